What follows belongs to an exercise in optimizing a design on an open flow for small area, a short achievable clock period and few clock cycles per item; a production flow would make more cautious choices. Where RTL was checked, it was by simulation tests only, not by an equivalence proof against the original. Runs are listed by start time; runs that overlapped did not see each other's results, and the first one shown may already differ from the original design. The series may have gaps, and a smaller design here may also do less where the tests do not look. Function not checked in runs 2 to 23, 29 to 32, 34, 37 to 42, 45 to 47, 52 and 54 to 56: the RTL went through the layout flow alone. No activity file was given, so power comes from the tool's default toggle rates.

==> flow/run.sh <==
#!/bin/bash
# synth_recipe.tcl (not shown) runs the flow's synth.tcl, then flattens the netlist and writes it again
# the make line also repeats each setting of config.mk as NAME=value (left out here)
make -C /OpenROAD-flow-scripts/flow DESIGN_CONFIG=/design/flow/config.mk WORK_HOME=/design/flow/orfs CLKGATE_MAP_FILE= SYNTH_SCRIPT=/design/flow/synth_recipe.tcl finish
==> flow/config.mk <==
export PLATFORM = sky130hd
export DESIGN_NAME = modulo_sec
export DESIGN_NICKNAME = modulo_sec
export VERILOG_FILES = /design/flow/design.v
export SDC_FILE = /design/flow/constraint.sdc
export NUM_CORES = 4
export LEC_CHECK = 0
export CAP_MARGIN = 20
export CORE_MARGIN = 2
export CORE_UTILIZATION = 40
export SLEW_MARGIN = 20
==> flow/constraint.sdc <==
create_clock -name core_clock -period 4.0 [get_ports {clk}]
set_input_delay 0.8000 -clock core_clock [delete_from_list [all_inputs] [get_ports {clk}]]
set_output_delay 0.8000 -clock core_clock [all_outputs]
set_load 0.01 [all_outputs]
==> flow/design.v <==
module modulo_sec#(
  parameter SIZE = 16,
  parameter CALCULATION_OUT = 1'b0 )(
  input clk,
  input rst,
  input [(SIZE-1):0] divident,
  input [(SIZE-1):0] divisor,
  input start,
  output done,
  output [(SIZE-1):0] remainder);
  reg calculating;  
  wire negativeRes;
  reg [(SIZE-1):0] stepVal, divisor_reg;
  wire [(SIZE-1):0] stepRes;
  assign done = ~calculating;
  assign remainder = (done) ? stepVal : {SIZE{CALCULATION_OUT}};
  assign {negativeRes, stepRes} = {1'b0, stepVal} - {1'b0, divisor_reg};
  always@(posedge clk)
    begin
      if(start & done)
        begin
          stepVal <= divident;
        end
      else
        begin
          stepVal <= (~negativeRes & calculating) ? stepRes : stepVal;
        end
    end
  always@(posedge clk)
    begin
      divisor_reg <= (done) ? divisor : divisor_reg;
    end
  always@(posedge clk or posedge rst)
    begin
      if(rst)
        begin
          calculating <= 1'b0;
        end
      else
        begin
          case(calculating)
            1'b0:
              begin
                calculating <= start;
              end
            1'b1:
              begin
                calculating <= ~negativeRes;
              end
          endcase
        end
    end
endmodule
==> impl_results.md, run 1 <==
- Status: no timing/DRC/antenna violations
- DIE HEIGHT: ~80 µm
- Slowest CP cell: fa_1
- WP data arrival: 2560 ps
- Fin. max-slew vios: 0
- RD Place Congestion: slightly above 0.8
- Synthesized area per cell: 9.53 µm²
- Core Box Area: 5510 µm²
- Met3 routed WL: 232 µm
- Highest clock rate: 386 MHz
- Clk pin slew, worst setup/hold paths: 60 ps
- First-pass GRT wire length: 9280 µm
- Final Routed Wirelength: 5450 µm
- Yosys warning count: 1
- GRT Total Usage: 0.191
- NumNets Final: 345
- CTS tree: yes
- Post-CTS sizing: 0
- CP Buf/Inv Count: 2
- Cell area after synthesis: ~2300 µm²
- Setup Skew: 9.30 ps
- Post-CTS Hold Fix Bufs: 0
- Synth area leader: edfxtp_1
- Syn Nets: roughly 290
- Sequential cell area fraction in the yosys report: 0.431
- Top Layer Used: met4
- # placed instances: 358
- Diode count: 0
- Slew headroom: 0.492
- Root Driver: clkbuf_8
- DRC: 0
- Layout cells sized above 1: 0.0510
- 1st-pass router iterations: 4
- TritonCTS buffer count: 5
- CP endpoint kind: flip-flop
- Synth cell count leaders: edfxtp_1 (32), nor2_1 (25), inv_1 (22)
- Final setup TNS: 0 ps
- Area of the multi-input gates: ~1200 µm²
- DP HPWL: 3960 µm
- Critical Path, Cell by Cell: inv_1, ha_1, fa_1, nor2b_1, o31a_1, o31ai_1, a21oi_1, a2bb2oi_1, buf_4
- Vias in the first global route: 1982
- Crit start category: flip-flop
- Final Hold Viols: 0
- Post-CTS Setup Bufs: 0
- Finished Core Util: 0.537
- Max H-tree Level: 2
- Fillers: 529
- Sequential cell area: 986 µm²
- Critical Path Fanout Max: 17
- WP data required: 3970 ps
- Ranking of synthesized cells by area: edfxtp_1 (42%), ha_1 (8.8%), nor2b_1 (4.6%)
- Post-synth ARST share: 0.0303
- I/O pins: 52
- Max Buffers Root-to-Sink: 2
- Post-route minimum period: 2590 ps
- Total die area: about 6300 µm²
- CP delay by family, top: compound AO/OA/AOI/OAI gates
- RSZ-0062 raised after global routing: false
- Average routed wire per standard cell: 14.9 µm
- Cell variety after synth: 50
- Wl on met1: 2580 µm
- Max cap viols: 0
- Most frequent cell after synthesis: edfxtp_1
- # port buffers: slightly above 50
- Die X: 79.6 µm
- Antenna Nets Post-Route: 0
- Final setup violation count: 0
- Worst Tran Pin Value: between 700 and 800 ps
- # clock sinks: 33
- Hold crit path type: in -> async
- Number of flops mapped to enable cells by yosys: 32
- Pin count of the biggest net entering global routing: 23
- Most used DFF post-synth: edfxtp_1
- Vias per cell: 5.32
- Rows: 27
- Initial antenna violation count: 0
- Starting density of the core: 0.415
- WL met2: 2550 µm
- Post-synth top area share: 0.420
- Register bit count reported by yosys: 33
- Area growth, synth to finish: 29.3%
- Initial drt markers: about 120
- Post-Synthesis Cells: 240
- Grt ovf: 0
- Tcrit/Tclk final: 0.647
- Vias: 1948
- Fin cells: 366
- CP Class: reg -> reg
- Critical Path Max Stage Delay: 410 ps
- Clock Latency Late Sink: ~290 ps
## final timing paths
check                                         start                    end  slack (ps)  cells after the start
max                            stepVal[0]$_DFFE_PP_   stepVal[7]$_DFFE_PP_        1410                      9
min                                             rst  calculating$_DFF_PP0_         650                      2
max reg2reg                    stepVal[0]$_DFFE_PP_   stepVal[7]$_DFFE_PP_        1410                      9
min reg2reg                divisor_reg[0]$_DFFE_PN_   stepVal[0]$_DFFE_PP_         660                      2
max in group asynchronous                       rst  calculating$_DFF_PP0_        3260                      2
min in group core_clock    divisor_reg[0]$_DFFE_PN_   stepVal[0]$_DFFE_PP_         660                      2
## stage by stage
step	hold WS (ps)	setup slack (ps)	instance area, µm²
final	650	1410	2960
after global routing	646	1270	2960
after CTS	642	1390	2960
after detailed placement	659	1250	2880
after global placement	646	1280	2880
after floorplan	529	1110	2290
## area by class of cell
class                   instances  area share
repair buffers                 55       0.183
flip-flops and latches         33       0.333
well taps                      72      0.0305
multi-input cells             176       0.398
clock buffers                   8      0.0271
inverters                      22      0.0279
## placed cells by master, fill, tap and decap left out, types with 2 or more instances in the layout
master and count:
buf_4 4, a21oi_1 13, nand3_1 4, or3_1 2, edfxtp_1 32, o211a_1 2, clkbuf_1 3, a21o_1 4
nor2b_1 17, or4_1 2, clkbuf_8 5, nor4_1 2, o21ai_1 3, o22ai_1 4, o21ai_0 7, nor3_1 7
o311a_1 2, o211ai_1 2, and3_1 4, xor2_1 3, a211oi_1 7, nor2_1 25, inv_1 22, mux2i_1 2
clkdlybuf4s50_1 51, o31ai_1 3, a211o_1 2, ha_1 16, nand2_1 17, o21a_1 7
## per-layer routing
| metal | global-route usage | vias up |
|---|---|---|
| li1 | - | 987 |
| met1 | 0.259 | 907 |
| met2 | 0.303 | 45 |
| met3 | 0.0373 | 9 |
| met4 | 0.0655 | 0 |
| met5 | 0 | - |
## kinds of logic after synthesis
| family | Yosys count | synth area share |
|---|---|---|
| XOR/XNOR | 3 | 0.0115 |
| AO/OA/AOI/OAI | 69 | 0.216 |
| buffers and inverters | 31 | 0.0536 |
| AND/OR/NAND/NOR | 85 | 0.183 |
| adder cells (fa/ha/maj) | 17 | 0.0963 |
| flip-flops | 33 | 0.431 |
| multiplexers | 2 | 0.00875 |
Testbench counts, summed over its fixed seeds: cycles 864,721, items 1,280.
Power of run 1 is not shown: the default activity estimate is doubtful for this run.
==> run 2, diff against run 1 <==
==> flow/design.v (replaced) <==
module modulo_sec#(
  parameter SIZE = 16,
  parameter CALCULATION_OUT = 1'b0 )(
  input clk,
  input rst,
  input [(SIZE-1):0] divident,
  input [(SIZE-1):0] divisor,
  input start,
  output done,
  output [(SIZE-1):0] remainder);
  localparam CW = $clog2(SIZE);
  function [CW-1:0] lzc;
    input [SIZE-1:0] v;
    integer i;
    begin
      lzc = SIZE-1;
      for (i = 0; i < SIZE; i = i + 1)
        if (v[i]) lzc = SIZE-1-i;
    end
  endfunction
  reg busy;
  reg [SIZE-1:0] rem_reg, div_reg;
  reg [CW-1:0] cnt;
  assign done = ~busy;
  assign remainder = rem_reg;
  wire [CW-1:0] lz_a = lzc(divident);
  wire [CW-1:0] lz_b = lzc(divisor);
  wire [CW:0] shift = {1'b0, lz_b} - {1'b0, lz_a};
  wire [SIZE:0] diff = {1'b0, rem_reg} - {1'b0, div_reg};
  always @(posedge clk) begin
    if (busy) begin
      if (~diff[SIZE])
        rem_reg <= diff[SIZE-1:0];
      div_reg <= div_reg >> 1;
      cnt <= cnt - 1'b1;
    end else begin
      if (start)
        rem_reg <= divident;
      div_reg <= divisor << shift[CW-1:0];
      cnt <= shift[CW-1:0];
    end
  end
  always @(posedge clk or posedge rst) begin
    if (rst)
      busy <= 1'b0;
    else if (busy)
      busy <= |cnt;
    else
      busy <= start & ~shift[CW];
  end
endmodule
==> run 2 against run 1 <==
Critical path depth is 5 higher. Sequential share of layout area is 11 points lower. First-iteration DRC count is 8.1% higher. Area after synthesis is 42% higher. Register-to-register slack better by 40 ps. Global-route usage is 0.40 points higher. Worst hold slack worse by 170 ps. Highest routed layer unchanged. Worst setup slack worse by 1100 ps. Design area is 39% higher. Clock-buffer cell count is 2 lower.
==> impl_results.md, run 2 <==
- Status: no timing/DRC/antenna violations
- Synthesized area per cell: 8.66 µm² (-9.1%)
- NumNets Final: 497 (+44%)
- Slew headroom: 0.604 (+0.112)
- Vias per cell: 5.43 (+2.0%)
- Crit start category: primary input
- Highest clock rate: 268 MHz (-31%)
- Fin. max-slew vios: 0 (unchanged)
- Tcrit/Tclk final: 0.932 (+0.285)
- # port buffers: 51 (unchanged)
- Setup Skew: 8.45 ps (-0.850 ps)
- Post-Synthesis Cells: 375 (+56%)
- Max cap viols: 0 (unchanged)
- Fillers: 759 (+43%)
- Leak: 1.75 nW
- Vias: 2936 (+51%)
- Syn Nets: 434 (+49%)
- Grt met3 use: 0.0281 (-0.00924)
- DP HPWL: 6610 µm (+67%)
- Core Box Area: 7810 µm² (+42%)
- Root Driver: clkbuf_8
- Worst path most repeated cell: a21oi_1
- Antenna Nets Post-Route: 0 (unchanged)
- # placed instances: 533 (+49%)
- Post-CTS Hold Fix Bufs: 0 (unchanged)
- RSZ-0062 raised after global routing: false
- Final Hold Viols: 0 (unchanged)
- Yosys warning count: 1 (unchanged)
- Fin cells: 541 (+48%)
- Pin count of the biggest net entering global routing: 55 (+140%)
- Power density over cell area: 855 nW/µm²
- Slowest CP cell: clkdlybuf4s50_1
- Max VDD drop: 0.000269 V
- Most frequent cell after synthesis: inv_1
- Cell variety after synth: 60 (+20%)
- Post-route minimum period: 3730 ps (+1140 ps)
- Layout cells sized above 1: 0.125 (+0.0743)
- Max Buffers Root-to-Sink: 2 (unchanged)
- DIE HEIGHT: 94.1 µm (+18%)
- Vias in the first global route: 2821 (+42%)
- Final setup violation count: 0 (unchanged)
- Overall power: about 3.5 mW
- Cell area after synthesis: 3250 µm² (+42%)
- GRT Total Usage: 0.195 (+0.00399)
- Synth cell count leaders: inv_1 (37), nand2_1 (35), a21oi_1 (30)
- Diode count: 0 (unchanged)
- Initial antenna violation count: 0 (unchanged)
- Sequential cell area fraction in the yosys report: 0.279 (-0.152)
- Average routed wire per standard cell: 15.2 µm (+2.0%)
- DRC: 0 (unchanged)
- Rows: 32 (+19%)
- CP endpoint kind: flip-flop
- Hold crit path type: reg -> reg
- WP data arrival: 3890 ps (+1330 ps)
- Final Routed Wirelength: 8220 µm (+51%)
- WP data required: 4160 ps (+190 ps)
- Register bit count reported by yosys: 37 (+12%)
- TritonCTS buffer count: 5 (unchanged)
- Most common cell after layout, fill and taps aside: clkdlybuf4s50_1
- 1st-pass router iterations: 4 (unchanged)
- Number of flops mapped to enable cells by yosys: 16 (-50%)
- Critical Path, Cell by Cell: clkdlybuf4s50_1, inv_1, a21oi_1, o21bai_1, a21oi_1, o31ai_1, a221oi_1, ha_1, fa_1, buf_12, o21ai_1, nor2_1, a21oi_1, a211oi_2
- Initial drt markers: 133 (+8.1%)
- Grt ovf: 0 (unchanged)
- CP Class: in -> reg
- GRT busiest layer: met2
- Global Route met2 Usage: 0.336 (+0.0329)
- Ranking of synthesized cells by area: edfxtp_1 (15%), dfxtp_1 (12%), ha_1 (8.5%)
- Post-CTS sizing: 0 (unchanged)
- Post-synth top area share: 0.148 (-0.272)
- Critical Path Fanout Max: 20 (+3)
- Most frequent cells in the layout: clkdlybuf4s50_1 (51), inv_1 (37), nand2_1 (35), a21oi_1 (30), nor2_1 (26)
- Die X: 94.1 µm (+18%)
- Max H-tree Level: 2 (unchanged)
- Clock Latency Late Sink: 290 ps (about the same)
- Synth area leader: edfxtp_1
- Clk pin slew, worst setup/hold paths: 80 ps (+20 ps)
- RD Place Congestion: 0.957 (+17%)
- I/O pins: 52 (unchanged)
- Area growth, synth to finish: 26.6%
- Worst Tran Pin Value: 594 ps (-166 ps)
- # clock sinks: 37 (+12%)
- CTS tree: yes
- Critical Path Max Stage Delay: 480 ps (+70 ps)
- Most used DFF post-synth: dfxtp_1
- Total die area: 8850 µm² (+40%)
- First-pass GRT wire length: 13600 µm (+46%)
- Post-CTS Setup Bufs: 0 (unchanged)
- Starting density of the core: 0.416 (+0.000505)
- Met1 usage: 0.258 (-0.000735)
- Post-synth ARST share: 0.0270 (-0.00328)
## run 2: stage by stage
stage	hold slack, ps	instance area [µm²]	TNS [ps]	utilization	worst slack, ps
after global routing	495	4110	0	0.526	49.5
after CTS	479	4110	0	0.526	122
after floorplan	425	3250	0	-	724
after detailed placement	463	3980	-479	0.509	-200
final	476	4110	0	0.526	272
after global placement	446	3980	-473	0.509	-210
## run 2: critical path, delay by kind of cell
family / cells / cell delay (ps)
AOI/OAI and AO/OA: 8 / 1580
adders and majority gates: 2 / 720
buffers and inverters: 3 / 710
and+or+nand+nor: 1 / 80
## run 2: layout make-up
type | instances | area (µm²) | area share
clock inverter | 2 | 38.8 | 0.00944
multi-input combinational | 287 | 2120 | 0.517
timing repair buffer | 70 | 678 | 0.165
clock buffer | 6 | 93.8 | 0.0228
inverter | 37 | 139 | 0.0338
sequential | 37 | 907 | 0.221
tap | 102 | 128 | 0.0311
## run 2: power by group
group | internal (mW) | total, mW | leakage (nW) | switching [mW]
logic | 1.07 | 2.32 | 1.35 | 1.26
registers | 0.710 | 0.816 | 0.336 | 0.105
clock network | 0.226 | 0.375 | 0.0669 | 0.149
## run 2: cell families (layout without fill, tap and decap cells)
logic type,Yosys count,count (layout),share of synthesized area
multiplexers,39,39,0.146
XOR/XNOR,13,13,0.0443
adder cells (fa/ha/maj),24,24,0.0971
AO/OA/AOI/OAI,105,105,0.216
AND/OR/NAND/NOR,106,106,0.151
flip-flops,37,37,0.279
buffers and inverters,51,115,0.0667
## run 2: path summary, 6_finish.rpt
kind                                          end                  from  slack, ps  cells past startpoint
min in group asynchronous          busy$_DFF_PP0_                   rst        640                      2
min                                cnt[0]$_DFF_P_        cnt[0]$_DFF_P_        480                      1
min reg2reg                        cnt[0]$_DFF_P_        cnt[0]$_DFF_P_        480                      1
max in group asynchronous          busy$_DFF_PP0_                   rst       3260                      2
max                        div_reg[15]$_SDFF_PP0_           divident[2]        270                     14
max reg2reg                  rem_reg[8]$_DFFE_PP_  rem_reg[0]$_DFFE_PP_       1450                     10
## run 2: metal layers
metal / up-vias / wire (µm)
met5: - / 0
met4: 0 / 59
met3: 4 / 288
met2: 64 / 3950
met1: 1371 / 3930
li1: 1497 / -
==> run 3, diff against run 2 <==
--- a/flow/design.v
+++ b/flow/design.v
@@ -10,4 +10,5 @@
   output [(SIZE-1):0] remainder);
   localparam CW = $clog2(SIZE);
+  localparam STEPS = 2;
   function [CW-1:0] lzc;
     input [SIZE-1:0] v;
@@ -21,5 +22,5 @@
   reg busy;
   reg [SIZE-1:0] rem_reg, div_reg;
-  reg [CW-1:0] cnt;
+  reg [CW-1:0] cnt;   
   assign done = ~busy;
   assign remainder = rem_reg;
@@ -27,11 +28,19 @@
   wire [CW-1:0] lz_b = lzc(divisor);
   wire [CW:0] shift = {1'b0, lz_b} - {1'b0, lz_a};
-  wire [SIZE:0] diff = {1'b0, rem_reg} - {1'b0, div_reg};
+  reg [SIZE-1:0] r [0:STEPS];
+  reg [SIZE:0] diff;
+  integer j;
+  always @(*) begin
+    r[0] = rem_reg;
+    for (j = 0; j < STEPS; j = j + 1) begin
+      diff = {1'b0, r[j]} - {1'b0, div_reg >> j};
+      r[j+1] = (~diff[SIZE] && cnt >= j) ? diff[SIZE-1:0] : r[j];
+    end
+  end
   always @(posedge clk) begin
     if (busy) begin
-      if (~diff[SIZE])
-        rem_reg <= diff[SIZE-1:0];
-      div_reg <= div_reg >> 1;
-      cnt <= cnt - 1'b1;
+      rem_reg <= r[STEPS];
+      div_reg <= div_reg >> STEPS;
+      cnt <= cnt - STEPS;
     end else begin
       if (start)
@@ -45,5 +54,5 @@
       busy <= 1'b0;
     else if (busy)
-      busy <= |cnt;
+      busy <= (cnt >= STEPS);
     else
       busy <= start & ~shift[CW];
==> run 3 against run 2 <==
The layout now fails its checks (negative setup slack). Via count is 55% higher. Critical path depth increased by 9. Die area up 24%. Clock skew down 1.9 ps. Design area increased by 57%. Non-clock buffer count grew 166. Sequential share of layout area fell by 7.8 points. Cell count rose by 60%. First-iteration DRC count is 140% higher. Critical endpoint is now rem_reg[3]$_DFFE_PP_.
==> impl_results.md, run 3 <==
- Status: failed layout checks
- Layout Check Fails: negative setup slack
- CP startpoint: rem_reg[0]$_DFFE_PP_
- Fin cells: 865 (+60%)
- Cell variety after synth: 59 (-1.7%)
- Crit start category: flip-flop
- Setup Skew: 6.58 ps (-1.86 ps)
- Core Box Area: 9820 µm² (+26%)
- Clk pin slew, worst setup/hold paths: 80 ps (about the same)
- Vias per cell: 5.26 (-3.0%)
- Area of the multi-input gates: 3130 µm² (+47%)
- Max cap viols: 0 (unchanged)
- Ranking of synthesized cells by area: edfxtp_1 (13%), ha_1 (11%), dfxtp_1 (9.3%)
- Average routed wire per standard cell: 15.6 µm (+2.6%)
- Pin count of the biggest net entering global routing: 64 (+16%)
- Hold crit path type: reg -> reg
- First-pass GRT wire length: 20900 µm (+54%)
- Post-route minimum period: 4750 ps (+1020 ps)
- Final setup TNS: -10510 ps (-10510 ps)
- Area growth, synth to finish: 58.0%
- Initial drt markers: 316 (+140%)
- RD Place Congestion: 0.944 (-1.4%)
- Worst reg2reg path depth: 23 (+13)
- Layout cells sized above 1: 0.347 (+0.222)
- Grt ovf: 0 (unchanged)
- Synthesized area per cell: 8.06 µm² (-6.9%)
- WP data required: 4030 ps (-130 ps)
- Post-synth top area share: 0.125 (-0.0228)
- DIE HEIGHT: 105 µm (+12%)
- Antenna Nets Post-Route: 0 (unchanged)
- CP Class: reg -> reg
- Most frequent cell after synthesis: a21oi_1
- Critical Path Max Stage Delay: 400 ps (-80 ps)
- Register bit count reported by yosys: 37 (unchanged)
- Worst Tran Pin Value: 641 ps (+46.5 ps)
- CP endpoint kind: flip-flop
- Highest clock rate: 210 MHz (-22%)
- R2r setup slk: -750 ps (-2200 ps)
- Fin. max-slew vios: 0 (unchanged)
- NumNets Final: 805 (+62%)
- Max Buffers Root-to-Sink: 2 (unchanged)
- Total die area: 11000 µm² (+24%)
- DP HPWL: 10400 µm (+57%)
- Critical Path, Cell by Cell: inv_1, ha_2, fa_2, and2b_1, o31ai_2, a21oi_2, a21boi_2, o21ai_2, nand2_1, o21ai_2, ha_2, inv_2, fa_2, a21oi_2, o211ai_1, o311ai_2, a21oi_1, or2_1, a21o_1, o21ba_4, buf_12, mux2i_1, a21oi_1
- Final setup violation count: 16 (+16)
- TritonCTS buffer count: 5 (unchanged)
- Tcrit/Tclk final: 1.19 (+0.256)
- Final worst slack: -751 ps (-1020 ps)
- RR Startpoint: rem_reg[0]$_DFFE_PP_
- Most common cell after layout, fill and taps aside: buf_4
- Syn Nets: 580 (+34%)
- Starting density of the core: 0.415 (-0.000600)
- Final Routed Wirelength: 13500 µm (+64%)
- Clock Latency Late Sink: 310 ps (+20 ps)
- Post-Synthesis Cells: 506 (+35%)
- CTS tree: yes
- Diode count: 0 (unchanged)
- CP Capture Point: rem_reg[3]$_DFFE_PP_
- Slowest CP cell: fa_2
- Vias in the first global route: 4468 (+58%)
- RSZ-0062 raised after global routing: true
- Cell area after synthesis: 4080 µm² (+26%)
- I/O pins: 52 (unchanged)
- Root Driver: clkbuf_8
- Max H-tree Level: 2 (unchanged)
- 1st-pass router iterations: 4 (unchanged)
- R2R Path End: rem_reg[3]$_DFFE_PP_
- Initial antenna violation count: 0 (unchanged)
- Slew headroom: 0.573 (-0.0310)
- Most used DFF post-synth: dfxtp_1
- Critical Path Fanout Max: 5 (-75%)
- DRC: 0 (unchanged)
- WP data arrival: 4780 ps (+890 ps)
- Place WS: -804 ps (-604 ps)
- Rows: 36 (+13%)
- Die X: 105 µm (+12%)
- Sequential cell area: 917 µm² (+1.1%)
- # clock sinks: 37 (unchanged)
- Yosys warning count: 2 (+1)
- Vias: 4554 (+55%)
- Synth cell count leaders: a21oi_1 (63), nor2_1 (49), nand2_1 (40)
- # port buffers: 51 (unchanged)
- # placed instances: 826 (+55%)
- Synth area leader: edfxtp_1
- Final Hold Viols: 0 (unchanged)
- GRT Total Usage: 0.237 (+0.0424)
- Most frequent cells in the layout: buf_4 (177), a21oi_1 (51), clkdlybuf4s50_1 (50), nor2_1 (47), nand2_1 (40)
- Number of flops mapped to enable cells by yosys: 17 (+1)
- Fillers: 851 (+12%)
- Sequential cell area fraction in the yosys report: 0.225 (-0.0544)
- Post-synth ARST share: 0.0270 (unchanged)
run 3: layout make-up:
type | instances | area share
tap | 133 | 0.0258
timing repair buffer | 236 | 0.306
sequential | 37 | 0.142
clock buffer | 7 | 0.0167
inverter | 38 | 0.0221
clock inverter | 1 | 0.00117
multi-input combinational | 413 | 0.486
run 3: critical path: cells and delay by family, from the launching register on:
family                   cells  cell delay [ps]
buffers and inverters        3              240
flip-flops                   1              360
multiplexers                 1              190
AO/OA/AOI/OAI               12             1950
adder cells (fa/ha/maj)      4             1160
AND/OR/NAND/NOR              3              570
run 3: how the worst min path moves through the flow:
stage,endpoint,cells past startpoint,startpoint,slack (ps)
after floorplan,div_reg[0]$_DFF_P_,2,div_reg[2]$_DFF_P_,430
after global placement,cnt[1]$_DFF_P_,1,cnt[1]$_DFF_P_,470
after detailed placement,div_reg[13]$_DFF_P_,2,div_reg[15]$_SDFF_PP0_,480
after CTS,div_reg[13]$_DFF_P_,2,div_reg[15]$_SDFF_PP0_,500
after global routing,cnt[1]$_DFF_P_,1,cnt[1]$_DFF_P_,520
final,div_reg[13]$_DFF_P_,2,div_reg[15]$_SDFF_PP0_,490
run 3: cells by family (layout without fill, tap and decap cells):
family,count (synthesis),in the layout,share of synthesized area
and+or+nand+nor,145,145,0.164
DFF,37,37,0.225
buffers and inverters,56,282,0.0574
adders and majority gates,39,39,0.125
muxes,35,35,0.104
AOI/OAI and AO/OA,169,169,0.272
xor gates and xnor gates,25,25,0.0537
run 3: metrics by stage:
stage | instance area, µm² | hold WS, ps | utilization
global route | 6440 | 521 | 0.656
finish | 6440 | 493 | 0.656
global placement | 5870 | 471 | 0.598
CTS | 6210 | 504 | 0.632
floorplan | 4130 | 425 | -
detailed placement | 5870 | 484 | 0.598
run 3: repair_timing:
item / 4_1_cts / 5_1_grt
buffers inserted: 17 / 13
hold buffers: 0 / 0
pin swaps: 16 / 21
setup endpoints to repair: 24 / 28
resized for setup: 13 / 38
gates cloned: 2 / 0
run 3: layer usage:
metal | vias up | track usage | wire length (µm)
li1 | 2307 | - | -
met1 | 2106 | 0.279 | 5570
met2 | 114 | 0.437 | 6940
met3 | 27 | 0.0318 | 608
met4 | 0 | 0.0819 | 371
met5 | - | 0 | 0
Power of run 3 is not shown: default switching activity piles up to over one toggle a cycle in this logic, so the estimate is an artifact.
==> run 4, diff against run 3 <==
==> flow/design.v (replaced) <==
module modulo_sec#(
  parameter SIZE = 16,
  parameter CALCULATION_OUT = 1'b0 )(
  input clk,
  input rst,
  input [(SIZE-1):0] divident,
  input [(SIZE-1):0] divisor,
  input start,
  output done,
  output [(SIZE-1):0] remainder);
  localparam CW = $clog2(SIZE);
  function [CW-1:0] lzc;
    input [SIZE-1:0] v;
    integer i;
    begin
      lzc = SIZE-1;
      for (i = 0; i < SIZE; i = i + 1)
        if (v[i]) lzc = SIZE-1-i;
    end
  endfunction
  reg busy;
  reg [SIZE-1:0] rem_reg, div_reg;
  reg [CW-1:0] cnt;
  assign done = ~busy;
  assign remainder = rem_reg;
  wire [CW-1:0] lz_a = lzc(divident);
  wire [CW-1:0] lz_b = lzc(divisor);
  wire [CW:0] shift = {1'b0, lz_b} - {1'b0, lz_a};
  wire [SIZE-1:0] step_div = div_reg << cnt;
  wire [SIZE:0] diff = {1'b0, rem_reg} - {1'b0, step_div};
  always @(posedge clk) begin
    if (busy) begin
      if (~diff[SIZE])
        rem_reg <= diff[SIZE-1:0];
      cnt <= cnt - 1'b1;
    end else begin
      if (start)
        rem_reg <= divident;
      div_reg <= divisor;
      cnt <= shift[CW-1:0];
    end
  end
  always @(posedge clk or posedge rst) begin
    if (rst)
      busy <= 1'b0;
    else if (busy)
      busy <= |cnt;
    else
      busy <= start & ~shift[CW];
  end
endmodule
==> run 4 against run 3 <==
Now clean on timing, DRC and antenna. Worst setup slack better by 1200 ps. Area after synthesis is 23% lower. Die area is 22% lower. Wire length is 44% lower. Design area is 40% lower. Non-clock buffer count is 177 lower. Sequential share of layout area is 13 points higher. Worst hold slack better by 150 ps. Critical path depth is 12 lower. Core utilization is 16 points lower. Critical endpoint is now rem_reg[11]$_DFFE_PP_. Highest routed layer unchanged.
==> impl_results.md, run 4 <==
- Rows: 32 (-11%)
- 1st-pass router iterations: 4 (unchanged)
- Post-CTS Hold Fix Bufs: 0 (unchanged)
- Post-synth top area share: 0.305 (+0.180)
- Total die area: 8590 µm² (-22%)
- Most common cell after layout, fill and taps aside: clkdlybuf4s50_1
- Most frequent cells in the layout: clkdlybuf4s50_1 (51), nand2_1 (32), edfxtp_1 (32), o21ai_0 (29), a21oi_1 (23)
- Sequential cell area: 1070 µm² (+16%)
- Ranking of synthesized cells by area: edfxtp_1 (31%), ha_1 (8.8%), mux2_2 (5.4%)
- RD Place Congestion: 0.810 (-14%)
- Most used DFF post-synth: edfxtp_1
- Pin count of the biggest net entering global routing: 30 (-53%)
- Register bit count reported by yosys: 37 (unchanged)
- DIE HEIGHT: 92.7 µm (-12%)
- Fin. max-slew vios: 0 (unchanged)
- Vias: 2637 (-42%)
- RSZ-0062 raised after global routing: false
- Synthesized area per cell: 9.59 µm² (+19%)
- Final setup TNS: 0 ps (+10510 ps)
- Highest clock rate: 280 MHz (+33%)
- # clock sinks: 37 (unchanged)
- Setup Skew: 10.2 ps (+3.64 ps)
- Synth area leader: edfxtp_1
- Vias per cell: 5.46 (+3.7%)
- # port buffers: 51 (unchanged)
- WP data required: 4060 ps (+30 ps)
- Post-route minimum period: 3580 ps (-1170 ps)
- Clk pin slew, worst setup/hold paths: 90 ps (about the same)
- Final Hold Viols: 0 (unchanged)
- Syn Nets: 387 (-33%)
- Worst Tran Pin Value: 766 ps (+126 ps)
- I/O pins: 52 (unchanged)
- Area of the multi-input gates: 1930 µm² (-38%)
- Synth cell count leaders: edfxtp_1 (32), nand2_1 (32), o21ai_0 (29)
- Die X: 92.7 µm (-12%)
- Final Routed Wirelength: 7540 µm (-44%)
- Antenna Nets Post-Route: 0 (unchanged)
- Min Hold Slack: 642 ps (+149 ps)
- DRC: 0 (unchanged)
- Clock Latency Late Sink: 300 ps (about the same)
- Cell variety after synth: 56 (-5.1%)
- Post-synth ARST share: 0.0270 (unchanged)
- Diode count: 0 (unchanged)
- Layout cells sized above 1: 0.121 (-0.226)
- Initial antenna violation count: 0 (unchanged)
- WP data arrival: 3640 ps (-1140 ps)
- Hold crit path type: in -> async
- Fillers: 732 (-14%)
- Sequential cell area fraction in the yosys report: 0.339 (+0.114)
- Number of flops mapped to enable cells by yosys: 32 (+15)
- Grt ovf: 0 (unchanged)
- GRT Total Usage: 0.183 (-0.0542)
- TritonCTS buffer count: 5 (unchanged)
- Core Box Area: 7690 µm² (-22%)
- Area growth, synth to finish: 22.3%
- Post-CTS Setup Bufs: 0 (-17)
- Tcrit/Tclk final: 0.894 (-0.293)
- Final setup violation count: 0 (-16)
- Max H-tree Level: 2 (unchanged)
- Average routed wire per standard cell: 15.6 µm (+0.15%)
- Max cap viols: 0 (unchanged)
- CP endpoint kind: flip-flop
- Initial drt markers: 140 (-56%)
- NumNets Final: 439 (-45%)
- DP HPWL: 5860 µm (-44%)
- Slew headroom: 0.482 (-0.0905)
- CP Class: reg -> reg
- CTS tree: yes
- Starting density of the core: 0.409 (-0.00609)
- Max Buffers Root-to-Sink: 2 (unchanged)
- Status: no timing/DRC/antenna violations
- Root Driver: clkbuf_8
- Post-CTS sizing: 0 (-13)
- Post-Synthesis Cells: 328 (-35%)
- Yosys warning count: 1 (-1)
- Critical Path Fanout Max: 9 (+4)
- Vias in the first global route: 2559 (-43%)
- Crit start category: flip-flop
- First-pass GRT wire length: 12300 µm (-41%)
- Cell area after synthesis: 3150 µm² (-23%)
[run 4: critical path: stages, from the launching register on]
cell	delay, ps
dfxtp_1	590
clkinv_1	350
and3_1	270
mux2_2	260
o21ai_0	350
ha_1	380
a21o_1	220
nand2_1	70
o21ai_0	130
a311oi_2	360
nor4b_1	90
a211o_1	270
[run 4: kinds of logic (layout without fill, tap and decap cells)]
group | count (synthesis) | count (layout) | share of synthesized area
compound gates | 93 | 93 | 0.186
xor+xnor | 11 | 11 | 0.0306
fa+ha+maj | 24 | 24 | 0.100
buf+inv | 31 | 84 | 0.0485
flops | 37 | 37 | 0.339
mux | 37 | 37 | 0.149
simple gates | 95 | 95 | 0.146
[run 4: area by class of cell]
cell class              count  area share
clock buffers               5      0.0179
clock inverters             3     0.00586
inverters                  17      0.0166
multi-input cells         260       0.501
flip-flops and latches     37       0.277
well taps                 102      0.0332
repair buffers             59       0.148
[run 4: path summary, 6_finish.rpt]
check | from | end | slack, ps | cells past startpoint
setup / recovery | cnt[0]$_DFF_P_ | rem_reg[11]$_DFFE_PP_ | 420 | 11
hold / removal | rst | busy$_DFF_PP0_ | 640 | 2
setup reg to reg | cnt[0]$_DFF_P_ | rem_reg[11]$_DFFE_PP_ | 420 | 11
hold reg to reg | cnt[0]$_DFF_P_ | cnt[0]$_DFF_P_ | 650 | 1
max in group asynchronous | rst | busy$_DFF_PP0_ | 3270 | 2
min in group core_clock | cnt[0]$_DFF_P_ | cnt[0]$_DFF_P_ | 650 | 1
[run 4: per-layer routing]
| metal | vias to the layer above | GRT usage | share of wire |
|---|---|---|---|
| met4 | 0 | 0.0539 | 0.018 |
| met1 | 1213 | 0.237 | 0.45 |
| met5 | - | 0 | 0 |
| met3 | 11 | 0.0309 | 0.052 |
| met2 | 79 | 0.313 | 0.48 |
| li1 | 1334 | - | - |
[run 4: stage by stage]
stage | cells | utilization | setup slack (ps) | cell area, µm²
CTS | 483 | 0.500 | 406 | 3850
finish | 483 | 0.500 | 423 | 3850
global route | 483 | 0.500 | 122 | 3850
floorplan | 328 | - | 415 | 3150
detailed placement | 475 | 0.488 | 462 | 3750
global placement | 475 | 0.488 | 542 | 3750
Power of run 4 is not shown: the default activity estimate is doubtful for this run.
==> run 5, diff against run 4 <==
--- a/flow/design.v
+++ b/flow/design.v
@@ -19,5 +19,5 @@
     end
   endfunction
-  reg busy;
+  reg busy, align;
   reg [SIZE-1:0] rem_reg, div_reg;
   reg [CW-1:0] cnt;
@@ -27,16 +27,20 @@
   wire [CW-1:0] lz_b = lzc(divisor);
   wire [CW:0] shift = {1'b0, lz_b} - {1'b0, lz_a};
-  wire [SIZE-1:0] step_div = div_reg << cnt;
-  wire [SIZE:0] diff = {1'b0, rem_reg} - {1'b0, step_div};
+  wire [SIZE:0] diff = {1'b0, rem_reg} - {1'b0, div_reg};
   always @(posedge clk) begin
-    if (busy) begin
-      if (~diff[SIZE])
-        rem_reg <= diff[SIZE-1:0];
-      cnt <= cnt - 1'b1;
-    end else begin
+    if (~busy) begin
       if (start)
         rem_reg <= divident;
       div_reg <= divisor;
       cnt <= shift[CW-1:0];
+      align <= |shift[CW-1:0];
+    end else if (align) begin
+      div_reg <= div_reg << cnt;
+      align <= 1'b0;
+    end else begin
+      if (~diff[SIZE])
+        rem_reg <= diff[SIZE-1:0];
+      div_reg <= div_reg >> 1;
+      cnt <= cnt - 1'b1;
     end
   end
@@ -44,8 +48,8 @@
     if (rst)
       busy <= 1'b0;
-    else if (busy)
+    else if (~busy)
+      busy <= start & ~shift[CW];
+    else if (~align)
       busy <= |cnt;
-    else
-      busy <= start & ~shift[CW];
   end
 endmodule
==> run 5 against run 4 <==
Still clean on timing, DRC and antenna. Fmax up 17%. Area after synthesis grew 7.3%. Clock skew down 2.9 ps. Worst setup slack improved by 520 ps.
==> impl_results.md, run 5 <==
- Most frequent cells in the layout: clkdlybuf4s50_1 (51), nand2_1 (35), nor2_1 (33), inv_1 (32), a21oi_1 (30)
- Number of flops mapped to enable cells by yosys: 22 (-31%)
- Area after DPL: 3920 µm² (+4.5%)
- Vias: 3202 (+21%)
- Antenna Nets Post-Route: 0 (unchanged)
- Rows: 33 (+3.1%)
- Sequential cell area: 986 µm² (-7.5%)
- Post-synth top area share: 0.196 (-0.110)
- Die X: 95.9 µm (+3.4%)
- Grt ovf: 0 (unchanged)
- R2r setup slk: 1090 ps (+670 ps)
- Max H-tree Level: 2 (unchanged)
- DP HPWL: 7500 µm (+28%)
- Fillers: 812 (+11%)
- Post-Synthesis Cells: 398 (+21%)
- # port buffers: 51 (unchanged)
- Cell area after synthesis: 3370 µm² (+7.3%)
- CP endpoint kind: flip-flop
- Layout cells sized above 1: 0.0753 (-0.0454)
- Slew headroom: 0.442 (-0.0406)
- Final setup TNS: 0 ps (unchanged)
- RR Startpoint: rem_reg[0]$_DFFE_PP_
- Initial drt markers: 211 (+51%)
- WP data arrival: 3230 ps (-410 ps)
- Status: no timing/DRC/antenna violations
- RD Place Congestion: 0.923 (+14%)
- Tcrit/Tclk final: 0.765 (-0.129)
- Worst Tran Pin Value: 837 ps (+70.9 ps)
- Register bit count reported by yosys: 38 (+2.7%)
- Slowest CP cell: clkdlybuf4s50_1
- Starting density of the core: 0.411 (+0.00151)
- Min Hold Slack: 618 ps (-23.7 ps)
- Final Hold Viols: 0 (unchanged)
- Setup Skew: 7.37 ps (-2.85 ps)
- Synth area leader: edfxtp_1
- Most frequent cell after synthesis: nand2_1
- Most common cell after layout, fill and taps aside: clkdlybuf4s50_1
- Critical Path Max Stage Delay: 480 ps (-110 ps)
- Post-CTS Hold Fix Bufs: 0 (unchanged)
- Hold crit path type: in -> async
- I/O pins: 52 (unchanged)
- Sequential cell area fraction in the yosys report: 0.292 (-0.0467)
- Diode count: 0 (unchanged)
- CTS tree: yes
- Yosys warning count: 1 (unchanged)
- DRC: 0 (unchanged)
- Area growth, synth to finish: 18.7%
- Synth cell count leaders: nand2_1 (35), nor2_1 (33), inv_1 (32)
- Pin count of the biggest net entering global routing: 57 (+90%)
- Fin. max-slew vios: 0 (unchanged)
- 1st-pass router iterations: 5 (+1)
- NumNets Final: 496 (+13%)
- First-pass GRT wire length: 15600 µm (+26%)
- Crit start category: primary input
- Initial antenna violation count: 0 (unchanged)
- Cell variety after synth: 64 (+14%)
- Syn Nets: 457 (+18%)
- CP Class: in -> reg
- Clk pin slew, worst setup/hold paths: 90 ps (about the same)
- DIE HEIGHT: 95.9 µm (+3.4%)
- Vias per cell: 5.90 (+8.0%)
- Total die area: 9190 µm² (+7.0%)
- # placed instances: 535 (+13%)
- CP delay by family, top: compound AO/OA/AOI/OAI gates
- Highest clock rate: 327 MHz (+17%)
- Area of the multi-input gates: 2160 µm² (+12%)
- RSZ-0062 raised after global routing: false
- WP data required: 4170 ps (+110 ps)
- Critical Path Fanout Max: 2 (-7)
- Most used DFF post-synth: edfxtp_1
- CP startpoint: divident[2]
- Worst path most repeated cell: a21oi_1
- Final setup violation count: 0 (unchanged)
- Clock Latency Late Sink: 300 ps (about the same)
- Final instance area: 4010 µm² (+4.1%)
- Fin cells: 543 (+12%)
- Max cap viols: 0 (unchanged)
- Post-route minimum period: 3060 ps (-517 ps)
- Root Driver: clkbuf_8
- Critical Path, Cell by Cell: clkdlybuf4s50_1, inv_1, a21oi_1, o21bai_1, a21oi_1, o21ai_0, a221oi_1, ha_1, inv_1, fa_1, xor2_1, nor3b_1, a21oi_1
- Final Routed Wirelength: 9780 µm (+30%)
- Max Buffers Root-to-Sink: 2 (unchanged)
- Worst reg2reg path depth: 9 (-2)
- Post-synth ARST share: 0.0263 (-0.000711)
- Worst path depth: 13 (+2)
- Core Box Area: 8220 µm² (+6.9%)
- CP Buf/Inv Count: 3 (+2)
- R2R Path End: rem_reg[0]$_DFFE_PP_
- Vias in the first global route: 3073 (+20%)
- CP Capture Point: align$_SDFF_PP0_
- Post-CTS sizing: 0 (unchanged)
- Synthesized area per cell: 8.48 µm² (-12%)
- Ranking of synthesized cells by area: edfxtp_1 (20%), dfxtp_1 (8.9%), ha_1 (8.2%)
- GRT Total Usage: 0.224 (+0.0409)
- Average routed wire per standard cell: 18.0 µm (+15%)
- Post-CTS Setup Bufs: 0 (unchanged)
- TritonCTS buffer count: 5 (unchanged)
- # clock sinks: 38 (+2.7%)
## run 5: kinds of logic after synthesis
| group | share of synthesized area |
|---|---|
| adders and majority gates | 0.0934 |
| DFF | 0.292 |
| xor gates and xnor gates | 0.0311 |
| AOI/OAI and AO/OA | 0.240 |
| buffers and inverters | 0.0690 |
| muxes | 0.112 |
| and+or+nand+nor | 0.162 |
## run 5: per-layer routing
| metal | vias to the layer above | global-route usage | share of wire |
|---|---|---|---|
| met5 | - | 0 | 0 |
| met4 | 0 | 0.0643 | 0.016 |
| met3 | 14 | 0.0298 | 0.054 |
| met2 | 108 | 0.367 | 0.46 |
| met1 | 1538 | 0.308 | 0.47 |
| li1 | 1542 | - | - |
## run 5: final cells by class
cell class	instances	share of cell area
Multi-Input combinational cell	306	0.538
Sequential cell	38	0.246
Timing Repair Buffer	53	0.131
Tap cell	105	0.0328
Inverter	33	0.0309
Clock buffer	6	0.0181
Clock inverter	2	0.00250
## run 5: worst min-delay path by stage
stage | cells past startpoint | to | from
after CTS | 2 | busy$_DFF_PP0_ | rst
after floorplan | 1 | busy$_DFF_PP0_ | rst
after detailed placement | 2 | div_reg[2]$_DFF_P_ | div_reg[3]$_DFF_P_
after global placement | 2 | div_reg[2]$_DFF_P_ | div_reg[3]$_DFF_P_
final | 2 | busy$_DFF_PP0_ | rst
after global routing | 2 | busy$_DFF_PP0_ | rst
## run 5: per-stage QoR
step           worst slack (ps)  utilization
2_1_floorplan              1360            -
5_1_grt                     677        0.487
4_1_cts                     903        0.487
6_report                    940        0.487
3_3_place_gp                627        0.477
3_5_place_dp                580        0.477
Power of run 5 is not shown: the default activity estimate is doubtful for this run.
==> run 6, diff against run 5 <==
--- a/flow/design.v
+++ b/flow/design.v
@@ -19,5 +19,5 @@
     end
   endfunction
-  reg busy, align;
+  reg busy;
   reg [SIZE-1:0] rem_reg, div_reg;
   reg [CW-1:0] cnt;
@@ -27,20 +27,16 @@
   wire [CW-1:0] lz_b = lzc(divisor);
   wire [CW:0] shift = {1'b0, lz_b} - {1'b0, lz_a};
-  wire [SIZE:0] diff = {1'b0, rem_reg} - {1'b0, div_reg};
+  wire [SIZE-1:0] step_div = div_reg << cnt;
+  wire [SIZE:0] diff = {1'b0, rem_reg} - {1'b0, step_div};
   always @(posedge clk) begin
-    if (~busy) begin
+    if (busy) begin
+      if (~diff[SIZE])
+        rem_reg <= diff[SIZE-1:0];
+      cnt <= cnt - 1'b1;
+    end else begin
       if (start)
         rem_reg <= divident;
       div_reg <= divisor;
       cnt <= shift[CW-1:0];
-      align <= |shift[CW-1:0];
-    end else if (align) begin
-      div_reg <= div_reg << cnt;
-      align <= 1'b0;
-    end else begin
-      if (~diff[SIZE])
-        rem_reg <= diff[SIZE-1:0];
-      div_reg <= div_reg >> 1;
-      cnt <= cnt - 1'b1;
     end
   end
@@ -48,8 +44,8 @@
     if (rst)
       busy <= 1'b0;
-    else if (~busy)
+    else if (busy)
+      busy <= |cnt;
+    else
       busy <= start & ~shift[CW];
-    else if (~align)
-      busy <= |cnt;
   end
 endmodule
--- a/flow/config.mk
+++ b/flow/config.mk
@@ -9,3 +9,4 @@
 export CORE_MARGIN = 2
 export CORE_UTILIZATION = 40
+export SETUP_SLACK_MARGIN = 1.0
 export SLEW_MARGIN = 20
==> run 6 against run 5 <==
Still clean on timing, DRC and antenna. Clock-buffer cell count is the same. Sequential share of layout area is 1.2 points lower. Area after synthesis shrank 6.8%. Design area grew 15%. Global-route usage fell by 1.5 points. Clock skew down 5.0 ps. Synthesized cell count decreased by 18%. Cell count fell by 4.6%.
==> impl_results.md, run 6 <==
- Cell area after synthesis: 3150 µm² (-6.8%)
- # clock sinks: 37 (-2.6%)
- Layout cells sized above 1: 0.339 (+0.264)
- Core Box Area: 7690 µm² (-6.4%)
- Clock Latency Late Sink: 300 ps (about the same)
- Status: no timing/DRC/antenna violations
- TritonCTS buffer count: 5 (unchanged)
- Max cap viols: 0 (unchanged)
- Final setup violation count: 0 (unchanged)
- CP endpoint kind: flip-flop
- Yosys warning count: 1 (unchanged)
- Critical Path Max Stage Delay: 480 ps (about the same)
- Syn Nets: 387 (-15%)
- Setup Skew: 2.35 ps (-5.02 ps)
- DRC: 0 (unchanged)
- Most frequent cells in the layout: clkdlybuf4s50_1 (41), buf_4 (35), edfxtp_1 (32), nand2_1 (31), inv_1 (16)
- Final instance area: 4590 µm² (+15%)
- Total die area: 8590 µm² (-6.5%)
- First-pass GRT wire length: 13900 µm (-11%)
- Number of flops mapped to enable cells by yosys: 32 (+45%)
- Highest clock rate: 333 MHz (+1.9%)
- Post-Synthesis Cells: 328 (-18%)
- Cell variety after synth: 56 (-13%)
- Crit start category: flip-flop
- Die X: 92.7 µm (-3.3%)
- Fin. max-slew vios: 0 (unchanged)
- Post-route minimum period: 3000 ps (-58.1 ps)
- CP delay by family, top: compound AO/OA/AOI/OAI gates
- Critical Path, Cell by Cell: mux2_2, mux2i_1, o21ai_2, nand2b_1, ha_4, a21oi_2, o21ai_2, a31o_4, a211oi_4, nand2b_4, a31oi_4, buf_6, buf_16
- Average routed wire per standard cell: 16.7 µm (-7.0%)
- DIE HEIGHT: 92.7 µm (-3.3%)
- Max H-tree Level: 2 (unchanged)
- Diode count: 0 (unchanged)
- RSZ-0062 raised after global routing: true
- Slew headroom: 0.575 (+0.133)
- NumNets Final: 474 (-4.4%)
- Most common cell after layout, fill and taps aside: clkdlybuf4s50_1
- Starting density of the core: 0.409 (-0.00151)
- Sequential cell area fraction in the yosys report: 0.339 (+0.0467)
- Synth cell count leaders: edfxtp_1 (32), nand2_1 (32), o21ai_0 (29)
- Max Buffers Root-to-Sink: 2 (unchanged)
- Clk pin slew, worst setup/hold paths: 80 ps (about the same)
- WP data required: 4070 ps (-100 ps)
- WP data arrival: 3070 ps (-160 ps)
- Place WS: 415 ps (-165 ps)
- CTS tree: yes
- Area growth, synth to finish: 45.9%
- Register bit count reported by yosys: 37 (-2.6%)
- Worst path most repeated cell: o21ai_2
- Tcrit/Tclk final: 0.750 (-0.0145)
- Antenna Nets Post-Route: 0 (unchanged)
- RD Place Congestion: 0.901 (-2.3%)
- Slowest CP cell: edfxtp_1
- Synth area leader: edfxtp_1
- Final Routed Wirelength: 8680 µm (-11%)
- Most used DFF post-synth: edfxtp_1
- Final worst slack: 998 ps (+58.1 ps)
- GRT Total Usage: 0.209 (-0.0148)
- Critical Path Fanout Max: 7 (+5)
- Post-synth ARST share: 0.0270 (+0.000711)
- Final Hold Viols: 0 (unchanged)
- Area after DPL: 3800 µm² (-3.2%)
- Worst Tran Pin Value: 629 ps (-208 ps)
- Hold crit path type: in -> async
- I/O pins: 52 (unchanged)
- CP Buf/Inv Count: 2 (-1)
- Pin count of the biggest net entering global routing: 30 (-47%)
- Grt ovf: 0 (unchanged)
- # port buffers: 51 (unchanged)
- Vias: 2872 (-10%)
- Vias in the first global route: 2830 (-7.9%)
- Post-synth top area share: 0.305 (+0.110)
- Rows: 32 (-3.0%)
- Ranking of synthesized cells by area: edfxtp_1 (31%), ha_1 (8.8%), mux2_2 (5.4%)
- 1st-pass router iterations: 4 (-1)
- Synthesized area per cell: 9.59 µm² (+13%)
- Vias per cell: 5.54 (-6.0%)
- Initial antenna violation count: 0 (unchanged)
- DP HPWL: 6000 µm (-20%)
- Root Driver: clkbuf_8
- Initial drt markers: 163 (-23%)
- Final setup TNS: 0 ps (unchanged)
- CP Class: reg -> reg
==> run 6: changes by cell type after synthesis, sizes merged, moves of 10 or more <==
| cell | delta |
|---|---|
| inv | -17 |
| nor2 | -16 |
| dfxtp | -11 |
| a221oi | -10 |
| edfxtp | +10 |
==> run 6: final timing paths <==
check	from	endpoint	slack [ps]	cells past startpoint
min in group core_clock	cnt[0]$_DFF_P_	cnt[0]$_DFF_P_	640	2
hold / removal	rst	busy$_DFF_PP0_	620	2
setup / recovery	div_reg[7]$_DFFE_PN_	rem_reg[1]$_DFFE_PP_	1000	13
max in group asynchronous	rst	busy$_DFF_PP0_	3290	2
setup reg to reg	div_reg[7]$_DFFE_PN_	rem_reg[1]$_DFFE_PP_	1000	13
hold reg to reg	cnt[0]$_DFF_P_	cnt[0]$_DFF_P_	640	2
==> run 6: cell type report <==
type                    count  area [µm²]
well taps                 102         128
clock inverters             2        15.0
fillers                   687        3100
inverters                  17        65.1
multi-input cells         260        2320
clock buffers               6        72.6
flip-flops and latches     37        1070
repair buffers             94         915
==> run 6: metrics by stage <==
step                std cells  hold WS [ps]   util
floorplan                 328           529      -
global placement          475           736  0.494
detailed placement        475           726  0.494
CTS                       511           619  0.567
global route              518           630  0.597
finish                    518           622  0.597
==> run 6: what timing repair did <==
action                                  4_1_cts  5_1_grt
pin swaps                                    24       28
gates resized for setup                      65       43
hold buffers                                  0        0
gates cloned                                  1        0
buffers inserted                             27        7
endpoints found under the setup margin       27       26
==> run 6: cells by family after synthesis <==
group	Yosys count	share of synthesized area
buffers and inverters	31	0.0485
and+or+nand+nor	95	0.146
DFF	37	0.339
xor gates and xnor gates	11	0.0306
AOI/OAI and AO/OA	93	0.186
adders and majority gates	24	0.100
muxes	37	0.149
==> run 6: routing by layer <==
| layer | vias up | track usage | part of all wire |
|---|---|---|---|
| met5 | - | 0 | 0 |
| met1 | 1367 | 0.274 | 0.43 |
| met4 | 0 | 0.0662 | 0.020 |
| met3 | 14 | 0.0260 | 0.057 |
| met2 | 87 | 0.359 | 0.49 |
| li1 | 1404 | - | - |
Power of run 6 is not shown: the default activity estimate is doubtful for this run.
==> run 7, diff against run 6 <==
--- a/flow/design.v
+++ b/flow/design.v
@@ -19,5 +19,5 @@
     end
   endfunction
-  reg busy;
+  reg busy, align;
   reg [SIZE-1:0] rem_reg, div_reg;
   reg [CW-1:0] cnt;
@@ -27,16 +27,20 @@
   wire [CW-1:0] lz_b = lzc(divisor);
   wire [CW:0] shift = {1'b0, lz_b} - {1'b0, lz_a};
-  wire [SIZE-1:0] step_div = div_reg << cnt;
-  wire [SIZE:0] diff = {1'b0, rem_reg} - {1'b0, step_div};
+  wire [SIZE:0] diff = {1'b0, rem_reg} - {1'b0, div_reg};
   always @(posedge clk) begin
-    if (busy) begin
-      if (~diff[SIZE])
-        rem_reg <= diff[SIZE-1:0];
-      cnt <= cnt - 1'b1;
-    end else begin
+    if (~busy) begin
       if (start)
         rem_reg <= divident;
       div_reg <= divisor;
       cnt <= shift[CW-1:0];
+      align <= |shift[CW-1:0];
+    end else if (align) begin
+      div_reg <= div_reg << cnt;
+      align <= 1'b0;
+    end else begin
+      if (~diff[SIZE])
+        rem_reg <= diff[SIZE-1:0];
+      div_reg <= div_reg >> 1;
+      cnt <= cnt - 1'b1;
     end
   end
@@ -44,8 +48,8 @@
     if (rst)
       busy <= 1'b0;
-    else if (busy)
+    else if (~busy)
+      busy <= start & ~shift[CW];
+    else if (~align)
       busy <= |cnt;
-    else
-      busy <= start & ~shift[CW];
   end
 endmodule
--- a/flow/config.mk
+++ b/flow/config.mk
@@ -6,7 +6,7 @@
 export NUM_CORES = 4
 export LEC_CHECK = 0
+export ABC_CLOCK_PERIOD_IN_PS = 2000
 export CAP_MARGIN = 20
 export CORE_MARGIN = 2
 export CORE_UTILIZATION = 40
-export SETUP_SLACK_MARGIN = 1.0
 export SLEW_MARGIN = 20
==> run 7 against run 6 <==
Non-clock buffer count is 41 lower. Highest routed layer unchanged. Still clean. Wire length rose by 13%. Die area is 7.0% higher.
==> impl_results.md, run 7 <==
- Status: no timing/DRC/antenna violations
- DRC: 0 (unchanged)
- Synth cell count leaders: nand2_1 (35), nor2_1 (33), inv_1 (32)
- Crit start category: primary input
- DIE HEIGHT: 95.9 µm (+3.4%)
- Hold crit path type: in -> async
- Area growth, synth to finish: 18.7%
- Cell area after synthesis: 3370 µm² (+7.3%)
- Tcrit/Tclk final: 0.765 (+0.0145)
- Ranking of synthesized cells by area: edfxtp_1 (20%), dfxtp_1 (8.9%), ha_1 (8.2%)
- Vias in the first global route: 3073 (+8.6%)
- Place WS: 580 ps (+165 ps)
- Critical Path Fanout Max: 2 (-5)
- GRT Total Usage: 0.224 (+0.0148)
- Vias: 3202 (+11%)
- Synthesized area per cell: 8.48 µm² (-12%)
- DP HPWL: 7500 µm (+25%)
- CP endpoint kind: flip-flop
- Final setup violation count: 0 (unchanged)
- Post-synth top area share: 0.196 (-0.110)
- Register bit count reported by yosys: 38 (+2.7%)
- Clk pin slew, worst setup/hold paths: 90 ps (about the same)
- WP data arrival: 3230 ps (+160 ps)
- Final Routed Wirelength: 9780 µm (+13%)
- TritonCTS buffer count: 5 (unchanged)
- Post-synth ARST share: 0.0263 (-0.000711)
- R2r setup slk: 1090 ps (+90 ps)
- Cell variety after synth: 64 (+14%)
- Layout cells sized above 1: 0.0753 (-0.264)
- RD Place Congestion: 0.923 (+2.4%)
- # placed instances: 535 (+13%)
- Post-Synthesis Cells: 398 (+21%)
- Initial antenna violation count: 0 (unchanged)
- R2R Path End: rem_reg[0]$_DFFE_PP_
- Yosys warning count: 1 (unchanged)
- Fin cells: 543 (+4.8%)
- # clock sinks: 38 (+2.7%)
- WP data required: 4170 ps (+100 ps)
- Most frequent cells in the layout: clkdlybuf4s50_1 (51), nand2_1 (35), nor2_1 (33), inv_1 (32), a21oi_1 (30)
- Slew headroom: 0.442 (-0.133)
- Die X: 95.9 µm (+3.4%)
- Pin count of the biggest net entering global routing: 57 (+90%)
- Most frequent cell after synthesis: nand2_1
- CTS tree: yes
- Post-CTS sizing: 0 (-100%)
- Most used DFF post-synth: edfxtp_1
- Highest clock rate: 327 MHz (-1.9%)
- Post-CTS Hold Fix Bufs: 0 (unchanged)
- Final worst slack: 940 ps (-58.1 ps)
- # port buffers: 51 (unchanged)
- Most common cell after layout, fill and taps aside: clkdlybuf4s50_1
- Diode count: 0 (unchanged)
- Synth area leader: edfxtp_1
- Final Hold Viols: 0 (unchanged)
- Total die area: 9190 µm² (+7.0%)
- Initial drt markers: 211 (+29%)
- I/O pins: 52 (unchanged)
- Max cap viols: 0 (unchanged)
- Clock Latency Late Sink: 300 ps (about the same)
- Post-route minimum period: 3060 ps (+58.1 ps)
- Root Driver: clkbuf_8
- Antenna Nets Post-Route: 0 (unchanged)
- Max H-tree Level: 2 (unchanged)
- Syn Nets: 457 (+18%)
- Sequential cell area fraction in the yosys report: 0.292 (-0.0467)
- Grt ovf: 0 (unchanged)
- RR Startpoint: rem_reg[0]$_DFFE_PP_
- First-pass GRT wire length: 15600 µm (+12%)
- 1st-pass router iterations: 5 (+1)
- CP Class: in -> reg
- Number of flops mapped to enable cells by yosys: 22 (-31%)
- RSZ-0062 raised after global routing: false
- Setup Skew: 7.37 ps (+5.02 ps)
- Worst Tran Pin Value: 837 ps (+208 ps)
- Post-CTS Setup Bufs: 0 (-100%)
- Core Box Area: 8220 µm² (+6.9%)
- NumNets Final: 496 (+4.6%)
- Vias per cell: 5.90 (+6.4%)
- Average routed wire per standard cell: 18.0 µm (+7.5%)
- Starting density of the core: 0.411 (+0.00151)
- Worst reg2reg path depth: 9 (-4)
- Rows: 33 (+3.1%)
- Max Buffers Root-to-Sink: 2 (unchanged)
- Final setup TNS: 0 ps (unchanged)
- Fin. max-slew vios: 0 (unchanged)
[run 7: cell count changes after synthesis, sizes merged, moves of 7 or more]
cell,delta
a21oi,+7
a221oi,+10
dfxtp,+11
edfxtp,-10
inv,+17
nand2b,-7
nor2,+16
[run 7: cells by family (layout without fill, tap and decap cells)]
| group | after synthesis | after routing | synth area share |
|---|---|---|---|
| compound gates | 119 | 119 | 0.240 |
| simple gates | 117 | 117 | 0.162 |
| buf+inv | 54 | 94 | 0.0690 |
| flops | 38 | 38 | 0.292 |
| mux | 34 | 34 | 0.112 |
| fa+ha+maj | 24 | 24 | 0.0934 |
| xor+xnor | 12 | 12 | 0.0311 |
[run 7: cell type report]
class | count | area (µm²)
fillers | 812 | 4210
multi-input cells | 306 | 2160
flip-flops and latches | 38 | 986
repair buffers | 53 | 526
well taps | 105 | 131
inverters | 33 | 124
clock buffers | 6 | 72.6
clock inverters | 2 | 10.0
[run 7: critical path, stage by stage]
cell,delay [ps]
clkdlybuf4s50_1,480
inv_1,50
a21oi_1,160
o21bai_1,90
a21oi_1,170
o21ai_0,110
a221oi_1,260
ha_1,190
inv_1,60
fa_1,390
xor2_1,180
nor3b_1,210
a21oi_1,90
[run 7: metal layers]
| metal | vias up | share of wire | global-route usage |
|---|---|---|---|
| met5 | - | 0 | 0 |
| met3 | 14 | 0.054 | 0.0298 |
| met2 | 108 | 0.46 | 0.367 |
| met1 | 1538 | 0.47 | 0.308 |
| met4 | 0 | 0.016 | 0.0643 |
| li1 | 1542 | - | - |
[run 7: worst max path at each step]
stage	start	to	slack, ps
final	divident[2]	align$_SDFF_PP0_	940
after global routing	divident[3]	cnt[3]$_DFFE_PP_	680
after CTS	divident[2]	align$_SDFF_PP0_	900
after detailed placement	divident[2]	align$_SDFF_PP0_	580
after global placement	divident[2]	busy$_DFF_PP0_	630
after floorplan	divident[5]	cnt[3]$_DFFE_PP_	1360
[run 7: through the flow]
stage	utilization	hold slack, ps	cell area (µm²)
after global routing	0.487	617	4010
after floorplan	-	529	3370
after detailed placement	0.477	615	3920
after CTS	0.487	618	4010
after global placement	0.477	605	3920
final	0.487	618	4010
Power of run 7 is not shown: the default activity estimate is doubtful for this run.
==> run 8, diff against run 7 <==
--- a/flow/config.mk
+++ b/flow/config.mk
@@ -6,5 +6,5 @@
 export NUM_CORES = 4
 export LEC_CHECK = 0
-export ABC_CLOCK_PERIOD_IN_PS = 2000
+export ABC_CLOCK_PERIOD_IN_PS = 2800
 export CAP_MARGIN = 20
 export CORE_MARGIN = 2
==> run 8 against run 7 <==
Still clean. Critical path depth unchanged. Core utilization unchanged. Design area unchanged.
==> impl_results.md, run 8 <==
- Status: no timing/DRC/antenna violations
- Setup Skew: 7.37 ps (unchanged)
- Layout cells sized above 1: 0.0753 (unchanged)
- Root Driver: clkbuf_8
- Final Routed Wirelength: 9780 µm (unchanged)
- # port buffers: 51 (unchanged)
- Final setup TNS: 0 ps (unchanged)
- Most used DFF post-synth: edfxtp_1
- Critical Path Fanout Max: 2 (unchanged)
- WP data arrival: 3230 ps (about the same)
- RD Place Congestion: 0.923 (unchanged)
- Yosys warning count: 1 (unchanged)
- R2r setup slk: 1090 ps (about the same)
- Average routed wire per standard cell: 18.0 µm (unchanged)
- Clock Latency Late Sink: 300 ps (about the same)
- Worst Tran Pin Value: 837 ps (unchanged)
- Syn Nets: 457 (unchanged)
- I/O pins: 52 (unchanged)
- Post-CTS Hold Fix Bufs: 0 (unchanged)
- Core Box Area: 8220 µm² (unchanged)
- CP Class: in -> reg
- Most frequent cell after synthesis: nand2_1
- GRT Total Usage: 0.224 (unchanged)
- Main combinational cell family by area after synthesis: compound AO/OA/AOI/OAI gates
- Starting density of the core: 0.411 (unchanged)
- Max Buffers Root-to-Sink: 2 (unchanged)
- CTS tree: yes
- Vias: 3202 (unchanged)
- Synth area leader: edfxtp_1
- Critical Path Max Stage Delay: 480 ps (about the same)
- Most frequent cells in the layout: clkdlybuf4s50_1 (51), nand2_1 (35), nor2_1 (33), inv_1 (32), a21oi_1 (30)
- Clk pin slew, worst setup/hold paths: 90 ps (about the same)
- RR Startpoint: rem_reg[0]$_DFFE_PP_
- R2R Path End: rem_reg[0]$_DFFE_PP_
- Initial antenna violation count: 0 (unchanged)
- Antenna Nets Post-Route: 0 (unchanged)
- CP delay by family, top: compound AO/OA/AOI/OAI gates
- Die X: 95.9 µm (unchanged)
- Final instance area: 4010 µm² (unchanged)
- Synthesized area per cell: 8.48 µm² (unchanged)
- Post-Synth Simple-Gate Area: 0.162 (unchanged)
- Synth cell count leaders: nand2_1 (35), nor2_1 (33), inv_1 (32)
- Register bit count reported by yosys: 38 (unchanged)
- Crit start category: primary input
- Area after DPL: 3920 µm² (unchanged)
- Grt ovf: 0 (unchanged)
- Slew headroom: 0.442 (unchanged)
- Hold crit path type: in -> async
- Post-Synth Adder-Cell Area: 0.0934 (unchanged)
- Cell area after synthesis: 3370 µm² (unchanged)
- Post-CTS sizing: 0 (unchanged)
- Post-route minimum period: 3060 ps (unchanged)
- Ranking of synthesized cells by area: edfxtp_1 (20%), dfxtp_1 (8.9%), ha_1 (8.2%)
- Post-synth ARST share: 0.0263 (unchanged)
- Place WS: 580 ps (unchanged)
- Slowest CP cell: clkdlybuf4s50_1
- Sequential cell area fraction in the yosys report: 0.292 (unchanged)
- Most common cell after layout, fill and taps aside: clkdlybuf4s50_1
- Final setup violation count: 0 (unchanged)
- Critical Path, Cell by Cell: clkdlybuf4s50_1, inv_1, a21oi_1, o21bai_1, a21oi_1, o21ai_0, a221oi_1, ha_1, inv_1, fa_1, xor2_1, nor3b_1, a21oi_1
- Final Hold Viols: 0 (unchanged)
- Tcrit/Tclk final: 0.765 (unchanged)
- Compound-gate portion of the synthesized area: 0.240 (unchanged)
- Vias per cell: 5.90 (unchanged)
- Max H-tree Level: 2 (unchanged)
- DRC: 0 (unchanged)
- Post-Synthesis Cells: 398 (unchanged)
- Cell variety after synth: 64 (unchanged)
- Post-CTS Setup Bufs: 0 (unchanged)
- Worst reg2reg path depth: 9 (unchanged)
- Rows: 33 (unchanged)
- Worst path most repeated cell: a21oi_1
- WP data required: 4170 ps (about the same)
- Fin. max-slew vios: 0 (unchanged)
- Area growth, synth to finish: 18.7% (unchanged)
- Total die area: 9190 µm² (unchanged)
- Post-synth top area share: 0.196 (unchanged)
- Final worst slack: 940 ps (unchanged)
- First-pass GRT wire length: 15600 µm (unchanged)
- Fillers: 812 (unchanged)
- Pin count of the biggest net entering global routing: 57 (unchanged)
- Xor and xnor area share after synthesis: 0.0311 (unchanged)
- # clock sinks: 38 (unchanged)
- Highest clock rate: 327 MHz (unchanged)
- DP HPWL: 7500 µm (unchanged)
- Multiplexer share of the synthesized area: 0.112 (unchanged)
- CP endpoint kind: flip-flop
- CP Buf/Inv Count: 3 (unchanged)
- NumNets Final: 496 (unchanged)
- RSZ-0062 raised after global routing: false
- Number of flops mapped to enable cells by yosys: 22 (unchanged)
- Max cap viols: 0 (unchanged)
- Vias in the first global route: 3073 (unchanged)
- DIE HEIGHT: 95.9 µm (unchanged)
- TritonCTS buffer count: 5 (unchanged)
- Initial drt markers: 211 (unchanged)
- 1st-pass router iterations: 5 (unchanged)
- Diode count: 0 (unchanged)
run 8: cell counts after synthesis:
No cell type changed its count.
run 8: worst reg2reg max path: cells and delay by family (launching register included):
| family | cells | cell delay [ps] |
|---|---|---|
| flops | 1 | 350 |
| simple gates | 1 | 210 |
| buf+inv | 1 | 50 |
| compound gates | 5 | 1330 |
| fa+ha+maj | 2 | 600 |
run 8: per-stage QoR:
stage	util	hold slack [ps]	instances
6_report	0.487	618	543
5_1_grt	0.487	617	543
4_1_cts	0.487	618	543
3_5_place_dp	0.477	615	535
3_3_place_gp	0.477	605	535
2_1_floorplan	-	529	398
run 8: layout make-up:
type	count	area, µm²	area share
Clock buffer	6	72.6	0.0181
Clock inverter	2	10.0	0.00250
Inverter	33	124	0.0309
Multi-Input combinational cell	306	2160	0.538
Sequential cell	38	986	0.246
Tap cell	105	131	0.0328
Timing Repair Buffer	53	526	0.131
run 8: cell families (layout without fill, tap and decap cells):
| logic type | count (synthesis) | in the layout |
|---|---|---|
| AOI/OAI and AO/OA | 119 | 119 |
| and+or+nand+nor | 117 | 117 |
| buffers and inverters | 54 | 94 |
| DFF | 38 | 38 |
| muxes | 34 | 34 |
| adders and majority gates | 24 | 24 |
| xor gates and xnor gates | 12 | 12 |
run 8: metal layers:
layer | vias up | part of all wire | track usage
li1 | 1542 | - | -
met4 | 0 | 0.016 | 0.0643
met1 | 1538 | 0.47 | 0.308
met5 | - | 0 | 0
met2 | 108 | 0.46 | 0.367
met3 | 14 | 0.054 | 0.0298
run 8: worst max path at each step:
stage,cells past startpoint,slack (ps),end,startpoint
final,13,940,align$_SDFF_PP0_,divident[2]
after detailed placement,13,580,align$_SDFF_PP0_,divident[2]
after global routing,12,680,cnt[3]$_DFFE_PP_,divident[3]
after global placement,14,630,busy$_DFF_PP0_,divident[2]
after CTS,13,900,align$_SDFF_PP0_,divident[2]
after floorplan,10,1360,cnt[3]$_DFFE_PP_,divident[5]
Power of run 8 is not shown: the default activity estimate is doubtful for this run.
==> run 9, diff against run 8 <==
==> flow/flow/run.sh (new file) <==
#!/bin/bash
# The standard layout, with plain buf_1 cells (not delay cells) as the port buffers.
set -euo pipefail
bash standard.sh BUFFER_PORTS_ARGS="-buffer_cell sky130_fd_sc_hd__buf_1" finish > standard.log 2>&1
==> flow/standard.sh (new file) <==
#!/bin/bash
# synth_recipe.tcl (not shown) runs the flow's synth.tcl, then flattens the netlist and writes it again
# the make line also repeats each setting of config.mk as NAME=value (left out here)
make -C /OpenROAD-flow-scripts/flow DESIGN_CONFIG=/design/flow/config.mk WORK_HOME=/design/flow/orfs CLKGATE_MAP_FILE= SYNTH_SCRIPT=/design/flow/synth_recipe.tcl "${@:-finish}"
--- a/flow/config.mk
+++ b/flow/config.mk
@@ -6,5 +6,4 @@
 export NUM_CORES = 4
 export LEC_CHECK = 0
-export ABC_CLOCK_PERIOD_IN_PS = 2800
 export CAP_MARGIN = 20
 export CORE_MARGIN = 2
removed: flow/run.sh
==> run 9 against run 8 <==
Non-clock buffer count unchanged. Fmax increased by 4.9%. Sequential cell count unchanged. Wire length decreased by 2.6%. Synthesized cell count unchanged. Via count decreased by 1.6%. Worst setup slack improved by 140 ps. Design area decreased by 7.3%. Register-to-register slack about the same. Core utilization decreased by 3.5 points. Clock-buffer cell count decreased by 1. Die area unchanged.
==> impl_results.md, run 9 <==
- Status: no timing/DRC/antenna violations
- WP data arrival: 2860 ps (-370 ps)
- Most frequent cells in the layout: buf_1 (51), nand2_1 (35), nor2_1 (33), inv_1 (32), a21oi_1 (30)
- Root Driver: clkbuf_8
- Post-synth ARST share: 0.0263 (unchanged)
- I/O pins: 52 (unchanged)
- RSZ-0062 raised after global routing: false
- WP data required: 3940 ps (-230 ps)
- Rows: 33 (unchanged)
- CP delay by family, top: compound AO/OA/AOI/OAI gates
- Grt met3 use: 0.0384 (+0.00861)
- Grt ovf: 0 (unchanged)
- CP Class: reg -> reg
- Antenna Nets Post-Route: 0 (unchanged)
- Global Route met2 Usage: 0.338 (-0.0286)
- CP endpoint kind: flip-flop
- Ranking of synthesized cells by area: edfxtp_1 (20%), dfxtp_1 (8.9%), ha_1 (8.2%)
- Number of flops mapped to enable cells by yosys: 22 (unchanged)
- DP HPWL: 7420 µm (-0.98%)
- DIE HEIGHT: 95.9 µm (unchanged)
- Synth cell count leaders: nand2_1 (35), nor2_1 (33), inv_1 (32)
- NumNets Final: 496 (unchanged)
- Synthesized area per cell: 8.48 µm² (unchanged)
- Vias in the first global route: 2959 (-3.7%)
- Syn Nets: 457 (unchanged)
- Vias: 3150 (-1.6%)
- Register bit count reported by yosys: 38 (unchanged)
- TritonCTS buffer count: 5 (unchanged)
- Final Hold Viols: 0 (unchanged)
- Most frequent cell after synthesis: nand2_1
- CP Buf/Inv Count: 1 (-2)
- Final setup TNS: 0 ps (unchanged)
- Starting density of the core: 0.411 (unchanged)
- Max H-tree Level: 2 (unchanged)
- 1st-pass router iterations: 4 (-1)
- Critical Path, Cell by Cell: inv_1, ha_1, fa_1, nand2b_1, a21oi_2, o211ai_2, a21o_1, a21oi_1, o221a_2
- Pin count of the biggest net entering global routing: 51 (-11%)
- Post-CTS Setup Bufs: 0 (unchanged)
- Final setup violation count: 0 (unchanged)
- GRT Total Usage: 0.215 (-0.00848)
- Diode count: 0 (unchanged)
- GRT busiest layer: met2
- Initial drt markers: 157 (-26%)
- Clock Latency Late Sink: 310 ps (about the same)
- Total die area: 9190 µm² (unchanged)
- Core Box Area: 8220 µm² (unchanged)
- Cell variety after synth: 64 (unchanged)
- Slowest CP cell: o221a_2
- Setup Skew: 12.3 ps (+4.93 ps)
- # port buffers: 51 (unchanged)
- Post-route minimum period: 2920 ps (-144 ps)
- Critical Path Fanout Max: 16 (+14)
- Initial antenna violation count: 0 (unchanged)
- Max cap viols: 0 (unchanged)
- First-pass GRT wire length: 15000 µm (-3.9%)
- Fin. max-slew vios: 0 (unchanged)
- # clock sinks: 38 (unchanged)
- Vias per cell: 5.80 (-1.6%)
- Post-Synthesis Cells: 398 (unchanged)
- Critical Path Max Stage Delay: 540 ps (+60 ps)
- Cell area after synthesis: 3370 µm² (unchanged)
- Sequential cell area fraction in the yosys report: 0.292 (unchanged)
- Post-CTS Hold Fix Bufs: 0 (unchanged)
- Worst Tran Pin Value: 860 ps (+22.5 ps)
- Slew headroom: 0.427 (-0.0150)
- Synth area leader: edfxtp_1
- Die X: 95.9 µm (unchanged)
- Yosys warning count: 1 (unchanged)
- Most common cell after layout, fill and taps aside: buf_1
- Crit start category: flip-flop
- Layout cells sized above 1: 0.0799 (+0.00457)
- Clk pin slew, worst setup/hold paths: 80 ps (about the same)
- Most used DFF post-synth: edfxtp_1
- Area growth, synth to finish: 10.0%
- DRC: 0 (unchanged)
- CTS tree: yes
- Met1 usage: 0.298 (-0.00949)
- Hold crit path type: in -> async
- Highest clock rate: 343 MHz (+4.9%)
- Max Buffers Root-to-Sink: 2 (unchanged)
- RD Place Congestion: 0.958 (+3.9%)
- Final Routed Wirelength: 9530 µm (-2.6%)
- Post-CTS sizing: 0 (unchanged)
- Tcrit/Tclk final: 0.729 (-0.0359)
- Post-synth top area share: 0.196 (unchanged)
- Average routed wire per standard cell: 17.5 µm (-2.6%)
## run 9: cell counts after synthesis
Identical to the previous run, type by type.
## run 9: layout make-up
class | count | area (µm²)
tap | 105 | 131
sequential | 38 | 987
clock buffer | 5 | 68.8
timing repair buffer | 53 | 206
inverter | 33 | 124
multi-input combinational | 306 | 2160
clock inverter | 3 | 40.0
fill | 816 | 4500
## run 9: worst register-to-register path: stages, from the launching register on
cell and delay, ps:
edfxtp_1 350, inv_1 50, ha_1 220, fa_1 390, nand2b_1 210, a21oi_2 190, o211ai_2 140, a21o_1 260
a21oi_1 200, o221a_2 540
## run 9: worst paths after layout
path	from	endpoint	slack, ps	cells after the start
worst max-delay path	rem_reg[0]$_DFFE_PP_	rem_reg[14]$_DFFE_PP_	1080	9
worst min-delay path	rst	busy$_DFF_PP0_	290	2
worst max register to register	rem_reg[0]$_DFFE_PP_	rem_reg[14]$_DFFE_PP_	1080	9
worst min register to register	busy$_DFF_PP0_	div_reg[12]$_DFF_P_	590	1
max in group asynchronous	rst	busy$_DFF_PP0_	3610	2
min in group core_clock	busy$_DFF_PP0_	div_reg[12]$_DFF_P_	590	1
## run 9: cell families (layout without fill, tap and decap cells)
kind of cell    count (synthesis)  count (layout)  share of synthesized area
compound gates                119             119                      0.240
flops                          38              38                      0.292
mux                            34              34                      0.112
xor+xnor                       12              12                     0.0311
fa+ha+maj                      24              24                     0.0934
buf+inv                        54              94                     0.0690
simple gates                  117             117                      0.162
## run 9: routing by layer
metal,vias up,share of wire
li1,1541,-
met1,1475,0.47
met2,113,0.45
met3,21,0.058
met4,0,0.022
met5,-,0
## run 9: through the flow
| step | instance area (µm²) | hold slack, ps | worst slack (ps) | instances | utilization |
|---|---|---|---|---|---|
| 6_report | 3710 | 294 | 1080 | 543 | 0.452 |
| 5_1_grt | 3710 | 294 | 939 | 543 | 0.452 |
| 3_5_place_dp | 3600 | 594 | 941 | 535 | 0.439 |
| 4_1_cts | 3710 | 293 | 1080 | 543 | 0.452 |
| 2_1_floorplan | 3370 | 529 | 1360 | 398 | - |
| 3_3_place_gp | 3600 | 594 | 974 | 535 | 0.439 |
Power of run 9 is not shown: the default activity estimate is doubtful for this run.
==> run 10, diff against run 9 <==
--- a/flow/config.mk
+++ b/flow/config.mk
@@ -9,3 +9,4 @@
 export CORE_MARGIN = 2
 export CORE_UTILIZATION = 40
+export SETUP_SLACK_MARGIN = 0.5
 export SLEW_MARGIN = 20
==> run 10 against run 9 <==
Critical path depth unchanged. First-iteration DRC count unchanged. Cell count is the same. Clock-buffer cell count did not move. Critical path type unchanged. Area after synthesis did not move. Still clean.
==> impl_results.md, run 10 <==
- Status: no timing/DRC/antenna violations
- Initial antenna violation count: 0 (unchanged)
- Initial drt markers: 157 (unchanged)
- Setup Skew: 12.3 ps (unchanged)
- Post-CTS sizing: 0 (unchanged)
- Max H-tree Level: 2 (unchanged)
- Post-CTS Setup Bufs: 0 (unchanged)
- RR Startpoint: rem_reg[0]$_DFFE_PP_
- Core Box Area: 8220 µm² (unchanged)
- I/O pins: 52 (unchanged)
- Rows: 33 (unchanged)
- Sequential cell area fraction in the yosys report: 0.292 (unchanged)
- Post-synth ARST share: 0.0263 (unchanged)
- Most frequent cell after synthesis: nand2_1
- Final Hold Viols: 0 (unchanged)
- Die X: 95.9 µm (unchanged)
- TritonCTS buffer count: 5 (unchanged)
- Diode count: 0 (unchanged)
- CP endpoint kind: flip-flop
- # clock sinks: 38 (unchanged)
- Fin. max-slew vios: 0 (unchanged)
- Syn Nets: 457 (unchanged)
- Synth cell count leaders: nand2_1 (35), nor2_1 (33), inv_1 (32)
- Yosys warning count: 1 (unchanged)
- Root Driver: clkbuf_8
- Final setup TNS: 0 ps (unchanged)
- R2R Path End: rem_reg[14]$_DFFE_PP_
- GRT Total Usage: 0.215 (unchanged)
- Most common cell after layout, fill and taps aside: buf_1
- Number of flops mapped to enable cells by yosys: 22 (unchanged)
- Sequential cell area: 987 µm² (unchanged)
- Post-synth top area share: 0.196 (unchanged)
- Synth area leader: edfxtp_1
- CP Class: reg -> reg
- Fillers: 816 (unchanged)
- Post-route minimum period: 2920 ps (unchanged)
- Grt ovf: 0 (unchanged)
- Highest clock rate: 343 MHz (unchanged)
- Vias per cell: 5.80 (unchanged)
- CP startpoint: rem_reg[0]$_DFFE_PP_
- Synthesized area per cell: 8.48 µm² (unchanged)
- NumNets Final: 496 (unchanged)
- Worst Tran Pin Value: 860 ps (unchanged)
- Post-Synthesis Cells: 398 (unchanged)
- RD Place Congestion: 0.958 (unchanged)
- CTS tree: yes
- Hold crit path type: in -> async
- Worst reg2reg path depth: 9 (unchanged)
- DIE HEIGHT: 95.9 µm (unchanged)
- Area of the multi-input gates: 2160 µm² (unchanged)
- Tcrit/Tclk final: 0.729 (unchanged)
- WP data required: 3940 ps (about the same)
- Area growth, synth to finish: 10.0% (unchanged)
- DRC: 0 (unchanged)
- RSZ-0062 raised after global routing: false
- Antenna Nets Post-Route: 0 (unchanged)
- Layout cells sized above 1: 0.0799 (unchanged)
- Starting density of the core: 0.411 (unchanged)
- R2r setup slk: 1080 ps (about the same)
- Vias: 3150 (unchanged)
- Vias in the first global route: 2959 (unchanged)
- First-pass GRT wire length: 15000 µm (unchanged)
- Max cap viols: 0 (unchanged)
- WP data arrival: 2860 ps (about the same)
- Clk pin slew, worst setup/hold paths: 80 ps (about the same)
- Final setup violation count: 0 (unchanged)
- Post-CTS Hold Fix Bufs: 0 (unchanged)
- Final Routed Wirelength: 9530 µm (unchanged)
- Most used DFF post-synth: edfxtp_1
- Pin count of the biggest net entering global routing: 51 (unchanged)
- Register bit count reported by yosys: 38 (unchanged)
- Crit start category: flip-flop
- Clock Latency Late Sink: 310 ps (about the same)
- Average routed wire per standard cell: 17.5 µm (unchanged)
- Ranking of synthesized cells by area: edfxtp_1 (20%), dfxtp_1 (8.9%), ha_1 (8.2%)
- Critical Path Fanout Max: 16 (unchanged)
- Slew headroom: 0.427 (unchanged)
- Cell variety after synth: 64 (unchanged)
- # port buffers: 51 (unchanged)
- Total die area: 9190 µm² (unchanged)
- Most frequent cells in the layout: buf_1 (51), nand2_1 (35), nor2_1 (33), inv_1 (32), a21oi_1 (30)
- DP HPWL: 7420 µm (unchanged)
- Cell area after synthesis: 3370 µm² (unchanged)
- CP Capture Point: rem_reg[14]$_DFFE_PP_
- Max Buffers Root-to-Sink: 2 (unchanged)
- 1st-pass router iterations: 4 (unchanged)
run 10: cell counts after synthesis:
Identical to the previous run, type by type.
run 10: stage by stage:
stage	setup slack [ps]	hold slack [ps]	cells	utilization	area (µm²)
6_report	1080	294	543	0.452	3710
5_1_grt	939	294	543	0.452	3710
4_1_cts	1080	293	543	0.452	3710
3_5_place_dp	941	594	535	0.439	3600
3_3_place_gp	974	594	535	0.439	3600
2_1_floorplan	1360	529	398	-	3370
run 10: how the worst min path moves through the flow:
stage | slack, ps | start | endpoint | depth (start not counted)
after global placement | 590 | busy$_DFF_PP0_ | div_reg[12]$_DFF_P_ | 1
after floorplan | 530 | rst | busy$_DFF_PP0_ | 1
final | 290 | rst | busy$_DFF_PP0_ | 2
after global routing | 290 | rst | busy$_DFF_PP0_ | 2
after detailed placement | 590 | busy$_DFF_PP0_ | div_reg[12]$_DFF_P_ | 1
after CTS | 290 | rst | busy$_DFF_PP0_ | 2
run 10: critical path, stage by stage (launching register included):
cell and delay [ps]:
edfxtp_1 350, inv_1 50, ha_1 220, fa_1 390, nand2b_1 210, a21oi_2 190
o211ai_2 140, a21o_1 260, a21oi_1 200, o221a_2 540
run 10: layout make-up:
type,instances,share of cell area
Multi-Input combinational cell,306,0.581
Sequential cell,38,0.266
Timing Repair Buffer,53,0.0556
Tap cell,105,0.0354
Inverter,33,0.0334
Clock buffer,5,0.0185
Clock inverter,3,0.0108
run 10: layer usage:
| layer | global-route usage | share of wire | vias up |
|---|---|---|---|
| li1 | - | - | 1541 |
| met1 | 0.298 | 0.47 | 1475 |
| met2 | 0.338 | 0.45 | 113 |
| met3 | 0.0384 | 0.058 | 21 |
| met4 | 0.0714 | 0.022 | 0 |
| met5 | 0 | 0 | - |
run 10: kinds of logic after synthesis:
family	count (synthesis)	synth area share
AO/OA/AOI/OAI	119	0.240
AND/OR/NAND/NOR	117	0.162
buffers and inverters	54	0.0690
flip-flops	38	0.292
multiplexers	34	0.112
adder cells (fa/ha/maj)	24	0.0934
XOR/XNOR	12	0.0311
Power of run 10 is not shown: the default activity estimate is doubtful for this run.
==> run 11, diff against run 10 <==
--- a/flow/design.v
+++ b/flow/design.v
@@ -19,4 +19,39 @@
     end
   endfunction
+  function [SIZE:0] sub_bk;
+    input [SIZE-1:0] x, y;
+    reg [SIZE-1:0] g, p, gn, pn;
+    integer i, j, l;
+    begin
+      for (i = 0; i < SIZE; i = i + 1) begin
+        g[i] = ~x[i] & y[i];
+        p[i] = ~(x[i] ^ y[i]);
+      end
+      for (l = 0; (1 << l) < SIZE; l = l + 1) begin
+        gn = g; pn = p;
+        for (i = 0; i < SIZE; i = i + 1)
+          if (((i + 1) % (2 << l)) == 0) begin
+            j = i - (1 << l);
+            gn[i] = g[i] | (p[i] & g[j]);
+            pn[i] = p[i] & p[j];
+          end
+        g = gn; p = pn;
+      end
+      for (l = CW - 2; l >= 0; l = l - 1) begin
+        gn = g; pn = p;
+        for (i = 0; i < SIZE; i = i + 1)
+          if (((i + 1) % (2 << l)) == (1 << l) && i > (1 << l)) begin
+            j = i - (1 << l);
+            gn[i] = g[i] | (p[i] & g[j]);
+            pn[i] = p[i] & p[j];
+          end
+        g = gn; p = pn;
+      end
+      sub_bk[SIZE] = g[SIZE-1];
+      sub_bk[0] = x[0] ^ y[0];
+      for (i = 1; i < SIZE; i = i + 1)
+        sub_bk[i] = x[i] ^ y[i] ^ g[i-1];
+    end
+  endfunction
   reg busy, align;
   reg [SIZE-1:0] rem_reg, div_reg;
@@ -27,5 +62,5 @@
   wire [CW-1:0] lz_b = lzc(divisor);
   wire [CW:0] shift = {1'b0, lz_b} - {1'b0, lz_a};
-  wire [SIZE:0] diff = {1'b0, rem_reg} - {1'b0, div_reg};
+  wire [SIZE:0] diff = sub_bk(rem_reg, div_reg);
   always @(posedge clk) begin
     if (~busy) begin
--- a/flow/config.mk
+++ b/flow/config.mk
@@ -9,4 +9,3 @@
 export CORE_MARGIN = 2
 export CORE_UTILIZATION = 40
-export SETUP_SLACK_MARGIN = 0.5
 export SLEW_MARGIN = 20
==> run 11 against run 10 <==
Die area shrank 1.7%. Core utilization is 0.059 points higher. Design area fell by 0.88%. Worst setup slack better by 35 ps. Sequential cell count unchanged. Critical endpoint is now rem_reg[15]$_DFFE_PP_. Area after synthesis is 1.7% lower. Clock skew decreased by 3.2 ps. Synthesized cell count down 11%.
==> impl_results.md, run 11 <==
- Status: no timing/DRC/antenna violations
- DP HPWL: 6930 µm (-6.6%)
- Most common cell after layout, fill and taps aside: buf_1
- Post-synth top area share: 0.199 (+0.00347)
- Grt ovf: 0 (unchanged)
- Critical Path Max Stage Delay: 510 ps (-30 ps)
- # clock sinks: 38 (unchanged)
- Initial antenna violation count: 0 (unchanged)
- Syn Nets: 420 (-8.1%)
- Cell variety after synth: 60 (-6.3%)
- Post-CTS Setup Bufs: 0 (unchanged)
- CP Class: reg -> reg
- Vias per cell: 5.65 (-2.7%)
- Crit start category: flip-flop
- Initial drt markers: 205 (+31%)
- Synth area leader: edfxtp_1
- Synthesized area per cell: 9.34 µm² (+10%)
- Vias: 2863 (-9.1%)
- Max Buffers Root-to-Sink: 2 (unchanged)
- Worst path most repeated cell: a21oi_1
- Number of flops mapped to enable cells by yosys: 22 (unchanged)
- # placed instances: 498 (-6.9%)
- Post-Synthesis Cells: 355 (-11%)
- Core Box Area: 8130 µm² (-1.0%)
- Synth cell count leaders: nor2_1 (36), inv_1 (35), a21oi_1 (25)
- Highest clock rate: 347 MHz (+1.2%)
- Antenna Nets Post-Route: 0 (unchanged)
- CP delay by family, top: compound AO/OA/AOI/OAI gates
- Sequential cell area fraction in the yosys report: 0.297 (+0.00518)
- Clock Latency Late Sink: 300 ps (about the same)
- Average routed wire per standard cell: 17.7 µm (+0.65%)
- I/O pins: 52 (unchanged)
- Final Hold Viols: 0 (unchanged)
- GRT Total Usage: 0.208 (-0.00715)
- # port buffers: 51 (unchanged)
- Area growth, synth to finish: 11.0%
- Slew headroom: 0.362 (-0.0645)
- Fin. max-slew vios: 0 (unchanged)
- WP data required: 4050 ps (+110 ps)
- Yosys warning count: 1 (unchanged)
- Post-route minimum period: 2880 ps (-34.8 ps)
- TritonCTS buffer count: 5 (unchanged)
- Die X: 95.0 µm (-0.84%)
- Rows: 33 (unchanged)
- Layout cells sized above 1: 0.0896 (+0.00964)
- CP Buf/Inv Count: 0 (-1)
- Area after DPL: 3570 µm² (-0.83%)
- Root Driver: clkbuf_8
- Register bit count reported by yosys: 38 (unchanged)
- Starting density of the core: 0.408 (-0.00306)
- NumNets Final: 466 (-6.0%)
- Critical Path Fanout Max: 7 (-9)
- Clk pin slew, worst setup/hold paths: 80 ps (about the same)
- Min Hold Slack: 300 ps (+5.57 ps)
- Slowest CP cell: dfxtp_1
- Pin count of the biggest net entering global routing: 39 (-24%)
- Post-CTS sizing: 0 (unchanged)
- Max H-tree Level: 2 (unchanged)
- Hold crit path type: in -> async
- Diode count: 0 (unchanged)
- Fillers: 804 (-1.5%)
- RSZ-0062 raised after global routing: false
- Most frequent cells in the layout: buf_1 (51), nor2_1 (36), inv_1 (35), a21oi_1 (25), o21ai_0 (23)
- Final setup violation count: 0 (unchanged)
- CTS tree: yes
- Most frequent cell after synthesis: nor2_1
- Most used DFF post-synth: edfxtp_1
- Final instance area: 3680 µm² (-0.88%)
- Ranking of synthesized cells by area: edfxtp_1 (20%), dfxtp_1 (9.1%), ha_1 (7.9%)
- Tcrit/Tclk final: 0.720 (-0.00871)
- CP endpoint kind: flip-flop
- Final setup TNS: 0 ps (unchanged)
- Post-CTS Hold Fix Bufs: 0 (unchanged)
- 1st-pass router iterations: 5 (+1)
- First-pass GRT wire length: 14400 µm (-3.8%)
- DIE HEIGHT: 95.0 µm (-0.84%)
- Cell area after synthesis: 3320 µm² (-1.7%)
- Final Routed Wirelength: 8950 µm (-6.0%)
- Critical Path, Cell by Cell: ha_1, a21o_1, a21oi_1, nand3_1, a41oi_1, a21oi_1, fa_1, xnor2_1, mux2_2
- Post-synth ARST share: 0.0263 (unchanged)
- Setup Skew: 9.13 ps (-3.17 ps)
- WP data arrival: 2930 ps (+70 ps)
- DRC: 0 (unchanged)
- Total die area: 9030 µm² (-1.7%)
- Fin cells: 507 (-6.6%)
- Max cap viols: 0 (unchanged)
- RD Place Congestion: 0.873 (-8.9%)
- Worst Tran Pin Value: 956 ps (+95.9 ps)
- Vias in the first global route: 2844 (-3.9%)
==> run 11: changes by cell type after synthesis, sizes merged, moves of 6 or more <==
cell / before / now
nor3: 12 / 3
fa: 2 / 9
mux4: 2 / 9
clkbuf: 12 / 5
a21oi: 32 / 26
a221oi: 11 / 3
o211ai: 6 / 0
nand2: 35 / 22
==> run 11: stage by stage <==
step | util | setup slack (ps)
finish | 0.453 | 1120
global route | 0.453 | 875
CTS | 0.451 | 1100
detailed placement | 0.439 | 974
global placement | 0.439 | 1020
floorplan | - | 1160
==> run 11: area by class of cell <==
cell class                      count  area, µm²  share of cell area
Clock buffer                        7       86.3              0.0235
Timing Repair Buffer               54        221              0.0602
Multi-Input combinational cell    264       2110               0.573
Tap cell                          105        131              0.0357
Inverter                           38        143              0.0387
Sequential cell                    38        986               0.268
Clock inverter                      1       5.00             0.00136
==> run 11: path summary, 6_finish.rpt <==
check / start / to / slack [ps] / cells past startpoint
setup / recovery: div_reg[4]$_DFF_P_ / rem_reg[15]$_DFFE_PP_ / 1120 / 9
hold / removal: rst / busy$_DFF_PP0_ / 300 / 2
setup reg to reg: div_reg[4]$_DFF_P_ / rem_reg[15]$_DFFE_PP_ / 1120 / 9
hold reg to reg: div_reg[1]$_DFF_P_ / div_reg[0]$_DFF_P_ / 660 / 2
max in group asynchronous: rst / busy$_DFF_PP0_ / 3610 / 2
min in group core_clock: div_reg[1]$_DFF_P_ / div_reg[0]$_DFF_P_ / 660 / 2
==> run 11: logic make-up after synthesis <==
family | share of synthesized area
XOR/XNOR | 0.0291
flip-flops | 0.297
AND/OR/NAND/NOR | 0.126
AO/OA/AOI/OAI | 0.179
adder cells (fa/ha/maj) | 0.134
buffers and inverters | 0.0687
multiplexers | 0.166
==> run 11: layer usage <==
layer	track usage	share of wire
met1	0.276	0.43
met5	0	0
met4	0.0556	0.017
met3	0.0348	0.063
met2	0.353	0.49
Power of run 11 is not shown: the default activity estimate is doubtful for this run.
==> run 12, diff against run 11 <==
==> flow/design.v (replaced) <==
module modulo_sec#(
  parameter SIZE = 16,
  parameter CALCULATION_OUT = 1'b0 )(
  input clk,
  input rst,
  input [(SIZE-1):0] divident,
  input [(SIZE-1):0] divisor,
  input start,
  output done,
  output [(SIZE-1):0] remainder);
  localparam CW = $clog2(SIZE);
  function [CW-1:0] lzc;
    input [SIZE-1:0] v;
    integer i;
    begin
      lzc = SIZE-1;
      for (i = 0; i < SIZE; i = i + 1)
        if (v[i]) lzc = SIZE-1-i;
    end
  endfunction
  reg busy, align;
  reg [SIZE-1:0] rem_reg, div_reg;
  reg [CW-1:0] cnt;
  assign done = ~busy;
  assign remainder = rem_reg;
  wire [CW-1:0] lz_a = lzc(divident);
  wire [CW-1:0] lz_b = lzc(divisor);
  wire [CW:0] shift = {1'b0, lz_b} - {1'b0, lz_a};
  wire [SIZE:0] diff = {1'b0, rem_reg} - {1'b0, div_reg};
  always @(posedge clk) begin
    if (~busy) begin
      if (start)
        rem_reg <= divident;
      div_reg <= divisor;
      cnt <= shift[CW-1:0];
      align <= |shift[CW-1:0];
    end else if (align) begin
      div_reg <= div_reg << cnt;
      align <= 1'b0;
    end else begin
      if (~diff[SIZE])
        rem_reg <= diff[SIZE-1:0];
      div_reg <= div_reg >> 1;
      cnt <= cnt - 1'b1;
    end
  end
  always @(posedge clk or posedge rst) begin
    if (rst)
      busy <= 1'b0;
    else if (~busy)
      busy <= start & ~shift[CW];
    else if (~align)
      busy <= |cnt;
  end
endmodule
--- a/flow/config.mk
+++ b/flow/config.mk
@@ -9,3 +9,4 @@
 export CORE_MARGIN = 2
 export CORE_UTILIZATION = 40
+export SETUP_SLACK_MARGIN = 1.5
 export SLEW_MARGIN = 20
==> run 12 against run 11 <==
Still clean on timing, DRC and antenna. Via count up 12%. Wire length up 13%. Worst setup slack better by 290 ps. Die area up 1.7%. Cell count up 8.5%. Global-route usage up 1.7 points. Fmax up 11%. Non-clock buffer count up 5. Sequential cell count unchanged. Sequential share of layout area down 1.9 points. Clock-buffer cell count down 2. Critical path type is now in -> reg. Largest cell class unchanged.
==> impl_results.md, run 12 <==
- Synth area leader: edfxtp_1
- Hold crit path type: in -> async
- Crit start category: primary input
- Antenna Nets Post-Route: 0 (unchanged)
- Sequential cell area fraction in the yosys report: 0.292 (-0.00518)
- Most frequent cell after synthesis: nand2_1
- Most used DFF post-synth: edfxtp_1
- Syn Nets: 457 (+8.8%)
- Most frequent cells in the layout: buf_1 (46), nand2_1 (34), nor2_1 (31), inv_1 (29), a21oi_1 (23)
- Critical Path Fanout Max: 3 (-4)
- Cell variety after synth: 64 (+6.7%)
- Slew headroom: 0.488 (+0.126)
- Area growth, synth to finish: 17.6%
- WP data required: 4030 ps (-20 ps)
- Die X: 95.9 µm (+0.85%)
- Status: no timing/DRC/antenna violations
- Synth cell count leaders: nand2_1 (35), nor2_1 (33), inv_1 (32)
- Final Routed Wirelength: 10100 µm (+13%)
- DRC: 0 (unchanged)
- Vias in the first global route: 2987 (+5.0%)
- Initial drt markers: 196 (-4.4%)
- Area of the multi-input gates: 2320 µm² (+10%)
- Tcrit/Tclk final: 0.649 (-0.0716)
- 1st-pass router iterations: 4 (-1)
- DIE HEIGHT: 95.9 µm (+0.85%)
- Layout cells sized above 1: 0.175 (+0.0857)
- CP endpoint kind: flip-flop
- Average routed wire per standard cell: 18.4 µm (+4.4%)
- TritonCTS buffer count: 5 (unchanged)
- Grt ovf: 0 (unchanged)
- Diode count: 0 (unchanged)
- Core Box Area: 8220 µm² (+1.0%)
- # port buffers: 51 (unchanged)
- I/O pins: 52 (unchanged)
- Root Driver: clkbuf_8
- # placed instances: 535 (+7.4%)
- CP Class: in -> reg
- Synthesized area per cell: 8.48 µm² (-9.2%)
- Max H-tree Level: 2 (unchanged)
- Finished Core Util: 0.483 (+0.0303)
- RSZ-0062 raised after global routing: true
- Post-route minimum period: 2590 ps (-286 ps)
- Initial antenna violation count: 0 (unchanged)
- Final setup violation count: 0 (unchanged)
- Min Hold Slack: 306 ps (+6.01 ps)
- Final worst slack: 1410 ps (+286 ps)
- Max cap viols: 0 (unchanged)
- RD Place Congestion: 0.938 (+7.4%)
- Post-synth ARST share: 0.0263 (unchanged)
- Post-synth top area share: 0.196 (-0.00347)
- Place WS: 918 ps (-55.7 ps)
- Yosys warning count: 1 (unchanged)
- Final setup TNS: 0 ps (unchanged)
- NumNets Final: 503 (+7.9%)
- Worst Tran Pin Value: 768 ps (-188 ps)
- Ranking of synthesized cells by area: edfxtp_1 (20%), dfxtp_1 (8.9%), ha_1 (8.2%)
- Final Hold Viols: 0 (unchanged)
- WP data arrival: 2620 ps (-310 ps)
- Highest clock rate: 385 MHz (+11%)
- Pin count of the biggest net entering global routing: 32 (-18%)
- GRT Total Usage: 0.225 (+0.0166)
- Vias per cell: 5.85 (+3.7%)
- Post-Synthesis Cells: 398 (+12%)
- Fillers: 808 (+0.50%)
- Register bit count reported by yosys: 38 (unchanged)
- CTS tree: yes
- Cell area after synthesis: 3370 µm² (+1.8%)
- Starting density of the core: 0.411 (+0.00306)
- Number of flops mapped to enable cells by yosys: 22 (unchanged)
- Clock Latency Late Sink: 290 ps (about the same)
- Final instance area: 3970 µm² (+7.8%)
- Total die area: 9190 µm² (+1.7%)
- Fin. max-slew vios: 0 (unchanged)
- Area after DPL: 3620 µm² (+1.2%)
- Clk pin slew, worst setup/hold paths: 80 ps (about the same)
- Vias: 3220 (+12%)
- Max Buffers Root-to-Sink: 2 (unchanged)
- Post-CTS Hold Fix Bufs: 0 (unchanged)
- DP HPWL: 7430 µm (+7.2%)
- First-pass GRT wire length: 15700 µm (+9.0%)
- # clock sinks: 38 (unchanged)
- Rows: 33 (unchanged)
- Sequential cell area: 987 µm² (+0.13%)
- Fin cells: 550 (+8.5%)
- Most common cell after layout, fill and taps aside: buf_1
- Setup Skew: 8.32 ps (-0.802 ps)
==> run 12: changes by cell type in the layout (fill, tap and decap cells not counted), sizes merged, moves of 6 or more <==
cell / before / now
fa: 9 / 2
nand2: 22 / 35
mux4: 9 / 2
o211ai: 0 / 6
a21oi: 26 / 32
a221oi: 3 / 11
nor3: 3 / 12
==> run 12: final cells by class <==
| class | instances | share of cell area |
|---|---|---|
| Multi-Input combinational cell | 307 | 0.585 |
| Sequential cell | 38 | 0.249 |
| Timing Repair Buffer | 59 | 0.0732 |
| Tap cell | 105 | 0.0331 |
| Inverter | 33 | 0.0325 |
| Clock buffer | 5 | 0.0173 |
| Clock inverter | 3 | 0.0101 |
==> run 12: critical path: stages <==
cell      delay (ps)
buf_1            110
nor2_2           170
o21ai_2          100
a211oi_1         200
nor3_1            70
nor3_1           220
nor3_2            90
ha_1             280
a21o_1           160
a21oi_2          140
xor2_1           200
o21ai_1           70
==> run 12: metal layers <==
layer	global-route usage	part of all wire
met5	0	0
met4	0.0583	0.017
met3	0.0298	0.051
met2	0.362	0.46
met1	0.317	0.47
==> run 12: logic make-up after synthesis <==
| family | count (synthesis) | synth area share |
|---|---|---|
| AOI/OAI and AO/OA | 119 | 0.240 |
| xor gates and xnor gates | 12 | 0.0311 |
| adders and majority gates | 24 | 0.0934 |
| buffers and inverters | 54 | 0.0690 |
| DFF | 38 | 0.292 |
| muxes | 34 | 0.112 |
| and+or+nand+nor | 117 | 0.162 |
==> run 12: final timing paths <==
path / startpoint / slack, ps / depth (start not counted) / endpoint
max: divisor[5] / 1410 / 12 / cnt[3]$_DFFE_PP_
max in group asynchronous: rst / 3590 / 2 / busy$_DFF_PP0_
min in group core_clock: div_reg[3]$_DFF_P_ / 650 / 2 / div_reg[2]$_DFF_P_
min: rst / 310 / 2 / busy$_DFF_PP0_
max reg2reg: rem_reg[0]$_DFFE_PP_ / 1530 / 9 / rem_reg[15]$_DFFE_PP_
min reg2reg: div_reg[3]$_DFF_P_ / 650 / 2 / div_reg[2]$_DFF_P_
==> run 12: repair_timing <==
item                                    CTS  global route
endpoints found under the setup margin   21            24
cloned                                    1             0
gates resized for setup                  17            40
pin swaps                                14            30
setup buffers                             2             4
Power of run 12 is not shown: the default activity estimate is doubtful for this run.
==> run 13, diff against run 12 <==
--- a/flow/design.v
+++ b/flow/design.v
@@ -19,4 +19,39 @@
     end
   endfunction
+  function [SIZE:0] sub_bk;
+    input [SIZE-1:0] x, y;
+    reg [SIZE-1:0] g, p, gn, pn;
+    integer i, j, l;
+    begin
+      for (i = 0; i < SIZE; i = i + 1) begin
+        g[i] = ~x[i] & y[i];
+        p[i] = ~(x[i] ^ y[i]);
+      end
+      for (l = 0; (1 << l) < SIZE; l = l + 1) begin
+        gn = g; pn = p;
+        for (i = 0; i < SIZE; i = i + 1)
+          if (((i + 1) % (2 << l)) == 0) begin
+            j = i - (1 << l);
+            gn[i] = g[i] | (p[i] & g[j]);
+            pn[i] = p[i] & p[j];
+          end
+        g = gn; p = pn;
+      end
+      for (l = CW - 2; l >= 0; l = l - 1) begin
+        gn = g; pn = p;
+        for (i = 0; i < SIZE; i = i + 1)
+          if (((i + 1) % (2 << l)) == (1 << l) && i > (1 << l)) begin
+            j = i - (1 << l);
+            gn[i] = g[i] | (p[i] & g[j]);
+            pn[i] = p[i] & p[j];
+          end
+        g = gn; p = pn;
+      end
+      sub_bk[SIZE] = g[SIZE-1];
+      sub_bk[0] = x[0] ^ y[0];
+      for (i = 1; i < SIZE; i = i + 1)
+        sub_bk[i] = x[i] ^ y[i] ^ g[i-1];
+    end
+  endfunction
   reg busy, align;
   reg [SIZE-1:0] rem_reg, div_reg;
@@ -27,5 +62,5 @@
   wire [CW-1:0] lz_b = lzc(divisor);
   wire [CW:0] shift = {1'b0, lz_b} - {1'b0, lz_a};
-  wire [SIZE:0] diff = {1'b0, rem_reg} - {1'b0, div_reg};
+  wire [SIZE:0] diff = sub_bk(rem_reg, div_reg);
   always @(posedge clk) begin
     if (~busy) begin
--- a/flow/config.mk
+++ b/flow/config.mk
@@ -6,7 +6,7 @@
 export NUM_CORES = 4
 export LEC_CHECK = 0
+export ABC_AREA = 1
 export CAP_MARGIN = 20
 export CORE_MARGIN = 2
 export CORE_UTILIZATION = 40
-export SETUP_SLACK_MARGIN = 1.5
 export SLEW_MARGIN = 20
==> run 13 against run 12 <==
Clock skew shrank 2.2 ps. Area after synthesis shrank 3.2%. Non-clock buffer count shrank 6. Core utilization shrank 2.4 points. Wire length shrank 19%. Synthesized cell count grew 12%.
==> impl_results.md, run 13 <==
- Sequential cell area: 986 µm² (-0.13%)
- RSZ-0062 raised after global routing: false
- Most frequent cell after synthesis: nand2_1
- Pin count of the biggest net entering global routing: 34 (+6.3%)
- WP data arrival: 2710 ps (+90 ps)
- Hold crit path type: in -> async
- Register bit count reported by yosys: 38 (unchanged)
- Synthesized area per cell: 7.32 µm² (-14%)
- Status: no timing/DRC/antenna violations
- Layout cells sized above 1: 0.0613 (-0.114)
- Tcrit/Tclk final: 0.713 (+0.0639)
- Most common cell after layout, fill and taps aside: nand2_1
- First-pass GRT wire length: 14200 µm (-9.7%)
- TritonCTS buffer count: 5 (unchanged)
- Final Hold Viols: 0 (unchanged)
- Syn Nets: 511 (+12%)
- Max cap viols: 0 (unchanged)
- Vias per cell: 5.07 (-13%)
- Area of the multi-input gates: 1930 µm² (-17%)
- # clock sinks: 38 (unchanged)
- Synth area leader: edfxtp_1
- I/O pins: 52 (unchanged)
- Grt ovf: 0 (unchanged)
- Worst path most repeated cell: nand2_1
- Post-Synthesis Cells: 446 (+12%)
- Synth cell count leaders: nand2_1 (130), inv_1 (61), o21ai_0 (28)
- Core Box Area: 7810 µm² (-5.0%)
- Die X: 94.4 µm (-1.6%)
- R2r setup slk: 1150 ps (-380 ps)
- DP HPWL: 6560 µm (-12%)
- Max Buffers Root-to-Sink: 2 (unchanged)
- Post-synth top area share: 0.202 (+0.00653)
- NumNets Final: 553 (+9.9%)
- Final Routed Wirelength: 8190 µm (-19%)
- Diode count: 0 (unchanged)
- Fillers: 851 (+5.3%)
- Ranking of synthesized cells by area: edfxtp_1 (20%), nand2_1 (15%), dfxtp_1 (9.2%)
- RR Startpoint: rem_reg[0]$_DFFE_PP_
- CP endpoint kind: flip-flop
- Critical Path, Cell by Cell: inv_1, ha_1, inv_1, fa_1, inv_1, nand3_1, nand2_1, nand3_1, nand2_1, nand2_1, nand2_1, nand4_1, nand2_1, nand2_1, nand2_1, nand2_1
- Crit start category: flip-flop
- GRT Total Usage: 0.204 (-0.0207)
- Average routed wire per standard cell: 13.9 µm (-25%)
- CP Class: reg -> reg
- Cell area after synthesis: 3270 µm² (-3.2%)
- Initial antenna violation count: 0 (unchanged)
- Worst Tran Pin Value: 783 ps (+15.7 ps)
- Fin. max-slew vios: 0 (unchanged)
- Area growth, synth to finish: 9.62%
- Vias: 2999 (-6.9%)
- Root Driver: clkbuf_8
- 1st-pass router iterations: 4 (unchanged)
- Worst reg2reg path depth: 16 (+7)
- Sequential cell area fraction in the yosys report: 0.302 (+0.00974)
- Starting density of the core: 0.418 (+0.00758)
- Yosys warning count: 1 (unchanged)
- Slowest CP cell: nand2_1
- Vias in the first global route: 2942 (-1.5%)
- Highest clock rate: 351 MHz (-9.0%)
- Final setup violation count: 0 (unchanged)
- Post-synth ARST share: 0.0263 (unchanged)
- Total die area: 8900 µm² (-3.1%)
- Post-CTS Hold Fix Bufs: 0 (unchanged)
- Final setup TNS: 0 ps (unchanged)
- Initial drt markers: 188 (-4.1%)
- Post-CTS sizing: 0 (-17)
- CTS tree: yes
- RD Place Congestion: 0.919 (-2.0%)
- Clk pin slew, worst setup/hold paths: 80 ps (about the same)
- Rows: 32 (-3.0%)
- Slew headroom: 0.476 (-0.0124)
- Post-route minimum period: 2850 ps (+255 ps)
- Critical Path Fanout Max: 16 (+13)
- Most frequent cells in the layout: nand2_1 (130), inv_1 (61), buf_1 (51), o21ai_0 (28)
- DRC: 0 (unchanged)
- Post-CTS Setup Bufs: 0 (-2)
- DIE HEIGHT: 94.4 µm (-1.6%)
- Most used DFF post-synth: edfxtp_1
- WP data required: 3860 ps (-170 ps)
- # port buffers: 51 (unchanged)
- Cell variety after synth: 43 (-33%)
- R2R Path End: rem_reg[0]$_DFFE_PP_
- Critical Path Max Stage Delay: 450 ps (+170 ps)
- Max H-tree Level: 2 (unchanged)
- Clock Latency Late Sink: 290 ps (about the same)
- Setup Skew: 6.15 ps (-2.17 ps)
- Number of flops mapped to enable cells by yosys: 22 (unchanged)
- Antenna Nets Post-Route: 0 (unchanged)
==> run 13: cell types whose count changed after synthesis, moves of 13 or more <==
| cell | delta |
|---|---|
| inv_1 | +29 |
| mux2i_1 | -19 |
| nand2_1 | +95 |
| nand3_1 | +15 |
| nor2_1 | -13 |
==> run 13: cell type report <==
class	count	share of cell area
Clock buffer	5	0.0192
Clock inverter	3	0.00454
Inverter	65	0.0689
Multi-Input combinational cell	325	0.539
Sequential cell	38	0.275
Tap cell	102	0.0357
Timing Repair Buffer	53	0.0577
==> run 13: layer usage <==
metal | routed length, µm | global-route usage
met4 | 165 | 0.0580
met3 | 401 | 0.0271
met2 | 3860 | 0.340
met1 | 3770 | 0.278
met5 | 0 | 0
==> run 13: worst max-delay path: cells and delay by family (launching register included) <==
family,cells,cell delay (ps)
flip-flops,1,390
AND/OR/NAND/NOR,11,1350
buffers and inverters,3,200
adder cells (fa/ha/maj),2,480
==> run 13: worst max-delay path by stage <==
stage	startpoint	endpoint	slack, ps	cells past startpoint
after floorplan	divisor[1]	cnt[2]$_DFFE_PP_	1400	20
after global placement	divident[2]	cnt[2]$_DFFE_PP_	1050	21
after detailed placement	divident[2]	cnt[2]$_DFFE_PP_	930	21
after CTS	rem_reg[0]$_DFFE_PP_	rem_reg[0]$_DFFE_PP_	1090	16
after global routing	rem_reg[0]$_DFFE_PP_	rem_reg[0]$_DFFE_PP_	780	16
final	rem_reg[0]$_DFFE_PP_	rem_reg[0]$_DFFE_PP_	1150	16
==> run 13: cells by family (layout without fill, tap and decap cells) <==
logic type               after synthesis  after routing  share of synthesized area
buffers and inverters                 83            126                      0.108
AND/OR/NAND/NOR                      187            187                      0.238
XOR/XNOR                              11             11                     0.0295
flip-flops                            38             38                      0.302
AO/OA/AOI/OAI                         95             95                      0.182
adder cells (fa/ha/maj)               30             30                      0.136
multiplexers                           2              2                    0.00613
==> run 13: stage by stage <==
step | utilization | worst slack [ps] | area, µm² | std cells | hold slack, ps
2_1_floorplan | - | 1400 | 3270 | 446 | 529
3_3_place_gp | 0.448 | 1050 | 3490 | 583 | 584
3_5_place_dp | 0.448 | 934 | 3490 | 583 | 589
4_1_cts | 0.458 | 1090 | 3580 | 591 | 296
5_1_grt | 0.458 | 778 | 3580 | 591 | 298
6_report | 0.458 | 1150 | 3580 | 591 | 296
Power of run 13 is not shown: the default activity estimate is doubtful for this run.
==> run 14, diff against run 13 <==
--- a/flow/design.v
+++ b/flow/design.v
@@ -54,5 +54,5 @@
     end
   endfunction
-  reg busy, align;
+  reg busy;
   reg [SIZE-1:0] rem_reg, div_reg;
   reg [CW-1:0] cnt;
@@ -64,18 +64,14 @@
   wire [SIZE:0] diff = sub_bk(rem_reg, div_reg);
   always @(posedge clk) begin
-    if (~busy) begin
-      if (start)
-        rem_reg <= divident;
-      div_reg <= divisor;
-      cnt <= shift[CW-1:0];
-      align <= |shift[CW-1:0];
-    end else if (align) begin
-      div_reg <= div_reg << cnt;
-      align <= 1'b0;
-    end else begin
+    if (busy) begin
       if (~diff[SIZE])
         rem_reg <= diff[SIZE-1:0];
       div_reg <= div_reg >> 1;
       cnt <= cnt - 1'b1;
+    end else begin
+      if (start)
+        rem_reg <= divident;
+      div_reg <= divisor << shift[CW-1:0];
+      cnt <= shift[CW-1:0];
     end
   end
@@ -83,8 +79,8 @@
     if (rst)
       busy <= 1'b0;
-    else if (~busy)
+    else if (busy)
+      busy <= |cnt;
+    else
       busy <= start & ~shift[CW];
-    else if (~align)
-      busy <= |cnt;
   end
 endmodule
--- a/flow/config.mk
+++ b/flow/config.mk
@@ -6,5 +6,4 @@
 export NUM_CORES = 4
 export LEC_CHECK = 0
-export ABC_AREA = 1
 export CAP_MARGIN = 20
 export CORE_MARGIN = 2
==> run 14 against run 13 <==
Critical path type is now in -> reg. Wire length down 12%. Highest routed layer unchanged. Still clean. Global-route usage down 2.0 points. First-iteration DRC count fell by 57%.
==> impl_results.md, run 14 <==
- Diode count: 0 (unchanged)
- DP HPWL: 5880 µm (-10%)
- Core Box Area: 7290 µm² (-6.6%)
- Post-synth ARST share: 0.0270 (+0.000711)
- Post-synth top area share: 0.159 (-0.0434)
- Status: no timing/DRC/antenna violations
- Max VDD drop: 0.000228 V
- Critical Path Fanout Max: 7 (-9)
- Vias: 2539 (-15%)
- Power density over cell area: 800 nW/µm²
- GRT Total Usage: 0.184 (-0.0202)
- Most frequent cells in the layout: buf_1 (51), inv_1 (39), nand2_1 (26), nor2_1 (25), mux2i_1 (23)
- Final Routed Wirelength: 7200 µm (-12%)
- CP delay by family, top: compound AO/OA/AOI/OAI gates
- Clock Latency Late Sink: 280 ps (about the same)
- Worst Tran Pin Value: 607 ps (-177 ps)
- WP data arrival: 3600 ps (+890 ps)
- Critical Path, Cell by Cell: buf_1, inv_1, a21oi_1, o21bai_1, a21oi_1, o21ai_0, a221oi_1, buf_4, ha_1, fa_1, buf_4, o21ai_0, nor2_1, a21oi_1, a211oi_1
- CTS tree: yes
- CP Class: in -> reg
- Layout cells sized above 1: 0.110 (+0.0483)
- Root Driver: clkbuf_8
- Critical Path Max Stage Delay: 500 ps (+50 ps)
- Area growth, synth to finish: 14.7%
- WP data required: 4150 ps (+290 ps)
- Vias in the first global route: 2513 (-15%)
- Number of flops mapped to enable cells by yosys: 16 (-27%)
- Total die area: 8270 µm² (-7.1%)
- First-pass GRT wire length: 12300 µm (-13%)
- Yosys warning count: 1 (unchanged)
- Hold crit path type: in -> async
- TritonCTS buffer count: 5 (unchanged)
- Slew headroom: 0.593 (+0.117)
- Post-route minimum period: 3450 ps (+599 ps)
- Place WS: 265 ps (-669 ps)
- Pin count of the biggest net entering global routing: 31 (-8.8%)
- Cell variety after synth: 57 (+33%)
- Post-CTS sizing: 0 (unchanged)
- Initial antenna violation count: 0 (unchanged)
- Cell area after synthesis: 3020 µm² (-7.4%)
- Final worst slack: 550 ps (-599 ps)
- Die X: 90.9 µm (-3.6%)
- Setup Skew: 6.50 ps (+0.350 ps)
- Most used DFF post-synth: dfxtp_1
- Final setup TNS: 0 ps (unchanged)
- DRC: 0 (unchanged)
- Crit start category: primary input
- Synth cell count leaders: inv_1 (39), nand2_1 (26), nor2_1 (25)
- Highest clock rate: 290 MHz (-17%)
- Most common cell after layout, fill and taps aside: buf_1
- Final Hold Viols: 0 (unchanged)
- Starting density of the core: 0.415 (-0.00372)
- Clk pin slew, worst setup/hold paths: 70 ps (about the same)
- Antenna Nets Post-Route: 0 (unchanged)
- Average routed wire per standard cell: 14.7 µm (+5.8%)
- Grt ovf: 0 (unchanged)
- Post-Synthesis Cells: 330 (-26%)
- DIE HEIGHT: 90.9 µm (-3.6%)
- Fin. max-slew vios: 0 (unchanged)
- CP endpoint kind: flip-flop
- Ranking of synthesized cells by area: edfxtp_1 (16%), dfxtp_1 (13%), ha_1 (8.7%)
- Register bit count reported by yosys: 37 (-2.6%)
- RSZ-0062 raised after global routing: false
- Final setup violation count: 0 (unchanged)
- Initial drt markers: 81 (-57%)
- Worst path most repeated cell: a21oi_1
- Post-CTS Hold Fix Bufs: 0 (unchanged)
- Tcrit/Tclk final: 0.862 (+0.150)
- Max Buffers Root-to-Sink: 2 (unchanged)
- Sequential cell area fraction in the yosys report: 0.300 (-0.00225)
- Post-CTS Setup Bufs: 0 (unchanged)
- Fillers: 730 (-14%)
- # port buffers: 51 (unchanged)
- Leak: 1.52 nW
- Max cap viols: 0 (unchanged)
- # clock sinks: 37 (-2.6%)
- RD Place Congestion: 0.875 (-4.9%)
- CP Buf/Inv Count: 4 (+1)
- I/O pins: 52 (unchanged)
- Syn Nets: 395 (-23%)
- Most frequent cell after synthesis: inv_1
- Max H-tree Level: 2 (unchanged)
- Slowest CP cell: fa_1
- Rows: 31 (-3.1%)
- 1st-pass router iterations: 4 (unchanged)
- NumNets Final: 456 (-18%)
- Vias per cell: 5.17 (+1.9%)
- Synth area leader: edfxtp_1
- Synthesized area per cell: 9.16 µm² (+25%)
[run 14: cell types whose count changed after synthesis, moves of 11 or more]
cell	change
mux2_2	+13
mux2i_1	+21
inv_1	-22
nand3_1	-18
nand2_1	-104
o21ai_1	-11
[run 14: cells by family (layout without fill, tap and decap cells)]
group                      after synthesis  count (layout)  share of synthesized area
and+or+nand+nor                         81              81                      0.122
AOI/OAI and AO/OA                       79              79                      0.172
buffers and inverters                   51             113                     0.0728
muxes                                   39              39                      0.141
DFF                                     37              37                      0.300
adders and majority gates               30              30                      0.147
xor gates and xnor gates                13              13                     0.0464
[run 14: final timing paths]
check,start,to,cells after the start,slack [ps]
worst min-delay path,rst,busy$_DFF_PP0_,2,320
worst min register to register,cnt[0]$_DFF_P_,cnt[0]$_DFF_P_,1,480
max in group asynchronous,rst,busy$_DFF_PP0_,2,3590
worst max register to register,rem_reg[2]$_DFFE_PP_,rem_reg[11]$_DFFE_PP_,11,930
min in group core_clock,cnt[0]$_DFF_P_,cnt[0]$_DFF_P_,1,480
worst max-delay path,divident[2],div_reg[15]$_SDFF_PP0_,15,550
[run 14: cell type report]
class                   count  area [µm²]  share of cell area
multi-input cells         242        1900               0.547
repair buffers             66         304              0.0877
clock buffers               8        90.1              0.0260
inverters                  39         146              0.0422
well taps                  99         124              0.0357
flip-flops and latches     37         906               0.261
[run 14: per-layer routing]
layer / wire [µm] / vias to the layer above / track usage
met5: 0 / - / 0
met2: 3380 / 64 / 0.303
li1: - / 1304 / -
met3: 352 / 10 / 0.0290
met1: 3340 / 1161 / 0.250
met4: 126 / 0 / 0.0518
[run 14: through the flow]
stage / instance area (µm²) / instances / total power, mW / util / hold WS [ps]
floorplan: 3020 / 330 / 2.10 / - / 432
global placement: 3380 / 483 / 2.47 / 0.463 / 465
detailed placement: 3380 / 483 / 2.52 / 0.463 / 470
CTS: 3470 / 491 / 2.81 / 0.475 / 307
global route: 3470 / 491 / 3.06 / 0.475 / 306
finish: 3470 / 491 / 2.77 / 0.475 / 317
[run 14: report_power, final]
part / total (mW) / switching [mW] / internal [mW]
registers: 0.857 / 0.140 / 0.717
clock network: 0.271 / 0.130 / 0.141
logic: 1.65 / 0.871 / 0.774
total: 2.77 / 1.14 / 1.63
==> run 15, diff against run 14 <==
--- a/flow/design.v
+++ b/flow/design.v
@@ -54,5 +54,5 @@
     end
   endfunction
-  reg busy;
+  reg busy, align;
   reg [SIZE-1:0] rem_reg, div_reg;
   reg [CW-1:0] cnt;
@@ -64,14 +64,18 @@
   wire [SIZE:0] diff = sub_bk(rem_reg, div_reg);
   always @(posedge clk) begin
-    if (busy) begin
+    if (~busy) begin
+      if (start)
+        rem_reg <= divident;
+      div_reg <= divisor;
+      cnt <= shift[CW-1:0];
+      align <= |shift[CW-1:0];
+    end else if (align) begin
+      div_reg <= div_reg << cnt;
+      align <= 1'b0;
+    end else begin
       if (~diff[SIZE])
         rem_reg <= diff[SIZE-1:0];
       div_reg <= div_reg >> 1;
       cnt <= cnt - 1'b1;
-    end else begin
-      if (start)
-        rem_reg <= divident;
-      div_reg <= divisor << shift[CW-1:0];
-      cnt <= shift[CW-1:0];
     end
   end
@@ -79,8 +83,8 @@
     if (rst)
       busy <= 1'b0;
-    else if (busy)
+    else if (~busy)
+      busy <= start & ~shift[CW];
+    else if (~align)
       busy <= |cnt;
-    else
-      busy <= start & ~shift[CW];
   end
 endmodule
--- a/flow/config.mk
+++ b/flow/config.mk
@@ -6,6 +6,8 @@
 export NUM_CORES = 4
 export LEC_CHECK = 0
+export ABC_AREA = 1
 export CAP_MARGIN = 20
 export CORE_MARGIN = 2
 export CORE_UTILIZATION = 40
+export SETUP_SLACK_MARGIN = 1.5
 export SLEW_MARGIN = 20
==> run 15 against run 14 <==
Still clean on timing, DRC and antenna. Wire length is 25% higher. Clock-buffer cell count is 3 lower. Clock skew is 5.7 ps higher. Area after synthesis is 8.0% higher. Critical path depth is 6 higher. Non-clock buffer count is 3 lower. Sequential cell count is 1 higher. Worst setup slack better by 850 ps. Sequential share of layout area is 0.72 points lower. First-iteration DRC count grew to 2.6 times the previous value. Critical endpoint is now cnt[2]$_DFFE_PP_.
==> impl_results.md, run 15 <==
- Status: no timing/DRC/antenna violations
- Max Buffers Root-to-Sink: 2 (unchanged)
- Critical Path Fanout Max: 2 (-5)
- Slowest CP cell: fa_2
- Cell variety after synth: 43 (-25%)
- Syn Nets: 511 (+29%)
- CP Class: in -> reg
- Post-CTS sizing: 23 (+23)
- Most common cell after layout, fill and taps aside: nand2_1
- Most frequent cell after synthesis: nand2_1
- Antenna Nets Post-Route: 0 (unchanged)
- Worst reg2reg path depth: 17 (+6)
- Layout cells sized above 1: 0.170 (+0.0603)
- Number of flops mapped to enable cells by yosys: 22 (+6)
- GRT Total Usage: 0.206 (+0.0220)
- Highest clock rate: 385 MHz (+33%)
- Critical Path Max Stage Delay: 380 ps (-120 ps)
- Final Hold Viols: 0 (unchanged)
- Synthesized area per cell: 7.32 µm² (-20%)
- Vias in the first global route: 2918 (+16%)
- Total die area: 8900 µm² (+7.7%)
- Worst path depth: 21 (+6)
- DRC: 0 (unchanged)
- Max cap viols: 0 (unchanged)
- 1st-pass router iterations: 4 (unchanged)
- CP endpoint kind: flip-flop
- Register bit count reported by yosys: 38 (+2.7%)
- Root Driver: clkbuf_8
- Synth area leader: edfxtp_1
- Initial antenna violation count: 0 (unchanged)
- DIE HEIGHT: 94.4 µm (+3.8%)
- Tcrit/Tclk final: 0.649 (-0.213)
- Ranking of synthesized cells by area: edfxtp_1 (20%), nand2_1 (15%), dfxtp_1 (9.2%)
- CP Buf/Inv Count: 3 (-1)
- Clk pin slew, worst setup/hold paths: 70 ps (about the same)
- Worst Tran Pin Value: 919 ps (+312 ps)
- CTS tree: yes
- CP delay by family, top: simple AND/OR/NAND/NOR gates
- # port buffers: 51 (unchanged)
- Average routed wire per standard cell: 15.0 µm (+2.4%)
- Starting density of the core: 0.418 (+0.00372)
- Vias per cell: 5.27 (+2.0%)
- Final Routed Wirelength: 9030 µm (+25%)
- RSZ-0062 raised after global routing: true
- Clock Latency Late Sink: 300 ps (+20 ps)
- Slew headroom: 0.385 (-0.207)
- DP HPWL: 6830 µm (+16%)
- Vias: 3175 (+25%)
- Crit start category: primary input
- Fin. max-slew vios: 0 (unchanged)
- Post-Synthesis Cells: 446 (+35%)
- Post-CTS Setup Bufs: 6 (+6)
- I/O pins: 52 (unchanged)
- Initial drt markers: 211 (+160%)
- Rows: 32 (+3.2%)
- Worst path most repeated cell: nand2_1
- Die X: 94.4 µm (+3.8%)
- Area growth, synth to finish: 18.9%
- TritonCTS buffer count: 5 (unchanged)
- Max H-tree Level: 2 (unchanged)
- Critical Path, Cell by Cell: buf_8, inv_2, nand2_2, nand2_2, nand2_1, nand2_1, nand2_1, nand2_1, nand2_1, nand2_1, nand2_1, nand2_2, nand2_2, nand2_2, a21oi_2, ha_2, inv_2, fa_2, xor2_2, nand2_1, o21ai_1
- Final setup violation count: 0 (unchanged)
- Sequential cell area fraction in the yosys report: 0.302 (+0.00225)
- Grt ovf: 0 (unchanged)
- # clock sinks: 38 (+2.7%)
- Post-CTS Hold Fix Bufs: 0 (unchanged)
- Post-synth top area share: 0.202 (+0.0434)
- Core Box Area: 7810 µm² (+7.1%)
- Synth cell count leaders: nand2_1 (130), inv_1 (61), o21ai_0 (28)
- Most frequent cells in the layout: nand2_1 (115), inv_1 (56), buf_1 (47), edfxtp_1 (22), o21ai_1 (21)
- First-pass GRT wire length: 14300 µm (+16%)
- WP data arrival: 2630 ps (-970 ps)
- Yosys warning count: 1 (unchanged)
- Setup Skew: 12.2 ps (+5.74 ps)
- Cell area after synthesis: 3270 µm² (+8.0%)
- RD Place Congestion: 0.933 (+6.7%)
- Post-route minimum period: 2600 ps (-854 ps)
- WP data required: 4030 ps (-120 ps)
- Hold crit path type: in -> async
- NumNets Final: 564 (+24%)
- Diode count: 0 (unchanged)
- Pin count of the biggest net entering global routing: 40 (+29%)
- Post-synth ARST share: 0.0263 (-0.000711)
- Final setup TNS: 0 ps (unchanged)
- Most used DFF post-synth: edfxtp_1
-- run 15: cell count changes in the layout (fill, tap and decap cells not counted), sizes merged, moves of 15 or more --
cell and delta:
inv +26, mux2 -15, mux2i -21, nand2 +106, nand3 +21, o21ai +26
-- run 15: cell type report --
type	instances	area [µm²]
inverters	65	246
multi-input cells	326	2090
repair buffers	63	317
flip-flops and latches	38	986
well taps	102	128
clock buffers	5	68.8
clock inverters	3	45.0
fillers	807	3930
-- run 15: kinds of logic (layout without fill, tap and decap cells) --
| logic type | after synthesis | in the layout | share of synthesized area |
|---|---|---|---|
| adder cells (fa/ha/maj) | 30 | 30 | 0.136 |
| buffers and inverters | 83 | 136 | 0.108 |
| flip-flops | 38 | 38 | 0.302 |
| XOR/XNOR | 11 | 11 | 0.0295 |
| AO/OA/AOI/OAI | 95 | 95 | 0.182 |
| AND/OR/NAND/NOR | 187 | 188 | 0.238 |
| multiplexers | 2 | 2 | 0.00613 |
-- run 15: final timing paths --
check                                      from                    end  slack [ps]
hold reg to reg              div_reg[1]$_DFF_P_     div_reg[0]$_DFF_P_         620
setup / recovery                    divident[2]       cnt[2]$_DFFE_PP_        1400
hold / removal                              rst         busy$_DFF_PP0_         300
min in group core_clock      div_reg[1]$_DFF_P_     div_reg[0]$_DFF_P_         620
setup reg to reg           rem_reg[0]$_DFFE_PP_  rem_reg[14]$_DFFE_PP_        1410
max in group asynchronous                   rst         busy$_DFF_PP0_        3620
-- run 15: per-layer routing --
metal | vias to the layer above | wire length [µm] | track usage
li1 | 1592 | - | -
met1 | 1455 | 4280 | 0.287
met2 | 120 | 4120 | 0.347
met3 | 8 | 570 | 0.0263
met4 | 0 | 63 | 0.0362
met5 | - | 0 | 0
-- run 15: through the flow --
stage / worst slack [ps] / util / instances / instance area [µm²] / hold slack [ps]
6_report: 1400 / 0.497 / 602 / 3880 / 295
5_1_grt: 1240 / 0.497 / 602 / 3880 / 298
4_1_cts: 1410 / 0.478 / 596 / 3730 / 295
3_5_place_dp: 1000 / 0.448 / 582 / 3500 / 592
3_3_place_gp: 1090 / 0.448 / 582 / 3500 / 592
2_1_floorplan: 1480 / - / 446 / 3280 / 529
-- run 15: worst reg2reg max path: cells and delay by family, from the launching register on --
family          cells  cell delay [ps]
buf+inv             3              200
fa+ha+maj           3              940
compound gates      1              120
flops               1              400
simple gates       10              800
Power of run 15 is not shown: the default activity estimate is doubtful for this run.
==> run 16, diff against run 15 <==
--- a/flow/design.v
+++ b/flow/design.v
@@ -54,5 +54,5 @@
     end
   endfunction
-  reg busy, align;
+  reg busy;
   reg [SIZE-1:0] rem_reg, div_reg;
   reg [CW-1:0] cnt;
@@ -64,18 +64,14 @@
   wire [SIZE:0] diff = sub_bk(rem_reg, div_reg);
   always @(posedge clk) begin
-    if (~busy) begin
-      if (start)
-        rem_reg <= divident;
-      div_reg <= divisor;
-      cnt <= shift[CW-1:0];
-      align <= |shift[CW-1:0];
-    end else if (align) begin
-      div_reg <= div_reg << cnt;
-      align <= 1'b0;
-    end else begin
+    if (busy) begin
       if (~diff[SIZE])
         rem_reg <= diff[SIZE-1:0];
       div_reg <= div_reg >> 1;
       cnt <= cnt - 1'b1;
+    end else begin
+      if (start)
+        rem_reg <= divident;
+      div_reg <= divisor << shift[CW-1:0];
+      cnt <= shift[CW-1:0];
     end
   end
@@ -83,8 +79,8 @@
     if (rst)
       busy <= 1'b0;
-    else if (~busy)
+    else if (busy)
+      busy <= |cnt;
+    else
       busy <= start & ~shift[CW];
-    else if (~align)
-      busy <= |cnt;
   end
 endmodule
--- a/flow/config.mk
+++ b/flow/config.mk
@@ -10,4 +10,4 @@
 export CORE_MARGIN = 2
 export CORE_UTILIZATION = 40
-export SETUP_SLACK_MARGIN = 1.5
+export SETUP_SLACK_MARGIN = 1.0
 export SLEW_MARGIN = 20
==> run 16 against run 15 <==
Core utilization increased by 0.30 points. Via count down 13%. Clock skew decreased by 7.8 ps. Register-to-register slack worse by 120 ps. Die area fell by 10%. Clock-buffer cell count is 3 higher. Worst hold slack gained 7.1 ps. First-iteration DRC count decreased by 58%. Area after synthesis down 10%. Worst setup slack worse by 430 ps.
==> impl_results.md, run 16 <==
- Diode count: 0 (unchanged)
- Slew headroom: 0.699 (+0.314)
- Hold crit path type: in -> async
- DRC: 0 (unchanged)
- Critical Path, Cell by Cell: buf_6, inv_2, nand2_1, nand2_1, nand2_1, nand2_1, nand2_1, nand2_1, nand2_1, nand2_1, nand2_1, nand2_1, nand2_1, nand2_1, a21oi_4, ha_4, fa_2, clkinvlp_4, o21ai_1, o21ai_0, o22ai_1, nand2_1
- WP data arrival: 3220 ps (+590 ps)
- Worst reg2reg path depth: 17 (unchanged)
- Global Route met2 Usage: 0.301 (-0.0460)
- Post-CTS Hold Fix Bufs: 0 (unchanged)
- CP delay by family, top: adder cells
- Synthesized area per cell: 7.23 µm² (-1.2%)
- Worst Tran Pin Value: 447 ps (-471 ps)
- Fin cells: 563 (-6.5%)
- CP Capture Point: div_reg[10]$_DFF_P_
- Critical Path Max Stage Delay: 630 ps (+250 ps)
- Starting density of the core: 0.407 (-0.0109)
- Status: no timing/DRC/antenna violations
- Fin. max-slew vios: 0 (unchanged)
- DIE HEIGHT: 89.5 µm (-5.2%)
- Average routed wire per standard cell: 12.5 µm (-17%)
- Grt ovf: 0 (unchanged)
- Final instance area: 3590 µm² (-7.5%)
- CP startpoint: divident[2]
- Total die area: 8010 µm² (-10%)
- Tcrit/Tclk final: 0.758 (+0.109)
- CP Buf/Inv Count: 3 (unchanged)
- Initial antenna violation count: 0 (unchanged)
- Pin count of the biggest net entering global routing: 25 (-38%)
- WP data required: 4190 ps (+160 ps)
- R2r setup slk: 1290 ps (-120 ps)
- Cell area after synthesis: 2920 µm² (-10%)
- Vias: 2767 (-13%)
- # port buffers: 51 (unchanged)
- First-pass GRT wire length: 11400 µm (-20%)
- Worst path most repeated cell: nand2_1
- Die X: 89.5 µm (-5.2%)
- Met1 usage: 0.248 (-0.0389)
- Ranking of synthesized cells by area: edfxtp_1 (16%), nand2_1 (15%), dfxtp_1 (14%)
- Vias in the first global route: 2543 (-13%)
- RD Place Congestion: 0.840 (-9.9%)
- Area growth, synth to finish: 22.8%
- Final worst slack: 970 ps (-435 ps)
- Syn Nets: 469 (-8.2%)
- Most common cell after layout, fill and taps aside: nand2_1
- Min Hold Slack: 303 ps (+7.09 ps)
- 1st-pass router iterations: 4 (unchanged)
- GRT Total Usage: 0.183 (-0.0223)
- RR Startpoint: rem_reg[0]$_DFFE_PP_
- Synth cell count leaders: nand2_1 (114), inv_1 (59), o21ai_0 (57)
- Clock Latency Late Sink: 300 ps (about the same)
- Area after DPL: 3210 µm² (-8.2%)
- Post-route minimum period: 3030 ps (+435 ps)
- Most frequent cells in the layout: nand2_1 (107), inv_1 (52), buf_1 (46), o21ai_0 (38)
- Grt met3 use: 0.0314 (+0.00506)
- R2R Path End: rem_reg[14]$_DFFE_PP_
- Finished Core Util: 0.500 (+0.00297)
- Number of flops mapped to enable cells by yosys: 16 (-27%)
- Core Box Area: 7180 µm² (-8.1%)
- Most frequent cell after synthesis: nand2_1
- NumNets Final: 528 (-6.4%)
- Slowest CP cell: fa_2
- Max cap viols: 0 (unchanged)
- Max Buffers Root-to-Sink: 2 (unchanged)
- Place WS: 590 ps (-413 ps)
- CP endpoint kind: flip-flop
- Final setup TNS: 0 ps (unchanged)
- Initial drt markers: 89 (-58%)
- RSZ-0062 raised after global routing: true
- CP Class: in -> reg
- Highest clock rate: 330 MHz (-14%)
- Final Hold Viols: 0 (unchanged)
run 16: power by group:
| part | switching (mW) | total [mW] | internal (mW) | leakage [nW] |
|---|---|---|---|---|
| logic | 0.879 | 1.45 | 0.568 | 1.24 |
| registers | 0.120 | 0.813 | 0.692 | 0.340 |
| clock network | 0.143 | 0.321 | 0.178 | 0.0566 |
| total | 1.14 | 2.58 | 1.44 | 1.64 |
run 16: cell families after synthesis:
logic type | Yosys count | share of synthesized area
AND/OR/NAND/NOR | 154 | 0.212
flip-flops | 37 | 0.310
AO/OA/AOI/OAI | 94 | 0.182
buffers and inverters | 76 | 0.102
multiplexers | 2 | 0.00685
adder cells (fa/ha/maj) | 30 | 0.152
XOR/XNOR | 11 | 0.0355
run 16: what timing repair did:
action,4_1_cts,5_1_grt
pin swaps,5,15
gates resized for setup,21,52
gates cloned,1,1
buffers inserted,4,5
setup endpoints to repair,16,33
run 16: final cells by class:
| type | count | area, µm² |
|---|---|---|
| fill | 748 | 3590 |
| multi-input combinational | 291 | 1850 |
| sequential | 37 | 906 |
| timing repair buffer | 66 | 349 |
| inverter | 61 | 244 |
| tap | 99 | 124 |
| clock buffer | 8 | 111 |
| timing repair inverter | 1 | 7.51 |
run 16: worst min-delay path by stage:
| stage | from | end | slack, ps | depth (start not counted) |
|---|---|---|---|---|
| 2_1_floorplan | div_reg[9]$_DFF_P_ | div_reg[8]$_DFF_P_ | 430 | 2 |
| 3_3_place_gp | div_reg[9]$_DFF_P_ | div_reg[8]$_DFF_P_ | 470 | 2 |
| 3_5_place_dp | div_reg[9]$_DFF_P_ | div_reg[8]$_DFF_P_ | 460 | 2 |
| 4_1_cts | rst | busy$_DFF_PP0_ | 300 | 2 |
| 5_1_grt | rst | busy$_DFF_PP0_ | 300 | 2 |
| 6_report | rst | busy$_DFF_PP0_ | 300 | 2 |
run 16: layer usage:
layer / vias to the layer above / wire (µm)
li1: 1444 / -
met1: 1248 / 3310
met2: 66 / 3310
met3: 9 / 269
met4: 0 / 121
met5: - / 0
==> run 17, diff against run 16 <==
--- a/flow/design.v
+++ b/flow/design.v
@@ -10,11 +10,21 @@
   output [(SIZE-1):0] remainder);
   localparam CW = $clog2(SIZE);
-  function [CW-1:0] lzc;
-    input [SIZE-1:0] v;
-    integer i;
+  function [3:0] lzc;
+    input [15:0] v;
+    reg [3:0] z;
+    reg [1:0] lz0, lz1, lz2, lz3, hi;
     begin
-      lzc = SIZE-1;
-      for (i = 0; i < SIZE; i = i + 1)
-        if (v[i]) lzc = SIZE-1-i;
+      z[3] = ~|v[15:12]; z[2] = ~|v[11:8]; z[1] = ~|v[7:4]; z[0] = ~|v[3:0];
+      lz3 = {~v[15] & ~v[14], ~v[15] & (v[14] | ~v[13])};
+      lz2 = {~v[11] & ~v[10], ~v[11] & (v[10] | ~v[9])};
+      lz1 = {~v[7] & ~v[6], ~v[7] & (v[6] | ~v[5])};
+      lz0 = {~v[3] & ~v[2], ~v[3] & (v[2] | ~v[1])};
+      hi = {z[3] & z[2], z[3] & (~z[2] | z[1])};
+      case (hi)
+        2'd0: lzc = {hi, lz3};
+        2'd1: lzc = {hi, lz2};
+        2'd2: lzc = {hi, lz1};
+        default: lzc = {hi, lz0};
+      endcase
     end
   endfunction
--- a/flow/config.mk
+++ b/flow/config.mk
@@ -6,8 +6,6 @@
 export NUM_CORES = 4
 export LEC_CHECK = 0
-export ABC_AREA = 1
 export CAP_MARGIN = 20
 export CORE_MARGIN = 2
 export CORE_UTILIZATION = 40
-export SETUP_SLACK_MARGIN = 1.0
 export SLEW_MARGIN = 20
==> run 17 against run 16 <==
Clock-buffer cell count down 2. Core utilization down 1.2 points. Clock power decreased by 21%. Combinational power is 13% higher. Highest routed layer unchanged. Non-clock buffer count increased by 11. Critical path type unchanged. Global-route usage about the same. Worst hold slack improved by 12 ps. Die area increased by 4.1%.
==> impl_results.md, run 17 <==
- Ranking of synthesized cells by area: edfxtp_1 (16%), dfxtp_1 (13%), ha_1 (8.6%)
- Area growth, synth to finish: 17.3%
- Most frequent cells in the layout: buf_1 (51), nor2_1 (30), inv_1 (30), nand2_1 (25), buf_4 (25)
- Post-route minimum period: 3840 ps (+813 ps)
- Sequential cell area fraction in the yosys report: 0.297
- Overall power: ~2.8 mW
- Pin count of the biggest net entering global routing: 38 (+52%)
- Fin. max-slew vios: 0 (unchanged)
- WP data arrival: 4000 ps (+780 ps)
- DP HPWL: 6070 µm
- CP Buf/Inv Count: 2 (-1)
- CP delay by family, top: simple AND/OR/NAND/NOR gates
- CP Class: in -> reg
- Power density over cell area: ~770 nW/µm²
- Leak: 1.57 nW
- Initial drt markers: 126 (+42%)
- Post-Synth Simple-Gate Area: 0.142 (-0.0702)
- Clock Latency Late Sink: 280 ps (-20 ps)
- Yosys warning count: 1
- Grt ovf: 0 (unchanged)
- Vias per cell: 5.27
- Post-Synthesis Cells: 329
- Layout cells sized above 1: 0.141
- WP data required: 4160 ps (-30 ps)
- RSZ-0062 raised after global routing: false
- Multiplexer share of the synthesized area: 0.137 (+0.130)
- Cell area after synthesis: 3050 µm² (+4.2%)
- Final worst slack: 157 ps (-813 ps)
- DIE HEIGHT: 91.3 µm (+2.0%)
- Tcrit/Tclk final: 0.961 (+0.203)
- Max VDD drop: between 0.0002 and 0.00025 V
- Root Driver: clkbuf_8
- Most used DFF post-synth: dfxtp_1
- Post-CTS sizing: 0 (-100%)
- Vias: 2618 (-5.4%)
- Vias in the first global route: 2548 (+0.20%)
- Highest clock rate: 260 MHz (-21%)
- Min Hold Slack: 315 ps (+12.3 ps)
- Status: no timing/DRC/antenna violations
- GRT Total Usage: 0.183 (-0.000334)
- Synth area leader: edfxtp_1
- DRC: 0 (unchanged)
- NumNets Final: 462 (-13%)
- Core Box Area: 7330 µm² (+2.2%)
- Die X: 91.3 µm (+2.0%)
- CP endpoint kind: flip-flop
- Average routed wire per standard cell: 14.9 µm (+20%)
- Synth cell count leaders: inv_1 (30), nor2_1 (30), nand2_1 (25)
- Post-CTS Hold Fix Bufs: 0 (unchanged)
- Slowest CP cell: or4_4
- Register bit count reported by yosys: 37
- # clock sinks: 37
- Fillers: 741 (-0.94%)
- Starting density of the core: 0.416 (+0.00828)
- Hold crit path type: in -> async
- Diode count: 0 (unchanged)
- Total die area: 8330 µm² (+4.1%)
- CTS tree: yes
- Worst path most repeated cell: o22ai_1
- RD Place Congestion: 0.846 (+0.65%)
- Setup Skew: 6.01 ps
- Final setup violation count: 0
- I/O pins: 52
- Worst Tran Pin Value: 462 ps (+15.2 ps)
- Final Hold Viols: 0 (unchanged)
- Area after DPL: 3490 µm² (+8.8%)
- Final instance area: 3570 µm² (-0.38%)
- Post-synth top area share: 0.158
- Rows: 31
- Slew headroom: 0.689 (-0.0102)
- 1st-pass router iterations: 4 (unchanged)
- Compound-gate portion of the synthesized area: 0.178 (-0.00370)
- TritonCTS buffer count: 5
- Xor and xnor area share after synthesis: 0.0374 (+0.00184)
- Post-CTS Setup Bufs: 0 (-4)
- Max Buffers Root-to-Sink: 2 (unchanged)
- Place WS: -113 ps (-703 ps)
- Clk pin slew, worst setup/hold paths: ~70 ps
- Max H-tree Level: 2
- Most common cell after layout, fill and taps aside: buf_1
- Syn Nets: 394 (-16%)
- Initial antenna violation count: 0 (unchanged)
- Critical Path, Cell by Cell: buf_1, or4_4, nor2b_4, nand2b_1, o22ai_1, o22ai_1, ha_1, fa_1, buf_12, mux2_1, mux2i_1, nor2_1, a211oi_1, o31ai_1
- Max cap viols: 0 (unchanged)
- Antenna Nets Post-Route: 0
- # port buffers: 51 (unchanged)
- Critical Path Max Stage Delay: 570 ps (-60 ps)
- Post-Synth Adder-Cell Area: 0.145 (-0.00616)
- Post-synth ARST share: 0.0270
- Crit start category: primary input
- Number of flops mapped to enable cells by yosys: 16 (unchanged)
- Cell variety after synth: 55
- First-pass GRT wire length: 12300 µm (+7.6%)
- Main combinational cell family by area after synthesis: compound AO/OA/AOI/OAI gates
- Final Routed Wirelength: between 7000 and 8000 µm
- Synthesized area per cell: 9.26 µm² (+28%)
- Critical Path Fanout Max: 22
## run 17: final cells by class
type                    instances  area [µm²]  share of cell area
multi-input cells             246        1950               0.546
clock inverters                 2        10.0             0.00280
clock buffers                   6        72.6              0.0203
flip-flops and latches         37         906               0.253
inverters                      30         113              0.0315
repair buffers                 77         399               0.112
well taps                      99         124              0.0347
## run 17: power by group
part	switching [mW]	internal (mW)	total, mW	leakage, nW
clock network	0.131	0.121	0.252	0.0450
registers	0.142	0.720	0.862	0.340
logic	0.866	0.772	1.64	1.19
## run 17: worst register-to-register path, stage by stage (launching register included)
cell and delay (ps):
edfxtp_1 340, inv_1 50, ha_1 200, fa_1 400, a21o_1 170, nand2_1 100, o21ai_1 130, a41o_1 330
a31o_1 250, fa_1 370, xnor2_1 130, mux2_2 250
## run 17: per-layer routing
metal	vias to the layer above	global-route usage	share of wire	routed length, µm
met5	-	0	0	0
met4	0	0.0429	0.015	110
met3	10	0.0232	0.043	321
met2	77	0.312	0.47	3500
met1	1208	0.247	0.47	3480
li1	1323	-	-	-
## run 17: kinds of logic (layout without fill, tap and decap cells)
group,after synthesis,count (layout)
xor gates and xnor gates,13,13
adders and majority gates,30,30
and+or+nand+nor,88,88
DFF,37,37
AOI/OAI and AO/OA,80,80
buffers and inverters,46,115
muxes,35,35
## run 17: final timing paths
check,from,depth (start not counted),end,slack (ps)
min in group core_clock,div_reg[13]$_DFF_P_,2,div_reg[12]$_DFF_P_,480
worst max-delay path,divisor[13],14,div_reg[13]$_DFF_P_,160
worst min-delay path,rst,2,busy$_DFF_PP0_,310
max in group asynchronous,rst,2,busy$_DFF_PP0_,3590
worst max register to register,rem_reg[0]$_DFFE_PP_,11,rem_reg[15]$_DFFE_PP_,1020
worst min register to register,div_reg[13]$_DFF_P_,2,div_reg[12]$_DFF_P_,480
## run 17: through the flow
| step | setup TNS [ps] | utilization | std cells |
|---|---|---|---|
| 2_1_floorplan | 0 | - | 329 |
| 3_3_place_gp | -72.3 | 0.476 | 489 |
| 3_5_place_dp | -174 | 0.476 | 489 |
| 4_1_cts | 0 | 0.488 | 497 |
| 5_1_grt | 0 | 0.488 | 497 |
| 6_report | 0 | 0.488 | 497 |
==> run 18, diff against run 17 <==
--- a/flow/design.v
+++ b/flow/design.v
@@ -10,21 +10,11 @@
   output [(SIZE-1):0] remainder);
   localparam CW = $clog2(SIZE);
-  function [3:0] lzc;
-    input [15:0] v;
-    reg [3:0] z;
-    reg [1:0] lz0, lz1, lz2, lz3, hi;
+  function [CW-1:0] lzc;
+    input [SIZE-1:0] v;
+    integer i;
     begin
-      z[3] = ~|v[15:12]; z[2] = ~|v[11:8]; z[1] = ~|v[7:4]; z[0] = ~|v[3:0];
-      lz3 = {~v[15] & ~v[14], ~v[15] & (v[14] | ~v[13])};
-      lz2 = {~v[11] & ~v[10], ~v[11] & (v[10] | ~v[9])};
-      lz1 = {~v[7] & ~v[6], ~v[7] & (v[6] | ~v[5])};
-      lz0 = {~v[3] & ~v[2], ~v[3] & (v[2] | ~v[1])};
-      hi = {z[3] & z[2], z[3] & (~z[2] | z[1])};
-      case (hi)
-        2'd0: lzc = {hi, lz3};
-        2'd1: lzc = {hi, lz2};
-        2'd2: lzc = {hi, lz1};
-        default: lzc = {hi, lz0};
-      endcase
+      lzc = SIZE-1;
+      for (i = 0; i < SIZE; i = i + 1)
+        if (v[i]) lzc = SIZE-1-i;
     end
   endfunction
--- a/flow/config.mk
+++ b/flow/config.mk
@@ -6,6 +6,8 @@
 export NUM_CORES = 4
 export LEC_CHECK = 0
+export ABC_AREA = 1
 export CAP_MARGIN = 20
 export CORE_MARGIN = 2
 export CORE_UTILIZATION = 40
+export SETUP_SLACK_MARGIN = 1.5
 export SLEW_MARGIN = 20
==> run 18 against run 17 <==
Worst hold slack lost 3.5 ps. Still clean. First-iteration DRC count down 17%. Critical endpoint is now div_reg[8]$_DFF_P_. Critical path depth grew 9. Non-clock buffer count down 4. Sequential cell count did not move. Combinational power grew 4%. Core utilization up 5.1 points.
==> impl_results.md, run 18 <==
- GRT Total Usage: 0.185 (+0.00227)
- Max H-tree Level: 2 (unchanged)
- Total die area: 8010 µm² (-3.9%)
- 1st-pass router iterations: 4 (unchanged)
- Rows: 31 (unchanged)
- Critical Path Fanout Max: 7 (-68%)
- Fin. max-slew vios: 0 (unchanged)
- DRC: 0 (unchanged)
- Post-synth ARST share: 0.0270 (unchanged)
- Starting density of the core: 0.407 (-0.00828)
- Register bit count reported by yosys: 37 (unchanged)
- Root Driver: clkbuf_8
- Die X: 89.5 µm (-2.0%)
- TritonCTS buffer count: 5 (unchanged)
- Worst Tran Pin Value: 499 ps (+36.5 ps)
- Grt ovf: 0 (unchanged)
- Number of flops mapped to enable cells by yosys: 16 (unchanged)
- Leak: 1.73 nW (+9.7%)
- Max VDD drop: 0.000230 V (+6.5%)
- Vias per cell: 4.92 (-6.6%)
- Seq power: 817 µW (-5.2%)
- Final worst slack: 1070 ps (+912 ps)
- Min Hold Slack: 311 ps (-3.47 ps)
- Final instance area: 3870 µm² (+8.2%)
- I/O pins: 52 (unchanged)
- Clock Latency Late Sink: 290 ps (about the same)
- RD Place Congestion: 0.867 (+2.5%)
- Synth cell count leaders: nand2_1 (114), inv_1 (59), o21ai_0 (57)
- CTS tree: yes
- # clock sinks: 37 (unchanged)
- Diode count: 0 (unchanged)
- Ranking of synthesized cells by area: edfxtp_1 (16%), nand2_1 (15%), dfxtp_1 (14%)
- WP data required: 4240 ps (+80 ps)
- Max cap viols: 0 (unchanged)
- Final Hold Viols: 0 (unchanged)
- Initial drt markers: 104 (-17%)
- Vias in the first global route: 2598 (+2.0%)
- Internal Power: 1.61 mW (-0.21%)
- Reg power frac: 0.286 (-0.027)
- Comb pwr: 1.70 mW (+4%)
- Top Consumer: combinational logic
- Core Box Area: 7180 µm² (-2.1%)
- Most common cell after layout, fill and taps aside: nand2_1
- Most frequent cell after synthesis: nand2_1
- Yosys warning count: 1 (unchanged)
- Antenna Nets Post-Route: 0 (unchanged)
- Syn Nets: 469 (+19%)
- Clk pin slew, worst setup/hold paths: 80 ps (about the same)
- Sequential cell area fraction in the yosys report: 0.310 (+0.0126)
- Final setup violation count: 0 (unchanged)
- Clock network fraction of total power: 0.119 (+0.028)
- CP Class: in -> reg
- Most frequent cells in the layout: nand2_1 (99), inv_1 (49), buf_1 (43), o21ai_0 (27)
- Switching power: 1.25 mW (+9.4%)
- Slew headroom: 0.664 (-0.0250)
- Cell variety after synth: 35 (-36%)
- Setup Skew: 8.94 ps (+2.93 ps)
- Area after DPL: 3300 µm² (-5.6%)
- Logic pwr share: 0.594 (about the same)
- Post-synth top area share: 0.164 (+0.00668)
- Cell area after synthesis: 2920 µm² (-4.1%)
- Max Buffers Root-to-Sink: 2 (unchanged)
- Area growth, synth to finish: 32.3%
- Hold crit path type: in -> async
- Finished Core Util: 0.539 (+0.0513)
- Highest clock rate: 341 MHz (+31%)
- Synthesized area per cell: 7.23 µm² (-22%)
- Tcrit/Tclk final: 0.733 (-0.228)
- RSZ-0062 raised after global routing: true
- NumNets Final: 535 (+16%)
- DP HPWL: 5390 µm (-11%)
- Overall power: 2.85 mW (+3.8%)
- DIE HEIGHT: 89.5 µm (-2.0%)
- Clock Power: 341 µW (+35%)
- Power density over cell area: 738 nW/µm² (-4.1%)
- Post-Synthesis Cells: 404 (+23%)
- Pin count of the biggest net entering global routing: 28 (-26%)
- Final setup TNS: 0 ps (unchanged)
- Fin cells: 570 (+15%)
- First-pass GRT wire length: 11500 µm (-6.3%)
- Crit start category: primary input
- Initial antenna violation count: 0 (unchanged)
- Layout cells sized above 1: 0.234 (+0.0928)
- # port buffers: 51 (unchanged)
- Post-CTS Hold Fix Bufs: 0 (unchanged)
- CP endpoint kind: flip-flop
- # placed instances: 545 (+11%)
- Final Routed Wirelength: 7230 µm (-2.4%)
- Synth area leader: edfxtp_1
- Place WS: 585 ps (+699 ps)
- Average routed wire per standard cell: 12.7 µm (-15%)
- WP data arrival: 3170 ps (-830 ps)
- Status: no timing/DRC/antenna violations
- Vias: 2803 (+7.1%)
- Most used DFF post-synth: dfxtp_1
- Post-route minimum period: 2930 ps (-912 ps)
- Switching Share: 0.436 (+0.0224)
-- run 18: cell types whose count changed after synthesis, moves of 12 or more --
| cell | change |
|---|---|
| nand3_1 | +12 |
| mux2i_1 | -15 |
| nand2_1 | +89 |
| nor2_1 | -14 |
| inv_1 | +29 |
| o21ai_0 | +44 |
-- run 18: final timing paths --
kind                            slack (ps)                    end  cells after the start                 start
worst max-delay path                  1070     div_reg[8]$_DFF_P_                     23            divisor[1]
worst min-delay path                   310         busy$_DFF_PP0_                      2                   rst
worst max register to register        1500  rem_reg[15]$_DFFE_PP_                     18  rem_reg[0]$_DFFE_PP_
worst min register to register         480     div_reg[8]$_DFF_P_                      2    div_reg[9]$_DFF_P_
max in group asynchronous             3600         busy$_DFF_PP0_                      2                   rst
min in group core_clock                480     div_reg[8]$_DFF_P_                      2    div_reg[9]$_DFF_P_
-- run 18: cells by family after synthesis --
family | Yosys count | share of synthesized area
AOI/OAI and AO/OA | 94 | 0.182
DFF | 37 | 0.310
xor gates and xnor gates | 11 | 0.0355
buffers and inverters | 76 | 0.102
muxes | 2 | 0.00685
adders and majority gates | 30 | 0.152
and+or+nand+nor | 154 | 0.212
-- run 18: layout make-up --
class | instances | area [µm²]
clock inverters | 1 | 30.0
well taps | 99 | 124
flip-flops and latches | 37 | 906
fillers | 696 | 3310
repair buffers | 73 | 433
inverters | 61 | 246
multi-input cells | 291 | 2040
repair inverters | 1 | 3.75
clock buffers | 7 | 86.3
-- run 18: what timing repair did --
action | CTS | global route
cloned | 2 | 0
resized for setup | 53 | 52
setup buffers | 11 | 4
pin swaps | 16 | 26
setup endpoints to repair | 39 | 42
-- run 18: routing by layer --
metal	track usage	vias to the layer above	wire length, µm	part of all wire
met4	0.0611	0	120	0.017
li1	-	1455	-	-
met5	0	-	0	0
met3	0.0268	11	275	0.038
met1	0.244	1275	3350	0.46
met2	0.312	62	3490	0.48
-- run 18: worst max-delay path: stages --
cell	delay [ps]
buf_8	110
inv_12	40
o21ai_1	50
nand2_1	60
nand2_1	40
nand2_1	50
nand2_1	40
nand2_1	50
nand2_1	50
nand2_1	60
nand2_1	40
nand2_1	50
nand2_1	50
nand2_1	60
nand2_2	60
ha_4	170
fa_2	670
buf_6	180
mux2i_4	240
nand2_1	80
o21ai_2	60
o22ai_2	80
nand2_1	60
==> run 19, diff against run 18 <==
--- a/flow/design.v
+++ b/flow/design.v
@@ -10,11 +10,21 @@
   output [(SIZE-1):0] remainder);
   localparam CW = $clog2(SIZE);
-  function [CW-1:0] lzc;
-    input [SIZE-1:0] v;
-    integer i;
+  function [3:0] lzc;
+    input [15:0] v;
+    reg [3:0] z;
+    reg [1:0] lz0, lz1, lz2, lz3, hi;
     begin
-      lzc = SIZE-1;
-      for (i = 0; i < SIZE; i = i + 1)
-        if (v[i]) lzc = SIZE-1-i;
+      z[3] = ~|v[15:12]; z[2] = ~|v[11:8]; z[1] = ~|v[7:4]; z[0] = ~|v[3:0];
+      lz3 = {~v[15] & ~v[14], ~v[15] & (v[14] | ~v[13])};
+      lz2 = {~v[11] & ~v[10], ~v[11] & (v[10] | ~v[9])};
+      lz1 = {~v[7] & ~v[6], ~v[7] & (v[6] | ~v[5])};
+      lz0 = {~v[3] & ~v[2], ~v[3] & (v[2] | ~v[1])};
+      hi = {z[3] & z[2], z[3] & (~z[2] | z[1])};
+      case (hi)
+        2'd0: lzc = {hi, lz3};
+        2'd1: lzc = {hi, lz2};
+        2'd2: lzc = {hi, lz1};
+        default: lzc = {hi, lz0};
+      endcase
     end
   endfunction
==> run 19 against run 18 <==
Clock power up 1%. Worst hold slack worse by 7.4 ps. Clock skew about the same. Non-clock buffer count up 2. Design area up 4.3%. First-iteration DRC count up 41%. Via count up 12%. Largest cell class unchanged.
==> impl_results.md, run 19 <==
- Status: no timing/DRC/antenna violations
- Ranking of synthesized cells by area: nand2_1 (18%), edfxtp_1 (16%), dfxtp_1 (13%)
- Post-route minimum period: 2880 ps (-49.4 ps)
- CP Class: in -> reg
- Highest clock rate: 347 MHz (+1.7%)
- Grt met3 use: 0.0207 (-0.00603)
- # port buffers: 51 (unchanged)
- RSZ-0062 raised after global routing: true
- Fillers: 751 (+7.9%)
- WP data required: 4190 ps (-50 ps)
- Overall power: 2.88 mW (+1.0%)
- Yosys warning count: 1 (unchanged)
- Sequential cell area: 906 µm² (unchanged)
- Layout cells sized above 1: 0.229 (-0.00442)
- Post-CTS Hold Fix Bufs: 0 (unchanged)
- Average routed wire per standard cell: 13.8 µm (+8.9%)
- Critical Path, Cell by Cell: buf_6, or2_4, nor3_4, nand2_2, o21ai_1, inv_1, ha_4, fa_2, buf_6, nand3_2, nand3_2, nand3_2, nand2_1, nand2_1
- Area growth, synth to finish: 33.2%
- # placed instances: 582 (+6.8%)
- Worst path depth: 14 (-39%)
- Worst Tran Pin Value: 489 ps (-10.4 ps)
- Most common cell after layout, fill and taps aside: nand2_1
- Max Buffers Root-to-Sink: 2 (unchanged)
- Final instance area: 4030 µm² (+4.3%)
- Fin. max-slew vios: 0 (unchanged)
- Cell area after synthesis: 3030 µm² (+3.6%)
- Synth area leader: nand2_1
- Met1 usage: 0.261 (+0.0171)
- Area of the multi-input gates: 2260 µm² (+11%)
- WP data arrival: 3070 ps (-100 ps)
- Rows: 31 (unchanged)
- DP HPWL: 6170 µm (+14%)
- Finished Core Util: 0.553 (+0.0142)
- CP delay by family, top: simple AND/OR/NAND/NOR gates
- Starting density of the core: 0.415 (+0.00808)
- GRT Total Usage: 0.202 (+0.0170)
- Min Hold Slack: 304 ps (-7.37 ps)
- Hold crit path type: in -> async
- Crit start category: primary input
- Slowest CP cell: fa_2
- Setup Skew: 8.80 ps (-0.143 ps)
- Critical Path Max Stage Delay: 680 ps (about the same)
- Initial drt markers: 147 (+41%)
- Global Route met2 Usage: 0.360 (+0.0480)
- Fin cells: 614 (+7.7%)
- 1st-pass router iterations: 4 (unchanged)
- Cell variety after synth: 30 (-14%)
- Register bit count reported by yosys: 37 (unchanged)
- # clock sinks: 37 (unchanged)
- Final setup violation count: 0 (unchanged)
- Max cap viols: 0 (unchanged)
- Clk pin slew, worst setup/hold paths: 70 ps (about the same)
- Final worst slack: 1120 ps (+49.4 ps)
- First-pass GRT wire length: 13700 µm (+19%)
- Final Routed Wirelength: 8480 µm (+17%)
- Critical Path Fanout Max: 7 (unchanged)
- RR Startpoint: rem_reg[0]$_DFFE_PP_
- Max VDD drop: 0.000255 V (+11%)
- Number of flops mapped to enable cells by yosys: 16 (unchanged)
- Synth cell count leaders: nand2_1 (148), nand3_1 (68), inv_1 (48)
- CP Buf/Inv Count: 3 (unchanged)
- Tcrit/Tclk final: 0.720 (-0.0124)
- I/O pins: 52 (unchanged)
- CP endpoint kind: flip-flop
- Slew headroom: 0.671 (+0.00701)
- Max H-tree Level: 2 (unchanged)
- Clock Latency Late Sink: 300 ps (about the same)
- Area after DPL: 3380 µm² (+2.6%)
- Total die area: 8280 µm² (+3.5%)
- Core Box Area: 7290 µm² (+1.6%)
- Most frequent cells in the layout: nand2_1 (133), inv_1 (45), buf_1 (44), nand3_1 (35), nand3_2 (28)
## run 19: cell count changes in the layout (fill, tap and decap cells not counted), sizes merged, moves of 4 or more
cell,previous run,this run
a22o,6,0
o22ai,5,1
inv,61,48
nor2,18,24
nand2,114,148
o211ai,5,1
nand3,17,68
o21ai,58,33
## run 19: layout make-up
| cell class | count | share of cell area |
|---|---|---|
| multi-input combinational | 344 | 0.561 |
| clock inverter | 1 | 0.00744 |
| clock buffer | 7 | 0.0214 |
| inverter | 49 | 0.0487 |
| timing repair inverter | 2 | 0.00217 |
| tap | 99 | 0.0307 |
| timing repair buffer | 75 | 0.104 |
| sequential | 37 | 0.225 |
## run 19: logic make-up (layout without fill, tap and decap cells)
| family | count (synthesis) | after routing | synth area share |
|---|---|---|---|
| adders and majority gates | 30 | 30 | 0.146 |
| AOI/OAI and AO/OA | 56 | 56 | 0.0983 |
| xor gates and xnor gates | 11 | 11 | 0.0318 |
| buffers and inverters | 62 | 134 | 0.0843 |
| and+or+nand+nor | 246 | 247 | 0.340 |
| DFF | 37 | 37 | 0.299 |
## run 19: path summary, 6_finish.rpt
| path | slack (ps) | to |
|---|---|---|
| worst max register to register | 1630 | rem_reg[14]$_DFFE_PP_ |
| worst min-delay path | 300 | busy$_DFF_PP0_ |
| worst max-delay path | 1120 | div_reg[11]$_DFF_P_ |
| worst min register to register | 460 | div_reg[10]$_DFF_P_ |
| min in group core_clock | 460 | div_reg[10]$_DFF_P_ |
| max in group asynchronous | 3610 | busy$_DFF_PP0_ |
## run 19: worst register-to-register path: stages, from the launching register on
cell	delay [ps]
edfxtp_1	350
inv_1	50
ha_2	180
fa_2	400
nand2_1	70
nand2_1	60
nand3_1	80
nand2_2	90
nand2_2	100
nand2_2	60
nand2_1	60
nand2_1	60
fa_2	520
o21ai_1	50
## run 19: what timing repair did
action	4_1_cts	5_1_grt
pin swaps	22	21
endpoints found under the setup margin	39	26
gates cloned	3	0
buffers inserted	12	9
gates resized for setup	48	52
## run 19: layer usage
metal / up-vias / share of wire
li1: 1592 / -
met1: 1466 / 0.45
met2: 80 / 0.51
met3: 7 / 0.036
met4: 0 / 0.011
met5: - / 0
## run 19: power by group
group          internal (mW)  total (mW)  switching (mW)
combinational          0.664        1.71            1.05
sequential             0.701       0.825           0.124
clock                  0.203       0.345           0.142
==> run 20, diff against run 19 <==
--- a/flow/config.mk
+++ b/flow/config.mk
@@ -6,5 +6,4 @@
 export NUM_CORES = 4
 export LEC_CHECK = 0
-export ABC_AREA = 1
 export CAP_MARGIN = 20
 export CORE_MARGIN = 2
==> run 20 against run 19 <==
Critical path type unchanged. Still clean. Combinational power increased by 21%. Design area rose by 0.90%. Area after synthesis up 0.58%. Power up 15%. Largest cell class unchanged.
==> impl_results.md, run 20 <==
- Switching Share: 0.394 (-0.0614)
- DIE HEIGHT: 91.3 µm
- Synth cell count leaders: inv_1 (30), nor2_1 (30), nand2_1 (25)
- Slew headroom: 0.635 (-0.0362)
- CTS tree: yes
- Most common cell after layout, fill and taps aside: buf_1
- First-pass GRT wire length: 12900 µm (-5.7%)
- Critical Path Max Stage Delay: 700 ps (+20 ps)
- Reg power frac: 0.258 (-0.028)
- Most used DFF post-synth: dfxtp_1
- Post-route minimum period: 3690 ps (+804 ps)
- Worst Tran Pin Value: 545 ps (+56.7 ps)
- Setup Skew: 5.55 ps (-3.25 ps)
- Cell area after synthesis: 3050 µm² (+0.58%)
- WP data arrival: 3880 ps (+810 ps)
- Die X: 91.3 µm
- Final worst slack: 314 ps (-804 ps)
- Worst path most repeated cell: a22o_1
- Grt ovf: 0
- Status: no timing/DRC/antenna violations
- Initial drt markers: 136 (-7.5%)
- Crit start category: primary input
- Post-synth top area share: 0.158
- Final setup violation count: 0 (unchanged)
- Clk pin slew, worst setup/hold paths: 80 ps (about the same)
- Antenna Nets Post-Route: 0
- Synth area leader: edfxtp_1
- Diode count: 0
- Vias: 2760
- Pin count of the biggest net entering global routing: 45
- Power density over cell area: 815 nW/µm²
- Logic pwr share: 0.625 (+0.031)
- Max VDD drop: 0.000320 V (+26%)
- Initial antenna violation count: 0
- Internal Power: 2.01 mW (+28%)
- I/O pins: 52 (unchanged)
- Register bit count reported by yosys: 37 (unchanged)
- Cell variety after synth: 55 (+83%)
- Highest clock rate: 271 MHz (-22%)
- Min Hold Slack: 293 ps (-10.8 ps)
- # port buffers: 51 (unchanged)
- Syn Nets: 394
- Vias per cell: around 5.4
- Fin. max-slew vios: 0 (unchanged)
- NumNets Final: 480
- CP Buf/Inv Count: 3 (unchanged)
- CP endpoint kind: flip-flop
- Post-CTS Hold Fix Bufs: 0 (unchanged)
- Post-synth ARST share: 0.0270
- Sequential cell area fraction in the yosys report: 0.297
- RD Place Congestion: 0.825
- Final Routed Wirelength: 7960 µm (-6.1%)
- Final Hold Viols: 0
- Max Buffers Root-to-Sink: 2 (unchanged)
- Starting density of the core: 0.416 (about the same)
- Place WS: -39.7 ps
- Switching power: 1.31 mW (-0.49%)
- Root Driver: clkbuf_8
- Layout cells sized above 1: 0.288 (+0.0593)
- Rows: 31 (unchanged)
- GRT Total Usage: 0.193 (-0.00913)
- Critical Path Fanout Max: 7 (unchanged)
- Hold crit path type: in -> async
- Total die area: 8330 µm² (+0.56%)
- Ranking of synthesized cells by area: edfxtp_1 (16%), dfxtp_1 (13%), ha_1 (8.6%)
- Area growth, synth to finish: 33.6%
- Critical Path, Cell by Cell: buf_8, or4_4, nor2b_4, nand2b_1, o22ai_2, o22ai_1, ha_2, fa_2, buf_6, mux2i_2, mux2i_1, a22o_1, buf_4, a22o_1
- Slowest CP cell: fa_2
- RSZ-0062 raised after global routing: true
- CP delay by family, top: adder cells
- Vias in the first global route: 2693
- Core Box Area: 7330 µm² (+0.53%)
- Number of flops mapped to enable cells by yosys: 16 (unchanged)
- Max cap viols: 0 (unchanged)
- Yosys warning count: 1 (unchanged)
- TritonCTS buffer count: 5
- Most frequent cells in the layout: buf_1 (50), buf_4 (33), nor2_1 (29), inv_1 (28), nand2_1 (23)
- # clock sinks: 37 (unchanged)
- Clock Latency Late Sink: 290 ps (about the same)
- CP Class: in -> reg
- Average routed wire per standard cell: 15.5 µm (+12%)
- Tcrit/Tclk final: 0.921 (+0.201)
- Synthesized area per cell: 9.26 µm²
- Clock network fraction of total power: 0.117 (-0.003)
- DRC: 0
- Post-Synthesis Cells: about 330
- 1st-pass router iterations: 4 (unchanged)
- Overall power: 3.32 mW (+15%)
- Leak: approximately 1.7 nW
- WP data required: 4190 ps (about the same)
- DP HPWL: 5940 µm (-3.7%)
- Max H-tree Level: 2 (unchanged)
## run 20: layout make-up
class,instances,area [µm²]
fillers,672,3260
clock inverters,3,65.1
well taps,99,124
inverters,30,113
multi-input cells,246,2200
repair buffers,95,592
clock buffers,5,68.8
flip-flops and latches,37,906
## run 20: worst paths after layout
check | start | endpoint | slack (ps) | cells past startpoint
setup / recovery | divisor[15] | div_reg[5]$_DFF_P_ | 310 | 14
hold reg to reg | cnt[0]$_DFF_P_ | cnt[0]$_DFF_P_ | 480 | 1
min in group core_clock | cnt[0]$_DFF_P_ | cnt[0]$_DFF_P_ | 480 | 1
hold / removal | rst | busy$_DFF_PP0_ | 290 | 2
setup reg to reg | rem_reg[9]$_DFFE_PP_ | rem_reg[15]$_DFFE_PP_ | 1170 | 10
max in group asynchronous | rst | busy$_DFF_PP0_ | 3620 | 2
## run 20: power by group through the flow
stage / clock network, mW / registers (mW) / logic (mW)
after CTS: 0.397 / 0.856 / 1.96
after global routing: 0.414 / 0.882 / 2.31
after floorplan: 0 / 0.877 / 1.30
after detailed placement: 0 / 0.866 / 1.72
final: 0.390 / 0.855 / 2.07
after global placement: 0 / 0.860 / 1.68
## run 20: metal layers
layer  global-route usage  wire length, µm
met2                0.331             3860
met4               0.0518              112
met3               0.0241              356
met5                    0                0
met1                0.257             3630
## run 20: repair_timing
action / in CTS / in global routing
gates resized for setup: 27 / 26
cloned: 1 / 0
setup buffers: 13 / 9
endpoints found under the hold margin: 0 / 0
setup endpoints to repair: 44 / 45
pin swaps: 17 / 13
## run 20: through the flow
stage,instance area [µm²],util,TNS (ps),cells
after floorplan,3150,-,0,329
after global placement,3530,0.481,0,484
after detailed placement,3530,0.481,-125,484
after CTS,3890,0.531,0,506
after global routing,4070,0.555,0,515
final,4070,0.555,0,515
## run 20: cells by family (layout without fill, tap and decap cells)
family	after synthesis	count (layout)	synth area share
fa+ha+maj	30	30	0.145
buf+inv	46	133	0.0624
flops	37	37	0.297
compound gates	80	80	0.178
mux	35	35	0.137
simple gates	88	88	0.142
xor+xnor	13	13	0.0374
==> run 21, diff against run 20 <==
--- a/flow/design.v
+++ b/flow/design.v
@@ -64,5 +64,5 @@
     end
   endfunction
-  reg busy;
+  reg busy, align;
   reg [SIZE-1:0] rem_reg, div_reg;
   reg [CW-1:0] cnt;
@@ -74,14 +74,18 @@
   wire [SIZE:0] diff = sub_bk(rem_reg, div_reg);
   always @(posedge clk) begin
-    if (busy) begin
+    if (~busy) begin
+      if (start)
+        rem_reg <= divident;
+      div_reg <= divisor;
+      cnt <= shift[CW-1:0];
+      align <= |shift[CW-1:0];
+    end else if (align) begin
+      div_reg <= div_reg << cnt;
+      align <= 1'b0;
+    end else begin
       if (~diff[SIZE])
         rem_reg <= diff[SIZE-1:0];
       div_reg <= div_reg >> 1;
       cnt <= cnt - 1'b1;
-    end else begin
-      if (start)
-        rem_reg <= divident;
-      div_reg <= divisor << shift[CW-1:0];
-      cnt <= shift[CW-1:0];
     end
   end
@@ -89,8 +93,8 @@
     if (rst)
       busy <= 1'b0;
-    else if (busy)
+    else if (~busy)
+      busy <= start & ~shift[CW];
+    else if (~align)
       busy <= |cnt;
-    else
-      busy <= start & ~shift[CW];
   end
 endmodule
--- a/flow/config.mk
+++ b/flow/config.mk
@@ -6,4 +6,5 @@
 export NUM_CORES = 4
 export LEC_CHECK = 0
+export ABC_AREA = 1
 export CAP_MARGIN = 20
 export CORE_MARGIN = 2
==> run 21 against run 20 <==
Still clean. Sequential cell count is 1 higher. First-iteration DRC count increased by 38%. Global-route usage up 2.8 points. Critical path depth shrank 2. Sequential share of layout area rose by 3.3 points. Worst hold slack improved by 8.0 ps. Via count increased by 21%. Critical path type is now reg -> reg. Highest routed layer unchanged.
==> impl_results.md, run 21 <==
- # clock sinks: 38 (+2.7%)
- Final instance area: 3860 µm² (-5.1%)
- Synth cell count leaders: nand2_1 (125), nand3_1 (64), inv_1 (57)
- Number of flops mapped to enable cells by yosys: 22 (+6)
- WP data required: 4050 ps (-140 ps)
- DRC: 0 (unchanged)
- Post-synth ARST share: 0.0263 (-0.000711)
- Met1 usage: 0.302 (+0.0445)
- Ranking of synthesized cells by area: edfxtp_1 (19%), nand2_1 (14%), nand3_1 (9.4%)
- RR Startpoint: rem_reg[0]$_DFFE_PP_
- RSZ-0062 raised after global routing: true
- Final Routed Wirelength: 9580 µm (+20%)
- Critical Path Fanout Max: 3 (-4)
- DP HPWL: 7230 µm (+22%)
- Vias: 3348 (+21%)
- Most common cell after layout, fill and taps aside: nand2_1
- WP data arrival: 2520 ps (-1360 ps)
- Post-CTS Hold Fix Bufs: 0 (unchanged)
- Die X: 96.2 µm (+5.3%)
- Sequential cell area: 986 µm² (+8.8%)
- Area of the multi-input gates: 2150 µm² (-2.2%)
- Vias in the first global route: 3130 (+16%)
- Average routed wire per standard cell: 15.1 µm (-2.1%)
- Syn Nets: 544 (+38%)
- Initial antenna violation count: 0 (unchanged)
- Slew headroom: 0.498 (-0.136)
- # port buffers: 51 (unchanged)
- Max H-tree Level: 2 (unchanged)
- Total die area: 9250 µm² (+11%)
- Area growth, synth to finish: 13.7%
- TritonCTS buffer count: 5 (unchanged)
- I/O pins: 52 (unchanged)
- Vias per cell: 5.29 (-1.3%)
- CP startpoint: rem_reg[0]$_DFFE_PP_
- Yosys warning count: 1 (unchanged)
- Hold crit path type: in -> async
- Pin count of the biggest net entering global routing: 38 (-16%)
- Clk pin slew, worst setup/hold paths: 80 ps (about the same)
- Tcrit/Tclk final: 0.617 (-0.305)
- Synthesized area per cell: 7.09 µm² (-23%)
- Final setup TNS: 0 ps (unchanged)
- NumNets Final: 592 (+23%)
- GRT busiest layer: met2
- Clock Latency Late Sink: 300 ps (about the same)
- Layout cells sized above 1: 0.131 (-0.158)
- RD Place Congestion: 0.916 (+11%)
- Starting density of the core: 0.413 (-0.00217)
- Post-Synthesis Cells: 479 (+46%)
- Area after DPL: 3590 µm² (+2.0%)
- Most frequent cells in the layout: nand2_1 (117), nand3_1 (59), inv_1 (52), buf_1 (46), a21oi_1 (30)
- Post-route minimum period: 2470 ps (-1220 ps)
- Crit start category: flip-flop
- Rows: 33 (+6.5%)
- Most frequent cell after synthesis: nand2_1
- CTS tree: yes
- CP endpoint kind: flip-flop
- Status: no timing/DRC/antenna violations
- Max Buffers Root-to-Sink: 2 (unchanged)
- DIE HEIGHT: 96.2 µm (+5.3%)
- Initial drt markers: 188 (+38%)
- Root Driver: clkbuf_8
- CP Class: reg -> reg
- Final setup violation count: 0 (unchanged)
- Setup Skew: 9.36 ps (+3.81 ps)
- Final Hold Viols: 0 (unchanged)
- 1st-pass router iterations: 5 (+1)
- Most used DFF post-synth: edfxtp_1
- GRT Total Usage: 0.221 (+0.0279)
- Fillers: 847 (+26%)
- Cell area after synthesis: 3400 µm² (+11%)
- Grt met3 use: 0.0290 (+0.00491)
- Register bit count reported by yosys: 38 (+2.7%)
- Fin. max-slew vios: 0 (unchanged)
- Synth area leader: edfxtp_1
- Max cap viols: 0 (unchanged)
- Highest clock rate: 405 MHz (+49%)
- Antenna Nets Post-Route: 0 (unchanged)
- Post-synth top area share: 0.194 (+0.0368)
- Diode count: 0 (unchanged)
- Grt ovf: 0 (unchanged)
- Worst Tran Pin Value: 752 ps (+207 ps)
- Core Box Area: 8220 µm² (+12%)
- Cell variety after synth: 39 (-29%)
- Sequential cell area fraction in the yosys report: 0.290 (-0.00709)
- First-pass GRT wire length: 15500 µm (+20%)
- Global Route met2 Usage: 0.348 (+0.0169)
[run 21: cell count changes after synthesis, sizes merged, moves of 9 or more]
cell   before  now
nand3       5   66
a21oi      20   31
xnor2      10    1
nand2      25  130
mux2i      17    0
o21ai      17   38
inv        30   61
mux2       14    0
[run 21: cells by family after synthesis]
family / count (synthesis) / synth area share
AOI/OAI and AO/OA: 80 / 0.127
xor gates and xnor gates: 11 / 0.0284
adders and majority gates: 30 / 0.130
buffers and inverters: 79 / 0.112
DFF: 38 / 0.290
and+or+nand+nor: 241 / 0.312
[run 21: worst max-delay path: stages (launching register included)]
cell and delay (ps):
edfxtp_1 360, inv_1 60, ha_2 190, fa_2 410, nand3_2 80, nand2_2 80
nand2_2 100, nand3_4 90, buf_4 160, nand3_1 60, nand2_1 70, fa_2 520
o21ai_1 60
[run 21: area by class of cell]
cell class              instances  share of cell area
clock inverters                 2             0.00227
repair buffers                 59              0.0677
flip-flops and latches         38               0.255
well taps                     105              0.0340
multi-input cells             362               0.558
clock buffers                   6              0.0188
inverters                      61              0.0638
[run 21: stage by stage]
stage	setup slack [ps]	utilization	hold slack [ps]	instances
3_3_place_gp	1220	0.437	606	618
6_report	1530	0.470	301	633
4_1_cts	1490	0.457	294	631
2_1_floorplan	1520	-	525	479
5_1_grt	1410	0.470	320	633
3_5_place_dp	1110	0.437	609	618
[run 21: final timing paths]
check,cells past startpoint,slack [ps],to
max,12,1530,rem_reg[10]$_DFFE_PP_
min,2,300,busy$_DFF_PP0_
max reg2reg,12,1530,rem_reg[10]$_DFFE_PP_
min reg2reg,2,650,div_reg[2]$_DFF_P_
max in group asynchronous,2,3610,busy$_DFF_PP0_
min in group core_clock,2,650,div_reg[2]$_DFF_P_
[run 21: per-layer routing]
metal / up-vias / wire length (µm)
li1: 1695 / -
met5: - / 0
met2: 103 / 4430
met4: 0 / 352
met1: 1528 / 4400
met3: 22 / 400
[run 21: timing repair]
| item | 4_1_cts | 5_1_grt |
|---|---|---|
| buffers inserted | 5 | 2 |
| setup endpoints to repair | 25 | 11 |
| pin swaps | 6 | 21 |
| resized for setup | 14 | 36 |
Power of run 21 is not shown: the default activity estimate is doubtful for this run.
==> run 22, diff against run 21 <==
--- a/flow/config.mk
+++ b/flow/config.mk
@@ -10,4 +10,4 @@
 export CORE_MARGIN = 2
 export CORE_UTILIZATION = 40
-export SETUP_SLACK_MARGIN = 1.5
+export SETUP_SLACK_MARGIN = 1.8
 export SLEW_MARGIN = 20
==> run 22 against run 21 <==
Design area up 8.1%. Worst setup slack better by 44 ps. First-iteration DRC count rose by 24%. Global-route usage grew 1.2 points. Critical endpoint is now cnt[2]$_DFFE_PP_. Highest routed layer unchanged.
==> impl_results.md, run 22 <==
- Final Hold Viols: 0 (unchanged)
- Post-synth ARST share: 0.0263 (unchanged)
- Synthesized area per cell: 7.09 µm² (unchanged)
- Fin. max-slew vios: 0 (unchanged)
- GRT Total Usage: 0.233 (+0.0120)
- Critical Path Max Stage Delay: 380 ps (-140 ps)
- DIE HEIGHT: 96.2 µm (unchanged)
- Post-synth top area share: 0.194 (unchanged)
- Clk pin slew, worst setup/hold paths: 80 ps (about the same)
- Final setup violation count: 0 (unchanged)
- Register bit count reported by yosys: 38 (unchanged)
- Number of flops mapped to enable cells by yosys: 22 (unchanged)
- Post-route minimum period: 2420 ps (-44.1 ps)
- Worst reg2reg path depth: 13 (+1)
- R2R Path End: rem_reg[14]$_DFFE_PP_
- Total die area: 9250 µm² (unchanged)
- CTS tree: yes
- Average routed wire per standard cell: 15.7 µm (+3.6%)
- Root Driver: clkbuf_8
- Global Route met2 Usage: 0.361 (+0.0133)
- Hold crit path type: in -> async
- Area growth, synth to finish: 22.9%
- Critical Path Fanout Max: 3 (unchanged)
- Highest clock rate: 413 MHz (+1.8%)
- Final instance area: 4180 µm² (+8.1%)
- Vias in the first global route: 3305 (+5.6%)
- DP HPWL: 7270 µm (+0.59%)
- Syn Nets: 544 (unchanged)
- Initial drt markers: 234 (+24%)
- R2r setup slk: 1610 ps (+80 ps)
- # clock sinks: 38 (unchanged)
- Vias: 3485 (+4.1%)
- Max H-tree Level: 2 (unchanged)
- Yosys warning count: 1 (unchanged)
- # port buffers: 51 (unchanged)
- Vias per cell: 5.37 (+1.5%)
- Most used DFF post-synth: edfxtp_1
- Slew headroom: 0.507 (+0.00835)
- TritonCTS buffer count: 5 (unchanged)
- Slowest CP cell: fa_2
- Most frequent cells in the layout: nand2_1 (115), nand3_1 (58), inv_1 (49), buf_1 (38), a21oi_1 (30)
- Core Box Area: 8220 µm² (unchanged)
- Sequential cell area fraction in the yosys report: 0.290 (unchanged)
- Ranking of synthesized cells by area: edfxtp_1 (19%), nand2_1 (14%), nand3_1 (9.4%)
- Grt met3 use: 0.0446 (+0.0157)
- NumNets Final: 608 (+2.7%)
- WP data required: 4050 ps (about the same)
- First-pass GRT wire length: 16300 µm (+5.1%)
- Initial antenna violation count: 0 (unchanged)
- Most frequent cell after synthesis: nand2_1
- Max cap viols: 0 (unchanged)
- Cell variety after synth: 39 (unchanged)
- CP Class: in -> reg
- Layout cells sized above 1: 0.206 (+0.0752)
- GRT busiest layer: met2
- Max Buffers Root-to-Sink: 2 (unchanged)
- Final Routed Wirelength: 10200 µm (+6.2%)
- Pin count of the biggest net entering global routing: 37 (-2.6%)
- Crit start category: primary input
- 1st-pass router iterations: 5 (unchanged)
- CP delay by family, top: adder cells
- RSZ-0062 raised after global routing: true
- Status: no timing/DRC/antenna violations
- Critical Path, Cell by Cell: clkbuf_2, nor2_4, nand3_2, nand3b_1, inv_2, o21ai_1, o21ai_1, ha_2, inv_2, fa_2, xor2_2, nand2_1, o21ai_1
- Synth area leader: edfxtp_1
- Rows: 33 (unchanged)
- Most common cell after layout, fill and taps aside: nand2_1
- Clock Latency Late Sink: 320 ps (+20 ps)
- Met1 usage: 0.315 (+0.0132)
- Sequential cell area: 987 µm² (+0.13%)
- Final setup TNS: 0 ps (unchanged)
- I/O pins: 52 (unchanged)
- Fillers: 817 (-3.5%)
- DRC: 0 (unchanged)
- CP Buf/Inv Count: 3 (+1)
- Die X: 96.2 µm (unchanged)
- Post-CTS Hold Fix Bufs: 0 (unchanged)
- Grt ovf: 0 (unchanged)
- Starting density of the core: 0.413 (unchanged)
- CP endpoint kind: flip-flop
- Setup Skew: 10.2 ps (+0.795 ps)
- WP data arrival: 2480 ps (-40 ps)
- Post-Synthesis Cells: 479 (unchanged)
- RD Place Congestion: 0.867 (-5.3%)
- Worst Tran Pin Value: 740 ps (-12.5 ps)
- Area after DPL: 3670 µm² (+2.2%)
- Cell area after synthesis: 3400 µm² (unchanged)
- Antenna Nets Post-Route: 0 (unchanged)
- Synth cell count leaders: nand2_1 (125), nand3_1 (64), inv_1 (57)
- Tcrit/Tclk final: 0.606 (-0.0110)
- Area of the multi-input gates: 2250 µm² (+4.3%)
- Worst path most repeated cell: o21ai_1
- Diode count: 0 (unchanged)
- RR Startpoint: rem_reg[0]$_DFFE_PP_
-- run 22: cell counts after synthesis --
Identical to the previous run, type by type.
-- run 22: how the worst max path moves through the flow --
stage,start,endpoint,cells past startpoint
2_1_floorplan,divident[11],cnt[2]$_DFFE_PP_,13
3_3_place_gp,divisor[9],cnt[2]$_DFFE_PP_,14
3_5_place_dp,divident[14],align$_SDFF_PP0_,14
4_1_cts,rem_reg[0]$_DFFE_PP_,rem_reg[14]$_DFFE_PP_,13
5_1_grt,divisor[8],align$_SDFF_PP0_,14
6_report,divisor[6],cnt[2]$_DFFE_PP_,13
-- run 22: cells by family after synthesis --
group                    share of synthesized area
AO/OA/AOI/OAI                                0.127
XOR/XNOR                                    0.0284
adder cells (fa/ha/maj)                      0.130
buffers and inverters                        0.112
flip-flops                                   0.290
AND/OR/NAND/NOR                              0.312
-- run 22: per-layer routing --
layer,vias to the layer above,part of all wire
li1,1723,-
met3,25,0.073
met2,140,0.45
met5,-,0
met1,1597,0.45
met4,0,0.030
-- run 22: final cells by class --
type / instances / area share
multi-input cells: 363 / 0.538
flip-flops and latches: 38 / 0.236
repair buffers: 74 / 0.104
inverters: 61 / 0.0584
well taps: 105 / 0.0315
clock buffers: 5 / 0.0165
clock inverters: 3 / 0.0153
-- run 22: repair_timing --
action	CTS	global route
resized for setup	40	34
pin swaps	19	24
setup endpoints to repair	29	32
gates cloned	0	1
setup buffers	17	5
-- run 22: worst reg2reg max path, cell delays in order, from the launching register on --
cell,delay [ps]
edfxtp_1,350
inv_1,50
ha_2,180
fa_2,350
nand3_2,80
nand2_2,60
nand2_2,100
nand3_4,110
nand2_2,90
nand2_2,60
nand2_1,50
nand2_1,60
fa_2,540
o21ai_2,60
-- run 22: per-stage QoR --
step                       util  hold WS [ps]  std cells  setup WS [ps]
after floorplan               -           529        479           1570
after global placement    0.447           602        618           1270
after detailed placement  0.447           606        618           1220
after CTS                 0.492           270        643           1590
after global routing      0.508           275        649           1470
final                     0.508           275        649           1580
Power of run 22 is not shown: the default activity estimate is doubtful for this run.
==> run 23, diff against run 22 <==
--- a/flow/config.mk
+++ b/flow/config.mk
@@ -10,4 +10,3 @@
 export CORE_MARGIN = 2
 export CORE_UTILIZATION = 40
-export SETUP_SLACK_MARGIN = 1.8
 export SLEW_MARGIN = 20
==> run 23 against run 22 <==
Still clean on timing, DRC and antenna. Sequential cell count unchanged. Global-route usage shrank 1.3 points. Cell count is 3.5% lower. Via count fell by 6.2%. Clock-buffer cell count grew 2. Synthesized cell count did not move. Worst setup slack got worse by 310 ps. Register-to-register slack worse by 300 ps. Design area decreased by 12%. Critical path type unchanged. Largest cell class unchanged.
==> impl_results.md, run 23 <==
- Status: no timing/DRC/antenna violations
- Post-route minimum period: 2730 ps (+311 ps)
- CP startpoint: divisor[15]
- Pin count of the biggest net entering global routing: 35 (-5.4%)
- Synthesized area per cell: 7.09 µm² (unchanged)
- Total die area: 9250 µm² (unchanged)
- Initial antenna violation count: 0 (unchanged)
- CP Class: in -> reg
- Clk pin slew, worst setup/hold paths: 70 ps (about the same)
- Starting density of the core: 0.413 (unchanged)
- CTS tree: yes
- Cell variety after synth: 39 (unchanged)
- Slew headroom: 0.481 (-0.0254)
- Rows: 33 (unchanged)
- Final setup violation count: 0 (unchanged)
- Initial drt markers: 272 (+16%)
- Register bit count reported by yosys: 38 (unchanged)
- Critical Path Fanout Max: 4 (+1)
- Diode count: 0 (unchanged)
- Layout cells sized above 1: 0.0461 (-0.160)
- Root Driver: clkbuf_8
- Sequential cell area fraction in the yosys report: 0.290 (unchanged)
- Number of flops mapped to enable cells by yosys: 22 (unchanged)
- Synth area leader: edfxtp_1
- Top Layer Used: met4
- Post-Synthesis Cells: 479 (unchanged)
- Worst Tran Pin Value: 776 ps (+36.2 ps)
- Ranking of synthesized cells by area: edfxtp_1 (19%), nand2_1 (14%), nand3_1 (9.4%)
- TritonCTS buffer count: 5 (unchanged)
- Most frequent cell after synthesis: nand2_1
- Vias per cell: 5.22 (-2.7%)
- Final setup TNS: 0 ps (unchanged)
- Antenna Nets Post-Route: 0 (unchanged)
- Min Hold Slack: 298 ps (+22.5 ps)
- GRT Total Usage: 0.220 (-0.0134)
- # port buffers: 51 (unchanged)
- Grt ovf: 0 (unchanged)
- WP data required: 4040 ps (about the same)
- Max cap viols: 0 (unchanged)
- Met3 routed WL: 544 µm (-27%)
- WP data arrival: 2770 ps (+290 ps)
- Syn Nets: 544 (unchanged)
- Clock Latency Late Sink: 300 ps (-20 ps)
- Most common cell after layout, fill and taps aside: nand2_1
- Post-CTS Setup Bufs: 0 (-17)
- Post-CTS sizing: 0 (-100%)
- Final Hold Viols: 0 (unchanged)
- Post-synth ARST share: 0.0263 (unchanged)
- # placed instances: 618 (unchanged)
- Most used DFF post-synth: edfxtp_1
- RD Place Congestion: 0.860 (-0.78%)
- NumNets Final: 585 (-3.8%)
- RSZ-0062 raised after global routing: false
- CP endpoint kind: flip-flop
- Die X: 96.2 µm (unchanged)
- Wl on met1: 4330 µm (-5.2%)
- Vias in the first global route: 3154 (-4.6%)
- Max Buffers Root-to-Sink: 2 (unchanged)
- RR Startpoint: rem_reg[0]$_DFFE_PP_
- Fin cells: 626 (-3.5%)
- Average routed wire per standard cell: 15.0 µm (-4.6%)
- Highest clock rate: 366 MHz (-11%)
- Cell area after synthesis: 3400 µm² (unchanged)
- DRC: 0 (unchanged)
- Post-CTS Hold Fix Bufs: 0 (unchanged)
- Fin. max-slew vios: 0 (unchanged)
- Synth cell count leaders: nand2_1 (125), nand3_1 (64), inv_1 (57)
- Final Routed Wirelength: 9370 µm (-8.0%)
- Max H-tree Level: 2 (unchanged)
- First-pass GRT wire length: 15500 µm (-5.1%)
- I/O pins: 52 (unchanged)
- Post-synth top area share: 0.194 (unchanged)
- DIE HEIGHT: 96.2 µm (unchanged)
- Vias: 3270 (-6.2%)
- Hold crit path type: in -> async
- Yosys warning count: 1 (unchanged)
- 1st-pass router iterations: 5 (unchanged)
- Crit start category: primary input
- DP HPWL: 7250 µm (-0.25%)
- # clock sinks: 38 (unchanged)
- Setup Skew: 6.65 ps (-3.50 ps)
- Most frequent cells in the layout: nand2_1 (125), nand3_1 (64), inv_1 (57), buf_1 (51), nor2_1 (31)
- Area growth, synth to finish: 8.36%
- Tcrit/Tclk final: 0.683 (+0.0777)
- WL met2: 4330 µm (-4.9%)
- Core Box Area: 8220 µm² (unchanged)
run 23: path summary, 6_finish.rpt:
kind                            slack, ps  depth (start not counted)                    end
worst max register to register       1310                         14  rem_reg[15]$_DFFE_PP_
worst min register to register        620                          2     div_reg[2]$_DFF_P_
worst max-delay path                 1270                         14       cnt[2]$_DFFE_PP_
max in group asynchronous            3610                          2         busy$_DFF_PP0_
worst min-delay path                  300                          2         busy$_DFF_PP0_
min in group core_clock               620                          2     div_reg[2]$_DFF_P_
run 23: worst max-delay path, stage by stage:
cell and delay (ps):
buf_1 100, nor2_1 270, nand2_1 170, inv_1 130, nand3b_1 80, inv_1 80, o21ai_0 80, o21ai_0 100
ha_1 180, inv_1 50, fa_1 400, xor2_1 190, nand2_1 60, o21ai_0 80
run 23: cell type report:
class,instances,area (µm²)
sequential,38,986
clock buffer,7,86.3
fill,891,4540
multi-input combinational,362,2030
timing repair buffer,52,199
inverter,61,241
tap,105,131
clock inverter,1,5.00
run 23: kinds of logic after synthesis:
| family | Yosys count | synth area share |
|---|---|---|
| DFF | 38 | 0.290 |
| adders and majority gates | 30 | 0.130 |
| and+or+nand+nor | 241 | 0.312 |
| AOI/OAI and AO/OA | 80 | 0.127 |
| buffers and inverters | 79 | 0.112 |
| xor gates and xnor gates | 11 | 0.0284 |
run 23: stage by stage:
step	utilization	instance area, µm²	setup WS [ps]
2_1_floorplan	-	3400	1470
3_3_place_gp	0.437	3590	1090
3_5_place_dp	0.437	3590	1030
4_1_cts	0.448	3680	1290
5_1_grt	0.448	3680	1010
6_report	0.448	3680	1270
run 23: per-layer routing:
layer,global-route usage,vias up
met1,0.299,1476
met2,0.361,116
li1,-,1663
met4,0.0607,0
met3,0.0352,15
met5,0,-
Power of run 23 is not shown: the default activity estimate is doubtful for this run.
==> run 24, diff against run 23 <==
--- a/flow/design.v
+++ b/flow/design.v
@@ -9,5 +9,5 @@
   output done,
   output [(SIZE-1):0] remainder);
-  localparam CW = $clog2(SIZE);
+  localparam CW = 4;   
   function [3:0] lzc;
     input [15:0] v;
--- a/flow/config.mk
+++ b/flow/config.mk
@@ -10,3 +10,4 @@
 export CORE_MARGIN = 2
 export CORE_UTILIZATION = 40
+export SETUP_SLACK_MARGIN = 1.5
 export SLEW_MARGIN = 20
==> run 24 against run 23 <==
Critical path depth fell by 2. Worst setup slack better by 270 ps. Via count is 2.4% higher. Fmax is 11% higher. Global-route usage increased by 0.14 points. Worst hold slack improved by 3.6 ps. Die area did not move. Clock-buffer cell count fell by 1. Area after synthesis unchanged. First-iteration DRC count fell by 31%.
==> impl_results.md, run 24 <==
- Synthesized area per cell: 7.09 µm² (unchanged)
- Wl on met1: 4400 µm (+1.5%)
- Final setup violation count: 0 (unchanged)
- Most frequent cell after synthesis: nand2_1
- Pin count of the biggest net entering global routing: 38 (+8.6%)
- Final Routed Wirelength: 9580 µm (+2.3%)
- Vias in the first global route: 3130 (-0.76%)
- GRT Total Usage: 0.221 (+0.00141)
- Vias per cell: 5.29 (+1.3%)
- Hold crit path type: in -> async
- Synth area leader: edfxtp_1
- Critical Path Max Stage Delay: 520 ps (+120 ps)
- Synth cell count leaders: nand2_1 (125), nand3_1 (64), inv_1 (57)
- # port buffers: 51 (unchanged)
- CP Buf/Inv Count: 2 (-2)
- Critical Path Fanout Max: 3 (-1)
- Tcrit/Tclk final: 0.617 (-0.0667)
- Syn Nets: 544 (unchanged)
- Vias: 3348 (+2.4%)
- RD Place Congestion: 0.916 (+6.5%)
- Post-Synthesis Cells: 479 (unchanged)
- Most frequent cells in the layout: nand2_1 (117), nand3_1 (59), inv_1 (52), buf_1 (46), a21oi_1 (30)
- CP delay by family, top: adder cells
- Post-synth ARST share: 0.0263 (unchanged)
- Die X: 96.2 µm (unchanged)
- CP Class: reg -> reg
- Area growth, synth to finish: 13.7%
- Core Box Area: 8220 µm² (unchanged)
- WP data required: 4050 ps (about the same)
- NumNets Final: 592 (+1.2%)
- Layout cells sized above 1: 0.131 (+0.0846)
- TritonCTS buffer count: 5 (unchanged)
- Max Buffers Root-to-Sink: 2 (unchanged)
- RSZ-0062 raised after global routing: true
- Critical Path, Cell by Cell: inv_1, ha_2, fa_2, nand3_2, nand2_2, nand2_2, nand3_4, buf_4, nand3_1, nand2_1, fa_2, o21ai_1
- Initial antenna violation count: 0 (unchanged)
- DIE HEIGHT: 96.2 µm (unchanged)
- WP data arrival: 2520 ps (-250 ps)
- Top Layer Used: met4
- Post-route minimum period: 2470 ps (-267 ps)
- Met3 routed WL: 400 µm (-26%)
- Ranking of synthesized cells by area: edfxtp_1 (19%), nand2_1 (14%), nand3_1 (9.4%)
- Max H-tree Level: 2 (unchanged)
- Initial drt markers: 188 (-31%)
- Setup Skew: 9.36 ps (+2.70 ps)
- Root Driver: clkbuf_8
- Cell area after synthesis: 3400 µm² (unchanged)
- Post-CTS Hold Fix Bufs: 0 (unchanged)
- Total die area: 9250 µm² (unchanged)
- DRC: 0 (unchanged)
- # clock sinks: 38 (unchanged)
- DP HPWL: 7230 µm (-0.34%)
- Slew headroom: 0.498 (+0.0170)
- Cell variety after synth: 39 (unchanged)
- Most common cell after layout, fill and taps aside: nand2_1
- Starting density of the core: 0.413 (unchanged)
- Rows: 33 (unchanged)
- 1st-pass router iterations: 5 (unchanged)
- I/O pins: 52 (unchanged)
- CP endpoint kind: flip-flop
- CTS tree: yes
- Most used DFF post-synth: edfxtp_1
- First-pass GRT wire length: 15500 µm (+0.27%)
- Max cap viols: 0 (unchanged)
- Yosys warning count: 1 (unchanged)
- Antenna Nets Post-Route: 0 (unchanged)
- Average routed wire per standard cell: 15.1 µm (+1.2%)
- Highest clock rate: 405 MHz (+11%)
- Sequential cell area fraction in the yosys report: 0.290 (unchanged)
- Final Hold Viols: 0 (unchanged)
- Diode count: 0 (unchanged)
- Clock Latency Late Sink: 300 ps (about the same)
- WL met2: 4430 µm (+2.3%)
- Register bit count reported by yosys: 38 (unchanged)
- Status: no timing/DRC/antenna violations
- Fin. max-slew vios: 0 (unchanged)
- Clk pin slew, worst setup/hold paths: 80 ps (about the same)
- Grt ovf: 0 (unchanged)
- Final setup TNS: 0 ps (unchanged)
- Slowest CP cell: fa_2
- Crit start category: flip-flop
- Number of flops mapped to enable cells by yosys: 22 (unchanged)
- Post-synth top area share: 0.194 (unchanged)
- Worst Tran Pin Value: 752 ps (-23.7 ps)
## run 24: cell types whose count changed in the layout (fill, tap and decap cells not counted), moves of 5 or more
cell     before  now
buf_1        51   46
buf_4         1    7
inv_1        57   52
nand2_1     125  117
nand2_2       3   11
nand3_1      64   59
nor2_1       31   23
nor2_2        0    5
## run 24: final cells by class
cell class	instances	area, µm²
Fill cell	847	4360
Sequential cell	38	986
Inverter	61	246
Clock buffer	6	72.6
Tap cell	105	131
Clock inverter	2	8.76
Timing Repair Buffer	59	262
Multi-Input combinational cell	362	2150
## run 24: metrics by stage
stage               hold slack (ps)  cells  cell area, µm²  utilization  setup slack, ps
floorplan                       525    479            3400            -             1520
global placement                606    618            3590        0.437             1220
detailed placement              609    618            3590        0.437             1110
CTS                             294    631            3750        0.457             1490
global route                    320    633            3860        0.470             1410
finish                          301    633            3860        0.470             1530
## run 24: worst paths after layout
kind / depth (start not counted) / slack, ps / end / from
max: 12 / 1530 / rem_reg[10]$_DFFE_PP_ / rem_reg[0]$_DFFE_PP_
min: 2 / 300 / busy$_DFF_PP0_ / rst
max reg2reg: 12 / 1530 / rem_reg[10]$_DFFE_PP_ / rem_reg[0]$_DFFE_PP_
min reg2reg: 2 / 650 / div_reg[2]$_DFF_P_ / div_reg[3]$_DFF_P_
max in group asynchronous: 2 / 3610 / busy$_DFF_PP0_ / rst
min in group core_clock: 2 / 650 / div_reg[2]$_DFF_P_ / div_reg[3]$_DFF_P_
## run 24: cells by family (layout without fill, tap and decap cells)
family | Yosys count | in the layout | share of synthesized area
xor+xnor | 11 | 11 | 0.0284
compound gates | 80 | 80 | 0.127
flops | 38 | 38 | 0.290
simple gates | 241 | 241 | 0.312
fa+ha+maj | 30 | 30 | 0.130
buf+inv | 79 | 128 | 0.112
## run 24: routing by layer
layer,track usage,vias to the layer above
li1,-,1695
met1,0.302,1528
met3,0.0290,22
met4,0.0988,0
met2,0.348,103
met5,0,-
## run 24: worst register-to-register path, delay by kind of cell, from the launching register on
family | cells | cell delay, ps
simple gates | 6 | 480
buf+inv | 2 | 220
compound gates | 1 | 60
flops | 1 | 360
fa+ha+maj | 3 | 1120
## run 24: timing repair
item | in CTS | in global routing
resized for setup | 14 | 36
pin swaps | 6 | 21
setup buffers | 5 | 2
hold endpoints to repair | 0 | 0
setup endpoints to repair | 25 | 11
Testbench counts for the RTL of run 24, summed over its fixed seeds: cycles 6,344, items 1,280.
Power of run 24 is not shown: the default activity estimate is doubtful for this run.
==> run 25, diff against run 24 <==
--- a/flow/config.mk
+++ b/flow/config.mk
@@ -10,4 +10,4 @@
 export CORE_MARGIN = 2
 export CORE_UTILIZATION = 40
-export SETUP_SLACK_MARGIN = 1.5
+export SETUP_SLACK_MARGIN = 1.3
 export SLEW_MARGIN = 20
==> run 25 against run 24 <==
Sequential cell count unchanged. Design area decreased by 2.6%. Area after synthesis unchanged. Core utilization decreased by 1.2 points. Cell count decreased by 0.63%. Clock skew decreased by 3.1 ps. Global-route usage decreased by 0.14 points. First-iteration DRC count increased by 51%. Critical path type is now in -> reg.
==> impl_results.md, run 25 <==
- Final setup TNS: 0 ps (unchanged)
- Worst path depth: 14 (+2)
- Area growth, synth to finish: 10.7%
- # clock sinks: 38 (unchanged)
- Average routed wire per standard cell: 15.1 µm (about the same)
- # placed instances: 618 (unchanged)
- Critical Path Fanout Max: 3 (unchanged)
- Number of flops mapped to enable cells by yosys: 22 (unchanged)
- Vias per cell: 5.22 (-1.4%)
- Most common cell after layout, fill and taps aside: nand2_1
- Fin cells: 629 (-0.63%)
- R2R Path End: rem_reg[15]$_DFFE_PP_
- CP Buf/Inv Count: 4 (+2)
- DRC: 0 (unchanged)
- I/O pins: 52 (unchanged)
- Post-synth top area share: 0.194 (unchanged)
- Cell variety after synth: 39 (unchanged)
- Final setup violation count: 0 (unchanged)
- Finished Core Util: 0.458 (-0.0122)
- Post-route minimum period: 2530 ps (+58.6 ps)
- CP Class: in -> reg
- Most frequent cell after synthesis: nand2_1
- Hold crit path type: in -> async
- Worst reg2reg path depth: 14 (+2)
- Fin. max-slew vios: 0 (unchanged)
- # port buffers: 51 (unchanged)
- First-pass GRT wire length: 15500 µm (-0.26%)
- Slowest CP cell: fa_2
- Antenna Nets Post-Route: 0 (unchanged)
- Die X: 96.2 µm (unchanged)
- WP data arrival: 2570 ps (+50 ps)
- Final Hold Viols: 0 (unchanged)
- Slew headroom: 0.506 (+0.00768)
- Vias in the first global route: 3154 (+0.77%)
- CP Capture Point: cnt[1]$_DFFE_PP_
- DIE HEIGHT: 96.2 µm (unchanged)
- Min Hold Slack: 294 ps (-6.84 ps)
- CP startpoint: divident[11]
- Crit start category: primary input
- TritonCTS buffer count: 5 (unchanged)
- Cell area after synthesis: 3400 µm² (unchanged)
- Area of the multi-input gates: 2090 µm² (-3.0%)
- Worst Tran Pin Value: 741 ps (-11.5 ps)
- Clk pin slew, worst setup/hold paths: 80 ps (about the same)
- Max Buffers Root-to-Sink: 2 (unchanged)
- Most frequent cells in the layout: nand2_1 (121), nand3_1 (61), inv_1 (57), buf_1 (51), a21oi_1 (30)
- RSZ-0062 raised after global routing: false
- Total die area: 9250 µm² (unchanged)
- Highest clock rate: 396 MHz (-2.3%)
- Register bit count reported by yosys: 38 (unchanged)
- Layout cells sized above 1: 0.0821 (-0.0486)
- Rows: 33 (unchanged)
- Post-synth ARST share: 0.0263 (unchanged)
- GRT Total Usage: 0.220 (-0.00141)
- Critical Path Max Stage Delay: 450 ps (-70 ps)
- R2r setup slk: 1500 ps (-30 ps)
- CP delay by family, top: simple AND/OR/NAND/NOR gates
- NumNets Final: 588 (-0.68%)
- Core Box Area: 8220 µm² (unchanged)
- Synthesized area per cell: 7.09 µm² (unchanged)
- CP endpoint kind: flip-flop
- Root Driver: clkbuf_8
- Status: no timing/DRC/antenna violations
- RR Startpoint: rem_reg[0]$_DFFE_PP_
- Post-CTS Hold Fix Bufs: 0 (unchanged)
- Initial antenna violation count: 0 (unchanged)
- Sequential cell area fraction in the yosys report: 0.290 (unchanged)
- Most used DFF post-synth: edfxtp_1
- Syn Nets: 544 (unchanged)
- Initial drt markers: 284 (+51%)
- Synth cell count leaders: nand2_1 (125), nand3_1 (64), inv_1 (57)
- Pin count of the biggest net entering global routing: 35 (-7.9%)
- Vias: 3281 (-2.0%)
- Yosys warning count: 1 (unchanged)
- Fillers: 889 (+5.0%)
- 1st-pass router iterations: 5 (unchanged)
- Grt ovf: 0 (unchanged)
- Starting density of the core: 0.413 (unchanged)
- Tcrit/Tclk final: 0.631 (+0.0147)
- Critical Path, Cell by Cell: buf_1, nor2_2, nand3_2, nor2_2, nand2_1, inv_1, o21ai_0, nand2_1, inv_1, ha_1, inv_1, fa_2, nand2_1, o21ai_0
- Post-Synthesis Cells: 479 (unchanged)
- CTS tree: yes
- WP data required: 4040 ps (about the same)
- Synth area leader: edfxtp_1
- Final Routed Wirelength: 9520 µm (-0.64%)
- Clock Latency Late Sink: 300 ps (about the same)
- Max cap viols: 0 (unchanged)
- Setup Skew: 6.30 ps (-3.06 ps)
- Ranking of synthesized cells by area: edfxtp_1 (19%), nand2_1 (14%), nand3_1 (9.4%)
- Max H-tree Level: 2 (unchanged)
- Diode count: 0 (unchanged)
- DP HPWL: 7250 µm (+0.34%)
- Sequential cell area: 986 µm² (unchanged)
- RD Place Congestion: 0.860 (-6.1%)
## run 25: worst min-delay path by stage
stage	start	end	slack (ps)	cells after the start
CTS	rst	busy$_DFF_PP0_	290	2
detailed placement	rst	busy$_DFF_PP0_	610	2
global route	rst	busy$_DFF_PP0_	300	2
floorplan	align$_SDFF_PP0_	busy$_DFF_PP0_	520	2
global placement	div_reg[3]$_DFF_P_	div_reg[2]$_DFF_P_	600	2
finish	rst	busy$_DFF_PP0_	290	2
## run 25: logic make-up (layout without fill, tap and decap cells)
family	after synthesis	count (layout)	share of synthesized area
XOR/XNOR	11	11	0.0284
adder cells (fa/ha/maj)	30	30	0.130
flip-flops	38	38	0.290
AND/OR/NAND/NOR	241	241	0.312
buffers and inverters	79	124	0.112
AO/OA/AOI/OAI	80	80	0.127
## run 25: routing by layer
layer | up-vias | GRT usage | part of all wire
li1 | 1674 | - | -
met1 | 1489 | 0.299 | 0.46
met2 | 104 | 0.361 | 0.47
met3 | 14 | 0.0352 | 0.056
met4 | 0 | 0.0607 | 0.015
met5 | - | 0 | 0
## run 25: cell type report
class,instances,area share
repair buffers,55,0.0589
clock buffers,7,0.0230
clock inverters,1,0.00133
well taps,105,0.0349
multi-input cells,362,0.556
inverters,61,0.0642
flip-flops and latches,38,0.262
## run 25: repair_timing
item / in CTS / in global routing
buffers inserted: 0 / 3
pin swaps: 0 / 4
gates resized for setup: 1 / 16
endpoints found under the setup margin: 1 / 23
## run 25: through the flow
stage               setup WS (ps)  cell area [µm²]
finish                       1470             3760
global route                 1300             3760
CTS                          1330             3690
detailed placement           1030             3590
global placement             1090             3590
floorplan                    1470             3400
Power of run 25 is not shown: the default activity estimate is doubtful for this run.
==> run 26, diff against run 25 <==
--- a/flow/design.v
+++ b/flow/design.v
@@ -64,8 +64,8 @@
     end
   endfunction
-  reg busy, align;
+  reg idle, align;
   reg [SIZE-1:0] rem_reg, div_reg;
   reg [CW-1:0] cnt;
-  assign done = ~busy;
+  assign done = idle;
   assign remainder = rem_reg;
   wire [CW-1:0] lz_a = lzc(divident);
@@ -74,5 +74,5 @@
   wire [SIZE:0] diff = sub_bk(rem_reg, div_reg);
   always @(posedge clk) begin
-    if (~busy) begin
+    if (idle) begin
       if (start)
         rem_reg <= divident;
@@ -92,9 +92,9 @@
   always @(posedge clk or posedge rst) begin
     if (rst)
-      busy <= 1'b0;
-    else if (~busy)
-      busy <= start & ~shift[CW];
+      idle <= 1'b1;
+    else if (idle)
+      idle <= ~start | shift[CW];
     else if (~align)
-      busy <= |cnt;
+      idle <= ~|cnt;
   end
 endmodule
--- a/flow/config.mk
+++ b/flow/config.mk
@@ -10,4 +10,4 @@
 export CORE_MARGIN = 2
 export CORE_UTILIZATION = 40
-export SETUP_SLACK_MARGIN = 1.3
+export SETUP_SLACK_MARGIN = 1.65
 export SLEW_MARGIN = 20
==> run 26 against run 25 <==
Fmax grew 4.9%. Design area grew 9.8%. Die area shrank 1.3%. Area after synthesis shrank 1.3%. Clock-buffer cell count is the same. Cell count grew 0.32%. Non-clock buffer count grew 12. Highest routed layer unchanged. Clock skew grew 3.0 ps. Sequential share of layout area shrank 2.3 points. Worst hold slack gained 170 ps. Still clean. Core utilization grew 4.7 points. Register-to-register slack gained 130 ps.
==> impl_results.md, run 26 <==
- Status: no timing/DRC/antenna violations
- NumNets Final: 590 (+0.34%)
- CP delay by family, top: adder cells
- Core Box Area: 8180 µm² (-0.50%)
- Finished Core Util: 0.505 (+0.0475)
- Grt met3 use: 0.0324 (-0.00283)
- Final setup TNS: 0 ps (unchanged)
- WP data required: 4040 ps (about the same)
- CP endpoint kind: flip-flop
- CP startpoint: divisor[7]
- Max cap viols: 0 (unchanged)
- Synth area leader: edfxtp_1
- Register bit count reported by yosys: 38 (unchanged)
- Critical Path, Cell by Cell: buf_1, nor2_2, nand3_2, inv_1, nand2_2, nand4_1, o21ai_2, ha_2, inv_2, fa_2, nand2_1, o21ai_1
- CP Class: in -> reg
- Cell variety after synth: 39 (unchanged)
- Vias in the first global route: 3259 (+3.3%)
- Post-synth ARST share: 0.0263 (unchanged)
- Most frequent cell after synthesis: nand2_1
- Post-CTS Hold Fix Bufs: 0 (unchanged)
- Max Buffers Root-to-Sink: 2 (unchanged)
- Sequential cell area fraction in the yosys report: 0.295 (+0.00427)
- 1st-pass router iterations: 7 (+2)
- Met1 usage: 0.320 (+0.0215)
- DIE HEIGHT: 95.5 µm (-0.64%)
- Hold crit path type: in -> async
- Fin. max-slew vios: 0 (unchanged)
- Clk pin slew, worst setup/hold paths: 80 ps (about the same)
- Max H-tree Level: 2 (unchanged)
- Slowest CP cell: fa_2
- CP Buf/Inv Count: 3 (-1)
- Tcrit/Tclk final: 0.602 (-0.0293)
- Die X: 95.5 µm (-0.64%)
- Root Driver: clkbuf_8
- WL met2: 4720 µm (+5.4%)
- Syn Nets: 530 (-2.6%)
- Most used DFF post-synth: edfxtp_1
- Post-Synthesis Cells: 465 (-2.9%)
- Synth cell count leaders: nand2_1 (123), nand3_1 (56), inv_1 (54)
- Crit start category: primary input
- Final instance area: 4130 µm² (+9.8%)
- Starting density of the core: 0.410 (-0.00342)
- Final Routed Wirelength: 10200 µm (+6.7%)
- DRC: 0 (unchanged)
- RD Place Congestion: 0.957 (+11%)
- Ranking of synthesized cells by area: edfxtp_1 (20%), nand2_1 (14%), dfxtp_1 (9.0%)
- Layout cells sized above 1: 0.230 (+0.148)
- Number of flops mapped to enable cells by yosys: 22 (unchanged)
- Top Layer Used: met4
- Vias per cell: 5.33 (+2.2%)
- Yosys warning count: 1 (unchanged)
- I/O pins: 52 (unchanged)
- Synthesized area per cell: 7.21 µm² (+1.6%)
- GRT Total Usage: 0.233 (+0.0135)
- Most frequent cells in the layout: nand2_1 (109), nand3_1 (50), inv_1 (48), buf_1 (39), edfxtp_1 (22)
- RSZ-0062 raised after global routing: true
- GRT busiest layer: met2
- Average routed wire per standard cell: 16.1 µm (+6.4%)
- Cell area after synthesis: 3350 µm² (-1.3%)
- Initial drt markers: 320 (+13%)
- TritonCTS buffer count: 5 (unchanged)
- Final Hold Viols: 0 (unchanged)
- First-pass GRT wire length: 16300 µm (+5.6%)
- # clock sinks: 38 (unchanged)
- Initial antenna violation count: 0 (unchanged)
- Critical Path Fanout Max: 3 (unchanged)
- Min Hold Slack: 467 ps (+173 ps)
- Wl on met1: 4500 µm (+3.1%)
- Clock Latency Late Sink: 300 ps (about the same)
- Rows: 33 (unchanged)
- Area after DPL: 3640 µm² (+1.5%)
==> run 26: cell type report <==
cell class | count | area (µm²)
Tap cell | 105 | 131
Inverter | 60 | 233
Sequential cell | 38 | 988
Timing Repair Buffer | 67 | 398
Clock inverter | 1 | 5.00
Multi-Input combinational cell | 353 | 2290
Fill cell | 805 | 4050
Clock buffer | 7 | 86.3
==> run 26: cells by family (layout without fill, tap and decap cells) <==
kind of cell	Yosys count	count (layout)	share of synthesized area
simple gates	236	236	0.314
flops	38	38	0.295
buf+inv	74	135	0.102
compound gates	76	76	0.129
fa+ha+maj	30	30	0.132
xor+xnor	11	11	0.0287
==> run 26: power by group through the flow <==
stage / logic [mW] / clock network (mW) / registers [mW]
floorplan: 1.68 / 0 / 0.971
global placement: 2.04 / 0 / 1.08
detailed placement: 2.08 / 0 / 1.09
CTS: 2.16 / 0.295 / 1.08
global route: 2.60 / 0.309 / 1.12
finish: 2.26 / 0.293 / 1.08
==> run 26: worst paths after layout <==
| path | to | slack [ps] | depth (start not counted) |
|---|---|---|---|
| worst max register to register | rem_reg[11]$_DFFE_PP_ | 1630 | 10 |
| worst min register to register | div_reg[0]$_DFF_P_ | 580 | 2 |
| max in group asynchronous | idle$_DFF_PP1_ | 3510 | 2 |
| min in group core_clock | div_reg[0]$_DFF_P_ | 580 | 2 |
| worst max-delay path | cnt[1]$_DFFE_PP_ | 1590 | 12 |
| worst min-delay path | idle$_DFF_PP1_ | 470 | 2 |
==> run 26: what timing repair did <==
item,CTS,global route
setup buffers,9,6
gates resized for setup,32,67
setup endpoints to repair,27,14
pin swaps,21,24
cloned,0,0
==> run 26: worst reg2reg max path: cells and delay by family (launching register included) <==
family	cells	cell delay, ps
flops	1	380
simple gates	4	490
compound gates	2	160
fa+ha+maj	3	940
xor+xnor	1	150
==> run 26: stage by stage <==
| stage | cells | total power, mW | setup WS (ps) |
|---|---|---|---|
| after floorplan | 465 | 2.65 | 1570 |
| after global placement | 608 | 3.12 | 1260 |
| after detailed placement | 608 | 3.17 | 1220 |
| after CTS | 625 | 3.54 | 1630 |
| after global routing | 631 | 4.03 | 1480 |
| final | 631 | 3.63 | 1590 |
Testbench counts for the RTL of run 26, summed over its fixed seeds: cycles 6,344, items 1,280.
==> run 27, diff against run 26 <==
--- a/flow/config.mk
+++ b/flow/config.mk
@@ -9,5 +9,5 @@
 export CAP_MARGIN = 20
 export CORE_MARGIN = 2
-export CORE_UTILIZATION = 40
-export SETUP_SLACK_MARGIN = 1.65
+export CORE_UTILIZATION = 65
+export SETUP_SLACK_MARGIN = 1.5
 export SLEW_MARGIN = 20
==> run 27 against run 26 <==
Register-to-register slack got worse by 130 ps. Still clean. Core utilization grew 26 points. Via count is 2.1% higher. Critical endpoint is now rem_reg[10]$_DFFE_PP_.
==> impl_results.md, run 27 <==
- Max cap viols: 0 (unchanged)
- NumNets Final: 580 (-1.7%)
- Initial drt markers: 393 (+23%)
- Fin. max-slew vios: 0 (unchanged)
- Post-route minimum period: around 2500 ps
- Syn Nets: 530 (unchanged)
- Crit start category: flip-flop
- R2r setup slk: 1500 ps (-130 ps)
- Final setup TNS: 0 ps (unchanged)
- Number of flops mapped to enable cells by yosys: 22 (unchanged)
- Status: no timing/DRC/antenna violations
- I/O pins: 52 (unchanged)
- RR Startpoint: rem_reg[0]$_DFFE_PP_
- Most used DFF post-synth: edfxtp_1
- Cell area after synthesis: 3350 µm² (unchanged)
- Final Routed Wirelength: 9180 µm (-9.7%)
- Slew headroom: 0.470
- Die X: 75.8 µm (-21%)
- Setup Skew: 2.47 ps
- Cell variety after synth: 39 (unchanged)
- DRC: 0 (unchanged)
- Root Driver: clkbuf_8
- Pin count of the biggest net entering global routing: 60
- Layout cells sized above 1: 0.151 (-0.0789)
- CP endpoint kind: flip-flop
- Rows: 26 (-21%)
- Initial antenna violation count: 0 (unchanged)
- WP data required: 4040 ps (about the same)
- Highest clock rate: roughly 400 MHz
- Area growth, synth to finish: 14.7%
- Worst reg2reg path depth: 10 (unchanged)
- Final Hold Viols: 0 (unchanged)
- CP Class: reg -> reg
- Synth cell count leaders: nand2_1 (123), nand3_1 (56), inv_1 (54)
- Diode count: 0
- RSZ-0062 raised after global routing: true
- Most frequent cell after synthesis: nand2_1
- Clk pin slew, worst setup/hold paths: 80 ps (about the same)
- Ranking of synthesized cells by area: edfxtp_1 (20%), nand2_1 (14%), dfxtp_1 (9.0%)
- Synthesized area per cell: 7.21 µm² (unchanged)
- Tcrit/Tclk final: 0.625 (+0.0224)
- Vias: 3435
- WL met2: 4280 µm (-9.2%)
- R2R Path End: rem_reg[10]$_DFFE_PP_
- 1st-pass router iterations: 5 (-2)
- Wl on met1: 3920 µm (-13%)
- RD Place Congestion: 0.954 (-0.33%)
- Yosys warning count: 1 (unchanged)
- DP HPWL: 6630 µm
- Synth area leader: edfxtp_1
- Finished Core Util: 0.762 (+0.257)
- Sequential cell area fraction in the yosys report: 0.295 (unchanged)
- Max Buffers Root-to-Sink: 2 (unchanged)
- Clock Latency Late Sink: 290 ps (about the same)
- TritonCTS buffer count: 5 (unchanged)
- Register bit count reported by yosys: 38 (unchanged)
- Post-synth ARST share: 0.0263 (unchanged)
- Post-Synthesis Cells: 465 (unchanged)
- Vias per cell: 5.86 (+9.9%)
- CTS tree: yes
- Most frequent cells in the layout: nand2_1 (113), inv_1 (53), nand3_1 (51), buf_1 (49), nor2_1 (25)
- Post-synth top area share: 0.197
- GRT Total Usage: 0.318 (+0.0849)
- # clock sinks: 38 (unchanged)
- Met3 routed WL: 832 µm
- Core Box Area: 5040 µm² (-38%)
- WP data arrival: approximately 2500 ps
- # port buffers: a little over 50
- Antenna Nets Post-Route: 0
- DIE HEIGHT: 75.8 µm (-21%)
- Worst Tran Pin Value: 796 ps
- Max H-tree Level: 2 (unchanged)
- Top Layer Used: met4
- Most common cell after layout, fill and taps aside: nand2_1
- First-pass GRT wire length: 13600 µm (-17%)
- Grt ovf: 0
- Starting density of the core: 0.665 (+0.255)
- Hold crit path type: in -> async
- Post-CTS Hold Fix Bufs: 0 (unchanged)
- Final setup violation count: 0
- Critical Path Fanout Max: 3 (unchanged)
- Average routed wire per standard cell: 15.7 µm (-2.7%)
- Total die area: between 5000 and 6000 µm²
- Vias in the first global route: 2865 (-12%)
-- run 27: changes by cell type in the layout (fill, tap and decap cells not counted), moves of 5 or more --
cell,delta
buf_1,+10
buf_4,-7
buf_6,-11
inv_1,+5
inv_2,-5
o21ai_0,+9
o21ai_1,-8
-- run 27: layout make-up --
type / instances / area [µm²]
clock inverters: 3 / 40.0
well taps: 70 / 87.6
inverters: 60 / 233
clock buffers: 5 / 68.8
fillers: 410 / 1200
repair buffers: 57 / 239
multi-input cells: 353 / 2190
flip-flops and latches: 38 / 988
-- run 27: kinds of logic after synthesis --
| group | synth area share |
|---|---|
| simple gates | 0.314 |
| compound gates | 0.129 |
| buf+inv | 0.102 |
| fa+ha+maj | 0.132 |
| flops | 0.295 |
| xor+xnor | 0.0287 |
-- run 27: how the worst max path moves through the flow --
stage	startpoint	end	slack (ps)	cells past startpoint
after CTS	rem_reg[0]$_DFFE_PP_	rem_reg[11]$_DFFE_PP_	1500	11
final	rem_reg[0]$_DFFE_PP_	rem_reg[10]$_DFFE_PP_	1500	10
after detailed placement	divisor[8]	cnt[1]$_DFFE_PP_	1230	12
after global routing	rem_reg[0]$_DFFE_PP_	rem_reg[11]$_DFFE_PP_	1450	11
after floorplan	divident[11]	cnt[1]$_DFFE_PP_	1510	13
after global placement	divisor[8]	cnt[1]$_DFFE_PP_	1280	12
-- run 27: layer usage --
layer | track usage | vias up
li1 | - | 1639
met1 | 0.446 | 1596
met2 | 0.500 | 185
met3 | 0.0648 | 15
met4 | 0.0877 | 0
met5 | 0 | -
-- run 27: timing repair --
action	CTS	global route
gates resized for setup	6	42
buffers inserted	1	4
setup endpoints to repair	21	25
pin swaps	2	17
-- run 27: worst max-delay path, stage by stage, from the launching register on --
cell      delay [ps]
edfxtp_1         360
inv_1             60
ha_2             190
fa_2             410
nand3_2           80
nand2_2           80
nand3_4          100
a21oi_2           70
or2_4            260
fa_2             570
o21ai_2           60
-- run 27: per-stage QoR --
step,setup slack (ps),hold WS [ps],instance area [µm²],std cells
final,1500,466,3840,586
after global routing,1450,487,3840,586
after CTS,1500,470,3670,582
after detailed placement,1230,550,3540,573
after global placement,1280,552,3540,573
after floorplan,1510,496,3360,465
Power of run 27 is not shown: the default activity estimate is doubtful for this run.
==> run 28, diff against run 27 <==
--- a/flow/config.mk
+++ b/flow/config.mk
@@ -9,5 +9,7 @@
 export CAP_MARGIN = 20
 export CORE_MARGIN = 2
-export CORE_UTILIZATION = 65
+export CORE_UTILIZATION = 40
+export CTS_CLUSTER_DIAMETER = 200
+export CTS_CLUSTER_SIZE = 40
 export SETUP_SLACK_MARGIN = 1.5
 export SLEW_MARGIN = 20
==> run 28 against run 27 <==
Still clean on timing, DRC and antenna. Core utilization fell by 29 points. Clock-buffer cell count did not move. Wire length rose by 3.5%. Clock skew rose by 6.3 ps. Fmax rose by 3.6%. Design area rose by 0.39%. Via count fell by 3.7%. Largest cell class unchanged. Highest routed layer unchanged.
==> impl_results.md, run 28 <==
- # clock sinks: 38 (unchanged)
- DP HPWL: 7300 µm (+10%)
- Post-CTS Hold Fix Bufs: 0 (unchanged)
- Yosys warning count: 1 (unchanged)
- Setup Skew: 8.77 ps (+6.30 ps)
- TritonCTS buffer count: 5 (unchanged)
- I/O pins: 52 (unchanged)
- Synth area leader: edfxtp_1
- Post-synth top area share: 0.197 (unchanged)
- WP data arrival: 2440 ps (-100 ps)
- Critical Path, Cell by Cell: buf_1, nor2_2, nand3_2, nor2_4, nand2_1, o21ai_1, ha_1, inv_2, fa_2, xor2_1, nand2_1, o21ai_0
- Total die area: 9130 µm² (+59%)
- RSZ-0062 raised after global routing: true
- Number of flops mapped to enable cells by yosys: 22 (unchanged)
- Ranking of synthesized cells by area: edfxtp_1 (20%), nand2_1 (14%), dfxtp_1 (9.0%)
- Fillers: 850 (+110%)
- Final instance area: 3860 µm² (+0.39%)
- Vias in the first global route: 3021 (+5.4%)
- Area after DPL: 3580 µm² (+1.2%)
- DIE HEIGHT: 95.5 µm (+26%)
- Final setup violation count: 0 (unchanged)
- Worst Tran Pin Value: 833 ps (+37.8 ps)
- Max cap viols: 0 (unchanged)
- Critical Path Max Stage Delay: 350 ps (-220 ps)
- 1st-pass router iterations: 5 (unchanged)
- Final Hold Viols: 0 (unchanged)
- Initial drt markers: 258 (-34%)
- Slowest CP cell: fa_2
- Most used DFF post-synth: edfxtp_1
- Post-Synthesis Cells: 465 (unchanged)
- Vias: 3309 (-3.7%)
- Sequential cell area fraction in the yosys report: 0.295 (unchanged)
- DRC: 0 (unchanged)
- Syn Nets: 530 (unchanged)
- Final setup TNS: 0 ps (unchanged)
- Vias per cell: 5.33 (-9.1%)
- RR Startpoint: rem_reg[0]$_DFFE_PP_
- NumNets Final: 580 (unchanged)
- Cell variety after synth: 39 (unchanged)
- Rows: 33 (+27%)
- Most frequent cell after synthesis: nand2_1
- Status: no timing/DRC/antenna violations
- Die X: 95.5 µm (+26%)
- Final worst slack: 1590 ps (+86.2 ps)
- Final Routed Wirelength: 9500 µm (+3.5%)
- Initial antenna violation count: 0 (unchanged)
- First-pass GRT wire length: 15000 µm (+10%)
- Post-synth ARST share: 0.0263 (unchanged)
- Antenna Nets Post-Route: 0 (unchanged)
- GRT Total Usage: 0.215 (-0.103)
- Hold crit path type: in -> async
- Most common cell after layout, fill and taps aside: nand2_1
- Slew headroom: 0.444 (-0.0252)
- Tcrit/Tclk final: 0.603 (-0.0215)
- Post-route minimum period: 2410 ps (-86.2 ps)
- Average routed wire per standard cell: 15.3 µm (-2.3%)
- WP data required: 4030 ps (about the same)
- Pin count of the biggest net entering global routing: 60 (unchanged)
- Worst path most repeated cell: nand2_1
- Area growth, synth to finish: 15.1%
- CTS tree: yes
- Diode count: 0 (unchanged)
- Fin cells: 621 (+6.0%)
- Root Driver: clkbuf_8
- Layout cells sized above 1: 0.138 (-0.0136)
- CP startpoint: divisor[9]
- Max Buffers Root-to-Sink: 2 (unchanged)
- Register bit count reported by yosys: 38 (unchanged)
- Synth cell count leaders: nand2_1 (123), nand3_1 (56), inv_1 (54)
- Synthesized area per cell: 7.21 µm² (unchanged)
- Cell area after synthesis: 3350 µm² (unchanged)
- Sequential cell area: 990 µm² (+0.13%)
- Fin. max-slew vios: 0 (unchanged)
- Grt ovf: 0 (unchanged)
- Most frequent cells in the layout: nand2_1 (115), inv_1 (53), nand3_1 (52), buf_1 (50), nor2_1 (26)
- Clock Latency Late Sink: 300 ps (about the same)
- CP Class: in -> reg
- Critical Path Fanout Max: 3 (unchanged)
- CP endpoint kind: flip-flop
- Highest clock rate: 415 MHz (+3.6%)
- Crit start category: primary input
- Starting density of the core: 0.410 (-0.255)
- Core Box Area: 8180 µm² (+62%)
- # port buffers: 51 (unchanged)
- Area of the multi-input gates: 2130 µm² (-2.6%)
- Clk pin slew, worst setup/hold paths: 90 ps (about the same)
- Max H-tree Level: 2 (unchanged)
- Place WS: 1170 ps (-52.2 ps)
- # placed instances: 608 (+6.1%)
- RD Place Congestion: 0.905 (-5.2%)
run 28: cell type report:
cell class	count	area share
clock buffer	5	0.0178
clock inverter	3	0.0178
inverter	60	0.0603
multi-input combinational	353	0.552
sequential	38	0.256
tap	105	0.0340
timing repair buffer	57	0.0616
run 28: repair_timing:
action                     4_1_cts  5_1_grt
setup endpoints to repair       22       26
gates resized for setup         11       26
buffers inserted                 0        5
pin swaps                        3       11
run 28: per-stage QoR:
step,hold WS (ps),utilization
after global routing,470,0.472
final,463,0.472
after global placement,550,0.438
after detailed placement,556,0.438
after floorplan,496,-
after CTS,470,0.459
run 28: worst max-delay path: cells and delay by family:
family          cells  cell delay (ps)
simple gates        5              600
compound gates      2              210
fa+ha+maj           2              520
xor+xnor            1              160
buf+inv             2              150
run 28: path summary, 6_finish.rpt:
| check | to | slack [ps] | cells past startpoint |
|---|---|---|---|
| worst min-delay path | idle$_DFF_PP1_ | 460 | 2 |
| worst max register to register | rem_reg[14]$_DFFE_PP_ | 1630 | 13 |
| worst min register to register | div_reg[0]$_DFF_P_ | 560 | 2 |
| min in group core_clock | div_reg[0]$_DFF_P_ | 560 | 2 |
| worst max-delay path | cnt[2]$_DFFE_PP_ | 1590 | 12 |
| max in group asynchronous | idle$_DFF_PP1_ | 3520 | 2 |
run 28: cell families after synthesis:
logic type               Yosys count  synth area share
AND/OR/NAND/NOR                  236             0.314
AO/OA/AOI/OAI                     76             0.129
buffers and inverters             74             0.102
flip-flops                        38             0.295
adder cells (fa/ha/maj)           30             0.132
XOR/XNOR                          11            0.0287
run 28: per-layer routing:
metal	part of all wire	track usage	vias up
met3	0.072	0.0300	16
met4	0.011	0.0381	0
met5	0	0	-
met2	0.46	0.348	142
li1	-	-	1633
met1	0.46	0.307	1518
Power of run 28 is not shown: the default activity estimate is doubtful for this run.
==> run 29, diff against run 28 <==
--- a/flow/design.v
+++ b/flow/design.v
@@ -64,5 +64,5 @@
     end
   endfunction
-  reg idle, align;
+  reg idle;
   reg [SIZE-1:0] rem_reg, div_reg;
   reg [CW-1:0] cnt;
@@ -72,4 +72,9 @@
   wire [CW-1:0] lz_b = lzc(divisor);
   wire [CW:0] shift = {1'b0, lz_b} - {1'b0, lz_a};
+  wire [1:0] hi_d = lz_b[3:2] - lz_a[3:2];
+  wire [2:0] lo_d = {1'b0, lz_b[1:0]} + {1'b0, ~lz_a[1:0]};
+  wire [SIZE+2:0] by_nibbles = {3'b000, divisor} << {hi_d, 2'b00};
+  wire [SIZE+8:0] by_bits = {6'b000000, by_nibbles} << lo_d;
+  wire [SIZE-1:0] aligned = by_bits[SIZE+2:3];
   wire [SIZE:0] diff = sub_bk(rem_reg, div_reg);
   always @(posedge clk) begin
@@ -77,10 +82,6 @@
       if (start)
         rem_reg <= divident;
-      div_reg <= divisor;
+      div_reg <= aligned;
       cnt <= shift[CW-1:0];
-      align <= |shift[CW-1:0];
-    end else if (align) begin
-      div_reg <= div_reg << cnt;
-      align <= 1'b0;
     end else begin
       if (~diff[SIZE])
@@ -95,5 +96,5 @@
     else if (idle)
       idle <= ~start | shift[CW];
-    else if (~align)
+    else
       idle <= ~|cnt;
   end
--- a/flow/config.mk
+++ b/flow/config.mk
@@ -10,6 +10,3 @@
 export CORE_MARGIN = 2
 export CORE_UTILIZATION = 40
-export CTS_CLUSTER_DIAMETER = 200
-export CTS_CLUSTER_SIZE = 40
-export SETUP_SLACK_MARGIN = 1.5
 export SLEW_MARGIN = 20
==> run 29 against run 28 <==
Die area is 4.7% higher. Sequential cell count is 1 lower. Critical path type unchanged. Via count grew 4.8%. Clock skew rose by 0.97 ps. Global-route usage fell by 2.3 points. Cell count grew 6.9%. First-iteration DRC count is 33% lower. Synthesized cell count increased by 10%. Area after synthesis up 4.9%. Sequential share of layout area fell by 2.1 points. Register-to-register slack worse by 350 ps. Fmax decreased by 24%.
==> impl_results.md, run 29 <==
- Status: no timing/DRC/antenna violations
- Synthesized area per cell: 6.87 µm² (-4.7%)
- First-pass GRT wire length: 15200 µm (+1.5%)
- RR Startpoint: rem_reg[0]$_DFFE_PP_
- R2r setup slk: 1280 ps (-350 ps)
- 1st-pass router iterations: 5 (unchanged)
- Worst Hold Path Cells: 1
- Fin. max-slew vios: 0 (unchanged)
- Total die area: 9560 µm² (+4.7%)
- Hold Crit Endpoint: cnt[0]$_DFF_P_
- Sequential cell area fraction in the yosys report: 0.258 (-0.0365)
- Max H-tree Level: 2 (unchanged)
- WP data required: 4170 ps (+140 ps)
- DRC: 0 (unchanged)
- Average routed wire per standard cell: 13.2 µm (-14%)
- Grt ovf: 0 (unchanged)
- Most common cell after layout, fill and taps aside: nand2_1
- Post-CTS Hold Fix Bufs: 0 (unchanged)
- Post-Synth Adder-Cell Area: 0.135 (+0.00309)
- Layout cells sized above 1: 0.0701 (-0.0675)
- Critical Path, Cell by Cell: buf_1, nor2_1, nand3_1, nor2_1, nand2_1, nand4_1, nand2_1, ha_1, inv_1, o21ai_0, or2_1, nand3_1, nand3_1
- I/O pins: 52 (unchanged)
- Post-CTS sizing: 0 (-11)
- Post-Synth Simple-Gate Area: 0.341 (+0.0274)
- Vias: 3468 (+4.8%)
- Clock Latency Late Sink: 290 ps (about the same)
- Core Box Area: 8640 µm² (+5.6%)
- Final Hold Viols: 0 (unchanged)
- Most frequent cell after synthesis: nand2_1
- Xor and xnor area share after synthesis: 0.0249 (-0.00383)
- Initial drt markers: 174 (-33%)
- Main combinational cell family by area after synthesis: simple AND/OR/NAND/NOR gates
- CP Buf/Inv Count: 2 (unchanged)
- Cell variety after synth: 35 (-10%)
- Max Buffers Root-to-Sink: 2 (unchanged)
- Antenna Nets Post-Route: 0 (unchanged)
- Final instance area: 3850 µm² (-0.23%)
- Final setup violation count: 0 (unchanged)
- Pin count of the biggest net entering global routing: 31 (-48%)
- Crit start category: primary input
- Post-route minimum period: 3160 ps (+752 ps)
- CTS tree: yes
- Highest clock rate: 316 MHz (-24%)
- Worst reg2reg path depth: 16 (+3)
- Worst Tran Pin Value: 772 ps (-61.0 ps)
- Post-CTS Setup Bufs: 0 (unchanged)
- Slowest CP cell: inv_1
- Post-synth top area share: 0.144 (-0.0530)
- Worst path most repeated cell: nand3_1
- RSZ-0062 raised after global routing: false
- Clk pin slew, worst setup/hold paths: 80 ps (about the same)
- Vias per cell: 5.22 (-2.0%)
- Final worst slack: 836 ps (-752 ps)
- Synth area leader: nand2_1
- Root Driver: clkbuf_8
- Fillers: 938 (+10%)
- Rows: 34 (+3.0%)
- Most used DFF post-synth: dfxtp_1
- Slew headroom: 0.484 (+0.0394)
- R2R Path End: rem_reg[15]$_DFFE_PP_
- Diode count: 0 (unchanged)
- Area growth, synth to finish: 9.50%
- Die X: 97.8 µm (+2.3%)
- Place WS: 556 ps (-618 ps)
- Register bit count reported by yosys: 37 (-2.6%)
- # clock sinks: 37 (-2.6%)
- Final setup TNS: 0 ps (unchanged)
- Area after DPL: 3760 µm² (+4.9%)
- Post-synth ARST share: 0.0270 (+0.000711)
- Critical Path Fanout Max: 23 (+20)
- Cell area after synthesis: 3520 µm² (+4.9%)
-- run 29: cell types whose count changed after synthesis, moves of 8 or more --
cell	before	now
nand3_1	56	84
nor2_1	33	18
a22oi_1	8	0
nand2_1	123	135
o211ai_1	1	14
inv_1	54	65
-- run 29: through the flow --
stage	hold slack (ps)	std cells	util
floorplan	427	512	-
global placement	448	656	0.435
detailed placement	448	656	0.435
CTS	458	664	0.446
global route	474	664	0.446
finish	462	664	0.446
-- run 29: cell type report --
type	count	area (µm²)	share of cell area
Clock buffer	6	82.6	0.0214
Inverter	68	255	0.0663
Clock inverter	2	8.76	0.00227
Multi-Input combinational cell	384	2210	0.574
Timing Repair Buffer	59	251	0.0653
Tap cell	108	135	0.0351
Sequential cell	37	907	0.236
-- run 29: routing by layer --
| layer | up-vias | global-route usage | part of all wire |
|---|---|---|---|
| li1 | 1781 | - | - |
| met1 | 1587 | 0.260 | 0.49 |
| met3 | 14 | 0.0243 | 0.042 |
| met2 | 86 | 0.317 | 0.45 |
| met4 | 0 | 0.0662 | 0.021 |
| met5 | - | 0 | 0 |
-- run 29: worst max-delay path by stage --
stage                          end  slack, ps  cells after the start
2_1_floorplan  div_reg[10]$_DFF_P_        720                     12
3_3_place_gp    div_reg[5]$_DFF_P_        540                     13
3_5_place_dp    div_reg[5]$_DFF_P_        560                     13
4_1_cts         div_reg[5]$_DFF_P_        860                     13
5_1_grt         div_reg[5]$_DFF_P_        610                     13
6_report        div_reg[5]$_DFF_P_        840                     13
-- run 29: power groups by stage --
stage / combinational (mW) / sequential, mW / clock (mW)
final: 1.52 / 0.842 / 0.275
after detailed placement: 1.53 / 0.855 / 0
after global routing: 1.80 / 0.876 / 0.294
after CTS: 1.53 / 0.848 / 0.281
after global placement: 1.50 / 0.849 / 0
after floorplan: 1.16 / 0.846 / 0
-- run 29: cell families (layout without fill, tap and decap cells) --
logic type               count (synthesis)  after routing
AND/OR/NAND/NOR                        269            269
buffers and inverters                   91            135
adder cells (fa/ha/maj)                 32             32
XOR/XNOR                                10             10
AO/OA/AOI/OAI                           73             73
flip-flops                              37             37
==> run 30, diff against run 29 <==
--- a/flow/config.mk
+++ b/flow/config.mk
@@ -10,3 +10,4 @@
 export CORE_MARGIN = 2
 export CORE_UTILIZATION = 40
+export SETUP_SLACK_MARGIN = 1.5
 export SLEW_MARGIN = 20
==> run 30 against run 29 <==
Still clean. Core utilization increased by 11 points. Wire length increased by 20%. Sequential cell count unchanged. Critical path depth increased by 2. Fmax increased by 8.9%. Global-route usage increased by 2.5 points. Via count increased by 9.5%. Worst setup slack improved by 260 ps. Critical path type unchanged. Largest cell class unchanged.
==> impl_results.md, run 30 <==
- Vias: 3798 (+9.5%)
- Starting density of the core: 0.407
- Hold path startpoint: cnt[0]$_DFF_P_
- Syn Nets: 579
- Initial drt markers: 206 (+18%)
- Pin count of the biggest net entering global routing: 45 (+45%)
- Yosys warning count: 1
- DIE HEIGHT: ~98 µm
- Synth cell count leaders: nand2_1 (135), nand3_1 (84), inv_1 (65)
- Place WS: 372 ps (-184 ps)
- Post-CTS Hold Fix Bufs: 0 (unchanged)
- Critical Path, Cell by Cell: buf_1, inv_2, nand2_4, nor3_4, nor3_2, nand2_1, nand4_1, nand2_2, inv_2, ha_4, fa_2, buf_6, o211ai_1, o211ai_1, nand3_1
- Leak: 2.23 nW
- DRC: 0 (unchanged)
- Synth area leader: nand2_1
- Clock Latency Late Sink: 290 ps (about the same)
- Highest clock rate: 344 MHz (+8.9%)
- Worst reg2reg path depth: 16 (unchanged)
- Slew headroom: 0.551 (+0.0674)
- Fin. max-slew vios: 0 (unchanged)
- # placed instances: 654 (-0.30%)
- Fillers: 837 (-11%)
- Cell variety after synth: 35 (unchanged)
- Slowest CP cell: fa_2
- RSZ-0062 raised after global routing: true
- Max cap viols: 0
- GRT Total Usage: 0.217
- Layout cells sized above 1: 0.302 (+0.232)
- Crit start category: primary input
- Most frequent cells in the layout: nand2_1 (121), nand3_1 (68), inv_1 (48), buf_4 (41), buf_1 (37)
- Vias in the first global route: 3704
- CP startpoint: divisor[6]
- Critical Path Fanout Max: 5 (-78%)
- Root Driver: clkbuf_8
- Final setup TNS: 0 ps (unchanged)
- RD Place Congestion: 0.878
- Fin cells: 711 (+7.1%)
- I/O pins: 52 (unchanged)
- Overall power: 3.27 mW
- Post-Synthesis Cells: 512
- Status: no timing/DRC/antenna violations
- Power density over cell area: 680 nW/µm²
- Diode count: 0 (unchanged)
- Grt ovf: 0 (unchanged)
- TritonCTS buffer count: 5
- Average routed wire per standard cell: 14.8 µm (+12%)
- Rows: 34 (unchanged)
- Most common cell after layout, fill and taps aside: nand2_1
- Worst Hold Path Cells: 1 (unchanged)
- Setup Skew: 8.91 ps
- First-pass GRT wire length: 17100 µm (+12%)
- Max H-tree Level: 2 (unchanged)
- CP delay by family, top: adder cells
- Antenna Nets Post-Route: 0 (unchanged)
- Sequential cell area fraction in the yosys report: 0.258 (unchanged)
- Final Hold Viols: 0 (unchanged)
- Critical Path Max Stage Delay: 680 ps
- Core Box Area: 8640 µm² (unchanged)
- Clk pin slew, worst setup/hold paths: 70 ps (about the same)
- Worst path depth: 15 (+2)
- Hold crit path type: reg -> reg
- Vias per cell: 5.34 (+2.3%)
- Ranking of synthesized cells by area: nand2_1 (14%), edfxtp_1 (14%), nand3_1 (12%)
- Register bit count reported by yosys: 37 (unchanged)
- Max VDD drop: around 0.00028 V
- # port buffers: 51
- Most frequent cell after synthesis: nand2_1
- Most used DFF post-synth: dfxtp_1
- Cell area after synthesis: 3520 µm² (unchanged)
- Min Hold Slack: 462 ps (-0.628 ps)
- Final instance area: 4810 µm² (+25%)
- Number of flops mapped to enable cells by yosys: 16
- Synthesized area per cell: 6.87 µm² (unchanged)
- NumNets Final: 669
- Tcrit/Tclk final: 0.726
- Area of the multi-input gates: 2640 µm² (+20%)
- Area growth, synth to finish: 36.7%
- DP HPWL: around 7300 µm
- 1st-pass router iterations: 5 (unchanged)
- WP data arrival: 3070 ps
- WP data required: 4160 ps (about the same)
- Final worst slack: 1090 ps (+258 ps)
- CP Buf/Inv Count: 4 (+2)
- Finished Core Util: 0.557 (+0.111)
- Area after DPL: 3870 µm² (+3.1%)
- Post-synth top area share: 0.144 (unchanged)
- CTS tree: yes
- CP endpoint kind: flip-flop
- RR Startpoint: rem_reg[0]$_DFFE_PP_
- Max Buffers Root-to-Sink: 2 (unchanged)
- Die X: 97.8 µm (unchanged)
- Total die area: 9560 µm² (unchanged)
- Final Routed Wirelength: 10500 µm
- CP Class: in -> reg
- # clock sinks: 37 (unchanged)
- Sequential cell area: 907 µm² (unchanged)
- Post-synth ARST share: 0.0270 (unchanged)
- Post-route minimum period: 2910 ps (-258 ps)
- Final setup violation count: 0 (unchanged)
- Worst Tran Pin Value: 673 ps (-99.9 ps)
- Initial antenna violation count: 0
[run 30: cell counts after synthesis]
No cell type changed its count.
[run 30: area by class of cell]
cell class,count,share of cell area
multi-input cells,385,0.550
clock inverters,1,0.00104
flip-flops and latches,37,0.189
repair inverters,2,0.00364
inverters,68,0.0643
repair buffers,103,0.144
well taps,108,0.0281
clock buffers,7,0.0200
[run 30: worst reg2reg max path, cell delays in order (launching register included)]
cell and delay, ps:
edfxtp_1 360, inv_1 50, ha_2 170, fa_2 330
nand2_1 70, nand2_1 60, nand2_2 110, o21bai_4 80
nand2_2 80, nand2_4 60, nand2_2 70, nand3_2 90
nand2_1 80, nand2_1 60, fa_2 330, xor2_1 170
o21ai_1 80
[run 30: report_power, final]
group / switching, mW / total (mW) / internal, mW
combinational: 1.24 / 2.15 / 0.914
sequential: 0.133 / 0.829 / 0.695
clock: 0.137 / 0.293 / 0.156
[run 30: worst paths after layout]
| kind | end | slack (ps) |
|---|---|---|
| worst max-delay path | div_reg[3]$_DFF_P_ | 1090 |
| worst min-delay path | cnt[0]$_DFF_P_ | 460 |
| worst max register to register | rem_reg[15]$_DFFE_PP_ | 1500 |
| worst min register to register | cnt[0]$_DFF_P_ | 460 |
| max in group asynchronous | idle$_DFF_PP1_ | 3510 |
| min in group asynchronous | idle$_DFF_PP1_ | 470 |
[run 30: cell families (layout without fill, tap and decap cells)]
family | after synthesis | in the layout | synth area share
AND/OR/NAND/NOR | 269 | 270 | 0.341
buffers and inverters | 91 | 181 | 0.114
AO/OA/AOI/OAI | 73 | 73 | 0.127
flip-flops | 37 | 37 | 0.258
adder cells (fa/ha/maj) | 32 | 32 | 0.135
XOR/XNOR | 10 | 10 | 0.0249
[run 30: per-layer routing]
layer	part of all wire	up-vias	track usage
li1	-	1884	-
met1	0.43	1771	0.269
met2	0.49	125	0.381
met3	0.051	18	0.0308
met4	0.023	0	0.0833
met5	0	-	0
[run 30: repair_timing]
action / 4_1_cts / 5_1_grt
pin swaps: 32 / 40
resized for setup: 74 / 65
endpoints found under the setup margin: 42 / 45
cloned: 4 / 1
setup buffers: 31 / 13
==> run 31, diff against run 30 <==
--- a/flow/design.v
+++ b/flow/design.v
@@ -72,6 +72,18 @@
   wire [CW-1:0] lz_b = lzc(divisor);
   wire [CW:0] shift = {1'b0, lz_b} - {1'b0, lz_a};
-  wire [1:0] hi_d = lz_b[3:2] - lz_a[3:2];
-  wire [2:0] lo_d = {1'b0, lz_b[1:0]} + {1'b0, ~lz_a[1:0]};
+  reg [1:0] hi_d;
+  reg [2:0] lo_d;
+  integer x, y;
+  always @(*) begin
+    hi_d = 2'd0;
+    lo_d = 3'd0;
+    for (x = 0; x < 4; x = x + 1)
+      for (y = 0; y < 4; y = y + 1) begin
+        if (lz_b[3:2] == x && lz_a[3:2] == y)
+          hi_d = hi_d | ((x - y) & 3);
+        if (lz_b[1:0] == x && lz_a[1:0] == y)
+          lo_d = lo_d | (x - y + 3);
+      end
+  end
   wire [SIZE+2:0] by_nibbles = {3'b000, divisor} << {hi_d, 2'b00};
   wire [SIZE+8:0] by_bits = {6'b000000, by_nibbles} << lo_d;
==> run 31 against run 30 <==
Worst setup slack better by 260 ps. Combinational power is 3% lower. Worst hold slack got worse by 11 ps. Clock power shrank 5%. Critical path depth is 2 higher. Non-clock buffer count increased by 6. Sequential share of layout area is 3.2 points lower. Die area increased by 9.6%. Sequential power down 0.6%. Cell count up 11%. Clock-buffer cell count down 2. Register-to-register slack got worse by 50 ps.
==> impl_results.md, run 31 <==
- Status: no timing/DRC/antenna violations
- Vias: 4301 (+13%)
- Starting density of the core: 0.415 (+0.00749)
- Max Buffers Root-to-Sink: 2 (unchanged)
- Max cap viols: 0 (unchanged)
- Average routed wire per standard cell: 17.1 µm (+15%)
- Ranking of synthesized cells by area: nand3_1 (15%), edfxtp_1 (12%), nand2_1 (12%)
- Post-synth ARST share: 0.0270 (unchanged)
- Final setup violation count: 0 (unchanged)
- Register bit count reported by yosys: 37 (unchanged)
- Pin count of the biggest net entering global routing: 44 (-2.2%)
- WL met2: 6440 µm (+24%)
- # clock sinks: 37 (unchanged)
- Final setup TNS: 0 ps (unchanged)
- Setup Skew: 11.1 ps (+2.17 ps)
- Most frequent cells in the layout: nand2_1 (89), nand3_1 (60), inv_1 (49), nand3_2 (46), buf_4 (45)
- NumNets Final: 723 (+8.1%)
- Highest clock rate: 378 MHz (+9.8%)
- Post-route minimum period: 2650 ps (-260 ps)
- Leak: 2.66 nW (+19%)
- Clk pin slew, worst setup/hold paths: 90 ps (+20 ps)
- Final Hold Viols: 0 (unchanged)
- DIE HEIGHT: 102 µm (+4.7%)
- Die X: 102 µm (+4.7%)
- Hold crit path type: in -> async
- GRT busiest layer: met2
- Root Driver: clkbuf_8
- Vias per cell: 5.44 (+1.9%)
- # placed instances: 718 (+9.8%)
- Clock Latency Late Sink: 300 ps (about the same)
- Top Layer Used: met4
- TritonCTS buffer count: 5 (unchanged)
- Yosys warning count: 1 (unchanged)
- Post-Synthesis Cells: 557 (+8.8%)
- Grt ovf: 0 (unchanged)
- Fin. max-slew vios: 0 (unchanged)
- Crit start category: primary input
- Layout cells sized above 1: 0.443 (+0.141)
- Worst Tran Pin Value: 489 ps (-183 ps)
- Met1 usage: 0.309 (+0.0396)
- RD Place Congestion: 0.866 (-1.3%)
- Global Route met2 Usage: 0.367 (-0.0140)
- Critical Path Fanout Max: 4 (-1)
- Cell area after synthesis: 3870 µm² (+10%)
- Post-synth top area share: 0.148 (+0.00340)
- CP Class: in -> reg
- Number of flops mapped to enable cells by yosys: 16 (unchanged)
- Grt met3 use: 0.0178 (-0.0130)
- Area growth, synth to finish: 49.4%
- WP data arrival: 2890 ps (-180 ps)
- Syn Nets: 620 (+7.1%)
- Wl on met1: 5850 µm (+28%)
- Most frequent cell after synthesis: nand2_1
- Synth area leader: nand3_1
- Cell variety after synth: 43 (+23%)
- Synthesized area per cell: 6.94 µm² (+1.1%)
- Core Box Area: 9330 µm² (+8.0%)
- Diode count: 0 (unchanged)
- Power density over cell area: 551 nW/µm² (-19%)
- WP data required: 4240 ps (+80 ps)
- Antenna Nets Post-Route: 0 (unchanged)
- Rows: 35 (+2.9%)
- Slew headroom: 0.670 (+0.119)
- Fin cells: 790 (+11%)
- Max H-tree Level: 2 (unchanged)
- Most used DFF post-synth: dfxtp_1
- RSZ-0062 raised after global routing: true
- Total die area: 10500 µm² (+9.6%)
- Met3 routed WL: 717 µm (+35%)
- Initial antenna violation count: 0 (unchanged)
- Synth cell count leaders: nand2_1 (125), nand3_1 (114), inv_1 (55)
- First-pass GRT wire length: 18200 µm (+6.6%)
- GRT Total Usage: 0.221 (+0.00390)
- 1st-pass router iterations: 5 (unchanged)
- # port buffers: 51 (unchanged)
- Post-CTS Hold Fix Bufs: 0 (unchanged)
- CP endpoint kind: flip-flop
- DP HPWL: 8430 µm (+15%)
- DRC: 0 (unchanged)
- Tcrit/Tclk final: 0.661 (-0.0649)
- Vias in the first global route: 3764 (+1.6%)
- Sequential cell area fraction in the yosys report: 0.235 (-0.0235)
- Initial drt markers: 259 (+26%)
- Max VDD drop: 0.000241 V (-15%)
- CTS tree: yes
- Most common cell after layout, fill and taps aside: nand2_1
- Final Routed Wirelength: 13500 µm (+28%)
- I/O pins: 52 (unchanged)
run 31: layout make-up:
class                   instances  area, µm²
clock inverters                 3       17.5
multi-input cells             434       3480
clock buffers                   5       68.8
repair inverters                1       8.76
inverters                      72        315
repair buffers                109        818
flip-flops and latches         37        907
fillers                       783       3550
well taps                     129        161
run 31: logic make-up after synthesis:
group                      after synthesis  share of synthesized area
DFF                                     37                      0.235
xor gates and xnor gates                 7                     0.0159
buffers and inverters                   93                      0.106
and+or+nand+nor                        324                      0.434
adders and majority gates               28                      0.106
AOI/OAI and AO/OA                       68                      0.104
run 31: path summary, 6_finish.rpt:
kind | startpoint | end | slack [ps] | depth (start not counted)
max | divisor[9] | idle$_DFF_PP1_ | 1350 | 17
min | rst | idle$_DFF_PP1_ | 450 | 2
max reg2reg | rem_reg[5]$_DFFE_PP_ | rem_reg[10]$_DFFE_PP_ | 1450 | 12
min reg2reg | div_reg[13]$_DFF_P_ | div_reg[12]$_DFF_P_ | 480 | 2
max in group asynchronous | rst | idle$_DFF_PP1_ | 3530 | 2
min in group core_clock | div_reg[13]$_DFF_P_ | div_reg[12]$_DFF_P_ | 480 | 2
run 31: repair_timing:
item	CTS	global route
resized for setup	38	236
cloned	2	8
hold endpoints to repair	0	0
endpoints found under the setup margin	37	41
buffers inserted	12	42
pin swaps	14	83
run 31: critical path: stages:
cell,delay (ps)
buf_4,130
inv_4,70
nand2_4,50
nor2_4,210
nand2_8,100
nor2_4,200
nand2_2,80
nand4_1,180
nand2_4,100
nand2_4,110
inv_1,50
ha_1,210
nor2_2,140
nor2_1,70
o21ai_1,140
a21oi_1,110
nor2_1,110
run 31: power breakdown:
| group | switching (mW) | leakage, nW | internal [mW] |
|---|---|---|---|
| Sequential | 0.134 | 0.339 | 0.690 |
| Combinational | 1.21 | 2.27 | 0.870 |
| Clock | 0.158 | 0.0455 | 0.121 |
| Total | 1.50 | 2.66 | 1.68 |
run 31: stage by stage:
stage	utilization	worst slack, ps	area, µm²	hold WS (ps)	power [mW]
after floorplan	-	1520	3880	430	1.97
after global placement	0.442	780	4120	470	2.30
after detailed placement	0.442	725	4120	469	2.37
after CTS	0.483	1450	4500	457	2.91
after global routing	0.619	1240	5780	453	3.49
final	0.619	1350	5780	451	3.18
==> run 32, diff against run 31 <==
--- a/flow/config.mk
+++ b/flow/config.mk
@@ -10,4 +10,3 @@
 export CORE_MARGIN = 2
 export CORE_UTILIZATION = 40
-export SETUP_SLACK_MARGIN = 1.5
 export SLEW_MARGIN = 20
==> run 32 against run 31 <==
Combinational power down 29%. Area after synthesis unchanged. Wire length down 25%. Clock-buffer cell count unchanged. Global-route usage down 1.2 points. Power down 17%. Cell count down 8.1%. Register-to-register slack worse by 540 ps. First-iteration DRC count down 15%. Fmax down 14%. Core utilization down 17 points. Via count down 14%. Largest cell class unchanged.
==> impl_results.md, run 32 <==
- Status: no timing/DRC/antenna violations
- Post-CTS Setup Bufs: 0 (-12)
- Grt ovf: 0 (unchanged)
- Initial drt markers: 221 (-15%)
- TritonCTS buffer count: 5 (unchanged)
- Tcrit/Tclk final: 0.773 (+0.111)
- Diode count: 0 (unchanged)
- DRC: 0 (unchanged)
- Leak: 2.01 nW (-24%)
- Highest clock rate: 324 MHz (-14%)
- Max VDD drop: 0.000220 V (-8.5%)
- Core Box Area: 9330 µm² (unchanged)
- Sequential cell area fraction in the yosys report: 0.235 (unchanged)
- Slew headroom: 0.478 (-0.192)
- Cell variety after synth: 43 (unchanged)
- Worst Tran Pin Value: 780 ps (+290 ps)
- Most common cell after layout, fill and taps aside: nand2_1
- Antenna Nets Post-Route: 0 (unchanged)
- WP data arrival: 2970 ps (+80 ps)
- Setup Skew: 5.24 ps (-5.83 ps)
- Rows: 35 (unchanged)
- Synth cell count leaders: nand2_1 (125), nand3_1 (114), inv_1 (55)
- Synthesized area per cell: 6.94 µm² (unchanged)
- Synth area leader: nand3_1
- Post-synth ARST share: 0.0270 (unchanged)
- Syn Nets: 620 (unchanged)
- # clock sinks: 37 (unchanged)
- Post-synth top area share: 0.148 (unchanged)
- Fin cells: 726 (-8.1%)
- Vias per cell: 5.09 (-6.5%)
- Max H-tree Level: 2 (unchanged)
- CP endpoint kind: flip-flop
- Pin count of the biggest net entering global routing: 36 (-18%)
- Power density over cell area: 628 nW/µm² (+14%)
- RD Place Congestion: 0.876 (+1.1%)
- Most frequent cell after synthesis: nand2_1
- Max cap viols: 0 (unchanged)
- Final Routed Wirelength: 10200 µm (-25%)
- DIE HEIGHT: 102 µm (unchanged)
- Critical Path Fanout Max: 16 (+12)
- Vias: 3694 (-14%)
- Max Buffers Root-to-Sink: 2 (unchanged)
- Total die area: 10500 µm² (unchanged)
- Post-CTS Hold Fix Bufs: 0 (unchanged)
- Initial antenna violation count: 0 (unchanged)
- DP HPWL: 8450 µm (+0.20%)
- Final instance area: 4210 µm² (-27%)
- Cell area after synthesis: 3870 µm² (unchanged)
- CP Class: reg -> reg
- Average routed wire per standard cell: 14.0 µm (-18%)
- Post-Synthesis Cells: 557 (unchanged)
- Ranking of synthesized cells by area: nand3_1 (15%), edfxtp_1 (12%), nand2_1 (12%)
- Crit start category: flip-flop
- CTS tree: yes
- Final setup violation count: 0 (unchanged)
- Fin. max-slew vios: 0 (unchanged)
- Area growth, synth to finish: 8.96%
- Most used DFF post-synth: dfxtp_1
- 1st-pass router iterations: 5 (unchanged)
- Post-route minimum period: 3090 ps (+445 ps)
- Number of flops mapped to enable cells by yosys: 16 (unchanged)
- Place WS: 781 ps (+56.1 ps)
- First-pass GRT wire length: 17200 µm (-5.7%)
- Post-CTS sizing: 0 (-100%)
- Vias in the first global route: 3457 (-8.2%)
- Area after DPL: 4100 µm² (-0.36%)
- Most frequent cells in the layout: nand2_1 (125), nand3_1 (114), inv_1 (55), buf_1 (51), nor2_1 (33)
- Root Driver: clkbuf_8
- RSZ-0062 raised after global routing: false
- NumNets Final: 659 (-8.9%)
- Starting density of the core: 0.415 (unchanged)
- # placed instances: 718 (unchanged)
- Final setup TNS: 0 ps (unchanged)
- Register bit count reported by yosys: 37 (unchanged)
- Yosys warning count: 1 (unchanged)
- Hold crit path type: in -> async
- Die X: 102 µm (unchanged)
- I/O pins: 52 (unchanged)
- WP data required: 3880 ps (-360 ps)
- Final worst slack: 909 ps (-445 ps)
- GRT Total Usage: 0.209 (-0.0117)
- Layout cells sized above 1: 0.126 (-0.318)
- Final Hold Viols: 0 (unchanged)
- Clk pin slew, worst setup/hold paths: 80 ps (about the same)
- Clock Latency Late Sink: 290 ps (about the same)
- # port buffers: 51 (unchanged)
-- run 32: path summary, 6_finish.rpt --
path | slack (ps) | endpoint | cells past startpoint | start
setup / recovery | 910 | rem_reg[14]$_DFFE_PP_ | 18 | rem_reg[0]$_DFFE_PP_
hold / removal | 450 | idle$_DFF_PP1_ | 2 | rst
setup reg to reg | 910 | rem_reg[14]$_DFFE_PP_ | 18 | rem_reg[0]$_DFFE_PP_
hold reg to reg | 480 | div_reg[12]$_DFF_P_ | 2 | div_reg[13]$_DFF_P_
max in group asynchronous | 3530 | idle$_DFF_PP1_ | 2 | rst
min in group core_clock | 480 | div_reg[12]$_DFF_P_ | 2 | div_reg[13]$_DFF_P_
-- run 32: power by group --
| part | switching [mW] | internal [mW] | total, mW | leakage, nW |
|---|---|---|---|---|
| Combinational | 0.927 | 0.554 | 1.48 | 1.62 |
| Clock | 0.147 | 0.184 | 0.331 | 0.0518 |
| Sequential | 0.143 | 0.694 | 0.836 | 0.339 |
-- run 32: metrics by stage --
stage	total power [mW]	utilization	hold WS (ps)
global route	2.97	0.452	468
floorplan	1.95	-	430
CTS	2.68	0.452	447
finish	2.65	0.452	455
global placement	2.29	0.440	483
detailed placement	2.34	0.440	483
-- run 32: layout make-up --
cell class	count	area [µm²]
tap	129	161
sequential	37	907
clock buffer	5	68.8
fill	1017	5110
inverter	72	278
timing repair buffer	53	206
clock inverter	3	41.3
multi-input combinational	427	2550
-- run 32: layer usage --
| layer | vias to the layer above | GRT usage | share of wire |
|---|---|---|---|
| li1 | 1928 | - | - |
| met1 | 1665 | 0.297 | 0.50 |
| met2 | 94 | 0.346 | 0.45 |
| met3 | 7 | 0.0212 | 0.042 |
| met4 | 0 | 0.0431 | 0.0089 |
| met5 | - | 0 | 0 |
-- run 32: logic make-up after synthesis --
kind of cell,count (synthesis),synth area share
compound gates,68,0.104
xor+xnor,7,0.0159
fa+ha+maj,28,0.106
buf+inv,93,0.106
flops,37,0.235
simple gates,324,0.434
-- run 32: worst max-delay path: stages, from the launching register on --
cell and delay, ps:
edfxtp_1 400, inv_1 70, ha_1 130, inv_1 50, fa_1 350, inv_1 100
nand3_1 70, nand2_1 130, nand4_1 90, nand2_1 130, nand3_1 90, nand2_1 100
nand2_1 60, nand2_1 90, nand3_1 70, nand2_1 110, nand3_1 80, nand2_1 120
nand2_1 440
==> run 33, diff against run 32 <==
--- a/flow/design.v
+++ b/flow/design.v
@@ -64,5 +64,5 @@
     end
   endfunction
-  reg idle;
+  reg idle, align;
   reg [SIZE-1:0] rem_reg, div_reg;
   reg [CW-1:0] cnt;
@@ -72,21 +72,4 @@
   wire [CW-1:0] lz_b = lzc(divisor);
   wire [CW:0] shift = {1'b0, lz_b} - {1'b0, lz_a};
-  reg [1:0] hi_d;
-  reg [2:0] lo_d;
-  integer x, y;
-  always @(*) begin
-    hi_d = 2'd0;
-    lo_d = 3'd0;
-    for (x = 0; x < 4; x = x + 1)
-      for (y = 0; y < 4; y = y + 1) begin
-        if (lz_b[3:2] == x && lz_a[3:2] == y)
-          hi_d = hi_d | ((x - y) & 3);
-        if (lz_b[1:0] == x && lz_a[1:0] == y)
-          lo_d = lo_d | (x - y + 3);
-      end
-  end
-  wire [SIZE+2:0] by_nibbles = {3'b000, divisor} << {hi_d, 2'b00};
-  wire [SIZE+8:0] by_bits = {6'b000000, by_nibbles} << lo_d;
-  wire [SIZE-1:0] aligned = by_bits[SIZE+2:3];
   wire [SIZE:0] diff = sub_bk(rem_reg, div_reg);
   always @(posedge clk) begin
@@ -94,6 +77,10 @@
       if (start)
         rem_reg <= divident;
-      div_reg <= aligned;
+      div_reg <= divisor;
       cnt <= shift[CW-1:0];
+      align <= |shift[CW-1:0];
+    end else if (align) begin
+      div_reg <= div_reg << cnt;
+      align <= 1'b0;
     end else begin
       if (~diff[SIZE])
@@ -108,5 +95,5 @@
     else if (idle)
       idle <= ~start | shift[CW];
-    else
+    else if (~align)
       idle <= ~|cnt;
   end
--- a/flow/config.mk
+++ b/flow/config.mk
@@ -10,3 +10,5 @@
 export CORE_MARGIN = 2
 export CORE_UTILIZATION = 40
+export SETUP_SLACK_MARGIN = 1.5
 export SLEW_MARGIN = 20
+export TNS_END_PERCENT = 0
==> run 33 against run 32 <==
Still clean on timing, DRC and antenna. Largest cell class unchanged. Critical path depth down 6. Die area down 13%. Non-clock buffer count up 8. Via count down 9.2%. Worst hold slack better by 7.5 ps. Wire length down 5.4%. Clock-buffer cell count unchanged.
==> impl_results.md, run 33 <==
- Die X: 95.5 µm (-6.6%)
- Most used DFF post-synth: edfxtp_1
- Yosys warning count: 1 (unchanged)
- Cell area after synthesis: 3350 µm² (-13%)
- Max Buffers Root-to-Sink: 2 (unchanged)
- Clock Latency Late Sink: 300 ps (about the same)
- Most common cell after layout, fill and taps aside: nand2_1
- Root Driver: clkbuf_8
- Worst Tran Pin Value: 831 ps (+51.4 ps)
- Vias per cell: 5.36 (+5.4%)
- Register bit count reported by yosys: 38 (+2.7%)
- Area growth, synth to finish: 17.5%
- Grt ovf: 0 (unchanged)
- Worst path most repeated cell: nor2_4
- Fin. max-slew vios: 0 (unchanged)
- CP Class: in -> reg
- Rows: 33 (-5.7%)
- Post-route minimum period: 2390 ps (-698 ps)
- Sequential cell area fraction in the yosys report: 0.295 (+0.0600)
- Clk pin slew, worst setup/hold paths: 90 ps (about the same)
- RSZ-0062 raised after global routing: true
- Worst path depth: 12 (-6)
- Grt met3 use: 0.0300 (+0.00884)
- Final Routed Wirelength: 9640 µm (-5.4%)
- DP HPWL: 7290 µm (-14%)
- Synth cell count leaders: nand2_1 (123), nand3_1 (56), inv_1 (54)
- Status: no timing/DRC/antenna violations
- Most frequent cell after synthesis: nand2_1
- DRC: 0 (unchanged)
- CP endpoint kind: flip-flop
- DIE HEIGHT: 95.5 µm (-6.6%)
- Hold crit path type: in -> async
- RR Startpoint: rem_reg[0]$_DFFE_PP_
- Met1 usage: 0.319 (+0.0221)
- Initial drt markers: 276 (+25%)
- Synth area leader: edfxtp_1
- Critical Path, Cell by Cell: clkbuf_2, nor2_4, nand3_2, nor2_4, nand2_2, nand4_1, o21ai_2, ha_2, inv_2, fa_2, nand2_1, o21ai_1
- Max cap viols: 0 (unchanged)
- Critical Path Max Stage Delay: 440 ps (about the same)
- Ranking of synthesized cells by area: edfxtp_1 (20%), nand2_1 (14%), dfxtp_1 (9.0%)
- Global Route met2 Usage: 0.347 (+0.00109)
- Crit start category: primary input
- Highest clock rate: 418 MHz (+29%)
- Final Hold Viols: 0 (unchanged)
- Most frequent cells in the layout: nand2_1 (116), nand3_1 (52), inv_1 (51), buf_1 (41)
- Vias in the first global route: 3088 (-11%)
- Worst reg2reg path depth: 13 (-5)
- Vias: 3353 (-9.2%)
- Layout cells sized above 1: 0.175 (+0.0494)
- CP Buf/Inv Count: 2 (-1)
- I/O pins: 52 (unchanged)
- Synthesized area per cell: 7.21 µm² (+3.8%)
- Syn Nets: 530 (-15%)
- Average routed wire per standard cell: 15.4 µm (+9.9%)
- Antenna Nets Post-Route: 0 (unchanged)
- Total die area: 9130 µm² (-13%)
- First-pass GRT wire length: 15400 µm (-10%)
- GRT Total Usage: 0.220 (+0.0114)
- CP Capture Point: cnt[1]$_DFFE_PP_
- Initial antenna violation count: 0 (unchanged)
- TritonCTS buffer count: 5 (unchanged)
- WP data arrival: 2420 ps (-550 ps)
- Post-synth ARST share: 0.0263 (-0.000711)
- Max H-tree Level: 2 (unchanged)
- Tcrit/Tclk final: 0.598 (-0.174)
- Post-Synthesis Cells: 465 (-17%)
- CP delay by family, top: simple AND/OR/NAND/NOR gates
- Slowest CP cell: fa_2
- GRT busiest layer: met2
- CTS tree: yes
- R2r setup slk: 1630 ps (+720 ps)
- Final setup TNS: 0 ps (unchanged)
- Cell variety after synth: 39 (-9.3%)
- Critical Path Fanout Max: 3 (-13)
- NumNets Final: 584 (-11%)
- RD Place Congestion: 0.865 (-1.3%)
- WP data required: 4030 ps (+150 ps)
- # port buffers: 51 (unchanged)
- Post-synth top area share: 0.197 (+0.0496)
- Diode count: 0 (unchanged)
- Setup Skew: 4.15 ps (-1.10 ps)
- Number of flops mapped to enable cells by yosys: 22 (+6)
- R2R Path End: rem_reg[14]$_DFFE_PP_
- # clock sinks: 38 (+2.7%)
- CP startpoint: divisor[9]
- Pin count of the biggest net entering global routing: 60 (+67%)
- Core Box Area: 8180 µm² (-12%)
- Fillers: 848 (-17%)
- 1st-pass router iterations: 5 (unchanged)
- Slew headroom: 0.446 (-0.0323)
- Starting density of the core: 0.410 (-0.00461)
- Final setup violation count: 0 (unchanged)
run 33: changes by cell type in the layout (fill, tap and decap cells not counted), sizes merged, moves of 5 or more:
cell / before / now
nand3: 118 / 60
nor2: 51 / 34
nand2: 143 / 131
inv: 70 / 60
o211ai: 10 / 1
a22oi: 0 / 8
clkbuf: 5 / 13
edfxtp: 16 / 22
dfxtp: 20 / 15
o21ai: 34 / 39
run 33: final cells by class:
class	instances	area, µm²	share of cell area
Multi-Input combinational cell	353	2180	0.554
Sequential cell	38	988	0.251
Timing Repair Buffer	61	292	0.0740
Inverter	60	233	0.0591
Tap cell	105	131	0.0334
Clock buffer	5	68.8	0.0175
Clock inverter	3	45.0	0.0114
run 33: worst register-to-register path, delay by kind of cell (launching register included):
family          cells  cell delay, ps
simple gates        8             580
flops               1             350
compound gates      1              60
fa+ha+maj           3            1080
buf+inv             1              50
run 33: per-layer routing:
layer / vias to the layer above / share of wire
met5: - / 0
met4: 0 / 0.023
met3: 22 / 0.068
met2: 128 / 0.46
met1: 1554 / 0.45
li1: 1649 / -
run 33: per-stage QoR:
step | hold slack (ps) | setup WS [ps] | util | instance area, µm² | instances
floorplan | 496 | 1480 | - | 3360 | 465
global placement | 559 | 1200 | 0.438 | 3580 | 608
detailed placement | 566 | 1140 | 0.438 | 3580 | 608
CTS | 466 | 1490 | 0.457 | 3740 | 617
global route | 458 | 1490 | 0.482 | 3940 | 625
finish | 462 | 1610 | 0.482 | 3940 | 625
run 33: repair_timing:
item	CTS	global route
buffers inserted	1	8
hold endpoints to repair	0	0
gates resized for setup	15	52
hold buffers	0	0
pin swaps	5	24
setup endpoints to repair	25	27
run 33: kinds of logic (layout without fill, tap and decap cells):
| group | after synthesis | in the layout | share of synthesized area |
|---|---|---|---|
| DFF | 38 | 38 | 0.295 |
| AOI/OAI and AO/OA | 76 | 76 | 0.129 |
| buffers and inverters | 74 | 129 | 0.102 |
| and+or+nand+nor | 236 | 236 | 0.314 |
| xor gates and xnor gates | 11 | 11 | 0.0287 |
| adders and majority gates | 30 | 30 | 0.132 |
Testbench counts for the RTL of run 33, summed over its fixed seeds: cycles 6,344, items 1,280.
Power of run 33 is not shown: the default activity estimate is doubtful for this run.
==> run 34, diff against run 33 <==
--- a/flow/design.v
+++ b/flow/design.v
@@ -64,5 +64,5 @@
     end
   endfunction
-  reg idle, align;
+  reg idle;
   reg [SIZE-1:0] rem_reg, div_reg;
   reg [CW-1:0] cnt;
@@ -72,4 +72,9 @@
   wire [CW-1:0] lz_b = lzc(divisor);
   wire [CW:0] shift = {1'b0, lz_b} - {1'b0, lz_a};
+  wire [1:0] hi_d = lz_b[3:2] - lz_a[3:2];
+  wire [2:0] lo_d = {1'b0, lz_b[1:0]} + {1'b0, ~lz_a[1:0]};
+  wire [SIZE+2:0] by_nibbles = {3'b000, divisor} << {hi_d, 2'b00};
+  wire [SIZE+8:0] by_bits = {6'b000000, by_nibbles} << lo_d;
+  wire [SIZE-1:0] aligned = by_bits[SIZE+2:3];
   wire [SIZE:0] diff = sub_bk(rem_reg, div_reg);
   always @(posedge clk) begin
@@ -77,10 +82,6 @@
       if (start)
         rem_reg <= divident;
-      div_reg <= divisor;
+      div_reg <= aligned;
       cnt <= shift[CW-1:0];
-      align <= |shift[CW-1:0];
-    end else if (align) begin
-      div_reg <= div_reg << cnt;
-      align <= 1'b0;
     end else begin
       if (~diff[SIZE])
@@ -95,5 +96,5 @@
     else if (idle)
       idle <= ~start | shift[CW];
-    else if (~align)
+    else
       idle <= ~|cnt;
   end
==> run 34 against run 33 <==
Critical endpoint is now div_reg[10]$_DFF_P_. Critical path type unchanged. Clock-buffer cell count up 2. Sequential share of layout area down 3.9 points. Register-to-register slack worse by 330 ps. Largest cell class unchanged. Worst hold slack worse by 4.4 ps.
==> impl_results.md, run 34 <==
- Area growth, synth to finish: 21.7%
- Post-Synthesis Cells: 512 (+10%)
- Max H-tree Level: 2 (unchanged)
- Tcrit/Tclk final: 0.744 (+0.145)
- Overall power: 2.75 mW
- NumNets Final: 638 (+9.2%)
- Slowest CP cell: fa_2
- Final Hold Viols: 0 (unchanged)
- R2r setup slk: 1300 ps (-330 ps)
- TritonCTS buffer count: 5 (unchanged)
- Final instance area: 4280 µm² (+8.7%)
- DIE HEIGHT: 97.8 µm (+2.3%)
- Highest clock rate: 336 MHz (-20%)
- Max Buffers Root-to-Sink: 2 (unchanged)
- CTS tree: yes
- Sequential cell area: 907 µm² (-8.2%)
- Pin count of the biggest net entering global routing: 33 (-45%)
- Post-synth ARST share: 0.0270 (+0.000711)
- Post-synth top area share: 0.144 (-0.0530)
- Cell variety after synth: 35 (-10%)
- Clk pin slew, worst setup/hold paths: 80 ps (about the same)
- Synthesized area per cell: 6.87 µm² (-4.7%)
- Most frequent cells in the layout: nand2_1 (129), nand3_1 (70), inv_1 (53), buf_1 (43), o21ai_0 (28)
- Slew headroom: 0.504 (+0.0579)
- GRT Total Usage: 0.196 (-0.0240)
- Vias: 3557 (+6.1%)
- 1st-pass router iterations: 4 (-1)
- Antenna Nets Post-Route: 0 (unchanged)
- Final setup violation count: 0 (unchanged)
- DRC: 0 (unchanged)
- # port buffers: 51 (unchanged)
- Initial drt markers: 137 (-50%)
- Area of the multi-input gates: 2440 µm² (+12%)
- Crit start category: primary input
- Max VDD drop: ~0.0002 V
- Post-route minimum period: 2970 ps (+581 ps)
- Sequential cell area fraction in the yosys report: 0.258 (-0.0365)
- Worst Tran Pin Value: 743 ps (-88.6 ps)
- Core Box Area: 8640 µm² (+5.6%)
- Area after DPL: 3790 µm² (+5.9%)
- I/O pins: 52 (unchanged)
- Status: no timing/DRC/antenna violations
- Leak: ~2.0 nW
- Max cap viols: 0 (unchanged)
- Most frequent cell after synthesis: nand2_1
- Vias in the first global route: 3396 (+10%)
- RD Place Congestion: 0.864 (-0.13%)
- WP data arrival: 3150 ps (+730 ps)
- Final Routed Wirelength: 9560 µm (-0.84%)
- Min Hold Slack: 458 ps (-4.38 ps)
- Root Driver: clkbuf_8
- Most used DFF post-synth: dfxtp_1
- Diode count: 0 (unchanged)
- CP delay by family, top: simple AND/OR/NAND/NOR gates
- Initial antenna violation count: 0 (unchanged)
- Yosys warning count: 1 (unchanged)
- Cell area after synthesis: 3520 µm² (+4.9%)
- Total die area: 9560 µm² (+4.7%)
- Vias per cell: 5.23 (-2.5%)
- Worst Hold Path Cells: 1
- # clock sinks: 37 (-2.6%)
- Clock Latency Late Sink: 290 ps (about the same)
- CP endpoint kind: flip-flop
- Syn Nets: 579 (+9.2%)
- Starting density of the core: 0.407 (-0.00288)
- DP HPWL: 7200 µm (-1.2%)
- Critical Path Max Stage Delay: 690 ps (+250 ps)
- RR Startpoint: rem_reg[0]$_DFFE_PP_
- Most common cell after layout, fill and taps aside: nand2_1
- CP Class: in -> reg
- First-pass GRT wire length: 15600 µm (+1.4%)
- RSZ-0062 raised after global routing: true
- Die X: 97.8 µm (+2.3%)
- Hold path startpoint: cnt[0]$_DFF_P_
- R2R Path End: rem_reg[15]$_DFFE_PP_
- Number of flops mapped to enable cells by yosys: 16 (-27%)
- Layout cells sized above 1: 0.194 (+0.0191)
- Critical Path Fanout Max: 7 (+4)
- Grt ovf: 0 (unchanged)
- Worst reg2reg path depth: 16 (+3)
- Hold Crit Endpoint: cnt[0]$_DFF_P_
- Average routed wire per standard cell: 14.1 µm (-8.9%)
- Setup Skew: 9.37 ps (+5.22 ps)
- Final setup TNS: 0 ps (unchanged)
- Critical Path, Cell by Cell: clkbuf_2, nor2_1, nand2_2, inv_1, nor3_4, nand2_1, nand4_1, nand2_2, ha_4, fa_2, buf_6, buf_8, nand3_4, nand3_2, nand3_2
- Hold crit path type: reg -> reg
- Ranking of synthesized cells by area: nand2_1 (14%), edfxtp_1 (14%), nand3_1 (12%)
- Fillers: 894 (+5.4%)
- WP data required: 4170 ps (+140 ps)
- Register bit count reported by yosys: 37 (-2.6%)
- Fin. max-slew vios: 0 (unchanged)
- Power density over cell area: 642 nW/µm²
- CP Buf/Inv Count: 4 (+2)
- Rows: 34 (+3.0%)
- Synth cell count leaders: nand2_1 (135), nand3_1 (84), inv_1 (65)
- Synth area leader: nand2_1
run 34: cell families (layout without fill, tap and decap cells):
group	Yosys count	count (layout)	synth area share
simple gates	269	269	0.341
compound gates	73	73	0.127
xor+xnor	10	10	0.0249
fa+ha+maj	32	32	0.135
flops	37	37	0.258
buf+inv	91	151	0.114
run 34: routing by layer:
layer / GRT usage / vias to the layer above / part of all wire
met2: 0.337 / 77 / 0.48
li1: - / 1825 / -
met3: 0.0243 / 13 / 0.031
met1: 0.259 / 1642 / 0.47
met4: 0.0609 / 0 / 0.021
met5: 0 / - / 0
run 34: where the power goes:
part | internal (mW) | switching, mW
Clock | 0.156 | 0.141
Sequential | 0.699 | 0.148
Combinational | 0.624 | 0.980
run 34: timing repair:
item / CTS / global route
buffers inserted: 12 / 5
hold buffers: 0 / 0
gates resized for setup: 34 / 37
gates cloned: 1 / 2
pin swaps: 14 / 13
setup endpoints to repair: 40 / 44
run 34: final cells by class:
class,instances,share of cell area
Sequential cell,37,0.212
Inverter,68,0.0634
Multi-Input combinational cell,384,0.569
Timing Repair inverter,3,0.00438
Tap cell,108,0.0316
Timing Repair Buffer,72,0.0959
Clock inverter,1,0.00117
Clock buffer,7,0.0225
run 34: metrics by stage:
step	setup slack, ps	instances	util
2_1_floorplan	1170	512	-
3_3_place_gp	596	652	0.439
3_5_place_dp	549	652	0.439
4_1_cts	1140	673	0.476
5_1_grt	951	680	0.496
6_report	1030	680	0.496
run 34: worst max-delay path by stage:
stage                  from                  end  slack (ps)  cells after the start
2_1_floorplan    divisor[7]   div_reg[4]$_DFF_P_        1170                     15
3_3_place_gp   divident[10]  div_reg[13]$_DFF_P_         600                     18
3_5_place_dp   divident[13]   div_reg[5]$_DFF_P_         550                     14
4_1_cts        divident[11]  div_reg[10]$_DFF_P_        1140                     16
5_1_grt         divident[4]  div_reg[11]$_DFF_P_         950                     15
6_report        divident[5]  div_reg[10]$_DFF_P_        1030                     15
==> run 35, diff against run 34 <==
--- a/flow/design.v
+++ b/flow/design.v
@@ -64,5 +64,5 @@
     end
   endfunction
-  reg idle;
+  reg idle, align;
   reg [SIZE-1:0] rem_reg, div_reg;
   reg [CW-1:0] cnt;
@@ -72,9 +72,4 @@
   wire [CW-1:0] lz_b = lzc(divisor);
   wire [CW:0] shift = {1'b0, lz_b} - {1'b0, lz_a};
-  wire [1:0] hi_d = lz_b[3:2] - lz_a[3:2];
-  wire [2:0] lo_d = {1'b0, lz_b[1:0]} + {1'b0, ~lz_a[1:0]};
-  wire [SIZE+2:0] by_nibbles = {3'b000, divisor} << {hi_d, 2'b00};
-  wire [SIZE+8:0] by_bits = {6'b000000, by_nibbles} << lo_d;
-  wire [SIZE-1:0] aligned = by_bits[SIZE+2:3];
   wire [SIZE:0] diff = sub_bk(rem_reg, div_reg);
   always @(posedge clk) begin
@@ -82,6 +77,10 @@
       if (start)
         rem_reg <= divident;
-      div_reg <= aligned;
+      div_reg <= divisor;
       cnt <= shift[CW-1:0];
+      align <= |shift[CW-1:0];
+    end else if (align) begin
+      div_reg <= div_reg << cnt;
+      align <= 1'b0;
     end else begin
       if (~diff[SIZE])
@@ -96,5 +95,5 @@
     else if (idle)
       idle <= ~start | shift[CW];
-    else
+    else if (~align)
       idle <= ~|cnt;
   end
--- a/flow/config.mk
+++ b/flow/config.mk
@@ -10,5 +10,5 @@
 export CORE_MARGIN = 2
 export CORE_UTILIZATION = 40
-export SETUP_SLACK_MARGIN = 1.5
+export SETUP_SLACK_MARGIN = 1.7
 export SLEW_MARGIN = 20
 export TNS_END_PERCENT = 0
==> run 35 against run 34 <==
Sequential share of layout area rose by 4.3 points. First-iteration DRC count rose by 120%. Clock skew fell by 0.64 ps. Die area fell by 4.5%. Synthesized cell count fell by 9.2%. Non-clock buffer count fell by 15. Sequential cell count rose by 1. Critical path depth fell by 3. Area after synthesis fell by 4.7%. Worst hold slack improved by 7.5 ps. Critical path type unchanged.
==> impl_results.md, run 35 <==
- Core Box Area: 8180 µm² (-5.3%)
- Vias per cell: 5.26 (+0.63%)
- TritonCTS buffer count: 5 (unchanged)
- Final Routed Wirelength: 9590 µm (+0.26%)
- CP startpoint: divisor[13]
- Layout cells sized above 1: 0.143 (-0.0506)
- Most used DFF post-synth: edfxtp_1
- I/O pins: 52 (unchanged)
- Status: no timing/DRC/antenna violations
- 1st-pass router iterations: 5 (+1)
- Post-synth top area share: 0.197 (+0.0530)
- Highest clock rate: 413 MHz (+23%)
- RSZ-0062 raised after global routing: true
- Crit start category: primary input
- Post-synth ARST share: 0.0263 (-0.000711)
- CTS tree: yes
- Average routed wire per standard cell: 15.4 µm (+9.8%)
- CP endpoint kind: flip-flop
- Synth cell count leaders: nand2_1 (123), nand3_1 (56), inv_1 (54)
- Area growth, synth to finish: 15.6%
- Final Hold Viols: 0 (unchanged)
- CP Class: in -> reg
- # clock sinks: 38 (+2.7%)
- Tcrit/Tclk final: 0.606 (-0.138)
- Number of flops mapped to enable cells by yosys: 22 (+6)
- WP data arrival: 2470 ps (-680 ps)
- Total die area: 9130 µm² (-4.5%)
- First-pass GRT wire length: 15400 µm (-1.2%)
- Antenna Nets Post-Route: 0 (unchanged)
- Starting density of the core: 0.410 (+0.00288)
- Area of the multi-input gates: 2150 µm² (-12%)
- Pin count of the biggest net entering global routing: 60 (+82%)
- DRC: 0 (unchanged)
- RR Startpoint: rem_reg[0]$_DFFE_PP_
- Register bit count reported by yosys: 38 (+2.7%)
- Most frequent cells in the layout: nand2_1 (114), inv_1 (53), nand3_1 (51), buf_1 (51), nor2_1 (23)
- Final setup violation count: 0 (unchanged)
- Synth area leader: edfxtp_1
- Initial drt markers: 302 (+120%)
- Min Hold Slack: 465 ps (+7.51 ps)
- Cell variety after synth: 39 (+11%)
- Vias: 3269 (-8.1%)
- Clk pin slew, worst setup/hold paths: 90 ps (about the same)
- Most common cell after layout, fill and taps aside: nand2_1
- Grt ovf: 0 (unchanged)
- Initial antenna violation count: 0 (unchanged)
- # port buffers: 51 (unchanged)
- Max cap viols: 0 (unchanged)
- NumNets Final: 580 (-9.1%)
- Hold crit path type: in -> async
- Post-CTS Hold Fix Bufs: 0 (unchanged)
- Final setup TNS: 0 ps (unchanged)
- Post-Synthesis Cells: 465 (-9.2%)
- Synthesized area per cell: 7.21 µm² (+5.0%)
- Diode count: 0 (unchanged)
- WP data required: 4040 ps (-130 ps)
- Die X: 95.5 µm (-2.3%)
- Cell area after synthesis: 3350 µm² (-4.7%)
- Max H-tree Level: 2 (unchanged)
- RD Place Congestion: 0.876 (+1.4%)
- Syn Nets: 530 (-8.5%)
- Slew headroom: 0.479 (-0.0243)
- Most frequent cell after synthesis: nand2_1
- DIE HEIGHT: 95.5 µm (-2.3%)
- Sequential cell area: 988 µm² (+9.0%)
- Worst Tran Pin Value: 781 ps (+38.3 ps)
- Critical Path Fanout Max: 4 (-3)
- Yosys warning count: 1 (unchanged)
- Ranking of synthesized cells by area: edfxtp_1 (20%), nand2_1 (14%), dfxtp_1 (9.0%)
- Fillers: 872 (-2.5%)
- Vias in the first global route: 3137 (-7.6%)
- GRT Total Usage: 0.223 (+0.0266)
- Root Driver: clkbuf_8
- Post-route minimum period: 2420 ps (-552 ps)
- DP HPWL: 7360 µm (+2.2%)
- Sequential cell area fraction in the yosys report: 0.295 (+0.0365)
- Rows: 33 (-2.9%)
- Setup Skew: 8.73 ps (-0.636 ps)
- Clock Latency Late Sink: 300 ps (about the same)
- Fin. max-slew vios: 0 (unchanged)
- Max Buffers Root-to-Sink: 2 (unchanged)
[run 35: final cells by class]
| cell class | count | area share |
|---|---|---|
| clock buffer | 5 | 0.0178 |
| clock inverter | 3 | 0.0178 |
| inverter | 60 | 0.0600 |
| multi-input combinational | 353 | 0.555 |
| sequential | 38 | 0.255 |
| tap | 105 | 0.0339 |
| timing repair buffer | 57 | 0.0610 |
[run 35: cell families (layout without fill, tap and decap cells)]
kind of cell,after synthesis,after routing,synth area share
XOR/XNOR,11,11,0.0287
AO/OA/AOI/OAI,76,76,0.129
adder cells (fa/ha/maj),30,30,0.132
AND/OR/NAND/NOR,236,236,0.314
flip-flops,38,38,0.295
buffers and inverters,74,125,0.102
[run 35: through the flow]
stage	setup slack, ps	instances	cell area [µm²]	util
2_1_floorplan	1570	465	3390	-
3_3_place_gp	1260	608	3620	0.442
3_5_place_dp	1230	608	3620	0.442
4_1_cts	1530	619	3810	0.466
5_1_grt	1420	621	3880	0.474
6_report	1580	621	3880	0.474
[run 35: layer usage]
metal / share of wire / GRT usage / wire [µm]
met5: 0 / 0 / 0
met4: 0.011 / 0.0393 / 108
met1: 0.47 / 0.313 / 4550
met2: 0.47 / 0.363 / 4460
met3: 0.048 / 0.0387 / 462
[run 35: what timing repair did]
item                                    4_1_cts  5_1_grt
pin swaps                                     5        9
endpoints found under the setup margin       29       32
resized for setup                            13       17
setup buffers                                 3        2
[run 35: worst max-delay path: stages]
cell	delay, ps
buf_1	90
nor2_2	180
nand2_2	120
nor2_4	130
nand2_1	90
o21ai_1	130
ha_2	190
inv_2	40
fa_2	370
xor2_1	180
nand2_1	70
o21ai_1	60
[run 35: final timing paths]
| kind | end | cells past startpoint | slack (ps) |
|---|---|---|---|
| min in group core_clock | div_reg[0]$_DFF_P_ | 2 | 550 |
| max in group asynchronous | idle$_DFF_PP1_ | 2 | 3510 |
| hold reg to reg | div_reg[0]$_DFF_P_ | 2 | 550 |
| setup / recovery | cnt[2]$_DFFE_PP_ | 12 | 1580 |
| setup reg to reg | rem_reg[14]$_DFFE_PP_ | 13 | 1590 |
| hold / removal | idle$_DFF_PP1_ | 2 | 470 |
Testbench counts for the RTL of run 35, summed over its fixed seeds: cycles 6,344, items 1,280.
Power of run 35 is not shown: the default activity estimate is doubtful for this run.
==> run 36, diff against run 35 <==
--- a/flow/config.mk
+++ b/flow/config.mk
@@ -10,5 +10,4 @@
 export CORE_MARGIN = 2
 export CORE_UTILIZATION = 40
-export SETUP_SLACK_MARGIN = 1.7
+export SETUP_SLACK_MARGIN = 1.5
 export SLEW_MARGIN = 20
-export TNS_END_PERCENT = 0
==> run 36 against run 35 <==
Design area decreased by 0.45%. Wire length decreased by 0.91%. Register-to-register slack improved by 40 ps. Global-route usage decreased by 0.84 points. Worst setup slack improved by 11 ps. Highest routed layer unchanged.
==> impl_results.md, run 36 <==
- CP delay by family, top: simple AND/OR/NAND/NOR gates
- CTS tree: yes
- WP data required: 4030 ps (about the same)
- GRT Total Usage: 0.215 (-0.00842)
- Synth cell count leaders: nand2_1 (123), nand3_1 (56), inv_1 (54)
- CP Class: in -> reg
- Critical Path, Cell by Cell: buf_1, nor2_2, nand3_2, nor2_4, nand2_1, o21ai_1, ha_1, inv_2, fa_2, xor2_1, nand2_1, o21ai_0
- Rows: 33 (unchanged)
- First-pass GRT wire length: 15000 µm (-2.8%)
- Sequential cell area: 990 µm² (+0.13%)
- Critical Path Max Stage Delay: 350 ps (-20 ps)
- DP HPWL: 7300 µm (-0.82%)
- Final Hold Viols: 0 (unchanged)
- Tcrit/Tclk final: 0.603 (-0.00270)
- Vias in the first global route: 3021 (-3.7%)
- Slowest CP cell: fa_2
- Clk pin slew, worst setup/hold paths: 90 ps (about the same)
- # clock sinks: 38 (unchanged)
- Total die area: 9130 µm² (unchanged)
- # port buffers: 51 (unchanged)
- Most common cell after layout, fill and taps aside: nand2_1
- Status: no timing/DRC/antenna violations
- RD Place Congestion: 0.905 (+3.3%)
- CP Buf/Inv Count: 2 (unchanged)
- Post-synth top area share: 0.197 (unchanged)
- Cell variety after synth: 39 (unchanged)
- Final Routed Wirelength: 9500 µm (-0.91%)
- Grt ovf: 0 (unchanged)
- Crit start category: primary input
- Hold crit path type: in -> async
- RSZ-0062 raised after global routing: true
- Ranking of synthesized cells by area: edfxtp_1 (20%), nand2_1 (14%), dfxtp_1 (9.0%)
- Post-Synthesis Cells: 465 (unchanged)
- Number of flops mapped to enable cells by yosys: 22 (unchanged)
- Core Box Area: 8180 µm² (unchanged)
- Root Driver: clkbuf_8
- Pin count of the biggest net entering global routing: 60 (unchanged)
- Final setup TNS: 0 ps (unchanged)
- Cell area after synthesis: 3350 µm² (unchanged)
- Final worst slack: 1590 ps (+10.8 ps)
- Final setup violation count: 0 (unchanged)
- Initial antenna violation count: 0 (unchanged)
- Post-synth ARST share: 0.0263 (unchanged)
- NumNets Final: 580 (unchanged)
- DIE HEIGHT: 95.5 µm (unchanged)
- Die X: 95.5 µm (unchanged)
- Average routed wire per standard cell: 15.3 µm (-0.91%)
- Max cap viols: 0 (unchanged)
- Layout cells sized above 1: 0.138 (-0.00581)
- Initial drt markers: 258 (-15%)
- Highest clock rate: 415 MHz (+0.45%)
- Synthesized area per cell: 7.21 µm² (unchanged)
- Vias per cell: 5.33 (+1.2%)
- Most frequent cell after synthesis: nand2_1
- TritonCTS buffer count: 5 (unchanged)
- Register bit count reported by yosys: 38 (unchanged)
- Antenna Nets Post-Route: 0 (unchanged)
- Fillers: 850 (-2.5%)
- DRC: 0 (unchanged)
- R2r setup slk: 1630 ps (+40 ps)
- Yosys warning count: 1 (unchanged)
- Critical Path Fanout Max: 3 (-1)
- Setup Skew: 8.77 ps (+0.0449 ps)
- I/O pins: 52 (unchanged)
- Worst path most repeated cell: nand2_1
- Clock Latency Late Sink: 300 ps (about the same)
- Diode count: 0 (unchanged)
- 1st-pass router iterations: 5 (unchanged)
- Slew headroom: 0.444 (-0.0350)
- Starting density of the core: 0.410 (unchanged)
- Post-route minimum period: 2410 ps (-10.8 ps)
- Vias: 3309 (+1.2%)
- Sequential cell area fraction in the yosys report: 0.295 (unchanged)
- Max H-tree Level: 2 (unchanged)
- WP data arrival: 2440 ps (-30 ps)
- CP endpoint kind: flip-flop
- Syn Nets: 530 (unchanged)
- Max Buffers Root-to-Sink: 2 (unchanged)
- Fin. max-slew vios: 0 (unchanged)
- Synth area leader: edfxtp_1
- Most frequent cells in the layout: nand2_1 (115), inv_1 (53), nand3_1 (52), buf_1 (50), nor2_1 (26)
- Most used DFF post-synth: edfxtp_1
- Area growth, synth to finish: 15.1%
- Place WS: 1170 ps (-51.1 ps)
- Worst Tran Pin Value: 833 ps (+52.5 ps)
- Area of the multi-input gates: 2130 µm² (-0.93%)
run 36: cell counts after synthesis:
No cell type changed its count.
run 36: kinds of logic (layout without fill, tap and decap cells):
| family | Yosys count | in the layout | share of synthesized area |
|---|---|---|---|
| DFF | 38 | 38 | 0.295 |
| buffers and inverters | 74 | 125 | 0.102 |
| and+or+nand+nor | 236 | 236 | 0.314 |
| AOI/OAI and AO/OA | 76 | 76 | 0.129 |
| xor gates and xnor gates | 11 | 11 | 0.0287 |
| adders and majority gates | 30 | 30 | 0.132 |
run 36: path summary, 6_finish.rpt:
kind / startpoint / end / depth (start not counted)
worst max-delay path: divisor[9] / cnt[2]$_DFFE_PP_ / 12
min in group core_clock: div_reg[1]$_DFF_P_ / div_reg[0]$_DFF_P_ / 2
worst min-delay path: rst / idle$_DFF_PP1_ / 2
worst max register to register: rem_reg[0]$_DFFE_PP_ / rem_reg[14]$_DFFE_PP_ / 13
worst min register to register: div_reg[1]$_DFF_P_ / div_reg[0]$_DFF_P_ / 2
max in group asynchronous: rst / idle$_DFF_PP1_ / 2
run 36: layout make-up:
class / instances / area share
flip-flops and latches: 38 / 0.256
clock buffers: 5 / 0.0178
well taps: 105 / 0.0340
inverters: 60 / 0.0603
repair buffers: 57 / 0.0616
clock inverters: 3 / 0.0178
multi-input cells: 353 / 0.552
run 36: timing repair:
action,in CTS,in global routing
pin swaps,3,11
setup buffers,0,5
setup endpoints to repair,22,26
resized for setup,11,26
hold buffers,0,0
run 36: through the flow:
stage / utilization / hold slack (ps) / area, µm² / std cells
final: 0.472 / 463 / 3860 / 621
after global routing: 0.472 / 470 / 3860 / 621
after CTS: 0.459 / 470 / 3750 / 616
after detailed placement: 0.438 / 556 / 3580 / 608
after global placement: 0.438 / 550 / 3580 / 608
after floorplan: - / 496 / 3360 / 465
run 36: layer usage:
metal | global-route usage | wire length [µm] | up-vias
met4 | 0.0381 | 108 | 0
met2 | 0.348 | 4340 | 142
met1 | 0.307 | 4370 | 1518
met3 | 0.0300 | 685 | 16
li1 | - | - | 1633
met5 | 0 | 0 | -
Power of run 36 is not shown: the default activity estimate is doubtful for this run.
==> run 37, diff against run 36 <==
--- a/flow/design.v
+++ b/flow/design.v
@@ -77,9 +77,9 @@
       if (start)
         rem_reg <= divident;
-      div_reg <= divisor;
+      div_reg <= divisor << shift[1:0];
       cnt <= shift[CW-1:0];
-      align <= |shift[CW-1:0];
+      align <= |shift[CW-1:2];
     end else if (align) begin
-      div_reg <= div_reg << cnt;
+      div_reg <= div_reg << {cnt[CW-1:2], 2'b00};
       align <= 1'b0;
     end else begin
==> run 37 against run 36 <==
Critical path depth grew 3. Still clean. Register-to-register slack barely moved. Cell count fell by 3.9%. First-iteration DRC count is 23% lower. Largest cell class unchanged.
==> impl_results.md, run 37 <==
- Crit start category: primary input
- Setup Skew: 9.62 ps (+0.846 ps)
- Post-synth top area share: 0.265 (+0.0675)
- Area growth, synth to finish: 22.0%
- R2r setup slk: 1620 ps (about the same)
- Initial drt markers: 199 (-23%)
- Vias per cell: 5.15 (-3.3%)
- Post-Synthesis Cells: 433 (-6.9%)
- Post-synth ARST share: 0.0263 (unchanged)
- Fin. max-slew vios: 0 (unchanged)
- Die X: 93.1 µm (-2.5%)
- RR Startpoint: rem_reg[0]$_DFFE_PP_
- Most common cell after layout, fill and taps aside: nand2_1
- CP Class: in -> reg
- Worst Tran Pin Value: 510 ps (-323 ps)
- Root Driver: clkbuf_8
- Slowest CP cell: fa_2
- Antenna Nets Post-Route: 0 (unchanged)
- Synth cell count leaders: nand2_1 (115), inv_1 (66), o21ai_0 (51)
- Yosys warning count: 1 (unchanged)
- Final Routed Wirelength: 8410 µm (-11%)
- Synth area leader: edfxtp_1
- Synthesized area per cell: 7.34 µm² (+1.8%)
- Place WS: 664 ps (-510 ps)
- Power density over cell area: 757 nW/µm²
- Final worst slack: 1180 ps (-411 ps)
- Syn Nets: 498 (-6.0%)
- Finished Core Util: 0.502 (+0.0296)
- Critical Path Fanout Max: 5 (+2)
- Area of the multi-input gates: 2020 µm² (-5.3%)
- Starting density of the core: 0.411 (+0.00126)
- 1st-pass router iterations: 5 (unchanged)
- Number of flops mapped to enable cells by yosys: 28 (+27%)
- Max Buffers Root-to-Sink: 2 (unchanged)
- Clock Latency Late Sink: 290 ps (about the same)
- Cell area after synthesis: 3180 µm² (-5.2%)
- Vias in the first global route: 2904 (-3.9%)
- Cell variety after synth: 35 (-10%)
- Ranking of synthesized cells by area: edfxtp_1 (26%), nand2_1 (14%), ha_1 (8.3%)
- Diode count: 0 (unchanged)
- Post-CTS Hold Fix Bufs: 0 (unchanged)
- Max H-tree Level: 2 (unchanged)
- Most frequent cells in the layout: nand2_1 (103), inv_1 (64), o21ai_0 (46), buf_1 (43), edfxtp_1 (28)
- R2R Path End: rem_reg[15]$_DFFE_PP_
- NumNets Final: 559 (-3.6%)
- CTS tree: yes
- Vias: 3075 (-7.1%)
- Status: no timing/DRC/antenna violations
- Initial antenna violation count: 0 (unchanged)
- Max cap viols: 0 (unchanged)
- TritonCTS buffer count: 5 (unchanged)
- Leak: roughly 1.8 nW
- CP endpoint kind: flip-flop
- # placed instances: 575 (-5.4%)
- Critical Path Max Stage Delay: 610 ps (+260 ps)
- Pin count of the biggest net entering global routing: 41 (-32%)
- # clock sinks: 38 (unchanged)
- Post-route minimum period: 2820 ps (+411 ps)
- Most frequent cell after synthesis: nand2_1
- Final setup TNS: 0 ps (unchanged)
- RSZ-0062 raised after global routing: true
- WL met2: 3880 µm (-11%)
- Sequential cell area fraction in the yosys report: 0.330 (+0.0350)
- Average routed wire per standard cell: 14.1 µm (-7.9%)
- Core Box Area: 7730 µm² (-5.5%)
- Total die area: 8670 µm² (-5.0%)
- DRC: 0 (unchanged)
- Layout cells sized above 1: 0.170 (+0.0321)
- Met3 routed WL: 602 µm (-12%)
- Register bit count reported by yosys: 38 (unchanged)
- Sequential cell area: 1050 µm² (+5.8%)
- Grt ovf: 0 (unchanged)
- Highest clock rate: 354 MHz (-15%)
- Worst reg2reg path depth: 14 (+1)
- Fillers: 780 (-8.2%)
- Clk pin slew, worst setup/hold paths: 80 ps (about the same)
- Tcrit/Tclk final: 0.706 (+0.103)
- Critical Path, Cell by Cell: buf_8, nor2_4, nand2_2, nor2_4, nand2_1, nor2_1, nor2_1, nor2_2, ha_4, inv_2, fa_2, nor2_4, a22o_1, inv_1, nand2_1
- RD Place Congestion: 0.917 (+1.4%)
- Final setup violation count: 0 (unchanged)
- DIE HEIGHT: 93.1 µm (-2.5%)
- WP data arrival: 2860 ps (+420 ps)
- Most used DFF post-synth: edfxtp_1
- GRT Total Usage: 0.199 (-0.0155)
- CP delay by family, top: simple AND/OR/NAND/NOR gates
- # port buffers: 51 (unchanged)
- Wl on met1: 3850 µm (-12%)
- WP data required: 4040 ps (about the same)
- DP HPWL: 6430 µm (-12%)
- Rows: 32 (-3.0%)
- Worst path most repeated cell: nor2_4
- I/O pins: 52 (unchanged)
- First-pass GRT wire length: 13600 µm (-9.6%)
- Slew headroom: 0.659 (+0.215)
- Max VDD drop: between 0.0003 and 0.0004 V
- Hold crit path type: in -> async
- CP Buf/Inv Count: 3 (+1)
- Final Hold Viols: 0 (unchanged)
- Top Layer Used: met4
- Fin cells: 597 (-3.9%)
## run 37: worst max-delay path by stage
stage | start | end | slack (ps) | cells after the start
finish | divident[12] | div_reg[12]$_DFFE_PP_ | 1180 | 15
global route | divident[12] | div_reg[13]$_DFFE_PP_ | 1040 | 15
CTS | divident[12] | div_reg[12]$_DFFE_PP_ | 1240 | 15
detailed placement | divident[11] | div_reg[13]$_DFFE_PP_ | 660 | 12
global placement | divident[13] | div_reg[13]$_DFFE_PP_ | 740 | 16
floorplan | divident[11] | div_reg[10]$_DFFE_PP_ | 1170 | 14
## run 37: cells by family after synthesis
logic type | Yosys count | share of synthesized area
AOI/OAI and AO/OA | 97 | 0.174
xor gates and xnor gates | 8 | 0.0220
adders and majority gates | 30 | 0.139
buffers and inverters | 81 | 0.103
DFF | 38 | 0.330
and+or+nand+nor | 179 | 0.232
## run 37: cell type report
class / count / area share
sequential: 38 / 0.270
timing repair buffer: 64 / 0.0872
inverter: 69 / 0.0681
timing repair inverter: 1 / 0.000968
multi-input combinational: 315 / 0.520
tap: 102 / 0.0329
clock buffer: 8 / 0.0207
## run 37: routing by layer
| layer | vias up | track usage |
|---|---|---|
| li1 | 1559 | - |
| met2 | 124 | 0.338 |
| met3 | 11 | 0.0306 |
| met5 | - | 0 |
| met1 | 1381 | 0.267 |
| met4 | 0 | 0.0490 |
## run 37: report_power, final
part           internal [mW]  switching, mW
Sequential             0.782          0.197
Combinational          0.651           1.04
Clock                  0.124          0.141
Total                   1.56           1.38
## run 37: worst reg2reg max path, delay by kind of cell, from the launching register on
kind | cells | cell delay [ps]
AOI/OAI and AO/OA | 1 | 70
DFF | 1 | 360
adders and majority gates | 3 | 940
and+or+nand+nor | 8 | 540
buffers and inverters | 1 | 50
xor gates and xnor gates | 1 | 150
## run 37: timing repair
action	4_1_cts	5_1_grt
resized for setup	37	22
gates cloned	2	0
setup buffers	8	4
setup endpoints to repair	37	40
pin swaps	23	12
## run 37: stage by stage
stage | cell area [µm²] | hold WS [ps] | power, mW
after floorplan | 3270 | 497 | 2.15
after global placement | 3510 | 564 | 2.51
after detailed placement | 3510 | 571 | 2.57
after CTS | 3770 | 468 | 2.87
after global routing | 3880 | 469 | 3.23
final | 3880 | 466 | 2.93
==> run 38, diff against run 37 <==
--- a/flow/design.v
+++ b/flow/design.v
@@ -77,9 +77,9 @@
       if (start)
         rem_reg <= divident;
-      div_reg <= divisor << shift[1:0];
+      div_reg <= divisor << shift[2:0];
       cnt <= shift[CW-1:0];
-      align <= |shift[CW-1:2];
+      align <= shift[CW-1];
     end else if (align) begin
-      div_reg <= div_reg << {cnt[CW-1:2], 2'b00};
+      div_reg <= div_reg << 8;
       align <= 1'b0;
     end else begin
==> run 38 against run 37 <==
Largest cell class unchanged. Fmax rose by 8.9%. Worst hold slack lost 1.9 ps. Cell count is 1.2% higher. First-iteration DRC count decreased by 31%. Clock-buffer cell count down 2. Core utilization up 3.3 points. Critical endpoint is now div_reg[13]$_DFF_P_.
==> impl_results.md, run 38 <==
- Vias in the first global route: 2795 (-3.8%)
- Highest clock rate: 386 MHz (+8.9%)
- RD Place Congestion: 0.844 (-7.9%)
- Most used DFF post-synth: edfxtp_1
- Place WS: 841 ps (+177 ps)
- Number of flops mapped to enable cells by yosys: 20 (-29%)
- Diode count: 0 (unchanged)
- WP data arrival: 2760 ps (-100 ps)
- Seq power: 957 µW (-2.3%)
- Final setup violation count: 0 (unchanged)
- # clock sinks: 38 (unchanged)
- Leak: 1.90 nW (+6.8%)
- Switching power: 1.27 mW (-7.7%)
- Final worst slack: 1410 ps (+231 ps)
- Root Driver: clkbuf_8
- RR Startpoint: rem_reg[0]$_DFFE_PP_
- Core Box Area: 7610 µm² (-1.6%)
- Reg power frac: 0.343 (+0.009)
- Clk pin slew, worst setup/hold paths: 80 ps (about the same)
- Post-Synthesis Cells: 431 (-0.46%)
- Cell area after synthesis: 3090 µm² (-2.7%)
- Vias per cell: 4.92 (-4.5%)
- Ranking of synthesized cells by area: edfxtp_1 (19%), nand2_1 (17%), dfxtp_1 (11%)
- Synthesized area per cell: 7.17 µm² (-2.3%)
- TritonCTS buffer count: 5 (unchanged)
- Final Routed Wirelength: 8040 µm (-4.4%)
- Worst reg2reg path depth: 13 (-1)
- Layout cells sized above 1: 0.267 (+0.0972)
- 1st-pass router iterations: 4 (-1)
- Final setup TNS: 0 ps (unchanged)
- Crit start category: primary input
- Synth area leader: edfxtp_1
- Final Hold Viols: 0 (unchanged)
- Most frequent cells in the layout: nand2_1 (110), inv_1 (52), buf_1 (32), o21ai_0 (27), nand2_2 (25)
- DIE HEIGHT: 91.9 µm (-1.3%)
- GRT Total Usage: 0.194 (-0.00524)
- Top Consumer: combinational logic
- Syn Nets: 496 (-0.40%)
- Starting density of the core: 0.406 (-0.00485)
- Pin count of the biggest net entering global routing: 44 (+7.3%)
- Register bit count reported by yosys: 38 (unchanged)
- Hold crit path type: in -> async
- Power density over cell area: 686 nW/µm² (-9.4%)
- Rows: 32 (unchanged)
- DRC: 0 (unchanged)
- Switching Share: 0.456 (-0.0136)
- Cell variety after synth: 35 (unchanged)
- Max Buffers Root-to-Sink: 2 (unchanged)
- R2R Path End: rem_reg[14]$_DFFE_PP_
- Post-synth top area share: 0.194 (-0.0703)
- Antenna Nets Post-Route: 0 (unchanged)
- Status: no timing/DRC/antenna violations
- Most frequent cell after synthesis: nand2_1
- NumNets Final: 566 (+1.3%)
- DP HPWL: 6050 µm (-5.9%)
- I/O pins: 52 (unchanged)
- Max cap viols: 0 (unchanged)
- Setup Skew: 10.9 ps (+1.26 ps)
- Post-CTS sizing: 93 (+150%)
- Post-route minimum period: 2590 ps (-231 ps)
- Slew headroom: 0.542 (-0.117)
- WP data required: 4170 ps (+130 ps)
- Area growth, synth to finish: 31.6%
- CTS tree: yes
- Critical Path Fanout Max: 8 (+3)
- Yosys warning count: 1 (unchanged)
- Clock network fraction of total power: 0.092 (+0.002)
- Total die area: 8450 µm² (-2.6%)
- Initial antenna violation count: 0 (unchanged)
- Max VDD drop: 0.000235 V (-24%)
- Most common cell after layout, fill and taps aside: nand2_1
- Post-CTS Hold Fix Bufs: 0 (unchanged)
- CP endpoint kind: flip-flop
- Worst Tran Pin Value: 684 ps (+174 ps)
- Fin. max-slew vios: 0 (unchanged)
- Max H-tree Level: 2 (unchanged)
- Die X: 91.9 µm (-1.3%)
- CP Class: in -> reg
- R2r setup slk: 1630 ps (about the same)
- Average routed wire per standard cell: 13.3 µm (-5.6%)
- Tcrit/Tclk final: 0.648 (-0.0577)
- Sequential cell area fraction in the yosys report: 0.313 (-0.0167)
- Post-CTS Setup Bufs: 16 (+8)
- Comb pwr: 1.58 mW (-7%)
- RSZ-0062 raised after global routing: true
- Clock Latency Late Sink: 290 ps (about the same)
- Grt ovf: 0 (unchanged)
- Initial drt markers: 137 (-31%)
- Vias: 2970 (-3.4%)
- Logic pwr share: 0.565 (-0.011)
- Internal Power: 1.52 mW (-2.5%)
- # port buffers: 51 (unchanged)
- Post-synth ARST share: 0.0263 (unchanged)
- First-pass GRT wire length: 13000 µm (-3.9%)
- Clock Power: 258 µW (-3%)
- Synth cell count leaders: nand2_1 (141), inv_1 (60), o21ai_0 (36)
run 38: cell count changes after synthesis, sizes merged, moves of 2 or more:
cell	change
a22o	-2
nor3	-3
a31oi	-3
dfxtp	+8
a22oi	-2
o211ai	-2
o21ai	-5
edfxtp	-8
a21oi	-4
o221ai	-2
nand3	+3
buf	+2
inv	-9
nand2	+25
run 38: cells by family after synthesis:
logic type	count (synthesis)	share of synthesized area
buf+inv	74	0.105
simple gates	203	0.268
compound gates	78	0.148
fa+ha+maj	30	0.143
flops	38	0.313
xor+xnor	8	0.0227
run 38: final cells by class:
| type | count | area [µm²] |
|---|---|---|
| clock inverter | 2 | 8.76 |
| timing repair buffer | 75 | 536 |
| timing repair inverter | 2 | 13.8 |
| clock buffer | 6 | 72.6 |
| multi-input combinational | 319 | 2100 |
| sequential | 38 | 971 |
| fill | 750 | 3540 |
| inverter | 60 | 238 |
| tap | 102 | 128 |
run 38: how the worst max path moves through the flow:
stage,start,endpoint,slack [ps]
global route,divisor[14],div_reg[15]$_DFF_P_,1300
global placement,divisor[7],div_reg[14]$_DFF_P_,890
detailed placement,divisor[7],div_reg[12]$_DFF_P_,840
finish,divisor[14],div_reg[13]$_DFF_P_,1410
floorplan,divisor[9],div_reg[5]$_DFF_P_,1350
CTS,divisor[14],div_reg[13]$_DFF_P_,1450
run 38: through the flow:
stage               total power, mW  std cells  hold slack (ps)  cell area, µm²   util
floorplan                      2.00        431              447            3200      -
detailed placement             2.36        572              498            3420  0.450
CTS                            2.73        599              463            3950  0.519
global placement               2.32        572              497            3420  0.450
global route                   3.08        604              461            4070  0.535
finish                         2.79        604              464            4070  0.535
run 38: metal layers:
| layer | routed length (µm) | part of all wire | track usage | vias to the layer above |
|---|---|---|---|---|
| met3 | 328 | 0.041 | 0.0271 | 11 |
| met1 | 3600 | 0.45 | 0.245 | 1361 |
| met5 | 0 | 0 | 0 | - |
| met4 | 119 | 0.015 | 0.0622 | 0 |
| li1 | - | - | - | 1532 |
| met2 | 3990 | 0.50 | 0.341 | 66 |
run 38: worst max-delay path, cell delays in order:
cell     delay [ps]
buf_8           100
nor2_4          130
nand2_4          90
nor2_4          120
nand2_2          60
nand4_1         110
nand2_2          90
ha_4            170
fa_2            550
buf_12          150
buf_8           130
a21oi_2          50
o21ai_1         110
nand3_1          90
==> run 39, diff against run 38 <==
--- a/flow/config.mk
+++ b/flow/config.mk
@@ -6,5 +6,4 @@
 export NUM_CORES = 4
 export LEC_CHECK = 0
-export ABC_AREA = 1
 export CAP_MARGIN = 20
 export CORE_MARGIN = 2
==> run 39 against run 38 <==
Still clean. Core utilization up 0.051 points. Worst hold slack better by 9.3 ps. Register-to-register slack worse by 280 ps. Sequential cell count unchanged. Power up 11%. Via count down 8.4%. Wire length up 7.7%. Cell count down 17%.
==> impl_results.md, run 39 <==
- Initial drt markers: 144 (+5.1%)
- Overall power: 3.10 mW (+11%)
- Min Hold Slack: 473 ps (+9.30 ps)
- Crit start category: primary input
- GRT Total Usage: 0.205 (+0.0107)
- Vias: 2721 (-8.4%)
- Status: no timing/DRC/antenna violations
- Sequential cell area fraction in the yosys report: 0.325 (+0.0121)
- Final Routed Wirelength: 8650 µm (+7.7%)
- Max cap viols: 0 (unchanged)
- TritonCTS buffer count: 5 (unchanged)
- Power density over cell area: 802 nW/µm² (+17%)
- Most frequent cells in the layout: buf_1 (48), nand2_1 (31), inv_1 (29), mux2i_1 (24), buf_4 (23)
- Clock Latency Late Sink: 290 ps (about the same)
- Vias in the first global route: 2684 (-4.0%)
- Fin. max-slew vios: 0 (unchanged)
- Register bit count reported by yosys: 38 (unchanged)
- CTS tree: yes
- Number of flops mapped to enable cells by yosys: 20 (unchanged)
- Area after DPL: 3320 µm² (-2.9%)
- Tcrit/Tclk final: 0.872 (+0.224)
- Rows: 31 (-3.1%)
- Post-route minimum period: 3490 ps (+898 ps)
- Root Driver: clkbuf_8
- Synth cell count leaders: nand2_1 (33), mux2i_1 (32), inv_1 (29)
- Most common cell after layout, fill and taps aside: buf_1
- 1st-pass router iterations: 4 (unchanged)
- RD Place Congestion: 0.908 (+7.6%)
- Most frequent cell after synthesis: nand2_1
- WP data arrival: 3510 ps (+750 ps)
- Diode count: 0 (unchanged)
- CP delay by family, top: simple AND/OR/NAND/NOR gates
- Worst path most repeated cell: buf_4
- Most used DFF post-synth: edfxtp_1
- Vias per cell: 5.44 (+11%)
- Critical Path, Cell by Cell: buf_6, or4_4, nor4b_4, nand3_1, buf_4, buf_4, buf_4, buf_4, buf_4, o31ai_2, ha_1, nor2b_1, o21ai_1, nor3b_4, o31ai_2
- Ranking of synthesized cells by area: edfxtp_1 (20%), dfxtp_1 (11%), mux2i_1 (11%)
- Critical Path Max Stage Delay: 550 ps (about the same)
- # clock sinks: 38 (unchanged)
- RSZ-0062 raised after global routing: true
- Max H-tree Level: 2 (unchanged)
- Setup Skew: 10.4 ps (-0.453 ps)
- CP Class: in -> reg
- Post-Synthesis Cells: 322 (-25%)
- Worst Tran Pin Value: 806 ps (+122 ps)
- Fin cells: 500 (-17%)
- Antenna Nets Post-Route: 0 (unchanged)
- DP HPWL: 6210 µm (+2.7%)
- DIE HEIGHT: 90.3 µm (-1.8%)
- WP data required: 4020 ps (-150 ps)
- Final instance area: 3860 µm² (-5.1%)
- First-pass GRT wire length: 13300 µm (+2.3%)
- Cell area after synthesis: 2980 µm² (-3.7%)
- Final setup violation count: 0 (unchanged)
- R2r setup slk: 1350 ps (-280 ps)
- Post-synth ARST share: 0.0263 (unchanged)
- Synth area leader: edfxtp_1
- Initial antenna violation count: 0 (unchanged)
- Max VDD drop: 0.000295 V (+26%)
- # placed instances: 467 (-18%)
- Slowest CP cell: or4_4
- CP endpoint kind: flip-flop
- Clk pin slew, worst setup/hold paths: 70 ps (about the same)
- DRC: 0 (unchanged)
- Cell variety after synth: 50 (+43%)
- Die X: 90.3 µm (-1.8%)
- Syn Nets: 387 (-22%)
- Starting density of the core: 0.413 (+0.00618)
- # port buffers: 51 (unchanged)
- CP Buf/Inv Count: 6 (+3)
- Layout cells sized above 1: 0.214 (-0.0525)
- Area growth, synth to finish: 29.8%
- I/O pins: 52 (unchanged)
- Synthesized area per cell: 9.24 µm² (+29%)
- Average routed wire per standard cell: 17.3 µm (+30%)
- Final Hold Viols: 0 (unchanged)
- Final setup TNS: 0 ps (unchanged)
- Hold crit path type: in -> async
- Yosys warning count: 1 (unchanged)
- Highest clock rate: 287 MHz (-26%)
- Post-synth top area share: 0.202 (+0.00751)
- NumNets Final: 465 (-18%)
- Post-CTS Hold Fix Bufs: 0 (unchanged)
- Max Buffers Root-to-Sink: 2 (unchanged)
- Critical Path Fanout Max: 3 (-5)
- Leak: 1.58 nW (-17%)
- Total die area: 8150 µm² (-3.6%)
- Core Box Area: 7210 µm² (-5.2%)
- Pin count of the biggest net entering global routing: 47 (+6.8%)
- Slew headroom: 0.455 (-0.0868)
- Grt ovf: 0 (unchanged)
==> run 39: cell types whose count changed in the layout (fill, tap and decap cells not counted), sizes merged, moves of 7 or more <==
| cell | change |
|---|---|
| nand2 | -109 |
| nand3 | -22 |
| inv | -32 |
| mux2i | +32 |
| o21ai | -19 |
| a22oi | -7 |
| nor2 | -10 |
==> run 39: area by class of cell <==
class / instances / area, µm²
fillers: 694 / 3350
multi-input cells: 245 / 2120
flip-flops and latches: 38 / 967
repair buffers: 81 / 463
well taps: 99 / 124
inverters: 29 / 109
clock buffers: 7 / 76.3
clock inverters: 1 / 7.51
==> run 39: cell families (layout without fill, tap and decap cells) <==
family,count (synthesis),count (layout),share of synthesized area
xor gates and xnor gates,11,11,0.0324
muxes,35,35,0.124
AOI/OAI and AO/OA,91,92,0.195
buffers and inverters,40,118,0.0517
DFF,38,38,0.325
adders and majority gates,30,30,0.149
and+or+nand+nor,77,77,0.124
==> run 39: power breakdown <==
group,total [mW],internal (mW),switching [mW]
clock,0.258,0.123,0.135
combinational,1.87,0.844,1.03
sequential,0.965,0.761,0.205
==> run 39: timing repair <==
action                     4_1_cts  5_1_grt
setup endpoints to repair       42       48
pin swaps                       21       25
buffers inserted                17        7
gates cloned                     0        1
gates resized for setup         29       37
==> run 39: path summary, 6_finish.rpt <==
check	end	cells after the start	start
worst min register to register	div_reg[15]$_DFF_P_	2	div_reg[7]$_DFF_P_
worst min-delay path	idle$_DFF_PP1_	2	rst
worst max register to register	rem_reg[14]$_DFFE_PP_	9	rem_reg[0]$_DFFE_PP_
worst max-delay path	cnt[3]$_DFFE_PP_	15	divisor[13]
min in group core_clock	div_reg[15]$_DFF_P_	2	div_reg[7]$_DFF_P_
max in group asynchronous	idle$_DFF_PP1_	2	rst
==> run 39: through the flow <==
| step | worst slack (ps) | util |
|---|---|---|
| after floorplan | 509 | - |
| after global placement | 181 | 0.460 |
| after detailed placement | 112 | 0.460 |
| after CTS | 658 | 0.505 |
| after global routing | 395 | 0.535 |
| final | 510 | 0.535 |
==> run 39: per-layer routing <==
metal  routed length [µm]  vias to the layer above  GRT usage
met5                    0                        -          0
met3                  433                       12     0.0317
li1                     -                     1348          -
met2                 4140                       91      0.326
met4                  172                        0     0.0667
met1                 3910                     1270      0.286
==> run 40, diff against run 39 <==
--- a/flow/design.v
+++ b/flow/design.v
@@ -64,4 +64,17 @@
     end
   endfunction
+  function [CW:0] sub_sel;
+    input [CW-1:0] x, y;
+    reg [CW:0] bw;
+    integer k;
+    begin
+      bw[0] = 1'b0;
+      for (k = 0; k < CW; k = k + 1) begin
+        sub_sel[k] = bw[k] ? (x[k] ~^ y[k]) : (x[k] ^ y[k]);
+        bw[k+1] = (~x[k] & y[k]) | (~(x[k] ^ y[k]) & bw[k]);
+      end
+      sub_sel[CW] = bw[CW];
+    end
+  endfunction
   reg idle, align;
   reg [SIZE-1:0] rem_reg, div_reg;
@@ -71,5 +84,5 @@
   wire [CW-1:0] lz_a = lzc(divident);
   wire [CW-1:0] lz_b = lzc(divisor);
-  wire [CW:0] shift = {1'b0, lz_b} - {1'b0, lz_a};
+  wire [CW:0] shift = sub_sel(lz_b, lz_a);
   wire [SIZE:0] diff = sub_bk(rem_reg, div_reg);
   always @(posedge clk) begin
--- a/flow/config.mk
+++ b/flow/config.mk
@@ -6,4 +6,5 @@
 export NUM_CORES = 4
 export LEC_CHECK = 0
+export ABC_AREA = 1
 export CAP_MARGIN = 20
 export CORE_MARGIN = 2
==> run 40 against run 39 <==
Largest power group unchanged. Synthesized cell count up 38%. Still clean on timing, DRC and antenna. Sequential power down 7.5%. Die area up 4.9%. Non-clock buffer count down 9. Wire length shrank 2.0%. Combinational power down 7%.
==> impl_results.md, run 40 <==
- Pin count of the biggest net entering global routing: 52 (+11%)
- Setup Skew: 8.52 ps (-1.91 ps)
- Status: no timing/DRC/antenna violations
- Starting density of the core: 0.409 (-0.00340)
- Min Hold Slack: 453 ps (-20.1 ps)
- TritonCTS buffer count: 5 (unchanged)
- Final setup TNS: 0 ps (unchanged)
- Sequential cell area fraction in the yosys report: 0.309 (-0.0159)
- Max H-tree Level: 2 (unchanged)
- Final Routed Wirelength: 8480 µm (-2.0%)
- Clk pin slew, worst setup/hold paths: 80 ps (about the same)
- Crit start category: primary input
- WP data required: 4190 ps (+170 ps)
- # clock sinks: 38 (unchanged)
- Worst path most repeated cell: nor2_4
- Total die area: 8550 µm² (+4.9%)
- RD Place Congestion: 0.878 (-3.3%)
- Max Buffers Root-to-Sink: 2 (unchanged)
- Core Box Area: 7650 µm² (+6.0%)
- DRC: 0 (unchanged)
- Clock network fraction of total power: 0.131 (+0.048)
- Vias per cell: 5.05 (-7.1%)
- Final setup violation count: 0 (unchanged)
- Switching power: 1.35 mW (-1.2%)
- Place WS: 911 ps (+799 ps)
- GRT Total Usage: 0.183 (-0.0220)
- Rows: 32 (+3.2%)
- Diode count: 0 (unchanged)
- Layout cells sized above 1: 0.272 (+0.0574)
- Overall power: 3.02 mW (-2.4%)
- Number of flops mapped to enable cells by yosys: 20 (unchanged)
- Post-route minimum period: 2500 ps (-985 ps)
- Max cap viols: 0 (unchanged)
- 1st-pass router iterations: 4 (unchanged)
- Power density over cell area: 713 nW/µm² (-11%)
- Reg power frac: 0.295 (-0.017)
- DP HPWL: 5980 µm (-3.8%)
- CTS tree: yes
- Critical Path Fanout Max: 7 (+4)
- Antenna Nets Post-Route: 0 (unchanged)
- Worst Tran Pin Value: 689 ps (-117 ps)
- # placed instances: 586 (+25%)
- Switching Share: 0.447 (+0.00524)
- Most used DFF post-synth: edfxtp_1
- Most frequent cells in the layout: nand2_1 (109), inv_1 (57), buf_1 (44), nand3_1 (29), nand2_2 (21)
- Final worst slack: 1500 ps (+985 ps)
- Area after DPL: 3390 µm² (+2.2%)
- Post-CTS Hold Fix Bufs: 0 (unchanged)
- Most common cell after layout, fill and taps aside: nand2_1
- Synth area leader: edfxtp_1
- CP Class: in -> reg
- NumNets Final: 578 (+24%)
- RR Startpoint: rem_reg[0]$_DFFE_PP_
- Syn Nets: 509 (+32%)
- Fin. max-slew vios: 0 (unchanged)
- Final instance area: 4240 µm² (+9.7%)
- Post-synth ARST share: 0.0263 (unchanged)
- Cell variety after synth: 33 (-34%)
- CP endpoint kind: flip-flop
- Vias in the first global route: 2676 (-0.30%)
- DIE HEIGHT: 92.5 µm (+2.4%)
- RSZ-0062 raised after global routing: true
- Ranking of synthesized cells by area: edfxtp_1 (19%), nand2_1 (16%), dfxtp_1 (11%)
- Fin cells: 617 (+23%)
- Critical Path Max Stage Delay: 300 ps (-250 ps)
- I/O pins: 52 (unchanged)
- CP Capture Point: div_reg[10]$_DFF_P_
- Critical Path, Cell by Cell: buf_1, inv_2, nand3_4, nor2_4, nand3_2, nor2_4, nor2_4, ha_4, inv_2, nand2_4, nand2_8, buf_8, nand2_1, nand3_1, nand3_2, nand2_1
- First-pass GRT wire length: 12600 µm (-5.5%)
- Hold crit path type: in -> async
- Highest clock rate: 399 MHz (+39%)
==> run 40: changes by cell type in the layout (fill, tap and decap cells not counted), sizes merged, moves of 4 or more <==
cell    delta
a22oi      +6
buf       -15
clkbuf     +6
inv       +35
mux2i     -32
nand2    +110
nand3     +43
nor2      +11
nor3       -6
nor4       -4
o21ai      +9
o22ai      -7
==> run 40: worst min-delay path by stage <==
stage	from	end	slack, ps
floorplan	div_reg[3]$_DFF_P_	div_reg[2]$_DFF_P_	450
global placement	div_reg[9]$_DFF_P_	div_reg[8]$_DFF_P_	490
detailed placement	div_reg[3]$_DFF_P_	div_reg[2]$_DFF_P_	500
CTS	rst	idle$_DFF_PP1_	450
global route	rst	idle$_DFF_PP1_	460
finish	rst	idle$_DFF_PP1_	450
==> run 40: power groups by stage <==
stage / Clock, mW / Combinational (mW) / Sequential, mW
global placement: 0 / 1.47 / 0.899
floorplan: 0 / 1.13 / 0.905
finish: 0.395 / 1.74 / 0.893
CTS: 0.398 / 1.52 / 0.899
global route: 0.412 / 2.02 / 0.920
detailed placement: 0 / 1.50 / 0.908
==> run 40: final cells by class <==
class | instances | area, µm²
clock inverter | 1 | 30.0
clock buffer | 7 | 108
timing repair inverter | 1 | 8.76
inverter | 64 | 258
timing repair buffer | 72 | 405
sequential | 38 | 967
multi-input combinational | 332 | 2330
tap | 102 | 128
fill | 726 | 3410
==> run 40: cells by family after synthesis <==
group                      synth area share
adders and majority gates             0.135
xor gates and xnor gates             0.0252
DFF                                   0.309
AOI/OAI and AO/OA                     0.119
buffers and inverters                 0.107
and+or+nand+nor                       0.305
==> run 40: worst max-delay path: cells and delay by family <==
kind                       cells  cell delay [ps]
adders and majority gates      1              300
buffers and inverters          4              450
and+or+nand+nor               11             1140
==> run 40: repair_timing <==
| action | 4_1_cts | 5_1_grt |
|---|---|---|
| buffers inserted | 4 | 13 |
| setup endpoints to repair | 34 | 38 |
| gates resized for setup | 23 | 126 |
| pin swaps | 10 | 38 |
| cloned | 0 | 6 |
==> run 40: metal layers <==
metal | share of wire | track usage | vias up
met5 | 0 | 0 | -
met4 | 0.019 | 0.0448 | 0
met3 | 0.040 | 0.0203 | 14
met2 | 0.49 | 0.305 | 91
met1 | 0.45 | 0.252 | 1429
li1 | - | - | 1584
==> run 41, diff against run 40 <==
--- a/flow/design.v
+++ b/flow/design.v
@@ -64,18 +64,5 @@
     end
   endfunction
-  function [CW:0] sub_sel;
-    input [CW-1:0] x, y;
-    reg [CW:0] bw;
-    integer k;
-    begin
-      bw[0] = 1'b0;
-      for (k = 0; k < CW; k = k + 1) begin
-        sub_sel[k] = bw[k] ? (x[k] ~^ y[k]) : (x[k] ^ y[k]);
-        bw[k+1] = (~x[k] & y[k]) | (~(x[k] ^ y[k]) & bw[k]);
-      end
-      sub_sel[CW] = bw[CW];
-    end
-  endfunction
-  reg idle, align;
+  reg idle, busy, align;   
   reg [SIZE-1:0] rem_reg, div_reg;
   reg [CW-1:0] cnt;
@@ -84,15 +71,15 @@
   wire [CW-1:0] lz_a = lzc(divident);
   wire [CW-1:0] lz_b = lzc(divisor);
-  wire [CW:0] shift = sub_sel(lz_b, lz_a);
+  wire [CW:0] shift = {1'b0, lz_b} - {1'b0, lz_a};
   wire [SIZE:0] diff = sub_bk(rem_reg, div_reg);
   always @(posedge clk) begin
-    if (idle) begin
+    if (~busy) begin
       if (start)
         rem_reg <= divident;
-      div_reg <= divisor << shift[2:0];
+      div_reg <= divisor;
       cnt <= shift[CW-1:0];
-      align <= shift[CW-1];
+      align <= |shift[CW-1:0];
     end else if (align) begin
-      div_reg <= div_reg << 8;
+      div_reg <= div_reg << cnt;
       align <= 1'b0;
     end else begin
@@ -104,10 +91,14 @@
   end
   always @(posedge clk or posedge rst) begin
-    if (rst)
+    if (rst) begin
       idle <= 1'b1;
-    else if (idle)
+      busy <= 1'b0;
+    end else if (~busy) begin
       idle <= ~start | shift[CW];
-    else if (~align)
+      busy <= start & ~shift[CW];
+    end else if (~align) begin
       idle <= ~|cnt;
+      busy <= |cnt;
+    end
   end
 endmodule
==> run 41 against run 40 <==
Wire length is 19% higher. Area after synthesis rose by 11%. Via count increased by 10%. Sequential share of layout area grew 2.2 points. Die area grew 10%. Clock-buffer cell count decreased by 2. Critical path type unchanged. Critical endpoint is now cnt[2]$_DFFE_PP_.
==> impl_results.md, run 41 <==
- Status: no timing/DRC/antenna violations
- Synthesized area per cell: 7.29 µm²
- Max H-tree Level: 2 (unchanged)
- Final setup TNS: 0 ps (unchanged)
- Highest clock rate: 409 MHz (+2.5%)
- Max cap viols: 0 (unchanged)
- WP data required: 4050 ps (-140 ps)
- Fin. max-slew vios: 0 (unchanged)
- Root Driver: clkbuf_8
- Vias: 3430
- Worst Tran Pin Value: 845 ps (+155 ps)
- RSZ-0062 raised after global routing: true
- Worst reg2reg path depth: 10
- Tcrit/Tclk final: 0.611
- Sequential cell area: 1010 µm² (+4.7%)
- DIE HEIGHT: 97.1 µm (+5.1%)
- Critical Path Fanout Max: 3 (-4)
- WP data arrival: 2490 ps
- Cell area after synthesis: about 3500 µm²
- Wl on met1: 4550 µm (+20%)
- Met3 routed WL: 713 µm (+110%)
- TritonCTS buffer count: 5 (unchanged)
- Post-synth top area share: 0.190
- Synth cell count leaders: nand2_1 (121), nand3_1 (74), inv_1 (56)
- # placed instances: 616 (+5.1%)
- First-pass GRT wire length: 16000 µm (+27%)
- Crit start category: primary input
- DP HPWL: 7420 µm (+24%)
- Top Layer Used: met4
- Final Hold Viols: 0
- NumNets Final: 592 (+2.4%)
- CP endpoint kind: flip-flop
- # clock sinks: 39 (+2.6%)
- Setup Skew: 15.8 ps (+7.31 ps)
- WL met2: 4700 µm (+12%)
- Place WS: 1150 ps (+240 ps)
- Hold crit path type: in -> async
- Post-CTS Hold Fix Bufs: 0 (unchanged)
- Fillers: 830 (+14%)
- Cell variety after synth: 41 (+24%)
- Initial antenna violation count: 0
- Grt ovf: 0
- Pin count of the biggest net entering global routing: 51 (-1.9%)
- Post-route minimum period: 2440 ps (-61.7 ps)
- Post-Synthesis Cells: 476
- Most frequent cell after synthesis: nand2_1
- Min Hold Slack: 314 ps (-139 ps)
- Antenna Nets Post-Route: 0 (unchanged)
- Post-synth ARST share: 0.0513 (+0.0250)
- Register bit count reported by yosys: 39
- Die X: between 90 and 100 µm
- Clk pin slew, worst setup/hold paths: 90 ps (about the same)
- I/O pins: 52 (unchanged)
- Fin cells: 633 (+2.6%)
- Diode count: 0 (unchanged)
- DRC: 0 (unchanged)
- Total die area: 9440 µm² (+10%)
- Rows: 33 (+3.1%)
- CP Class: in -> reg
- Initial drt markers: 214
- Slew headroom: 0.437
- # port buffers: 51
- Most frequent cells in the layout: nand2_1 (111), nand3_1 (69), inv_1 (47), buf_1 (42), o21ai_0 (26)
- Ranking of synthesized cells by area: edfxtp_1 (19%), nand2_1 (13%), nand3_1 (11%)
- Number of flops mapped to enable cells by yosys: 22 (+10%)
- Final setup violation count: 0 (unchanged)
- 1st-pass router iterations: 5 (+1)
- Yosys warning count: 1
- Sequential cell area fraction in the yosys report: 0.292 (-0.0173)
- Core Box Area: 8300 µm² (+8.5%)
- Average routed wire per standard cell: 15.9 µm
- Synth area leader: edfxtp_1
- Clock Latency Late Sink: 310 ps
- Most used DFF post-synth: edfxtp_1
- CTS tree: yes
- Final worst slack: 1560 ps (+61.7 ps)
- Final Routed Wirelength: 10100 µm (+19%)
- Area growth, synth to finish: 16.5%
- Most common cell after layout, fill and taps aside: nand2_1
- Starting density of the core: 0.418 (+0.00887)
- Max Buffers Root-to-Sink: 2 (unchanged)
- Vias in the first global route: 3219 (+20%)
- GRT Total Usage: 0.209 (+0.0266)
- Layout cells sized above 1: 0.186 (-0.0862)
- Syn Nets: 541 (+6.3%)
- Vias per cell: 5.42 (+7.2%)
- RD Place Congestion: 0.912 (+3.9%)
- Area of the multi-input gates: 2230 µm² (-4.5%)
-- run 41: cells by family (layout without fill, tap and decap cells) --
logic type,count (synthesis),count (layout),synth area share
XOR/XNOR,11,11,0.0278
buffers and inverters,77,129,0.109
AND/OR/NAND/NOR,249,249,0.329
AO/OA/AOI/OAI,70,70,0.115
adder cells (fa/ha/maj),30,30,0.128
flip-flops,39,39,0.292
-- run 41: area by class of cell --
type                            count  area share
Multi-Input combinational cell    360       0.552
Inverter                           59      0.0579
Tap cell                          105      0.0325
Clock buffer                        5      0.0170
Clock inverter                      3      0.0167
Sequential cell                    39       0.250
Timing Repair Buffer               62      0.0737
-- run 41: path summary, 6_finish.rpt --
kind                                            from               endpoint  slack (ps)
worst max-delay path                      divisor[7]       cnt[2]$_DFFE_PP_        1560
worst min-delay path                             rst         busy$_DFF_PP0_         310
worst max register to register  rem_reg[0]$_DFFE_PP_  rem_reg[10]$_DFFE_PP_        1610
worst min register to register      idle$_DFFE_PP1P_       idle$_DFFE_PP1P_         490
max in group asynchronous                        rst       idle$_DFFE_PP1P_        3480
min in group core_clock             idle$_DFFE_PP1P_       idle$_DFFE_PP1P_         490
-- run 41: worst max-delay path: stages --
cell and delay [ps]:
clkbuf_2 130, nor2_4 150, nand3_2 110, nand3b_1 180
inv_2 70, o21ai_1 60, o21ai_1 80, ha_2 190
inv_2 40, fa_2 380, xor2_2 170, nand2_1 60
o21ai_1 60
-- run 41: stage by stage --
stage          cell area (µm²)  utilization
3_3_place_gp              3670        0.442
6_report                  4040        0.487
4_1_cts                   3860        0.465
2_1_floorplan             3470            -
5_1_grt                   4040        0.487
3_5_place_dp              3670        0.442
-- run 41: timing repair --
action,CTS,global route
setup buffers,3,6
pin swaps,6,22
gates resized for setup,12,59
gates cloned,0,0
endpoints found under the setup margin,25,28
-- run 41: per-layer routing --
metal	global-route usage	up-vias
met1	0.290	1597
met2	0.341	137
met4	0.0509	0
met3	0.0353	9
met5	0	-
li1	-	1687
Power of run 41 is not shown: the default activity estimate is doubtful for this run.
==> run 42, diff against run 41 <==
--- a/flow/config.mk
+++ b/flow/config.mk
@@ -10,4 +10,4 @@
 export CORE_MARGIN = 2
 export CORE_UTILIZATION = 40
-export SETUP_SLACK_MARGIN = 1.5
+export SETUP_SLACK_MARGIN = 1.8
 export SLEW_MARGIN = 20
==> run 42 against run 41 <==
Largest cell class unchanged. Die area is the same. Sequential share of layout area decreased by 0.85 points. Clock skew fell by 5.9 ps.
==> impl_results.md, run 42 <==
- Status: no timing/DRC/antenna violations
- # port buffers: 51 (unchanged)
- Post-synth top area share: 0.190 (unchanged)
- Vias per cell: 5.37 (-0.89%)
- Fin cells: 645 (+1.9%)
- Layout cells sized above 1: 0.239 (+0.0533)
- Clk pin slew, worst setup/hold paths: 80 ps (about the same)
- Post-Synthesis Cells: 476 (unchanged)
- Slew headroom: 0.420 (-0.0172)
- Pin count of the biggest net entering global routing: 51 (unchanged)
- Cell area after synthesis: 3470 µm² (unchanged)
- Most common cell after layout, fill and taps aside: nand2_1
- Critical Path, Cell by Cell: buf_8, nor2_4, nand3_2, nor2_4, nand2_2, nand4_1, nand2_1, inv_1, ha_2, inv_2, fa_2, xor2_2, nand2_1, o21ai_1
- Synth cell count leaders: nand2_1 (121), nand3_1 (74), inv_1 (56)
- Final Hold Viols: 0 (unchanged)
- Clock Latency Late Sink: 300 ps (about the same)
- Highest clock rate: 416 MHz (+1.5%)
- Max H-tree Level: 2 (unchanged)
- TritonCTS buffer count: 5 (unchanged)
- Ranking of synthesized cells by area: edfxtp_1 (19%), nand2_1 (13%), nand3_1 (11%)
- Sequential cell area fraction in the yosys report: 0.292 (unchanged)
- Post-route minimum period: 2410 ps (-36.5 ps)
- CP delay by family, top: simple AND/OR/NAND/NOR gates
- CTS tree: yes
- Critical Path Max Stage Delay: 380 ps (about the same)
- Fin. max-slew vios: 0 (unchanged)
- Slowest CP cell: fa_2
- WP data required: 4030 ps (-20 ps)
- Cell variety after synth: 41 (unchanged)
- DRC: 0 (unchanged)
- Average routed wire per standard cell: 15.9 µm (about the same)
- Syn Nets: 541 (unchanged)
- Antenna Nets Post-Route: 0 (unchanged)
- Register bit count reported by yosys: 39 (unchanged)
- Post-CTS Hold Fix Bufs: 0 (unchanged)
- Post-synth ARST share: 0.0513 (unchanged)
- Area growth, synth to finish: 20.7%
- I/O pins: 52 (unchanged)
- Most frequent cells in the layout: nand2_1 (105), nand3_1 (66), inv_1 (44), buf_1 (39), nand2_2 (23)
- Vias in the first global route: 3302 (+2.6%)
- First-pass GRT wire length: 16200 µm (+1.3%)
- Final Routed Wirelength: 10300 µm (+1.9%)
- Crit start category: primary input
- Number of flops mapped to enable cells by yosys: 22 (unchanged)
- Hold crit path type: in -> async
- Vias: 3464 (+0.99%)
- Total die area: 9440 µm² (unchanged)
- # placed instances: 616 (unchanged)
- RSZ-0062 raised after global routing: true
- Tcrit/Tclk final: 0.602 (-0.00912)
- Final instance area: 4190 µm² (+3.7%)
- Die X: 97.1 µm (unchanged)
- DIE HEIGHT: 97.1 µm (unchanged)
- Most frequent cell after synthesis: nand2_1
- Initial antenna violation count: 0 (unchanged)
- Max cap viols: 0 (unchanged)
- CP Class: in -> reg
- Fillers: 834 (+0.48%)
- Worst Tran Pin Value: 871 ps (+25.8 ps)
- Max Buffers Root-to-Sink: 2 (unchanged)
- # clock sinks: 39 (unchanged)
- Synth area leader: edfxtp_1
- CP endpoint kind: flip-flop
- Initial drt markers: 224 (+4.7%)
- Most used DFF post-synth: edfxtp_1
- Diode count: 0 (unchanged)
- Area after DPL: 3720 µm² (+1.5%)
- WP data arrival: 2440 ps (-50 ps)
- Final setup TNS: 0 ps (unchanged)
- Root Driver: clkbuf_8
- Yosys warning count: 1 (unchanged)
- Starting density of the core: 0.418 (unchanged)
- NumNets Final: 604 (+2.0%)
- Final setup violation count: 0 (unchanged)
- CP Buf/Inv Count: 3 (unchanged)
- Setup Skew: 9.95 ps (-5.89 ps)
- RD Place Congestion: 0.874 (-4.2%)
- DP HPWL: 7390 µm (-0.36%)
- Core Box Area: 8300 µm² (unchanged)
- Grt ovf: 0 (unchanged)
- Rows: 33 (unchanged)
- Critical Path Fanout Max: 3 (unchanged)
- 1st-pass router iterations: 4 (-1)
- Finished Core Util: 0.505 (+0.0178)
- Synthesized area per cell: 7.29 µm² (unchanged)
- GRT Total Usage: 0.213 (+0.00346)
[run 42: cell types whose count changed in the layout (fill, tap and decap cells not counted), sizes merged]
cell	delta
clkbuf	+1
bufinv	-1
buf	+11
clkinvlp	-1
nand2	+1
clkinv	+1
[run 42: cells by family (layout without fill, tap and decap cells)]
kind of cell | count (synthesis) | after routing | synth area share
simple gates | 249 | 250 | 0.329
buf+inv | 77 | 140 | 0.109
compound gates | 70 | 70 | 0.115
flops | 39 | 39 | 0.292
fa+ha+maj | 30 | 30 | 0.128
xor+xnor | 11 | 11 | 0.0278
[run 42: layout make-up]
class	instances	area, µm²	share of cell area
Timing Repair Buffer	73	400	0.0956
Multi-Input combinational cell	361	2290	0.547
Clock inverter	2	35.0	0.00836
Clock buffer	6	82.6	0.0197
Tap cell	105	131	0.0314
Inverter	59	234	0.0559
Sequential cell	39	1010	0.242
[run 42: final timing paths]
| path | startpoint | end | slack [ps] | cells after the start |
|---|---|---|---|---|
| max in group asynchronous | rst | idle$_DFFE_PP1P_ | 3490 | 2 |
| min reg2reg | idle$_DFFE_PP1P_ | idle$_DFFE_PP1P_ | 480 | 2 |
| min | rst | busy$_DFF_PP0_ | 310 | 2 |
| min in group core_clock | idle$_DFFE_PP1P_ | idle$_DFFE_PP1P_ | 480 | 2 |
| max | divident[10] | cnt[2]$_DFFE_PP_ | 1590 | 14 |
| max reg2reg | rem_reg[7]$_DFFE_PP_ | rem_reg[10]$_DFFE_PP_ | 1600 | 9 |
[run 42: repair_timing]
item,4_1_cts,5_1_grt
resized for setup,34,36
pin swaps,24,16
endpoints found under the setup margin,29,32
setup buffers,11,9
cloned,0,1
[run 42: per-stage QoR]
step	hold slack [ps]	worst slack [ps]
2_1_floorplan	473	1530
3_3_place_gp	463	1260
3_5_place_dp	463	1230
4_1_cts	306	1610
5_1_grt	310	1500
6_report	309	1590
[run 42: routing by layer]
metal	track usage	part of all wire	up-vias
met4	0.0683	0.020	0
met3	0.0324	0.056	18
met1	0.287	0.47	1618
li1	-	-	1709
met2	0.350	0.46	119
met5	0	0	-
Power of run 42 is not shown: the default activity estimate is doubtful for this run.
==> run 43, diff against run 42 <==
--- a/flow/design.v
+++ b/flow/design.v
@@ -64,5 +64,5 @@
     end
   endfunction
-  reg idle, busy, align;   
+  reg idle, align;
   reg [SIZE-1:0] rem_reg, div_reg;
   reg [CW-1:0] cnt;
@@ -74,5 +74,5 @@
   wire [SIZE:0] diff = sub_bk(rem_reg, div_reg);
   always @(posedge clk) begin
-    if (~busy) begin
+    if (idle) begin
       if (start)
         rem_reg <= divident;
@@ -91,14 +91,10 @@
   end
   always @(posedge clk or posedge rst) begin
-    if (rst) begin
+    if (rst)
       idle <= 1'b1;
-      busy <= 1'b0;
-    end else if (~busy) begin
+    else if (idle)
       idle <= ~start | shift[CW];
-      busy <= start & ~shift[CW];
-    end else if (~align) begin
+    else if (~align)
       idle <= ~|cnt;
-      busy <= |cnt;
-    end
   end
 endmodule
==> flow/flow/run.sh (replaced) <==
#!/bin/bash
# The standard layout, with plain buf_1 cells (not delay cells) as the port
# buffers and no dummy loads in the clock tree.
set -euo pipefail
bash standard.sh BUFFER_PORTS_ARGS="-buffer_cell sky130_fd_sc_hd__buf_1" \
  CTS_ARGS="-sink_clustering_enable -repair_clock_nets -dont_use_dummy_load" \
  finish > standard.log 2>&1
--- a/flow/config.mk
+++ b/flow/config.mk
@@ -10,4 +10,4 @@
 export CORE_MARGIN = 2
 export CORE_UTILIZATION = 40
-export SETUP_SLACK_MARGIN = 1.8
+export SETUP_SLACK_MARGIN = 1.5
 export SLEW_MARGIN = 20
==> run 43 against run 42 <==
Clock-buffer cell count fell by 1. Clock skew is 9.9 ps higher. Via count down 4.7%. Highest routed layer unchanged.
==> impl_results.md, run 43 <==
- Post-Synthesis Cells: 465 (-2.3%)
- Highest clock rate: 413 MHz (-0.52%)
- Critical Path Max Stage Delay: 380 ps (about the same)
- Clock Latency Late Sink: 300 ps (about the same)
- Critical Path Fanout Max: 3 (unchanged)
- Compound-gate portion of the synthesized area: 0.129 (+0.0134)
- Register bit count reported by yosys: 38 (-2.6%)
- Multiplexer share of the synthesized area: 0 (unchanged)
- Antenna Nets Post-Route: 0 (unchanged)
- CP delay by family, top: simple AND/OR/NAND/NOR gates
- Syn Nets: 530 (-2.0%)
- Hold crit path type: in -> async
- RSZ-0062 raised after global routing: true
- Most common cell after layout, fill and taps aside: nand2_1
- Ranking of synthesized cells by area: edfxtp_1 (20%), nand2_1 (14%), dfxtp_1 (9.0%)
- GRT Total Usage: 0.214 (+0.00129)
- Synth area leader: edfxtp_1
- Finished Core Util: 0.469 (-0.0354)
- Clk pin slew, worst setup/hold paths: 80 ps (about the same)
- Fillers: 859 (+3.0%)
- Yosys warning count: 1 (unchanged)
- Core Box Area: 8180 µm² (-1.5%)
- Xor and xnor area share after synthesis: 0.0287 (+0.000974)
- Vias: 3302 (-4.7%)
- Slowest CP cell: fa_2
- Most frequent cell after synthesis: nand2_1
- # placed instances: 608 (-1.3%)
- Rows: 33 (unchanged)
- Synth cell count leaders: nand2_1 (123), nand3_1 (56), inv_1 (54)
- 1st-pass router iterations: 5 (+1)
- Cell area after synthesis: 3350 µm² (-3.4%)
- Max cap viols: 0 (unchanged)
- Final setup TNS: 0 ps (unchanged)
- Min Hold Slack: 476 ps (+167 ps)
- Initial drt markers: 296 (+32%)
- Critical Path, Cell by Cell: clkbuf_2, nor2_2, nand3_2, nor2_4, nand2_2, o21ai_2, ha_2, inv_2, fa_2, xor2_2, nand2_1, o21ai_0
- Diode count: 0 (unchanged)
- Die X: 95.5 µm (-1.6%)
- WP data arrival: 2460 ps (+20 ps)
- Number of flops mapped to enable cells by yosys: 22 (unchanged)
- I/O pins: 52 (unchanged)
- Final Routed Wirelength: 9550 µm (-6.9%)
- Setup Skew: 19.8 ps (+9.85 ps)
- WP data required: 4040 ps (about the same)
- # clock sinks: 38 (-2.6%)
- NumNets Final: 581 (-3.8%)
- Worst Tran Pin Value: 821 ps (-49.6 ps)
- # port buffers: 51 (unchanged)
- Most frequent cells in the layout: nand2_1 (114), inv_1 (52), nand3_1 (52), buf_1 (48)
- Most used DFF post-synth: edfxtp_1
- Initial antenna violation count: 0 (unchanged)
- RD Place Congestion: 0.905 (+3.5%)
- DRC: 0 (unchanged)
- Main combinational cell family by area after synthesis: simple AND/OR/NAND/NOR gates
- Average routed wire per standard cell: 15.4 µm (-3.0%)
- Post-route minimum period: 2420 ps (+12.7 ps)
- Grt ovf: 0 (unchanged)
- Fin cells: 619 (-4.0%)
- Slew headroom: 0.453 (+0.0331)
- TritonCTS buffer count: 5 (unchanged)
- Root Driver: clkbuf_8
- Starting density of the core: 0.410 (-0.00805)
- Synthesized area per cell: 7.21 µm² (-1.1%)
- Vias in the first global route: 3020 (-8.5%)
- Cell variety after synth: 39 (-4.9%)
- Crit start category: primary input
- Pin count of the biggest net entering global routing: 60 (+18%)
- CP Buf/Inv Count: 2 (-1)
- Post-synth ARST share: 0.0263 (-0.0250)
- Sequential cell area fraction in the yosys report: 0.295 (+0.00277)
- Post-CTS Hold Fix Bufs: 0 (unchanged)
- Final setup violation count: 0 (unchanged)
- Status: no timing/DRC/antenna violations
- Vias per cell: 5.33 (-0.67%)
- Final Hold Viols: 0 (unchanged)
- DIE HEIGHT: 95.5 µm (-1.6%)
- Total die area: 9130 µm² (-3.3%)
- Area growth, synth to finish: 14.5%
- CP endpoint kind: flip-flop
- Max H-tree Level: 2 (unchanged)
- Post-Synth Simple-Gate Area: 0.314 (-0.0146)
- Fin. max-slew vios: 0 (unchanged)
- Post-synth top area share: 0.197 (+0.00668)
- Post-Synth Adder-Cell Area: 0.132 (+0.00448)
- Max Buffers Root-to-Sink: 2 (unchanged)
- Tcrit/Tclk final: 0.605 (+0.00318)
- Layout cells sized above 1: 0.158 (-0.0813)
- First-pass GRT wire length: 14900 µm (-7.9%)
- CP Class: in -> reg
- CTS tree: yes
- DP HPWL: 7300 µm (-1.2%)
-- run 43: cell count changes after synthesis, moves of 2 or more --
| cell | before | now |
|---|---|---|
| nand3_1 | 74 | 56 |
| o21ai_1 | 3 | 9 |
| nor2_1 | 24 | 33 |
| inv_2 | 1 | 4 |
| nand2_4 | 3 | 1 |
| nand2_1 | 121 | 123 |
| a22oi_1 | 0 | 8 |
| o211ai_1 | 6 | 1 |
| o21ai_0 | 32 | 29 |
| inv_1 | 56 | 54 |
-- run 43: path summary, 6_finish.rpt --
check	endpoint	slack [ps]	start	cells past startpoint
max in group asynchronous	idle$_DFF_PP1_	3500	rst	2
setup / recovery	cnt[2]$_DFFE_PP_	1580	divisor[9]	12
hold reg to reg	div_reg[0]$_DFF_P_	560	div_reg[1]$_DFF_P_	2
min in group core_clock	div_reg[0]$_DFF_P_	560	div_reg[1]$_DFF_P_	2
hold / removal	idle$_DFF_PP1_	480	rst	2
setup reg to reg	rem_reg[10]$_DFFE_PP_	1620	rem_reg[0]$_DFFE_PP_	10
-- run 43: stage by stage --
stage	setup WS [ps]	instance area, µm²
6_report	1580	3840
5_1_grt	1460	3840
4_1_cts	1490	3680
3_5_place_dp	1170	3580
3_3_place_gp	1240	3580
2_1_floorplan	1510	3360
-- run 43: layout make-up --
type / count / area (µm²) / area share
tap: 105 / 131 / 0.0342
multi-input combinational: 353 / 2170 / 0.565
clock buffer: 5 / 68.8 / 0.0179
inverter: 60 / 233 / 0.0606
timing repair buffer: 58 / 248 / 0.0646
sequential: 38 / 990 / 0.258
-- run 43: cell families after synthesis --
logic type | after synthesis
buf+inv | 74
fa+ha+maj | 30
flops | 38
simple gates | 236
xor+xnor | 11
compound gates | 76
-- run 43: timing repair --
action / in CTS / in global routing
gates resized for setup: 11 / 39
hold endpoints to repair: 0 / 0
cloned: 0 / 0
endpoints found under the setup margin: 22 / 26
pin swaps: 3 / 19
setup buffers: 0 / 6
-- run 43: per-layer routing --
metal	routed length, µm	up-vias	global-route usage	part of all wire
li1	-	1636	-	-
met2	4390	123	0.347	0.46
met5	0	-	0	0
met1	4400	1531	0.304	0.46
met4	104	0	0.0429	0.011
met3	661	12	0.0300	0.069
Testbench counts for the RTL of run 43, summed over its fixed seeds: cycles 6,344, items 1,280.
Power of run 43 is not shown: the default activity estimate is doubtful for this run.
==> run 44, diff against run 43 <==
--- a/flow/design.v
+++ b/flow/design.v
@@ -61,5 +61,18 @@
       sub_bk[0] = x[0] ^ y[0];
       for (i = 1; i < SIZE; i = i + 1)
-        sub_bk[i] = x[i] ^ y[i] ^ g[i-1];
+        sub_bk[i] = g[i-1] ? (x[i] ~^ y[i]) : (x[i] ^ y[i]);
+    end
+  endfunction
+  function [CW:0] sub_sel;
+    input [CW-1:0] x, y;
+    reg [CW:0] bw;
+    integer k;
+    begin
+      bw[0] = 1'b0;
+      for (k = 0; k < CW; k = k + 1) begin
+        sub_sel[k] = bw[k] ? (x[k] ~^ y[k]) : (x[k] ^ y[k]);
+        bw[k+1] = (~x[k] & y[k]) | (~(x[k] ^ y[k]) & bw[k]);
+      end
+      sub_sel[CW] = bw[CW];
     end
   endfunction
@@ -71,5 +84,5 @@
   wire [CW-1:0] lz_a = lzc(divident);
   wire [CW-1:0] lz_b = lzc(divisor);
-  wire [CW:0] shift = {1'b0, lz_b} - {1'b0, lz_a};
+  wire [CW:0] shift = sub_sel(lz_b, lz_a);
   wire [SIZE:0] diff = sub_bk(rem_reg, div_reg);
   always @(posedge clk) begin
==> run 44 against run 43 <==
Critical endpoint is now cnt[3]$_DFFE_PP_. Register-to-register slack better by 50 ps. Worst setup slack worse by 21 ps. Worst hold slack better by 14 ps. First-iteration DRC count is 20% lower. Die area is 4.8% lower. Sequential share of layout area is 1.0 points higher. Design area is 4.1% lower. Highest routed layer unchanged. Cell count is 0.65% lower. Sequential cell count stayed put. Area after synthesis is 5.0% lower.
==> impl_results.md, run 44 <==
- Synthesized area per cell: 6.91 µm² (-4.1%)
- RSZ-0062 raised after global routing: true
- Most common cell after layout, fill and taps aside: nand2_1
- Highest clock rate: 410 MHz (-0.88%)
- R2r setup slk: 1670 ps (+50 ps)
- Vias in the first global route: 2974 (-1.5%)
- Grt ovf: 0 (unchanged)
- Clk pin slew, worst setup/hold paths: 70 ps (about the same)
- Diode count: 0 (unchanged)
- Post-Synthesis Cells: 461 (-0.86%)
- CP Class: in -> reg
- I/O pins: 52 (unchanged)
- First-pass GRT wire length: 14800 µm (-1.0%)
- Setup Skew: 4.87 ps (-14.9 ps)
- RD Place Congestion: 0.922 (+1.9%)
- Most used DFF post-synth: edfxtp_1
- Syn Nets: 518 (-2.3%)
- DP HPWL: 7340 µm (+0.55%)
- Final Hold Viols: 0 (unchanged)
- 1st-pass router iterations: 5 (unchanged)
- Post-route minimum period: 2440 ps (+21.5 ps)
- Post-synth ARST share: 0.0263 (unchanged)
- Antenna Nets Post-Route: 0 (unchanged)
- Fillers: 818 (-4.8%)
- GRT busiest layer: met2
- Max cap viols: 0 (unchanged)
- NumNets Final: 572 (-1.5%)
- # clock sinks: 38 (unchanged)
- Pin count of the biggest net entering global routing: 30 (-50%)
- Status: no timing/DRC/antenna violations
- TritonCTS buffer count: 5 (unchanged)
- Vias per cell: 5.26 (-1.3%)
- Final Routed Wirelength: 9550 µm (about the same)
- Most frequent cells in the layout: nand2_1 (106), inv_1 (70), buf_1 (48), nor2_1 (36), o21ai_0 (30)
- DIE HEIGHT: 93.2 µm (-2.4%)
- WP data required: 4040 ps (about the same)
- Worst reg2reg path depth: 16 (+6)
- Register bit count reported by yosys: 38 (unchanged)
- Max H-tree Level: 2 (unchanged)
- Area growth, synth to finish: 15.5%
- Synth area leader: edfxtp_1
- Layout cells sized above 1: 0.125 (-0.0328)
- WP data arrival: 2480 ps (+20 ps)
- Sequential cell area: 987 µm² (-0.25%)
- Global Route met2 Usage: 0.336 (-0.0110)
- CP endpoint kind: flip-flop
- Post-CTS Hold Fix Bufs: 0 (unchanged)
- Total die area: 8690 µm² (-4.8%)
- # port buffers: 51 (unchanged)
- Starting density of the core: 0.412 (+0.00223)
- Root Driver: clkbuf_8
- Hold crit path type: in -> async
- Critical Path Fanout Max: 3 (unchanged)
- Rows: 32 (-3.0%)
- CTS tree: yes
- GRT Total Usage: 0.219 (+0.00472)
- Sequential cell area fraction in the yosys report: 0.310 (+0.0154)
- Number of flops mapped to enable cells by yosys: 22 (unchanged)
- DRC: 0 (unchanged)
- Core Box Area: 7730 µm² (-5.5%)
- Most frequent cell after synthesis: nand2_1
- Grt met3 use: 0.0346 (+0.00461)
- Tcrit/Tclk final: 0.610 (+0.00537)
- Yosys warning count: 1 (unchanged)
- Met1 usage: 0.319 (+0.0150)
- Slew headroom: 0.565 (+0.112)
- Post-synth top area share: 0.207 (+0.0103)
- Synth cell count leaders: nand2_1 (108), inv_1 (73), nor2_1 (39)
- Vias: 3237 (-2.0%)
- Average routed wire per standard cell: 15.5 µm (+0.64%)
- Ranking of synthesized cells by area: edfxtp_1 (21%), nand2_1 (13%), dfxtp_1 (9.4%)
- Clock Latency Late Sink: 290 ps (about the same)
- Initial antenna violation count: 0 (unchanged)
- Area of the multi-input gates: 1900 µm² (-12%)
- Cell variety after synth: 42 (+7.7%)
- R2R Path End: rem_reg[0]$_DFFE_PP_
- Max Buffers Root-to-Sink: 2 (unchanged)
- Cell area after synthesis: 3190 µm² (-5.0%)
- Crit start category: primary input
- Worst Tran Pin Value: 653 ps (-168 ps)
- Initial drt markers: 238 (-20%)
- Die X: 93.2 µm (-2.4%)
- Fin. max-slew vios: 0 (unchanged)
- Final setup TNS: 0 ps (unchanged)
- Final setup violation count: 0 (unchanged)
- RR Startpoint: rem_reg[3]$_DFFE_PP_
-- run 44: worst max-delay path by stage --
stage	start	slack [ps]	cells past startpoint	endpoint
floorplan	divisor[10]	1480	13	cnt[3]$_DFFE_PP_
global placement	divisor[14]	1160	14	cnt[3]$_DFFE_PP_
detailed placement	divisor[10]	1170	13	cnt[3]$_DFFE_PP_
CTS	divident[11]	1500	17	cnt[3]$_DFFE_PP_
global route	divisor[14]	1460	15	cnt[3]$_DFFE_PP_
finish	divisor[14]	1560	15	cnt[3]$_DFFE_PP_
-- run 44: final cells by class --
type	instances	area share
clock buffers	5	0.0187
repair buffers	63	0.0830
flip-flops and latches	38	0.268
multi-input cells	331	0.518
well taps	102	0.0347
inverters	76	0.0776
-- run 44: critical path, stage by stage --
cell,delay [ps]
buf_1,110
nor2_1,200
nand2_1,100
nor2_1,110
inv_1,80
nor3_2,180
a221oi_2,110
ha_4,280
nand2_1,40
nand2_1,80
nand2_2,60
nand2_1,60
nor2_1,40
o21ai_1,150
o21ai_1,80
-- run 44: cell families after synthesis --
group | after synthesis | share of synthesized area
AND/OR/NAND/NOR | 195 | 0.266
multiplexers | 2 | 0.00628
XOR/XNOR | 3 | 0.00825
AO/OA/AOI/OAI | 109 | 0.205
flip-flops | 38 | 0.310
adder cells (fa/ha/maj) | 22 | 0.0864
buffers and inverters | 92 | 0.119
-- run 44: layer usage --
layer,routed length (µm),share of wire,vias up
met5,0,0,-
met4,186,0.019,0
met3,694,0.073,14
met2,4140,0.43,138
met1,4530,0.47,1450
li1,-,-,1635
-- run 44: what timing repair did --
action | CTS | global route
setup buffers | 7 | 1
gates cloned | 0 | 1
pin swaps | 9 | 13
endpoints found under the setup margin | 1 | 22
gates resized for setup | 9 | 24
-- run 44: metrics by stage --
| stage | instance area (µm²) | std cells | hold slack [ps] | util | worst slack, ps |
|---|---|---|---|---|---|
| 4_1_cts | 3600 | 613 | 482 | 0.466 | 1500 |
| 5_1_grt | 3680 | 615 | 509 | 0.476 | 1460 |
| 3_3_place_gp | 3450 | 601 | 538 | 0.446 | 1160 |
| 2_1_floorplan | 3200 | 461 | 489 | - | 1480 |
| 6_report | 3680 | 615 | 490 | 0.476 | 1560 |
| 3_5_place_dp | 3450 | 601 | 558 | 0.446 | 1170 |
Testbench counts for the RTL of run 44, summed over its fixed seeds: cycles 6,344, items 1,280.
Power of run 44 is not shown: the default activity estimate is doubtful for this run.
==> run 45, diff against run 44 <==
--- a/flow/design.v
+++ b/flow/design.v
@@ -90,9 +90,9 @@
       if (start)
         rem_reg <= divident;
-      div_reg <= divisor;
+      div_reg <= divisor << shift[1:0];
       cnt <= shift[CW-1:0];
-      align <= |shift[CW-1:0];
+      align <= |shift[CW-1:2];
     end else if (align) begin
-      div_reg <= div_reg << cnt;
+      div_reg <= div_reg << {cnt[CW-1:2], 2'b00};
       align <= 1'b0;
     end else begin
==> run 45 against run 44 <==
Worst hold slack worse by 38 ps. Critical endpoint is now div_reg[12]$_DFFE_PP_. Critical path type unchanged. Largest cell class unchanged. Via count is 0.83% lower. Clock skew is 6.8 ps higher. Clock-buffer cell count stayed put. Wire length is 3.7% lower.
==> impl_results.md, run 45 <==
- Status: no timing/DRC/antenna violations
- Vias in the first global route: 2967 (-0.24%)
- Final worst slack: 1290 ps (-270 ps)
- TritonCTS buffer count: 5 (unchanged)
- Cell variety after synth: 45 (+7.1%)
- First-pass GRT wire length: 13900 µm (-5.8%)
- CP Buf/Inv Count: 5 (+3)
- Synthesized area per cell: 7.15 µm² (+3.5%)
- Sequential cell area fraction in the yosys report: 0.333 (+0.0236)
- Rows: 32 (unchanged)
- R2r setup slk: 1750 ps (+80 ps)
- Worst path depth: 15 (unchanged)
- Core Box Area: 7650 µm² (-1.0%)
- I/O pins: 52 (unchanged)
- Post-synth top area share: 0.268 (+0.0603)
- # port buffers: 51 (unchanged)
- Critical Path Max Stage Delay: 300 ps (+20 ps)
- Root Driver: clkbuf_8
- Tcrit/Tclk final: 0.678 (+0.0675)
- Critical Path Fanout Max: 13 (+10)
- Diode count: 0 (unchanged)
- Most frequent cell after synthesis: nand2_1
- RR Startpoint: rem_reg[7]$_DFFE_PP_
- Slowest CP cell: xor2_4
- Power density over cell area: 759 nW/µm²
- Final setup violation count: 0 (unchanged)
- Crit start category: primary input
- Grt ovf: 0 (unchanged)
- Clk pin slew, worst setup/hold paths: 80 ps (about the same)
- Final Hold Viols: 0 (unchanged)
- CP delay by family, top: simple AND/OR/NAND/NOR gates
- Most used DFF post-synth: edfxtp_1
- Post-route minimum period: 2710 ps (+270 ps)
- Max cap viols: 0 (unchanged)
- Setup Skew: 11.7 ps (+6.79 ps)
- WP data arrival: 2870 ps (+390 ps)
- Register bit count reported by yosys: 38 (unchanged)
- Place WS: 856 ps (-309 ps)
- CP Capture Point: div_reg[12]$_DFFE_PP_
- Fin. max-slew vios: 0 (unchanged)
- Post-CTS Hold Fix Bufs: 0 (unchanged)
- Max VDD drop: 0.000233 V
- Worst Tran Pin Value: 535 ps (-117 ps)
- CP Class: in -> reg
- CP startpoint: divident[10]
- Cell area after synthesis: 3140 µm² (-1.4%)
- Overall power: 3.14 mW
- Final Routed Wirelength: 9200 µm (-3.7%)
- Vias: 3210 (-0.83%)
- Slew headroom: 0.641 (+0.0761)
- Die X: 92.6 µm (-0.68%)
- 1st-pass router iterations: 5 (unchanged)
- Total die area: 8580 µm² (-1.4%)
- # clock sinks: 38 (unchanged)
- GRT Total Usage: 0.208 (-0.0103)
- Min Hold Slack: 452 ps (-37.9 ps)
- Vias per cell: 5.18 (-1.6%)
- R2R Path End: rem_reg[9]$_DFFE_PP_
- Worst path most repeated cell: inv_2
- Max Buffers Root-to-Sink: 2 (unchanged)
- RD Place Congestion: 0.910 (-1.3%)
- RSZ-0062 raised after global routing: true
- Area growth, synth to finish: 31.8%
- Post-synth ARST share: 0.0263 (unchanged)
- DP HPWL: 6540 µm (-11%)
- Synth cell count leaders: nand2_1 (94), inv_1 (74), o21ai_0 (41)
- Max H-tree Level: 2 (unchanged)
- Antenna Nets Post-Route: 0 (unchanged)
- Initial antenna violation count: 0 (unchanged)
- Hold crit path type: in -> async
- Layout cells sized above 1: 0.255 (+0.130)
- Starting density of the core: 0.411 (-0.00157)
- Worst reg2reg path depth: 14 (-2)
- Most common cell after layout, fill and taps aside: nand2_1
- Post-Synthesis Cells: 439 (-4.8%)
- Final setup TNS: 0 ps (unchanged)
- Leak: 1.86 nW
- WP data required: 4160 ps (+120 ps)
- DIE HEIGHT: 92.6 µm (-0.68%)
- Initial drt markers: 182 (-24%)
- Average routed wire per standard cell: 14.8 µm (-4.5%)
- Highest clock rate: 369 MHz (-10%)
- Synth area leader: edfxtp_1
- Ranking of synthesized cells by area: edfxtp_1 (27%), nand2_1 (11%), inv_1 (8.8%)
- Clock Latency Late Sink: 300 ps (about the same)
- CP endpoint kind: flip-flop
- Yosys warning count: 1 (unchanged)
- Most frequent cells in the layout: nand2_1 (89), inv_1 (66), buf_1 (42), nor2_1 (28), edfxtp_1 (28)
- Pin count of the biggest net entering global routing: 23 (-23%)
- CTS tree: yes
- DRC: 0 (unchanged)
- Syn Nets: 496 (-4.2%)
- Number of flops mapped to enable cells by yosys: 28 (+27%)
- NumNets Final: 577 (+0.87%)
- Critical Path, Cell by Cell: buf_8, nor2_4, inv_2, nor3_4, inv_2, nor3_4, o21ai_1, nand2_1, inv_2, ha_4, xor2_4, inv_4, a21oi_1, o21ai_2, nand2_1
-- run 45: changes by cell type in the layout (fill, tap and decap cells not counted), sizes merged, moves of 4 or more --
cell	change
nand3	+10
nand2	-12
edfxtp	+6
clkbuf	+5
a21oi	-4
o21ai	-6
buf	+17
nor3	-4
dfxtp	-6
-- run 45: per-layer routing --
metal,up-vias,part of all wire,global-route usage
met5,-,0,0
met1,1438,0.43,0.258
met2,123,0.49,0.367
met3,15,0.055,0.0293
met4,0,0.023,0.0771
li1,1634,-,-
-- run 45: cells by family after synthesis --
family / count (synthesis) / share of synthesized area
and+or+nand+nor: 189 / 0.264
AOI/OAI and AO/OA: 95 / 0.186
buffers and inverters: 89 / 0.109
DFF: 38 / 0.333
adders and majority gates: 22 / 0.0876
xor gates and xnor gates: 5 / 0.0163
muxes: 1 / 0.00319
-- run 45: worst min path at each step --
stage / start / end / slack [ps] / depth (start not counted)
after floorplan: div_reg[5]$_DFF_P_ / div_reg[4]$_DFF_P_ / 530 / 2
after global placement: cnt[0]$_DFFE_PP_ / cnt[0]$_DFFE_PP_ / 570 / 1
after detailed placement: cnt[0]$_DFFE_PP_ / cnt[0]$_DFFE_PP_ / 580 / 1
after CTS: rst / idle$_DFF_PP1_ / 450 / 2
after global routing: rst / idle$_DFF_PP1_ / 450 / 2
final: rst / idle$_DFF_PP1_ / 450 / 2
-- run 45: power breakdown --
group	switching, mW	internal, mW	total [mW]
logic	1.19	0.747	1.94
registers	0.162	0.789	0.951
clock network	0.135	0.113	0.248
total	1.49	1.65	3.14
-- run 45: layout make-up --
class                   count  area, µm²
repair buffers             85        538
well taps                 102        128
inverters                  78        299
multi-input cells         312       2060
clock buffers               5       68.8
flip-flops and latches     38       1050
fillers                   767       3510
-- run 45: what timing repair did --
action / CTS / global route
buffers inserted: 21 / 10
pin swaps: 15 / 22
endpoints found under the setup margin: 34 / 38
resized for setup: 38 / 53
-- run 45: stage by stage --
step	area (µm²)	std cells	utilization
6_report	4140	620	0.541
5_1_grt	4140	620	0.541
4_1_cts	3870	610	0.506
3_5_place_dp	3530	584	0.461
3_3_place_gp	3530	584	0.461
2_1_floorplan	3250	439	-
==> run 46, diff against run 45 <==
--- a/flow/design.v
+++ b/flow/design.v
@@ -90,9 +90,9 @@
       if (start)
         rem_reg <= divident;
-      div_reg <= divisor << shift[1:0];
+      div_reg <= divisor << shift[2:0];
       cnt <= shift[CW-1:0];
-      align <= |shift[CW-1:2];
+      align <= shift[CW-1];
     end else if (align) begin
-      div_reg <= div_reg << {cnt[CW-1:2], 2'b00};
+      div_reg <= div_reg << 8;
       align <= 1'b0;
     end else begin
==> run 46 against run 45 <==
Fmax decreased by 2.4%. Design area decreased by 8.3%. Still clean. Sequential power decreased by 11%. Sequential share of layout area increased by 0.17 points. Critical endpoint is now div_reg[12]$_DFF_P_. Die area decreased by 3.4%. Area after synthesis decreased by 3.5%. Non-clock buffer count decreased by 13. Wire length decreased by 10%. Core utilization decreased by 2.0 points. Cell count decreased by 1.3%. Worst setup slack got worse by 66 ps.
==> impl_results.md, run 46 <==
- Status: no timing/DRC/antenna violations
- DIE HEIGHT: 91.0 µm (-1.7%)
- Most frequent cells in the layout: nand2_1 (102), inv_1 (69), buf_1 (43), nor2_1 (37), o21ai_0 (22)
- # placed instances: 586 (+0.34%)
- NumNets Final: 572 (-0.87%)
- Root Driver: clkbuf_8
- Max Buffers Root-to-Sink: 2 (unchanged)
- Synth cell count leaders: nand2_1 (109), inv_1 (79), nor2_1 (44)
- Starting density of the core: 0.415 (+0.00474)
- Fin cells: 612 (-1.3%)
- WP data required: 4160 ps (about the same)
- Final instance area: 3800 µm² (-8.3%)
- Max VDD drop: 0.000182 V (-22%)
- CTS tree: yes
- Switching power: 1.20 mW (-19%)
- DRC: 0 (unchanged)
- Rows: 31 (-3.1%)
- Post-synth ARST share: 0.0263 (unchanged)
- Average routed wire per standard cell: 13.5 µm (-9.2%)
- Worst Tran Pin Value: 548 ps (+12.6 ps)
- Max H-tree Level: 2 (unchanged)
- Final setup violation count: 0 (unchanged)
- Post-synth top area share: 0.198 (-0.0695)
- Cell variety after synth: 42 (-6.7%)
- Core Box Area: 7290 µm² (-4.6%)
- Layout cells sized above 1: 0.203 (-0.0521)
- Post-CTS Hold Fix Bufs: 0 (unchanged)
- Leak: 1.79 nW (-4.0%)
- 1st-pass router iterations: 4 (-1)
- Setup Skew: 15.1 ps (+3.46 ps)
- Yosys warning count: 1 (unchanged)
- Final worst slack: 1220 ps (-66.4 ps)
- Fin. max-slew vios: 0 (unchanged)
- Crit start category: primary input
- Slew headroom: 0.635 (-0.00622)
- Diode count: 0 (unchanged)
- CP Class: in -> reg
- TritonCTS buffer count: 5 (unchanged)
- Min Hold Slack: 465 ps (+13.2 ps)
- Max cap viols: 0 (unchanged)
- Post-route minimum period: 2780 ps (+66.4 ps)
- Vias in the first global route: 2812 (-5.2%)
- Reg power frac: 0.322 (+0.019)
- Clock network fraction of total power: 0.094 (+0.015)
- Initial drt markers: 95 (-48%)
- Overall power: 2.64 mW (-16%)
- Most common cell after layout, fill and taps aside: nand2_1
- R2r setup slk: 1660 ps (-90 ps)
- Grt ovf: 0 (unchanged)
- Hold crit path type: in -> async
- Synthesized area per cell: 6.79 µm² (-5.1%)
- Final Routed Wirelength: 8250 µm (-10%)
- Number of flops mapped to enable cells by yosys: 20 (-29%)
- Total die area: 8280 µm² (-3.4%)
- WP data arrival: 2930 ps (+60 ps)
- Most used DFF post-synth: edfxtp_1
- # port buffers: 51 (unchanged)
- Power density over cell area: 695 nW/µm² (-8.4%)
- GRT Total Usage: 0.192 (-0.0164)
- Logic pwr share: 0.584 (-0.034)
- Syn Nets: 503 (+1.4%)
- DP HPWL: 5940 µm (-9.2%)
- Clk pin slew, worst setup/hold paths: 70 ps (about the same)
- Final setup TNS: 0 ps (unchanged)
- CP endpoint kind: flip-flop
- Antenna Nets Post-Route: 0 (unchanged)
- Vias: 3025 (-5.8%)
- Finished Core Util: 0.521 (-0.0205)
- Switching Share: 0.457 (-0.0182)
- Critical Path Fanout Max: 13 (unchanged)
- Area growth, synth to finish: 25.3%
- I/O pins: 52 (unchanged)
- Clock Latency Late Sink: 300 ps (about the same)
- RSZ-0062 raised after global routing: true
- Pin count of the biggest net entering global routing: 26 (+13%)
- Final Hold Viols: 0 (unchanged)
- # clock sinks: 38 (unchanged)
- Place WS: 532 ps (-325 ps)
- Most frequent cell after synthesis: nand2_1
- Initial antenna violation count: 0 (unchanged)
- Tcrit/Tclk final: 0.694 (+0.0166)
- Cell area after synthesis: 3030 µm² (-3.5%)
- Die X: 91.0 µm (-1.7%)
- Area after DPL: 3350 µm² (-5.0%)
- Ranking of synthesized cells by area: edfxtp_1 (20%), nand2_1 (14%), dfxtp_1 (11%)
- Post-Synthesis Cells: 446 (+1.6%)
- Internal Power: 1.43 mW (-13%)
- Register bit count reported by yosys: 38 (unchanged)
- Synth area leader: edfxtp_1
- Sequential cell area fraction in the yosys report: 0.319 (-0.0142)
- Highest clock rate: 360 MHz (-2.4%)
- First-pass GRT wire length: 12900 µm (-7.0%)
- Vias per cell: 4.94 (-4.5%)
- RD Place Congestion: 0.882 (-3.1%)
==> run 46: cell count changes after synthesis, moves of 8 or more <==
cell,previous run,this run
nand2_2,15,5
o221ai_1,10,1
dfxtp_1,9,17
nand2_1,94,109
o211ai_1,2,13
edfxtp_1,28,20
==> run 46: cells by family after synthesis <==
group,count (synthesis),share of synthesized area
simple gates,193,0.264
compound gates,95,0.188
xor+xnor,3,0.0149
flops,38,0.319
buf+inv,95,0.124
fa+ha+maj,22,0.0909
==> run 46: critical path, cell delays in order <==
cell and delay [ps]:
buf_1 110, inv_2 80, nand4_1 190, buf_4 190
buf_4 140, nor2_4 130, a31oi_2 120, ha_4 250
a21oi_4 220, xor2_4 240, inv_4 100, o211ai_1 230
o211ai_1 130
==> run 46: area by class of cell <==
class	count	area (µm²)
clock buffer	5	68.8
sequential	38	967
multi-input combinational	315	1910
inverter	83	320
timing repair buffer	72	402
fill	772	3500
tap	99	124
==> run 46: worst paths after layout <==
path | endpoint | startpoint | depth (start not counted)
setup / recovery | div_reg[12]$_DFF_P_ | divisor[6] | 13
min in group core_clock | div_reg[7]$_DFF_P_ | div_reg[8]$_DFF_P_ | 2
setup reg to reg | rem_reg[14]$_DFFE_PP_ | idle$_DFF_PP1_ | 4
hold reg to reg | div_reg[7]$_DFF_P_ | div_reg[8]$_DFF_P_ | 2
max in group asynchronous | idle$_DFF_PP1_ | rst | 2
hold / removal | idle$_DFF_PP1_ | rst | 2
==> run 46: what timing repair did <==
| action | in CTS | in global routing |
|---|---|---|
| resized for setup | 35 | 41 |
| buffers inserted | 11 | 7 |
| endpoints found under the hold margin | 0 | 0 |
| setup endpoints to repair | 22 | 41 |
| cloned | 2 | 1 |
| pin swaps | 5 | 13 |
==> run 46: power by group through the flow <==
stage / clock, mW / combinational, mW / sequential, mW
detailed placement: 0 / 1.41 / 0.858
CTS: 0.253 / 1.46 / 0.849
finish: 0.247 / 1.54 / 0.849
global route: 0.264 / 1.77 / 0.877
floorplan: 0 / 1.08 / 0.849
global placement: 0 / 1.39 / 0.847
==> run 46: metal layers <==
layer  part of all wire  vias to the layer above  routed length (µm)  track usage
li1                   -                     1596                   -            -
met1               0.46                     1348                3790        0.245
met4              0.025                        0                 207       0.0606
met2               0.48                       67                3940        0.337
met5                  0                        -                   0            0
met3              0.038                       14                 312       0.0232
==> run 47, diff against run 46 <==
--- a/flow/design.v
+++ b/flow/design.v
@@ -87,17 +87,18 @@
   wire [SIZE:0] diff = sub_bk(rem_reg, div_reg);
   always @(posedge clk) begin
+    align <= idle;
     if (idle) begin
       if (start)
         rem_reg <= divident;
-      div_reg <= divisor << shift[2:0];
+      div_reg <= divisor;
       cnt <= shift[CW-1:0];
-      align <= shift[CW-1];
-    end else if (align) begin
-      div_reg <= div_reg << 8;
-      align <= 1'b0;
     end else begin
-      if (~diff[SIZE])
-        rem_reg <= diff[SIZE-1:0];
-      div_reg <= div_reg >> 1;
+      if (align)
+        div_reg <= div_reg << cnt;
+      else begin
+        if (~diff[SIZE])
+          rem_reg <= diff[SIZE-1:0];
+        div_reg <= div_reg >> 1;
+      end
       cnt <= cnt - 1'b1;
     end
@@ -108,6 +109,6 @@
     else if (idle)
       idle <= ~start | shift[CW];
-    else if (~align)
-      idle <= ~|cnt;
+    else
+      idle <= ~align & (&cnt);
   end
 endmodule
==> run 47 against run 46 <==
Clock skew is 1.4 ps lower. Worst setup slack better by 290 ps. Non-clock buffer count is 4 lower. Critical endpoint is now cnt[3]$_DFF_P_. Register-to-register slack worse by 20 ps. Critical path type unchanged. Highest routed layer unchanged.
==> impl_results.md, run 47 <==
- Post-synth ARST share: 0.0263 (unchanged)
- DIE HEIGHT: 92.3 µm (+1.4%)
- Finished Core Util: 0.493 (-0.0275)
- Met3 routed WL: 516 µm (+65%)
- TritonCTS buffer count: 5 (unchanged)
- Final Routed Wirelength: 9320 µm (+13%)
- Initial drt markers: 216 (+130%)
- Worst Tran Pin Value: 849 ps (+301 ps)
- Most frequent cell after synthesis: nand2_1
- Tcrit/Tclk final: 0.621 (-0.0736)
- Synth cell count leaders: nand2_1 (104), inv_1 (73), nor2_1 (37)
- DP HPWL: 7000 µm (+18%)
- Final setup TNS: 0 ps (unchanged)
- WL met2: 4330 µm (+9.8%)
- Antenna Nets Post-Route: 0 (unchanged)
- Critical Path, Cell by Cell: clkbuf_2, nor2_2, nand2_2, inv_2, a21oi_2, a32o_1, nor3_2, ha_4, nand2_2, inv_2, o21ai_4, nand2_2, xnor2_2, nand2_1, o21ai_1
- Register bit count reported by yosys: 38 (unchanged)
- Number of flops mapped to enable cells by yosys: 18 (-10%)
- Synth area leader: edfxtp_1
- Synthesized area per cell: 6.83 µm² (+0.59%)
- Slew headroom: 0.433 (-0.201)
- Highest clock rate: 403 MHz (+12%)
- Min Hold Slack: 472 ps (+7.08 ps)
- CP endpoint kind: flip-flop
- Vias in the first global route: 3037 (+8.0%)
- Starting density of the core: 0.407 (-0.00801)
- Post-CTS Hold Fix Bufs: 0 (unchanged)
- Worst path most repeated cell: nand2_2
- Worst reg2reg path depth: 9 (+5)
- Syn Nets: 514 (+2.2%)
- Place WS: 1070 ps (+540 ps)
- Final worst slack: 1520 ps (+294 ps)
- Max H-tree Level: 2 (unchanged)
- CP startpoint: divisor[13]
- Status: no timing/DRC/antenna violations
- Fillers: 788 (+2.1%)
- Post-synth top area share: 0.173 (-0.0248)
- Total die area: 8510 µm² (+2.7%)
- Max Buffers Root-to-Sink: 2 (unchanged)
- GRT Total Usage: 0.221 (+0.0294)
- Clk pin slew, worst setup/hold paths: 80 ps (about the same)
- Most used DFF post-synth: dfxtp_1
- # port buffers: 51 (unchanged)
- Cell area after synthesis: 3120 µm² (+2.9%)
- WP data arrival: 2640 ps (-290 ps)
- Wl on met1: 4390 µm (+16%)
- Vias: 3228 (+6.7%)
- # clock sinks: 38 (unchanged)
- Area of the multi-input gates: 1970 µm² (+3.0%)
- Yosys warning count: 1 (unchanged)
- Crit start category: primary input
- Sequential cell area fraction in the yosys report: 0.304 (-0.0153)
- Grt ovf: 0 (unchanged)
- R2R Path End: div_reg[14]$_DFFE_PP_
- Cell variety after synth: 44 (+4.8%)
- # placed instances: 596 (+1.7%)
- Average routed wire per standard cell: 15.1 µm (+12%)
- Layout cells sized above 1: 0.175 (-0.0276)
- Area after DPL: 3430 µm² (+2.4%)
- I/O pins: 52 (unchanged)
- R2r setup slk: 1640 ps (-20 ps)
- Rows: 32 (+3.2%)
- CTS tree: yes
- 1st-pass router iterations: 5 (+1)
- Post-route minimum period: 2480 ps (-294 ps)
- CP Capture Point: cnt[3]$_DFF_P_
- Max cap viols: 0 (unchanged)
- Diode count: 0 (unchanged)
- Critical Path Fanout Max: 4 (-9)
- Setup Skew: 13.7 ps (-1.37 ps)
- Clock Latency Late Sink: 290 ps (about the same)
- RD Place Congestion: 0.899 (+2.0%)
- Sequential cell area: 947 µm² (-2.1%)
- DRC: 0 (unchanged)
- Fin. max-slew vios: 0 (unchanged)
- Final setup violation count: 0 (unchanged)
- Die X: 92.3 µm (+1.4%)
- Final Hold Viols: 0 (unchanged)
- Pin count of the biggest net entering global routing: 38 (+46%)
- CP Class: in -> reg
- Root Driver: clkbuf_8
- Hold crit path type: in -> async
- Area growth, synth to finish: 21.0%
- Post-Synthesis Cells: 456 (+2.2%)
- NumNets Final: 574 (+0.35%)
- First-pass GRT wire length: 15000 µm (+16%)
- RR Startpoint: cnt[0]$_DFF_P_
- Most frequent cells in the layout: nand2_1 (100), inv_1 (66), buf_1 (39), nor2_1 (30), o21ai_0 (24)
- Most common cell after layout, fill and taps aside: nand2_1
- WP data required: 4160 ps (about the same)
- Vias per cell: 5.24 (+6.0%)
- Slowest CP cell: nor3_2
- Final instance area: 3770 µm² (-0.66%)
- Top Layer Used: met4
- Core Box Area: 7650 µm² (+4.9%)
- Fin cells: 616 (+0.65%)
- Critical Path Max Stage Delay: 250 ps (about the same)
- RSZ-0062 raised after global routing: true
- Initial antenna violation count: 0 (unchanged)
- Ranking of synthesized cells by area: edfxtp_1 (17%), nand2_1 (13%), dfxtp_1 (12%)
[run 47: cell count changes after synthesis, moves of 3 or more]
cell	change
nand3_1	+3
o21ai_0	-15
o211ai_1	-6
nand2_2	+9
o221ai_1	+6
inv_1	-6
buf_2	-4
o21ai_1	+13
buf_4	+3
nand2_1	-5
nor2_1	-7
clkbuf_1	+5
a22oi_1	+5
[run 47: layer usage]
metal,up-vias,global-route usage
met2,124,0.371
met4,0,0.0410
met1,1464,0.308
met5,-,0
li1,1630,-
met3,10,0.0271
[run 47: worst min path at each step]
stage,from,depth (start not counted),to
2_1_floorplan,idle$_DFF_PP1_,0,align$_DFF_P_
3_3_place_gp,cnt[3]$_DFF_P_,2,idle$_DFF_PP1_
3_5_place_dp,cnt[3]$_DFF_P_,2,idle$_DFF_PP1_
4_1_cts,rst,2,idle$_DFF_PP1_
5_1_grt,rst,2,idle$_DFF_PP1_
6_report,rst,2,idle$_DFF_PP1_
[run 47: what timing repair did]
| item | in CTS | in global routing |
|---|---|---|
| endpoints found under the setup margin | 12 | 13 |
| buffers inserted | 8 | 6 |
| hold endpoints to repair | 0 | 0 |
| gates cloned | 0 | 1 |
| pin swaps | 11 | 17 |
| gates resized for setup | 24 | 34 |
[run 47: worst max-delay path, delay by kind of cell]
family                     cells  cell delay (ps)
AOI/OAI and AO/OA              4              480
xor gates and xnor gates       1              130
adders and majority gates      1              250
buffers and inverters          3              280
and+or+nand+nor                6              710
[run 47: cell families (layout without fill, tap and decap cells)]
family / after synthesis / in the layout / share of synthesized area
AOI/OAI and AO/OA: 103 / 103 / 0.199
xor gates and xnor gates: 3 / 3 / 0.00844
adders and majority gates: 23 / 23 / 0.0924
buffers and inverters: 90 / 148 / 0.113
DFF: 38 / 38 / 0.304
muxes: 2 / 2 / 0.00643
and+or+nand+nor: 197 / 197 / 0.277
[run 47: area by class of cell]
type,instances,area share
Timing Repair Buffer,68,0.0992
Inverter,75,0.0747
Multi-Input combinational cell,328,0.523
Sequential cell,38,0.251
Tap cell,102,0.0338
Clock buffer,5,0.0182
Power of run 47 is not shown: the default activity estimate is doubtful for this run.
==> run 48, diff against run 47 <==
--- a/flow/design.v
+++ b/flow/design.v
@@ -87,5 +87,4 @@
   wire [SIZE:0] diff = sub_bk(rem_reg, div_reg);
   always @(posedge clk) begin
-    align <= idle;
     if (idle) begin
       if (start)
@@ -93,12 +92,12 @@
       div_reg <= divisor;
       cnt <= shift[CW-1:0];
+      align <= |shift[CW-1:0];
+    end else if (align) begin
+      div_reg <= div_reg << cnt;
+      align <= 1'b0;
     end else begin
-      if (align)
-        div_reg <= div_reg << cnt;
-      else begin
-        if (~diff[SIZE])
-          rem_reg <= diff[SIZE-1:0];
-        div_reg <= div_reg >> 1;
-      end
+      if (~diff[SIZE])
+        rem_reg <= diff[SIZE-1:0];
+      div_reg <= div_reg >> 1;
       cnt <= cnt - 1'b1;
     end
@@ -109,6 +108,6 @@
     else if (idle)
       idle <= ~start | shift[CW];
-    else
-      idle <= ~align & (&cnt);
+    else if (~align)
+      idle <= ~|cnt;
   end
 endmodule
--- a/flow/config.mk
+++ b/flow/config.mk
@@ -6,5 +6,4 @@
 export NUM_CORES = 4
 export LEC_CHECK = 0
-export ABC_AREA = 1
 export CAP_MARGIN = 20
 export CORE_MARGIN = 2
==> run 48 against run 47 <==
Sequential share of layout area increased by 0.91 points. Worst setup slack lost 100 ps. Design area up 0.56%. Register-to-register slack got worse by 80 ps. Area after synthesis grew 3.3%.
==> impl_results.md, run 48 <==
- Most frequent cells in the layout: buf_1 (44), nor2_1 (36), inv_1 (34), nand2_1 (34), a21oi_1 (23)
- Die X: 93.7 µm (+1.5%)
- CP Class: in -> reg
- Critical Path Max Stage Delay: 340 ps (+90 ps)
- Vias: 3038 (-5.9%)
- Slew headroom: 0.563 (+0.130)
- Highest clock rate: 387 MHz (-3.9%)
- Final Routed Wirelength: 9020 µm (-3.2%)
- Synth area leader: edfxtp_1
- Final setup violation count: 0 (unchanged)
- CP endpoint kind: flip-flop
- Post-CTS Hold Fix Bufs: 0 (unchanged)
- Cell variety after synth: 52 (+18%)
- GRT busiest layer: met2
- CTS tree: yes
- Diode count: 0 (unchanged)
- Status: no timing/DRC/antenna violations
- Clk pin slew, worst setup/hold paths: 80 ps (about the same)
- I/O pins: 52 (unchanged)
- Post-Synthesis Cells: 377 (-17%)
- Grt met3 use: 0.0385 (+0.0114)
- Area growth, synth to finish: 17.9%
- Most common cell after layout, fill and taps aside: buf_1
- Worst Tran Pin Value: 655 ps (-194 ps)
- NumNets Final: 489 (-15%)
- Grt ovf: 0 (unchanged)
- Final Hold Viols: 0 (unchanged)
- Max cap viols: 0 (unchanged)
- Post-route minimum period: 2580 ps (+102 ps)
- Final instance area: 3790 µm² (+0.56%)
- CP delay by family, top: simple AND/OR/NAND/NOR gates
- Most used DFF post-synth: edfxtp_1
- Setup Skew: 12.7 ps (-1.09 ps)
- Rows: 32 (unchanged)
- Fin cells: 532 (-14%)
- 1st-pass router iterations: 5 (unchanged)
- Antenna Nets Post-Route: 0 (unchanged)
- Global Route met2 Usage: 0.350 (-0.0212)
- GRT Total Usage: 0.216 (-0.00584)
- TritonCTS buffer count: 5 (unchanged)
- Crit start category: primary input
- RSZ-0062 raised after global routing: true
- Critical Path, Cell by Cell: buf_12, nor4_4, nand2_1, nor3_2, o22ai_1, ha_1, a21oi_2, nor2b_1, nor2_1, xnor2_1, a21oi_1
- Sequential cell area: 987 µm² (+4.2%)
- Initial antenna violation count: 0 (unchanged)
- Cell area after synthesis: 3220 µm² (+3.3%)
- Root Driver: clkbuf_8
- WP data required: 4030 ps (-130 ps)
- CP Buf/Inv Count: 1 (-2)
- Critical Path Fanout Max: 4 (unchanged)
- Most frequent cell after synthesis: nor2_1
- WP data arrival: 2610 ps (-30 ps)
- Clock Latency Late Sink: 300 ps (about the same)
- Initial drt markers: 189 (-13%)
- Vias in the first global route: 2940 (-3.2%)
- Ranking of synthesized cells by area: edfxtp_1 (21%), dfxtp_1 (9.3%), ha_1 (8.6%)
- Met1 usage: 0.291 (-0.0170)
- Average routed wire per standard cell: 17.0 µm (+12%)
- Synth cell count leaders: nor2_1 (37), inv_1 (34), nand2_1 (34)
- Post-synth top area share: 0.205 (+0.0319)
- RD Place Congestion: 0.831 (-7.6%)
- Total die area: 8780 µm² (+3.1%)
- Core Box Area: 7770 µm² (+1.6%)
- Area after DPL: 3520 µm² (+2.6%)
- # placed instances: 515 (-14%)
- # clock sinks: 38 (unchanged)
- Layout cells sized above 1: 0.140 (-0.0356)
- Fillers: 814 (+3.3%)
- Area of the multi-input gates: 2120 µm² (+7.4%)
- First-pass GRT wire length: 14700 µm (-1.6%)
- DP HPWL: 6750 µm (-3.6%)
- Slowest CP cell: nor4_4
- Syn Nets: 434 (-16%)
- Post-synth ARST share: 0.0263 (unchanged)
- Hold crit path type: in -> async
- Synthesized area per cell: 8.53 µm² (+25%)
- Starting density of the core: 0.414 (+0.00675)
- # port buffers: 51 (unchanged)
- Vias per cell: 5.71 (+9.0%)
- Final setup TNS: 0 ps (unchanged)
- Fin. max-slew vios: 0 (unchanged)
- DRC: 0 (unchanged)
- Pin count of the biggest net entering global routing: 38 (unchanged)
- Max Buffers Root-to-Sink: 2 (unchanged)
- Tcrit/Tclk final: 0.646 (+0.0254)
- Number of flops mapped to enable cells by yosys: 22 (+4)
- Register bit count reported by yosys: 38 (unchanged)
- Yosys warning count: 1 (unchanged)
- Sequential cell area fraction in the yosys report: 0.307 (+0.00287)
- Max H-tree Level: 2 (unchanged)
- DIE HEIGHT: 93.7 µm (+1.5%)
run 48: logic make-up (layout without fill, tap and decap cells):
logic type,Yosys count,in the layout,share of synthesized area
mux,33,33,0.130
buf+inv,54,107,0.0677
simple gates,111,111,0.161
compound gates,104,104,0.208
xor+xnor,15,15,0.0408
fa+ha+maj,22,22,0.0856
flops,38,38,0.307
run 48: final timing paths:
| check | start | endpoint | slack (ps) | depth (start not counted) |
|---|---|---|---|---|
| worst min register to register | div_reg[14]$_DFFE_PP_ | div_reg[13]$_DFF_P_ | 600 | 2 |
| worst max-delay path | divisor[15] | cnt[3]$_DFFE_PP_ | 1420 | 11 |
| worst min-delay path | rst | idle$_DFF_PP1_ | 460 | 2 |
| worst max register to register | rem_reg[1]$_DFFE_PP_ | rem_reg[3]$_DFFE_PP_ | 1560 | 8 |
| max in group asynchronous | rst | idle$_DFF_PP1_ | 3520 | 2 |
| min in group core_clock | div_reg[14]$_DFFE_PP_ | div_reg[13]$_DFF_P_ | 600 | 2 |
run 48: repair_timing:
action / CTS / global route
setup buffers: 8 / 4
hold endpoints to repair: 0 / 0
endpoints found under the setup margin: 21 / 22
pin swaps: 11 / 11
gates resized for setup: 22 / 11
run 48: worst reg2reg max path, delay by kind of cell, from the launching register on:
kind,cells,cell delay [ps]
simple gates,1,130
buf+inv,1,50
compound gates,5,1240
flops,1,360
fa+ha+maj,1,320
run 48: routing by layer:
| metal | routed length (µm) | vias up |
|---|---|---|
| met3 | 547 | 11 |
| met2 | 4230 | 102 |
| met1 | 4090 | 1433 |
| met4 | 149 | 0 |
| li1 | - | 1492 |
| met5 | 0 | - |
run 48: final cells by class:
class | count | share of cell area
multi-input combinational | 285 | 0.559
clock buffer | 5 | 0.0181
tap | 102 | 0.0337
timing repair buffer | 65 | 0.0920
inverter | 37 | 0.0373
sequential | 38 | 0.260
run 48: through the flow:
stage	hold WS [ps]	util	setup WS (ps)
floorplan	498	-	1450
global placement	588	0.453	1090
detailed placement	587	0.453	1030
CTS	462	0.479	1470
global route	469	0.488	1260
finish	460	0.488	1420
Testbench counts for the RTL of run 48, summed over its fixed seeds: cycles 6,344, items 1,280.
Power of run 48 is not shown: the default activity estimate is doubtful for this run.
==> run 49, diff against run 48 <==
--- a/flow/config.mk
+++ b/flow/config.mk
@@ -6,7 +6,8 @@
 export NUM_CORES = 4
 export LEC_CHECK = 0
+export ABC_AREA = 1
 export CAP_MARGIN = 20
 export CORE_MARGIN = 2
 export CORE_UTILIZATION = 40
-export SETUP_SLACK_MARGIN = 1.5
+export SETUP_SLACK_MARGIN = 1.4
 export SLEW_MARGIN = 20
==> run 49 against run 48 <==
Critical path depth rose by 6. Clock skew rose by 13 ps. Critical endpoint unchanged. Sequential cell count did not move. Worst hold slack improved by 21 ps. Wire length did not move. Via count rose by 5.5%. Global-route usage fell by 0.13 points. Still clean. Worst setup slack improved by 94 ps. Non-clock buffer count fell by 7. Area after synthesis fell by 0.97%. First-iteration DRC count rose by 25%.
==> impl_results.md, run 49 <==
- Status: no timing/DRC/antenna violations
- Sequential cell area fraction in the yosys report: 0.310 (+0.00301)
- Post-synth top area share: 0.207 (+0.00202)
- Final Hold Viols: 0 (unchanged)
- Vias in the first global route: 3055 (+3.9%)
- Final setup TNS: 0 ps (unchanged)
- Core Box Area: 7730 µm² (-0.52%)
- Fillers: 824 (+1.2%)
- Most frequent cell after synthesis: nand2_1
- Starting density of the core: 0.412 (-0.00190)
- DRC: 0 (unchanged)
- RR Startpoint: rem_reg[7]$_DFFE_PP_
- WL met2: 4160 µm (-1.7%)
- Synth area leader: edfxtp_1
- First-pass GRT wire length: 14600 µm (-0.75%)
- Fin cells: 610 (+15%)
- # port buffers: 51 (unchanged)
- DIE HEIGHT: 93.2 µm (-0.46%)
- Final worst slack: 1510 ps (+93.8 ps)
- CP endpoint kind: flip-flop
- Root Driver: clkbuf_8
- WP data required: 4030 ps (about the same)
- Initial antenna violation count: 0 (unchanged)
- Area of the multi-input gates: 1890 µm² (-11%)
- Place WS: 999 ps (-27.2 ps)
- Vias: 3204 (+5.5%)
- Most used DFF post-synth: edfxtp_1
- Met3 routed WL: 654 µm (+20%)
- Fin. max-slew vios: 0 (unchanged)
- Top Layer Used: met4
- Most common cell after layout, fill and taps aside: nand2_1
- 1st-pass router iterations: 4 (-1)
- I/O pins: 52 (unchanged)
- Synthesized area per cell: 6.91 µm² (-19%)
- Most frequent cells in the layout: nand2_1 (105), inv_1 (71), buf_1 (48), nor2_1 (37), o21ai_0 (31)
- Rows: 32 (unchanged)
- Clk pin slew, worst setup/hold paths: 60 ps (-20 ps)
- Register bit count reported by yosys: 38 (unchanged)
- RD Place Congestion: 0.909 (+9.4%)
- Crit start category: primary input
- Final instance area: 3620 µm² (-4.5%)
- Initial drt markers: 237 (+25%)
- Post-synth ARST share: 0.0263 (unchanged)
- Clock Latency Late Sink: 310 ps (about the same)
- # clock sinks: 38 (unchanged)
- Min Hold Slack: 481 ps (+20.5 ps)
- Worst Tran Pin Value: 972 ps (+317 ps)
- Cell area after synthesis: 3190 µm² (-0.97%)
- Tcrit/Tclk final: 0.623 (-0.0235)
- Hold crit path type: in -> async
- WP data arrival: 2520 ps (-90 ps)
- # placed instances: 600 (+17%)
- GRT Total Usage: 0.214 (-0.00128)
- Antenna Nets Post-Route: 0 (unchanged)
- Diode count: 0 (unchanged)
- Cell variety after synth: 42 (-19%)
- Number of flops mapped to enable cells by yosys: 22 (unchanged)
- Post-route minimum period: 2490 ps (-93.8 ps)
- CP Class: in -> reg
- Post-Synthesis Cells: 461 (+22%)
- Wl on met1: 4130 µm (+0.83%)
- CP startpoint: divident[10]
- Pin count of the biggest net entering global routing: 37 (-2.6%)
- Setup Skew: 25.6 ps (+13.0 ps)
- Max H-tree Level: 2 (unchanged)
- Final setup violation count: 0 (unchanged)
- Die X: 93.2 µm (-0.46%)
- Total die area: 8690 µm² (-0.93%)
- Max Buffers Root-to-Sink: 2 (unchanged)
- Syn Nets: 518 (+19%)
- Critical Path Fanout Max: 3 (-1)
- Ranking of synthesized cells by area: edfxtp_1 (21%), nand2_1 (13%), dfxtp_1 (9.4%)
- Area growth, synth to finish: 13.7%
- Average routed wire per standard cell: 14.8 µm (-13%)
- Vias per cell: 5.25 (-8.0%)
- Highest clock rate: 401 MHz (+3.8%)
- Grt ovf: 0 (unchanged)
- TritonCTS buffer count: 5 (unchanged)
- Max cap viols: 0 (unchanged)
- CTS tree: yes
- RSZ-0062 raised after global routing: true
- Sequential cell area: 987 µm² (unchanged)
- Layout cells sized above 1: 0.110 (-0.0293)
- Area after DPL: 3430 µm² (-2.4%)
- Synth cell count leaders: nand2_1 (108), inv_1 (73), nor2_1 (39)
- Yosys warning count: 1 (unchanged)
- DP HPWL: 7120 µm (+5.4%)
- Slew headroom: 0.352 (-0.212)
- Finished Core Util: 0.469 (-0.0197)
- NumNets Final: 567 (+16%)
- Final Routed Wirelength: 9020 µm (unchanged)
==> run 49: cell count changes in the layout (fill, tap and decap cells not counted), moves of 7 or more <==
cell | before | now
nand2_1 | 34 | 105
inv_1 | 34 | 71
o21ai_0 | 10 | 31
nand2_2 | 0 | 16
mux2i_1 | 17 | 2
nand3_1 | 2 | 14
mux2_2 | 8 | 0
nor2b_1 | 8 | 0
buf_4 | 14 | 7
xor2_1 | 7 | 0
==> run 49: repair_timing <==
item | in CTS | in global routing
setup buffers | 0 | 5
pin swaps | 0 | 10
resized for setup | 4 | 27
endpoints found under the setup margin | 3 | 4
hold buffers | 0 | 0
==> run 49: logic make-up (layout without fill, tap and decap cells) <==
logic type,Yosys count,count (layout),share of synthesized area
AO/OA/AOI/OAI,109,109,0.205
XOR/XNOR,3,3,0.00825
adder cells (fa/ha/maj),22,22,0.0864
buffers and inverters,92,139,0.119
flip-flops,38,38,0.310
multiplexers,2,2,0.00628
AND/OR/NAND/NOR,195,195,0.266
==> run 49: layer usage <==
| layer | up-vias | GRT usage |
|---|---|---|
| met5 | - | 0 |
| met1 | 1463 | 0.292 |
| met2 | 108 | 0.351 |
| met4 | 0 | 0.0441 |
| li1 | 1624 | - |
| met3 | 9 | 0.0451 |
==> run 49: final timing paths <==
check / slack (ps) / to / cells after the start
max: 1510 / cnt[3]$_DFFE_PP_ / 17
min: 480 / idle$_DFF_PP1_ / 2
max reg2reg: 1610 / rem_reg[11]$_DFFE_PP_ / 15
min reg2reg: 550 / div_reg[7]$_DFF_P_ / 2
max in group asynchronous: 3500 / idle$_DFF_PP1_ / 2
min in group core_clock: 550 / div_reg[7]$_DFF_P_ / 2
==> run 49: worst max-delay path, stage by stage <==
cell and delay (ps):
buf_8 100, nor2_4 90, inv_2 50, nor3_4 180, buf_4 150, o21ai_2 50, a32o_1 250, nand2_1 70
inv_2 50, ha_4 260, nand2_2 40, nand2_2 70, nand2_2 60, nand2_1 60, nor2_1 40, o21ai_1 130
o21ai_1 80
==> run 49: layout make-up <==
class	count	area share
Inverter	76	0.0788
Multi-Input combinational cell	331	0.521
Tap cell	102	0.0352
Sequential cell	38	0.273
Clock buffer	5	0.0190
Timing Repair Buffer	58	0.0729
Power of run 49 is not shown: the default activity estimate is doubtful for this run.
==> run 50, diff against run 49 <==
--- a/flow/config.mk
+++ b/flow/config.mk
@@ -10,4 +10,4 @@
 export CORE_MARGIN = 2
 export CORE_UTILIZATION = 40
-export SETUP_SLACK_MARGIN = 1.4
+export SETUP_SLACK_MARGIN = 1.6
 export SLEW_MARGIN = 20
==> run 50 against run 49 <==
Register-to-register slack better by 90 ps. Cell count up 0.33%. Worst hold slack better by 22 ps. Global-route usage up 0.26 points. Non-clock buffer count up 2. Via count up 1.4%. Clock skew down 15 ps. Critical path type unchanged.
==> impl_results.md, run 50 <==
- Most common cell after layout, fill and taps aside: nand2_1
- Cell area after synthesis: 3190 µm² (unchanged)
- I/O pins: 52 (unchanged)
- Final Routed Wirelength: 9700 µm (+7.5%)
- Most frequent cell after synthesis: nand2_1
- Critical Path Fanout Max: 3 (unchanged)
- Post-synth ARST share: 0.0263 (unchanged)
- Post-route minimum period: 2490 ps (-1.59 ps)
- WP data required: 4030 ps (about the same)
- DIE HEIGHT: 93.2 µm (unchanged)
- Max cap viols: 0 (unchanged)
- CP Class: in -> reg
- Total die area: 8690 µm² (unchanged)
- RD Place Congestion: 0.923 (+1.5%)
- Initial drt markers: 195 (-18%)
- Starting density of the core: 0.412 (unchanged)
- CTS tree: yes
- Min Hold Slack: 502 ps (+21.6 ps)
- Grt ovf: 0 (unchanged)
- CP endpoint kind: flip-flop
- # clock sinks: 38 (unchanged)
- Ranking of synthesized cells by area: edfxtp_1 (21%), nand2_1 (13%), dfxtp_1 (9.4%)
- Sequential cell area fraction in the yosys report: 0.310 (unchanged)
- Antenna Nets Post-Route: 0 (unchanged)
- Area growth, synth to finish: 20.3%
- Average routed wire per standard cell: 15.8 µm (+7.2%)
- First-pass GRT wire length: 14800 µm (+0.99%)
- DRC: 0 (unchanged)
- TritonCTS buffer count: 5 (unchanged)
- Die X: 93.2 µm (unchanged)
- Post-Synthesis Cells: 461 (unchanged)
- Vias per cell: 5.31 (+1.0%)
- GRT Total Usage: 0.217 (+0.00257)
- Clk pin slew, worst setup/hold paths: 70 ps (about the same)
- Synth cell count leaders: nand2_1 (108), inv_1 (73), nor2_1 (39)
- Number of flops mapped to enable cells by yosys: 22 (unchanged)
- Max Buffers Root-to-Sink: 2 (unchanged)
- Root Driver: clkbuf_8
- Core Box Area: 7730 µm² (unchanged)
- Vias in the first global route: 3013 (-1.4%)
- Fin. max-slew vios: 0 (unchanged)
- Tcrit/Tclk final: 0.622 (about the same)
- Cell variety after synth: 42 (unchanged)
- Max H-tree Level: 2 (unchanged)
- Rows: 32 (unchanged)
- Most used DFF post-synth: edfxtp_1
- Final setup violation count: 0 (unchanged)
- Hold crit path type: in -> async
- Most frequent cells in the layout: nand2_1 (100), inv_1 (65), buf_1 (44), nor2_1 (35), o21ai_0 (30)
- Layout cells sized above 1: 0.161 (+0.0505)
- Clock Latency Late Sink: 290 ps (-20 ps)
- Status: no timing/DRC/antenna violations
- Yosys warning count: 1 (unchanged)
- Synthesized area per cell: 6.91 µm² (unchanged)
- Crit start category: primary input
- RSZ-0062 raised after global routing: true
- Post-synth top area share: 0.207 (unchanged)
- Worst Tran Pin Value: 625 ps (-346 ps)
- Setup Skew: 11.1 ps (-14.6 ps)
- Highest clock rate: 402 MHz (about the same)
- Initial antenna violation count: 0 (unchanged)
- Final Hold Viols: 0 (unchanged)
- # port buffers: 51 (unchanged)
- Post-CTS Hold Fix Bufs: 0 (unchanged)
- NumNets Final: 569 (+0.35%)
- Diode count: 0 (unchanged)
- Syn Nets: 518 (unchanged)
- Slew headroom: 0.583 (+0.232)
- Synth area leader: edfxtp_1
- WP data arrival: 2520 ps (about the same)
- DP HPWL: 7200 µm (+1.2%)
- Vias: 3248 (+1.4%)
- Final setup TNS: 0 ps (unchanged)
- 1st-pass router iterations: 5 (+1)
- Pin count of the biggest net entering global routing: 38 (+2.7%)
- Register bit count reported by yosys: 38 (unchanged)
-- run 50: cell type report --
class	instances	area (µm²)
sequential	38	991
inverter	76	285
tap	102	128
fill	807	3890
multi-input combinational	331	2020
clock buffer	5	68.8
timing repair buffer	60	340
-- run 50: metal layers --
layer  global-route usage  vias up  routed length, µm
met2                0.335      118               4490
met4               0.0441        0                 50
met1                0.313     1495               4470
met3               0.0475        6                690
li1                     -     1629                  -
met5                    0        -                  0
-- run 50: repair_timing --
action / 4_1_cts / 5_1_grt
setup endpoints to repair: 19 / 23
pin swaps: 1 / 24
setup buffers: 0 / 7
resized for setup: 5 / 55
cloned: 0 / 1
-- run 50: path summary, 6_finish.rpt --
check,from,to,slack (ps),cells after the start
max in group asynchronous,rst,idle$_DFF_PP1_,3480,2
setup reg to reg,rem_reg[2]$_DFFE_PP_,rem_reg[8]$_DFFE_PP_,1700,18
setup / recovery,divident[10],cnt[3]$_DFFE_PP_,1510,16
hold reg to reg,cnt[3]$_DFFE_PP_,idle$_DFF_PP1_,580,1
hold / removal,rst,idle$_DFF_PP1_,500,2
min in group core_clock,cnt[3]$_DFFE_PP_,idle$_DFF_PP1_,580,1
-- run 50: logic make-up (layout without fill, tap and decap cells) --
| logic type | Yosys count | after routing | synth area share |
|---|---|---|---|
| compound gates | 109 | 109 | 0.205 |
| xor+xnor | 3 | 3 | 0.00825 |
| fa+ha+maj | 22 | 22 | 0.0864 |
| buf+inv | 92 | 141 | 0.119 |
| flops | 38 | 38 | 0.310 |
| mux | 2 | 2 | 0.00628 |
| simple gates | 195 | 195 | 0.266 |
-- run 50: critical path, stage by stage --
cell     delay [ps]
buf_6           100
nor2_4           90
inv_2            50
nor3_4          230
o21ai_1         100
a32o_2          280
nand2_2          60
inv_2            40
ha_4            250
nand2_2          50
nand2_2          70
nand2_2          60
nand2_1          70
nor2_1           40
o21ai_1         150
o21ai_1          90
-- run 50: through the flow --
step | setup slack, ps | util | area, µm² | cells
floorplan | 1510 | - | 3240 | 461
detailed placement | 1150 | 0.449 | 3470 | 599
finish | 1510 | 0.496 | 3830 | 612
global route | 1340 | 0.496 | 3830 | 612
CTS | 1500 | 0.461 | 3560 | 604
global placement | 1190 | 0.449 | 3470 | 599
Power of run 50 is not shown: the default activity estimate is doubtful for this run.
==> run 51, diff against run 50 <==
--- a/flow/config.mk
+++ b/flow/config.mk
@@ -10,4 +10,5 @@
 export CORE_MARGIN = 2
 export CORE_UTILIZATION = 40
-export SETUP_SLACK_MARGIN = 1.6
+export GPL_TIMING_DRIVEN = 1
+export SETUP_SLACK_MARGIN = 1.5
 export SLEW_MARGIN = 20
==> run 51 against run 50 <==
Global-route usage up 0.18 points. Sequential share of layout area up 0.98 points. Core utilization down 2.0 points. Register-to-register slack worse by 30 ps. Synthesized cell count unchanged. Area after synthesis unchanged. Worst setup slack better by 49 ps. Critical path depth down 1. Critical path type unchanged.
==> impl_results.md, run 51 <==
- Clk pin slew, worst setup/hold paths: 70 ps (about the same)
- Critical Path Fanout Max: 3 (unchanged)
- Initial antenna violation count: 0 (unchanged)
- Layout cells sized above 1: 0.125 (-0.0360)
- Tcrit/Tclk final: 0.610 (-0.0121)
- RD Place Congestion: 0.922 (-0.11%)
- CP endpoint kind: flip-flop
- Max cap viols: 0 (unchanged)
- Highest clock rate: 410 MHz (+2.0%)
- Synthesized area per cell: 6.91 µm² (unchanged)
- Met3 routed WL: 694 µm (+0.58%)
- Place WS: 1170 ps (+11.3 ps)
- Ranking of synthesized cells by area: edfxtp_1 (21%), nand2_1 (13%), dfxtp_1 (9.4%)
- Worst Tran Pin Value: 653 ps (+27.4 ps)
- TritonCTS buffer count: 5 (unchanged)
- Finished Core Util: 0.476 (-0.0199)
- Final instance area: 3680 µm² (-4.0%)
- Post-Synthesis Cells: 461 (unchanged)
- RSZ-0062 raised after global routing: true
- Post-synth ARST share: 0.0263 (unchanged)
- Cell variety after synth: 42 (unchanged)
- Synth area leader: edfxtp_1
- WP data required: 4040 ps (about the same)
- Sequential cell area fraction in the yosys report: 0.310 (unchanged)
- Final Routed Wirelength: 9550 µm (-1.5%)
- Vias: 3237 (-0.34%)
- CP Class: in -> reg
- Critical Path, Cell by Cell: buf_1, nor2_1, nand2_1, nor2_1, inv_1, nor3_2, a221oi_2, ha_4, nand2_1, nand2_1, nand2_2, nand2_1, nor2_1, o21ai_1, o21ai_1
- DP HPWL: 7340 µm (+2.0%)
- DIE HEIGHT: 93.2 µm (unchanged)
- R2r setup slk: 1670 ps (-30 ps)
- 1st-pass router iterations: 5 (unchanged)
- Wl on met1: 4530 µm (+1.4%)
- Setup Skew: 4.87 ps (-6.19 ps)
- Starting density of the core: 0.412 (unchanged)
- Syn Nets: 518 (unchanged)
- Final Hold Viols: 0 (unchanged)
- # clock sinks: 38 (unchanged)
- NumNets Final: 572 (+0.53%)
- Average routed wire per standard cell: 15.5 µm (-2.0%)
- Status: no timing/DRC/antenna violations
- Worst path most repeated cell: nand2_1
- WL met2: 4140 µm (-7.8%)
- Final setup TNS: 0 ps (unchanged)
- Initial drt markers: 238 (+22%)
- Cell area after synthesis: 3190 µm² (unchanged)
- Yosys warning count: 1 (unchanged)
- Register bit count reported by yosys: 38 (unchanged)
- Fillers: 818 (+1.4%)
- Rows: 32 (unchanged)
- Slew headroom: 0.565 (-0.0182)
- Die X: 93.2 µm (unchanged)
- DRC: 0 (unchanged)
- Grt ovf: 0 (unchanged)
- Most frequent cells in the layout: nand2_1 (106), inv_1 (70), buf_1 (48), nor2_1 (36), o21ai_0 (30)
- Max H-tree Level: 2 (unchanged)
- Most common cell after layout, fill and taps aside: nand2_1
- Final worst slack: 1560 ps (+48.5 ps)
- CTS tree: yes
- Clock Latency Late Sink: 290 ps (about the same)
- Most used DFF post-synth: edfxtp_1
- Final setup violation count: 0 (unchanged)
- Number of flops mapped to enable cells by yosys: 22 (unchanged)
- Synth cell count leaders: nand2_1 (108), inv_1 (73), nor2_1 (39)
- Vias per cell: 5.26 (-0.82%)
- Post-synth top area share: 0.207 (unchanged)
- Top Layer Used: met4
- Most frequent cell after synthesis: nand2_1
- CP delay by family, top: simple AND/OR/NAND/NOR gates
- Pin count of the biggest net entering global routing: 30 (-21%)
- Area growth, synth to finish: 15.5%
- Worst reg2reg path depth: 16 (-2)
- Diode count: 0 (unchanged)
- Slowest CP cell: ha_4
- # port buffers: 51 (unchanged)
- Worst path depth: 15 (-1)
- Root Driver: clkbuf_8
- CP Buf/Inv Count: 2 (-1)
- Crit start category: primary input
- Antenna Nets Post-Route: 0 (unchanged)
- Fin. max-slew vios: 0 (unchanged)
- Hold crit path type: in -> async
- WP data arrival: 2480 ps (-40 ps)
- I/O pins: 52 (unchanged)
- Max Buffers Root-to-Sink: 2 (unchanged)
- Post-route minimum period: 2440 ps (-48.5 ps)
- Core Box Area: 7730 µm² (unchanged)
- First-pass GRT wire length: 14800 µm (about the same)
- Total die area: 8690 µm² (unchanged)
- Critical Path Max Stage Delay: 280 ps (about the same)
- GRT Total Usage: 0.219 (+0.00177)
- Vias in the first global route: 2974 (-1.3%)
- Area after DPL: 3450 µm² (-0.72%)
-- run 51: cell type report --
class,instances,area [µm²],area share
well taps,102,128,0.0347
flip-flops and latches,38,987,0.268
clock buffers,5,68.8,0.0187
inverters,76,285,0.0776
multi-input cells,331,1900,0.518
repair buffers,63,305,0.0830
-- run 51: cells by family (layout without fill, tap and decap cells) --
kind of cell    count (synthesis)  after routing  share of synthesized area
compound gates                109            109                      0.205
xor+xnor                        3              3                    0.00825
fa+ha+maj                      22             22                     0.0864
buf+inv                        92            144                      0.119
flops                          38             38                      0.310
mux                             2              2                    0.00628
simple gates                  195            195                      0.266
-- run 51: path summary, 6_finish.rpt --
kind,from,to
setup / recovery,divisor[14],cnt[3]$_DFFE_PP_
hold / removal,rst,idle$_DFF_PP1_
setup reg to reg,rem_reg[3]$_DFFE_PP_,rem_reg[0]$_DFFE_PP_
hold reg to reg,cnt[3]$_DFFE_PP_,idle$_DFF_PP1_
max in group asynchronous,rst,idle$_DFF_PP1_
min in group core_clock,cnt[3]$_DFFE_PP_,idle$_DFF_PP1_
-- run 51: worst reg2reg max path: cells and delay by family (launching register included) --
kind	cells	cell delay, ps
AO/OA/AOI/OAI	2	330
adder cells (fa/ha/maj)	1	340
buffers and inverters	2	260
flip-flops	1	360
AND/OR/NAND/NOR	11	750
-- run 51: repair_timing --
item / 4_1_cts / 5_1_grt
hold buffers: 0 / 0
pin swaps: 9 / 13
gates cloned: 0 / 1
endpoints found under the hold margin: 0 / 0
resized for setup: 9 / 24
setup buffers: 7 / 1
endpoints found under the setup margin: 1 / 22
-- run 51: per-stage QoR --
| step | hold slack (ps) | instances |
|---|---|---|
| after floorplan | 489 | 461 |
| after global placement | 538 | 601 |
| after detailed placement | 558 | 601 |
| after CTS | 482 | 613 |
| after global routing | 509 | 615 |
| final | 490 | 615 |
-- run 51: metal layers --
metal	vias up	GRT usage
met2	138	0.336
met4	0	0.0576
met5	-	0
li1	1635	-
met1	1450	0.319
met3	14	0.0346
Power of run 51 is not shown: the default activity estimate is doubtful for this run.
==> run 52, diff against run 51 <==
--- a/flow/design.v
+++ b/flow/design.v
@@ -92,13 +92,15 @@
       div_reg <= divisor;
       cnt <= shift[CW-1:0];
-      align <= |shift[CW-1:0];
-    end else if (align) begin
-      div_reg <= div_reg << cnt;
+      align <= lz_a != lz_b;
+    end else begin
+      if (align)
+        div_reg <= div_reg << cnt;
+      else begin
+        if (~diff[SIZE])
+          rem_reg <= diff[SIZE-1:0];
+        div_reg <= div_reg >> 1;
+      end
+      cnt <= cnt - {{(CW-1){1'b0}}, ~align};
       align <= 1'b0;
-    end else begin
-      if (~diff[SIZE])
-        rem_reg <= diff[SIZE-1:0];
-      div_reg <= div_reg >> 1;
-      cnt <= cnt - 1'b1;
     end
   end
@@ -107,5 +109,5 @@
       idle <= 1'b1;
     else if (idle)
-      idle <= ~start | shift[CW];
+      idle <= ~start | (lz_a > lz_b);
     else if (~align)
       idle <= ~|cnt;
--- a/flow/config.mk
+++ b/flow/config.mk
@@ -10,5 +10,4 @@
 export CORE_MARGIN = 2
 export CORE_UTILIZATION = 40
-export GPL_TIMING_DRIVEN = 1
 export SETUP_SLACK_MARGIN = 1.5
 export SLEW_MARGIN = 20
==> run 52 against run 51 <==
Worst hold slack lost 20 ps. Worst setup slack worse by 53 ps. Core utilization is 0.26 points lower. Cell count up 3.1%. Clock skew up 13 ps. Critical endpoint is now idle$_DFF_PP1_. Synthesized cell count increased by 5.6%. Critical path type unchanged. Sequential share of layout area down 0.95 points. First-iteration DRC count is 18% lower. Global-route usage up 0.18 points.
==> impl_results.md, run 52 <==
- Hold crit path type: in -> async
- GRT Total Usage: 0.221 (+0.00184)
- Area of the multi-input gates: 1950 µm² (+2.6%)
- RR Startpoint: cnt[0]$_DFF_P_
- Clk pin slew, worst setup/hold paths: 70 ps (about the same)
- Status: no timing/DRC/antenna violations
- Area after DPL: 3460 µm² (+0.22%)
- Most common cell after layout, fill and taps aside: nand2_1
- Critical Path Max Stage Delay: 280 ps (about the same)
- Worst Tran Pin Value: 1010 ps (+356 ps)
- WP data required: 4230 ps (+190 ps)
- Die X: 93.4 µm (+0.13%)
- Vias: 3250 (+0.40%)
- Worst path most repeated cell: nand2_1
- Total die area: 8720 µm² (+0.27%)
- Sequential cell area fraction in the yosys report: 0.297 (-0.0134)
- Sequential cell area: 947 µm² (-4.1%)
- Post-synth top area share: 0.169 (-0.0382)
- Pin count of the biggest net entering global routing: 36 (+20%)
- # clock sinks: 38 (unchanged)
- RD Place Congestion: 0.990 (+7.4%)
- Average routed wire per standard cell: 14.5 µm (-6.8%)
- Post-synth ARST share: 0.0263 (unchanged)
- CP Class: in -> reg
- Setup Skew: 17.6 ps (+12.7 ps)
- Final setup violation count: 0 (unchanged)
- Post-CTS Hold Fix Bufs: 0 (unchanged)
- Max cap viols: 0 (unchanged)
- Vias in the first global route: 2991 (+0.57%)
- Synth area leader: edfxtp_1
- RSZ-0062 raised after global routing: true
- Final setup TNS: 0 ps (unchanged)
- Worst reg2reg path depth: 5 (-11)
- Antenna Nets Post-Route: 0 (unchanged)
- DIE HEIGHT: 93.4 µm (+0.13%)
- Cell area after synthesis: 3190 µm² (+0.27%)
- Vias per cell: 5.13 (-2.6%)
- WP data arrival: 2730 ps (+250 ps)
- Layout cells sized above 1: 0.105 (-0.0195)
- First-pass GRT wire length: 14800 µm (about the same)
- Final instance area: 3660 µm² (-0.54%)
- Most frequent cells in the layout: nand2_1 (117), inv_1 (82), buf_1 (49), nor2_1 (47), o21ai_0 (40)
- Synthesized area per cell: 6.56 µm² (-5.1%)
- Yosys warning count: 1 (unchanged)
- Register bit count reported by yosys: 38 (unchanged)
- TritonCTS buffer count: 5 (unchanged)
- NumNets Final: 592 (+3.5%)
- Final Routed Wirelength: 9180 µm (-3.9%)
- Post-Synthesis Cells: 487 (+5.6%)
- CP endpoint kind: flip-flop
- Slowest CP cell: ha_4
- Critical Path, Cell by Cell: buf_6, nor2_4, inv_2, nor3_4, buf_4, o21ai_2, a32o_1, nand2_1, inv_2, ha_4, inv_4, o21ai_2, nand2_1, nand2_1, a21oi_2, o21ai_1, a22o_1
- I/O pins: 52 (unchanged)
- Place WS: 1010 ps (-159 ps)
- Crit start category: primary input
- Diode count: 0 (unchanged)
- Post-route minimum period: 2490 ps (+53.3 ps)
- Fin. max-slew vios: 0 (unchanged)
- Rows: 32 (unchanged)
- DRC: 0 (unchanged)
- Final worst slack: 1510 ps (-53.3 ps)
- Number of flops mapped to enable cells by yosys: 18 (-18%)
- Grt ovf: 0 (unchanged)
- Initial drt markers: 194 (-18%)
- 1st-pass router iterations: 5 (unchanged)
- Ranking of synthesized cells by area: edfxtp_1 (17%), nand2_1 (14%), dfxtp_1 (12%)
- Root Driver: clkbuf_8
- Tcrit/Tclk final: 0.624 (+0.0133)
- CTS tree: yes
- Initial antenna violation count: 0 (unchanged)
- Core Box Area: 7730 µm² (unchanged)
- Fillers: 852 (+4.2%)
- Synth cell count leaders: nand2_1 (119), inv_1 (87), nor2_1 (49)
- # port buffers: 51 (unchanged)
- Area growth, synth to finish: 14.5%
- Critical Path Fanout Max: 3 (unchanged)
- Max H-tree Level: 2 (unchanged)
- Starting density of the core: 0.413 (+0.00113)
- Slew headroom: 0.327 (-0.238)
- Most frequent cell after synthesis: nand2_1
- Cell variety after synth: 40 (-4.8%)
- DP HPWL: 7280 µm (-0.87%)
- R2R Path End: div_reg[15]$_DFFE_PP_
- Syn Nets: 545 (+5.2%)
- Highest clock rate: 401 MHz (-2.1%)
- Clock Latency Late Sink: 300 ps (about the same)
- Final Hold Viols: 0 (unchanged)
- Most used DFF post-synth: dfxtp_1
- Max Buffers Root-to-Sink: 2 (unchanged)
- R2r setup slk: 1700 ps (+30 ps)
[run 52: cell count changes after synthesis, moves of 3 or more]
cell      change
a21oi_1       +6
a22oi_1       -3
dfxtp_1       +4
edfxtp_1      -4
inv_1        +14
nand2_1      +11
nor2_1       +10
o21ai_0       +9
o21ai_1       -9
or2_1         -3
xnor2_1       -3
[run 52: logic make-up after synthesis]
family,synth area share
and+or+nand+nor,0.288
AOI/OAI and AO/OA,0.198
buffers and inverters,0.125
DFF,0.297
adders and majority gates,0.0901
xor gates and xnor gates,0.00274
[run 52: through the flow]
stage / cells / utilization / hold WS [ps]
global placement: 627 / 0.447 / 567
detailed placement: 627 / 0.447 / 563
floorplan: 487 / - / 489
finish: 634 / 0.473 / 470
CTS: 632 / 0.458 / 466
global route: 634 / 0.473 / 477
[run 52: timing repair]
action	4_1_cts	5_1_grt
gates resized for setup	5	34
gates cloned	0	0
endpoints found under the setup margin	18	21
buffers inserted	0	2
pin swaps	0	11
endpoints found under the hold margin	0	0
[run 52: layout make-up]
cell class / count / share of cell area
Clock buffer: 5 / 0.0188
Tap cell: 102 / 0.0349
Sequential cell: 38 / 0.259
Multi-Input combinational cell: 347 / 0.534
Timing Repair Buffer: 54 / 0.0626
Inverter: 88 / 0.0910
[run 52: per-layer routing]
layer  global-route usage  vias to the layer above  share of wire
li1                     -                     1675              -
met1                0.307                     1449           0.47
met2                0.341                      109           0.44
met3               0.0387                       17          0.064
met4               0.0833                        0          0.029
met5                    0                        -              0
[run 52: worst max-delay path by stage]
stage                     end  cells after the start  slack (ps)         start
2_1_floorplan  idle$_DFF_PP1_                     13        1510   divisor[11]
3_3_place_gp   idle$_DFF_PP1_                     14        1030  divident[11]
3_5_place_dp   idle$_DFF_PP1_                     14        1010  divident[11]
4_1_cts        idle$_DFF_PP1_                     14        1450   divisor[11]
5_1_grt        idle$_DFF_PP1_                     14        1350  divident[10]
6_report       idle$_DFF_PP1_                     17        1510  divident[10]
[run 52: critical path: cells and delay by family]
kind | cells | cell delay (ps)
AO/OA/AOI/OAI | 6 | 740
adder cells (fa/ha/maj) | 1 | 280
buffers and inverters | 5 | 390
AND/OR/NAND/NOR | 5 | 520
Power of run 52 is not shown: the default activity estimate is doubtful for this run.
==> run 53, diff against run 52 <==
--- a/flow/design.v
+++ b/flow/design.v
@@ -92,15 +92,13 @@
       div_reg <= divisor;
       cnt <= shift[CW-1:0];
-      align <= lz_a != lz_b;
+      align <= |shift[CW-1:0];
+    end else if (align) begin
+      div_reg <= div_reg << cnt;
+      align <= 1'b0;
     end else begin
-      if (align)
-        div_reg <= div_reg << cnt;
-      else begin
-        if (~diff[SIZE])
-          rem_reg <= diff[SIZE-1:0];
-        div_reg <= div_reg >> 1;
-      end
-      cnt <= cnt - {{(CW-1){1'b0}}, ~align};
-      align <= 1'b0;
+      if (~diff[SIZE])
+        rem_reg <= diff[SIZE-1:0];
+      div_reg <= div_reg >> 1;
+      cnt <= cnt - 1'b1;
     end
   end
@@ -109,5 +107,5 @@
       idle <= 1'b1;
     else if (idle)
-      idle <= ~start | (lz_a > lz_b);
+      idle <= ~start | shift[CW];
     else if (~align)
       idle <= ~|cnt;
==> flow/flow/run.sh (replaced) <==
#!/bin/bash
# The standard layout, with plain buf_1 cells (not delay cells) as the port
# buffers, and a clock tree of large buffers without dummy loads.
set -euo pipefail
bash standard.sh BUFFER_PORTS_ARGS="-buffer_cell sky130_fd_sc_hd__buf_1" \
  CTS_ARGS="-sink_clustering_enable -repair_clock_nets -dont_use_dummy_load -buf_list sky130_fd_sc_hd__clkbuf_16 -root_buf sky130_fd_sc_hd__clkbuf_16" \
  finish > standard.log 2>&1
==> run 53 against run 52 <==
Still clean on timing, DRC and antenna. Global-route usage grew 0.31 points. Worst hold slack gained 32 ps. Non-clock buffer count grew 13. Largest cell class unchanged. Highest routed layer unchanged.
==> impl_results.md, run 53 <==
- Worst path depth: 15 (-2)
- Worst reg2reg path depth: 16 (+11)
- Yosys warning count: 1 (unchanged)
- DIE HEIGHT: 93.2 µm (-0.13%)
- RD Place Congestion: 0.922 (-6.9%)
- CP delay by family, top: simple AND/OR/NAND/NOR gates
- Layout cells sized above 1: 0.164 (+0.0591)
- Syn Nets: 518 (-5.0%)
- Most frequent cells in the layout: nand2_1 (105), inv_1 (68), buf_1 (40), nor2_1 (32), o21ai_0 (29)
- CP Class: in -> reg
- Tcrit/Tclk final: 0.618 (-0.00511)
- Vias: 3291 (+1.3%)
- Vias per cell: 5.32 (+3.7%)
- Final Hold Viols: 0 (unchanged)
- Synth area leader: edfxtp_1
- 1st-pass router iterations: 5 (unchanged)
- Average routed wire per standard cell: 15.8 µm (+9.0%)
- Post-Synthesis Cells: 461 (-5.3%)
- TritonCTS buffer count: 5 (unchanged)
- First-pass GRT wire length: 15000 µm (+1.4%)
- Ranking of synthesized cells by area: edfxtp_1 (21%), nand2_1 (13%), dfxtp_1 (9.4%)
- Cell area after synthesis: 3190 µm² (-0.27%)
- Critical Path, Cell by Cell: buf_6, nor2_4, inv_2, nor3_4, buf_4, buf_4, buf_4, buf_4, buf_4, a21oi_2, ha_1, or2_2, nand2_2, nor3_1, o21ai_0
- CTS tree: yes
- Fin. max-slew vios: 0 (unchanged)
- Synth cell count leaders: nand2_1 (108), inv_1 (73), nor2_1 (39)
- RR Startpoint: rem_reg[3]$_DFFE_PP_
- Number of flops mapped to enable cells by yosys: 22 (+4)
- I/O pins: 52 (unchanged)
- Max cap viols: 0 (unchanged)
- DP HPWL: 7340 µm (+0.87%)
- CP Buf/Inv Count: 7 (+2)
- # placed instances: 601 (-4.1%)
- Hold crit path type: in -> async
- Post-CTS Hold Fix Bufs: 0 (unchanged)
- Final setup TNS: 0 ps (unchanged)
- Fin cells: 619 (-2.4%)
- Crit start category: primary input
- Post-synth ARST share: 0.0263 (unchanged)
- Slowest CP cell: ha_1
- Highest clock rate: 404 MHz (+0.83%)
- Setup Skew: 7.35 ps (-10.2 ps)
- Fillers: 806 (-5.4%)
- Worst Tran Pin Value: 648 ps (-360 ps)
- Max H-tree Level: 2 (unchanged)
- Rows: 32 (unchanged)
- Sequential cell area fraction in the yosys report: 0.310 (+0.0134)
- R2r setup slk: 1680 ps (-20 ps)
- Register bit count reported by yosys: 38 (unchanged)
- Initial drt markers: 243 (+25%)
- Antenna Nets Post-Route: 0 (unchanged)
- # port buffers: 51 (unchanged)
- WP data arrival: 2670 ps (-60 ps)
- RSZ-0062 raised after global routing: true
- Critical Path Max Stage Delay: 320 ps (+40 ps)
- Clock Latency Late Sink: 280 ps (-20 ps)
- Slew headroom: 0.568 (+0.241)
- Clk pin slew, worst setup/hold paths: 60 ps (about the same)
- Post-synth top area share: 0.207 (+0.0382)
- Final Routed Wirelength: 9760 µm (+6.4%)
- Area growth, synth to finish: 20.2%
- Vias in the first global route: 3027 (+1.2%)
- Cell variety after synth: 42 (+5.0%)
- Initial antenna violation count: 0 (unchanged)
- Finished Core Util: 0.495 (+0.0220)
- Starting density of the core: 0.412 (-0.00113)
- GRT Total Usage: 0.224 (+0.00311)
- DRC: 0 (unchanged)
- Synthesized area per cell: 6.91 µm² (+5.4%)
- Status: no timing/DRC/antenna violations
- # clock sinks: 38 (unchanged)
- Most common cell after layout, fill and taps aside: nand2_1
- CP endpoint kind: flip-flop
- Total die area: 8690 µm² (-0.27%)
- Most frequent cell after synthesis: nand2_1
- R2R Path End: rem_reg[0]$_DFFE_PP_
- Grt ovf: 0 (unchanged)
- Core Box Area: 7730 µm² (unchanged)
- Post-route minimum period: 2470 ps (-20.5 ps)
- Diode count: 0 (unchanged)
- Critical Path Fanout Max: 3 (unchanged)
- Pin count of the biggest net entering global routing: 30 (-17%)
- WP data required: 4200 ps (-30 ps)
- Worst path most repeated cell: buf_4
- Max Buffers Root-to-Sink: 2 (unchanged)
- Final setup violation count: 0 (unchanged)
- Die X: 93.2 µm (-0.13%)
- Root Driver: clkbuf_16
- NumNets Final: 576 (-2.7%)
- Most used DFF post-synth: edfxtp_1
[run 53: cell types whose count changed in the layout (fill, tap and decap cells not counted), moves of 6 or more]
cell      change
nor2_1       -15
inv_1        -14
nand2_1      -12
o21ai_1      +12
buf_4        +11
o21ai_0      -11
buf_1         -9
a21oi_1       -6
clkbuf_2      +6
[run 53: layout make-up]
| cell class | instances | area [µm²] | share of cell area |
|---|---|---|---|
| inverter | 76 | 285 | 0.0745 |
| clock buffer | 5 | 125 | 0.0327 |
| multi-input combinational | 331 | 1940 | 0.506 |
| tap | 102 | 128 | 0.0333 |
| sequential | 38 | 987 | 0.258 |
| timing repair buffer | 67 | 368 | 0.0961 |
[run 53: routing by layer]
| metal | vias to the layer above | routed length [µm] | global-route usage |
|---|---|---|---|
| li1 | 1641 | - | - |
| met4 | 0 | 282 | 0.0821 |
| met2 | 144 | 4250 | 0.341 |
| met3 | 22 | 762 | 0.0403 |
| met5 | - | 0 | 0 |
| met1 | 1484 | 4470 | 0.316 |
[run 53: worst max-delay path by stage]
stage               slack (ps)          from          endpoint
finish                    1530  divident[10]  align$_SDFF_PN0_
global route              1410   divisor[14]  cnt[3]$_DFFE_PP_
CTS                       1490  divident[10]  cnt[3]$_DFFE_PP_
detailed placement        1170   divisor[10]  cnt[3]$_DFFE_PP_
global placement          1160   divisor[14]  cnt[3]$_DFFE_PP_
floorplan                 1480   divisor[10]  cnt[3]$_DFFE_PP_
[run 53: through the flow]
stage | instance area (µm²) | setup WS (ps) | hold slack (ps)
CTS | 3670 | 1490 | 503
global route | 3830 | 1410 | 530
detailed placement | 3450 | 1170 | 558
global placement | 3450 | 1160 | 538
floorplan | 3200 | 1480 | 489
finish | 3830 | 1530 | 502
[run 53: cells by family after synthesis]
logic type | after synthesis | share of synthesized area
muxes | 2 | 0.00628
DFF | 38 | 0.310
adders and majority gates | 22 | 0.0864
buffers and inverters | 92 | 0.119
AOI/OAI and AO/OA | 109 | 0.205
and+or+nand+nor | 195 | 0.266
xor gates and xnor gates | 3 | 0.00825
[run 53: timing repair]
action / 4_1_cts / 5_1_grt
setup endpoints to repair: 1 / 22
gates resized for setup: 12 / 48
pin swaps: 10 / 26
buffers inserted: 8 / 4
cloned: 0 / 1
Testbench counts for the RTL of run 53, summed over its fixed seeds: cycles 6,344, items 1,280.
Power of run 53 is not shown: the default activity estimate is doubtful for this run.
==> run 54, diff against run 53 <==
--- a/flow/design.v
+++ b/flow/design.v
@@ -66,12 +66,24 @@
   function [CW:0] sub_sel;
     input [CW-1:0] x, y;
+    reg [CW-1:0] g, p;
     reg [CW:0] bw;
-    integer k;
+    integer k, l, m;
+    reg term;
     begin
-      bw[0] = 1'b0;
       for (k = 0; k < CW; k = k + 1) begin
-        sub_sel[k] = bw[k] ? (x[k] ~^ y[k]) : (x[k] ^ y[k]);
-        bw[k+1] = (~x[k] & y[k]) | (~(x[k] ^ y[k]) & bw[k]);
+        g[k] = ~x[k] & y[k];
+        p[k] = ~(x[k] ^ y[k]);
       end
+      for (k = 0; k <= CW; k = k + 1) begin
+        bw[k] = 1'b0;
+        for (m = 0; m < k; m = m + 1) begin
+          term = g[m];
+          for (l = m + 1; l < k; l = l + 1)
+            term = term & p[l];
+          bw[k] = bw[k] | term;
+        end
+      end
+      for (k = 0; k < CW; k = k + 1)
+        sub_sel[k] = bw[k] ? ~(x[k] ^ y[k]) : (x[k] ^ y[k]);
       sub_sel[CW] = bw[CW];
     end
==> flow/flow/run.sh (replaced) <==
#!/bin/bash
# The standard layout, with plain buf_1 cells (not delay cells) as the port
# buffers and no dummy loads in the clock tree.
set -euo pipefail
bash standard.sh BUFFER_PORTS_ARGS="-buffer_cell sky130_fd_sc_hd__buf_1" \
  CTS_ARGS="-sink_clustering_enable -repair_clock_nets -dont_use_dummy_load" \
  finish > standard.log 2>&1
--- a/flow/config.mk
+++ b/flow/config.mk
@@ -10,4 +10,4 @@
 export CORE_MARGIN = 2
 export CORE_UTILIZATION = 40
-export SETUP_SLACK_MARGIN = 1.5
+export SETUP_SLACK_MARGIN = 1.65
 export SLEW_MARGIN = 20
==> run 54 against run 53 <==
Fmax shrank 6.6%. Sequential share of layout area is 1.9 points lower. Clock skew grew 6.0 ps. Worst setup slack got worse by 180 ps. Design area is 8.2% higher. Critical path depth fell by 2.
==> impl_results.md, run 54 <==
- CTS tree: yes
- WP data required: 4040 ps (-160 ps)
- Max cap viols: 0 (unchanged)
- Fillers: 764 (-5.2%)
- Average routed wire per standard cell: 15.6 µm (-1.4%)
- Post-Synth Simple-Gate Area: 0.264 (-0.00111)
- Post-CTS Hold Fix Bufs: 0 (unchanged)
- 1st-pass router iterations: 6 (+1)
- Cell variety after synth: 43 (+2.4%)
- Synth cell count leaders: nand2_1 (99), inv_1 (79), nor2_1 (37)
- Slowest CP cell: ha_4
- Final setup TNS: 0 ps (unchanged)
- Max H-tree Level: 2 (unchanged)
- # port buffers: 51 (unchanged)
- Worst Tran Pin Value: 572 ps (-76.6 ps)
- Register bit count reported by yosys: 38 (unchanged)
- Vias in the first global route: 3068 (+1.4%)
- Compound-gate portion of the synthesized area: 0.197 (-0.00799)
- Final Routed Wirelength: 9830 µm (+0.71%)
- DIE HEIGHT: 93.6 µm (+0.41%)
- Total die area: 8770 µm² (+0.83%)
- Antenna Nets Post-Route: 0 (unchanged)
- Tcrit/Tclk final: 0.662 (+0.0440)
- Critical Path Fanout Max: 3 (unchanged)
- Slew headroom: 0.615 (+0.0470)
- CP endpoint kind: flip-flop
- Max Buffers Root-to-Sink: 2 (unchanged)
- Fin. max-slew vios: 0 (unchanged)
- NumNets Final: 591 (+2.6%)
- Setup Skew: 13.4 ps (+6.03 ps)
- GRT Total Usage: 0.223 (-0.00112)
- Hold crit path type: in -> async
- Clk pin slew, worst setup/hold paths: 70 ps (about the same)
- Highest clock rate: 377 MHz (-6.6%)
- Syn Nets: 523 (+0.97%)
- Layout cells sized above 1: 0.230 (+0.0658)
- DP HPWL: 7240 µm (-1.4%)
- Area growth, synth to finish: 28.9%
- Clock Latency Late Sink: 300 ps (+20 ps)
- Vias: 3328 (+1.1%)
- Synthesized area per cell: 6.92 µm² (+0.21%)
- # clock sinks: 38 (unchanged)
- Crit start category: primary input
- Status: no timing/DRC/antenna violations
- TritonCTS buffer count: 5 (unchanged)
- Critical Path, Cell by Cell: buf_1, nor2_2, nand2_1, nor2_4, a22o_1, a31oi_4, ha_4, ha_4, o21a_1, nor2_1, nor2_1, o21ai_1, nand2_1
- Vias per cell: 5.27 (-0.96%)
- Main combinational cell family by area after synthesis: simple AND/OR/NAND/NOR gates
- Die X: 93.6 µm (+0.41%)
- Final setup violation count: 0 (unchanged)
- Cell area after synthesis: 3210 µm² (+0.86%)
- Initial drt markers: 309 (+27%)
- Grt ovf: 0 (unchanged)
- Rows: 32 (unchanged)
- Root Driver: clkbuf_8
- Sequential cell area fraction in the yosys report: 0.307 (-0.00265)
- Final Hold Viols: 0 (unchanged)
- Number of flops mapped to enable cells by yosys: 22 (unchanged)
- CP Class: in -> reg
- Post-Synthesis Cells: 464 (+0.65%)
- Post-Synth Adder-Cell Area: 0.0958 (+0.00938)
- Most used DFF post-synth: edfxtp_1
- Xor and xnor area share after synthesis: 0.00818 (-0.0000707)
- Yosys warning count: 1 (unchanged)
- Post-route minimum period: 2650 ps (+176 ps)
- First-pass GRT wire length: 15200 µm (+1.2%)
- Ranking of synthesized cells by area: edfxtp_1 (21%), nand2_1 (12%), dfxtp_1 (9.3%)
- Post-synth top area share: 0.206 (-0.00178)
- Core Box Area: 7770 µm² (+0.52%)
- Critical Path Max Stage Delay: 240 ps (-80 ps)
- WP data arrival: 2690 ps (+20 ps)
- RD Place Congestion: 0.935 (+1.4%)
- RSZ-0062 raised after global routing: true
- Multiplexer share of the synthesized area: 0.00623 (-0.0000538)
- Starting density of the core: 0.414 (+0.00142)
- Pin count of the biggest net entering global routing: 33 (+10%)
- Most common cell after layout, fill and taps aside: nand2_1
- DRC: 0 (unchanged)
- I/O pins: 52 (unchanged)
- Synth area leader: edfxtp_1
- Diode count: 0 (unchanged)
- Post-synth ARST share: 0.0263 (unchanged)
- Most frequent cells in the layout: nand2_1 (93), inv_1 (63), buf_1 (41), o21ai_1 (32), nor2_1 (28)
- Most frequent cell after synthesis: nand2_1
- Initial antenna violation count: 0 (unchanged)
-- run 54: worst paths after layout --
| check | to | start | slack, ps | cells past startpoint |
|---|---|---|---|---|
| max in group asynchronous | idle$_DFF_PP1_ | rst | 3490 | 2 |
| worst max-delay path | cnt[3]$_DFFE_PP_ | divisor[13] | 1350 | 13 |
| worst max register to register | div_reg[14]$_DFFE_PP_ | cnt[2]$_DFFE_PP_ | 1740 | 5 |
| min in group core_clock | div_reg[14]$_DFFE_PP_ | div_reg[15]$_DFFE_PP_ | 580 | 2 |
| worst min-delay path | idle$_DFF_PP1_ | rst | 490 | 2 |
| worst min register to register | div_reg[14]$_DFFE_PP_ | div_reg[15]$_DFFE_PP_ | 580 | 2 |
-- run 54: cell families (layout without fill, tap and decap cells) --
| family | Yosys count | in the layout |
|---|---|---|
| AND/OR/NAND/NOR | 193 | 193 |
| buffers and inverters | 97 | 163 |
| multiplexers | 2 | 2 |
| AO/OA/AOI/OAI | 107 | 107 |
| flip-flops | 38 | 38 |
| adder cells (fa/ha/maj) | 24 | 24 |
| XOR/XNOR | 3 | 3 |
-- run 54: layout make-up --
class                      instances  area [µm²]  share of cell area
tap                              102         128              0.0308
timing repair buffer              76         477               0.115
clock buffer                       5        68.8              0.0166
multi-input combinational        329        2170               0.524
inverter                          82         312              0.0752
sequential                        38         988               0.239
-- run 54: critical path, delay by kind of cell --
| kind | cells | cell delay, ps |
|---|---|---|
| compound gates | 4 | 780 |
| buf+inv | 1 | 210 |
| fa+ha+maj | 2 | 380 |
| simple gates | 6 | 530 |
-- run 54: metrics by stage --
step                cell area [µm²]  hold WS, ps   util  std cells  worst slack, ps
floorplan                      3250          497      -        464             1340
global placement               3500          571  0.451        604             1030
detailed placement             3500          583  0.451        604              985
CTS                            3760          489  0.484        622             1360
global route                   4140          500  0.533        632             1240
finish                         4140          488  0.533        632             1350
-- run 54: routing by layer --
layer	routed length (µm)	GRT usage	vias up
met3	783	0.0443	14
met1	4520	0.321	1511
met2	4400	0.340	132
met5	0	0	-
met4	127	0.0592	0
li1	-	-	1671
-- run 54: timing repair --
action | in CTS | in global routing
gates cloned | 0 | 1
setup endpoints to repair | 21 | 26
pin swaps | 5 | 16
buffers inserted | 13 | 9
gates resized for setup | 22 | 77
Power of run 54 is not shown: the default activity estimate is doubtful for this run.
==> run 55, diff against run 54 <==
--- a/flow/config.mk
+++ b/flow/config.mk
@@ -10,4 +10,4 @@
 export CORE_MARGIN = 2
 export CORE_UTILIZATION = 40
-export SETUP_SLACK_MARGIN = 1.65
+export SETUP_SLACK_MARGIN = 1.5
 export SLEW_MARGIN = 20
==> run 55 against run 54 <==
Clock-buffer cell count stayed put. Sequential cell count stayed put. Cell count is 0.47% lower. Critical path type unchanged. Clock skew hardly changed. Fmax is 0.85% lower. Design area is 6.3% lower. Area after synthesis stayed put.
==> impl_results.md, run 55 <==
- Layout cells sized above 1: 0.165 (-0.0651)
- Power density over cell area: 878 nW/µm²
- Total die area: 8770 µm² (unchanged)
- Finished Core Util: 0.499 (-0.0338)
- Die X: 93.6 µm (unchanged)
- Ranking of synthesized cells by area: edfxtp_1 (21%), nand2_1 (12%), dfxtp_1 (9.3%)
- Area growth, synth to finish: 20.7%
- # port buffers: 51 (unchanged)
- Fin. max-slew vios: 0 (unchanged)
- Synth area leader: edfxtp_1
- Place WS: 931 ps (-54.4 ps)
- Number of flops mapped to enable cells by yosys: 22 (unchanged)
- CP Class: in -> reg
- Critical Path Fanout Max: 2 (-1)
- Clk pin slew, worst setup/hold paths: 80 ps (about the same)
- Fin cells: 629 (-0.47%)
- NumNets Final: 588 (-0.51%)
- First-pass GRT wire length: 15100 µm (-0.36%)
- RR Startpoint: cnt[2]$_DFFE_PP_
- Final Routed Wirelength: 9720 µm (-1.2%)
- Sequential cell area fraction in the yosys report: 0.307 (unchanged)
- Syn Nets: 523 (unchanged)
- Max Buffers Root-to-Sink: 2 (unchanged)
- GRT Total Usage: 0.223 (+0.000622)
- Max VDD drop: 0.000475 V
- Synthesized area per cell: 6.92 µm² (unchanged)
- Global Route met2 Usage: 0.360 (+0.0198)
- Min Hold Slack: 502 ps (+13.8 ps)
- Worst Tran Pin Value: 911 ps (+339 ps)
- Vias: 3323 (-0.15%)
- Most frequent cell after synthesis: nand2_1
- RD Place Congestion: 0.921 (-1.4%)
- Register bit count reported by yosys: 38 (unchanged)
- Diode count: 0 (unchanged)
- Post-route minimum period: 2670 ps (+22.6 ps)
- Crit start category: primary input
- Grt met3 use: 0.0298 (-0.0145)
- Final instance area: 3880 µm² (-6.3%)
- 1st-pass router iterations: 5 (-1)
- Post-synth top area share: 0.206 (unchanged)
- CP startpoint: divident[11]
- Leak: approximately 1.8 nW
- Antenna Nets Post-Route: 0 (unchanged)
- Final setup TNS: 0 ps (unchanged)
- Area after DPL: 3520 µm² (+0.32%)
- Most frequent cells in the layout: nand2_1 (97), inv_1 (73), buf_1 (44), nor2_1 (32), o21ai_1 (31)
- GRT busiest layer: met2
- Max cap viols: 0 (unchanged)
- Post-Synthesis Cells: 464 (unchanged)
- Average routed wire per standard cell: 15.4 µm (-0.73%)
- DRC: 0 (unchanged)
- Most common cell after layout, fill and taps aside: nand2_1
- Clock Latency Late Sink: 300 ps (about the same)
- Cell variety after synth: 43 (unchanged)
- Overall power: approximately 3.4 mW
- Final Hold Viols: 0 (unchanged)
- DIE HEIGHT: 93.6 µm (unchanged)
- Pin count of the biggest net entering global routing: 35 (+6.1%)
- Rows: 32 (unchanged)
- WP data required: 4050 ps (about the same)
- CTS tree: yes
- Cell area after synthesis: 3210 µm² (unchanged)
- Core Box Area: 7770 µm² (unchanged)
- WP data arrival: 2730 ps (+40 ps)
- Vias per cell: 5.28 (+0.33%)
- Grt ovf: 0 (unchanged)
- I/O pins: 52 (unchanged)
- Slew headroom: 0.392 (-0.222)
- Initial drt markers: 225 (-27%)
- Most used DFF post-synth: edfxtp_1
- RSZ-0062 raised after global routing: true
- Initial antenna violation count: 0 (unchanged)
- Final setup violation count: 0 (unchanged)
- Vias in the first global route: 3083 (+0.49%)
- Setup Skew: 13.2 ps (-0.229 ps)
- # clock sinks: 38 (unchanged)
- Status: no timing/DRC/antenna violations
- TritonCTS buffer count: 5 (unchanged)
- Hold crit path type: in -> async
- Starting density of the core: 0.414 (unchanged)
- Tcrit/Tclk final: 0.668 (+0.00565)
- Yosys warning count: 1 (unchanged)
- # placed instances: 606 (+0.33%)
- Root Driver: clkbuf_8
- Final worst slack: 1330 ps (-22.6 ps)
- Post-synth ARST share: 0.0263 (unchanged)
- Post-CTS Hold Fix Bufs: 0 (unchanged)
- CP endpoint kind: flip-flop
- Synth cell count leaders: nand2_1 (99), inv_1 (79), nor2_1 (37)
- DP HPWL: 7390 µm (+2.1%)
- Highest clock rate: 374 MHz (-0.85%)
- Met1 usage: 0.316 (-0.00447)
- Max H-tree Level: 2 (unchanged)
run 55: what timing repair did:
action | CTS | global route
endpoints found under the setup margin | 5 | 15
setup buffers | 16 | 1
pin swaps | 7 | 9
cloned | 0 | 1
resized for setup | 26 | 28
run 55: final timing paths:
path | to | slack (ps) | depth (start not counted)
min in group core_clock | div_reg[0]$_DFF_P_ | 590 | 2
max | cnt[3]$_DFFE_PP_ | 1330 | 16
max reg2reg | div_reg[14]$_DFFE_PP_ | 1640 | 5
min reg2reg | div_reg[0]$_DFF_P_ | 590 | 2
max in group asynchronous | idle$_DFF_PP1_ | 3480 | 2
min | idle$_DFF_PP1_ | 500 | 2
run 55: layout make-up:
class	instances	area, µm²
Timing Repair Buffer	73	409
Clock buffer	5	68.8
Inverter	82	308
Multi-Input combinational cell	329	1980
Fill cell	834	3890
Tap cell	102	128
Sequential cell	38	987
run 55: cells by family (layout without fill, tap and decap cells):
| kind of cell | count (synthesis) | in the layout | synth area share |
|---|---|---|---|
| xor gates and xnor gates | 3 | 3 | 0.00818 |
| adders and majority gates | 24 | 24 | 0.0958 |
| muxes | 2 | 2 | 0.00623 |
| AOI/OAI and AO/OA | 107 | 107 | 0.197 |
| and+or+nand+nor | 193 | 193 | 0.264 |
| DFF | 38 | 38 | 0.307 |
| buffers and inverters | 97 | 160 | 0.121 |
run 55: critical path: stages:
cell and delay, ps:
buf_8 100, nor2_4 90, inv_2 40, nor3_2 160
buf_4 150, o21ai_2 50, a32o_1 230, nand2_1 70
inv_1 40, ha_1 270, ha_2 160, o21a_1 180
nor2_1 90, nor2_1 60, o21ai_1 150, nand2_1 70
run 55: power breakdown:
part	switching, mW	internal [mW]	total (mW)
clock network	0.141	0.113	0.254
registers	0.237	0.746	0.983
logic	1.36	0.802	2.17
run 55: layer usage:
layer  part of all wire  up-vias
met5                  0        -
met4              0.013        0
met3              0.073       14
met2               0.45      140
li1                   -     1664
met1               0.46     1505
==> run 56, diff against run 55 <==
--- a/flow/design.v
+++ b/flow/design.v
@@ -66,28 +66,16 @@
   function [CW:0] sub_sel;
     input [CW-1:0] x, y;
-    reg [CW-1:0] g, p;
     reg [CW:0] bw;
-    integer k, l, m;
-    reg term;
+    integer k;
     begin
+      bw[0] = 1'b0;
       for (k = 0; k < CW; k = k + 1) begin
-        g[k] = ~x[k] & y[k];
-        p[k] = ~(x[k] ^ y[k]);
+        sub_sel[k] = bw[k] ? (x[k] ~^ y[k]) : (x[k] ^ y[k]);
+        bw[k+1] = (~x[k] & y[k]) | (~(x[k] ^ y[k]) & bw[k]);
       end
-      for (k = 0; k <= CW; k = k + 1) begin
-        bw[k] = 1'b0;
-        for (m = 0; m < k; m = m + 1) begin
-          term = g[m];
-          for (l = m + 1; l < k; l = l + 1)
-            term = term & p[l];
-          bw[k] = bw[k] | term;
-        end
-      end
-      for (k = 0; k < CW; k = k + 1)
-        sub_sel[k] = bw[k] ? ~(x[k] ^ y[k]) : (x[k] ^ y[k]);
       sub_sel[CW] = bw[CW];
     end
   endfunction
-  reg idle, align;
+  reg idle, busy, align;   
   reg [SIZE-1:0] rem_reg, div_reg;
   reg [CW-1:0] cnt;
@@ -99,5 +87,5 @@
   wire [SIZE:0] diff = sub_bk(rem_reg, div_reg);
   always @(posedge clk) begin
-    if (idle) begin
+    if (~busy) begin
       if (start)
         rem_reg <= divident;
@@ -116,10 +104,14 @@
   end
   always @(posedge clk or posedge rst) begin
-    if (rst)
+    if (rst) begin
       idle <= 1'b1;
-    else if (idle)
+      busy <= 1'b0;
+    end else if (~busy) begin
       idle <= ~start | shift[CW];
-    else if (~align)
+      busy <= start & ~shift[CW];
+    end else if (~align) begin
       idle <= ~|cnt;
+      busy <= |cnt;
+    end
   end
 endmodule
--- a/flow/config.mk
+++ b/flow/config.mk
@@ -10,4 +10,4 @@
 export CORE_MARGIN = 2
 export CORE_UTILIZATION = 40
-export SETUP_SLACK_MARGIN = 1.5
+export SETUP_SLACK_MARGIN = 1.6
 export SLEW_MARGIN = 20
==> run 56 against run 55 <==
Still clean. Wire length down 0.30%. Synthesized cell count down 0.43%. Non-clock buffer count down 13. Global-route usage down 0.11 points. Critical path depth down 1. Die area down 0.78%. Sequential share of layout area up 1.3 points. Register-to-register slack better by 150 ps. Core utilization down 0.89 points. Clock skew up 6.5 ps. Design area down 2.3%.
==> impl_results.md, run 56 <==
- NumNets Final: 571 (-2.9%)
- Post-CTS Hold Fix Bufs: 0 (unchanged)
- Register bit count reported by yosys: 39 (+2.6%)
- Highest clock rate: 398 MHz (+6.4%)
- Average routed wire per standard cell: 15.8 µm (+2.1%)
- Total die area: 8700 µm² (-0.78%)
- Slew headroom: 0.596 (+0.203)
- Critical Path Max Stage Delay: 290 ps (+20 ps)
- Syn Nets: 519 (-0.76%)
- Final setup violation count: 0 (unchanged)
- Clock Latency Late Sink: 300 ps (about the same)
- Post-synth top area share: 0.207 (+0.00170)
- Most frequent cell after synthesis: nand2_1
- Most frequent cells in the layout: nand2_1 (112), inv_1 (67), buf_1 (41), o21ai_0 (34), nor2_1 (27)
- DP HPWL: 7220 µm (-2.4%)
- Worst path most repeated cell: nand2_2
- I/O pins: 52 (unchanged)
- Most common cell after layout, fill and taps aside: nand2_1
- Area of the multi-input gates: 2020 µm² (+2.1%)
- Cell area after synthesis: 3190 µm² (-0.82%)
- Sequential cell area fraction in the yosys report: 0.318 (+0.0104)
- GRT Total Usage: 0.222 (-0.00110)
- Starting density of the core: 0.412 (-0.00126)
- Synthesized area per cell: 6.90 µm² (-0.39%)
- CP endpoint kind: flip-flop
- Final Routed Wirelength: 9690 µm (-0.30%)
- Antenna Nets Post-Route: 0 (unchanged)
- TritonCTS buffer count: 5 (unchanged)
- Die X: 93.3 µm (-0.39%)
- Final setup TNS: 0 ps (unchanged)
- Pin count of the biggest net entering global routing: 36 (+2.9%)
- Rows: 32 (unchanged)
- Setup Skew: 19.7 ps (+6.53 ps)
- Critical Path Fanout Max: 3 (+1)
- Clk pin slew, worst setup/hold paths: 60 ps (-20 ps)
- Hold crit path type: in -> async
- Post-route minimum period: 2510 ps (-162 ps)
- First-pass GRT wire length: 14800 µm (-2.0%)
- Fillers: 785 (-5.9%)
- Yosys warning count: 1 (unchanged)
- # clock sinks: 39 (+2.6%)
- Crit start category: primary input
- Vias: 3198 (-3.8%)
- DRC: 0 (unchanged)
- Status: no timing/DRC/antenna violations
- Diode count: 0 (unchanged)
- Cell variety after synth: 43 (unchanged)
- Max cap viols: 0 (unchanged)
- CTS tree: yes
- Max H-tree Level: 2 (unchanged)
- Max Buffers Root-to-Sink: 2 (unchanged)
- Vias per cell: 5.21 (-1.4%)
- Vias in the first global route: 3002 (-2.6%)
- Fin. max-slew vios: 0 (unchanged)
- Initial antenna violation count: 0 (unchanged)
- Layout cells sized above 1: 0.158 (-0.00688)
- Tcrit/Tclk final: 0.628 (-0.0404)
- WP data arrival: 2540 ps (-190 ps)
- Area growth, synth to finish: 18.9%
- Root Driver: clkbuf_8
- Worst Tran Pin Value: 606 ps (-305 ps)
- DIE HEIGHT: 93.3 µm (-0.39%)
- Core Box Area: 7730 µm² (-0.52%)
- Post-Synthesis Cells: 462 (-0.43%)
- # port buffers: 51 (unchanged)
- Initial drt markers: 298 (+32%)
- Most used DFF post-synth: edfxtp_1
- WP data required: 4030 ps (-20 ps)
- CP Class: in -> reg
- Sequential cell area: 1010 µm² (+2.7%)
- RD Place Congestion: 0.930 (+0.92%)
- Final Hold Viols: 0 (unchanged)
- 1st-pass router iterations: 5 (unchanged)
- Number of flops mapped to enable cells by yosys: 22 (unchanged)
- Grt ovf: 0 (unchanged)
- Slowest CP cell: ha_4
- Synth cell count leaders: nand2_1 (117), inv_1 (69), o21ai_0 (40)
- RSZ-0062 raised after global routing: true
- Critical Path, Cell by Cell: buf_1, nor2_4, nand2_1, nor2_1, inv_1, nor3_4, a221oi_4, ha_4, nand2_2, nand2_2, nand2_2, nand2_1, nor2_1, o21ai_2, o21ai_1
- Synth area leader: edfxtp_1
- Ranking of synthesized cells by area: edfxtp_1 (21%), nand2_1 (14%), dfxtp_1 (9.4%)
- Post-synth ARST share: 0.0513 (+0.0250)
run 56: worst max-delay path: cells and delay by family:
| kind | cells | cell delay, ps |
|---|---|---|
| simple gates | 9 | 910 |
| buf+inv | 2 | 210 |
| compound gates | 3 | 310 |
| fa+ha+maj | 1 | 290 |
run 56: layout make-up:
cell class,count,area share
Clock buffer,5,0.0182
Inverter,73,0.0723
Multi-Input combinational cell,335,0.533
Sequential cell,39,0.267
Tap cell,102,0.0337
Timing Repair Buffer,60,0.0756
run 56: per-stage QoR:
step	setup slack [ps]	cell area, µm²	utilization	instances	hold slack (ps)
after detailed placement	932	3450	0.446	601	459
after floorplan	1390	3200	-	462	472
after CTS	1530	3620	0.468	609	316
after global routing	1380	3790	0.490	614	332
final	1490	3790	0.490	614	322
after global placement	1020	3450	0.446	601	462
run 56: cells by family (layout without fill, tap and decap cells):
kind of cell               count (synthesis)  after routing  synth area share
AOI/OAI and AO/OA                        104            104             0.190
DFF                                       39             39             0.318
xor gates and xnor gates                   9              9            0.0247
muxes                                      2              2           0.00628
buffers and inverters                     89            138             0.113
adders and majority gates                 22             22            0.0864
and+or+nand+nor                          197            198             0.262
run 56: final timing paths:
path / start / to / slack, ps / cells after the start
min in group core_clock: idle$_DFFE_PP1P_ / idle$_DFFE_PP1P_ / 470 / 2
worst max-delay path: divisor[14] / cnt[3]$_DFFE_PP_ / 1490 / 15
worst min-delay path: rst / busy$_DFF_PP0_ / 320 / 2
max in group asynchronous: rst / idle$_DFFE_PP1P_ / 3480 / 2
worst max register to register: rem_reg[3]$_DFFE_PP_ / rem_reg[15]$_DFFE_PP_ / 1790 / 15
worst min register to register: idle$_DFFE_PP1P_ / idle$_DFFE_PP1P_ / 470 / 2
run 56: per-layer routing:
metal,track usage,wire length (µm),vias up
li1,-,-,1629
met1,0.305,4490,1438
met2,0.361,4350,119
met3,0.0475,717,12
met4,0.0453,135,0
met5,0,0,-
run 56: what timing repair did:
item | 4_1_cts | 5_1_grt
setup endpoints to repair | 22 | 24
buffers inserted | 3 | 4
resized for setup | 23 | 38
cloned | 0 | 1
pin swaps | 6 | 20
Power of run 56 is not shown: the default activity estimate is doubtful for this run.

[afterwards: timing with drivers on the ports]
The results above use ideal ports. As a check the final layouts listed here were re-extracted and re-timed, cells and wires unchanged. Step 1 sets driving cells, clkbuf_16 on the clock port and buf_2 on the other inputs (assumed; they add their load-dependent delay and slew). Step 2 moves the port delays by t, midway between the first and last clock arrival at a register: inputs arrive t later, outputs are due t later. That takes back most of the time a late clock gives input paths. Three values: ideal, step 1, step 2; two values: the first two.
| run | shift t [ns] | setup slack, ns | latest minus earliest clock arrival (ns) | worst register clock-pin slew, ns | worst data-port slew with drivers (ns) |
|---|---|---|---|---|---|
| run 1 | 0.313 | 1.411 / 1.406 / 1.215 | 0.010 / 0.010 | 0.07 / 0.07 | 0.03 |
| run 2 | 0.319 | 0.272 / 0.274 / -0.045 | 0.008 / 0.008 | 0.08 / 0.08 | 0.04 |
| run 3 | 0.340 | -0.751 / -0.751 / -0.751 | 0.007 / 0.007 | 0.08 / 0.08 | 0.04 |
| run 4 | 0.325 | 0.423 / 0.423 / 0.423 | 0.010 / 0.010 | 0.09 / 0.09 | 0.04 |
| run 5 | 0.330 | 0.940 / 0.947 / 0.617 | 0.007 / 0.007 | 0.09 / 0.09 | 0.04 |
| run 6 | 0.327 | 0.998 / 0.998 / 0.762 | 0.003 / 0.002 | 0.08 / 0.08 | 0.04 |
| run 7 | 0.330 | 0.940 / 0.947 / 0.617 | 0.007 / 0.007 | 0.09 / 0.09 | 0.04 |
| run 8 | 0.330 | 0.940 / 0.947 / 0.617 | 0.007 / 0.007 | 0.09 / 0.09 | 0.04 |
| run 9 | 0.334 | 1.084 / 1.084 / 0.954 | 0.013 / 0.012 | 0.09 / 0.09 | 0.04 |
| run 10 | 0.334 | 1.084 / 1.084 / 0.954 | 0.013 / 0.012 | 0.09 / 0.09 | 0.04 |
| run 11 | 0.325 | 1.119 / 1.119 / 1.013 | 0.009 / 0.009 | 0.08 / 0.08 | 0.05 |
| run 12 | 0.322 | 1.405 / 1.397 / 1.076 | 0.008 / 0.009 | 0.09 / 0.09 | 0.05 |
| run 13 | 0.324 | 1.150 / 1.150 / 0.918 | 0.006 / 0.006 | 0.08 / 0.08 | 0.03 |
| run 14 | 0.309 | 0.550 / 0.557 / 0.248 | 0.007 / 0.007 | 0.08 / 0.08 | 0.03 |
| run 15 | 0.327 | 1.404 / 1.381 / 1.054 | 0.013 / 0.012 | 0.09 / 0.09 | 0.05 |
| run 16 | 0.322 | 0.970 / 0.965 / 0.644 | 0.005 / 0.005 | 0.08 / 0.08 | 0.05 |
| run 17 | 0.309 | 0.157 / 0.166 / -0.143 | 0.006 / 0.006 | 0.08 / 0.08 | 0.03 |
| run 18 | 0.316 | 1.069 / 1.061 / 0.746 | 0.009 / 0.009 | 0.08 / 0.08 | 0.06 |
| run 19 | 0.317 | 1.118 / 1.112 / 0.796 | 0.009 / 0.009 | 0.08 / 0.08 | 0.04 |
| run 20 | 0.317 | 0.314 / 0.304 / -0.013 | 0.006 / 0.006 | 0.08 / 0.08 | 0.05 |
| run 21 | 0.325 | 1.533 / 1.524 / 1.277 | 0.010 / 0.009 | 0.08 / 0.08 | 0.04 |
| run 22 | 0.345 | 1.577 / 1.584 / 1.239 | 0.010 / 0.010 | 0.09 / 0.09 | 0.05 |
| run 23 | 0.328 | 1.266 / 1.277 / 0.949 | 0.007 / 0.007 | 0.08 / 0.08 | 0.03 |
| run 24 | 0.325 | 1.533 / 1.524 / 1.277 | 0.010 / 0.009 | 0.08 / 0.08 | 0.04 |
| run 25 | 0.328 | 1.474 / 1.487 / 1.160 | 0.007 / 0.007 | 0.08 / 0.08 | 0.03 |
| run 26 | 0.326 | 1.592 / 1.598 / 1.273 | 0.009 / 0.009 | 0.09 / 0.09 | 0.06 |
| run 27 | 0.323 | 1.502 / 1.502 / 1.260 | 0.002 / 0.003 | 0.08 / 0.08 | 0.04 |
| run 28 | 0.328 | 1.588 / 1.595 / 1.268 | 0.008 / 0.009 | 0.09 / 0.09 | 0.04 |
| run 29 | 0.317 | 0.836 / 0.849 / 0.532 | 0.010 / 0.010 | 0.08 / 0.08 | 0.03 |
| run 30 | 0.316 | 1.094 / 1.087 / 0.772 | 0.009 / 0.009 | 0.08 / 0.08 | 0.05 |
| run 31 | 0.328 | 1.354 / 1.362 / 1.034 | 0.011 / 0.011 | 0.09 / 0.09 | 0.05 |
| run 32 | 0.320 | 0.909 / 0.909 / 0.674 | 0.005 / 0.006 | 0.08 / 0.08 | 0.04 |
| run 33 | 0.327 | 1.607 / 1.614 / 1.287 | 0.005 / 0.004 | 0.09 / 0.09 | 0.04 |
| run 34 | 0.316 | 1.025 / 1.013 / 0.698 | 0.009 / 0.009 | 0.08 / 0.08 | 0.05 |
| run 35 | 0.328 | 1.577 / 1.588 / 1.260 | 0.008 / 0.009 | 0.09 / 0.09 | 0.04 |
| run 36 | 0.328 | 1.588 / 1.595 / 1.268 | 0.008 / 0.009 | 0.09 / 0.09 | 0.04 |
| run 37 | 0.316 | 1.177 / 1.164 / 0.848 | 0.009 / 0.009 | 0.08 / 0.08 | 0.05 |
| run 38 | 0.315 | 1.408 / 1.393 / 1.078 | 0.011 / 0.011 | 0.08 / 0.08 | 0.06 |
| run 39 | 0.316 | 0.510 / 0.505 / 0.189 | 0.010 / 0.011 | 0.08 / 0.08 | 0.05 |
| run 40 | 0.323 | 1.495 / 1.496 / 1.173 | 0.008 / 0.008 | 0.08 / 0.08 | 0.04 |
| run 41 | 0.336 | 1.557 / 1.568 / 1.232 | 0.016 / 0.016 | 0.10 / 0.10 | 0.04 |
| run 42 | 0.329 | 1.593 / 1.588 / 1.259 | 0.010 / 0.010 | 0.09 / 0.09 | 0.05 |
| run 43 | 0.323 | 1.581 / 1.587 / 1.264 | 0.020 / 0.020 | 0.09 / 0.09 | 0.04 |
| run 44 | 0.315 | 1.559 / 1.566 / 1.251 | 0.005 / 0.005 | 0.07 / 0.07 | 0.04 |
| run 45 | 0.322 | 1.289 / 1.276 / 0.954 | 0.012 / 0.012 | 0.08 / 0.08 | 0.06 |
| run 46 | 0.322 | 1.223 / 1.234 / 0.912 | 0.015 / 0.016 | 0.08 / 0.08 | 0.06 |
| run 47 | 0.312 | 1.517 / 1.511 / 1.199 | 0.014 / 0.014 | 0.08 / 0.08 | 0.05 |
| run 48 | 0.322 | 1.415 / 1.400 / 1.078 | 0.013 / 0.012 | 0.08 / 0.08 | 0.07 |
| run 49 | 0.326 | 1.509 / 1.501 / 1.175 | 0.026 / 0.026 | 0.09 / 0.09 | 0.05 |
| run 50 | 0.314 | 1.511 / 1.503 / 1.189 | 0.011 / 0.012 | 0.08 / 0.08 | 0.05 |
| run 51 | 0.315 | 1.559 / 1.566 / 1.251 | 0.005 / 0.005 | 0.07 / 0.07 | 0.04 |
| run 52 | 0.325 | 1.506 / 1.507 / 1.182 | 0.018 / 0.017 | 0.09 / 0.09 | 0.05 |
| run 53 | 0.314 | 1.526 / 1.529 / 1.215 | 0.008 / 0.007 | 0.06 / 0.06 | 0.05 |
| run 54 | 0.327 | 1.350 / 1.357 / 1.030 | 0.013 / 0.013 | 0.08 / 0.08 | 0.05 |
| run 55 | 0.326 | 1.328 / 1.315 / 0.989 | 0.013 / 0.013 | 0.08 / 0.08 | 0.06 |
| run 56 | 0.322 | 1.489 / 1.497 / 1.175 | 0.019 / 0.020 | 0.09 / 0.09 | 0.05 |
Met with ideal ports but missed after step 2: setup timing in run 2, run 17 and run 20. The setup slack of run 15, which loses most, moves by -0.023 ns with the drivers and by -0.350 ns with both steps.
